This design comes from an exercise in tuning for small area, a short achievable clock period and few clock cycles on the open sky130 flow, not from production work. At most, simulation tests tie the RTL to the original design; equivalence was not proved. Order is by start time. A run may have started before the one above it ended, and the first run may already hold edits. Not every run is shown, and edits may drop behaviour that the tests do not exercise. Only the layout flow was run in runs 2 to 10, 20, 21, 26, 27, 31 to 34, 38, 41, 42, 47, 49, 50, 53 to 57, 60, 61 and 66 to 69; the RTL was not checked for function there. The clock cells of runs 25 to 50 and 52 to 73 come from the design's own scripts or RTL, not from TritonCTS. The flow treats the clock pin as an ideal source. Dropping or thinning the clock tree relies on that and would not hold on a real chip.

<file path="constraint.sdc">
create_clock -name core_clock -period 14.0 [get_ports {clk}]
set_input_delay 2.8000 -clock core_clock [delete_from_list [all_inputs] [get_ports {clk}]]
set_output_delay 2.8000 -clock core_clock [all_outputs]
set_load 0.01 [all_outputs]
</file>
<file path="design.v">
module AEC(clk, rst, ascii_in, ready, valid, result);
input clk;
input rst;
input ready;
input [7:0] ascii_in;
output valid;
output [6:0] result;
reg active;             
reg valid_r;            
reg c_dig;              
reg c_op;               
reg [3:0] c_val;        
wire inexpr = ready | active;
wire [7:0] a = ascii_in;
wire is_eq  = a[4] & a[3] & a[2];             
wire is_dig = a[6] | (a[4] & ~(a[3] & a[2]));  
wire is_op  = ~a[6] & ~a[4];                   
wire [2:0] a_inc = a[2:0] + 3'd1;
wire [3:0] dval = a[6] ? {1'b1, a_inc} : a[3:0];
always @(posedge clk) begin
	if (rst) begin
		active  <= 1'b0;
		valid_r <= 1'b0;
		c_dig   <= 1'b0;
		c_op    <= 1'b0;
	end else begin
		active  <= inexpr & ~is_eq;
		valid_r <= inexpr & is_eq;
		c_dig   <= inexpr & is_dig;
		c_op    <= inexpr & is_op;
	end
	c_val <= c_op_next_val;
end
wire [3:0] c_op_next_val = is_dig ? dval : {1'b0, a[2:0]};
reg [6:0] A, B;
reg [13:0] E0, E1, E2;    
reg [5:0] F;              
reg po;                   
wire k_lp  = c_op & (c_val[2:0] == 3'd0);    
wire k_rp  = c_op & (c_val[2:0] == 3'd1);    
wire k_mul = c_op & (c_val[2:0] == 3'd2);    
wire k_add = c_op & (c_val[2:0] == 3'd3);    
wire k_sub = c_op & (c_val[2:0] == 3'd5);    
wire [6:0] Asel = k_rp ? (F[0] ? E0[13:7] : 7'd0) : A;
wire [6:0] Bsel = k_rp ? (F[0] ? E0[6:0]  : 7'd1) : B;
wire [6:0] X    = k_rp ? A : (k_mul ? 7'h7f : {3'd0, c_val});
wire [6:0] P    = Bsel * X;
wire [6:0] Q    = Asel + P;
always @(posedge clk) begin
	if (rst) begin
		A  <= 7'd0;
		B  <= 7'd1;
		F  <= 6'd0;
		po <= 1'b0;
	end else begin
		po <= k_mul | k_add | k_sub;
		if (valid_r | k_lp) begin
			A <= 7'd0;
			B <= 7'd1;
		end else if (c_dig | k_rp) begin
			A <= Q;
			B <= P;
		end else if (k_mul) begin
			A <= Q;
		end else if (k_add) begin
			B <= 7'd1;
		end else if (k_sub) begin
			B <= 7'h7f;
		end
		if (k_lp)
			F <= {F[4:0], po};
		else if (k_rp)
			F <= {1'b0, F[5:1]};
	end
	if (k_lp & po) begin
		E0 <= {A, B};
		E1 <= E0;
		E2 <= E1;
	end else if (k_rp & F[0]) begin
		E0 <= E1;
		E1 <= E2;
	end
end
assign valid  = valid_r;
assign result = A;
endmodule
</file>
<file path="config.mk">
export PLATFORM = sky130hd
export DESIGN_NAME = AEC
export DESIGN_NICKNAME = AEC
export VERILOG_FILES = /design/flow/design.v
export SDC_FILE = /design/flow/constraint.sdc
export NUM_CORES = 4
export LEC_CHECK = 0
export CAP_MARGIN = 20
export CORE_MARGIN = 2
export CORE_UTILIZATION = 30
export SLEW_MARGIN = 20
</file>
<file path="run.sh">
#!/bin/bash
# synth_recipe.tcl (not shown) runs the flow's synth.tcl, then flattens the netlist and writes it again
# the make line also repeats each setting of config.mk as NAME=value (left out here)
make -C /OpenROAD-flow-scripts/flow DESIGN_CONFIG=/design/flow/config.mk WORK_HOME=/design/flow/orfs CLKGATE_MAP_FILE= SYNTH_SCRIPT=/design/flow/synth_recipe.tcl finish
</file>
==> results.toml, run 1 <==
[status]
status = "finished clean"

[route]
highest_layer = "met4"
drt_pre_antenna_iters = 5
wl_met1_mm = 4.03
drtAntennaViolNets = 0
drtIter0Drc = 113
viasPerCell = 4.75
vias = 2852
met3_length_um = 379
route.detailed.drc = 0
wl_met2_mm = 4.00
routedWlPerCell_um = 14.2
wl_mm = 8.52

[synthesis]
synth_seq_cells = 71
ys_seq_area_frac = 0.469
yosys_warnings = 1
synth_cell_types = 48
synthesis.area_um2 = 3930
synth_nets = 450
synth_edf_count = 42
async_flop_share = 0
ys.flop_type = "edfxtp_1"
synth_area_per_cell_um2 = 9.56
synth_cells = 411

[final_layout]
layout_common_cells = "nand2_1, nor2_1, edfxtp_1"
diodes = 0
syn_to_final_growth_pct = 16.2
final_cell_area_um2 = 4570
layout_commonest_cell = "nand2_1"
finalNonFillerCells = 601
nets = 463
drive_gt1_frac = 0.0769

[setup_path]
path_cells = "and4bb_4, mux2i_1, or2_2, fa_1, inv_1, ha_1, inv_1, fa_1, fa_1, inv_1, ha_1, xnor2_1, ha_1, a21o_1, a31oi_1, xnor2_1, xnor3_1, mux2i_1, nor2_1"
required_ps = 14190
path_delay_family = "adder cells"
cp_max_fo = 20
worstPathBufferInverterCount = 3
startpoint = "c_val[0]$_DFF_P_"
cp-end-kind = "register"
cp_num_cells = 19
critPathKind = "reg -> reg"
critPathCapture = "A[6]$_SDFFE_PP0P_"
r2r_end = "A[6]$_SDFFE_PP0P_"
slowest_stage = "dfxtp_1"
max_stage_delay_ps = 790
crit_arrival_ps = 6280
r2r_slack_ps = 7910
startpoint_type = "register"
reg2regPathDepth = 19
reg2reg_from = "c_val[0]$_DFF_P_"

[placement]
dpl_cell_area_um2 = 4250
dp_cells = 585
numPortBuffers = 16
hpwl_mm = 5.66
routabilityCongestion = 0.886

[sta]
worst_pin_slew_ps = 799
setup_viol = 0
fmax_mhz = 164
setup-tns-final_ps = 0
post-route-min-period_ps = 6090
finalHoldViolations = 0
min_period_over_period = 0.435
clock-skew-final_ps = 7.31
rsz0062_at_grt = "no"
maxSlewHeadroom = 0.465
slew_viol_final = 0

[global_routing]
grt_remaining_overflow = 0
grt_pass1_vias = 2961
antenna_found_initial = 0
grt_max_degree = 42
grt_pass1_wl_mm = 14.4
grt.total_usage = 0.128

[clock_tree]
cts_max_level = 3
root_buffer = "clkbuf_16"
cts_resized = 0
cts_tree = "yes"
clockBufferDepth = 2
insertion_delay_ps = 330
cts_setup_buffers = 0
path_clk_slew_ps = 60
cts_buffers = 9
cts.sinks = 71
cts-hold-fix-buffers = 0

[floorplan]
num_rows = 41
initial_core_util = 0.309
coreArea_um2 = 12700
die_h_um = 118
die_w_um = 118
io_pins = 19
dieArea_um2 = 14000

[hold_path]
hp-class = "reg -> reg"
worstHoldPathCells = 0

[run]
cap_violations = 0
## how the worst min path moves through the flow
stage          slack, ps                to             start
2_1_floorplan        430   E2[0]$_DFFE_PP_   E1[0]$_DFFE_PP_
3_3_place_gp         430  E2[13]$_DFFE_PP_  E1[13]$_DFFE_PP_
3_5_place_dp         440  E2[11]$_DFFE_PP_  E1[11]$_DFFE_PP_
4_1_cts              460  E2[12]$_DFFE_PP_  E1[12]$_DFFE_PP_
5_1_grt              460   E2[7]$_DFFE_PP_   E1[7]$_DFFE_PP_
6_report             460  E2[12]$_DFFE_PP_  E1[12]$_DFFE_PP_
## routing by layer
| layer | vias to the layer above | track usage |
|---|---|---|
| li1 | 1418 | - |
| met1 | 1379 | 0.161 |
| met2 | 44 | 0.215 |
| met3 | 11 | 0.0338 |
| met4 | 0 | 0.0394 |
| met5 | - | 0 |
## sequential cells by signal, indices dropped and copies added, names as in the netlist
| signal | flops |
|---|---|
| c_val | 4 |
| E1 | 14 |
| active | 1 |
| A | 7 |
| valid_r | 1 |
| E2 | 14 |
| c_dig | 1 |
| c_op | 1 |
| E0 | 14 |
| po | 1 |
| F | 6 |
| B | 7 |
## cells by family (layout without fill, tap and decap cells)
| kind of cell | count (synthesis) | count (layout) | synth area share |
|---|---|---|---|
| simple gates | 198 | 198 | 0.222 |
| flops | 71 | 71 | 0.469 |
| compound gates | 54 | 54 | 0.0882 |
| fa+ha+maj | 28 | 28 | 0.104 |
| buf+inv | 28 | 46 | 0.0309 |
| xor+xnor | 20 | 20 | 0.0538 |
| mux | 12 | 12 | 0.0318 |
## metrics by stage
stage	setup slack, ps	utilization	hold WS (ps)
after floorplan	8790	-	426
after global placement	7940	0.334	432
after detailed placement	7860	0.334	439
after CTS	7850	0.359	456
after global routing	7680	0.359	463
final	7910	0.359	455
## cell type report
cell class,instances,area (um^2)
Sequential cell,71,1840
Fill cell,1350,8160
Multi-Input combinational cell,312,1970
Timing Repair Buffer,19,183
Tap cell,172,215
Clock inverter,6,85.1
Inverter,11,41.3
Clock buffer,10,229
## synthesized netlist by cell type, types with 2 or more instances
cell type  number  area, um^2
nand2_1       102         383
nor2_1         49         184
edfxtp_1       42        1260
dfxtp_1        29         581
ha_1           20         250
a21oi_1        19        95.1
xnor2_1        11        96.3
clkbuf_1       10        37.5
inv_1          10        37.5
mux2i_1        10         100
nor3_1         10        50.1
fa_1            8         160
nor2b_1         8        50.1
a21o_1          7        52.6
nand3_1         7        35.0
nand2b_1        6        37.5
o21ai_0         6        30.0
xor2_1          6        52.6
a211oi_1        5        37.5
and3b_1         4        35.0
buf_1           4        15.0
a21oi_2         3        26.3
o21ai_1         3        15.0
o21bai_1        3        22.5
or2_2           3        18.8
and2_1          2        12.5
buf_6           2        22.5
o21a_1          2        15.0
Testbench counts, summed over its fixed seeds: cycles 27,544.
Power of run 1 is not shown: the default activity estimate is doubtful for this run.
==> run 2, diff against run 1 <==
==> design.v (replaced) <==
module AEC(clk, rst, ascii_in, ready, valid, result);
input clk;
input rst;
input ready;
input [7:0] ascii_in;
output valid;
output [6:0] result;
reg active;             
reg valid_r;            
reg k_dig, k_pm, k_mul, k_lp, k_rp;    
reg [3:0] xv;           
wire inexpr = ready | active;
wire [7:0] a = ascii_in;
wire is_eq  = a[4] & a[3] & a[2];              
wire is_dig = a[6] | (a[4] & ~(a[3] & a[2]));  
wire is_op  = ~a[6] & ~a[4];                   
wire [2:0] a_inc = a[2:0] + 3'd1;
wire [3:0] dval = a[6] ? {1'b1, a_inc} : a[3:0];
always @(posedge clk) begin
	if (rst) begin
		active  <= 1'b0;
		valid_r <= 1'b0;
		k_dig   <= 1'b0;
		k_pm    <= 1'b0;
		k_mul   <= 1'b0;
		k_lp    <= 1'b0;
		k_rp    <= 1'b0;
	end else begin
		active  <= inexpr & ~is_eq;
		valid_r <= inexpr & is_eq;
		k_dig   <= inexpr & is_dig;
		k_pm    <= inexpr & is_op & a[0] & (a[1] | a[2]);  
		k_mul   <= inexpr & is_op & ~a[0] & a[1];    
		k_lp    <= inexpr & is_op & ~a[0] & ~a[1];   
		k_rp    <= inexpr & is_op & a[0] & ~a[2] & ~a[1];  
	end
	xv <= a[6] ? {1'b1, a_inc} : (is_op & a[1] & ~a[0]) ? 4'hf : a[3:0];
end
reg [6:0] A, B;
reg [13:0] E0, E1, E2;    
reg [5:0] F;              
reg po;                   
wire [6:0] Asel = k_rp ? (F[0] ? E0[13:7] : 7'd0) : A;
wire [6:0] Bsel = k_rp ? (F[0] ? E0[6:0]  : 7'd1) : B;
wire [6:0] X    = k_rp ? A : {{3{k_mul}}, xv};
wire [6:0] P    = Bsel * X;
wire [6:0] Q    = Asel + P;
always @(posedge clk) begin
	if (rst) begin
		A  <= 7'd0;
		B  <= 7'd1;
		F  <= 6'd0;
		po <= 1'b0;
	end else begin
		po <= k_mul | k_pm;
		if (valid_r | k_lp) begin
			A <= 7'd0;
			B <= 7'd1;
		end else if (k_dig | k_rp) begin
			A <= Q;
			B <= P;
		end else if (k_mul) begin
			A <= Q;
		end else if (k_pm) begin
			B <= xv[2] ? 7'h7f : 7'd1;
		end
		if (k_lp)
			F <= {F[4:0], po};
		else if (k_rp)
			F <= {1'b0, F[5:1]};
	end
	if (k_lp & po) begin
		E0 <= {A, B};
		E1 <= E0;
		E2 <= E1;
	end else if (k_rp & F[0]) begin
		E0 <= E1;
		E1 <= E2;
	end
end
assign valid  = valid_r;
assign result = A;
endmodule
==> run 2 against run 1 <==
  * Design area grew 1.5%
  * Sequential share of layout area grew 0.72 points
  * Core utilization shrank 0.63 points
  * Non-clock buffer count unchanged
  * Worst hold slack got worse by 12 ps
  * Global-route usage fell by 1.0 points
==> results.toml, run 2 <==
[status]
status = "finished clean"

[setup_path]
cp-end-kind = "register"
slowest_stage = "fa_1"
reg2reg_from = "k_rp$_SDFF_PP0_"
startpoint = "k_rp$_SDFF_PP0_"
max_stage_delay_ps = 560
critPathKind = "reg -> reg"
r2r_slack_ps = 8740
cp_max_fo = 47
required_ps = 14190
critPathCapture = "B[6]$_SDFFE_PP0P_"

[route]
route.detailed.drc = 0
wl_mm = 8.10
vias = 2716
viasPerCell = 4.74
drtAntennaViolNets = 0
drtIter0Drc = 186

[synthesis]
synthAdderAreaFrac = 0.102
synth_top_family_by_area = "simple AND/OR/NAND/NOR gates"
synth_edf_count = 42
ys_seq_area_frac = 0.475
synthesis.area_um2 = 4010
netlist_top_cells_count = "edfxtp_1, nor2_1, a21oi_1, dfxtp_1, nand2_1"
synthTopCellsByArea = "edfxtp_1, dfxtp_1, mux2_2"
ys.flop_type = "edfxtp_1"
synth_area_per_cell_um2 = 10.6
synth_seq_cells = 74
synthMuxAreaShare = 0.0872
yosys.area.top_type = "edfxtp_1"
synth_cell_types = 46
yosysTopAreaCellShare = 0.315
synthXorXnorAreaFrac = 0.0465
synth_compound_area_frac = 0.120

[hold_path]
hold-path-endpoint = "E2[4]$_DFFE_PP_"
hold_start = "E1[4]$_DFFE_PP_"
worstHoldPathCells = 0

[clock_tree]
clockBufferDepth = 2
root_buffer = "clkbuf_16"
cts_max_level = 3
insertion_delay_ps = 340
cts_setup_buffers = 0
cts_tree = "yes"
cts-hold-fix-buffers = 0
cts_buffers = 9
cts.sinks = 74

[global_routing]
grt_max_degree = 48
grt_pass1_vias = 2664
grt_pass1_wl_mm = 13.3

[sta]
maxSlewHeadroom = 0.509
clock-skew-final_ps = 11.0
finalHoldViolations = 0
setup_viol = 0
setup-tns-final_ps = 0
slew_viol_final = 0
fmax_mhz = 190
min_period_over_period = 0.376
timing.hold.ws_ps = 444

[floorplan]
die_w_um = 120
dieArea_um2 = 14300
num_rows = 42
coreArea_um2 = 13100
initial_core_util = 0.305
die_h_um = 120

[placement]
hpwl_mm = 5.76
numPortBuffers = 16
dpl_cell_area_um2 = 4330

[final_layout]
multi_input_area_um2 = 1950
nets = 431
syn_to_final_growth_pct = 15.7
diodes = 0

[run]
cap_violations = 0
run 2: cell types whose count changed in the layout (fill, tap and decap cells not counted), moves of 4 or more:
cell,change
a21o_1,-4
a21oi_1,+13
and3b_1,-4
inv_1,+10
mux2_2,+22
nand2_1,-71
nand3_1,-4
nor2_1,-7
o21ai_0,+10
or3_1,+4
xor2_1,-4
run 2: layer usage:
layer	part of all wire	up-vias	track usage
met2	0.45	44	0.179
met5	0	-	0
met1	0.50	1288	0.164
li1	-	1375	-
met4	0.0094	0	0.0301
met3	0.042	9	0.0352
run 2: area by class of cell:
type | instances | share of cell area
tap | 176 | 0.0475
multi-input combinational | 268 | 0.422
sequential | 74 | 0.411
timing repair buffer | 19 | 0.0394
clock buffer | 13 | 0.0562
clock inverter | 3 | 0.00837
inverter | 20 | 0.0162
run 2: stage by stage:
stage | setup WS, ps | cells | utilization
final | 8740 | 573 | 0.353
after CTS | 8730 | 573 | 0.353
after floorplan | 9190 | 379 | -
after global routing | 8400 | 573 | 0.353
after detailed placement | 8770 | 557 | 0.330
after global placement | 8820 | 557 | 0.330
run 2: worst max-delay path: cells and delay by family, from the launching register on:
| kind | cells | cell delay (ps) |
|---|---|---|
| adders and majority gates | 5 | 1950 |
| and+or+nand+nor | 3 | 890 |
| xor gates and xnor gates | 3 | 770 |
| AOI/OAI and AO/OA | 3 | 620 |
| buffers and inverters | 3 | 560 |
| DFF | 1 | 300 |
Power of run 2 is not shown: the default activity estimate is doubtful for this run.
==> run 3, diff against run 2 <==
==> flow/run.sh (new file) <==
#!/bin/bash
# Standard ORFS layout (standard.sh) with a few extra make settings:
# a tighter setup repair target, plain buf_1 port buffers instead of the
# delay buffers buffer_ports picks by default, and no CTS dummy loads.
set -euo pipefail
MARGIN=$(cat flow/margin 2>/dev/null || echo 10)
bash standard.sh \
  "SETUP_SLACK_MARGIN=${MARGIN}" \
  "BUFFER_PORTS_ARGS=-buffer_cell sky130_fd_sc_hd__buf_1" \
  "CTS_ARGS=-sink_clustering_enable -repair_clock_nets -dont_use_dummy_load" \
  finish > standard_flow.log 2>&1
==> flow/margin (new file) <==
10
==> standard.sh (new file) <==
#!/bin/bash
# synth_recipe.tcl (not shown) runs the flow's synth.tcl, then flattens the netlist and writes it again
# the make line also repeats each setting of config.mk as NAME=value (left out here)
make -C /OpenROAD-flow-scripts/flow DESIGN_CONFIG=/design/flow/config.mk WORK_HOME=/design/flow/orfs CLKGATE_MAP_FILE= SYNTH_SCRIPT=/design/flow/synth_recipe.tcl "${@:-finish}"
removed: run.sh
==> run 3 against run 2 <==
  * Sequential share of layout area shrank 1.7 points
  * Critical path depth shrank 1
  * Worst setup slack gained 1000 ps
  * Die area is the same
  * Final cell count grew 1.0%
  * Clock skew grew 5.3 ps
  * Global-route usage grew 1.1 points
  * Design area grew 4.9%
==> results.toml, run 3 <==
[clock_tree]
root_buffer = "clkbuf_16"
cts.sinks = 74
insertion_delay_ps = 340
cts_max_level = 3
path_clk_slew_ps = 50
clockBufferDepth = 2
cts_tree = "yes"
cts_buffers = 9

[synthesis]
ys.flop_type = "edfxtp_1"
synth_edf_count = 42
netlist_top_cells_count = "edfxtp_1, nor2_1, a21oi_1, dfxtp_1, nand2_1"
synth_seq_cells = 74
synth_nets = 418
synthTopCellsByArea = "edfxtp_1, dfxtp_1, mux2_2"
synth_cells = 379
yosys.area.top_type = "edfxtp_1"
synthesis.area_um2 = 4010
ys_seq_area_frac = 0.475
yosysTopAreaCellShare = 0.315
synth_area_per_cell_um2 = 10.6
async_flop_share = 0
synth_cell_types = 46
yosys_warnings = 1

[route]
drtIter0Drc = 215
drtAntennaViolNets = 0
vias = 2821
route.detailed.drc = 0
viasPerCell = 4.87
met3_length_um = 332
highest_layer = "met4"
routedWlPerCell_um = 15.1
wl_met2_mm = 4.04
wl_met1_mm = 4.29
drt_pre_antenna_iters = 5
wl_mm = 8.75

[sta]
slew_viol_final = 0
post-route-min-period_ps = 4260
rsz0062_at_grt = "yes"
clock-skew-final_ps = 16.3
fmax_mhz = 235
worst_pin_slew_ps = 727
timing.hold.ws_ps = 448
setup-tns-final_ps = 0
maxSlewHeadroom = 0.515
min_period_over_period = 0.304
finalWorstSetupSlack_ps = 9740
finalHoldViolations = 0
setup_viol = 0

[final_layout]
post-route-util = 0.370
nets = 444
layout_common_cells = "edfxtp_1, nor2_1, nand2_1"
final_cell_area_um2 = 4860
fillCellCount = 1314
finalNonFillerCells = 579
syn_to_final_growth_pct = 21.3
layout_commonest_cell = "edfxtp_1"
reg_top3 = "E0 (14), E1 (14), E2 (14)"
diodes = 0
drive_gt1_frac = 0.213

[setup_path]
cp_max_fo = 5
path_cells = "buf_12, and2b_2, a32o_2, fa_1, ha_4, ha_4, fa_1, ha_4, xor2_2, ha_4, o21ai_1, o21bai_1, a21oi_2, xnor2_1, xnor2_1, a211oi_2"
cp_common_cell = "ha_4"
worstPathBufferInverterCount = 1
crit_arrival_ps = 4450
max_stage_delay_ps = 570
path_delay_family = "adder cells"
required_ps = 14190
critPathKind = "reg -> reg"
cp-end-kind = "register"
slowest_stage = "fa_1"
startpoint_type = "register"

[global_routing]
grt_remaining_overflow = 0
grt_pass1_vias = 2766
antenna_found_initial = 0
use_met2 = 0.199
use_met1 = 0.178
grt_most_used_layer = "met2"
grt.total_usage = 0.129
grt_pass1_wl_mm = 14.3
grt_max_degree = 37
grtUsageMet3 = 0.0356

[placement]
numPortBuffers = 16
routabilityCongestion = 0.823
place_ws_ps = 9070
dpl_cell_area_um2 = 4290
hpwl_mm = 5.77
dp_cells = 557

[run]
cap_violations = 0

[hold_path]
hp-class = "reg -> reg"

[floorplan]
die_h_um = 120
coreArea_um2 = 13100
initial_core_util = 0.305
num_rows = 42
io_pins = 19
die_w_um = 120
dieArea_um2 = 14300

[status]
status = "finished clean"
run 3: path summary, 6_finish.rpt:
kind | from | end | slack, ps | depth (start not counted)
setup / recovery | k_rp$_SDFF_PP0_ | A[6]$_SDFFE_PP0P_ | 9740 | 16
hold / removal | E1[6]$_DFFE_PP_ | E2[6]$_DFFE_PP_ | 450 | 0
setup reg to reg | k_rp$_SDFF_PP0_ | A[6]$_SDFFE_PP0P_ | 9740 | 16
hold reg to reg | E1[6]$_DFFE_PP_ | E2[6]$_DFFE_PP_ | 450 | 0
run 3: layout make-up:
class | instances | area (um^2) | area share
Tap cell | 176 | 220 | 0.0453
Multi-Input combinational cell | 268 | 2150 | 0.443
Inverter | 20 | 75.1 | 0.0155
Clock buffer | 9 | 225 | 0.0464
Sequential cell | 74 | 1910 | 0.393
Timing Repair Buffer | 32 | 277 | 0.0569
run 3: what timing repair did:
| action | in CTS | in global routing |
|---|---|---|
| pin swaps | 7 | 6 |
| gates resized for setup | 15 | 17 |
| cloned | 2 | 1 |
| buffers inserted | 6 | 4 |
| hold buffers | 0 | 0 |
| setup endpoints to repair | 7 | 4 |
run 3: kinds of logic (layout without fill, tap and decap cells):
logic type | Yosys count | in the layout | share of synthesized area
compound gates | 76 | 76 | 0.120
xor+xnor | 18 | 18 | 0.0465
fa+ha+maj | 28 | 28 | 0.102
buf+inv | 37 | 61 | 0.0375
flops | 74 | 74 | 0.475
mux | 32 | 32 | 0.0872
simple gates | 114 | 114 | 0.132
Power of run 3 is not shown: the default activity estimate is doubtful for this run.
==> run 4, diff against run 3 <==
==> flow/run.sh (replaced) <==
#!/bin/bash
# Runs the standard ORFS layout (standard.sh) with the extra make
# settings listed one per line in flow/make_args.
set -euo pipefail
mapfile -t extra < flow/make_args
bash standard.sh "${extra[@]}" finish > standard_flow.log 2>&1
==> flow/make_args (new file) <==
SETUP_SLACK_MARGIN=10
BUFFER_PORTS_ARGS=-buffer_cell sky130_fd_sc_hd__buf_1
CTS_ARGS=-sink_clustering_enable -repair_clock_nets -dont_use_dummy_load -sink_clustering_size 40 -sink_clustering_max_diameter 150
removed: flow/margin
==> run 4 against run 3 <==
  * Critical path depth stayed put
  * Design area unchanged
  * Worst hold slack unchanged
  * Synthesized area is the same
  * Die area stayed put
  * Critical path type unchanged
  * Synthesized cell count stayed put
==> results.toml, run 4 <==
[setup_path]
reg2reg_from = "k_rp$_SDFF_PP0_"
slowest_stage = "fa_1"
critPathKind = "reg -> reg"
path_cells = "buf_12, and2b_2, a32o_2, fa_1, ha_4, ha_4, fa_1, ha_4, xor2_2, ha_4, o21ai_1, o21bai_1, a21oi_2, xnor2_1, xnor2_1, a211oi_2"
worstPathBufferInverterCount = 1
r2r_end = "A[6]$_SDFFE_PP0P_"
required_ps = 14190
reg2regPathDepth = 16
startpoint = "k_rp$_SDFF_PP0_"
startpoint_type = "register"

[placement]
hpwl_mm = 5.77
numPortBuffers = 16
dp_cells = 557
place_ws_ps = 9070

[hold_path]
worstHoldPathCells = 0
hold-path-endpoint = "E2[6]$_DFFE_PP_"
hp-class = "reg -> reg"
hold_start = "E1[6]$_DFFE_PP_"

[route]
wl_mm = 8.75
drtIter0Drc = 215
met3_length_um = 332
viasPerCell = 4.87
drtAntennaViolNets = 0
drt_pre_antenna_iters = 5
wl_met1_mm = 4.29
highest_layer = "met4"
vias = 2821

[sta]
timing.hold.ws_ps = 448
maxSlewHeadroom = 0.515
slew_viol_final = 0
fmax_mhz = 235
setup-tns-final_ps = 0
min_period_over_period = 0.304
rsz0062_at_grt = "yes"
post-route-min-period_ps = 4260
worst_pin_slew_ps = 727

[floorplan]
dieArea_um2 = 14300
io_pins = 19
coreArea_um2 = 13100
die_w_um = 120
die_h_um = 120
num_rows = 42

[synthesis]
synthXorXnorAreaFrac = 0.0465
synth_seq_cells = 74
synthesis.area_um2 = 4010
synthAdderAreaFrac = 0.102
yosysTopAreaCellShare = 0.315
async_flop_share = 0
synth_compound_area_frac = 0.120
netlist_top_cells_count = "edfxtp_1, nor2_1, a21oi_1, dfxtp_1, nand2_1"
synthSimpleGateAreaFrac = 0.132
synth_nets = 418

[clock_tree]
clockBufferDepth = 2
cts-hold-fix-buffers = 0
path_clk_slew_ps = 50
insertion_delay_ps = 340
cts.sinks = 74

[global_routing]
grt_pass1_wl_mm = 14.3
grt_pass1_vias = 2766
antenna_found_initial = 0
grt_most_used_layer = "met2"
use_met1 = 0.178
grtUsageMet3 = 0.0356
grt_max_degree = 37

[final_layout]
finalNonFillerCells = 579
layout_commonest_cell = "edfxtp_1"
nets = 444
diodes = 0
syn_to_final_growth_pct = 21.3
reg_top3 = "E0 (14), E1 (14), E2 (14)"

[status]
status = "finished clean"
-- run 4: cell counts in the layout (fill, tap and decap cells not counted) --
Identical to the previous run, type by type.
-- run 4: worst max path at each step --
stage | endpoint | cells after the start
finish | A[6]$_SDFFE_PP0P_ | 16
global route | A[6]$_SDFFE_PP0P_ | 15
CTS | A[6]$_SDFFE_PP0P_ | 16
detailed placement | A[6]$_SDFFE_PP0P_ | 17
global placement | A[6]$_SDFFE_PP0P_ | 17
floorplan | A[6]$_SDFFE_PP0P_ | 19
-- run 4: what timing repair did --
| item | 4_1_cts | 5_1_grt |
|---|---|---|
| resized for setup | 15 | 17 |
| cloned | 2 | 1 |
| pin swaps | 7 | 6 |
| endpoints found under the setup margin | 7 | 4 |
| buffers inserted | 6 | 4 |
-- run 4: stage by stage --
step	instance area [um^2]	util
2_1_floorplan	4100	-
3_3_place_gp	4290	0.327
3_5_place_dp	4290	0.327
4_1_cts	4700	0.358
5_1_grt	4860	0.370
6_report	4860	0.370
-- run 4: area by class of cell --
class,count,area [um^2],share of cell area
flip-flops and latches,74,1910,0.393
inverters,20,75.1,0.0155
repair buffers,32,277,0.0569
well taps,176,220,0.0453
multi-input cells,268,2150,0.443
clock buffers,9,225,0.0464
-- run 4: cell families after synthesis --
group	after synthesis
fa+ha+maj	28
mux	32
simple gates	114
flops	74
buf+inv	37
compound gates	76
xor+xnor	18
Power of run 4 is not shown: the default activity estimate is doubtful for this run.
==> run 5, diff against run 4 <==
==> flow/make_args (replaced) <==
SETUP_SLACK_MARGIN=10
BUFFER_PORTS_ARGS=-buffer_cell sky130_fd_sc_hd__buf_1
CTS_ARGS=-sink_clustering_enable -repair_clock_nets -dont_use_dummy_load
--- a/config.mk
+++ b/config.mk
@@ -5,7 +5,8 @@
 export SDC_FILE = /design/flow/constraint.sdc
 export NUM_CORES = 4
 export LEC_CHECK = 0
+export ABC_AREA = 1
 export CAP_MARGIN = 20
 export CORE_MARGIN = 2
-export CORE_UTILIZATION = 30
+export CORE_UTILIZATION = 50
 export SLEW_MARGIN = 20
==> run 5 against run 4 <==
  * Count of clock-buffer cells in the layout did not move
  * Sequential share of layout area grew 0.41 points
  * Clock skew rose by 5.8 ps
  * Global-route usage grew 8.9 points
  * Synthesized cell count up 29%
  * Die area down 37%
  * Worst hold slack better by 14 ps
  * First-iteration DRC count fell by 14%
  * Highest routed layer unchanged
  * Routed wire length rose by 1.1%
  * Still clean
  * Register-to-register slack improved by 120 ps
==> results.toml, run 5 <==
[synthesis]
ys.flop_type = "edfxtp_1"
yosys_warnings = 1
ys_seq_area_frac = 0.462
synth_edf_count = 42
synth_nets = 527
async_flop_share = 0
yosysTopAreaCellShare = 0.307
synthesis.area_um2 = 4110
synth_cells = 488
yosys.area.top_type = "edfxtp_1"
yosysMostFrequentCell = "nand2_1"
synth_area_per_cell_um2 = 8.43

[sta]
fmax_mhz = 242
finalHoldViolations = 0
min_period_over_period = 0.296
worst_pin_slew_ps = 744
rsz0062_at_grt = "yes"
setup-tns-final_ps = 0

[route]
routedWlPerCell_um = 14.2
wl_mm = 8.84
route.detailed.drc = 0
viasPerCell = 5.08
drt_pre_antenna_iters = 5

[global_routing]
grt_pass1_wl_mm = 14.7
grt_remaining_overflow = 0
antenna_found_initial = 0
grt.total_usage = 0.218
grt_pass1_vias = 3022

[clock_tree]
path_clk_slew_ps = 70
cts_tree = "yes"
cts.sinks = 74
root_buffer = "clkbuf_8"
clockBufferDepth = 2
cts_max_level = 3

[final_layout]
fillCellCount = 752
layout_commonest_cell = "nand2_1"
multi_input_area_um2 = 2020
layout_common_cells = "nand2_1, inv_1, edfxtp_1"
final_cell_area_um2 = 4800
syn_to_final_growth_pct = 16.6
regArea_um2 = 1910
nets = 560
reg_top3 = "E0 (14), E1 (14), E2 (14)"
drive_gt1_frac = 0.154

[placement]
numPortBuffers = 16
hpwl_mm = 6.28
routabilityCongestion = 0.853
dpl_cell_area_um2 = 4270

[hold_path]
worstHoldPathCells = 2
hp-class = "reg -> reg"
hold-path-endpoint = "F[5]$_SDFFE_PP0P_"

[status]
status = "finished clean"

[setup_path]
cp_num_cells = 19
critPathCapture = "A[6]$_SDFFE_PP0P_"
r2r_slack_ps = 9860
reg2reg_from = "k_rp$_SDFF_PP0_"
cp_common_cell = "fa_1"
crit_arrival_ps = 4350
cp-end-kind = "register"
slowest_stage = "fa_1"
startpoint_type = "register"
critPathKind = "reg -> reg"
cp_max_fo = 5
path_cells = "buf_12, buf_16, o21ai_4, nand2_2, fa_1, inv_1, ha_1, inv_2, fa_1, fa_1, inv_2, ha_4, xor2_4, ha_4, a21oi_4, xnor2_2, nand3_1, nand2_1, a21oi_2"
reg2regPathDepth = 19

[floorplan]
coreArea_um2 = 8090
dieArea_um2 = 8970
die_h_um = 94.7
io_pins = 19
die_w_um = 94.7

[run]
cap_violations = 0
==> run 5: layer usage <==
layer	part of all wire	track usage	wire [um]
met1	0.48	0.303	4250
met2	0.47	0.341	4180
met3	0.035	0.0431	312
met4	0.012	0.0749	104
met5	0	0	0
==> run 5: per-stage QoR <==
| step | utilization | worst slack (ps) | cells | hold slack [ps] |
|---|---|---|---|---|
| 5_1_grt | 0.593 | 9630 | 624 | 476 |
| 6_report | 0.593 | 9860 | 624 | 463 |
| 4_1_cts | 0.580 | 9830 | 623 | 465 |
| 3_3_place_gp | 0.527 | 9370 | 600 | 451 |
| 2_1_floorplan | - | 10010 | 488 | 427 |
| 3_5_place_dp | 0.527 | 9320 | 600 | 439 |
==> run 5: worst min-delay path: stages, from the launching register on <==
cell and delay [ps]:
dfxtp_1 310, nand2_1 60, a21oi_1 50
==> run 5: cell type report <==
class | instances | area share
inverters | 87 | 0.0707
flip-flops and latches | 74 | 0.397
clock buffers | 9 | 0.0258
multi-input cells | 314 | 0.421
repair buffers | 35 | 0.0576
well taps | 105 | 0.0274
==> run 5: cells by family after synthesis <==
logic type,Yosys count,share of synthesized area
adders and majority gates,28,0.0998
AOI/OAI and AO/OA,82,0.119
xor gates and xnor gates,8,0.0170
and+or+nand+nor,196,0.202
buffers and inverters,100,0.100
DFF,74,0.462
==> run 5: timing repair <==
action,4_1_cts,5_1_grt
setup endpoints to repair,6,4
buffers inserted,12,1
endpoints found under the hold margin,0,0
pin swaps,9,10
gates resized for setup,32,18
gates cloned,2,0
hold buffers,0,0
Power of run 5 is not shown: the default activity estimate is doubtful for this run.
==> run 6, diff against run 5 <==
==> flow/make_args (replaced) <==
SETUP_SLACK_MARGIN=10
BUFFER_PORTS_ARGS=-buffer_cell sky130_fd_sc_hd__buf_1
CTS_ARGS=-sink_clustering_enable -repair_clock_nets -dont_use_dummy_load -buf_list sky130_fd_sc_hd__clkbuf_4
==> run 6 against run 5 <==
  * Fmax fell by 0.32%
  * Via count fell by 0.44%
  * Still clean
  * Critical path type unchanged
  * Synthesized cell count did not move
  * Critical endpoint is now A[5]$_SDFFE_PP0P_
==> results.toml, run 6 <==
[status]
status = "finished clean"

[placement]
place_ws_ps = 9320
dpl_cell_area_um2 = 4270
hpwl_mm = 6.28
numPortBuffers = 16
routabilityCongestion = 0.853
dp_cells = 600

[route]
drt_pre_antenna_iters = 4
wl_mm = 8.84
routedWlPerCell_um = 14.2
drtIter0Drc = 180
vias = 3153
drtAntennaViolNets = 0
route.detailed.drc = 0
viasPerCell = 5.05

[global_routing]
grt.total_usage = 0.218
grt_pass1_wl_mm = 14.6
grt_remaining_overflow = 0
antenna_found_initial = 0
grt_max_degree = 54
grt_pass1_vias = 3013

[synthesis]
synth_cell_types = 41
yosysMostFrequentCell = "nand2_1"
ys.flop_type = "edfxtp_1"
synth_nets = 527
synth_area_per_cell_um2 = 8.43
synth_cells = 488
yosys.area.top_type = "edfxtp_1"
synth_edf_count = 42
yosysTopAreaCellShare = 0.307
yosys_warnings = 1
synthTopCellsByArea = "edfxtp_1, dfxtp_1, nand2_1"
netlist_top_cells_count = "nand2_1, inv_1, edfxtp_1, o21ai_0, dfxtp_1"
synth_seq_cells = 74
synthesis.area_um2 = 4110
async_flop_share = 0
ys_seq_area_frac = 0.462

[setup_path]
r2r_slack_ps = 9850
cp_common_cell = "fa_1"
critPathKind = "reg -> reg"
slowest_stage = "fa_1"
worstPathBufferInverterCount = 7
path_cells = "buf_12, buf_16, o21ai_4, nand2_2, fa_1, inv_1, ha_1, inv_2, fa_1, fa_1, inv_2, ha_4, xor2_4, ha_4, buf_4, xor2_1, o211ai_1, inv_1"
required_ps = 14300
max_stage_delay_ps = 560
cp_max_fo = 6
cp-end-kind = "register"
path_delay_family = "adder cells"
startpoint_type = "register"
crit_arrival_ps = 4450

[final_layout]
diodes = 0
post-route-util = 0.581
nets = 560
drive_gt1_frac = 0.146
layout_common_cells = "nand2_1, inv_1, edfxtp_1"
final_cell_area_um2 = 4700
syn_to_final_growth_pct = 14.3
reg_top3 = "E0 (14), E1 (14), E2 (14)"
finalNonFillerCells = 624
layout_commonest_cell = "nand2_1"

[sta]
finalWorstSetupSlack_ps = 9850
worst_pin_slew_ps = 749
rsz0062_at_grt = "yes"
post-route-min-period_ps = 4150
clock-skew-final_ps = 35.3
finalHoldViolations = 0
maxSlewHeadroom = 0.500
min_period_over_period = 0.297
setup-tns-final_ps = 0
timing.hold.ws_ps = 461
fmax_mhz = 241
slew_viol_final = 0
setup_viol = 0

[floorplan]
num_rows = 33
io_pins = 19
initial_core_util = 0.508
die_h_um = 94.7
die_w_um = 94.7
dieArea_um2 = 8970
coreArea_um2 = 8090

[clock_tree]
clockBufferDepth = 2
insertion_delay_ps = 430
cts_buffers = 9
cts.sinks = 74
root_buffer = "clkbuf_4"
path_clk_slew_ps = 110
cts_tree = "yes"
cts_max_level = 3

[run]
cap_violations = 0

[hold_path]
hp-class = "reg -> reg"
-- run 6: worst paths after layout --
path | from | cells past startpoint | end
min reg2reg | k_pm$_SDFF_PP0_ | 2 | po$_SDFF_PP0_
max reg2reg | k_rp$_SDFF_PP0_ | 18 | A[5]$_SDFFE_PP0P_
max | k_rp$_SDFF_PP0_ | 18 | A[5]$_SDFFE_PP0P_
min | k_pm$_SDFF_PP0_ | 2 | po$_SDFF_PP0_
-- run 6: area by class of cell --
| class | instances | area (um^2) |
|---|---|---|
| fillers | 766 | 3390 |
| clock buffers | 9 | 67.6 |
| repair buffers | 35 | 273 |
| inverters | 87 | 334 |
| multi-input cells | 314 | 1990 |
| flip-flops and latches | 74 | 1910 |
| well taps | 105 | 131 |
-- run 6: metal layers --
metal  track usage  up-vias  share of wire
met2         0.341       38           0.47
met4        0.0737        0          0.016
li1              -     1648              -
met1         0.303     1454           0.48
met5             0        -              0
met3        0.0431       13          0.028
-- run 6: cell families (layout without fill, tap and decap cells) --
group | count (synthesis) | after routing | share of synthesized area
AO/OA/AOI/OAI | 82 | 82 | 0.119
flip-flops | 74 | 74 | 0.462
XOR/XNOR | 8 | 8 | 0.0170
AND/OR/NAND/NOR | 196 | 196 | 0.202
adder cells (fa/ha/maj) | 28 | 28 | 0.0998
buffers and inverters | 100 | 131 | 0.100
-- run 6: timing repair --
action / in CTS / in global routing
buffers inserted: 11 / 2
gates resized for setup: 30 / 11
endpoints found under the hold margin: 0 / 0
cloned: 2 / 0
hold buffers: 0 / 0
pin swaps: 9 / 6
setup endpoints to repair: 6 / 5
Power of run 6 is not shown: the default activity estimate is doubtful for this run.
==> run 7, diff against run 6 <==
==> flow/make_args (replaced) <==
SETUP_SLACK_MARGIN=11
BUFFER_PORTS_ARGS=-buffer_cell sky130_fd_sc_hd__buf_1
CTS_ARGS=-sink_clustering_enable -repair_clock_nets -dont_use_dummy_load -buf_list sky130_fd_sc_hd__clkbuf_8
==> run 7 against run 6 <==
  * Still clean
  * Global-route usage is 1.5 points higher
  * Non-clock buffer count is 35 higher
  * Fmax fell by 0.47%
  * First-iteration DRC count increased by 30%
  * Core utilization rose by 10 points
  * Highest routed layer unchanged
==> results.toml, run 7 <==
[global_routing]
grt_remaining_overflow = 0
antenna_found_initial = 0
grt_pass1_wl_mm = 15.8
grt_max_degree = 54
grt_pass1_vias = 3203
grt.total_usage = 0.233

[route]
drtAntennaViolNets = 0
route.detailed.drc = 0
routedWlPerCell_um = 15.4
vias = 3464
drt_pre_antenna_iters = 5
drtIter0Drc = 234
viasPerCell = 5.26
wl_mm = 10.2

[synthesis]
synth_compound_area_frac = 0.119
synth_nets = 527
yosys_warnings = 1
yosys.area.top_type = "edfxtp_1"
synth_cells = 488
ys_seq_area_frac = 0.462
synth_top_family_by_area = "simple AND/OR/NAND/NOR gates"
synth_seq_cells = 74
yosysTopAreaCellShare = 0.307
synth_edf_count = 42
async_flop_share = 0
synthSimpleGateAreaFrac = 0.202
synthesis.area_um2 = 4110
yosysMostFrequentCell = "nand2_1"
synthXorXnorAreaFrac = 0.0170
synthMuxAreaShare = 0
synthAdderAreaFrac = 0.0998
synthTopCellsByArea = "edfxtp_1, dfxtp_1, nand2_1"
synth_cell_types = 41
ys.flop_type = "edfxtp_1"
netlist_top_cells_count = "nand2_1, inv_1, edfxtp_1, o21ai_0, dfxtp_1"
synth_area_per_cell_um2 = 8.43

[sta]
timing.hold.ws_ps = 444
clock-skew-final_ps = 22.6
setup-tns-final_ps = 0
min_period_over_period = 0.298
maxSlewHeadroom = 0.493
setup_viol = 0
rsz0062_at_grt = "yes"
post-route-min-period_ps = 4170
slew_viol_final = 0
finalWorstSetupSlack_ps = 9830
worst_pin_slew_ps = 760
fmax_mhz = 240
finalHoldViolations = 0

[placement]
place_ws_ps = 9220
hpwl_mm = 6.48
routabilityCongestion = 0.873
dp_cells = 598
numPortBuffers = 16
dpl_cell_area_um2 = 4400

[hold_path]
hp-class = "reg -> reg"

[setup_path]
cp-end-kind = "register"
crit_arrival_ps = 4430
required_ps = 14260
cp_max_fo = 7
startpoint_type = "register"
critPathKind = "reg -> reg"

[final_layout]
syn_to_final_growth_pct = 34.1
nets = 595
final_cell_area_um2 = 5520
finalNonFillerCells = 659
layout_common_cells = "nand2_1, inv_1, edfxtp_1"
fillCellCount = 660
reg_top3 = "E0 (14), E1 (14), E2 (14)"
drive_gt1_frac = 0.329
post-route-util = 0.682
diodes = 0
layout_commonest_cell = "nand2_1"

[floorplan]
die_w_um = 94.7
io_pins = 19
die_h_um = 94.7
initial_core_util = 0.508
coreArea_um2 = 8090
num_rows = 33
dieArea_um2 = 8970

[clock_tree]
clockBufferDepth = 2
path_clk_slew_ps = 80
root_buffer = "clkbuf_8"
cts.sinks = 74
cts_max_level = 3
cts_buffers = 9
cts_tree = "yes"
cts-hold-fix-buffers = 0
insertion_delay_ps = 350

[status]
status = "finished clean"

[run]
cap_violations = 0
## run 7: cell counts after synthesis
No cell type changed its count.
## run 7: path summary, 6_finish.rpt
kind              startpoint           endpoint  slack [ps]  cells after the start
max          k_rp$_SDFF_PP0_  A[6]$_SDFFE_PP0P_        9830                     20
max reg2reg  k_rp$_SDFF_PP0_  A[6]$_SDFFE_PP0P_        9830                     20
min          E1[9]$_DFFE_PP_    E2[9]$_DFFE_PP_         440                      0
min reg2reg  E1[9]$_DFFE_PP_    E2[9]$_DFFE_PP_         440                      0
## run 7: what timing repair did
action / CTS / global route
pin swaps: 19 / 45
gates cloned: 0 / 1
buffers inserted: 23 / 28
gates resized for setup: 70 / 67
endpoints found under the setup margin: 37 / 39
## run 7: critical path: stages (launching register included)
cell and delay [ps]:
dfxtp_4 460, buf_8 160, nand3_4 80, nand2_4 100
nand2_2 60, fa_1 560, inv_2 50, ha_4 250
inv_2 30, fa_1 470, fa_1 530, inv_2 50
ha_4 260, xor2_4 190, ha_4 280, a21oi_4 50
xnor2_2 220, inv_1 60, nand2_1 50, nand2_1 50
a21oi_2 110
## run 7: final cells by class
type,instances,area [um^2],area share
Multi-Input combinational cell,314,2240,0.406
Sequential cell,74,1930,0.350
Timing Repair Buffer,70,729,0.132
Inverter,87,365,0.0662
Tap cell,105,131,0.0238
Clock buffer,9,124,0.0225
## run 7: routing by layer
layer | part of all wire | global-route usage
met3 | 0.048 | 0.0367
met5 | 0 | 0
met1 | 0.44 | 0.334
met4 | 0.036 | 0.0978
met2 | 0.47 | 0.352
Power of run 7 is not shown: the default activity estimate is doubtful for this run.
==> run 8, diff against run 7 <==
--- a/design.v
+++ b/design.v
@@ -40,10 +40,13 @@
 reg [13:0] E0, E1, E2;    
 reg [5:0] F;              
 reg po;                   
+wire nx_rp = ~a[6] & ~a[4] & a[0] & ~a[1] & ~a[2];
+wire pop_now = k_rp & F[0];
+wire nx_f = k_rp ? F[1] : F[0];
+wire [6:0] nx_c = nx_f ? (pop_now ? E1[6:0] : E0[6:0]) : 7'd1;
 wire [6:0] Asel = k_rp ? (F[0] ? E0[13:7] : 7'd0) : A;
-wire [6:0] Bsel = k_rp ? (F[0] ? E0[6:0]  : 7'd1) : B;
 wire [6:0] X    = k_rp ? A : {{3{k_mul}}, xv};
-wire [6:0] P    = Bsel * X;
+wire [6:0] P    = B * X;
 wire [6:0] Q    = Asel + P;
 always @(posedge clk) begin
 	if (rst) begin
@@ -58,7 +61,7 @@
 			B <= 7'd1;
 		end else if (k_dig | k_rp) begin
 			A <= Q;
-			B <= P;
+			B <= nx_rp ? nx_c : P;
 		end else if (k_mul) begin
 			A <= Q;
 		end else if (k_pm) begin
==> flow/make_args (replaced) <==
SETUP_SLACK_MARGIN=10
BUFFER_PORTS_ARGS=-buffer_cell sky130_fd_sc_hd__buf_1
CTS_ARGS=-sink_clustering_enable -repair_clock_nets -dont_use_dummy_load -buf_list sky130_fd_sc_hd__clkbuf_8
==> run 8 against run 7 <==
  * Sequential share of layout area is 5.2 points higher
  * Via count is 5.7% lower
  * Global-route usage is 0.67 points lower
  * Non-clock buffer count is 43 lower
  * Clock skew hardly changed
  * Worst setup slack better by 99 ps
  * Core utilization is 9.5 points lower
  * First-iteration DRC count is 32% lower
  * Critical path type unchanged
  * Largest cell class unchanged
==> results.toml, run 8 <==
[synthesis]
synth_nets = 538
yosys_warnings = 1
synthesis.area_um2 = 4120
synth_cell_types = 39
async_flop_share = 0
ys_seq_area_frac = 0.462
synth_top_family_by_area = "simple AND/OR/NAND/NOR gates"
synthSimpleGateAreaFrac = 0.218
netlist_top_cells_count = "nand2_1, inv_1, edfxtp_1, nor2_1, o21ai_0"
synth_cells = 499
synthTopCellsByArea = "edfxtp_1, dfxtp_1, nand2_1"
synth_compound_area_frac = 0.122
synthXorXnorAreaFrac = 0.0128
yosysMostFrequentCell = "nand2_1"
yosysTopAreaCellShare = 0.306
synthMuxAreaShare = 0
synth_edf_count = 42
synth_seq_cells = 74
synthAdderAreaFrac = 0.0997

[sta]
fmax_mhz = 245
setup_viol = 0
min_period_over_period = 0.291
rsz0062_at_grt = "yes"
finalHoldViolations = 0
post-route-min-period_ps = 4070

[route]
viasPerCell = 5.19
drtIter0Drc = 159
route.detailed.drc = 0
drtAntennaViolNets = 0
wl_mm = 9.18
vias = 3267

[clock_tree]
cts-hold-fix-buffers = 0
cts_tree = "yes"
path_clk_slew_ps = 90
insertion_delay_ps = 360
cts.sinks = 74
cts_max_level = 3
root_buffer = "clkbuf_8"

[final_layout]
nets = 566
layout_commonest_cell = "nand2_1"
diodes = 0
layout_common_cells = "nand2_1, inv_1, edfxtp_1"
finalNonFillerCells = 630
fillCellCount = 755
final_cell_area_um2 = 4750
regArea_um2 = 1910

[setup_path]
startpoint_type = "register"
cp-end-kind = "register"
critPathCapture = "A[6]$_SDFFE_PP0P_"
startpoint = "k_rp$_SDFF_PP0_"
required_ps = 14230
critPathKind = "reg -> reg"
reg2reg_from = "k_rp$_SDFF_PP0_"
reg2regPathDepth = 22
r2r_slack_ps = 9930

[hold_path]
hp-class = "reg -> reg"
hold_start = "E1[10]$_DFFE_PP_"
worstHoldPathCells = 0
hold-path-endpoint = "E2[10]$_DFFE_PP_"

[placement]
routabilityCongestion = 0.812
dp_cells = 612
numPortBuffers = 16
dpl_cell_area_um2 = 4300

[floorplan]
coreArea_um2 = 8090
die_w_um = 94.7
io_pins = 19
num_rows = 33
initial_core_util = 0.509

[status]
status = "finished clean"

[global_routing]
grt.total_usage = 0.226
grt_remaining_overflow = 0
-- run 8: changes by cell type after synthesis, moves of 4 or more --
cell / change
nor2_1: +15
inv_1: -9
nand2_1: +5
nand2_2: +5
a31oi_1: +4
inv_2: +4
-- run 8: through the flow --
step	util	worst slack, ps	hold WS, ps
after global placement	0.531	9400	437
after detailed placement	0.531	9380	436
after global routing	0.587	9720	479
after floorplan	-	10060	427
after CTS	0.572	9830	464
final	0.587	9930	463
-- run 8: metal layers --
layer	up-vias	track usage	routed length, um
li1	1677	-	-
met1	1528	0.324	4540
met2	52	0.348	4210
met3	10	0.0407	320
met4	0	0.0749	112
met5	-	0	0
-- run 8: critical path: stages (launching register included) --
cell	delay, ps
dfxtp_4	390
buf_6	130
nand2_2	70
nand2_4	70
inv_4	80
nor2_4	40
fa_1	590
ha_4	220
ha_4	220
fa_1	580
ha_4	240
a21oi_2	150
nand2_2	100
xor2_4	210
ha_4	270
inv_2	40
nor2_4	90
nor2_4	40
xnor2_2	130
nand3_1	90
nand2_1	50
nor2_1	90
nor2_1	40
-- run 8: layout make-up --
type / count / area share
Sequential cell: 74 / 0.402
Multi-Input combinational cell: 334 / 0.447
Inverter: 81 / 0.0661
Clock buffer: 9 / 0.0261
Timing Repair Buffer: 27 / 0.0316
Tap cell: 105 / 0.0277
-- run 8: repair_timing --
| item | in CTS | in global routing |
|---|---|---|
| buffers inserted | 9 | 0 |
| endpoints found under the setup margin | 9 | 8 |
| cloned | 0 | 0 |
| hold endpoints to repair | 0 | 0 |
| gates resized for setup | 27 | 32 |
| pin swaps | 16 | 25 |
Power of run 8 is not shown: the default activity estimate is doubtful for this run.
==> run 9, diff against run 8 <==
==> design.v (replaced) <==
module AEC(clk, rst, ascii_in, ready, valid, result);
input clk;
input rst;
input ready;
input [7:0] ascii_in;
output valid;
output [6:0] result;
reg active;             
reg valid_r;            
reg k_dig, k_pm, k_mul, k_lp, k_rp;    
reg [3:0] xv;           
wire inexpr = ready | active;
wire [7:0] a = ascii_in;
wire is_eq  = a[4] & a[3] & a[2];              
wire is_dig = a[6] | (a[4] & ~(a[3] & a[2]));  
wire is_op  = ~a[6] & ~a[4];                   
wire [2:0] a_inc = a[2:0] + 3'd1;
always @(posedge clk) begin
	if (rst) begin
		active  <= 1'b0;
		valid_r <= 1'b0;
		k_dig   <= 1'b0;
		k_pm    <= 1'b0;
		k_mul   <= 1'b0;
		k_lp    <= 1'b0;
		k_rp    <= 1'b0;
	end else begin
		active  <= inexpr & ~is_eq;
		valid_r <= inexpr & is_eq;
		k_dig   <= inexpr & is_dig;
		k_pm    <= inexpr & is_op & a[0] & (a[1] | a[2]);  
		k_mul   <= inexpr & is_op & ~a[0] & a[1];           
		k_lp    <= inexpr & is_op & ~a[0] & ~a[1];          
		k_rp    <= inexpr & is_op & a[0] & ~a[2] & ~a[1];   
	end
	xv <= a[6] ? {1'b1, a_inc} : (is_op & a[1] & ~a[0]) ? 4'hf : a[3:0];
end
reg [6:0] A, B, K;
reg [13:0] E0, E1, E2;    
reg [5:0] F;              
reg po;                   
wire [6:0] P = B * xv + (k_mul ? {~B[2:0], 4'd0} + 7'd16 : 7'd0);
wire [6:0] Q = A + P;
wire [6:0] S_o = F[0] ? E0[13:7] : 7'd0;
wire [6:0] R = S_o + A;
wire [6:0] K_o = F[0] ? E0[6:0] : K;
wire [6:0] negK = ~K + 7'd1;
always @(posedge clk) begin
	if (rst) begin
		A  <= 7'd0;
		B  <= 7'd1;
		K  <= 7'd1;
		F  <= 6'd0;
		po <= 1'b0;
	end else begin
		po <= k_mul | k_pm;
		if (valid_r) begin
			A <= 7'd0;
			B <= 7'd1;
			K <= 7'd1;
		end else if (k_dig) begin
			A <= Q;
			B <= P;
		end else if (k_mul) begin
			A <= Q;
		end else if (k_pm) begin
			B <= xv[2] ? negK : K;
		end else if (k_lp) begin
			A <= 7'd0;
			K <= B;
		end else if (k_rp) begin
			A <= R;
			B <= A;
			K <= K_o;
		end
		if (k_lp)
			F <= {F[4:0], po};
		else if (k_rp)
			F <= {1'b0, F[5:1]};
	end
	if (k_lp & po) begin
		E0 <= {A, K};
		E1 <= E0;
		E2 <= E1;
	end else if (k_rp & F[0]) begin
		E0 <= E1;
		E1 <= E2;
	end
end
assign valid  = valid_r;
assign result = A;
endmodule
==> run 9 against run 8 <==
  * Via count is 13% higher
  * Design area is 5.9% higher
  * Die area rose by 12%
  * Critical path depth is 21 lower
  * Worst hold slack lost 10 ps
  * Core utilization fell by 3.7 points
  * First-iteration DRC count rose by 21%
  * Register-to-register slack improved by 290 ps
  * Final cell count is 11% higher
==> results.toml, run 9 <==
[clock_tree]
cts.sinks = 81
cts_buffers = 9
path_clk_slew_ps = 80
cts_max_level = 3
clockBufferDepth = 2
insertion_delay_ps = 350
cts_tree = "yes"
root_buffer = "clkbuf_8"

[placement]
dpl_cell_area_um2 = 4790
dp_cells = 687
hpwl_mm = 7.24
numPortBuffers = 16
routabilityCongestion = 0.848
place_ws_ps = 9640

[final_layout]
post-route-util = 0.549
diodes = 0
finalNonFillerCells = 701
fillCellCount = 904
layout_commonest_cell = "nand2_1"
layout_common_cells = "nand2_1, inv_1, edfxtp_1"
nets = 637
reg_top3 = "E0 (14), E1 (14), E2 (14)"
final_cell_area_um2 = 5030
syn_to_final_growth_pct = 8.10
drive_gt1_frac = 0.0983

[synthesis]
yosysTopAreaCellShare = 0.271
netlist_top_cells_count = "nand2_1, inv_1, edfxtp_1, dfxtp_1, o21ai_0"
synthMuxAreaShare = 0
synth_top_family_by_area = "simple AND/OR/NAND/NOR gates"
ys.flop_type = "edfxtp_1"
synth_area_per_cell_um2 = 8.12
yosysMostFrequentCell = "nand2_1"
synthSimpleGateAreaFrac = 0.221
synthAdderAreaFrac = 0.109
yosys_warnings = 1
synth_seq_cells = 81
synth_cell_types = 40
synthesis.area_um2 = 4650
synth_edf_count = 42
synth_cells = 573
async_flop_share = 0
synth_compound_area_frac = 0.128
synth_nets = 618
yosys.area.top_type = "edfxtp_1"
synthXorXnorAreaFrac = 0.0151
synthTopCellsByArea = "edfxtp_1, dfxtp_1, nand2_1"
ys_seq_area_frac = 0.439

[setup_path]
cp-end-kind = "output pin"
max_stage_delay_ps = 540
critPathKind = "reg -> out"
path_cells = "buf_1"
slowest_stage = "dfxtp_1"
required_ps = 11200
cp_max_fo = 6
path_delay_family = "flip-flops"
crit_arrival_ps = 1080
worstPathBufferInverterCount = 1
startpoint_type = "register"

[floorplan]
io_pins = 19
coreArea_um2 = 9150
initial_core_util = 0.508
die_w_um = 100
dieArea_um2 = 10100
num_rows = 35
die_h_um = 100

[sta]
fmax_mhz = 258
maxSlewHeadroom = 0.341
clock-skew-final_ps = 28.7
setup_viol = 0
post-route-min-period_ps = 3880
setup-tns-final_ps = 0
finalHoldViolations = 0
worst_pin_slew_ps = 982
finalWorstSetupSlack_ps = 10120
slew_viol_final = 0
min_period_over_period = 0.277
rsz0062_at_grt = "no"
timing.hold.ws_ps = 453

[global_routing]
grt_pass1_wl_mm = 16.9
antenna_found_initial = 0
grt_remaining_overflow = 0
grt.total_usage = 0.214
grt_pass1_vias = 3552
grt_max_degree = 43

[route]
routedWlPerCell_um = 14.3
route.detailed.drc = 0
vias = 3681
drt_pre_antenna_iters = 6
drtAntennaViolNets = 0
viasPerCell = 5.25
wl_mm = 10.0
drtIter0Drc = 192

[status]
status = "finished clean"

[hold_path]
hp-class = "reg -> reg"

[run]
cap_violations = 0
## run 9: cell types whose count changed after synthesis, sizes merged, moves of 4 or more
cell / previous run / this run
nand2: 149 / 188
dfxtp: 32 / 39
nand4: 2 / 7
a22oi: 1 / 5
nand3: 16 / 24
xor2: 4 / 8
a21oi: 18 / 27
nor2: 41 / 21
inv: 80 / 85
a31oi: 8 / 13
buf: 3 / 8
o22ai: 7 / 3
## run 9: path summary, 6_finish.rpt
kind | slack, ps | end | depth (start not counted) | from
setup / recovery | 10120 | result[2] | 1 | A[2]$_SDFFE_PP0P_
hold / removal | 450 | E2[4]$_DFFE_PP_ | 0 | E1[4]$_DFFE_PP_
setup reg to reg | 10220 | A[6]$_SDFFE_PP0P_ | 19 | xv[3]$_SDFF_PP1_
hold reg to reg | 450 | E2[4]$_DFFE_PP_ | 0 | E1[4]$_DFFE_PP_
## run 9: layout make-up
class	instances	area [um^2]	share of cell area
Clock buffer	9	124	0.0246
Timing Repair Buffer	23	113	0.0224
Multi-Input combinational cell	390	2260	0.450
Sequential cell	81	2060	0.410
Inverter	87	327	0.0649
Tap cell	111	139	0.0276
## run 9: layer usage
layer  vias to the layer above  GRT usage  part of all wire
li1                       1909          -                 -
met3                         7     0.0388             0.045
met4                         0     0.0474            0.0078
met1                      1694      0.286              0.46
met5                         -          0                 0
met2                        71      0.364              0.49
## run 9: what timing repair did
| action | 4_1_cts | 5_1_grt |
|---|---|---|
| hold buffers | 0 | 0 |
| gates resized for setup | 4 | 17 |
| setup buffers | 1 | 4 |
| pin swaps | 0 | 6 |
| endpoints found under the setup margin | 4 | 2 |
Power of run 9 is not shown: the default activity estimate is doubtful for this run.
==> run 10, diff against run 9 <==
--- a/design.v
+++ b/design.v
@@ -33,14 +33,26 @@
 		k_lp    <= inexpr & is_op & ~a[0] & ~a[1];          
 		k_rp    <= inexpr & is_op & a[0] & ~a[2] & ~a[1];   
 	end
-	xv <= a[6] ? {1'b1, a_inc} : (is_op & a[1] & ~a[0]) ? 4'hf : a[3:0];
+	xv <= a[6] ? {1'b1, a_inc} : (is_op & a[1] & ~a[0]) ? 4'h1 : a[3:0];
 end
 reg [6:0] A, B, K;
 reg [13:0] E0, E1, E2;    
 reg [5:0] F;              
 reg po;                   
-wire [6:0] P = B * xv + (k_mul ? {~B[2:0], 4'd0} + 7'd16 : 7'd0);
-wire [6:0] Q = A + P;
+wire [6:0] r0 = ({7{xv[0]}} & B) ^ {7{k_mul}};
+wire [6:0] r1 = {7{xv[1]}} & {B[5:0], 1'b0};
+wire [6:0] r2 = {7{xv[2]}} & {B[4:0], 2'b0};
+wire [6:0] r3 = {7{xv[3]}} & {B[3:0], 3'b0};
+wire [6:0] s1 = r0 ^ r1 ^ r2;
+wire [6:0] c1 = (r0 & r1) | (r0 & r2) | (r1 & r2);
+wire [6:0] t1 = {c1[5:0], 1'b0};
+wire [6:0] s2 = s1 ^ t1 ^ r3;
+wire [6:0] c2 = (s1 & t1) | (s1 & r3) | (t1 & r3);
+wire [6:0] t2 = {c2[5:0], k_mul};
+wire [6:0] s3 = s2 ^ t2 ^ A;
+wire [6:0] c3 = (s2 & t2) | (s2 & A) | (t2 & A);
+wire [6:0] P = s2 + t2;
+wire [6:0] Q = s3 + {c3[5:0], 1'b0};
 wire [6:0] S_o = F[0] ? E0[13:7] : 7'd0;
 wire [6:0] R = S_o + A;
 wire [6:0] K_o = F[0] ? E0[6:0] : K;
==> run 10 against run 9 <==
  * Worst setup slack lost 47 ps
  * Register-to-register slack gained 160 ps
  * Clock skew shrank 4.9 ps
  * Via count shrank 1.6%
  * Flip-flop and latch count is the same
  * Global-route usage grew 0.72 points
  * Routed wire length grew 0.32%
  * Critical path depth is the same
  * Core utilization shrank 0.83 points
  * Fmax shrank 1.2%
  * First-iteration DRC count grew 6.3%
  * Sequential share of layout area grew 0.45 points
  * Critical endpoint is now result[4]
==> results.toml, run 10 <==
[setup_path]
startpoint = "A[4]$_SDFFE_PP0P_"
worstPathBufferInverterCount = 1
path_delay_family = "flip-flops"
r2r_slack_ps = 10380
startpoint_type = "register"
crit_arrival_ps = 1120
reg2reg_from = "xv[0]$_DFF_P_"
critPathCapture = "result[4]"
max_stage_delay_ps = 590
cp_max_fo = 6
slowest_stage = "dfxtp_1"
r2r_end = "A[6]$_SDFFE_PP0P_"
critPathKind = "reg -> out"
required_ps = 11200
cp-end-kind = "output pin"
cp_num_cells = 1
reg2regPathDepth = 16
path_cells = "buf_1"

[floorplan]
num_rows = 35
die_h_um = 100
dieArea_um2 = 10100
coreArea_um2 = 9110
io_pins = 19
initial_core_util = 0.509
die_w_um = 100

[clock_tree]
clockBufferDepth = 2
cts-hold-fix-buffers = 0
cts_buffers = 9
cts.sinks = 81
insertion_delay_ps = 350
cts_tree = "yes"
cts_max_level = 3
cts_setup_buffers = 0
root_buffer = "clkbuf_8"
path_clk_slew_ps = 70

[sta]
setup-tns-final_ps = 0
min_period_over_period = 0.280
maxSlewHeadroom = 0.318
finalHoldViolations = 0
fmax_mhz = 255
post-route-min-period_ps = 3920
clock-skew-final_ps = 23.8
setup_viol = 0
rsz0062_at_grt = "no"
slew_viol_final = 0
worst_pin_slew_ps = 1020

[synthesis]
synth_nets = 608
yosysTopAreaCellShare = 0.272
synth_seq_cells = 81
yosys.area.top_type = "edfxtp_1"
ys_seq_area_frac = 0.440
synthAdderAreaFrac = 0.111
synthTopCellsByArea = "edfxtp_1, dfxtp_1, nand2_1"
synth_edf_count = 42
synth_top_family_by_area = "simple AND/OR/NAND/NOR gates"
synthMuxAreaShare = 0
async_flop_share = 0
ys.flop_type = "edfxtp_1"
synth_cell_types = 36
synthesis.area_um2 = 4640
synth_cells = 563
netlist_top_cells_count = "nand2_1, inv_1, edfxtp_1, o21ai_0, dfxtp_1"
synthXorXnorAreaFrac = 0.0264
yosysMostFrequentCell = "nand2_1"
synth_compound_area_frac = 0.134
yosys_warnings = 1
synthSimpleGateAreaFrac = 0.205
synth_area_per_cell_um2 = 8.24

[route]
route.detailed.drc = 0
viasPerCell = 5.26
wl_mm = 10.0
drtIter0Drc = 204
routedWlPerCell_um = 14.6
drtAntennaViolNets = 0
drt_pre_antenna_iters = 4
vias = 3622

[hold_path]
hp-class = "reg -> reg"
hold-path-endpoint = "E2[4]$_DFFE_PP_"
worstHoldPathCells = 0
hold_start = "E1[4]$_DFFE_PP_"

[placement]
routabilityCongestion = 0.807
hpwl_mm = 7.41
numPortBuffers = 16
dp_cells = 680

[final_layout]
multi_input_area_um2 = 2210
finalNonFillerCells = 689
nets = 625
syn_to_final_growth_pct = 6.26
diodes = 0
reg_top3 = "E0 (14), E1 (14), E2 (14)"
layout_commonest_cell = "nand2_1"
layout_common_cells = "nand2_1, inv_1, edfxtp_1"
drive_gt1_frac = 0.0467
regArea_um2 = 2040
fillCellCount = 878

[status]
status = "finished clean"

[global_routing]
grt_max_degree = 46
grt_remaining_overflow = 0
antenna_found_initial = 0
grt_pass1_vias = 3606
grt.total_usage = 0.221
grt_pass1_wl_mm = 17.2

[run]
cap_violations = 0
[run 10: timing repair]
action | in CTS | in global routing
endpoints found under the hold margin | 0 | 0
endpoints found under the setup margin | 0 | 1
resized for setup | 0 | 1
[run 10: logic make-up after synthesis]
| family | after synthesis |
|---|---|
| adder cells (fa/ha/maj) | 34 |
| XOR/XNOR | 14 |
| buffers and inverters | 100 |
| AND/OR/NAND/NOR | 231 |
| AO/OA/AOI/OAI | 103 |
| flip-flops | 81 |
[run 10: cell type report]
class,count,share of cell area
inverter,87,0.0663
timing repair buffer,19,0.0168
multi-input combinational,382,0.449
tap,111,0.0282
sequential,81,0.415
clock buffer,9,0.0251
[run 10: through the flow]
step | hold slack [ps] | worst slack, ps | area [um^2] | utilization
finish | 451 | 10080 | 4930 | 0.541
global route | 469 | 10020 | 4930 | 0.541
CTS | 451 | 10030 | 4930 | 0.541
detailed placement | 437 | 10230 | 4800 | 0.527
global placement | 430 | 10250 | 4800 | 0.527
floorplan | 427 | 10390 | 4640 | -
[run 10: routing by layer]
metal	track usage	routed length, um	share of wire
met5	0	0	0
met2	0.373	4920	0.49
met4	0.0738	128	0.013
met3	0.0432	427	0.042
met1	0.286	4570	0.45
Power of run 10 is not shown: the default activity estimate is doubtful for this run.
==> run 11, diff against run 10 <==
--- a/design.v
+++ b/design.v
@@ -36,7 +36,8 @@
 	xv <= a[6] ? {1'b1, a_inc} : (is_op & a[1] & ~a[0]) ? 4'h1 : a[3:0];
 end
 reg [6:0] A, B, K;
-reg [13:0] E0, E1, E2;    
+reg [13:0] E0, E1;        
+reg [6:0] E2;             
 reg [5:0] F;              
 reg po;                   
 wire [6:0] r0 = ({7{xv[0]}} & B) ^ {7{k_mul}};
@@ -93,10 +94,10 @@
 	if (k_lp & po) begin
 		E0 <= {A, K};
 		E1 <= E0;
-		E2 <= E1;
+		E2 <= E1[13:7];
 	end else if (k_rp & F[0]) begin
 		E0 <= E1;
-		E1 <= E2;
+		E1 <= {E2, 7'd1};
 	end
 end
 assign valid  = valid_r;
==> run 11 against run 10 <==
  * Still clean
  * Design area fell by 4.1%
  * Count of clock-buffer cells in the layout unchanged
  * Flip-flop and latch count is 7 lower
  * Global-route usage decreased by 1.6 points
  * Sequential share of layout area is 2.7 points lower
  * Core utilization rose by 0.35 points
  * Largest cell class unchanged
==> results.toml, run 11 <==
[status]
status = "finished clean"

[placement]
dp_cells = 661
routabilityCongestion = 0.830
dpl_cell_area_um2 = 4600
place_ws_ps = 10230
hpwl_mm = 6.91
numPortBuffers = 16

[clock_tree]
cts_tree = "yes"
cts_max_level = 3
cts.sinks = 74
insertion_delay_ps = 350
cts_setup_buffers = 0
clockBufferDepth = 2
cts-hold-fix-buffers = 0
cts_buffers = 9
path_clk_slew_ps = 70

[floorplan]
dieArea_um2 = 9700
die_h_um = 98.5
num_rows = 34
coreArea_um2 = 8680
initial_core_util = 0.515
io_pins = 19
die_w_um = 98.5

[sta]
slew_viol_final = 0
post-route-min-period_ps = 3950
setup-tns-final_ps = 0
maxSlewHeadroom = 0.587
worst_pin_slew_ps = 619
finalWorstSetupSlack_ps = 10050
finalHoldViolations = 0
fmax_mhz = 253
timing.hold.ws_ps = 456
clock-skew-final_ps = 30.3
setup_viol = 0
min_period_over_period = 0.282

[setup_path]
r2r_end = "A[6]$_SDFFE_PP0P_"
startpoint_type = "register"
cp-end-kind = "output pin"
worstPathBufferInverterCount = 1
required_ps = 11200
path_delay_family = "flip-flops"
critPathKind = "reg -> out"
max_stage_delay_ps = 620
cp_max_fo = 6
path_cells = "buf_1"
crit_arrival_ps = 1150
reg2regPathDepth = 16
reg2reg_from = "xv[0]$_DFF_P_"
slowest_stage = "dfxtp_1"
r2r_slack_ps = 10450

[route]
wl_met2_mm = 4.45
routedWlPerCell_um = 13.9
drtIter0Drc = 185
wl_met1_mm = 4.39
viasPerCell = 5.22
drtAntennaViolNets = 0
highest_layer = "met4"
wl_mm = 9.31
met3_length_um = 340
vias = 3500
drt_pre_antenna_iters = 4

[synthesis]
ys.flop_type = "dfxtp_1"
synth_edf_count = 35
synth_cell_types = 45
synthTopCellsByArea = "edfxtp_1, dfxtp_1, nand2_1"
yosys_warnings = 1
netlist_top_cells_count = "nand2_1, inv_1, dfxtp_1, o21ai_0, edfxtp_1"
synthesis.area_um2 = 4470
ys_seq_area_frac = 0.410
async_flop_share = 0
yosysMostFrequentCell = "nand2_1"
synth_seq_cells = 74
synth_cells = 549
synth_nets = 594
yosys.area.top_type = "edfxtp_1"
synth_area_per_cell_um2 = 8.13

[final_layout]
nets = 609
drive_gt1_frac = 0.0730
finalNonFillerCells = 670
layout_common_cells = "nand2_1, inv_1, dfxtp_1"
fillCellCount = 865
layout_commonest_cell = "nand2_1"
final_cell_area_um2 = 4730
post-route-util = 0.545
reg_top3 = "E0 (14), E1 (14)"
syn_to_final_growth_pct = 5.83
diodes = 0

[global_routing]
grt_remaining_overflow = 0
use_met2 = 0.350
grtUsageMet3 = 0.0362
grt_pass1_wl_mm = 15.9
use_met1 = 0.266
grt_most_used_layer = "met2"
antenna_found_initial = 0
grt.total_usage = 0.205
grt_pass1_vias = 3389
grt_max_degree = 41

[run]
cap_violations = 0

[hold_path]
hold-path-endpoint = "E2[3]$_DFFE_PP_"
hp-class = "reg -> reg"
worstHoldPathCells = 0
hold_start = "E1[10]$_DFFE_PP_"
-- run 11: logic make-up (layout without fill, tap and decap cells) --
family | count (synthesis) | after routing | share of synthesized area
simple gates | 223 | 223 | 0.214
buf+inv | 104 | 117 | 0.0941
compound gates | 101 | 101 | 0.139
flops | 74 | 74 | 0.410
fa+ha+maj | 34 | 34 | 0.115
xor+xnor | 13 | 13 | 0.0272
-- run 11: worst max-delay path by stage --
stage,start,endpoint,slack [ps],depth (start not counted)
detailed placement,k_mul$_SDFF_PP0_,A[6]$_SDFFE_PP0P_,10230,13
global placement,k_mul$_SDFF_PP0_,A[6]$_SDFFE_PP0P_,10250,13
finish,A[5]$_SDFFE_PP0P_,result[5],10050,1
floorplan,rst,B[2]$_SDFFE_PP0P_,10450,4
CTS,A[5]$_SDFFE_PP0P_,result[5],10030,1
global route,A[5]$_SDFFE_PP0P_,result[5],10020,1
-- run 11: worst reg2reg max path: cells and delay by family, from the launching register on --
family / cells / cell delay (ps)
AO/OA/AOI/OAI: 2 / 250
adder cells (fa/ha/maj): 4 / 1900
buffers and inverters: 2 / 120
AND/OR/NAND/NOR: 7 / 600
flip-flops: 1 / 480
XOR/XNOR: 1 / 160
-- run 11: cell type report --
cell class | count | area [um^2] | area share
repair buffers | 19 | 82.6 | 0.0175
well taps | 108 | 135 | 0.0286
flip-flops and latches | 74 | 1830 | 0.388
inverters | 89 | 334 | 0.0707
multi-input cells | 371 | 2220 | 0.469
clock buffers | 9 | 124 | 0.0262
Testbench counts for the RTL of run 11, summed over its fixed seeds: cycles 27,544.
Power of run 11 is not shown: the default activity estimate is doubtful for this run.
==> run 12, diff against run 11 <==
==> flow/make_args (replaced) <==
SETUP_SLACK_MARGIN=10.6
BUFFER_PORTS_ARGS=-buffer_cell sky130_fd_sc_hd__buf_1
CTS_ARGS=-sink_clustering_enable -repair_clock_nets -dont_use_dummy_load -buf_list sky130_fd_sc_hd__clkbuf_8
==> run 12 against run 11 <==
  * Fmax increased by 9.5%
  * Flip-flop and latch count unchanged
  * Final cell count increased by 2.4%
  * Core utilization increased by 3.1 points
  * Routed wire length increased by 5.5%
  * Die area unchanged
  * Highest routed layer unchanged
  * Worst hold slack got worse by 5.1 ps
  * Register-to-register slack improved by 190 ps
  * Largest cell class unchanged
  * Design area increased by 5.6%
==> results.toml, run 12 <==
[route]
vias = 3584
viasPerCell = 5.22
drt_pre_antenna_iters = 4
route.detailed.drc = 0
drtAntennaViolNets = 0
wl_mm = 9.83
routedWlPerCell_um = 14.3
drtIter0Drc = 133

[sta]
maxSlewHeadroom = 0.596
setup_viol = 0
min_period_over_period = 0.258
post-route-min-period_ps = 3610
worst_pin_slew_ps = 605
slew_viol_final = 0
clock-skew-final_ps = 23.0
timing.hold.ws_ps = 451
finalHoldViolations = 0
setup-tns-final_ps = 0
rsz0062_at_grt = "yes"
fmax_mhz = 277
finalWorstSetupSlack_ps = 10390

[placement]
routabilityCongestion = 0.849
dpl_cell_area_um2 = 4600
numPortBuffers = 16
place_ws_ps = 10090
dp_cells = 660
hpwl_mm = 7.02

[final_layout]
layout_common_cells = "nand2_1, inv_1, edfxtp_1"
drive_gt1_frac = 0.149
post-route-util = 0.575
nets = 625
final_cell_area_um2 = 4990
finalNonFillerCells = 686
layout_commonest_cell = "nand2_1"
syn_to_final_growth_pct = 11.8
diodes = 0
reg_top3 = "E0 (14), E1 (14)"

[floorplan]
initial_core_util = 0.515
die_w_um = 98.5
dieArea_um2 = 9700
io_pins = 19
num_rows = 34
coreArea_um2 = 8680
die_h_um = 98.5

[clock_tree]
cts.sinks = 74
root_buffer = "clkbuf_8"
cts-hold-fix-buffers = 0
cts_max_level = 3
cts_resized = 36
clockBufferDepth = 2
insertion_delay_ps = 350
path_clk_slew_ps = 70
cts_setup_buffers = 14
cts_buffers = 9
cts_tree = "yes"

[synthesis]
yosysTopAreaCellShare = 0.235
yosys.area.top_type = "edfxtp_1"
synth_edf_count = 35
synth_area_per_cell_um2 = 8.13
synthTopCellsByArea = "edfxtp_1, dfxtp_1, nand2_1"
synthesis.area_um2 = 4470
ys.flop_type = "dfxtp_1"
netlist_top_cells_count = "nand2_1, inv_1, dfxtp_1, o21ai_0, edfxtp_1"
ys_seq_area_frac = 0.410
synth_nets = 594
yosysMostFrequentCell = "nand2_1"
synth_seq_cells = 74
synth_cells = 549
synth_cell_types = 45
yosys_warnings = 1
async_flop_share = 0

[setup_path]
r2r_slack_ps = 10640
r2r_end = "A[6]$_SDFFE_PP0P_"
cp-end-kind = "output pin"
reg2reg_from = "xv[0]$_DFF_P_"
cp_max_fo = 2
required_ps = 11200
slowest_stage = "dfxtp_4"
path_cells = "buf_6"
critPathKind = "reg -> out"
path_delay_family = "flip-flops"
max_stage_delay_ps = 360
crit_arrival_ps = 810
startpoint_type = "register"
worstPathBufferInverterCount = 1
reg2regPathDepth = 16

[hold_path]
hp-class = "reg -> reg"
hold_start = "E1[10]$_DFFE_PP_"
worstHoldPathCells = 0
hold-path-endpoint = "E2[3]$_DFFE_PP_"

[global_routing]
grt_remaining_overflow = 0
grt.total_usage = 0.217
grt_pass1_wl_mm = 16.6
grt_max_degree = 41
grt_pass1_vias = 3524
antenna_found_initial = 0

[run]
cap_violations = 0

[status]
status = "finished clean"
run 12: cell counts after synthesis:
No cell type changed its count.
run 12: how the worst max path moves through the flow:
stage | from | slack [ps] | cells after the start | to
4_1_cts | A[5]$_SDFFE_PP0P_ | 10370 | 1 | result[5]
3_5_place_dp | rst | 10090 | 4 | A[1]$_SDFFE_PP0P_
6_report | A[5]$_SDFFE_PP0P_ | 10390 | 1 | result[5]
2_1_floorplan | ascii_in[6] | 10610 | 6 | xv[2]$_DFF_P_
5_1_grt | A[5]$_SDFFE_PP0P_ | 10370 | 1 | result[5]
3_3_place_gp | rst | 10130 | 4 | A[0]$_SDFFE_PP0P_
run 12: final cells by class:
cell class	count	area (um^2)
inverters	89	338
well taps	108	135
multi-input cells	371	2260
fillers	822	3690
flip-flops and latches	74	1870
clock buffers	9	124
repair buffers	35	263
run 12: cells by family after synthesis:
| kind of cell | count (synthesis) | synth area share |
|---|---|---|
| buffers and inverters | 104 | 0.0941 |
| AOI/OAI and AO/OA | 101 | 0.139 |
| adders and majority gates | 34 | 0.115 |
| and+or+nand+nor | 223 | 0.214 |
| DFF | 74 | 0.410 |
| xor gates and xnor gates | 13 | 0.0272 |
run 12: layer usage:
metal | track usage | wire length (um) | vias to the layer above
met5 | 0 | 0 | -
met4 | 0.0622 | 109 | 0
met3 | 0.0376 | 287 | 10
met2 | 0.379 | 4910 | 61
met1 | 0.277 | 4520 | 1665
li1 | - | - | 1848
Power of run 12 is not shown: the default activity estimate is doubtful for this run.
==> run 13, diff against run 12 <==
==> flow/make_args (replaced) <==
SETUP_SLACK_MARGIN=10.3
BUFFER_PORTS_ARGS=-buffer_cell sky130_fd_sc_hd__buf_1
CTS_ARGS=-sink_clustering_enable -repair_clock_nets -dont_use_dummy_load -buf_list sky130_fd_sc_hd__clkbuf_8
==> run 13 against run 12 <==
  * Count of clock-buffer cells in the layout did not move
  * Register-to-register slack got worse by 120 ps
  * Global-route usage decreased by 0.98 points
  * Synthesized cell count unchanged
  * Critical endpoint is now result[1]
  * Largest cell class unchanged
==> results.toml, run 13 <==
[sta]
maxSlewHeadroom = 0.587
fmax_mhz = 273
clock-skew-final_ps = 30.5
finalHoldViolations = 0
slew_viol_final = 0
finalWorstSetupSlack_ps = 10330
setup-tns-final_ps = 0
timing.hold.ws_ps = 456
setup_viol = 0
worst_pin_slew_ps = 618
rsz0062_at_grt = "yes"
min_period_over_period = 0.262
post-route-min-period_ps = 3670

[route]
drtIter0Drc = 175
vias = 3528
viasPerCell = 5.23
drtAntennaViolNets = 0
routedWlPerCell_um = 14.0
wl_mm = 9.46
route.detailed.drc = 0
drt_pre_antenna_iters = 4

[final_layout]
layout_commonest_cell = "nand2_1"
nets = 614
reg_top3 = "E0 (14), E1 (14)"
syn_to_final_growth_pct = 7.31
layout_common_cells = "nand2_1, inv_1, edfxtp_1, o21ai_0, dfxtp_1"
final_cell_area_um2 = 4790
diodes = 0
drive_gt1_frac = 0.104

[floorplan]
initial_core_util = 0.515
io_pins = 19
coreArea_um2 = 8680
die_h_um = 98.5
num_rows = 34
dieArea_um2 = 9700
die_w_um = 98.5

[synthesis]
yosysMostFrequentCell = "nand2_1"
yosys_warnings = 1
synthTopCellsByArea = "edfxtp_1, dfxtp_1, nand2_1"
async_flop_share = 0
synth_cells = 549
synth_seq_cells = 74
ys_seq_area_frac = 0.410
synth_nets = 594
yosys.area.top_type = "edfxtp_1"
synth_cell_types = 45
synth_edf_count = 35
ys.flop_type = "dfxtp_1"
synthesis.area_um2 = 4470
netlist_top_cells_count = "nand2_1, inv_1, dfxtp_1, o21ai_0, edfxtp_1"
yosysTopAreaCellShare = 0.235
synth_area_per_cell_um2 = 8.13

[setup_path]
cp_max_fo = 5
slowest_stage = "dfxtp_2"
crit_arrival_ps = 870
startpoint_type = "register"
worstPathBufferInverterCount = 1
path_cells = "clkbuf_2"
reg2reg_from = "B[3]$_SDFFE_PP0P_"
critPathKind = "reg -> out"
path_delay_family = "flip-flops"
cp-end-kind = "output pin"
max_stage_delay_ps = 390
required_ps = 11200
startpoint = "A[1]$_SDFFE_PP0P_"

[clock_tree]
cts.sinks = 74
path_clk_slew_ps = 70
cts_max_level = 3
root_buffer = "clkbuf_8"
cts_tree = "yes"
cts-hold-fix-buffers = 0
clockBufferDepth = 2
insertion_delay_ps = 350
cts_buffers = 9

[placement]
numPortBuffers = 16
routabilityCongestion = 0.830
hpwl_mm = 6.91
place_ws_ps = 10230
dpl_cell_area_um2 = 4600

[global_routing]
grt_remaining_overflow = 0
grt_pass1_vias = 3407
grt.total_usage = 0.207
grt_pass1_wl_mm = 16.0
antenna_found_initial = 0
grt_max_degree = 41

[status]
status = "finished clean"

[run]
cap_violations = 0

[hold_path]
hold_start = "E1[10]$_DFFE_PP_"
hp-class = "reg -> reg"
[run 13: kinds of logic (layout without fill, tap and decap cells)]
family                     count (synthesis)  in the layout  share of synthesized area
DFF                                       74             74                      0.410
AOI/OAI and AO/OA                        101            101                      0.139
buffers and inverters                    104            122                     0.0941
xor gates and xnor gates                  13             13                     0.0272
adders and majority gates                 34             34                      0.115
and+or+nand+nor                          223            223                      0.214
[run 13: stage by stage]
step	cells	util
2_1_floorplan	549	-
3_3_place_gp	661	0.530
6_report	675	0.552
3_5_place_dp	661	0.530
5_1_grt	675	0.552
4_1_cts	672	0.549
[run 13: area by class of cell]
cell class / count / area [um^2]
Clock buffer: 9 / 124
Fill cell: 856 / 3890
Inverter: 89 / 334
Multi-Input combinational cell: 371 / 2220
Sequential cell: 74 / 1850
Tap cell: 108 / 135
Timing Repair Buffer: 24 / 128
[run 13: per-layer routing]
| metal | track usage | part of all wire | vias up |
|---|---|---|---|
| met5 | 0 | 0 | - |
| met4 | 0.0643 | 0.014 | 0 |
| met3 | 0.0362 | 0.036 | 9 |
| met2 | 0.357 | 0.49 | 55 |
| met1 | 0.266 | 0.46 | 1626 |
| li1 | - | - | 1838 |
[run 13: final timing paths]
check	depth (start not counted)	endpoint	slack (ps)
worst max-delay path	1	result[1]	10330
worst min-delay path	0	E2[3]$_DFFE_PP_	460
worst max register to register	16	A[6]$_SDFFE_PP0P_	10520
worst min register to register	0	E2[3]$_DFFE_PP_	460
[run 13: what timing repair did]
action | CTS | global route
buffers inserted | 2 | 3
pin swaps | 0 | 0
endpoints found under the setup margin | 8 | 6
gates resized for setup | 13 | 6
Power of run 13 is not shown: the default activity estimate is doubtful for this run.
==> run 14, diff against run 13 <==
--- a/config.mk
+++ b/config.mk
@@ -5,7 +5,6 @@
 export SDC_FILE = /design/flow/constraint.sdc
 export NUM_CORES = 4
 export LEC_CHECK = 0
-export ABC_AREA = 1
 export CAP_MARGIN = 20
 export CORE_MARGIN = 2
 export CORE_UTILIZATION = 50
==> run 14 against run 13 <==
  * Via count fell by 14%
  * Flip-flop and latch count did not move
  * Critical endpoint is now result[2]
  * Critical path depth did not move
  * Clock skew fell by 12 ps
  * Synthesized cell count fell by 25%
  * Core utilization rose by 1.3 points
  * Worst hold slack got worse by 13 ps
  * Design area fell by 2.6%
  * Final cell count fell by 21%
  * Count of clock-buffer cells in the layout did not move
==> results.toml, run 14 <==
[route]
met3_length_um = 425
routedWlPerCell_um = 17.0
wl_met1_mm = 4.30
wl_mm = 9.07
vias = 3036
drt_pre_antenna_iters = 4
viasPerCell = 5.69
wl_met2_mm = 4.25
route.detailed.drc = 0
drtAntennaViolNets = 0

[synthesis]
synth_cells = 413
synthTopCellsByArea = "edfxtp_1, dfxtp_1, ha_1"
synth_nets = 458
ys.flop_type = "dfxtp_1"
synth_seq_cells = 74
synth_area_per_cell_um2 = 10.4
ys_seq_area_frac = 0.428
synth_edf_count = 35
yosysTopAreaCellShare = 0.246
yosysMostFrequentCell = "dfxtp_1"
synth_cell_types = 49
async_flop_share = 0

[floorplan]
io_pins = 19
taps = 105
die_h_um = 96.5
dieArea_um2 = 9310
initial_core_util = 0.518
num_rows = 33

[placement]
place_ws_ps = 9750
numPortBuffers = 16

[setup_path]
max_stage_delay_ps = 390
path_cells = "clkbuf_2"
slowest_stage = "dfxtp_4"
cp-end-kind = "output pin"
startpoint_type = "register"
critPathKind = "reg -> out"

[status]
status = "finished clean"

[clock_tree]
cts_buffers = 9
insertion_delay_ps = 350
path_clk_slew_ps = 80
cts-hold-fix-buffers = 0
clockBufferDepth = 2
cts_resized = 26
cts.sinks = 74
root_buffer = "clkbuf_8"
cts_setup_buffers = 4

[sta]
maxSlewHeadroom = 0.309
setup-tns-final_ps = 0
slew_viol_final = 0
post-route-min-period_ps = 3670
min_period_over_period = 0.262
fmax_mhz = 273
finalWorstSetupSlack_ps = 10330

[final_layout]
sh_seq_area = 0.401
nFlopsAndLatches = 74
multi_input_area_um2 = 2340
nNonClkBuffers = 27
syn_to_final_growth_pct = 9.03
regArea_um2 = 1870
drive_gt1_frac = 0.175
layout_common_cells = "nand2_1, nor2_1, edfxtp_1"
diodes = 0
final-clk-cell-share = 0.0265
multi_input_area_share = 0.501
bufAreaShareNonClock = 0.0330

[global_routing]
grt_pass1_vias = 2928
grt_pass1_wl_mm = 14.8
grt.total_usage = 0.212
antenna_found_initial = 0

[run]
cap_violations = 0

[hold_path]
hp-class = "reg -> reg"
[run 14: cell types whose count changed in the layout (fill, tap and decap cells not counted), sizes merged, moves of 13 or more]
| cell | previous run | this run |
|---|---|---|
| nand3 | 24 | 4 |
| o21ai | 41 | 12 |
| mux2 | 0 | 21 |
| and2 | 0 | 13 |
| nand2 | 159 | 38 |
| inv | 88 | 12 |
[run 14: kinds of logic (layout without fill, tap and decap cells)]
family	Yosys count	in the layout	synth area share
mux	33	33	0.0833
xor+xnor	30	30	0.0667
buf+inv	33	48	0.0313
simple gates	126	127	0.143
flops	74	74	0.428
fa+ha+maj	34	34	0.120
compound gates	83	83	0.127
[run 14: final timing paths]
check | from | cells after the start | endpoint | slack [ps]
setup / recovery | A[2]$_SDFFE_PP0P_ | 1 | result[2] | 10330
setup reg to reg | B[2]$_SDFFE_PP0P_ | 10 | A[6]$_SDFFE_PP0P_ | 10440
hold reg to reg | E1[7]$_DFFE_PP_ | 0 | E2[0]$_DFFE_PP_ | 440
hold / removal | E1[7]$_DFFE_PP_ | 0 | E2[0]$_DFFE_PP_ | 440
[run 14: metrics by stage]
step / hold slack, ps / util / area [um^2] / instances
after global placement: 421 / 0.533 / 4400 / 514
final: 443 / 0.565 / 4670 / 534
after floorplan: 420 / - / 4320 / 413
after global routing: 466 / 0.565 / 4670 / 534
after detailed placement: 427 / 0.534 / 4410 / 514
after CTS: 445 / 0.558 / 4610 / 528
[run 14: per-layer routing]
metal	global-route usage	vias to the layer above
met5	0	-
met4	0.0528	0
met3	0.0473	13
met2	0.339	57
met1	0.295	1457
li1	-	1509
Power of run 14 is not shown: the default activity estimate is doubtful for this run.
==> run 15, diff against run 14 <==
--- a/config.mk
+++ b/config.mk
@@ -5,7 +5,8 @@
 export SDC_FILE = /design/flow/constraint.sdc
 export NUM_CORES = 4
 export LEC_CHECK = 0
+export ABC_AREA = 1
 export CAP_MARGIN = 20
 export CORE_MARGIN = 2
-export CORE_UTILIZATION = 50
+export CORE_UTILIZATION = 65
 export SLEW_MARGIN = 20
==> run 15 against run 14 <==
  * Still clean
  * Non-clock buffer count fell by 3
  * Worst hold slack gained 12 ps
  * Global-route usage up 6.1 points
  * Clock skew rose by 1.6 ps
  * Count of clock-buffer cells in the layout stayed put
  * Die area shrank 19%
  * Routed wire length increased by 3.6%
  * Worst setup slack gained 8.3 ps
  * Core utilization rose by 14 points
  * Final cell count rose by 21%
  * Critical path type unchanged
==> results.toml, run 15 <==
[final_layout]
diodes = 0
nets = 614
layout_commonest_cell = "nand2_1"
layout_common_cells = "nand2_1, inv_1, edfxtp_1, o21ai_0"
final_cell_area_um2 = 4770
drive_gt1_frac = 0.111
reg_top3 = "E0 (14), E1 (14)"
syn_to_final_growth_pct = 6.72

[sta]
maxSlewHeadroom = 0.583
slew_viol_final = 0
setup-tns-final_ps = 0
min_period_over_period = 0.261
worst_pin_slew_ps = 625
post-route-min-period_ps = 3660
rsz0062_at_grt = "no"
setup_viol = 0
fmax_mhz = 273
finalHoldViolations = 0
clock-skew-final_ps = 20.4

[route]
drtAntennaViolNets = 0
wl_mm = 9.39
viasPerCell = 5.53
drt_pre_antenna_iters = 4
drtIter0Drc = 208
routedWlPerCell_um = 14.5
vias = 3578
route.detailed.drc = 0

[clock_tree]
cts_buffers = 9
cts.sinks = 74
cts-hold-fix-buffers = 0
insertion_delay_ps = 340
cts_tree = "yes"
clockBufferDepth = 2
cts_max_level = 3
root_buffer = "clkbuf_8"
path_clk_slew_ps = 80

[synthesis]
synthTopCellsByArea = "edfxtp_1, dfxtp_1, nand2_1"
synth_seq_cells = 74
async_flop_share = 0
ys.flop_type = "dfxtp_1"
yosys_warnings = 1
synth_edf_count = 35
yosysMostFrequentCell = "nand2_1"
synth_nets = 594
synth_cells = 549
yosysTopAreaCellShare = 0.235
netlist_top_cells_count = "nand2_1, inv_1, dfxtp_1, o21ai_0, edfxtp_1"
synth_area_per_cell_um2 = 8.13
synth_cell_types = 45
yosys.area.top_type = "edfxtp_1"
synthesis.area_um2 = 4470
ys_seq_area_frac = 0.410

[setup_path]
required_ps = 11200
max_stage_delay_ps = 390
cp-end-kind = "output pin"
crit_arrival_ps = 860
r2r_end = "A[6]$_SDFFE_PP0P_"
worstPathBufferInverterCount = 1
critPathKind = "reg -> out"
startpoint = "A[3]$_SDFFE_PP0P_"
cp_max_fo = 5
path_delay_family = "flip-flops"
cp_num_cells = 1
startpoint_type = "register"
critPathCapture = "result[3]"
slowest_stage = "dfxtp_4"
reg2reg_from = "k_mul$_SDFF_PP0_"
reg2regPathDepth = 13
path_cells = "clkbuf_2"
r2r_slack_ps = 10460

[floorplan]
die_h_um = 86.9
die_w_um = 86.9
initial_core_util = 0.665
num_rows = 30
io_pins = 19
coreArea_um2 = 6720
dieArea_um2 = 7550

[run]
cap_violations = 0

[global_routing]
antenna_found_initial = 0
grt.total_usage = 0.273
grt_remaining_overflow = 0
grt_pass1_wl_mm = 15.8
grt_pass1_vias = 3416
grt_max_degree = 41

[placement]
dpl_cell_area_um2 = 4560
numPortBuffers = 16
routabilityCongestion = 0.811
hpwl_mm = 7.02

[hold_path]
hold-path-endpoint = "E2[4]$_DFFE_PP_"
hold_start = "E1[11]$_DFFE_PP_"
hp-class = "reg -> reg"
worstHoldPathCells = 0

[status]
status = "finished clean"
-- run 15: cell types whose count changed after synthesis, moves of 17 or more --
cell / previous run / this run
mux2_2: 21 / 0
inv_1: 12 / 80
nand2_1: 38 / 151
o21ai_0: 12 / 36
nand3_1: 4 / 21
-- run 15: what timing repair did --
item	CTS	global route
setup endpoints to repair	12	9
resized for setup	13	9
buffers inserted	0	6
cloned	0	0
-- run 15: area by class of cell --
type | count | area (um^2)
clock buffer | 9 | 124
fill | 569 | 1950
inverter | 89 | 334
multi-input combinational | 371 | 2220
sequential | 74 | 1850
tap | 80 | 100
timing repair buffer | 24 | 129
-- run 15: per-layer routing --
layer  vias up  routed length, um  GRT usage
met4         0                146     0.0938
met1      1664               4300      0.348
li1       1834                  -          -
met2        65               4630      0.470
met5         -                  0          0
met3        15                308     0.0483
-- run 15: cells by family (layout without fill, tap and decap cells) --
logic type | count (synthesis) | in the layout | synth area share
compound gates | 101 | 101 | 0.139
xor+xnor | 13 | 13 | 0.0272
fa+ha+maj | 34 | 34 | 0.115
buf+inv | 104 | 122 | 0.0941
flops | 74 | 74 | 0.410
simple gates | 223 | 223 | 0.214
-- run 15: metrics by stage --
step	util	hold slack, ps	worst slack (ps)	cells
after floorplan	-	427	10450	549
after global placement	0.678	433	9500	632
after detailed placement	0.679	435	9870	632
after CTS	0.701	453	10200	641
after global routing	0.709	473	10300	647
final	0.709	455	10340	647
Power of run 15 is not shown: the default activity estimate is doubtful for this run.
==> run 16, diff against run 15 <==
==> flow/make_args (replaced) <==
SETUP_SLACK_MARGIN=10.3
BUFFER_PORTS_ARGS=-buffer_cell sky130_fd_sc_hd__buf_1
CTS_ARGS=-sink_clustering_enable -repair_clock_nets -dont_use_dummy_load -buf_list sky130_fd_sc_hd__clkbuf_8
ADDER_MAP_FILE=
--- a/config.mk
+++ b/config.mk
@@ -5,8 +5,7 @@
 export SDC_FILE = /design/flow/constraint.sdc
 export NUM_CORES = 4
 export LEC_CHECK = 0
-export ABC_AREA = 1
 export CAP_MARGIN = 20
 export CORE_MARGIN = 2
-export CORE_UTILIZATION = 65
+export CORE_UTILIZATION = 50
 export SLEW_MARGIN = 20
==> run 16 against run 15 <==
  * Worst hold slack worse by 2.7 ps
  * Design area grew 7.2%
  * Critical path depth unchanged
  * Final cell count increased by 0.77%
  * Synthesized cell count is 4.2% lower
  * Sequential share of layout area fell by 2.5 points
  * Core utilization fell by 16 points
  * Die area up 38%
  * Synthesized area is 7.7% higher
  * First-iteration DRC count grew 24%
  * Via count grew 7.9%
  * Critical path type unchanged
==> results.toml, run 16 <==
[status]
status = "finished clean"

[clock_tree]
clockBufferDepth = 2
cts-hold-fix-buffers = 0
root_buffer = "clkbuf_8"
insertion_delay_ps = 350
cts_tree = "yes"

[final_layout]
final-clk-cell-share = 0.0242
nets = 536
sh_seq_area = 0.365
largestClassByArea = "multi-input gates"
drive_gt1_frac = 0.163
fillCellCount = 896
post-route-util = 0.551
multi_input_gates = 401
layout_common_cells = "nand2_1, nor2_1, edfxtp_1"
syn_to_final_growth_pct = 6.27
diodes = 0
multi_input_area_share = 0.541
final_cell_area_um2 = 5110
bufAreaShareNonClock = 0.0282

[setup_path]
required_ps = 11200
cp_max_fo = 7
reg2regPathDepth = 10
worstPathBufferInverterCount = 1
crit_arrival_ps = 860
path_delay_family = "flip-flops"
reg2reg_from = "B[0]$_SDFFE_PP1P_"
slowest_stage = "dfxtp_4"
critPathKind = "reg -> out"
max_stage_delay_ps = 390
cp-end-kind = "output pin"

[synthesis]
synth_area_per_cell_um2 = 9.14
yosysTopAreaCellShare = 0.219
synthesis.area_um2 = 4810
synth_seq_cells = 74
async_flop_share = 0
netlist_top_cells_count = "nand2_1, nor2_1, dfxtp_1, edfxtp_1, o21ai_0"
synthTopCellsByArea = "edfxtp_1, dfxtp_1, xnor2_1"
synth_compound_area_frac = 0.221
ys_seq_area_frac = 0.381
synth_cells = 526

[hold_path]
hold-path-endpoint = "E2[1]$_DFFE_PP_"
worstHoldPathCells = 0
hold_start = "E1[8]$_DFFE_PP_"
hp-class = "reg -> reg"

[sta]
rsz0062_at_grt = "no"
setup-tns-final_ps = 0
finalHoldViolations = 0
finalWorstSetupSlack_ps = 10340
setup_viol = 0
worst_pin_slew_ps = 734
slew_viol_final = 0
clock-skew-final_ps = 25.2
min_period_over_period = 0.261

[route]
drtAntennaViolNets = 0
vias = 3860
wl_met2_mm = 5.03
drtIter0Drc = 258
route.detailed.drc = 0
wl_met1_mm = 5.00
met3_length_um = 567
viasPerCell = 5.92

[floorplan]
die_h_um = 102
taps = 129

[global_routing]
grt_most_used_layer = "met2"
use_met1 = 0.309

[placement]
hpwl_mm = 7.77
dp_cells = 638
place_ws_ps = 9900
numPortBuffers = 16
routabilityCongestion = 0.809
## run 16: changes by cell type in the layout (fill, tap and decap cells not counted), sizes merged, moves of 8 or more
cell and change:
a211oi +12, fa -12, ha -22, inv -74, maj3 +8, mux2 +20, mux2i +13, nand2 -103
nand3 -16, nor2 +17, nor3 +9, xnor2 +30
## run 16: cells by family (layout without fill, tap and decap cells)
| kind of cell | after synthesis | count (layout) |
|---|---|---|
| AO/OA/AOI/OAI | 147 | 147 |
| adder cells (fa/ha/maj) | 8 | 8 |
| flip-flops | 74 | 74 |
| XOR/XNOR | 47 | 47 |
| buffers and inverters | 51 | 48 |
| multiplexers | 33 | 33 |
| AND/OR/NAND/NOR | 166 | 166 |
## run 16: worst reg2reg max path: stages (launching register included)
cell      delay (ps)
dfxtp_1          660
nand2_2          200
xor2_2           360
mux2_2           400
a221oi_4         320
maj3_4           300
nor2_1            60
nor3_1           400
a21boi_0         270
or3_1            150
o211ai_1          80
## run 16: what timing repair did
item,4_1_cts,5_1_grt
setup endpoints to repair,9,8
resized for setup,17,8
setup buffers,4,1
## run 16: worst max path at each step
| stage | startpoint | to | slack, ps | cells past startpoint |
|---|---|---|---|---|
| finish | A[2]$_SDFFE_PP0P_ | result[2] | 10340 | 1 |
| floorplan | rst | A[6]$_SDFFE_PP0P_ | 10160 | 7 |
| global placement | rst | A[5]$_SDFFE_PP0P_ | 9920 | 6 |
| global route | A[2]$_SDFFE_PP0P_ | result[2] | 10300 | 1 |
| CTS | A[0]$_SDFFE_PP0P_ | result[0] | 10260 | 1 |
| detailed placement | rst | A[5]$_SDFFE_PP0P_ | 9900 | 6 |
Power of run 16 is not shown: the default activity estimate is doubtful for this run.
==> run 17, diff against run 16 <==
--- a/design.v
+++ b/design.v
@@ -5,10 +5,10 @@
 input [7:0] ascii_in;
 output valid;
 output [6:0] result;
-reg active;             
 reg valid_r;            
 reg k_dig, k_pm, k_mul, k_lp, k_rp;    
 reg [3:0] xv;           
+wire active = k_dig | k_pm | k_mul | k_lp | k_rp;
 wire inexpr = ready | active;
 wire [7:0] a = ascii_in;
 wire is_eq  = a[4] & a[3] & a[2];              
@@ -17,7 +17,6 @@
 wire [2:0] a_inc = a[2:0] + 3'd1;
 always @(posedge clk) begin
 	if (rst) begin
-		active  <= 1'b0;
 		valid_r <= 1'b0;
 		k_dig   <= 1'b0;
 		k_pm    <= 1'b0;
@@ -25,7 +24,6 @@
 		k_lp    <= 1'b0;
 		k_rp    <= 1'b0;
 	end else begin
-		active  <= inexpr & ~is_eq;
 		valid_r <= inexpr & is_eq;
 		k_dig   <= inexpr & is_dig;
 		k_pm    <= inexpr & is_op & a[0] & (a[1] | a[2]);  
@@ -33,17 +31,20 @@
 		k_lp    <= inexpr & is_op & ~a[0] & ~a[1];          
 		k_rp    <= inexpr & is_op & a[0] & ~a[2] & ~a[1];   
 	end
-	xv <= a[6] ? {1'b1, a_inc} : (is_op & a[1] & ~a[0]) ? 4'h1 : a[3:0];
+	xv <= a[6] ? {1'b1, a_inc} :
+	      is_op ? {2'b00, a[1] & ~a[0]} | {1'b0, a[2], 2'b00} :
+	      a[3:0];
 end
 reg [6:0] A, B, K;
 reg [13:0] E0, E1;        
 reg [6:0] E2;             
 reg [5:0] F;              
 reg po;                   
+wire [6:0] S_o = {7{k_rp & F[0]}} & E0[13:7];
 wire [6:0] r0 = ({7{xv[0]}} & B) ^ {7{k_mul}};
 wire [6:0] r1 = {7{xv[1]}} & {B[5:0], 1'b0};
 wire [6:0] r2 = {7{xv[2]}} & {B[4:0], 2'b0};
-wire [6:0] r3 = {7{xv[3]}} & {B[3:0], 3'b0};
+wire [6:0] r3 = ({7{xv[3]}} & {B[3:0], 3'b0}) | S_o;
 wire [6:0] s1 = r0 ^ r1 ^ r2;
 wire [6:0] c1 = (r0 & r1) | (r0 & r2) | (r1 & r2);
 wire [6:0] t1 = {c1[5:0], 1'b0};
@@ -54,8 +55,6 @@
 wire [6:0] c3 = (s2 & t2) | (s2 & A) | (t2 & A);
 wire [6:0] P = s2 + t2;
 wire [6:0] Q = s3 + {c3[5:0], 1'b0};
-wire [6:0] S_o = F[0] ? E0[13:7] : 7'd0;
-wire [6:0] R = S_o + A;
 wire [6:0] K_o = F[0] ? E0[6:0] : K;
 wire [6:0] negK = ~K + 7'd1;
 always @(posedge clk) begin
@@ -64,9 +63,7 @@
 		B  <= 7'd1;
 		K  <= 7'd1;
 		F  <= 6'd0;
-		po <= 1'b0;
 	end else begin
-		po <= k_mul | k_pm;
 		if (valid_r) begin
 			A <= 7'd0;
 			B <= 7'd1;
@@ -82,7 +79,7 @@
 			A <= 7'd0;
 			K <= B;
 		end else if (k_rp) begin
-			A <= R;
+			A <= Q;
 			B <= A;
 			K <= K_o;
 		end
@@ -91,6 +88,7 @@
 		else if (k_rp)
 			F <= {1'b0, F[5:1]};
 	end
+	po <= k_mul | k_pm;
 	if (k_lp & po) begin
 		E0 <= {A, K};
 		E1 <= E0;
==> flow/make_args (replaced) <==
SETUP_SLACK_MARGIN=10.3
BUFFER_PORTS_ARGS=-buffer_cell sky130_fd_sc_hd__buf_1
CTS_ARGS=-sink_clustering_enable -repair_clock_nets -dont_use_dummy_load -buf_list sky130_fd_sc_hd__clkbuf_8
==> run 17 against run 16 <==
  * Final cell count shrank 21%
  * Fmax is essentially flat
  * Synthesized cell count shrank 25%
  * Worst hold slack gained 8.4 ps
  * Synthesized area shrank 15%
  * Design area shrank 11%
  * Still clean on timing, DRC and antenna
  * Critical path depth is the same
==> results.toml, run 17 <==
[route]
wl_met2_mm = 4.12
met3_length_um = 293
wl_mm = 8.90
drt_pre_antenna_iters = 4
drtIter0Drc = 115
routedWlPerCell_um = 17.2
highest_layer = "met4"

[setup_path]
worstPathBufferInverterCount = 1
startpoint_type = "register"
max_stage_delay_ps = 380
cp_num_cells = 1
crit_arrival_ps = 860
reg2reg_from = "k_mul$_SDFF_PP0_"
r2r_end = "A[6]$_SDFFE_PP0P_"
cp-end-kind = "output pin"
slowest_stage = "dfxtp_4"
reg2regPathDepth = 14
path_delay_family = "flip-flops"
startpoint = "A[6]$_SDFFE_PP0P_"
cp_max_fo = 5

[sta]
setup_viol = 0
min_period_over_period = 0.261
maxSlewHeadroom = 0.535
clock-skew-final_ps = 19.4
setup-tns-final_ps = 0
finalHoldViolations = 0
rsz0062_at_grt = "yes"
fmax_mhz = 273

[final_layout]
reg_top3 = "E0 (14), E1 (14)"
bufAreaShareNonClock = 0.0353
largestClassByArea = "multi-input gates"
final-clk-cell-share = 0.0273
multi_input_area_um2 = 2150
fillCellCount = 754
final.clkbuf_count = 9
nNonClkBuffers = 28
drive_gt1_frac = 0.180
syn_to_final_growth_pct = 10.9
regArea_um2 = 1850

[synthesis]
netlist_top_cells_count = "nor2_1, dfxtp_1, edfxtp_1, inv_1, nand2_1"
synthesis.area_um2 = 4100
yosys_warnings = 1
ys.flop_type = "dfxtp_1"
synth_nets = 437
async_flop_share = 0
ys_seq_area_frac = 0.442
synth_edf_count = 35
synth_seq_cells = 73
synth_cell_types = 43
yosys.area.top_type = "edfxtp_1"

[floorplan]
dieArea_um2 = 8930
io_pins = 19
num_rows = 33
taps = 105
die_w_um = 94.5

[global_routing]
grt_pass1_vias = 2775
grt_most_used_layer = "met2"
grt_pass1_wl_mm = 14.4
grt_max_degree = 31
use_met2 = 0.350
grt_remaining_overflow = 0
use_met1 = 0.297

[clock_tree]
cts_buffers = 9
cts_tree = "yes"
cts_max_level = 3
insertion_delay_ps = 350

[placement]
routabilityCongestion = 0.822
hpwl_mm = 6.21
place_ws_ps = 9810

[hold_path]
hp-class = "reg -> reg"

[status]
status = "finished clean"
==> run 17: changes by cell type after synthesis, sizes merged, moves of 16 or more <==
cell / previous run / this run
ha: 0 / 17
o21ai: 36 / 10
fa: 0 / 16
inv: 14 / 31
nand2: 56 / 30
==> run 17: cell families after synthesis <==
kind of cell             Yosys count  synth area share
buffers and inverters             49            0.0476
adder cells (fa/ha/maj)           33             0.130
flip-flops                        73             0.442
multiplexers                      29            0.0757
XOR/XNOR                          29            0.0620
AND/OR/NAND/NOR                  107             0.122
AO/OA/AOI/OAI                     73             0.120
==> run 17: worst min-delay path by stage <==
stage,slack [ps],depth (start not counted),to,start
2_1_floorplan,420,0,E2[1]$_DFFE_PP_,E1[8]$_DFFE_PP_
3_3_place_gp,430,0,E2[0]$_DFFE_PP_,E1[7]$_DFFE_PP_
3_5_place_dp,430,0,E2[6]$_DFFE_PP_,E1[13]$_DFFE_PP_
4_1_cts,460,0,E2[3]$_DFFE_PP_,E1[10]$_DFFE_PP_
5_1_grt,480,0,E2[0]$_DFFE_PP_,E1[7]$_DFFE_PP_
6_report,460,0,E2[0]$_DFFE_PP_,E1[7]$_DFFE_PP_
==> run 17: timing repair <==
item | 4_1_cts | 5_1_grt
gates resized for setup | 21 | 19
buffers inserted | 4 | 4
setup endpoints to repair | 13 | 8
pin swaps | 0 | 3
==> run 17: metrics by stage <==
step	hold WS, ps	area, um^2	utilization	std cells
2_1_floorplan	420	4140	-	393
3_3_place_gp	431	4260	0.526	500
3_5_place_dp	435	4260	0.526	500
4_1_cts	463	4450	0.549	513
5_1_grt	475	4540	0.561	517
6_report	461	4540	0.561	517
Testbench counts for the RTL of run 17, summed over its fixed seeds: cycles 27,544.
Power of run 17 is not shown: the default activity estimate is doubtful for this run.
==> run 18, diff against run 17 <==
==> flow/make_args (replaced) <==
SETUP_SLACK_MARGIN=10.4
BUFFER_PORTS_ARGS=-buffer_cell sky130_fd_sc_hd__buf_1
CTS_ARGS=-sink_clustering_enable -repair_clock_nets -dont_use_dummy_load -buf_list sky130_fd_sc_hd__clkbuf_8
==> run 18 against run 17 <==
  * Sequential share of layout area down 1.6 points
  * Via count up 2.5%
  * Core utilization up 2.5 points
  * Die area unchanged
  * Non-clock buffer count up 13
  * Synthesized area unchanged
  * Design area up 4.4%
  * Final cell count up 2.5%
  * Clock skew down 5.6 ps
  * Count of clock-buffer cells in the layout unchanged
==> results.toml, run 18 <==
[status]
status = "finished clean"

[floorplan]
dieArea_um2 = 8930
io_pins = 19
die_h_um = 94.5
initial_core_util = 0.506
num_rows = 33
coreArea_um2 = 8090

[setup_path]
path_delay_family = "flip-flops"
reg2regPathDepth = 14
r2r_end = "A[6]$_SDFFE_PP0P_"
cp_max_fo = 2
r2r_slack_ps = 10520
max_stage_delay_ps = 350
crit_arrival_ps = 800
cp-end-kind = "output pin"
slowest_stage = "dfxtp_4"
startpoint_type = "register"
reg2reg_from = "B[2]$_SDFFE_PP0P_"
worstPathBufferInverterCount = 1

[sta]
setup-tns-final_ps = 0
slew_viol_final = 0
setup_viol = 0
fmax_mhz = 277
min_period_over_period = 0.257
finalHoldViolations = 0
timing.hold.ws_ps = 446
rsz0062_at_grt = "yes"
post-route-min-period_ps = 3600
clock-skew-final_ps = 13.9

[synthesis]
synth_edf_count = 35
synthMuxAreaShare = 0.0757
async_flop_share = 0
synthSimpleGateAreaFrac = 0.122
ys_seq_area_frac = 0.442
yosysMostFrequentCell = "nor2_1"
yosys_warnings = 1
synth_compound_area_frac = 0.120
synth_top_family_by_area = "adder cells"
ys.flop_type = "dfxtp_1"
synthesis.area_um2 = 4100
synth_seq_cells = 73
synthAdderAreaFrac = 0.130
synth_nets = 437
synthTopCellsByArea = "edfxtp_1, dfxtp_1, fa_1"
yosysTopAreaCellShare = 0.257

[final_layout]
reg_top3 = "E0 (14), E1 (14)"
final_cell_area_um2 = 4740
syn_to_final_growth_pct = 15.7
layout_commonest_cell = "nor2_1"
layout_common_cells = "nor2_1, edfxtp_1, nand2_1"
fillCellCount = 731

[route]
drt_pre_antenna_iters = 4
wl_mm = 9.10
vias = 2896
route.detailed.drc = 0
drtIter0Drc = 129

[global_routing]
grt_pass1_wl_mm = 14.5
grt.total_usage = 0.218
grt_remaining_overflow = 0
grt_pass1_vias = 2842
grt_max_degree = 31
antenna_found_initial = 0

[clock_tree]
cts_max_level = 3
insertion_delay_ps = 340
cts.sinks = 73
cts-hold-fix-buffers = 0

[hold_path]
worstHoldPathCells = 0
hold-path-endpoint = "E2[3]$_DFFE_PP_"

[run]
cap_violations = 0

[placement]
routabilityCongestion = 0.820
dpl_cell_area_um2 = 4270
## run 18: cell counts after synthesis
No cell type changed its count.
## run 18: routing by layer
metal  part of all wire  vias up  global-route usage
met2               0.49       42               0.364
li1                   -     1427                   -
met4              0.011        0              0.0543
met5                  0        -                   0
met3              0.038       10              0.0495
met1               0.46     1417               0.288
## run 18: worst max path at each step
stage	start	end	slack [ps]	cells after the start
after floorplan	rst	B[6]$_SDFFE_PP0P_	10350	5
after global placement	k_mul$_SDFF_PP0_	A[6]$_SDFFE_PP0P_	9840	13
after detailed placement	k_mul$_SDFF_PP0_	A[6]$_SDFFE_PP0P_	9790	13
after CTS	B[2]$_SDFFE_PP0P_	A[6]$_SDFFE_PP0P_	10350	14
after global routing	B[2]$_SDFFE_PP0P_	A[6]$_SDFFE_PP0P_	10340	14
final	A[6]$_SDFFE_PP0P_	result[6]	10400	1
## run 18: cell type report
cell class                      count  area, um^2  share of cell area
Multi-Input combinational cell    271        2200               0.464
Sequential cell                    73        1860               0.392
Timing Repair Buffer               41         308              0.0649
Tap cell                          105         131              0.0277
Clock buffer                        9         124              0.0261
Inverter                           31         120              0.0253
## run 18: per-stage QoR
| stage | utilization | worst slack [ps] | std cells |
|---|---|---|---|
| floorplan | - | 10350 | 393 |
| global placement | 0.528 | 9840 | 501 |
| detailed placement | 0.528 | 9790 | 501 |
| CTS | 0.567 | 10350 | 523 |
| global route | 0.586 | 10340 | 530 |
| finish | 0.586 | 10400 | 530 |
## run 18: timing repair
action | in CTS | in global routing
setup endpoints to repair | 13 | 10
buffers inserted | 13 | 7
resized for setup | 39 | 19
pin swaps | 1 | 19
Power of run 18 is not shown: the default activity estimate is doubtful for this run.
==> run 19, diff against run 18 <==
==> flow/make_args (replaced) <==
SETUP_SLACK_MARGIN=10.2
BUFFER_PORTS_ARGS=-buffer_cell sky130_fd_sc_hd__buf_1
CTS_ARGS=-sink_clustering_enable -repair_clock_nets -dont_use_dummy_load -buf_list sky130_fd_sc_hd__clkbuf_8
==> run 19 against run 18 <==
  * Worst hold slack lost 12 ps
  * Synthesized cell count is the same
  * Count of clock-buffer cells in the layout is the same
  * Clock skew grew 6.2 ps
  * Flip-flop and latch count is the same
  * Routed wire length shrank 7.1%
  * Final cell count shrank 2.1%
  * Register-to-register slack lost 190 ps
  * Design area shrank 5.0%
==> results.toml, run 19 <==
[status]
status = "finished clean"

[setup_path]
startpoint_type = "register"
required_ps = 11200
crit_arrival_ps = 970
cp-end-kind = "output pin"
path_delay_family = "flip-flops"
slowest_stage = "dfxtp_1"
path_cells = "buf_1"
max_stage_delay_ps = 450
critPathKind = "reg -> out"
worstPathBufferInverterCount = 1
cp_max_fo = 5

[synthesis]
synth_nets = 437
synth_area_per_cell_um2 = 10.4
yosys_warnings = 1
synth_seq_cells = 73
yosysMostFrequentCell = "nor2_1"
yosysTopAreaCellShare = 0.257
yosys.area.top_type = "edfxtp_1"
ys_seq_area_frac = 0.442
synthesis.area_um2 = 4100
synth_cell_types = 43
synthTopCellsByArea = "edfxtp_1, dfxtp_1, fa_1"
synth_edf_count = 35
ys.flop_type = "dfxtp_1"
netlist_top_cells_count = "nor2_1, dfxtp_1, edfxtp_1, inv_1, nand2_1"
async_flop_share = 0
synth_cells = 393

[global_routing]
grt_pass1_wl_mm = 14.0
grt_pass1_vias = 2691
grt.total_usage = 0.209
antenna_found_initial = 0
grt_remaining_overflow = 0
grt_max_degree = 31

[sta]
slew_viol_final = 0
worst_pin_slew_ps = 685
clock-skew-final_ps = 20.1
rsz0062_at_grt = "yes"
finalHoldViolations = 0
timing.hold.ws_ps = 434
fmax_mhz = 265
setup-tns-final_ps = 0
setup_viol = 0
post-route-min-period_ps = 3770
finalWorstSetupSlack_ps = 10230
min_period_over_period = 0.270
maxSlewHeadroom = 0.540

[clock_tree]
cts_max_level = 3
clockBufferDepth = 2
path_clk_slew_ps = 70
cts.sinks = 73
cts_buffers = 9
insertion_delay_ps = 350
cts_tree = "yes"
root_buffer = "clkbuf_8"

[final_layout]
nets = 460
layout_common_cells = "nor2_1, edfxtp_1, nand2_1, inv_1, dfxtp_1"
post-route-util = 0.557
diodes = 0
fillCellCount = 772
layout_commonest_cell = "nor2_1"
finalNonFillerCells = 519
syn_to_final_growth_pct = 9.96
regArea_um2 = 1830
multi_input_area_um2 = 2140
final_cell_area_um2 = 4500
reg_top3 = "E0 (14), E1 (14)"
drive_gt1_frac = 0.140

[floorplan]
num_rows = 33
initial_core_util = 0.506
coreArea_um2 = 8090
die_h_um = 94.5
die_w_um = 94.5
io_pins = 19
dieArea_um2 = 8930

[placement]
dp_cells = 500
hpwl_mm = 6.18
dpl_cell_area_um2 = 4260
routabilityCongestion = 0.822
numPortBuffers = 16
place_ws_ps = 9820

[hold_path]
hp-class = "reg -> reg"

[route]
wl_mm = 8.45
vias = 2889
route.detailed.drc = 0
drt_pre_antenna_iters = 5
drtAntennaViolNets = 0
drtIter0Drc = 184
viasPerCell = 5.57
routedWlPerCell_um = 16.3

[run]
cap_violations = 0
## run 19: path summary, 6_finish.rpt
kind,start,endpoint,slack [ps],depth (start not counted)
worst max-delay path,A[6]$_SDFFE_PP0P_,result[6],10230,1
worst min-delay path,E1[11]$_DFFE_PP_,E2[4]$_DFFE_PP_,430,0
worst max register to register,k_mul$_SDFF_PP0_,A[6]$_SDFFE_PP0P_,10330,14
worst min register to register,E1[11]$_DFFE_PP_,E2[4]$_DFFE_PP_,430,0
## run 19: logic make-up (layout without fill, tap and decap cells)
kind of cell,count (synthesis),after routing,share of synthesized area
buffers and inverters,49,70,0.0476
AND/OR/NAND/NOR,107,107,0.122
XOR/XNOR,29,29,0.0620
flip-flops,73,73,0.442
adder cells (fa/ha/maj),33,33,0.130
multiplexers,29,29,0.0757
AO/OA/AOI/OAI,73,73,0.120
## run 19: area by class of cell
class                      instances  area share
timing repair buffer              30      0.0367
inverter                          31      0.0267
sequential                        73       0.405
tap                              105      0.0292
multi-input combinational        271       0.475
clock buffer                       9      0.0275
## run 19: what timing repair did
item	4_1_cts	5_1_grt
resized for setup	2	12
hold buffers	0	0
endpoints found under the setup margin	3	7
pin swaps	0	1
setup buffers	0	10
## run 19: layer usage
metal | GRT usage | share of wire | vias up
li1 | - | - | 1406
met2 | 0.337 | 0.46 | 64
met4 | 0.0580 | 0.013 | 0
met1 | 0.287 | 0.49 | 1401
met3 | 0.0455 | 0.032 | 18
met5 | 0 | 0 | -
Power of run 19 is not shown: the default activity estimate is doubtful for this run.
==> run 20, diff against run 19 <==
--- a/design.v
+++ b/design.v
@@ -58,17 +58,13 @@
 wire [6:0] K_o = F[0] ? E0[6:0] : K;
 wire [6:0] negK = ~K + 7'd1;
 always @(posedge clk) begin
-	if (rst) begin
-		A  <= 7'd0;
-		B  <= 7'd1;
-		K  <= 7'd1;
-		F  <= 6'd0;
+	if (~active) begin
+		A <= 7'd0;
+		B <= 7'd1;
+		K <= 7'd1;
+		F <= 6'd0;
 	end else begin
-		if (valid_r) begin
-			A <= 7'd0;
-			B <= 7'd1;
-			K <= 7'd1;
-		end else if (k_dig) begin
+		if (k_dig) begin
 			A <= Q;
 			B <= P;
 		end else if (k_mul) begin
==> flow/make_args (replaced) <==
SETUP_SLACK_MARGIN=10.3
BUFFER_PORTS_ARGS=-buffer_cell sky130_fd_sc_hd__buf_1
CTS_ARGS=-sink_clustering_enable -repair_clock_nets -dont_use_dummy_load -buf_list sky130_fd_sc_hd__clkbuf_8
==> run 20 against run 19 <==
  * Final cell count decreased by 0.96%
  * Global-route usage rose by 0.79 points
  * Worst setup slack improved by 90 ps
  * Design area up 2.5%
  * First-iteration DRC count increased by 13%
  * Die area is 0.35% higher
  * Fmax increased by 2.4%
  * Still clean on timing, DRC and antenna
  * Critical path depth is 13 higher
  * Sequential share of layout area decreased by 0.26 points
  * Synthesized area is 0.37% higher
  * Count of clock-buffer cells in the layout unchanged
  * Clock skew grew 2.8 ps
==> results.toml, run 20 <==
[final_layout]
layout_common_cells = "edfxtp_1, nor2_1, nand2_1"
post-route-util = 0.571
drive_gt1_frac = 0.215
diodes = 0
layout_commonest_cell = "edfxtp_1"
nets = 455
fillCellCount = 745
reg_top3 = "E0 (14), E1 (14)"
final_cell_area_um2 = 4620

[floorplan]
dieArea_um2 = 8960
die_h_um = 94.7

[hold_path]
hold_start = "E1[11]$_DFFE_PP_"
worstHoldPathCells = 0
hold-path-endpoint = "E2[4]$_DFFE_PP_"

[clock_tree]
clockBufferDepth = 2
root_buffer = "clkbuf_8"
cts-hold-fix-buffers = 0
cts.sinks = 73
path_clk_slew_ps = 80
insertion_delay_ps = 350
cts_tree = "yes"

[placement]
routabilityCongestion = 0.825
dp_cells = 491
place_ws_ps = 9770
hpwl_mm = 6.36

[sta]
min_period_over_period = 0.263
setup_viol = 0
finalHoldViolations = 0
finalWorstSetupSlack_ps = 10320
fmax_mhz = 271
setup-tns-final_ps = 0
maxSlewHeadroom = 0.514
rsz0062_at_grt = "yes"
worst_pin_slew_ps = 724

[setup_path]
reg2regPathDepth = 14
path_delay_family = "adder cells"
reg2reg_from = "xv[0]$_DFF_P_"
critPathKind = "reg -> reg"
worstPathBufferInverterCount = 2
r2r_slack_ps = 10320
cp-end-kind = "register"
max_stage_delay_ps = 580
slowest_stage = "fa_1"
required_ps = 14230
crit_arrival_ps = 3910

[route]
vias = 2849
drtIter0Drc = 208
routedWlPerCell_um = 17.5
viasPerCell = 5.54
drtAntennaViolNets = 0

[synthesis]
synth_cells = 386
async_flop_share = 0
yosysMostFrequentCell = "dfxtp_1"
synth_edf_count = 35
synthTopCellsByArea = "edfxtp_1, dfxtp_1, fa_1"
synth_seq_cells = 73
synthesis.area_um2 = 4110
synth_top_family_by_area = "adder cells"
yosys_warnings = 1
synthSimpleGateAreaFrac = 0.117
netlist_top_cells_count = "dfxtp_1, edfxtp_1, nor2_1, nand2_1, inv_1"
ys_seq_area_frac = 0.441
synth_area_per_cell_um2 = 10.7
ys.flop_type = "dfxtp_1"
yosysTopAreaCellShare = 0.256

[global_routing]
grt_remaining_overflow = 0
grt_pass1_wl_mm = 14.2
grt_max_degree = 29
grt_pass1_vias = 2726

[status]
status = "finished clean"

[run]
cap_violations = 0
[run 20: final cells by class]
| class | instances | area, um^2 | area share |
|---|---|---|---|
| Timing Repair Buffer | 33 | 200 | 0.0434 |
| Tap cell | 105 | 131 | 0.0285 |
| Inverter | 31 | 124 | 0.0268 |
| Clock buffer | 9 | 124 | 0.0268 |
| Multi-Input combinational cell | 263 | 2180 | 0.472 |
| Sequential cell | 73 | 1860 | 0.403 |
[run 20: timing repair]
action | 4_1_cts | 5_1_grt
resized for setup | 24 | 20
setup buffers | 11 | 3
pin swaps | 4 | 9
gates cloned | 0 | 0
setup endpoints to repair | 9 | 6
[run 20: how the worst max path moves through the flow]
| stage | cells past startpoint | slack [ps] | start | to |
|---|---|---|---|---|
| global route | 14 | 10160 | xv[0]$_DFF_P_ | A[6]$_SDFFE_PN0P_ |
| finish | 14 | 10320 | xv[0]$_DFF_P_ | A[6]$_SDFFE_PN0P_ |
| floorplan | 3 | 10310 | ascii_in[6] | k_rp$_SDFF_PP0_ |
| CTS | 14 | 10270 | xv[0]$_DFF_P_ | A[6]$_SDFFE_PN0P_ |
| global placement | 13 | 9850 | k_mul$_SDFF_PP0_ | A[6]$_SDFFE_PN0P_ |
| detailed placement | 13 | 9770 | k_mul$_SDFF_PP0_ | A[6]$_SDFFE_PN0P_ |
[run 20: metal layers]
metal | routed length, um | up-vias | GRT usage
met5 | 0 | - | 0
met3 | 321 | 10 | 0.0567
met1 | 4000 | 1387 | 0.283
met4 | 97 | 0 | 0.0592
li1 | - | 1395 | -
met2 | 4550 | 57 | 0.360
Power of run 20 is not shown: the default activity estimate is doubtful for this run.
==> run 21, diff against run 20 <==
--- a/design.v
+++ b/design.v
@@ -32,7 +32,7 @@
 		k_rp    <= inexpr & is_op & a[0] & ~a[2] & ~a[1];   
 	end
 	xv <= a[6] ? {1'b1, a_inc} :
-	      is_op ? {2'b00, a[1] & ~a[0]} | {1'b0, a[2], 2'b00} :
+	      is_op ? {1'b0, a[2], 2'b00} :
 	      a[3:0];
 end
 reg [6:0] A, B, K;
@@ -41,7 +41,7 @@
 reg [5:0] F;              
 reg po;                   
 wire [6:0] S_o = {7{k_rp & F[0]}} & E0[13:7];
-wire [6:0] r0 = ({7{xv[0]}} & B) ^ {7{k_mul}};
+wire [6:0] r0 = {7{xv[0]}} & B;
 wire [6:0] r1 = {7{xv[1]}} & {B[5:0], 1'b0};
 wire [6:0] r2 = {7{xv[2]}} & {B[4:0], 2'b0};
 wire [6:0] r3 = ({7{xv[3]}} & {B[3:0], 3'b0}) | S_o;
@@ -50,13 +50,14 @@
 wire [6:0] t1 = {c1[5:0], 1'b0};
 wire [6:0] s2 = s1 ^ t1 ^ r3;
 wire [6:0] c2 = (s1 & t1) | (s1 & r3) | (t1 & r3);
-wire [6:0] t2 = {c2[5:0], k_mul};
+wire [6:0] t2 = {c2[5:0], 1'b0};
 wire [6:0] s3 = s2 ^ t2 ^ A;
 wire [6:0] c3 = (s2 & t2) | (s2 & A) | (t2 & A);
 wire [6:0] P = s2 + t2;
 wire [6:0] Q = s3 + {c3[5:0], 1'b0};
 wire [6:0] K_o = F[0] ? E0[6:0] : K;
 wire [6:0] negK = ~K + 7'd1;
+wire nx_mul = ~a[6] & ~a[4] & a[1] & ~a[0];
 always @(posedge clk) begin
 	if (~active) begin
 		A <= 7'd0;
@@ -65,17 +66,16 @@
 		F <= 6'd0;
 	end else begin
 		if (k_dig) begin
-			A <= Q;
+			if (~nx_mul)
+				A <= Q;
 			B <= P;
-		end else if (k_mul) begin
-			A <= Q;
 		end else if (k_pm) begin
 			B <= xv[2] ? negK : K;
 		end else if (k_lp) begin
 			A <= 7'd0;
 			K <= B;
 		end else if (k_rp) begin
-			A <= Q;
+			A <= nx_mul ? S_o : Q;
 			B <= A;
 			K <= K_o;
 		end
==> run 21 against run 20 <==
  * Critical path depth down 7
  * Fmax down 7.9%
  * Still clean
  * Highest routed layer unchanged
  * Routed wire length up 2.3%
  * Register-to-register slack worse by 60 ps
  * Synthesized area down 0.64%
  * Die area down 0.61%
  * Flip-flop and latch count unchanged
  * Clock skew down 0.72 ps
  * First-iteration DRC count down 15%
  * Sequential share of layout area about the same
==> results.toml, run 21 <==
[placement]
dp_cells = 501
numPortBuffers = 16
routabilityCongestion = 0.846
place_ws_ps = 9480

[synthesis]
ys_seq_area_frac = 0.443
async_flop_share = 0
synth_seq_cells = 73
synthesis.area_um2 = 4090
synth_edf_count = 35
yosysTopAreaCellShare = 0.257
synth_nets = 439
ys.flop_type = "dfxtp_1"
yosys_warnings = 1
netlist_top_cells_count = "nor2_1, dfxtp_1, nand2_1, edfxtp_1, a21oi_1"

[route]
highest_layer = "met4"
drt_pre_antenna_iters = 4
vias = 2962
wl_met2_mm = 4.51
route.detailed.drc = 0
viasPerCell = 5.69
routedWlPerCell_um = 17.6
drtIter0Drc = 177
wl_mm = 9.18

[final_layout]
final-clk-cell-share = 0.0271
nFlopsAndLatches = 73
syn_to_final_growth_pct = 11.7
multi_input_gates = 284
finalNonFillerCells = 521
drive_gt1_frac = 0.165
layout_commonest_cell = "nor2_1"
layout_common_cells = "nor2_1, nand2_1, edfxtp_1"
nets = 463
reg_top3 = "E0 (14), E1 (14)"
regArea_um2 = 1840
diodes = 0

[hold_path]
hold-path-endpoint = "E2[1]$_DFFE_PP_"
worstHoldPathCells = 0
hold_start = "E1[8]$_DFFE_PP_"
hp-class = "reg -> reg"

[setup_path]
reg2regPathDepth = 14
r2r_end = "A[5]$_SDFFE_PN0P_"
startpoint_type = "primary input"
required_ps = 14270
r2r_slack_ps = 10260
cp-end-kind = "register"

[sta]
rsz0062_at_grt = "yes"
finalHoldViolations = 0
maxSlewHeadroom = 0.363
timing.hold.ws_ps = 460
slew_viol_final = 0
setup-tns-final_ps = 0
min_period_over_period = 0.286
post-route-min-period_ps = 4000

[floorplan]
dieArea_um2 = 8910
num_rows = 32
die_w_um = 94.4
initial_core_util = 0.523
taps = 102
die_h_um = 94.4

[clock_tree]
root_buffer = "clkbuf_8"
path_clk_slew_ps = 80
cts_buffers = 9
cts-hold-fix-buffers = 0
cts_tree = "yes"
cts.sinks = 73

[global_routing]
grt_remaining_overflow = 0
grt_most_used_layer = "met2"
antenna_found_initial = 0
use_met1 = 0.282
grt_max_degree = 35

[status]
status = "finished clean"
## run 21: cell count changes in the layout (fill, tap and decap cells not counted), moves of 4 or more
cell | previous run | this run
dfxtp_1 | 22 | 26
inv_1 | 26 | 21
mux2_1 | 0 | 16
dfxtp_4 | 11 | 4
o22ai_1 | 4 | 0
a21oi_2 | 0 | 7
o21ai_0 | 14 | 4
mux2_2 | 16 | 0
nand2_1 | 29 | 36
nor2_1 | 33 | 44
o21ai_1 | 0 | 11
## run 21: timing repair
item / in CTS / in global routing
gates resized for setup: 28 / 19
pin swaps: 15 / 11
setup buffers: 4 / 7
setup endpoints to repair: 14 / 13
## run 21: metrics by stage
step	instance area, um^2	util
6_report	4560	0.584
5_1_grt	4560	0.584
4_1_cts	4460	0.572
3_5_place_dp	4250	0.545
3_3_place_gp	4250	0.545
2_1_floorplan	4120	-
## run 21: kinds of logic (layout without fill, tap and decap cells)
| kind of cell | count (synthesis) | count (layout) | synth area share |
|---|---|---|---|
| flops | 73 | 73 | 0.443 |
| buf+inv | 40 | 62 | 0.0380 |
| xor+xnor | 20 | 20 | 0.0518 |
| simple gates | 122 | 122 | 0.139 |
| compound gates | 80 | 80 | 0.124 |
| mux | 31 | 31 | 0.0809 |
| fa+ha+maj | 31 | 31 | 0.123 |
## run 21: worst max-delay path: stages
cell     delay [ps]
buf_8           100
or4b_4          630
nor2_4          260
nand2_1         120
a21oi_2         160
a21oi_1          70
nor2_1          130
Power of run 21 is not shown: the default activity estimate is doubtful for this run.
==> run 22, diff against run 21 <==
--- a/design.v
+++ b/design.v
@@ -32,7 +32,7 @@
 		k_rp    <= inexpr & is_op & a[0] & ~a[2] & ~a[1];   
 	end
 	xv <= a[6] ? {1'b1, a_inc} :
-	      is_op ? {1'b0, a[2], 2'b00} :
+	      is_op ? {2'b00, a[1] & ~a[0]} | {1'b0, a[2], 2'b00} :
 	      a[3:0];
 end
 reg [6:0] A, B, K;
@@ -41,7 +41,7 @@
 reg [5:0] F;              
 reg po;                   
 wire [6:0] S_o = {7{k_rp & F[0]}} & E0[13:7];
-wire [6:0] r0 = {7{xv[0]}} & B;
+wire [6:0] r0 = ({7{xv[0]}} & B) ^ {7{k_mul}};
 wire [6:0] r1 = {7{xv[1]}} & {B[5:0], 1'b0};
 wire [6:0] r2 = {7{xv[2]}} & {B[4:0], 2'b0};
 wire [6:0] r3 = ({7{xv[3]}} & {B[3:0], 3'b0}) | S_o;
@@ -50,32 +50,36 @@
 wire [6:0] t1 = {c1[5:0], 1'b0};
 wire [6:0] s2 = s1 ^ t1 ^ r3;
 wire [6:0] c2 = (s1 & t1) | (s1 & r3) | (t1 & r3);
-wire [6:0] t2 = {c2[5:0], 1'b0};
+wire [6:0] t2 = {c2[5:0], k_mul};
 wire [6:0] s3 = s2 ^ t2 ^ A;
 wire [6:0] c3 = (s2 & t2) | (s2 & A) | (t2 & A);
 wire [6:0] P = s2 + t2;
 wire [6:0] Q = s3 + {c3[5:0], 1'b0};
 wire [6:0] K_o = F[0] ? E0[6:0] : K;
 wire [6:0] negK = ~K + 7'd1;
-wire nx_mul = ~a[6] & ~a[4] & a[1] & ~a[0];
 always @(posedge clk) begin
-	if (~active) begin
-		A <= 7'd0;
-		B <= 7'd1;
-		K <= 7'd1;
-		F <= 6'd0;
+	if (rst) begin
+		A  <= 7'd0;
+		B  <= 7'd1;
+		K  <= 7'd1;
+		F  <= 6'd0;
 	end else begin
-		if (k_dig) begin
-			if (~nx_mul)
-				A <= Q;
+		if (valid_r) begin
+			A <= 7'd0;
+			B <= 7'd1;
+			K <= 7'd1;
+		end else if (k_dig) begin
+			A <= Q;
 			B <= P;
+		end else if (k_mul) begin
+			A <= Q;
 		end else if (k_pm) begin
 			B <= xv[2] ? negK : K;
 		end else if (k_lp) begin
 			A <= 7'd0;
 			K <= B;
 		end else if (k_rp) begin
-			A <= nx_mul ? S_o : Q;
+			A <= Q;
 			B <= A;
 			K <= K_o;
 		end
--- a/config.mk
+++ b/config.mk
@@ -7,5 +7,5 @@
 export LEC_CHECK = 0
 export CAP_MARGIN = 20
 export CORE_MARGIN = 2
-export CORE_UTILIZATION = 50
+export CORE_UTILIZATION = 40
 export SLEW_MARGIN = 20
==> run 22 against run 21 <==
  * Routed wire length is 1.5% lower
  * Critical path type is now reg -> out
  * Final cell count up 5.2%
  * First-iteration DRC count is 27% lower
  * Count of clock-buffer cells in the layout unchanged
  * Flip-flop and latch count unchanged
  * Worst hold slack worse by 15 ps
  * Fmax up 9.1%
  * Critical path depth decreased by 6
  * Still clean on timing, DRC and antenna
  * Clock skew is 7.0 ps lower
==> results.toml, run 22 <==
[final_layout]
diodes = 0
syn_to_final_growth_pct = 12.7
layout_common_cells = "nor2_1, edfxtp_1, nand2_1, inv_1, dfxtp_1"
multi_input_area_um2 = 2170
nFlopsAndLatches = 73
layout_commonest_cell = "nor2_1"
nNonClkBuffers = 31
drive_gt1_frac = 0.188
multi_input_area_share = 0.470
bufAreaShareNonClock = 0.0406
multi_input_gates = 271
final.clkbuf_count = 9
largestClassByArea = "multi-input gates"
fillCellCount = 918
sh_seq_area = 0.400

[setup_path]
startpoint_type = "register"
critPathKind = "reg -> out"
cp-end-kind = "output pin"
max_stage_delay_ps = 380
cp_max_fo = 5
slowest_stage = "dfxtp_4"
worstPathBufferInverterCount = 1
path_cells = "buf_2"

[synthesis]
ys.flop_type = "dfxtp_1"
synth_edf_count = 35
netlist_top_cells_count = "nor2_1, dfxtp_1, edfxtp_1, inv_1, nand2_1"
yosysTopAreaCellShare = 0.257
yosys_warnings = 1
synth_cells = 393
synthesis.area_um2 = 4100
synth_nets = 437
synth_seq_cells = 73
synth_area_per_cell_um2 = 10.4
yosys.area.top_type = "edfxtp_1"

[floorplan]
taps = 133
initial_core_util = 0.415
die_w_um = 105
num_rows = 36
dieArea_um2 = 11100
coreArea_um2 = 9860
io_pins = 19

[sta]
rsz0062_at_grt = "yes"
maxSlewHeadroom = 0.486
setup-tns-final_ps = 0
worst_pin_slew_ps = 766
setup_viol = 0
clock-skew-final_ps = 15.1
timing.hold.ws_ps = 446
finalHoldViolations = 0
slew_viol_final = 0
finalWorstSetupSlack_ps = 10330

[hold_path]
hp-class = "reg -> reg"

[clock_tree]
path_clk_slew_ps = 70
cts.sinks = 73
insertion_delay_ps = 350
cts_tree = "yes"
root_buffer = "clkbuf_8"
cts_max_level = 3
clockBufferDepth = 2

[route]
drt_pre_antenna_iters = 5
route.detailed.drc = 0
vias = 2903
drtIter0Drc = 129
viasPerCell = 5.30

[global_routing]
grt.total_usage = 0.171
grt_remaining_overflow = 0
grt_pass1_wl_mm = 14.8

[placement]
place_ws_ps = 9860
routabilityCongestion = 0.809
numPortBuffers = 16

[status]
status = "finished clean"
-- run 22: cell count changes in the layout (fill, tap and decap cells not counted), moves of 7 or more --
cell,change
mux2_1,-16
mux2_2,+16
o21ai_1,-11
inv_1,+9
xnor2_1,+9
a21oi_1,-7
a22oi_1,+7
-- run 22: cell families (layout without fill, tap and decap cells) --
| logic type | count (synthesis) | after routing | synth area share |
|---|---|---|---|
| and+or+nand+nor | 107 | 107 | 0.122 |
| AOI/OAI and AO/OA | 73 | 73 | 0.120 |
| DFF | 73 | 73 | 0.442 |
| buffers and inverters | 49 | 71 | 0.0476 |
| adders and majority gates | 33 | 33 | 0.130 |
| xor gates and xnor gates | 29 | 29 | 0.0620 |
| muxes | 29 | 29 | 0.0757 |
-- run 22: final timing paths --
check	depth (start not counted)	start	end	slack, ps
hold / removal	0	E1[10]$_DFFE_PP_	E2[3]$_DFFE_PP_	450
setup reg to reg	14	k_mul$_SDFF_PP0_	A[6]$_SDFFE_PP0P_	10430
setup / recovery	1	A[6]$_SDFFE_PP0P_	result[6]	10330
hold reg to reg	0	E1[10]$_DFFE_PP_	E2[3]$_DFFE_PP_	450
-- run 22: repair_timing --
| item | in CTS | in global routing |
|---|---|---|
| setup endpoints to repair | 10 | 7 |
| gates resized for setup | 25 | 16 |
| pin swaps | 0 | 6 |
| setup buffers | 1 | 10 |
| hold buffers | 0 | 0 |
-- run 22: metal layers --
layer  GRT usage  up-vias  part of all wire
met4      0.0514        0             0.018
met3      0.0418       15             0.047
li1            -     1414                 -
met1       0.228     1413              0.46
met2       0.275       61              0.47
met5           0        -                 0
Testbench counts for the RTL of run 22, summed over its fixed seeds: cycles 27,544.
Power of run 22 is not shown: the default activity estimate is doubtful for this run.
==> run 23, diff against run 22 <==
--- a/config.mk
+++ b/config.mk
@@ -7,5 +7,5 @@
 export LEC_CHECK = 0
 export CAP_MARGIN = 20
 export CORE_MARGIN = 2
-export CORE_UTILIZATION = 40
+export CORE_UTILIZATION = 70
 export SLEW_MARGIN = 20
==> run 23 against run 22 <==
  * Final cell count shrank 12%
  * Sequential share of layout area grew 0.96 points
  * Synthesized area is the same
  * Still clean
  * Non-clock buffer count decreased by 7
  * Clock skew up 13 ps
  * First-iteration DRC count grew 86%
  * Via count rose by 2.0%
  * Core utilization increased by 34 points
  * Flip-flop and latch count stayed put
  * Routed wire length is 0.15% higher
  * Design area shrank 2.4%
  * Critical path depth unchanged
==> results.toml, run 23 <==
[sta]
clock-skew-final_ps = 28.2
post-route-min-period_ps = 3680
slew_viol_final = 0
rsz0062_at_grt = "yes"
finalHoldViolations = 0
worst_pin_slew_ps = 996
fmax_mhz = 272
min_period_over_period = 0.263
setup_viol = 0
maxSlewHeadroom = 0.334
setup-tns-final_ps = 0

[global_routing]
grt_remaining_overflow = 0
grt.total_usage = 0.301
grt_max_degree = 31
antenna_found_initial = 0
grt_pass1_vias = 2900
grt_pass1_wl_mm = 14.2

[route]
route.detailed.drc = 0
vias = 2961
wl_met2_mm = 4.47
drtAntennaViolNets = 0
wl_mm = 9.05
wl_met1_mm = 3.77
drt_pre_antenna_iters = 4
met3_length_um = 419
routedWlPerCell_um = 18.9
viasPerCell = 6.17
highest_layer = "met4"
drtIter0Drc = 240

[final_layout]
nets = 454
diodes = 0
layout_common_cells = "nor2_1, edfxtp_1, nand2_1, inv_1, dfxtp_1"
post-route-util = 0.809
reg_top3 = "E0 (14), E1 (14)"
drive_gt1_frac = 0.172
syn_to_final_growth_pct = 10.0
layout_commonest_cell = "nor2_1"
finalNonFillerCells = 480

[hold_path]
hold_start = "E1[10]$_DFFE_PP_"
hp-class = "reg -> reg"

[setup_path]
cp_max_fo = 5
cp-end-kind = "output pin"
path_delay_family = "flip-flops"
required_ps = 11200
startpoint = "A[6]$_SDFFE_PP0P_"
critPathKind = "reg -> out"
reg2reg_from = "k_mul$_SDFF_PP0_"
crit_arrival_ps = 880
path_cells = "buf_1"
worstPathBufferInverterCount = 1
startpoint_type = "register"
slowest_stage = "dfxtp_2"
max_stage_delay_ps = 390

[floorplan]
io_pins = 19
die_h_um = 80.5
initial_core_util = 0.735
coreArea_um2 = 5570
dieArea_um2 = 6480
num_rows = 27
die_w_um = 80.5

[synthesis]
synth_cell_types = 43
synthTopCellsByArea = "edfxtp_1, dfxtp_1, fa_1"
synth_cells = 393
synth_nets = 437
yosysTopAreaCellShare = 0.257
synth_edf_count = 35
synthesis.area_um2 = 4100
async_flop_share = 0
ys_seq_area_frac = 0.442
ys.flop_type = "dfxtp_1"
synth_seq_cells = 73
netlist_top_cells_count = "nor2_1, dfxtp_1, edfxtp_1, inv_1, nand2_1"
synth_area_per_cell_um2 = 10.4
yosys_warnings = 1
yosys.area.top_type = "edfxtp_1"
yosysMostFrequentCell = "nor2_1"

[clock_tree]
cts_tree = "yes"
cts.sinks = 73
root_buffer = "clkbuf_8"
insertion_delay_ps = 360
path_clk_slew_ps = 80
cts_max_level = 3
cts_buffers = 9
clockBufferDepth = 2

[placement]
dp_cells = 466
hpwl_mm = 6.31
routabilityCongestion = 0.861
numPortBuffers = 16

[run]
cap_violations = 0

[status]
status = "finished clean"
-- run 23: cell counts after synthesis --
No cell type changed its count.
-- run 23: worst paths after layout --
kind                        to  slack [ps]  cells past startpoint
max                  result[6]       10320                      1
min            E2[3]$_DFFE_PP_         460                      0
max reg2reg  A[6]$_SDFFE_PP0P_       10420                     14
min reg2reg    E2[3]$_DFFE_PP_         460                      0
-- run 23: repair_timing --
item / 4_1_cts / 5_1_grt
setup endpoints to repair: 9 / 5
hold buffers: 0 / 0
pin swaps: 0 / 12
gates resized for setup: 18 / 22
setup buffers: 0 / 5
-- run 23: logic make-up after synthesis --
group                      after synthesis  synth area share
buffers and inverters                   49            0.0476
muxes                                   29            0.0757
AOI/OAI and AO/OA                       73             0.120
and+or+nand+nor                        107             0.122
DFF                                     73             0.442
adders and majority gates               33             0.130
xor gates and xnor gates                29            0.0620
-- run 23: cell type report --
cell class | instances | area (um^2)
clock buffer | 9 | 124
timing repair buffer | 24 | 128
inverter | 31 | 120
sequential | 73 | 1850
multi-input combinational | 271 | 2200
tap | 72 | 90.1
fill | 353 | 1070
-- run 23: routing by layer --
| metal | up-vias | global-route usage |
|---|---|---|
| met5 | - | 0 |
| met3 | 27 | 0.0416 |
| met1 | 1438 | 0.362 |
| met2 | 100 | 0.516 |
| met4 | 0 | 0.171 |
| li1 | 1396 | - |
-- run 23: metrics by stage --
stage	cell area [um^2]	hold WS (ps)	setup slack, ps
after CTS	4360	463	10250
after global routing	4510	461	10300
after floorplan	4140	420	10330
after global placement	4210	444	9980
after detailed placement	4210	440	9970
final	4510	458	10320
Power of run 23 is not shown: the default activity estimate is doubtful for this run.
==> run 24, diff against run 23 <==
--- a/config.mk
+++ b/config.mk
@@ -7,5 +7,5 @@
 export LEC_CHECK = 0
 export CAP_MARGIN = 20
 export CORE_MARGIN = 2
-export CORE_UTILIZATION = 70
+export CORE_UTILIZATION = 60
 export SLEW_MARGIN = 20
==> run 24 against run 23 <==
  * Critical endpoint unchanged
  * Critical path type unchanged
  * Core utilization decreased by 13 points
  * Register-to-register slack about the same
  * Routed wire length decreased by 5.4%
  * Fmax increased by 0.28%
  * Synthesized area unchanged
  * Still clean
==> results.toml, run 24 <==
[status]
status = "finished clean"

[synthesis]
async_flop_share = 0
synth_top_family_by_area = "adder cells"
synth_edf_count = 35
yosysMostFrequentCell = "nor2_1"
synth_area_per_cell_um2 = 10.4
synthAdderAreaFrac = 0.130
synth_cells = 393
synthXorXnorAreaFrac = 0.0620
yosys.area.top_type = "edfxtp_1"
yosys_warnings = 1
synthSimpleGateAreaFrac = 0.122
synth_compound_area_frac = 0.120
netlist_top_cells_count = "nor2_1, dfxtp_1, edfxtp_1, inv_1, nand2_1"
synth_nets = 437
ys.flop_type = "dfxtp_1"
synthTopCellsByArea = "edfxtp_1, dfxtp_1, fa_1"
synth_seq_cells = 73
synth_cell_types = 43
synthMuxAreaShare = 0.0757
synthesis.area_um2 = 4100
ys_seq_area_frac = 0.442
yosysTopAreaCellShare = 0.257

[floorplan]
coreArea_um2 = 6680
initial_core_util = 0.613
die_w_um = 86.6
io_pins = 19
die_h_um = 86.6
num_rows = 30
dieArea_um2 = 7500

[final_layout]
layout_commonest_cell = "nor2_1"
layout_common_cells = "nor2_1, edfxtp_1, nand2_1, inv_1, dfxtp_1"
fillCellCount = 553
syn_to_final_growth_pct = 10.8
reg_top3 = "E0 (14), E1 (14)"
nets = 458
drive_gt1_frac = 0.170
diodes = 0

[setup_path]
slowest_stage = "dfxtp_4"
r2r_end = "A[6]$_SDFFE_PP0P_"
critPathKind = "reg -> out"
max_stage_delay_ps = 390
startpoint = "A[6]$_SDFFE_PP0P_"
critPathCapture = "result[6]"
path_delay_family = "flip-flops"
required_ps = 11200
cp_num_cells = 1
cp-end-kind = "output pin"
r2r_slack_ps = 10410
startpoint_type = "register"
path_cells = "buf_2"
reg2regPathDepth = 14
cp_max_fo = 5
worstPathBufferInverterCount = 1
reg2reg_from = "k_mul$_SDFF_PP0_"
crit_arrival_ps = 870

[sta]
slew_viol_final = 0
rsz0062_at_grt = "yes"
min_period_over_period = 0.262
clock-skew-final_ps = 28.7
fmax_mhz = 273
worst_pin_slew_ps = 696
setup_viol = 0
post-route-min-period_ps = 3670
finalHoldViolations = 0
setup-tns-final_ps = 0
maxSlewHeadroom = 0.532

[route]
wl_mm = 8.57
viasPerCell = 5.71
route.detailed.drc = 0
drtIter0Drc = 131
drtAntennaViolNets = 0
routedWlPerCell_um = 17.4
drt_pre_antenna_iters = 5
vias = 2807

[clock_tree]
clockBufferDepth = 2
cts_buffers = 9
cts-hold-fix-buffers = 0
path_clk_slew_ps = 80
root_buffer = "clkbuf_8"
cts_max_level = 3
cts_tree = "yes"
insertion_delay_ps = 360
cts.sinks = 73

[hold_path]
hold_start = "E1[8]$_DFFE_PP_"
hp-class = "reg -> reg"
worstHoldPathCells = 0
hold-path-endpoint = "E2[1]$_DFFE_PP_"

[global_routing]
grt.total_usage = 0.250
grt_pass1_wl_mm = 14.0
grt_pass1_vias = 2779
grt_max_degree = 31
antenna_found_initial = 0
grt_remaining_overflow = 0

[run]
cap_violations = 0

[placement]
routabilityCongestion = 0.814
hpwl_mm = 6.12
numPortBuffers = 16
run 24: cell count changes in the layout (fill, tap and decap cells not counted), sizes merged:
cell and delta:
clkbuf +4
run 24: logic make-up after synthesis:
group           count (synthesis)
simple gates                  107
flops                          73
fa+ha+maj                      33
compound gates                 73
buf+inv                        49
xor+xnor                       29
mux                            29
run 24: per-layer routing:
metal	vias up	part of all wire	routed length, um	GRT usage
li1	1405	-	-	-
met1	1330	0.46	3980	0.323
met2	49	0.47	4040	0.410
met3	23	0.031	264	0.0429
met4	0	0.033	281	0.118
met5	-	0	0	0
run 24: metrics by stage:
| step | setup slack, ps | hold WS (ps) | cell area [um^2] | util | cells |
|---|---|---|---|---|---|
| after floorplan | 10330 | 420 | 4140 | - | 393 |
| after global placement | 9910 | 426 | 4220 | 0.632 | 474 |
| after detailed placement | 9870 | 435 | 4220 | 0.632 | 474 |
| after CTS | 10300 | 463 | 4430 | 0.663 | 488 |
| after global routing | 10290 | 479 | 4540 | 0.679 | 492 |
| final | 10330 | 458 | 4540 | 0.679 | 492 |
run 24: timing repair:
action,in CTS,in global routing
resized for setup,21,15
pin swaps,1,7
setup buffers,5,3
endpoints found under the hold margin,0,0
setup endpoints to repair,10,8
run 24: cell type report:
cell class,instances,area (um^2),area share
well taps,80,100,0.0221
multi-input cells,271,2170,0.478
clock buffers,9,124,0.0273
inverters,31,120,0.0265
flip-flops and latches,73,1850,0.407
repair buffers,28,179,0.0394
Power of run 24 is not shown: the default activity estimate is doubtful for this run.
==> run 25, diff against run 24 <==
==> flow/run.sh (replaced) <==
#!/bin/bash
# Runs the standard ORFS layout (standard.sh) with the extra make
# settings listed one per line in flow/make_args, and flow/pre_cts.tcl as
# the CTS step's PRE_CTS_TCL hook (it builds the clock tree itself).
# make's output goes to standard_flow.log; each ORFS step also writes its
# own log under orfs/logs/.
set -euo pipefail
mapfile -t extra < flow/make_args
bash standard.sh "${extra[@]}" "PRE_CTS_TCL=$PWD/flow/pre_cts.tcl" finish > standard_flow.log 2>&1
==> flow/make_args (replaced) <==
SETUP_SLACK_MARGIN=10.4
BUFFER_PORTS_ARGS=-buffer_cell sky130_fd_sc_hd__buf_1
==> flow/pre_cts.tcl (new file) <==
# Clock distribution for this small design: the clock port drives four
# clkbuf_16, one per quadrant of the clock sinks, each placed at the centre
# of its sinks and driving them directly.  TritonCTS builds a deeper tree
# (nine buffers in two levels) for the same sinks; here the CTS step's own
# clock_tree_synthesis call is turned into a no-op that only propagates the
# clock, and the rest of the step (legalisation, timing repair) runs as usual.
proc my_split_clock { } {
  set block [ord::get_db_block]
  set clknet [[$block findBTerm clk] getNet]
  set master [[ord::get_db] findMaster sky130_fd_sc_hd__clkbuf_16]
  set sinks {}
  foreach it [$clknet getITerms] {
    set loc [[$it getInst] getLocation]
    lappend sinks [list [lindex $loc 0] [lindex $loc 1] $it]
  }
  set sinks [lsort -integer -index 0 $sinks]
  set half [expr {([llength $sinks] + 1) / 2}]
  set groups {}
  foreach part [list [lrange $sinks 0 [expr {$half - 1}]] [lrange $sinks $half end]] {
    set part [lsort -integer -index 1 $part]
    set h [expr {([llength $part] + 1) / 2}]
    lappend groups [lrange $part 0 [expr {$h - 1}]] [lrange $part $h end]
  }
  set g 0
  foreach grp $groups {
    if { [llength $grp] == 0 } { continue }
    set buf [odb::dbInst_create $block $master clkbuf_q$g]
    set net [odb::dbNet_create $block clknet_q$g]
    $net setSigType CLOCK
    set sx 0
    set sy 0
    foreach s $grp {
      set it [lindex $s 2]
      incr sx [lindex $s 0]
      incr sy [lindex $s 1]
      $it disconnect
      $it connect $net
    }
    [$buf findITerm A] connect $clknet
    [$buf findITerm X] connect $net
    $buf setLocation [expr {$sx / [llength $grp]}] [expr {$sy / [llength $grp]}]
    $buf setPlacementStatus PLACED
    puts "clock buffer clkbuf_q$g drives [llength $grp] sinks"
    incr g
  }
}

my_split_clock
rename clock_tree_synthesis my_unused_clock_tree_synthesis
proc clock_tree_synthesis { args } {
  set_propagated_clock [all_clocks]
  puts "clock_tree_synthesis skipped: the clock tree was built in PRE_CTS_TCL"
}
--- a/config.mk
+++ b/config.mk
@@ -7,5 +7,5 @@
 export LEC_CHECK = 0
 export CAP_MARGIN = 20
 export CORE_MARGIN = 2
-export CORE_UTILIZATION = 60
+export CORE_UTILIZATION = 50
 export SLEW_MARGIN = 20
==> run 25 against run 24 <==
  * Still clean on timing, DRC and antenna
  * Worst setup slack better by 89 ps
  * First-iteration DRC count up 23%
  * Synthesized area unchanged
  * Register-to-register slack better by 90 ps
  * Largest cell class unchanged
==> results.toml, run 25 <==
[placement]
dpl_cell_area_um2 = 4270
hpwl_mm = 6.24
dp_cells = 501
numPortBuffers = 16
routabilityCongestion = 0.820

[route]
vias = 2826
drtAntennaViolNets = 0
highest_layer = "met4"
routedWlPerCell_um = 17.1
drtIter0Drc = 161
viasPerCell = 5.50
met3_length_um = 274
wl_met1_mm = 4.13
wl_met2_mm = 4.30
drt_pre_antenna_iters = 4
route.detailed.drc = 0
wl_mm = 8.77

[setup_path]
max_stage_delay_ps = 450
required_ps = 11200
slowest_stage = "dfxtp_1"
cp_max_fo = 4
worstPathBufferInverterCount = 1
path_cells = "buf_1"
cp-end-kind = "output pin"
crit_arrival_ps = 780
path_delay_family = "flip-flops"
critPathKind = "reg -> out"
startpoint_type = "register"

[global_routing]
use_met1 = 0.289
grt_most_used_layer = "met2"
grt_remaining_overflow = 0
grt_max_degree = 31
antenna_found_initial = 0
grtUsageMet3 = 0.0136
grt_pass1_vias = 2771
grt_pass1_wl_mm = 14.1
use_met2 = 0.346
grt.total_usage = 0.201

[final_layout]
final_cell_area_um2 = 4590
diodes = 0
layout_commonest_cell = "nor2_1"
drive_gt1_frac = 0.169
nets = 455
syn_to_final_growth_pct = 12.2
finalNonFillerCells = 514
fillCellCount = 746
layout_common_cells = "nor2_1, edfxtp_1, nand2_1"
reg_top3 = "E0 (14), E1 (14)"

[sta]
clock-skew-final_ps = 15.6
worst_pin_slew_ps = 766
slew_viol_final = 0
rsz0062_at_grt = "yes"
setup-tns-final_ps = 0
finalHoldViolations = 0
post-route-min-period_ps = 3580
setup_viol = 0
fmax_mhz = 279
maxSlewHeadroom = 0.489
min_period_over_period = 0.256

[floorplan]
num_rows = 33
dieArea_um2 = 8930
io_pins = 19
initial_core_util = 0.506
coreArea_um2 = 8090
die_h_um = 94.5
die_w_um = 94.5

[synthesis]
synthMuxAreaShare = 0.0757
synthesis.area_um2 = 4100
synthTopCellsByArea = "edfxtp_1, dfxtp_1, fa_1"
synthXorXnorAreaFrac = 0.0620
synth_seq_cells = 73
yosysMostFrequentCell = "nor2_1"
netlist_top_cells_count = "nor2_1, dfxtp_1, edfxtp_1, inv_1, nand2_1"
synth_nets = 437
synth_top_family_by_area = "adder cells"
yosys.area.top_type = "edfxtp_1"
synth_compound_area_frac = 0.120
synth_cells = 393
synth_edf_count = 35
yosys_warnings = 1
ys_seq_area_frac = 0.442
synth_area_per_cell_um2 = 10.4
yosysTopAreaCellShare = 0.257
async_flop_share = 0
synth_cell_types = 43
ys.flop_type = "dfxtp_1"
synthSimpleGateAreaFrac = 0.122
synthAdderAreaFrac = 0.130

[clock_tree]
cts-hold-fix-buffers = 0
insertion_delay_ps = 150
path_clk_slew_ps = 90

[hold_path]
hp-class = "reg -> reg"

[run]
cap_violations = 0

[status]
status = "finished clean"
run 25: cell counts after synthesis:
No cell type changed its count.
run 25: worst paths after layout:
| kind | endpoint | slack [ps] | cells past startpoint | start |
|---|---|---|---|---|
| worst max-delay path | result[5] | 10420 | 1 | A[5]$_SDFFE_PP0P_ |
| worst min-delay path | E2[3]$_DFFE_PP_ | 450 | 0 | E1[10]$_DFFE_PP_ |
| worst max register to register | A[6]$_SDFFE_PP0P_ | 10500 | 14 | B[2]$_SDFFE_PP0P_ |
| worst min register to register | E2[3]$_DFFE_PP_ | 450 | 0 | E1[10]$_DFFE_PP_ |
run 25: stage by stage:
stage	util	hold WS (ps)	worst slack (ps)
after global routing	0.568	455	10330
final	0.568	450	10420
after detailed placement	0.528	431	9790
after CTS	0.552	451	10330
after floorplan	-	420	10350
after global placement	0.528	426	9840
run 25: repair_timing:
action	in CTS	in global routing
buffers inserted	6	3
setup endpoints to repair	9	7
gates resized for setup	14	22
pin swaps	2	18
run 25: cells by family after synthesis:
| family | Yosys count |
|---|---|
| AND/OR/NAND/NOR | 107 |
| AO/OA/AOI/OAI | 73 |
| flip-flops | 73 |
| buffers and inverters | 49 |
| adder cells (fa/ha/maj) | 33 |
| XOR/XNOR | 29 |
| multiplexers | 29 |
run 25: cell type report:
cell class / instances / area (um^2) / share of cell area
multi-input combinational: 271 / 2210 / 0.481
tap: 105 / 131 / 0.0286
inverter: 31 / 120 / 0.0261
sequential: 73 / 1840 / 0.400
timing repair buffer: 30 / 193 / 0.0419
buffer: 4 / 100 / 0.0218
Power of run 25 is not shown: the default activity estimate is doubtful for this run.
==> run 26, diff against run 25 <==
--- a/design.v
+++ b/design.v
@@ -58,17 +58,13 @@
 wire [6:0] K_o = F[0] ? E0[6:0] : K;
 wire [6:0] negK = ~K + 7'd1;
 always @(posedge clk) begin
-	if (rst) begin
-		A  <= 7'd0;
-		B  <= 7'd1;
-		K  <= 7'd1;
-		F  <= 6'd0;
+	if (~active) begin
+		A <= 7'd0;
+		B <= 7'd1;
+		K <= 7'd1;
+		F <= 6'd0;
 	end else begin
-		if (valid_r) begin
-			A <= 7'd0;
-			B <= 7'd1;
-			K <= 7'd1;
-		end else if (k_dig) begin
+		if (k_dig) begin
 			A <= Q;
 			B <= P;
 		end else if (k_mul) begin
==> flow/make_args (replaced) <==
SETUP_SLACK_MARGIN=10.3
BUFFER_PORTS_ARGS=-buffer_cell sky130_fd_sc_hd__buf_1
==> run 26 against run 25 <==
  * Design area down 1.5%
  * Flip-flop and latch count unchanged
  * Routed wire length down 0.81%
  * Still clean
  * Fmax down 1.8%
  * Sequential share of layout area up 0.60 points
  * First-iteration DRC count down 6.2%
  * Worst setup slack worse by 67 ps
  * Clock skew down 5.6 ps
  * Via count down 2.1%
  * Highest routed layer unchanged
  * Synthesized area up 0.37%
  * Synthesized cell count down 1.8%
  * Register-to-register slack worse by 150 ps
==> results.toml, run 26 <==
[status]
status = "finished clean"

[floorplan]
die_w_um = 94.7
taps = 105
num_rows = 33
coreArea_um2 = 8090
initial_core_util = 0.508
dieArea_um2 = 8960
die_h_um = 94.7

[synthesis]
synth_cells = 386
yosysMostFrequentCell = "dfxtp_1"
ys.flop_type = "dfxtp_1"
synth_seq_cells = 73
yosys.area.top_type = "edfxtp_1"
yosysTopAreaCellShare = 0.256
yosys_warnings = 1
synth_area_per_cell_um2 = 10.7
synthesis.area_um2 = 4110
ys_seq_area_frac = 0.441

[final_layout]
nets = 446
syn_to_final_growth_pct = 10.1
final_cell_area_um2 = 4530
reg_top3 = "E0 (14), E1 (14)"
finalNonFillerCells = 505
multi_input_area_share = 0.481
fillCellCount = 740
post-route-util = 0.559
sh_seq_area = 0.406
nFlopsAndLatches = 73
drive_gt1_frac = 0.163
largestClassByArea = "multi-input gates"
multi_input_gates = 263
multi_input_area_um2 = 2180

[setup_path]
worstPathBufferInverterCount = 2
cp_max_fo = 6
cp-end-kind = "register"
crit_arrival_ps = 3690
max_stage_delay_ps = 580
cp_common_cell = "fa_1"
slowest_stage = "fa_1"
startpoint_type = "register"
required_ps = 14050
path_cells = "and2_1, fa_1, fa_1, inv_1, fa_1, inv_2, ha_4, a211oi_4, o21bai_1, a21oi_1, xnor3_1, a21o_1, a21o_1"

[clock_tree]
cts-hold-fix-buffers = 0
path_clk_slew_ps = 80
insertion_delay_ps = 150

[placement]
numPortBuffers = 16
hpwl_mm = 6.36
dpl_cell_area_um2 = 4270
routabilityCongestion = 0.825

[sta]
finalWorstSetupSlack_ps = 10350
slew_viol_final = 0
setup-tns-final_ps = 0
maxSlewHeadroom = 0.525
post-route-min-period_ps = 3650
rsz0062_at_grt = "yes"
min_period_over_period = 0.261
setup_viol = 0
timing.hold.ws_ps = 451

[route]
drt_pre_antenna_iters = 4
wl_mm = 8.70
drtAntennaViolNets = 0
drtIter0Drc = 151
vias = 2767
viasPerCell = 5.48
routedWlPerCell_um = 17.2

[global_routing]
antenna_found_initial = 0
grt_remaining_overflow = 0
grt_max_degree = 29
grt_pass1_vias = 2653

[hold_path]
hp-class = "reg -> reg"

[run]
cap_violations = 0
## run 26: changes by cell type in the layout (fill, tap and decap cells not counted), moves of 3 or more
cell,delta
a21o_1,+3
nor2_1,-7
a22oi_1,-9
xnor2_1,-8
o22ai_1,+4
a32oi_1,+3
a211oi_2,-3
nand3_1,-3
o21ai_0,+6
a21oi_1,+4
## run 26: logic make-up (layout without fill, tap and decap cells)
kind of cell    after synthesis  in the layout  synth area share
buf+inv                      50             64            0.0530
xor+xnor                     22             22            0.0590
mux                          30             30            0.0779
simple gates                101            101             0.117
compound gates               77             77             0.123
flops                        73             73             0.441
fa+ha+maj                    33             33             0.130
## run 26: path summary, 6_finish.rpt
check,slack [ps],startpoint,depth (start not counted),to
min,450,E1[9]$_DFFE_PP_,0,E2[2]$_DFFE_PP_
min reg2reg,450,E1[9]$_DFFE_PP_,0,E2[2]$_DFFE_PP_
max reg2reg,10350,B[0]$_SDFFE_PN1P_,13,A[6]$_SDFFE_PN0P_
max,10350,B[0]$_SDFFE_PN1P_,13,A[6]$_SDFFE_PN0P_
## run 26: worst reg2reg max path: stages, from the launching register on
cell	delay [ps]
dfxtp_1	370
and2_1	190
fa_1	510
fa_1	580
inv_1	60
fa_1	490
inv_2	60
ha_4	220
a211oi_4	220
o21bai_1	90
a21oi_1	150
xnor3_1	270
a21o_1	170
a21o_1	160
## run 26: routing by layer
metal,GRT usage,part of all wire
met5,0,0
met4,0.0266,0.016
met3,0.00798,0.030
met2,0.345,0.50
met1,0.281,0.45
## run 26: timing repair
action,in CTS,in global routing
buffers inserted,9,1
endpoints found under the setup margin,3,3
resized for setup,12,11
pin swaps,4,7
Power of run 26 is not shown: the default activity estimate is doubtful for this run.
==> run 27, diff against run 26 <==
==> flow/make_args (replaced) <==
SETUP_SLACK_MARGIN=10.5
BUFFER_PORTS_ARGS=-buffer_cell sky130_fd_sc_hd__buf_1
==> run 27 against run 26 <==
  * Still clean on timing, DRC and antenna
  * Synthesized area unchanged
  * Die area unchanged
  * Worst setup slack improved by 73 ps
  * Sequential share of layout area decreased by 0.97 points
  * Register-to-register slack improved by 70 ps
  * Clock skew decreased by 1.0 ps
  * Routed wire length decreased by 1.4%
  * Worst hold slack improved by 1.9 ps
  * Critical path depth increased by 1
==> results.toml, run 27 <==
[status]
status = "finished clean"

[synthesis]
synth_cells = 386
synth_area_per_cell_um2 = 10.7
async_flop_share = 0
synth_compound_area_frac = 0.123
yosys.area.top_type = "edfxtp_1"
synth_seq_cells = 73
synthMuxAreaShare = 0.0779
ys.flop_type = "dfxtp_1"
synth_cell_types = 50
yosys_warnings = 1
netlist_top_cells_count = "dfxtp_1, edfxtp_1, nor2_1, nand2_1, inv_1"
synthesis.area_um2 = 4110
synthTopCellsByArea = "edfxtp_1, dfxtp_1, fa_1"
synthSimpleGateAreaFrac = 0.117
synth_nets = 430
synthAdderAreaFrac = 0.130
synth_top_family_by_area = "adder cells"
synth_edf_count = 35
ys_seq_area_frac = 0.441
yosysMostFrequentCell = "dfxtp_1"
yosysTopAreaCellShare = 0.256
synthXorXnorAreaFrac = 0.0590

[placement]
dpl_cell_area_um2 = 4300
routabilityCongestion = 0.817
place_ws_ps = 9810
hpwl_mm = 6.20
dp_cells = 492
numPortBuffers = 16

[global_routing]
grt.total_usage = 0.201
grt_pass1_vias = 2718
grt_max_degree = 29
antenna_found_initial = 0
grt_remaining_overflow = 0
grt_pass1_wl_mm = 14.2

[clock_tree]
path_clk_slew_ps = 80
cts-hold-fix-buffers = 0
insertion_delay_ps = 140

[sta]
setup_viol = 0
min_period_over_period = 0.255
setup-tns-final_ps = 0
finalHoldViolations = 0
worst_pin_slew_ps = 708
slew_viol_final = 0
finalWorstSetupSlack_ps = 10430
post-route-min-period_ps = 3570
clock-skew-final_ps = 8.92
maxSlewHeadroom = 0.524
fmax_mhz = 280
rsz0062_at_grt = "yes"
timing.hold.ws_ps = 453

[route]
drtAntennaViolNets = 0
wl_mm = 8.57
route.detailed.drc = 0
viasPerCell = 5.45
routedWlPerCell_um = 16.8
drtIter0Drc = 182
drt_pre_antenna_iters = 4
vias = 2778

[run]
cap_violations = 0

[hold_path]
hp-class = "reg -> reg"

[floorplan]
io_pins = 19
die_h_um = 94.7
num_rows = 33
initial_core_util = 0.508
dieArea_um2 = 8960
coreArea_um2 = 8090
die_w_um = 94.7

[setup_path]
required_ps = 14040
cp_common_cell = "fa_1"
crit_arrival_ps = 3620
path_cells = "buf_4, and2_1, fa_1, inv_1, fa_1, inv_1, fa_1, ha_4, o21ai_4, o21bai_1, a21oi_2, xnor3_1, a21o_1, a21o_1"
cp_max_fo = 5
worstPathBufferInverterCount = 3
critPathKind = "reg -> reg"
slowest_stage = "fa_1"
startpoint_type = "register"
max_stage_delay_ps = 530
r2r_slack_ps = 10430
path_delay_family = "adder cells"
cp-end-kind = "register"

[final_layout]
post-route-util = 0.578
nets = 451
layout_commonest_cell = "edfxtp_1"
diodes = 0
layout_common_cells = "edfxtp_1, nor2_1, nand2_1"
final_cell_area_um2 = 4680
finalNonFillerCells = 510
syn_to_final_growth_pct = 13.7
reg_top3 = "E0 (14), E1 (14)"
drive_gt1_frac = 0.227
[run 27: final cells by class]
type                    count  area [um^2]
fillers                   697         3420
multi-input cells         263         2230
flip-flops and latches     73         1850
repair buffers             34          230
well taps                 105          131
inverters                  31          129
plain buffers               4          100
[run 27: routing by layer]
metal / routed length [um] / part of all wire / GRT usage / up-vias
met1: 4010 / 0.47 / 0.284 / 1346
met5: 0 / 0 / 0 / -
met3: 174 / 0.020 / 0.00718 / 9
li1: - / - / - / 1387
met4: 133 / 0.016 / 0.0242 / 0
met2: 4250 / 0.50 / 0.356 / 36
[run 27: what timing repair did]
item,4_1_cts,5_1_grt
pin swaps,9,7
buffers inserted,13,1
setup endpoints to repair,14,13
resized for setup,37,14
[run 27: worst register-to-register path: stages (launching register included)]
cell      delay (ps)
dfxtp_4          350
buf_4            160
and2_1           140
fa_1             480
inv_1             50
fa_1             530
inv_1             70
fa_1             510
ha_4             320
o21ai_4           60
o21bai_1         180
a21oi_2           80
xnor3_1          220
a21o_1           170
a21o_1           160
[run 27: path summary, 6_finish.rpt]
kind         cells after the start               from                 to
max                             14  B[2]$_SDFFE_PN0P_  A[6]$_SDFFE_PN0P_
min                              0    E1[7]$_DFFE_PP_    E2[0]$_DFFE_PP_
max reg2reg                     14  B[2]$_SDFFE_PN0P_  A[6]$_SDFFE_PN0P_
min reg2reg                      0    E1[7]$_DFFE_PP_    E2[0]$_DFFE_PP_
Power of run 27 is not shown: the default activity estimate is doubtful for this run.
==> run 28, diff against run 27 <==
--- a/design.v
+++ b/design.v
@@ -58,13 +58,17 @@
 wire [6:0] K_o = F[0] ? E0[6:0] : K;
 wire [6:0] negK = ~K + 7'd1;
 always @(posedge clk) begin
-	if (~active) begin
-		A <= 7'd0;
-		B <= 7'd1;
-		K <= 7'd1;
-		F <= 6'd0;
+	if (rst) begin
+		A  <= 7'd0;
+		B  <= 7'd1;
+		K  <= 7'd1;
+		F  <= 6'd0;
 	end else begin
-		if (k_dig) begin
+		if (valid_r) begin
+			A <= 7'd0;
+			B <= 7'd1;
+			K <= 7'd1;
+		end else if (k_dig) begin
 			A <= Q;
 			B <= P;
 		end else if (k_mul) begin
==> flow/make_args (replaced) <==
SETUP_SLACK_MARGIN=10.3
BUFFER_PORTS_ARGS=-buffer_cell sky130_fd_sc_hd__buf_1
==> run 28 against run 27 <==
  * Synthesized area decreased by 0.37%
  * Final cell count rose by 0.78%
  * Critical path depth decreased by 10
  * Via count increased by 0.50%
  * Global-route usage decreased by 0.48 points
  * Synthesized cell count grew 1.8%
  * Fmax down 1.2%
  * Clock skew is 4.2 ps lower
  * First-iteration DRC count fell by 53%
  * Design area fell by 3.3%
==> results.toml, run 28 <==
[route]
routedWlPerCell_um = 16.7
met3_length_um = 272
wl_met1_mm = 4.05
drtAntennaViolNets = 0
drt_pre_antenna_iters = 5
wl_met2_mm = 4.16
viasPerCell = 5.43

[setup_path]
required_ps = 14080
worstPathBufferInverterCount = 1
slowest_stage = "or2_4"
cp_max_fo = 18
startpoint_type = "primary input"
cp-end-kind = "register"
path_delay_family = "compound AO/OA/AOI/OAI gates"
crit_arrival_ps = 3700

[synthesis]
synth_seq_cells = 73
yosys.area.top_type = "edfxtp_1"
yosysMostFrequentCell = "nor2_1"
yosys_warnings = 1
synth_nets = 437
synth_edf_count = 35
synth_cells = 393
synth_area_per_cell_um2 = 10.4
synthTopCellsByArea = "edfxtp_1, dfxtp_1, fa_1"
synthAdderAreaFrac = 0.130
yosysTopAreaCellShare = 0.257
synthMuxAreaShare = 0.0757
ys.flop_type = "dfxtp_1"
synth_top_family_by_area = "adder cells"
synthXorXnorAreaFrac = 0.0620
synthesis.area_um2 = 4100
netlist_top_cells_count = "nor2_1, dfxtp_1, edfxtp_1, inv_1, nand2_1"
synthSimpleGateAreaFrac = 0.122

[final_layout]
multi_input_area_share = 0.481
syn_to_final_growth_pct = 10.4
layout_commonest_cell = "nor2_1"
inverters = 31
multi_input_gates = 271
layout_common_cells = "nor2_1, edfxtp_1, dfxtp_1, nand2_1, inv_1"
nFlopsAndLatches = 73
multi_input_area_um2 = 2180
sh_seq_area = 0.405
diodes = 0
regArea_um2 = 1830

[clock_tree]
cts_resized = 3
cts_setup_buffers = 0
insertion_delay_ps = 140
cts-hold-fix-buffers = 0

[global_routing]
grt_pass1_vias = 2689
use_met1 = 0.286
grt_max_degree = 31
grt_remaining_overflow = 0
grt_pass1_wl_mm = 13.9
grt.total_usage = 0.196
grt_most_used_layer = "met2"
antenna_found_initial = 0
use_met2 = 0.336

[sta]
clock-skew-final_ps = 4.77
rsz0062_at_grt = "no"
post-route-min-period_ps = 3620
slew_viol_final = 0
setup_viol = 0
fmax_mhz = 276

[floorplan]
io_pins = 19
die_w_um = 94.5
die_h_um = 94.5
coreArea_um2 = 8090

[status]
status = "finished clean"

[placement]
hpwl_mm = 6.21

[hold_path]
hp-class = "reg -> reg"

[run]
cap_violations = 0
## run 28: cell types whose count changed after synthesis, moves of 3 or more
| cell | before | now |
|---|---|---|
| a22oi_1 | 0 | 9 |
| xnor2_1 | 12 | 21 |
| nor2_1 | 33 | 40 |
| o21ai_0 | 15 | 10 |
| a211oi_1 | 15 | 19 |
| o22ai_1 | 4 | 0 |
| a21o_1 | 7 | 4 |
| a21oi_1 | 18 | 15 |
| a32oi_1 | 3 | 0 |
| nand3_1 | 1 | 4 |
## run 28: path summary, 6_finish.rpt
path	cells after the start	slack, ps	to	startpoint
min reg2reg	0	460	E2[0]$_DFFE_PP_	E1[7]$_DFFE_PP_
max reg2reg	13	10480	A[6]$_SDFFE_PP0P_	k_mul$_SDFF_PP0_
min	0	460	E2[0]$_DFFE_PP_	E1[7]$_DFFE_PP_
max	4	10380	B[6]$_SDFFE_PP0P_	rst
## run 28: cell families (layout without fill, tap and decap cells)
group	count (synthesis)	after routing
AO/OA/AOI/OAI	73	73
XOR/XNOR	29	29
adder cells (fa/ha/maj)	33	33
buffers and inverters	49	65
flip-flops	73	73
multiplexers	29	29
AND/OR/NAND/NOR	107	107
## run 28: per-stage QoR
stage / hold WS [ps] / area [um^2] / setup WS (ps) / instances / util
finish: 464 / 4520 / 10380 / 514 / 0.559
global route: 476 / 4520 / 10320 / 514 / 0.559
CTS: 466 / 4370 / 10200 / 504 / 0.539
detailed placement: 435 / 4260 / 9810 / 500 / 0.526
global placement: 431 / 4260 / 9860 / 500 / 0.526
floorplan: 420 / 4140 / 10330 / 393 / -
Testbench counts for the RTL of run 28, summed over its fixed seeds: cycles 27,544.
Power of run 28 is not shown: the default activity estimate is doubtful for this run.
==> run 29, diff against run 28 <==
==> flow/make_args (replaced) <==
SETUP_SLACK_MARGIN=10.35
BUFFER_PORTS_ARGS=-buffer_cell sky130_fd_sc_hd__buf_1
==> run 29 against run 28 <==
  * Critical endpoint is now result[5]
  * Routed wire length up 1.3%
  * Flip-flop and latch count unchanged
  * Largest cell class unchanged
  * Still clean on timing, DRC and antenna
  * Critical path type is now reg -> out
  * Fmax rose by 1.1%
==> results.toml, run 29 <==
[status]
status = "finished clean"

[setup_path]
path_delay_family = "flip-flops"
required_ps = 11200
worstPathBufferInverterCount = 1
cp_max_fo = 4
cp-end-kind = "output pin"
startpoint_type = "register"
critPathKind = "reg -> out"
max_stage_delay_ps = 450
slowest_stage = "dfxtp_1"
path_cells = "buf_1"
crit_arrival_ps = 780

[synthesis]
async_flop_share = 0
synth_top_family_by_area = "adder cells"
synth_compound_area_frac = 0.120
synthTopCellsByArea = "edfxtp_1, dfxtp_1, fa_1"
synth_seq_cells = 73
synthSimpleGateAreaFrac = 0.122
yosys_warnings = 1
yosys.area.top_type = "edfxtp_1"
netlist_top_cells_count = "nor2_1, dfxtp_1, edfxtp_1, inv_1, nand2_1"
synth_nets = 437
synthAdderAreaFrac = 0.130
ys.flop_type = "dfxtp_1"
yosysMostFrequentCell = "nor2_1"
synth_cell_types = 43
synthMuxAreaShare = 0.0757
yosysTopAreaCellShare = 0.257
ys_seq_area_frac = 0.442
synth_edf_count = 35
synthesis.area_um2 = 4100
synth_area_per_cell_um2 = 10.4
synthXorXnorAreaFrac = 0.0620
synth_cells = 393

[route]
drtIter0Drc = 117
wl_mm = 8.69
routedWlPerCell_um = 16.8
route.detailed.drc = 0
drt_pre_antenna_iters = 4
drtAntennaViolNets = 0
vias = 2820
viasPerCell = 5.45

[final_layout]
layout_common_cells = "nor2_1, edfxtp_1, nand2_1, inv_1, dfxtp_1"
layout_commonest_cell = "nor2_1"
reg_top3 = "E0 (14), E1 (14)"
diodes = 0
drive_gt1_frac = 0.167
nets = 458
syn_to_final_growth_pct = 12.4

[run]
cap_violations = 0

[sta]
finalHoldViolations = 0
clock-skew-final_ps = 12.7
fmax_mhz = 279
maxSlewHeadroom = 0.532
worst_pin_slew_ps = 701
setup_viol = 0
post-route-min-period_ps = 3580
setup-tns-final_ps = 0
min_period_over_period = 0.256
slew_viol_final = 0
rsz0062_at_grt = "yes"

[global_routing]
grt.total_usage = 0.196
grt_remaining_overflow = 0
grt_pass1_wl_mm = 13.9
grt_pass1_vias = 2748
antenna_found_initial = 0
grt_max_degree = 31

[clock_tree]
cts-hold-fix-buffers = 0
insertion_delay_ps = 150
path_clk_slew_ps = 90

[floorplan]
num_rows = 33
initial_core_util = 0.506
die_w_um = 94.5
io_pins = 19
die_h_um = 94.5
coreArea_um2 = 8090
dieArea_um2 = 8930

[placement]
hpwl_mm = 6.15
routabilityCongestion = 0.820
numPortBuffers = 16

[hold_path]
hp-class = "reg -> reg"
## run 29: cell counts after synthesis
Identical to the previous run, type by type.
## run 29: routing by layer
metal  track usage  share of wire  up-vias
met2         0.337           0.48       36
met4        0.0169         0.0084        0
li1              -              -     1403
met3        0.0128          0.024        4
met1         0.285           0.49     1377
met5             0              0        -
## run 29: worst paths after layout
kind | depth (start not counted) | endpoint | slack, ps | startpoint
hold / removal | 0 | E2[0]$_DFFE_PP_ | 450 | E1[7]$_DFFE_PP_
setup reg to reg | 13 | A[6]$_SDFFE_PP0P_ | 10470 | k_mul$_SDFF_PP0_
hold reg to reg | 0 | E2[0]$_DFFE_PP_ | 450 | E1[7]$_DFFE_PP_
setup / recovery | 1 | result[5] | 10420 | A[5]$_SDFFE_PP0P_
## run 29: area by class of cell
| type | count | area (um^2) |
|---|---|---|
| multi-input cells | 271 | 2220 |
| plain buffers | 4 | 100 |
| inverters | 31 | 120 |
| well taps | 105 | 131 |
| flip-flops and latches | 73 | 1840 |
| repair buffers | 33 | 201 |
| fillers | 720 | 3490 |
## run 29: repair_timing
action,4_1_cts,5_1_grt
setup endpoints to repair,7,10
setup buffers,6,6
gates resized for setup,8,23
pin swaps,1,7
## run 29: through the flow
stage               std cells  hold WS (ps)  utilization  setup slack [ps]  cell area, um^2
CTS                       511           452        0.549             10270             4440
detailed placement        501           434        0.528              9790             4270
global route              517           470        0.569             10290             4610
global placement          501           426        0.528              9840             4270
floorplan                 393           420            -             10350             4160
finish                    517           450        0.569             10420             4610
Power of run 29 is not shown: the default activity estimate is doubtful for this run.
==> run 30, diff against run 29 <==
==> flow/make_args (replaced) <==
SETUP_SLACK_MARGIN=10.3
BUFFER_PORTS_ARGS=-buffer_cell sky130_fd_sc_hd__buf_1
--- a/flow/pre_cts.tcl
+++ b/flow/pre_cts.tcl
@@ -1,5 +1,5 @@
 # Clock distribution for this small design: the clock port drives four
-# clkbuf_16, one per quadrant of the clock sinks, each placed at the centre
+# clkbuf_8, one per quadrant of the clock sinks, each placed at the centre
 # of its sinks and driving them directly.  TritonCTS builds a deeper tree
 # (nine buffers in two levels) for the same sinks; here the CTS step's own
 # clock_tree_synthesis call is turned into a no-op that only propagates the
@@ -7,7 +7,7 @@
 proc my_split_clock { } {
   set block [ord::get_db_block]
   set clknet [[$block findBTerm clk] getNet]
-  set master [[ord::get_db] findMaster sky130_fd_sc_hd__clkbuf_16]
+  set master [[ord::get_db] findMaster sky130_fd_sc_hd__clkbuf_8]
   set sinks {}
   foreach it [$clknet getITerms] {
     set loc [[$it getInst] getLocation]
==> run 30 against run 29 <==
  * Critical path depth is the same
  * Global-route usage about the same
  * Core utilization is 1.5 points lower
  * Flip-flop and latch count unchanged
  * Routed wire length decreased by 1.2%
  * Register-to-register slack hardly changed
  * Clock skew decreased by 4.3 ps
  * Synthesized area is the same
  * Synthesized cell count unchanged
  * First-iteration DRC count decreased by 12%
  * Critical endpoint is now result[3]
  * Largest cell class unchanged
==> results.toml, run 30 <==
[status]
status = "finished clean"

[sta]
fmax_mhz = 275
setup_viol = 0
clock-skew-final_ps = 8.39
rsz0062_at_grt = "no"
post-route-min-period_ps = 3630
slew_viol_final = 0
finalHoldViolations = 0
maxSlewHeadroom = 0.539
worst_pin_slew_ps = 686
setup-tns-final_ps = 0
min_period_over_period = 0.260

[placement]
routabilityCongestion = 0.822
dpl_cell_area_um2 = 4260
dp_cells = 500
hpwl_mm = 6.21
numPortBuffers = 16

[setup_path]
required_ps = 11200
path_delay_family = "flip-flops"
cp_max_fo = 5
max_stage_delay_ps = 480
critPathKind = "reg -> out"
slowest_stage = "dfxtp_1"
crit_arrival_ps = 830
startpoint_type = "register"
cp-end-kind = "output pin"
worstPathBufferInverterCount = 1
path_cells = "buf_1"

[floorplan]
io_pins = 19
initial_core_util = 0.506
die_h_um = 94.5
dieArea_um2 = 8930
coreArea_um2 = 8090
die_w_um = 94.5
num_rows = 33

[global_routing]
grt_max_degree = 31
grt.total_usage = 0.196
grt_remaining_overflow = 0
grt_pass1_vias = 2698
antenna_found_initial = 0
grt_pass1_wl_mm = 13.8

[synthesis]
synth_cells = 393
synthSimpleGateAreaFrac = 0.122
synth_cell_types = 43
ys.flop_type = "dfxtp_1"
synth_compound_area_frac = 0.120
yosysMostFrequentCell = "nor2_1"
netlist_top_cells_count = "nor2_1, dfxtp_1, edfxtp_1, inv_1, nand2_1"
synthXorXnorAreaFrac = 0.0620
synthTopCellsByArea = "edfxtp_1, dfxtp_1, fa_1"
ys_seq_area_frac = 0.442
synth_area_per_cell_um2 = 10.4
synthMuxAreaShare = 0.0757
yosysTopAreaCellShare = 0.257
synth_top_family_by_area = "adder cells"
yosys_warnings = 1
synth_edf_count = 35
yosys.area.top_type = "edfxtp_1"
synthesis.area_um2 = 4100
async_flop_share = 0
synth_seq_cells = 73
synth_nets = 437
synthAdderAreaFrac = 0.130

[final_layout]
syn_to_final_growth_pct = 9.44
diodes = 0
layout_common_cells = "nor2_1, edfxtp_1, dfxtp_1, nand2_1, inv_1"
finalNonFillerCells = 515
layout_commonest_cell = "nor2_1"
nets = 456
drive_gt1_frac = 0.141
reg_top3 = "E0 (14), E1 (14)"
final_cell_area_um2 = 4480

[route]
vias = 2790
drt_pre_antenna_iters = 4
wl_mm = 8.59
route.detailed.drc = 0
routedWlPerCell_um = 16.7
drtAntennaViolNets = 0
drtIter0Drc = 103
viasPerCell = 5.42

[hold_path]
hp-class = "reg -> reg"

[clock_tree]
path_clk_slew_ps = 120
insertion_delay_ps = 170
cts_resized = 3
cts-hold-fix-buffers = 0
cts_setup_buffers = 0

[run]
cap_violations = 0
==> run 30: cell counts after synthesis <==
Identical to the previous run, type by type.
==> run 30: worst paths after layout <==
path                             to  slack [ps]  cells past startpoint         startpoint
hold / removal      E2[0]$_DFFE_PP_         470                      0    E1[7]$_DFFE_PP_
hold reg to reg     E2[0]$_DFFE_PP_         470                      0    E1[7]$_DFFE_PP_
setup reg to reg  A[6]$_SDFFE_PP0P_       10480                     13   k_mul$_SDFF_PP0_
setup / recovery          result[3]       10370                      1  A[3]$_SDFFE_PP0P_
==> run 30: stage by stage <==
stage                     hold WS, ps   util  worst slack [ps]
after floorplan                   420      -             10330
after global placement            431  0.526              9860
after detailed placement          435  0.526              9810
after CTS                         474  0.534             10200
after global routing              485  0.554             10300
final                             472  0.554             10370
==> run 30: layout make-up <==
cell class	count	area [um^2]
flip-flops and latches	73	1830
multi-input cells	271	2180
well taps	105	131
inverters	31	120
repair buffers	31	171
fillers	748	3610
plain buffers	4	55.1
==> run 30: cells by family (layout without fill, tap and decap cells) <==
family                   after synthesis  count (layout)
AND/OR/NAND/NOR                      107             107
AO/OA/AOI/OAI                         73              73
flip-flops                            73              73
buffers and inverters                 49              66
adder cells (fa/ha/maj)               33              33
XOR/XNOR                              29              29
multiplexers                          29              29
==> run 30: metal layers <==
metal | vias to the layer above | part of all wire | GRT usage
met4 | 0 | 0.012 | 0.0193
met3 | 5 | 0.032 | 0.00718
met1 | 1340 | 0.48 | 0.285
li1 | 1403 | - | -
met2 | 42 | 0.47 | 0.339
met5 | - | 0 | 0
Power of run 30 is not shown: the default activity estimate is doubtful for this run.
==> run 31, diff against run 30 <==
--- a/design.v
+++ b/design.v
@@ -32,7 +32,7 @@
 		k_rp    <= inexpr & is_op & a[0] & ~a[2] & ~a[1];   
 	end
 	xv <= a[6] ? {1'b1, a_inc} :
-	      is_op ? {2'b00, a[1] & ~a[0]} | {1'b0, a[2], 2'b00} :
+	      is_op ? {1'b0, a[2], 2'b00} :
 	      a[3:0];
 end
 reg [6:0] A, B, K;
@@ -41,10 +41,10 @@
 reg [5:0] F;              
 reg po;                   
 wire [6:0] S_o = {7{k_rp & F[0]}} & E0[13:7];
-wire [6:0] r0 = ({7{xv[0]}} & B) ^ {7{k_mul}};
+wire [6:0] r0 = {7{xv[0]}} & B;
 wire [6:0] r1 = {7{xv[1]}} & {B[5:0], 1'b0};
 wire [6:0] r2 = {7{xv[2]}} & {B[4:0], 2'b0};
-wire [6:0] r3 = ({7{xv[3]}} & {B[3:0], 3'b0}) | S_o;
+wire [6:0] r3 = ({7{xv[3]}} & {B[3:0], 3'b0}) | S_o | ({7{k_mul}} & ~B);
 wire [6:0] s1 = r0 ^ r1 ^ r2;
 wire [6:0] c1 = (r0 & r1) | (r0 & r2) | (r1 & r2);
 wire [6:0] t1 = {c1[5:0], 1'b0};
--- a/flow/pre_cts.tcl
+++ b/flow/pre_cts.tcl
@@ -1,5 +1,5 @@
 # Clock distribution for this small design: the clock port drives four
-# clkbuf_8, one per quadrant of the clock sinks, each placed at the centre
+# clkbuf_16, one per quadrant of the clock sinks, each placed at the centre
 # of its sinks and driving them directly.  TritonCTS builds a deeper tree
 # (nine buffers in two levels) for the same sinks; here the CTS step's own
 # clock_tree_synthesis call is turned into a no-op that only propagates the
@@ -7,7 +7,7 @@
 proc my_split_clock { } {
   set block [ord::get_db_block]
   set clknet [[$block findBTerm clk] getNet]
-  set master [[ord::get_db] findMaster sky130_fd_sc_hd__clkbuf_8]
+  set master [[ord::get_db] findMaster sky130_fd_sc_hd__clkbuf_16]
   set sinks {}
   foreach it [$clknet getITerms] {
     set loc [[$it getInst] getLocation]
==> run 31 against run 30 <==
  * First-iteration DRC count rose by 20%
  * Final cell count shrank 0.97%
  * Via count shrank 0.75%
  * Synthesized area is 0.76% lower
  * Sequential share of layout area rose by 0.99 points
  * Global-route usage is 0.67 points higher
  * Routed wire length down 0.58%
  * Clock skew grew 3.9 ps
  * Core utilization is 0.33 points higher
  * Critical path depth unchanged
  * Critical path type unchanged
==> results.toml, run 31 <==
[route]
wl_met2_mm = 4.13
drt_pre_antenna_iters = 4
highest_layer = "met4"
wl_met1_mm = 3.99
vias = 2769
met3_length_um = 359
wl_mm = 8.54
viasPerCell = 5.43
route.detailed.drc = 0
drtIter0Drc = 124
routedWlPerCell_um = 16.7
drtAntennaViolNets = 0

[sta]
rsz0062_at_grt = "yes"
worst_pin_slew_ps = 761
min_period_over_period = 0.262
slew_viol_final = 0
setup_viol = 0
timing.hold.ws_ps = 454
finalHoldViolations = 0
post-route-min-period_ps = 3670
maxSlewHeadroom = 0.490
fmax_mhz = 273
clock-skew-final_ps = 12.2
finalWorstSetupSlack_ps = 10330
setup-tns-final_ps = 0

[final_layout]
regArea_um2 = 1820
diodes = 0
fillCellCount = 721
multi_input_area_um2 = 2070
finalNonFillerCells = 510
syn_to_final_growth_pct = 7.02
reg_top3 = "E0 (14), E1 (14)"
drive_gt1_frac = 0.0931
layout_common_cells = "nand2_1, nor2_1, edfxtp_1"
final_cell_area_um2 = 4350
nets = 453
layout_commonest_cell = "nand2_1"
post-route-util = 0.557

[synthesis]
async_flop_share = 0
synth_area_per_cell_um2 = 10.2
yosys_warnings = 1
yosysMostFrequentCell = "nand2_1"
synthesis.area_um2 = 4070
netlist_top_cells_count = "nand2_1, dfxtp_1, nor2_1, edfxtp_1, inv_1"
synthTopCellsByArea = "edfxtp_1, dfxtp_1, fa_1"
synth_cells = 400
yosys.area.top_type = "edfxtp_1"
synth_edf_count = 35
ys.flop_type = "dfxtp_1"
synth_nets = 443
yosysTopAreaCellShare = 0.259
synth_seq_cells = 73
ys_seq_area_frac = 0.446
synth_cell_types = 41

[global_routing]
grt_pass1_vias = 2760
grt_max_degree = 32
antenna_found_initial = 0
grt_pass1_wl_mm = 14.2
grt_remaining_overflow = 0
grt.total_usage = 0.203

[floorplan]
die_w_um = 94.2
die_h_um = 94.2
coreArea_um2 = 7810
num_rows = 32
io_pins = 19
initial_core_util = 0.521
dieArea_um2 = 8870

[setup_path]
reg2regPathDepth = 13
startpoint_type = "register"
critPathKind = "reg -> out"
max_stage_delay_ps = 530
slowest_stage = "dfxtp_1"
cp_max_fo = 5
crit_arrival_ps = 870
cp-end-kind = "output pin"
required_ps = 11200
path_delay_family = "flip-flops"
path_cells = "buf_1"
cp_num_cells = 1
worstPathBufferInverterCount = 1

[placement]
dp_cells = 504
routabilityCongestion = 0.841
place_ws_ps = 10160
numPortBuffers = 16
hpwl_mm = 6.26
dpl_cell_area_um2 = 4210

[hold_path]
hp-class = "reg -> reg"
worstHoldPathCells = 0

[run]
cap_violations = 0

[clock_tree]
insertion_delay_ps = 150
path_clk_slew_ps = 70
cts-hold-fix-buffers = 0

[status]
status = "finished clean"
## run 31: timing repair
action	4_1_cts	5_1_grt
resized for setup	0	6
endpoints found under the setup margin	0	6
buffers inserted	0	2
## run 31: worst paths after layout
kind	start	to	slack (ps)
max	A[6]$_SDFFE_PP0P_	result[6]	10330
min	E1[7]$_DFFE_PP_	E2[0]$_DFFE_PP_	450
max reg2reg	B[2]$_SDFFE_PP0P_	A[6]$_SDFFE_PP0P_	10440
min reg2reg	E1[7]$_DFFE_PP_	E2[0]$_DFFE_PP_	450
## run 31: worst register-to-register path, stage by stage (launching register included)
cell	delay (ps)
dfxtp_2	430
nand2_1	100
fa_1	530
inv_1	50
fa_1	560
inv_1	60
fa_1	520
inv_1	60
ha_1	260
a21o_1	170
a21oi_1	250
o21ai_0	200
xnor2_1	180
o21ai_1	70
## run 31: logic make-up (layout without fill, tap and decap cells)
kind of cell	after synthesis	count (layout)	synth area share
AND/OR/NAND/NOR	116	116	0.130
AO/OA/AOI/OAI	80	80	0.122
flip-flops	73	73	0.446
buffers and inverters	49	57	0.0474
adder cells (fa/ha/maj)	32	32	0.128
multiplexers	29	29	0.0760
XOR/XNOR	21	21	0.0505
## run 31: metal layers
| layer | vias up | GRT usage |
|---|---|---|
| met5 | - | 0 |
| met2 | 46 | 0.357 |
| li1 | 1393 | - |
| met1 | 1326 | 0.290 |
| met3 | 4 | 0.0120 |
| met4 | 0 | 0.0121 |
## run 31: layout make-up
type                    count  share of cell area
repair buffers             22              0.0270
plain buffers               4              0.0230
multi-input cells         278               0.476
inverters                  31              0.0267
flip-flops and latches     73               0.418
well taps                 102              0.0293
Power of run 31 is not shown: the default activity estimate is doubtful for this run.
==> run 32, diff against run 31 <==
==> flow/make_args (replaced) <==
SETUP_SLACK_MARGIN=10.4
BUFFER_PORTS_ARGS=-buffer_cell sky130_fd_sc_hd__buf_1
==> run 32 against run 31 <==
  * Core utilization grew 0.64 points
  * Sequential share of layout area shrank 0.28 points
  * Critical path depth increased by 3
  * Register-to-register slack better by 70 ps
  * Worst hold slack got worse by 9.9 ps
  * Routed wire length fell by 1.2%
  * Worst setup slack improved by 110 ps
  * Synthesized cell count unchanged
==> results.toml, run 32 <==
[final_layout]
layout_common_cells = "nand2_1, nor2_1, edfxtp_1"
reg_top3 = "E0 (14), E1 (14)"
layout_commonest_cell = "nand2_1"
fillCellCount = 718
syn_to_final_growth_pct = 8.25
nets = 453
diodes = 0
drive_gt1_frac = 0.123

[setup_path]
crit_arrival_ps = 3610
r2r_slack_ps = 10510
path_cells = "clkbuf_2, or2_4, buf_12, a211oi_1"
reg2regPathDepth = 13
cp_max_fo = 10
cp_num_cells = 4
required_ps = 14050
reg2reg_from = "B[2]$_SDFFE_PP0P_"
critPathCapture = "B[5]$_SDFFE_PP0P_"
worstPathBufferInverterCount = 2
startpoint_type = "primary input"
path_delay_family = "buffers and inverters"
slowest_stage = "or2_4"
cp-end-kind = "register"
startpoint = "rst"
max_stage_delay_ps = 300
r2r_end = "A[6]$_SDFFE_PP0P_"
critPathKind = "in -> reg"

[global_routing]
grtUsageMet3 = 0.0193
use_met1 = 0.282
use_met2 = 0.329
grt_pass1_vias = 2922
grt_pass1_wl_mm = 14.1
grt_remaining_overflow = 0
grt_max_degree = 32
grt_most_used_layer = "met2"
antenna_found_initial = 0
grt.total_usage = 0.199

[hold_path]
hold_start = "E1[13]$_DFFE_PP_"
worstHoldPathCells = 0
hp-class = "reg -> reg"
hold-path-endpoint = "E2[6]$_DFFE_PP_"

[run]
cap_violations = 0

[synthesis]
synth_nets = 443
ys_seq_area_frac = 0.446
synthesis.area_um2 = 4070
synthTopCellsByArea = "edfxtp_1, dfxtp_1, fa_1"
yosysMostFrequentCell = "nand2_1"
synth_cell_types = 41
synth_area_per_cell_um2 = 10.2
synth_seq_cells = 73
yosysTopAreaCellShare = 0.259
ys.flop_type = "dfxtp_1"
synth_edf_count = 35
netlist_top_cells_count = "nand2_1, dfxtp_1, nor2_1, edfxtp_1, inv_1"
yosys_warnings = 1
synth_cells = 400
yosys.area.top_type = "edfxtp_1"
async_flop_share = 0

[sta]
maxSlewHeadroom = 0.497
setup_viol = 0
min_period_over_period = 0.254
post-route-min-period_ps = 3550
rsz0062_at_grt = "yes"
finalHoldViolations = 0
slew_viol_final = 0
clock-skew-final_ps = 11.3
fmax_mhz = 281
worst_pin_slew_ps = 750
setup-tns-final_ps = 0

[route]
highest_layer = "met4"
drt_pre_antenna_iters = 4
routedWlPerCell_um = 16.6
drtAntennaViolNets = 0
viasPerCell = 5.51
wl_mm = 8.44
drtIter0Drc = 98
wl_met1_mm = 4.02
route.detailed.drc = 0
wl_met2_mm = 3.87
met3_length_um = 338
vias = 2812

[floorplan]
initial_core_util = 0.521
num_rows = 32
die_h_um = 94.2
io_pins = 19
coreArea_um2 = 7810
die_w_um = 94.2
dieArea_um2 = 8870

[clock_tree]
cts-hold-fix-buffers = 0
path_clk_slew_ps = 70
insertion_delay_ps = 150

[placement]
routabilityCongestion = 0.788
hpwl_mm = 6.17
numPortBuffers = 16

[status]
status = "finished clean"
-- run 32: cell counts after synthesis --
No cell type changed its count.
-- run 32: metrics by stage --
step	util	area (um^2)	cells	hold WS (ps)	worst slack (ps)
final	0.564	4400	510	444	10450
after global routing	0.564	4400	510	461	10360
after CTS	0.561	4380	510	448	10390
after detailed placement	0.542	4230	504	435	10170
after global placement	0.542	4230	504	423	10200
after floorplan	-	4130	400	420	10360
-- run 32: worst reg2reg max path, delay by kind of cell (launching register included) --
| family | cells | cell delay (ps) |
|---|---|---|
| simple gates | 1 | 100 |
| flops | 1 | 420 |
| compound gates | 4 | 600 |
| fa+ha+maj | 4 | 1910 |
| xor+xnor | 1 | 170 |
| buf+inv | 3 | 180 |
-- run 32: logic make-up (layout without fill, tap and decap cells) --
logic type | after synthesis | in the layout | share of synthesized area
xor+xnor | 21 | 21 | 0.0505
compound gates | 80 | 80 | 0.122
mux | 29 | 29 | 0.0760
fa+ha+maj | 32 | 32 | 0.128
flops | 73 | 73 | 0.446
buf+inv | 49 | 57 | 0.0474
simple gates | 116 | 116 | 0.130
-- run 32: cell type report --
class | count | area (um^2) | share of cell area
repair buffers | 22 | 131 | 0.0299
inverters | 31 | 116 | 0.0264
plain buffers | 4 | 100 | 0.0227
well taps | 102 | 128 | 0.0290
multi-input cells | 278 | 2100 | 0.477
flip-flops and latches | 73 | 1830 | 0.415
-- run 32: timing repair --
action / CTS / global route
setup buffers: 2 / 0
resized for setup: 6 / 10
cloned: 0 / 0
pin swaps: 1 / 1
setup endpoints to repair: 6 / 16
hold endpoints to repair: 0 / 0
Power of run 32 is not shown: the default activity estimate is doubtful for this run.
==> run 33, diff against run 32 <==
==> flow/make_args (replaced) <==
SETUP_SLACK_MARGIN=10.6
BUFFER_PORTS_ARGS=-buffer_cell sky130_fd_sc_hd__buf_1
==> run 33 against run 32 <==
  * First-iteration DRC count rose by 18%
  * Final cell count rose by 3.3%
  * Critical path type is now reg -> out
  * Worst hold slack improved by 21 ps
==> results.toml, run 33 <==
[setup_path]
startpoint_type = "register"
crit_arrival_ps = 630
cp_max_fo = 2
cp-end-kind = "output pin"
required_ps = 11200
slowest_stage = "dfxtp_4"
critPathKind = "reg -> out"
path_delay_family = "flip-flops"
max_stage_delay_ps = 370
worstPathBufferInverterCount = 1
path_cells = "buf_6"

[synthesis]
ys.flop_type = "dfxtp_1"
synth_nets = 443
synthesis.area_um2 = 4070
synthTopCellsByArea = "edfxtp_1, dfxtp_1, fa_1"
synth_cells = 400
synth_seq_cells = 73
synth_edf_count = 35
async_flop_share = 0
synth_cell_types = 41
yosys.area.top_type = "edfxtp_1"
synth_area_per_cell_um2 = 10.2
yosysTopAreaCellShare = 0.259
ys_seq_area_frac = 0.446
yosys_warnings = 1
netlist_top_cells_count = "nand2_1, dfxtp_1, nor2_1, edfxtp_1, inv_1"
yosysMostFrequentCell = "nand2_1"

[floorplan]
io_pins = 19
dieArea_um2 = 8870
coreArea_um2 = 7810
num_rows = 32
initial_core_util = 0.521
taps = 102
die_h_um = 94.2
die_w_um = 94.2

[hold_path]
hp-class = "reg -> reg"

[sta]
finalHoldViolations = 0
setup_viol = 0
slew_viol_final = 0
maxSlewHeadroom = 0.482
fmax_mhz = 292
worst_pin_slew_ps = 772
clock-skew-final_ps = 7.78
post-route-min-period_ps = 3430
setup-tns-final_ps = 0
rsz0062_at_grt = "yes"
min_period_over_period = 0.245

[final_layout]
multi_input_gates = 278
multi_input_area_share = 0.459
fillCellCount = 701
nets = 470
regArea_um2 = 1860
inverters = 31
final_cell_area_um2 = 4680
layout_commonest_cell = "nand2_1"
syn_to_final_growth_pct = 15.2
reg_top3 = "E0 (14), E1 (14)"
nFlopsAndLatches = 73
diodes = 0
largestClassByArea = "multi-input gates"
layout_common_cells = "nand2_1, edfxtp_1, nor2_1"
drive_gt1_frac = 0.228
multi_input_area_um2 = 2150
sh_seq_area = 0.398

[placement]
numPortBuffers = 16
dpl_cell_area_um2 = 4230
hpwl_mm = 6.37
routabilityCongestion = 0.820

[global_routing]
use_met2 = 0.362
grt_max_degree = 32
use_met1 = 0.290
antenna_found_initial = 0
grtUsageMet3 = 0.0144
grt_remaining_overflow = 0
grt_most_used_layer = "met2"
grt.total_usage = 0.210
grt_pass1_wl_mm = 14.5
grt_pass1_vias = 2873

[route]
routedWlPerCell_um = 17.1
drtAntennaViolNets = 0
route.detailed.drc = 0
drt_pre_antenna_iters = 4
drtIter0Drc = 116
viasPerCell = 5.43
vias = 2864
wl_mm = 9.00

[clock_tree]
path_clk_slew_ps = 80
insertion_delay_ps = 140

[run]
cap_violations = 0

[status]
status = "finished clean"
run 33: changes by cell type in the layout (fill, tap and decap cells not counted), moves of 8 or more:
cell,change
buf_4,+17
buf_1,-10
dfxtp_4,+10
buf_6,+9
dfxtp_1,-8
run 33: path summary, 6_finish.rpt:
kind                                         from           endpoint  slack [ps]  cells past startpoint
worst max-delay path            A[6]$_SDFFE_PP0P_          result[6]       10570                      1
worst min-delay path             E1[12]$_DFFE_PP_    E2[5]$_DFFE_PP_         470                      0
worst min register to register   E1[12]$_DFFE_PP_    E2[5]$_DFFE_PP_         470                      0
worst max register to register      xv[2]$_DFF_P_  A[6]$_SDFFE_PP0P_       10650                     13
run 33: cell families after synthesis:
logic type / Yosys count / share of synthesized area
xor gates and xnor gates: 21 / 0.0505
buffers and inverters: 49 / 0.0474
muxes: 29 / 0.0760
adders and majority gates: 32 / 0.128
and+or+nand+nor: 116 / 0.130
DFF: 73 / 0.446
AOI/OAI and AO/OA: 80 / 0.122
run 33: through the flow:
stage	hold slack, ps	cells	util	setup slack (ps)
2_1_floorplan	420	400	-	10360
3_3_place_gp	437	504	0.542	10190
3_5_place_dp	436	504	0.542	10190
4_1_cts	471	520	0.583	10560
5_1_grt	481	527	0.600	10520
6_report	466	527	0.600	10570
run 33: what timing repair did:
action	4_1_cts	5_1_grt
pin swaps	1	12
setup endpoints to repair	35	24
gates resized for setup	49	23
hold buffers	0	0
buffers inserted	12	7
run 33: layer usage:
metal	vias up	wire [um]
met5	-	0
met4	0	252
met3	14	312
met2	46	4320
met1	1375	4120
li1	1429	-
Power of run 33 is not shown: the default activity estimate is doubtful for this run.
==> run 34, diff against run 33 <==
==> flow/make_args (replaced) <==
SETUP_SLACK_MARGIN=10.5
BUFFER_PORTS_ARGS=-buffer_cell sky130_fd_sc_hd__buf_1
==> run 34 against run 33 <==
  * Design area is 4.1% lower
  * First-iteration DRC count is 6.0% higher
  * Fmax is 1.6% lower
  * Clock skew is 1.4 ps higher
  * Flip-flop and latch count stayed put
  * Critical path type unchanged
  * Largest cell class unchanged
==> results.toml, run 34 <==
[global_routing]
grtUsageMet3 = 0.0209
grt_max_degree = 32
grt_pass1_vias = 2817
grt_remaining_overflow = 0
use_met2 = 0.360
grt_most_used_layer = "met2"
antenna_found_initial = 0

[sta]
clock-skew-final_ps = 9.19
worst_pin_slew_ps = 878
rsz0062_at_grt = "yes"
min_period_over_period = 0.249
setup_viol = 0
post-route-min-period_ps = 3480
setup-tns-final_ps = 0
maxSlewHeadroom = 0.411
finalWorstSetupSlack_ps = 10520

[setup_path]
r2r_end = "A[6]$_SDFFE_PP0P_"
critPathKind = "reg -> out"
worstPathBufferInverterCount = 1
r2r_slack_ps = 10590
path_delay_family = "flip-flops"
slowest_stage = "dfxtp_2"
reg2reg_from = "B[2]$_SDFFE_PP0P_"
cp-end-kind = "output pin"
cp_max_fo = 4
reg2regPathDepth = 13
max_stage_delay_ps = 390
startpoint_type = "register"

[route]
routedWlPerCell_um = 17.2
wl_met1_mm = 4.15
wl_mm = 8.89
met3_length_um = 298
route.detailed.drc = 0
drtIter0Drc = 123
drt_pre_antenna_iters = 4
wl_met2_mm = 4.25
vias = 2813

[final_layout]
post-route-util = 0.575
inverters = 31
nFlopsAndLatches = 73
sh_seq_area = 0.410
diodes = 0
multi_input_area_um2 = 2110
layout_commonest_cell = "nand2_1"
largestClassByArea = "multi-input gates"
regArea_um2 = 1840
multi_input_area_share = 0.469
finalNonFillerCells = 517
multi_input_gates = 278
syn_to_final_growth_pct = 10.5

[synthesis]
yosys_warnings = 1
netlist_top_cells_count = "nand2_1, dfxtp_1, nor2_1, edfxtp_1, inv_1"
ys_seq_area_frac = 0.446
synth_seq_cells = 73
yosys.area.top_type = "edfxtp_1"
yosysMostFrequentCell = "nand2_1"
synthTopCellsByArea = "edfxtp_1, dfxtp_1, fa_1"
synth_cells = 400
yosysTopAreaCellShare = 0.259

[hold_path]
hp-class = "reg -> reg"
worstHoldPathCells = 0
hold-path-endpoint = "E2[2]$_DFFE_PP_"

[placement]
dp_cells = 504
place_ws_ps = 10170
numPortBuffers = 16

[status]
status = "finished clean"

[floorplan]
die_h_um = 94.2
initial_core_util = 0.521
dieArea_um2 = 8870
io_pins = 19

[clock_tree]
insertion_delay_ps = 150
## run 34: changes by cell type in the layout (fill, tap and decap cells not counted), sizes merged
| cell | change |
|---|---|
| buf | -14 |
| clkbuf | +4 |
## run 34: worst max-delay path by stage
| stage | endpoint | slack [ps] | startpoint | cells past startpoint |
|---|---|---|---|---|
| 2_1_floorplan | K[2]$_SDFFE_PP0P_ | 10360 | rst | 5 |
| 3_3_place_gp | B[6]$_SDFFE_PP0P_ | 10200 | rst | 5 |
| 3_5_place_dp | B[6]$_SDFFE_PP0P_ | 10170 | rst | 5 |
| 4_1_cts | result[6] | 10470 | A[6]$_SDFFE_PP0P_ | 1 |
| 5_1_grt | A[6]$_SDFFE_PP0P_ | 10410 | B[2]$_SDFFE_PP0P_ | 13 |
| 6_report | result[1] | 10520 | A[1]$_SDFFE_PP0P_ | 1 |
## run 34: through the flow
step	hold slack, ps	instance area (um^2)
5_1_grt	485	4490
4_1_cts	470	4420
2_1_floorplan	420	4130
3_3_place_gp	437	4230
6_report	473	4490
3_5_place_dp	442	4230
## run 34: logic make-up (layout without fill, tap and decap cells)
group	after synthesis	count (layout)	synth area share
AO/OA/AOI/OAI	80	80	0.122
XOR/XNOR	21	21	0.0505
adder cells (fa/ha/maj)	32	32	0.128
buffers and inverters	49	64	0.0474
flip-flops	73	73	0.446
multiplexers	29	29	0.0760
AND/OR/NAND/NOR	116	116	0.130
## run 34: repair_timing
action,in CTS,in global routing
pin swaps,1,1
resized for setup,22,13
endpoints found under the setup margin,29,18
hold buffers,0,0
setup buffers,3,6
Power of run 34 is not shown: the default activity estimate is doubtful for this run.
==> run 35, diff against run 34 <==
--- a/design.v
+++ b/design.v
@@ -58,17 +58,13 @@
 wire [6:0] K_o = F[0] ? E0[6:0] : K;
 wire [6:0] negK = ~K + 7'd1;
 always @(posedge clk) begin
-	if (rst) begin
-		A  <= 7'd0;
-		B  <= 7'd1;
-		K  <= 7'd1;
-		F  <= 6'd0;
+	if (~active) begin
+		A <= 7'd0;
+		B <= 7'd1;
+		K <= 7'd1;
+		F <= 6'd0;
 	end else begin
-		if (valid_r) begin
-			A <= 7'd0;
-			B <= 7'd1;
-			K <= 7'd1;
-		end else if (k_dig) begin
+		if (k_dig) begin
 			A <= Q;
 			B <= P;
 		end else if (k_mul) begin
==> flow/make_args (replaced) <==
SETUP_SLACK_MARGIN=10.4
BUFFER_PORTS_ARGS=-buffer_cell sky130_fd_sc_hd__buf_1
==> run 35 against run 34 <==
  * Still clean
  * Via count increased by 0.82%
  * Worst hold slack got worse by 14 ps
  * Clock skew increased by 1.8 ps
  * Routed wire length decreased by 2.7%
  * Critical endpoint is now result[5]
  * Highest routed layer unchanged
==> results.toml, run 35 <==
[synthesis]
async_flop_share = 0
synthesis.area_um2 = 4050
synth_seq_cells = 73
yosysTopAreaCellShare = 0.260
ys.flop_type = "dfxtp_1"
yosysMostFrequentCell = "nand2_1"
synthTopCellsByArea = "edfxtp_1, dfxtp_1, fa_1"
synth_nets = 442
synth_area_per_cell_um2 = 10.1
synth_edf_count = 35
ys_seq_area_frac = 0.448
yosys.area.top_type = "edfxtp_1"
netlist_top_cells_count = "nand2_1, dfxtp_1, edfxtp_1, nor2_1, inv_1"
yosys_warnings = 1
synth_cells = 399
synth_cell_types = 41

[sta]
setup-tns-final_ps = 0
maxSlewHeadroom = 0.520
finalHoldViolations = 0
clock-skew-final_ps = 11.0
slew_viol_final = 0
setup_viol = 0
rsz0062_at_grt = "no"
fmax_mhz = 281
worst_pin_slew_ps = 719
min_period_over_period = 0.254
post-route-min-period_ps = 3560

[global_routing]
grt.total_usage = 0.203
grt_pass1_wl_mm = 14.1
grt_max_degree = 32
antenna_found_initial = 0
grt_remaining_overflow = 0
grt_pass1_vias = 2763

[hold_path]
hp-class = "reg -> reg"
hold_start = "E1[13]$_DFFE_PP_"

[floorplan]
die_w_um = 94.0
io_pins = 19
initial_core_util = 0.521
die_h_um = 94.0
coreArea_um2 = 7770
dieArea_um2 = 8830
num_rows = 32

[final_layout]
multi_input_area_um2 = 2060
layout_common_cells = "nand2_1, edfxtp_1, nor2_1"
layout_commonest_cell = "nand2_1"
drive_gt1_frac = 0.123
reg_top3 = "E0 (14), E1 (14)"
nets = 459
regArea_um2 = 1840
fillCellCount = 702
diodes = 0
syn_to_final_growth_pct = 9.12

[route]
wl_mm = 8.65
drtIter0Drc = 136
vias = 2836
viasPerCell = 5.50
drtAntennaViolNets = 0
routedWlPerCell_um = 16.8
drt_pre_antenna_iters = 4
route.detailed.drc = 0

[setup_path]
startpoint = "A[5]$_SDFFE_PN0P_"
slowest_stage = "dfxtp_1"
cp-end-kind = "output pin"
reg2reg_from = "xv[0]$_DFF_P_"
path_cells = "buf_1"
max_stage_delay_ps = 430
critPathKind = "reg -> out"
startpoint_type = "register"
required_ps = 11200
crit_arrival_ps = 760
worstPathBufferInverterCount = 1
path_delay_family = "flip-flops"
cp_max_fo = 4

[placement]
numPortBuffers = 16
hpwl_mm = 6.34
routabilityCongestion = 0.788

[run]
cap_violations = 0

[clock_tree]
path_clk_slew_ps = 80
insertion_delay_ps = 150

[status]
status = "finished clean"
==> run 35: kinds of logic after synthesis <==
group / share of synthesized area
multiplexers: 0.0736
buffers and inverters: 0.0507
flip-flops: 0.448
AO/OA/AOI/OAI: 0.125
adder cells (fa/ha/maj): 0.129
XOR/XNOR: 0.0489
AND/OR/NAND/NOR: 0.125
==> run 35: what timing repair did <==
action,4_1_cts,5_1_grt
setup buffers,0,8
pin swaps,1,7
endpoints found under the setup margin,3,5
hold buffers,0,0
gates resized for setup,6,17
==> run 35: routing by layer <==
layer  wire, um  vias to the layer above  global-route usage
met3        272                        7              0.0193
met5          0                        -                   0
met4        109                        0              0.0254
met2       4230                       51               0.358
li1           -                     1402                   -
met1       4040                     1376               0.279
==> run 35: worst paths after layout <==
check / end / slack [ps] / cells after the start
setup reg to reg: A[6]$_SDFFE_PN0P_ / 10590 / 14
setup / recovery: result[5] / 10440 / 1
hold / removal: E2[6]$_DFFE_PP_ / 460 / 0
hold reg to reg: E2[6]$_DFFE_PP_ / 460 / 0
==> run 35: cell type report <==
| cell class | count | area share |
|---|---|---|
| plain buffers | 4 | 0.0227 |
| flip-flops and latches | 73 | 0.417 |
| multi-input cells | 274 | 0.467 |
| repair buffers | 29 | 0.0357 |
| inverters | 34 | 0.0289 |
| well taps | 102 | 0.0289 |
==> run 35: stage by stage <==
step	setup slack, ps	hold slack [ps]	instance area [um^2]	cells	utilization
floorplan	10480	420	4050	399	-
global placement	10200	428	4200	504	0.541
global route	10410	475	4420	516	0.568
detailed placement	10130	443	4200	504	0.541
CTS	10270	466	4310	508	0.555
finish	10440	459	4420	516	0.568
Testbench counts for the RTL of run 35, summed over its fixed seeds: cycles 27,544.
Power of run 35 is not shown: the default activity estimate is doubtful for this run.
==> run 36, diff against run 35 <==
==> flow/make_args (replaced) <==
SETUP_SLACK_MARGIN=10.5
BUFFER_PORTS_ARGS=-buffer_cell sky130_fd_sc_hd__buf_1
==> run 36 against run 35 <==
  * First-iteration DRC count is 21% lower
  * Global-route usage is 0.20 points lower
  * Fmax is 2.8% higher
  * Design area is 1.2% higher
  * Die area stayed put
  * Via count is 1.5% lower
  * Highest routed layer unchanged
  * Worst setup slack better by 98 ps
  * Register-to-register slack better by 50 ps
  * Largest cell class unchanged
  * Critical endpoint unchanged
==> results.toml, run 36 <==
[status]
status = "finished clean"

[sta]
clock-skew-final_ps = 9.73
slew_viol_final = 0
finalHoldViolations = 0
timing.hold.ws_ps = 458
maxSlewHeadroom = 0.517
min_period_over_period = 0.247
setup-tns-final_ps = 0
finalWorstSetupSlack_ps = 10540
fmax_mhz = 289
rsz0062_at_grt = "yes"
setup_viol = 0
worst_pin_slew_ps = 719
post-route-min-period_ps = 3460

[synthesis]
synth_edf_count = 35
synth_cells = 399
synth_nets = 442
async_flop_share = 0
yosys_warnings = 1
netlist_top_cells_count = "nand2_1, dfxtp_1, edfxtp_1, nor2_1, inv_1"
yosysTopAreaCellShare = 0.260
ys_seq_area_frac = 0.448
synth_area_per_cell_um2 = 10.1
ys.flop_type = "dfxtp_1"
synthTopCellsByArea = "edfxtp_1, dfxtp_1, fa_1"
synthesis.area_um2 = 4050
synth_seq_cells = 73
yosys.area.top_type = "edfxtp_1"
synth_cell_types = 41
yosysMostFrequentCell = "nand2_1"

[final_layout]
post-route-util = 0.575
multi_input_area_um2 = 2080
fillCellCount = 679
drive_gt1_frac = 0.166
diodes = 0
syn_to_final_growth_pct = 10.4
reg_top3 = "E0 (14), E1 (14)"
regArea_um2 = 1850
layout_commonest_cell = "nand2_1"
final_cell_area_um2 = 4470
nets = 461
layout_common_cells = "nand2_1, edfxtp_1, nor2_1"
finalNonFillerCells = 518

[clock_tree]
cts-hold-fix-buffers = 0
insertion_delay_ps = 150
path_clk_slew_ps = 80

[global_routing]
grt_pass1_vias = 2746
grt_max_degree = 32
grt_remaining_overflow = 0
grt_pass1_wl_mm = 14.1
antenna_found_initial = 0
grt.total_usage = 0.201

[placement]
place_ws_ps = 10160
routabilityCongestion = 0.793
hpwl_mm = 6.30
numPortBuffers = 16
dpl_cell_area_um2 = 4200
dp_cells = 504

[hold_path]
hp-class = "reg -> reg"
hold_start = "E1[13]$_DFFE_PP_"
hold-path-endpoint = "E2[6]$_DFFE_PP_"
worstHoldPathCells = 0

[floorplan]
die_h_um = 94.0
dieArea_um2 = 8830
die_w_um = 94.0
io_pins = 19
num_rows = 32
initial_core_util = 0.521
coreArea_um2 = 7770

[route]
route.detailed.drc = 0
drt_pre_antenna_iters = 4
routedWlPerCell_um = 16.2
vias = 2794
drtIter0Drc = 107
drtAntennaViolNets = 0
wl_mm = 8.41
viasPerCell = 5.39

[setup_path]
cp_max_fo = 4
path_cells = "clkbuf_2"
max_stage_delay_ps = 380
slowest_stage = "dfxtp_4"
worstPathBufferInverterCount = 1
crit_arrival_ps = 660
reg2reg_from = "B[0]$_SDFFE_PN1P_"
r2r_end = "A[6]$_SDFFE_PN0P_"
required_ps = 11200
critPathKind = "reg -> out"
reg2regPathDepth = 14
cp-end-kind = "output pin"
path_delay_family = "flip-flops"
startpoint_type = "register"
r2r_slack_ps = 10640

[run]
cap_violations = 0
run 36: cell families after synthesis:
| kind of cell | after synthesis | share of synthesized area |
|---|---|---|
| flip-flops | 73 | 0.448 |
| AO/OA/AOI/OAI | 82 | 0.125 |
| buffers and inverters | 52 | 0.0507 |
| AND/OR/NAND/NOR | 111 | 0.125 |
| XOR/XNOR | 21 | 0.0489 |
| adder cells (fa/ha/maj) | 32 | 0.129 |
| multiplexers | 28 | 0.0736 |
run 36: worst max-delay path by stage:
stage / depth (start not counted) / slack [ps] / to / from
after global placement: 14 / 10200 / A[6]$_SDFFE_PN0P_ / B[2]$_SDFFE_PN0P_
after global routing: 13 / 10470 / A[6]$_SDFFE_PN0P_ / B[3]$_SDFFE_PN0P_
after CTS: 14 / 10470 / A[6]$_SDFFE_PN0P_ / xv[0]$_DFF_P_
final: 1 / 10540 / result[5] / A[5]$_SDFFE_PN0P_
after floorplan: 3 / 10550 / k_lp$_SDFF_PP0_ / ascii_in[6]
after detailed placement: 14 / 10160 / A[6]$_SDFFE_PN0P_ / B[2]$_SDFFE_PN0P_
run 36: routing by layer:
metal  part of all wire  global-route usage  wire length [um]
met1               0.45               0.267              3760
met2               0.51               0.365              4310
met3              0.033              0.0177               274
met4             0.0076              0.0254                64
met5                  0                   0                 0
run 36: cell type report:
class,instances,share of cell area
multi-input combinational,274,0.465
sequential,73,0.415
timing repair buffer,31,0.0406
inverter,34,0.0286
tap,102,0.0286
buffer,4,0.0224
run 36: what timing repair did:
action                     CTS  global route
setup endpoints to repair    8            10
buffers inserted             3             7
resized for setup           23            18
pin swaps                    1             8
Power of run 36 is not shown: the default activity estimate is doubtful for this run.
==> run 37, diff against run 36 <==
==> flow/make_args (replaced) <==
SETUP_SLACK_MARGIN=10.6
BUFFER_PORTS_ARGS=-buffer_cell sky130_fd_sc_hd__buf_1
==> run 37 against run 36 <==
  * Routed wire length rose by 2.0%
  * Via count rose by 1.0%
  * Global-route usage rose by 0.20 points
  * Critical endpoint is now result[4]
  * Clock skew rose by 3.9 ps
  * Largest cell class unchanged
  * Flip-flop and latch count did not move
  * Still clean on timing, DRC and antenna
  * Design area rose by 2.5%
  * Final cell count rose by 1.2%
  * Synthesized cell count did not move
  * Register-to-register slack improved by 40 ps
  * Worst hold slack got worse by 3.6 ps
  * Core utilization rose by 1.4 points
  * Die area did not move
  * Critical path type unchanged
==> results.toml, run 37 <==
[final_layout]
diodes = 0
nets = 467
post-route-util = 0.589
reg_top3 = "E0 (14), E1 (14)"
syn_to_final_growth_pct = 13.1
layout_common_cells = "nand2_1, edfxtp_1, nor2_1"
drive_gt1_frac = 0.187
final_cell_area_um2 = 4580
fillCellCount = 686
layout_commonest_cell = "nand2_1"

[sta]
finalHoldViolations = 0
timing.hold.ws_ps = 454
worst_pin_slew_ps = 745
slew_viol_final = 0
rsz0062_at_grt = "yes"
setup_viol = 0
fmax_mhz = 292
maxSlewHeadroom = 0.499
min_period_over_period = 0.245
clock-skew-final_ps = 13.6
setup-tns-final_ps = 0
post-route-min-period_ps = 3430

[setup_path]
required_ps = 11200
reg2reg_from = "xv[0]$_DFF_P_"
reg2regPathDepth = 14
startpoint = "A[4]$_SDFFE_PN0P_"
critPathCapture = "result[4]"
startpoint_type = "register"
slowest_stage = "dfxtp_4"
worstPathBufferInverterCount = 1
path_delay_family = "flip-flops"
path_cells = "buf_6"
crit_arrival_ps = 630
critPathKind = "reg -> out"
cp_max_fo = 2
r2r_end = "A[6]$_SDFFE_PN0P_"
cp_num_cells = 1
max_stage_delay_ps = 360
cp-end-kind = "output pin"
r2r_slack_ps = 10680

[route]
drtIter0Drc = 178
viasPerCell = 5.39
routedWlPerCell_um = 16.4
drt_pre_antenna_iters = 4
drtAntennaViolNets = 0
wl_mm = 8.58
vias = 2822
route.detailed.drc = 0

[global_routing]
grt_pass1_vias = 2761
grt_max_degree = 32
antenna_found_initial = 0
grt_pass1_wl_mm = 14.2
grt_remaining_overflow = 0
grt.total_usage = 0.203

[floorplan]
num_rows = 32
coreArea_um2 = 7770
io_pins = 19
die_w_um = 94.0
dieArea_um2 = 8830
initial_core_util = 0.521
die_h_um = 94.0

[clock_tree]
insertion_delay_ps = 150
cts-hold-fix-buffers = 0
path_clk_slew_ps = 80

[hold_path]
hold-path-endpoint = "E2[6]$_DFFE_PP_"
hp-class = "reg -> reg"
worstHoldPathCells = 0
hold_start = "E1[13]$_DFFE_PP_"

[synthesis]
synth_cell_types = 41
synth_seq_cells = 73
synth_area_per_cell_um2 = 10.1
synthTopCellsByArea = "edfxtp_1, dfxtp_1, fa_1"
synthesis.area_um2 = 4050
yosys_warnings = 1
yosysMostFrequentCell = "nand2_1"
synth_cells = 399
yosysTopAreaCellShare = 0.260
synth_edf_count = 35
async_flop_share = 0
ys.flop_type = "dfxtp_1"
netlist_top_cells_count = "nand2_1, dfxtp_1, edfxtp_1, nor2_1, inv_1"
synth_nets = 442
yosys.area.top_type = "edfxtp_1"
ys_seq_area_frac = 0.448

[placement]
hpwl_mm = 6.22
routabilityCongestion = 0.789
dpl_cell_area_um2 = 4200
numPortBuffers = 16

[run]
cap_violations = 0

[status]
status = "finished clean"
## run 37: cell counts after synthesis
No cell type changed its count.
## run 37: area by class of cell
type,instances,area (um^2),share of cell area
multi-input cells,274,2090,0.457
inverters,34,128,0.0279
flip-flops and latches,73,1860,0.405
well taps,102,128,0.0279
repair buffers,37,274,0.0599
plain buffers,4,100,0.0219
## run 37: cell families (layout without fill, tap and decap cells)
family,after synthesis,after routing,share of synthesized area
multiplexers,28,28,0.0736
flip-flops,73,73,0.448
buffers and inverters,52,75,0.0507
AND/OR/NAND/NOR,111,111,0.125
XOR/XNOR,21,21,0.0489
adder cells (fa/ha/maj),32,32,0.129
AO/OA/AOI/OAI,82,82,0.125
## run 37: what timing repair did
action / 4_1_cts / 5_1_grt
gates resized for setup: 40 / 13
hold endpoints to repair: 0 / 0
setup buffers: 10 / 6
setup endpoints to repair: 15 / 12
pin swaps: 3 / 6
## run 37: through the flow
stage                     std cells  setup slack [ps]
final                           524             10570
after global placement          504             10210
after detailed placement        504             10210
after floorplan                 399             10600
after global routing            524             10560
after CTS                       518             10560
## run 37: routing by layer
| metal | part of all wire | routed length [um] | GRT usage |
|---|---|---|---|
| met2 | 0.50 | 4300 | 0.369 |
| met3 | 0.029 | 253 | 0.0144 |
| met1 | 0.46 | 3940 | 0.275 |
| met5 | 0 | 0 | 0 |
| met4 | 0.011 | 91 | 0.0193 |
Power of run 37 is not shown: the default activity estimate is doubtful for this run.
==> run 38, diff against run 37 <==
--- a/design.v
+++ b/design.v
@@ -32,7 +32,7 @@
 		k_rp    <= inexpr & is_op & a[0] & ~a[2] & ~a[1];   
 	end
 	xv <= a[6] ? {1'b1, a_inc} :
-	      is_op ? {1'b0, a[2], 2'b00} :
+	      is_op ? ((a[1] & ~a[0]) ? 4'hf : {1'b0, a[2], 2'b00}) :
 	      a[3:0];
 end
 reg [6:0] A, B, K;
@@ -41,20 +41,23 @@
 reg [5:0] F;              
 reg po;                   
 wire [6:0] S_o = {7{k_rp & F[0]}} & E0[13:7];
-wire [6:0] r0 = {7{xv[0]}} & B;
-wire [6:0] r1 = {7{xv[1]}} & {B[5:0], 1'b0};
-wire [6:0] r2 = {7{xv[2]}} & {B[4:0], 2'b0};
-wire [6:0] r3 = ({7{xv[3]}} & {B[3:0], 3'b0}) | S_o | ({7{k_mul}} & ~B);
+wire one0 = xv[0];
+wire two0 = xv[1] & ~xv[0];
+wire neg0 = xv[1];
+wire one1 = xv[1] ^ xv[2];
+wire two1 = (xv[3] & ~xv[2] & ~xv[1]) | (~xv[3] & xv[2] & xv[1]);
+wire neg1 = xv[3];
+wire d2   = xv[3] & ~k_mul;
+wire [6:0] r0 = (({7{one0}} & B) | ({7{two0}} & {B[5:0], 1'b0})) ^ {7{neg0}};
+wire [6:0] r1 = {((({5{one1}} & B[4:0]) | ({5{two1}} & {B[3:0], 1'b0})) ^ {5{neg1}}), 2'b00} | S_o;
+wire [6:0] r2 = {{3{d2}} & B[2:0], 1'b0, neg1, 1'b0, neg0};
 wire [6:0] s1 = r0 ^ r1 ^ r2;
 wire [6:0] c1 = (r0 & r1) | (r0 & r2) | (r1 & r2);
 wire [6:0] t1 = {c1[5:0], 1'b0};
-wire [6:0] s2 = s1 ^ t1 ^ r3;
-wire [6:0] c2 = (s1 & t1) | (s1 & r3) | (t1 & r3);
-wire [6:0] t2 = {c2[5:0], k_mul};
-wire [6:0] s3 = s2 ^ t2 ^ A;
-wire [6:0] c3 = (s2 & t2) | (s2 & A) | (t2 & A);
-wire [6:0] P = s2 + t2;
-wire [6:0] Q = s3 + {c3[5:0], 1'b0};
+wire [6:0] s2 = s1 ^ t1 ^ A;
+wire [6:0] c2 = (s1 & t1) | (s1 & A) | (t1 & A);
+wire [6:0] P = s1 + t1;
+wire [6:0] Q = s2 + {c2[5:0], 1'b0};
 wire [6:0] K_o = F[0] ? E0[6:0] : K;
 wire [6:0] negK = ~K + 7'd1;
 always @(posedge clk) begin
==> flow/make_args (replaced) <==
SETUP_SLACK_MARGIN=10.5
BUFFER_PORTS_ARGS=-buffer_cell sky130_fd_sc_hd__buf_1
==> run 38 against run 37 <==
  * Flip-flop and latch count unchanged
  * Synthesized area up 2.4%
  * Global-route usage up 0.097 points
  * Critical path type unchanged
  * Core utilization down 3.3 points
  * Worst setup slack worse by 95 ps
  * Critical endpoint is now result[0]
  * Synthesized cell count up 2.5%
  * Via count up 2.6%
  * Fmax down 2.7%
  * Sequential share of layout area up 0.083 points
  * Register-to-register slack worse by 50 ps
  * Still clean
==> results.toml, run 38 <==
[synthesis]
ys_seq_area_frac = 0.437
synth_seq_cells = 73
async_flop_share = 0
yosys_warnings = 1
yosysMostFrequentCell = "nor2_1"
synth_edf_count = 35
synth_cells = 409
synth_cell_types = 54
synthesis.area_um2 = 4140
synth_nets = 446
ys.flop_type = "dfxtp_1"
yosysTopAreaCellShare = 0.254
netlist_top_cells_count = "nor2_1, dfxtp_1, edfxtp_1, nand2_1"
synth_area_per_cell_um2 = 10.1
yosys.area.top_type = "edfxtp_1"
synthTopCellsByArea = "edfxtp_1, dfxtp_1, fa_1"

[route]
drtIter0Drc = 214
drt_pre_antenna_iters = 4
vias = 2896
viasPerCell = 5.54
drtAntennaViolNets = 0
route.detailed.drc = 0
routedWlPerCell_um = 17.0
wl_mm = 8.87

[setup_path]
critPathKind = "reg -> out"
r2r_slack_ps = 10630
reg2reg_from = "xv[2]$_DFF_P_"
cp_max_fo = 5
worstPathBufferInverterCount = 1
startpoint_type = "register"
r2r_end = "A[6]$_SDFFE_PN0P_"
crit_arrival_ps = 720
cp-end-kind = "output pin"
max_stage_delay_ps = 400
required_ps = 11200
startpoint = "A[0]$_SDFFE_PN0P_"
cp_num_cells = 1
slowest_stage = "dfxtp_2"
critPathCapture = "result[0]"
path_cells = "buf_1"
path_delay_family = "flip-flops"
reg2regPathDepth = 13

[sta]
setup_viol = 0
post-route-min-period_ps = 3520
rsz0062_at_grt = "yes"
min_period_over_period = 0.252
timing.hold.ws_ps = 451
fmax_mhz = 284
clock-skew-final_ps = 10.8
slew_viol_final = 0
worst_pin_slew_ps = 736
maxSlewHeadroom = 0.505
finalWorstSetupSlack_ps = 10480
setup-tns-final_ps = 0
finalHoldViolations = 0

[placement]
dp_cells = 512
hpwl_mm = 6.47
numPortBuffers = 16
dpl_cell_area_um2 = 4270
routabilityCongestion = 0.828
place_ws_ps = 10110

[hold_path]
worstHoldPathCells = 0
hold-path-endpoint = "E2[0]$_DFFE_PP_"
hp-class = "reg -> reg"
hold_start = "E1[7]$_DFFE_PP_"

[global_routing]
grt_max_degree = 32
grt_pass1_vias = 2825
grt.total_usage = 0.204
antenna_found_initial = 0
grt_remaining_overflow = 0
grt_pass1_wl_mm = 14.4

[final_layout]
final_cell_area_um2 = 4530
diodes = 0
syn_to_final_growth_pct = 9.24
layout_commonest_cell = "nor2_1"
finalNonFillerCells = 523
drive_gt1_frac = 0.189
reg_top3 = "E0 (14), E1 (14)"
nets = 457
post-route-util = 0.556
layout_common_cells = "nor2_1, edfxtp_1, dfxtp_1"

[floorplan]
num_rows = 33
io_pins = 19
die_w_um = 95.0
die_h_um = 95.0
dieArea_um2 = 9030
initial_core_util = 0.509
coreArea_um2 = 8130

[clock_tree]
insertion_delay_ps = 150
cts-hold-fix-buffers = 0
path_clk_slew_ps = 80

[status]
status = "finished clean"

[run]
cap_violations = 0
run 38: changes by cell type in the layout (fill, tap and decap cells not counted), sizes merged, moves of 7 or more:
cell,previous run,this run
buf,36,23
nor2,35,49
inv,34,26
nand2,42,26
a22oi,0,7
run 38: worst register-to-register path, cell delays in order (launching register included):
cell,delay [ps]
dfxtp_2,470
xor2_2,140
and2_2,230
a222oi_1,290
nand2_1,150
fa_1,560
inv_1,60
fa_1,480
inv_1,50
ha_1,320
nand2_1,60
o21ai_0,210
xor2_1,170
o22ai_1,80
run 38: final cells by class:
cell class              count  area, um^2
fillers                   715        3610
inverters                  26        97.6
well taps                 105         131
flip-flops and latches     73        1840
multi-input cells         287        2180
repair buffers             28         181
plain buffers               4         100
run 38: timing repair:
| item | CTS | global route |
|---|---|---|
| endpoints found under the setup margin | 18 | 17 |
| buffers inserted | 1 | 6 |
| pin swaps | 3 | 1 |
| resized for setup | 24 | 19 |
run 38: cells by family after synthesis:
kind of cell    synth area share
flops                      0.437
simple gates               0.126
fa+ha+maj                 0.0966
compound gates             0.146
xor+xnor                  0.0661
buf+inv                   0.0513
mux                       0.0773
run 38: layer usage:
metal	wire [um]	part of all wire	track usage
met1	4230	0.48	0.291
met2	4270	0.48	0.359
met3	292	0.033	0.0119
met4	74	0.0083	0.0133
met5	0	0	0
Power of run 38 is not shown: the default activity estimate is doubtful for this run.
==> run 39, diff against run 38 <==
--- a/design.v
+++ b/design.v
@@ -32,7 +32,7 @@
 		k_rp    <= inexpr & is_op & a[0] & ~a[2] & ~a[1];   
 	end
 	xv <= a[6] ? {1'b1, a_inc} :
-	      is_op ? ((a[1] & ~a[0]) ? 4'hf : {1'b0, a[2], 2'b00}) :
+	      is_op ? {1'b0, a[2], 2'b00} :
 	      a[3:0];
 end
 reg [6:0] A, B, K;
@@ -41,23 +41,20 @@
 reg [5:0] F;              
 reg po;                   
 wire [6:0] S_o = {7{k_rp & F[0]}} & E0[13:7];
-wire one0 = xv[0];
-wire two0 = xv[1] & ~xv[0];
-wire neg0 = xv[1];
-wire one1 = xv[1] ^ xv[2];
-wire two1 = (xv[3] & ~xv[2] & ~xv[1]) | (~xv[3] & xv[2] & xv[1]);
-wire neg1 = xv[3];
-wire d2   = xv[3] & ~k_mul;
-wire [6:0] r0 = (({7{one0}} & B) | ({7{two0}} & {B[5:0], 1'b0})) ^ {7{neg0}};
-wire [6:0] r1 = {((({5{one1}} & B[4:0]) | ({5{two1}} & {B[3:0], 1'b0})) ^ {5{neg1}}), 2'b00} | S_o;
-wire [6:0] r2 = {{3{d2}} & B[2:0], 1'b0, neg1, 1'b0, neg0};
+wire [6:0] r0 = {7{xv[0]}} & B;
+wire [6:0] r1 = {7{xv[1]}} & {B[5:0], 1'b0};
+wire [6:0] r2 = {7{xv[2]}} & {B[4:0], 2'b0};
+wire [6:0] r3 = ({7{xv[3]}} & {B[3:0], 3'b0}) | S_o | ({7{k_mul}} & ~B);
 wire [6:0] s1 = r0 ^ r1 ^ r2;
 wire [6:0] c1 = (r0 & r1) | (r0 & r2) | (r1 & r2);
 wire [6:0] t1 = {c1[5:0], 1'b0};
-wire [6:0] s2 = s1 ^ t1 ^ A;
-wire [6:0] c2 = (s1 & t1) | (s1 & A) | (t1 & A);
-wire [6:0] P = s1 + t1;
-wire [6:0] Q = s2 + {c2[5:0], 1'b0};
+wire [6:0] s2 = s1 ^ t1 ^ r3;
+wire [6:0] c2 = (s1 & t1) | (s1 & r3) | (t1 & r3);
+wire [6:0] t2 = {c2[5:0], k_mul};
+wire [6:0] s3 = s2 ^ t2 ^ A;
+wire [6:0] c3 = (s2 & t2) | (s2 & A) | (t2 & A);
+wire [6:0] P = s2 + t2;
+wire [6:0] Q = s3 + {c3[5:0], 1'b0};
 wire [6:0] K_o = F[0] ? E0[6:0] : K;
 wire [6:0] negK = ~K + 7'd1;
 always @(posedge clk) begin
--- a/config.mk
+++ b/config.mk
@@ -7,5 +7,5 @@
 export LEC_CHECK = 0
 export CAP_MARGIN = 20
 export CORE_MARGIN = 2
-export CORE_UTILIZATION = 50
+export CORE_UTILIZATION = 60
 export SLEW_MARGIN = 20
==> run 39 against run 38 <==
  * First-iteration DRC count grew 9.3%
  * Register-to-register slack about the same
  * Worst setup slack improved by 41 ps
  * Flip-flop and latch count stayed put
  * Via count shrank 1.6%
  * Synthesized area down 2.3%
  * Clock skew down 3.0 ps
  * Global-route usage rose by 2.5 points
  * Largest cell class unchanged
  * Highest routed layer unchanged
==> results.toml, run 39 <==
[synthesis]
yosys_warnings = 1
synth_cell_types = 41
yosys.area.top_type = "edfxtp_1"
synth_cells = 399
netlist_top_cells_count = "nand2_1, dfxtp_1, edfxtp_1, nor2_1, inv_1"
synth_top_family_by_area = "adder cells"
synthSimpleGateAreaFrac = 0.125
synthAdderAreaFrac = 0.129
synth_edf_count = 35
yosysTopAreaCellShare = 0.260
synth_seq_cells = 73
synthMuxAreaShare = 0.0736
synth_compound_area_frac = 0.125
synthTopCellsByArea = "edfxtp_1, dfxtp_1, fa_1"
ys.flop_type = "dfxtp_1"
async_flop_share = 0
synth_nets = 442
synthesis.area_um2 = 4050
yosysMostFrequentCell = "nand2_1"
synthXorXnorAreaFrac = 0.0489
synth_area_per_cell_um2 = 10.1
ys_seq_area_frac = 0.448

[setup_path]
worstPathBufferInverterCount = 1
slowest_stage = "dfxtp_1"
required_ps = 11200
path_delay_family = "flip-flops"
cp_max_fo = 4
max_stage_delay_ps = 390
cp-end-kind = "output pin"
cp_num_cells = 1
reg2regPathDepth = 14
startpoint_type = "register"
path_cells = "clkbuf_2"
crit_arrival_ps = 680
critPathKind = "reg -> out"

[status]
status = "finished clean"

[sta]
min_period_over_period = 0.249
maxSlewHeadroom = 0.501
timing.hold.ws_ps = 470
post-route-min-period_ps = 3480
setup-tns-final_ps = 0
rsz0062_at_grt = "yes"
setup_viol = 0
slew_viol_final = 0
worst_pin_slew_ps = 742
clock-skew-final_ps = 7.79
fmax_mhz = 287
finalHoldViolations = 0

[global_routing]
grt_pass1_vias = 2757
grtUsageMet3 = 0.00962
use_met2 = 0.416
grt_remaining_overflow = 0
grt_most_used_layer = "met2"
use_met1 = 0.312
grt_pass1_wl_mm = 13.5
antenna_found_initial = 0
grt.total_usage = 0.229
grt_max_degree = 32

[route]
met3_length_um = 246
wl_met2_mm = 4.14
wl_mm = 8.16
drt_pre_antenna_iters = 5
vias = 2849
highest_layer = "met4"
viasPerCell = 5.78
drtAntennaViolNets = 0
drtIter0Drc = 234
route.detailed.drc = 0
wl_met1_mm = 3.67
routedWlPerCell_um = 16.5

[final_layout]
nets = 461
reg_top3 = "E0 (14), E1 (14)"
fillCellCount = 512
syn_to_final_growth_pct = 9.37
layout_common_cells = "nand2_1, edfxtp_1, nor2_1"
layout_commonest_cell = "nand2_1"
drive_gt1_frac = 0.154
multi_input_area_um2 = 2070
diodes = 0
regArea_um2 = 1850

[placement]
hpwl_mm = 6.08
numPortBuffers = 16
routabilityCongestion = 0.847

[floorplan]
num_rows = 29
io_pins = 19
coreArea_um2 = 6420
die_w_um = 86.1
dieArea_um2 = 7420
die_h_um = 86.1
initial_core_util = 0.630

[hold_path]
worstHoldPathCells = 0
hp-class = "reg -> reg"

[clock_tree]
path_clk_slew_ps = 80
insertion_delay_ps = 140

[run]
cap_violations = 0
==> run 39: cell count changes in the layout (fill, tap and decap cells not counted), sizes merged, moves of 5 or more <==
cell,previous run,this run
a22oi,7,0
and2,4,9
buf,23,28
fa,10,16
inv,26,34
nand2,26,42
nor2,49,35
xor2,13,7
==> run 39: metrics by stage <==
step | setup WS, ps | utilization | instance area [um^2] | cells
after detailed placement | 10180 | 0.649 | 4170 | 479
after CTS | 10460 | 0.671 | 4310 | 484
final | 10520 | 0.689 | 4430 | 493
after global routing | 10480 | 0.689 | 4430 | 493
after floorplan | 10550 | - | 4050 | 399
after global placement | 10220 | 0.649 | 4170 | 479
==> run 39: repair_timing <==
action / 4_1_cts / 5_1_grt
setup endpoints to repair: 6 / 8
setup buffers: 1 / 9
gates resized for setup: 19 / 16
hold buffers: 0 / 0
pin swaps: 1 / 6
==> run 39: worst paths after layout <==
kind	from	end	slack, ps
worst max register to register	xv[0]$_DFF_P_	A[6]$_SDFFE_PN0P_	10640
worst max-delay path	A[2]$_SDFFE_PN0P_	result[2]	10520
worst min-delay path	E1[7]$_DFFE_PP_	E2[0]$_DFFE_PP_	470
worst min register to register	E1[7]$_DFFE_PP_	E2[0]$_DFFE_PP_	470
==> run 39: cell type report <==
class / count / area share
Multi-Input combinational cell: 274 / 0.469
Inverter: 34 / 0.0288
Buffer: 4 / 0.0226
Tap cell: 77 / 0.0218
Sequential cell: 73 / 0.418
Timing Repair Buffer: 31 / 0.0404
Testbench counts for the RTL of run 39, summed over its fixed seeds: cycles 27,544.
Power of run 39 is not shown: the default activity estimate is doubtful for this run.
==> run 40, diff against run 39 <==
--- a/config.mk
+++ b/config.mk
@@ -7,5 +7,5 @@
 export LEC_CHECK = 0
 export CAP_MARGIN = 20
 export CORE_MARGIN = 2
-export CORE_UTILIZATION = 60
+export CORE_UTILIZATION = 40
 export SLEW_MARGIN = 20
==> run 40 against run 39 <==
  * Largest cell class unchanged
  * Still clean
  * Routed wire length grew 1.0%
  * Synthesized area unchanged
  * Core utilization decreased by 23 points
  * First-iteration DRC count is 47% lower
  * Critical path type unchanged
  * Worst hold slack worse by 16 ps
  * Critical path depth unchanged
==> results.toml, run 40 <==
[route]
wl_mm = 8.24
drtIter0Drc = 125
highest_layer = "met4"
route.detailed.drc = 0
met3_length_um = 212
routedWlPerCell_um = 15.0
wl_met2_mm = 3.67
drt_pre_antenna_iters = 4

[synthesis]
yosys.area.top_type = "edfxtp_1"
synth_nets = 442
synth_seq_cells = 73
yosys_warnings = 1
netlist_top_cells_count = "nand2_1, dfxtp_1, edfxtp_1, nor2_1, inv_1"
synth_top_family_by_area = "adder cells"
synthesis.area_um2 = 4050
yosysMostFrequentCell = "nand2_1"
ys_seq_area_frac = 0.448
synth_edf_count = 35
synth_cell_types = 41
synth_cells = 399
synthSimpleGateAreaFrac = 0.125
synth_area_per_cell_um2 = 10.1
synthXorXnorAreaFrac = 0.0489
synth_compound_area_frac = 0.125
ys.flop_type = "dfxtp_1"

[global_routing]
grt_pass1_wl_mm = 13.8
grt_pass1_vias = 2661
grt.total_usage = 0.152
antenna_found_initial = 0
grt_most_used_layer = "met2"
grt_remaining_overflow = 0

[placement]
routabilityCongestion = 0.833
hpwl_mm = 6.13

[setup_path]
worstPathBufferInverterCount = 1
max_stage_delay_ps = 390
startpoint_type = "register"
required_ps = 11200
slowest_stage = "dfxtp_1"
cp-end-kind = "output pin"
reg2reg_from = "xv[0]$_DFF_P_"
path_cells = "clkbuf_2"
cp_num_cells = 1
crit_arrival_ps = 680

[sta]
setup-tns-final_ps = 0
post-route-min-period_ps = 3480
rsz0062_at_grt = "yes"
finalWorstSetupSlack_ps = 10520
worst_pin_slew_ps = 743
maxSlewHeadroom = 0.501
finalHoldViolations = 0
slew_viol_final = 0
clock-skew-final_ps = 6.96
min_period_over_period = 0.249

[floorplan]
die_h_um = 105
dieArea_um2 = 10900
coreArea_um2 = 9820
io_pins = 19

[clock_tree]
cts-hold-fix-buffers = 0
insertion_delay_ps = 140
cts_resized = 22

[status]
status = "finished clean"

[final_layout]
drive_gt1_frac = 0.163
fillCellCount = 987
post-route-util = 0.459
layout_commonest_cell = "nand2_1"
nets = 461

[hold_path]
hold-path-endpoint = "E2[4]$_DFFE_PP_"
worstHoldPathCells = 0
hold_start = "E1[11]$_DFFE_PP_"
hp-class = "reg -> reg"

[run]
cap_violations = 0
==> run 40: cell counts after synthesis <==
No cell type changed its count.
==> run 40: per-stage QoR <==
| step | instance area, um^2 | std cells |
|---|---|---|
| 2_1_floorplan | 4050 | 399 |
| 3_3_place_gp | 4240 | 535 |
| 3_5_place_dp | 4250 | 535 |
| 4_1_cts | 4410 | 543 |
| 5_1_grt | 4510 | 549 |
| 6_report | 4510 | 549 |
==> run 40: how the worst max path moves through the flow <==
stage | startpoint | end | slack [ps]
after global placement | B[2]$_SDFFE_PN0P_ | A[6]$_SDFFE_PN0P_ | 10170
after floorplan | ascii_in[6] | k_lp$_SDFF_PP0_ | 10550
after detailed placement | B[2]$_SDFFE_PN0P_ | A[6]$_SDFFE_PN0P_ | 10150
final | A[6]$_SDFFE_PN0P_ | result[6] | 10520
after global routing | xv[1]$_DFF_P_ | A[6]$_SDFFE_PN0P_ | 10460
after CTS | B[1]$_SDFFE_PN0P_ | A[6]$_SDFFE_PN0P_ | 10470
==> run 40: cells by family (layout without fill, tap and decap cells) <==
group / Yosys count / count (layout)
AND/OR/NAND/NOR: 111 / 111
flip-flops: 73 / 73
buffers and inverters: 52 / 69
multiplexers: 28 / 28
adder cells (fa/ha/maj): 32 / 32
XOR/XNOR: 21 / 21
AO/OA/AOI/OAI: 82 / 82
==> run 40: area by class of cell <==
type	instances	area (um^2)	share of cell area
flip-flops and latches	73	1850	0.410
well taps	133	166	0.0369
repair buffers	31	181	0.0402
multi-input cells	274	2090	0.463
inverters	34	128	0.0283
plain buffers	4	100	0.0222
Power of run 40 is not shown: the default activity estimate is doubtful for this run.
==> run 41, diff against run 40 <==
--- a/design.v
+++ b/design.v
@@ -32,7 +32,7 @@
 		k_rp    <= inexpr & is_op & a[0] & ~a[2] & ~a[1];   
 	end
 	xv <= a[6] ? {1'b1, a_inc} :
-	      is_op ? {1'b0, a[2], 2'b00} :
+	      is_op ? {a[2], 3'b000} :
 	      a[3:0];
 end
 reg [6:0] A, B, K;
@@ -44,19 +44,21 @@
 wire [6:0] r0 = {7{xv[0]}} & B;
 wire [6:0] r1 = {7{xv[1]}} & {B[5:0], 1'b0};
 wire [6:0] r2 = {7{xv[2]}} & {B[4:0], 2'b0};
-wire [6:0] r3 = ({7{xv[3]}} & {B[3:0], 3'b0}) | S_o | ({7{k_mul}} & ~B);
+wire sub = k_pm & xv[3];
+wire cin = k_mul | sub;
+wire [6:0] r3 = ({7{xv[3] & ~k_pm}} & {B[3:0], 3'b0}) | S_o | ({7{k_mul}} & ~B) |
+                ({7{k_pm}} & (K ^ {7{sub}}));
 wire [6:0] s1 = r0 ^ r1 ^ r2;
 wire [6:0] c1 = (r0 & r1) | (r0 & r2) | (r1 & r2);
 wire [6:0] t1 = {c1[5:0], 1'b0};
 wire [6:0] s2 = s1 ^ t1 ^ r3;
 wire [6:0] c2 = (s1 & t1) | (s1 & r3) | (t1 & r3);
-wire [6:0] t2 = {c2[5:0], k_mul};
+wire [6:0] t2 = {c2[5:0], cin};
 wire [6:0] s3 = s2 ^ t2 ^ A;
 wire [6:0] c3 = (s2 & t2) | (s2 & A) | (t2 & A);
 wire [6:0] P = s2 + t2;
 wire [6:0] Q = s3 + {c3[5:0], 1'b0};
 wire [6:0] K_o = F[0] ? E0[6:0] : K;
-wire [6:0] negK = ~K + 7'd1;
 always @(posedge clk) begin
 	if (~active) begin
 		A <= 7'd0;
@@ -70,7 +72,7 @@
 		end else if (k_mul) begin
 			A <= Q;
 		end else if (k_pm) begin
-			B <= xv[2] ? negK : K;
+			B <= P;
 		end else if (k_lp) begin
 			A <= 7'd0;
 			K <= B;
--- a/config.mk
+++ b/config.mk
@@ -7,5 +7,5 @@
 export LEC_CHECK = 0
 export CAP_MARGIN = 20
 export CORE_MARGIN = 2
-export CORE_UTILIZATION = 40
+export CORE_UTILIZATION = 50
 export SLEW_MARGIN = 20
==> run 41 against run 40 <==
  * Still clean on timing, DRC and antenna
  * Worst setup slack better by 5.2 ps
  * Clock skew increased by 2.6 ps
  * Highest routed layer unchanged
  * Critical path type unchanged
  * Global-route usage rose by 4.6 points
  * Synthesized cell count is 3.3% lower
  * Register-to-register slack worse by 90 ps
  * Sequential share of layout area up 0.69 points
  * Final cell count down 8.2%
  * Worst hold slack is essentially flat
==> results.toml, run 41 <==
[global_routing]
antenna_found_initial = 0
grt_most_used_layer = "met2"
grt_pass1_wl_mm = 13.9
grt_pass1_vias = 2660
grt_max_degree = 29
grt_remaining_overflow = 0
grt.total_usage = 0.199
grtUsageMet3 = 0.0136
use_met1 = 0.292

[setup_path]
max_stage_delay_ps = 400
startpoint = "A[6]$_SDFFE_PN0P_"
reg2regPathDepth = 13
critPathCapture = "result[6]"
r2r_end = "A[6]$_SDFFE_PN0P_"
critPathKind = "reg -> out"
startpoint_type = "register"
slowest_stage = "dfxtp_4"
cp_max_fo = 5
required_ps = 11200
crit_arrival_ps = 680

[synthesis]
synth_cell_types = 39
yosysMostFrequentCell = "nand2_1"
synth_seq_cells = 73
yosys_warnings = 1
synthSimpleGateAreaFrac = 0.126
synth_edf_count = 35
ys_seq_area_frac = 0.450
synth_cells = 386
ys.flop_type = "dfxtp_1"
synthTopCellsByArea = "edfxtp_1, dfxtp_1, fa_1"
synthMuxAreaShare = 0.0781
synthesis.area_um2 = 4020
async_flop_share = 0

[sta]
slew_viol_final = 0
fmax_mhz = 288
timing.hold.ws_ps = 454
rsz0062_at_grt = "yes"
setup_viol = 0

[route]
highest_layer = "met4"
wl_met2_mm = 4.08
viasPerCell = 5.51
vias = 2777
wl_met1_mm = 3.91
routedWlPerCell_um = 16.9
met3_length_um = 303
drtIter0Drc = 172
wl_mm = 8.52
drtAntennaViolNets = 0

[final_layout]
layout_common_cells = "nand2_1, edfxtp_1, nor2_1"
multi_input_gates = 268
post-route-util = 0.576
sh_seq_area = 0.417
nFlopsAndLatches = 73
largestClassByArea = "multi-input gates"
multi_input_area_share = 0.470
drive_gt1_frac = 0.201
diodes = 0
multi_input_area_um2 = 2100
regArea_um2 = 1860
inverters = 26

[placement]
routabilityCongestion = 0.790
numPortBuffers = 16
hpwl_mm = 6.03

[run]
cap_violations = 0

[floorplan]
dieArea_um2 = 8780
die_h_um = 93.7
num_rows = 32
initial_core_util = 0.518
taps = 102

[clock_tree]
insertion_delay_ps = 150

[status]
status = "finished clean"
[run 41: stage by stage]
| step | area [um^2] | setup slack [ps] | std cells |
|---|---|---|---|
| final | 4470 | 10520 | 504 |
| after global routing | 4470 | 10360 | 504 |
| after CTS | 4350 | 10480 | 498 |
| after detailed placement | 4150 | 10250 | 488 |
| after global placement | 4150 | 10290 | 488 |
| after floorplan | 4020 | 10530 | 386 |
[run 41: worst min-delay path by stage]
stage / from / endpoint / slack, ps / depth (start not counted)
2_1_floorplan: E1[7]$_DFFE_PP_ / E2[0]$_DFFE_PP_ / 420 / 0
3_3_place_gp: E1[13]$_DFFE_PP_ / E2[6]$_DFFE_PP_ / 420 / 0
3_5_place_dp: E1[7]$_DFFE_PP_ / E2[0]$_DFFE_PP_ / 440 / 0
4_1_cts: E1[7]$_DFFE_PP_ / E2[0]$_DFFE_PP_ / 450 / 0
5_1_grt: E1[13]$_DFFE_PP_ / E2[6]$_DFFE_PP_ / 480 / 0
6_report: E1[7]$_DFFE_PP_ / E2[0]$_DFFE_PP_ / 450 / 0
[run 41: timing repair]
item | CTS | global route
hold endpoints to repair | 0 | 0
pin swaps | 7 | 13
buffers inserted | 6 | 6
resized for setup | 33 | 18
endpoints found under the setup margin | 7 | 13
[run 41: worst reg2reg max path, cell delays in order, from the launching register on]
cell	delay (ps)
dfxtp_4	370
and2_4	160
fa_1	490
fa_1	570
inv_1	50
fa_1	510
inv_2	50
ha_4	260
a21oi_2	60
o211ai_1	250
a21oi_2	100
xnor2_1	210
xnor2_1	100
a32o_1	200
Power of run 41 is not shown: the default activity estimate is doubtful for this run.
==> run 42, diff against run 41 <==
==> flow/make_args (replaced) <==
SETUP_SLACK_MARGIN=10.4
BUFFER_PORTS_ARGS=-buffer_cell sky130_fd_sc_hd__buf_1
==> run 42 against run 41 <==
  * Fmax down 2.0%
  * Global-route usage shrank 0.11 points
  * Clock skew about the same
  * Synthesized cell count stayed put
  * Final cell count is 1.6% lower
  * Worst setup slack worse by 69 ps
  * Via count rose by 0.29%
  * Critical path type unchanged
==> results.toml, run 42 <==
[floorplan]
die_w_um = 93.7
coreArea_um2 = 7770
num_rows = 32
io_pins = 19
die_h_um = 93.7
initial_core_util = 0.518
dieArea_um2 = 8780

[route]
vias = 2785
wl_mm = 8.47
route.detailed.drc = 0
viasPerCell = 5.61
routedWlPerCell_um = 17.1
drtIter0Drc = 172
drtAntennaViolNets = 0
drt_pre_antenna_iters = 7

[synthesis]
synth_edf_count = 35
yosys.area.top_type = "edfxtp_1"
yosysMostFrequentCell = "nand2_1"
yosys_warnings = 1
netlist_top_cells_count = "nand2_1, dfxtp_1, edfxtp_1, nor2_1, inv_1"
synthTopCellsByArea = "edfxtp_1, dfxtp_1, fa_1"
synth_nets = 428
synth_cell_types = 39
ys.flop_type = "dfxtp_1"
synth_cells = 386
async_flop_share = 0
synth_seq_cells = 73
synthesis.area_um2 = 4020
ys_seq_area_frac = 0.450
yosysTopAreaCellShare = 0.261
synth_area_per_cell_um2 = 10.4

[sta]
fmax_mhz = 282
min_period_over_period = 0.253
finalWorstSetupSlack_ps = 10450
timing.hold.ws_ps = 453
rsz0062_at_grt = "yes"
setup-tns-final_ps = 0
maxSlewHeadroom = 0.426
post-route-min-period_ps = 3550
finalHoldViolations = 0
worst_pin_slew_ps = 862
clock-skew-final_ps = 9.85
setup_viol = 0
slew_viol_final = 0

[final_layout]
layout_commonest_cell = "nand2_1"
nets = 438
reg_top3 = "E0 (14), E1 (14)"
finalNonFillerCells = 496
post-route-util = 0.563
diodes = 0
drive_gt1_frac = 0.157
layout_common_cells = "nand2_1, edfxtp_1, nor2_1"
syn_to_final_growth_pct = 8.65
final_cell_area_um2 = 4370

[placement]
dp_cells = 488
routabilityCongestion = 0.790
dpl_cell_area_um2 = 4150
numPortBuffers = 16
hpwl_mm = 6.03
place_ws_ps = 10250

[status]
status = "finished clean"

[setup_path]
cp_num_cells = 1
path_delay_family = "flip-flops"
r2r_end = "A[6]$_SDFFE_PN0P_"
worstPathBufferInverterCount = 1
crit_arrival_ps = 750
path_cells = "buf_1"
max_stage_delay_ps = 430
r2r_slack_ps = 10530
startpoint_type = "register"
startpoint = "A[4]$_SDFFE_PN0P_"
slowest_stage = "dfxtp_2"
cp-end-kind = "output pin"
reg2regPathDepth = 13
reg2reg_from = "xv[1]$_DFF_P_"
cp_max_fo = 5
critPathKind = "reg -> out"
required_ps = 11200

[global_routing]
grt_remaining_overflow = 0
grt_pass1_vias = 2623
grt_pass1_wl_mm = 13.8
antenna_found_initial = 0
grt_max_degree = 29
grt.total_usage = 0.198

[hold_path]
worstHoldPathCells = 0
hp-class = "reg -> reg"
hold_start = "E1[7]$_DFFE_PP_"
hold-path-endpoint = "E2[0]$_DFFE_PP_"

[clock_tree]
cts-hold-fix-buffers = 0
insertion_delay_ps = 150
path_clk_slew_ps = 80

[run]
cap_violations = 0
[run 42: what timing repair did]
action | CTS | global route
resized for setup | 8 | 27
endpoints found under the setup margin | 6 | 4
buffers inserted | 0 | 4
pin swaps | 0 | 7
[run 42: metal layers]
metal | global-route usage | part of all wire | vias up | routed length, um
met3 | 0.0136 | 0.032 | 13 | 275
met2 | 0.318 | 0.47 | 55 | 3990
met5 | 0 | 0 | - | 0
met1 | 0.296 | 0.47 | 1355 | 3980
li1 | - | - | 1362 | -
met4 | 0.0399 | 0.026 | 0 | 219
[run 42: worst max path at each step]
stage | endpoint | slack (ps)
floorplan | xv[3]$_SDFF_PP1_ | 10530
CTS | A[6]$_SDFFE_PN0P_ | 10350
finish | result[4] | 10450
global placement | A[6]$_SDFFE_PN0P_ | 10290
global route | A[6]$_SDFFE_PN0P_ | 10390
detailed placement | A[6]$_SDFFE_PN0P_ | 10250
[run 42: cell families after synthesis]
kind of cell / share of synthesized area
flip-flops: 0.450
buffers and inverters: 0.0457
AO/OA/AOI/OAI: 0.122
XOR/XNOR: 0.0519
adder cells (fa/ha/maj): 0.126
AND/OR/NAND/NOR: 0.126
multiplexers: 0.0781
[run 42: cell type report]
cell class                 instances  area (um^2)
sequential                        73         1850
tap                              102          128
fill                             696         3400
timing repair buffer              23          113
inverter                          26         97.6
buffer                             4          100
multi-input combinational        268         2080
Power of run 42 is not shown: the default activity estimate is doubtful for this run.
==> run 43, diff against run 42 <==
--- a/design.v
+++ b/design.v
@@ -32,7 +32,7 @@
 		k_rp    <= inexpr & is_op & a[0] & ~a[2] & ~a[1];   
 	end
 	xv <= a[6] ? {1'b1, a_inc} :
-	      is_op ? {a[2], 3'b000} :
+	      is_op ? {1'b0, a[2], 2'b00} :
 	      a[3:0];
 end
 reg [6:0] A, B, K;
@@ -44,21 +44,19 @@
 wire [6:0] r0 = {7{xv[0]}} & B;
 wire [6:0] r1 = {7{xv[1]}} & {B[5:0], 1'b0};
 wire [6:0] r2 = {7{xv[2]}} & {B[4:0], 2'b0};
-wire sub = k_pm & xv[3];
-wire cin = k_mul | sub;
-wire [6:0] r3 = ({7{xv[3] & ~k_pm}} & {B[3:0], 3'b0}) | S_o | ({7{k_mul}} & ~B) |
-                ({7{k_pm}} & (K ^ {7{sub}}));
+wire [6:0] r3 = ({7{xv[3]}} & {B[3:0], 3'b0}) | S_o | ({7{k_mul}} & ~B);
 wire [6:0] s1 = r0 ^ r1 ^ r2;
 wire [6:0] c1 = (r0 & r1) | (r0 & r2) | (r1 & r2);
 wire [6:0] t1 = {c1[5:0], 1'b0};
 wire [6:0] s2 = s1 ^ t1 ^ r3;
 wire [6:0] c2 = (s1 & t1) | (s1 & r3) | (t1 & r3);
-wire [6:0] t2 = {c2[5:0], cin};
+wire [6:0] t2 = {c2[5:0], k_mul};
 wire [6:0] s3 = s2 ^ t2 ^ A;
 wire [6:0] c3 = (s2 & t2) | (s2 & A) | (t2 & A);
 wire [6:0] P = s2 + t2;
 wire [6:0] Q = s3 + {c3[5:0], 1'b0};
 wire [6:0] K_o = F[0] ? E0[6:0] : K;
+wire [6:0] negK = ~K + 7'd1;
 always @(posedge clk) begin
 	if (~active) begin
 		A <= 7'd0;
@@ -72,7 +70,7 @@
 		end else if (k_mul) begin
 			A <= Q;
 		end else if (k_pm) begin
-			B <= P;
+			B <= xv[2] ? negK : K;
 		end else if (k_lp) begin
 			A <= 7'd0;
 			K <= B;
==> flow/make_args (replaced) <==
SETUP_SLACK_MARGIN=10.5
BUFFER_PORTS_ARGS=-buffer_cell sky130_fd_sc_hd__buf_1
--- a/config.mk
+++ b/config.mk
@@ -9,3 +9,4 @@
 export CORE_MARGIN = 2
 export CORE_UTILIZATION = 50
 export SLEW_MARGIN = 20
+export TNS_END_PERCENT = 0
==> run 43 against run 42 <==
  * Still clean on timing, DRC and antenna
  * Die area increased by 0.57%
  * Clock skew decreased by 0.59 ps
  * Flip-flop and latch count unchanged
  * Design area increased by 1.7%
  * Largest cell class unchanged
==> results.toml, run 43 <==
[status]
status = "finished clean"

[final_layout]
regArea_um2 = 1850
layout_commonest_cell = "nand2_1"
reg_top3 = "E0 (14), E1 (14)"
diodes = 0
fillCellCount = 686
drive_gt1_frac = 0.144
layout_common_cells = "nand2_1, edfxtp_1, nor2_1"
syn_to_final_growth_pct = 9.86
multi_input_area_um2 = 2060
nets = 461

[clock_tree]
cts-hold-fix-buffers = 0
insertion_delay_ps = 150
path_clk_slew_ps = 80

[setup_path]
max_stage_delay_ps = 410
cp_num_cells = 1
cp_max_fo = 5
cp-end-kind = "output pin"
path_cells = "clkbuf_2"
required_ps = 11200
crit_arrival_ps = 700
reg2reg_from = "B[4]$_SDFFE_PN0P_"
worstPathBufferInverterCount = 1
critPathKind = "reg -> out"
path_delay_family = "flip-flops"
r2r_slack_ps = 10630
r2r_end = "A[6]$_SDFFE_PN0P_"
reg2regPathDepth = 13
startpoint = "A[3]$_SDFFE_PN0P_"
slowest_stage = "dfxtp_4"
critPathCapture = "result[3]"
startpoint_type = "register"

[synthesis]
yosysMostFrequentCell = "nand2_1"
synth_compound_area_frac = 0.125
synthSimpleGateAreaFrac = 0.125
ys_seq_area_frac = 0.448
synthMuxAreaShare = 0.0736
yosys_warnings = 1
synthXorXnorAreaFrac = 0.0489
yosysTopAreaCellShare = 0.260
synth_nets = 442
yosys.area.top_type = "edfxtp_1"
ys.flop_type = "dfxtp_1"
synth_edf_count = 35
netlist_top_cells_count = "nand2_1, dfxtp_1, edfxtp_1, nor2_1, inv_1"
synth_seq_cells = 73
synthAdderAreaFrac = 0.129
synthesis.area_um2 = 4050
synth_top_family_by_area = "adder cells"
synth_area_per_cell_um2 = 10.1
synth_cell_types = 41
async_flop_share = 0
synthTopCellsByArea = "edfxtp_1, dfxtp_1, fa_1"
synth_cells = 399

[global_routing]
grt.total_usage = 0.199
grt_pass1_wl_mm = 14.0
grt_remaining_overflow = 0
grt_max_degree = 32
antenna_found_initial = 0
grt_pass1_vias = 2735

[sta]
finalHoldViolations = 0
rsz0062_at_grt = "yes"
post-route-min-period_ps = 3500
fmax_mhz = 286
setup_viol = 0
timing.hold.ws_ps = 458
slew_viol_final = 0
min_period_over_period = 0.250
worst_pin_slew_ps = 706
maxSlewHeadroom = 0.526
setup-tns-final_ps = 0
clock-skew-final_ps = 9.26

[placement]
numPortBuffers = 16
routabilityCongestion = 0.793
hpwl_mm = 6.30

[floorplan]
io_pins = 19
initial_core_util = 0.521
dieArea_um2 = 8830
die_w_um = 94.0
die_h_um = 94.0
coreArea_um2 = 7770
num_rows = 32

[route]
vias = 2806
route.detailed.drc = 0
drtIter0Drc = 89
routedWlPerCell_um = 16.2
wl_mm = 8.40
viasPerCell = 5.42
drtAntennaViolNets = 0
drt_pre_antenna_iters = 5

[hold_path]
hp-class = "reg -> reg"

[run]
cap_violations = 0
[run 43: how the worst min path moves through the flow]
stage	slack, ps	start	endpoint	cells past startpoint
6_report	460	E1[13]$_DFFE_PP_	E2[6]$_DFFE_PP_	0
2_1_floorplan	420	E1[10]$_DFFE_PP_	E2[3]$_DFFE_PP_	0
4_1_cts	460	E1[13]$_DFFE_PP_	E2[6]$_DFFE_PP_	0
5_1_grt	480	E1[8]$_DFFE_PP_	E2[1]$_DFFE_PP_	0
3_5_place_dp	440	E1[10]$_DFFE_PP_	E2[3]$_DFFE_PP_	0
3_3_place_gp	430	E1[13]$_DFFE_PP_	E2[6]$_DFFE_PP_	0
[run 43: what timing repair did]
item,4_1_cts,5_1_grt
setup endpoints to repair,8,12
pin swaps,1,7
hold endpoints to repair,0,0
cloned,0,0
resized for setup,18,14
buffers inserted,1,9
[run 43: final cells by class]
class,instances,area share
Multi-Input combinational cell,274,0.464
Sequential cell,73,0.416
Timing Repair Buffer,31,0.0397
Inverter,34,0.0287
Tap cell,102,0.0287
Buffer,4,0.0225
[run 43: metrics by stage]
stage | utilization | std cells | setup WS (ps) | area [um^2]
after CTS | 0.559 | 509 | 10460 | 4340
after global placement | 0.541 | 504 | 10200 | 4200
final | 0.572 | 518 | 10500 | 4450
after global routing | 0.572 | 518 | 10460 | 4450
after floorplan | - | 399 | 10550 | 4050
after detailed placement | 0.541 | 504 | 10160 | 4200
[run 43: layer usage]
metal	track usage	share of wire	vias up
li1	-	-	1407
met1	0.270	0.46	1364
met2	0.357	0.50	29
met3	0.0177	0.030	6
met4	0.0254	0.012	0
met5	0	0	-
Testbench counts for the RTL of run 43, summed over its fixed seeds: cycles 27,544.
Power of run 43 is not shown: the default activity estimate is doubtful for this run.
==> run 44, diff against run 43 <==
--- a/config.mk
+++ b/config.mk
@@ -9,4 +9,4 @@
 export CORE_MARGIN = 2
 export CORE_UTILIZATION = 50
 export SLEW_MARGIN = 20
-export TNS_END_PERCENT = 0
+export TNS_END_PERCENT = 10
==> run 44 against run 43 <==
  * Via count unchanged
  * Final cell count unchanged
  * Clock skew unchanged
  * Highest routed layer unchanged
  * Routed wire length is the same
  * Synthesized cell count unchanged
  * Die area unchanged
  * Global-route usage unchanged
  * Sequential share of layout area did not move
  * Design area unchanged
  * Worst setup slack unchanged
  * Still clean on timing, DRC and antenna
  * First-iteration DRC count unchanged
  * Core utilization unchanged
==> results.toml, run 44 <==
[final_layout]
fillCellCount = 686
drive_gt1_frac = 0.144
post-route-util = 0.572
regArea_um2 = 1850
reg_top3 = "E0 (14), E1 (14)"
nets = 461
syn_to_final_growth_pct = 9.86
layout_common_cells = "nand2_1, edfxtp_1, nor2_1"
multi_input_area_um2 = 2060
layout_commonest_cell = "nand2_1"
finalNonFillerCells = 518
diodes = 0

[setup_path]
max_stage_delay_ps = 410
critPathKind = "reg -> out"
path_delay_family = "flip-flops"
cp_max_fo = 5
startpoint_type = "register"
slowest_stage = "dfxtp_4"
crit_arrival_ps = 700
cp_num_cells = 1
cp-end-kind = "output pin"
required_ps = 11200
worstPathBufferInverterCount = 1
reg2regPathDepth = 13
path_cells = "clkbuf_2"

[global_routing]
use_met1 = 0.270
antenna_found_initial = 0
grt_most_used_layer = "met2"
grt_pass1_wl_mm = 14.0
grt_max_degree = 32
grtUsageMet3 = 0.0177
grt_remaining_overflow = 0
grt.total_usage = 0.199
grt_pass1_vias = 2735
use_met2 = 0.357

[placement]
dp_cells = 504
routabilityCongestion = 0.793
hpwl_mm = 6.30
numPortBuffers = 16

[route]
route.detailed.drc = 0
drtAntennaViolNets = 0
routedWlPerCell_um = 16.2
vias = 2806
drt_pre_antenna_iters = 5
wl_mm = 8.40
drtIter0Drc = 89
viasPerCell = 5.42

[sta]
setup_viol = 0
setup-tns-final_ps = 0
finalHoldViolations = 0
slew_viol_final = 0
maxSlewHeadroom = 0.526
worst_pin_slew_ps = 706
clock-skew-final_ps = 9.26
min_period_over_period = 0.250
fmax_mhz = 286
timing.hold.ws_ps = 458
rsz0062_at_grt = "yes"
post-route-min-period_ps = 3500

[clock_tree]
cts_resized = 18
cts_setup_buffers = 1
path_clk_slew_ps = 80
insertion_delay_ps = 150
cts-hold-fix-buffers = 0

[floorplan]
num_rows = 32
io_pins = 19
initial_core_util = 0.521
die_w_um = 94.0
dieArea_um2 = 8830
die_h_um = 94.0
coreArea_um2 = 7770

[synthesis]
yosys.area.top_type = "edfxtp_1"
synth_edf_count = 35
async_flop_share = 0
synth_nets = 442
synthTopCellsByArea = "edfxtp_1, dfxtp_1, fa_1"
synth_area_per_cell_um2 = 10.1
yosysMostFrequentCell = "nand2_1"
ys.flop_type = "dfxtp_1"
yosys_warnings = 1
ys_seq_area_frac = 0.448
netlist_top_cells_count = "nand2_1, dfxtp_1, edfxtp_1, nor2_1, inv_1"
synthesis.area_um2 = 4050
synth_cell_types = 41
synth_seq_cells = 73
yosysTopAreaCellShare = 0.260
synth_cells = 399

[run]
cap_violations = 0

[hold_path]
worstHoldPathCells = 0
hp-class = "reg -> reg"

[status]
status = "finished clean"
run 44: cell type report:
type,instances,area share
inverter,34,0.0287
tap,102,0.0287
timing repair buffer,31,0.0397
buffer,4,0.0225
sequential,73,0.416
multi-input combinational,274,0.464
run 44: metal layers:
metal / up-vias / routed length (um)
li1: 1407 / -
met1: 1364 / 3830
met3: 6 / 252
met2: 29 / 4210
met5: - / 0
met4: 0 / 101
run 44: cell families (layout without fill, tap and decap cells):
group | after synthesis | count (layout) | share of synthesized area
and+or+nand+nor | 111 | 111 | 0.125
AOI/OAI and AO/OA | 82 | 82 | 0.125
DFF | 73 | 73 | 0.448
buffers and inverters | 52 | 69 | 0.0507
adders and majority gates | 32 | 32 | 0.129
muxes | 28 | 28 | 0.0736
xor gates and xnor gates | 21 | 21 | 0.0489
run 44: per-stage QoR:
step | instance area [um^2] | setup WS [ps]
final | 4450 | 10500
after global routing | 4450 | 10460
after CTS | 4340 | 10460
after detailed placement | 4200 | 10160
after global placement | 4200 | 10200
after floorplan | 4050 | 10550
run 44: path summary, 6_finish.rpt:
path | startpoint | end | slack (ps)
worst max-delay path | A[3]$_SDFFE_PN0P_ | result[3] | 10500
worst min-delay path | E1[13]$_DFFE_PP_ | E2[6]$_DFFE_PP_ | 460
worst max register to register | B[4]$_SDFFE_PN0P_ | A[6]$_SDFFE_PN0P_ | 10630
worst min register to register | E1[13]$_DFFE_PP_ | E2[6]$_DFFE_PP_ | 460
Power of run 44 is not shown: the default activity estimate is doubtful for this run.
==> run 45, diff against run 44 <==
--- a/flow/pre_cts.tcl
+++ b/flow/pre_cts.tcl
@@ -1,5 +1,5 @@
-# Clock distribution for this small design: the clock port drives four
-# clkbuf_16, one per quadrant of the clock sinks, each placed at the centre
+# Clock distribution for this small design: the clock port drives three
+# clkbuf_16, one per third of the clock sinks, each placed at the centre
 # of its sinks and driving them directly.  TritonCTS builds a deeper tree
 # (nine buffers in two levels) for the same sinks; here the CTS step's own
 # clock_tree_synthesis call is turned into a no-op that only propagates the
@@ -13,13 +13,12 @@
     set loc [[$it getInst] getLocation]
     lappend sinks [list [lindex $loc 0] [lindex $loc 1] $it]
   }
+  # three groups: sinks sorted by x, split in equal thirds
   set sinks [lsort -integer -index 0 $sinks]
-  set half [expr {([llength $sinks] + 1) / 2}]
+  set n [llength $sinks]
   set groups {}
-  foreach part [list [lrange $sinks 0 [expr {$half - 1}]] [lrange $sinks $half end]] {
-    set part [lsort -integer -index 1 $part]
-    set h [expr {([llength $part] + 1) / 2}]
-    lappend groups [lrange $part 0 [expr {$h - 1}]] [lrange $part $h end]
+  for {set k 0} {$k < 3} {incr k} {
+    lappend groups [lrange $sinks [expr {$k * $n / 3}] [expr {($k + 1) * $n / 3 - 1}]]
   }
   set g 0
   foreach grp $groups {
--- a/config.mk
+++ b/config.mk
@@ -9,4 +9,3 @@
 export CORE_MARGIN = 2
 export CORE_UTILIZATION = 50
 export SLEW_MARGIN = 20
-export TNS_END_PERCENT = 10
==> run 45 against run 44 <==
  * Sequential share of layout area is 0.21 points higher
  * First-iteration DRC count is 49% higher
  * Flip-flop and latch count stayed put
  * Worst hold slack better by 4.0 ps
  * Worst setup slack better by 5.2 ps
  * Synthesized cell count stayed put
  * Die area stayed put
  * Register-to-register slack worse by 20 ps
  * Critical path depth stayed put
  * Critical endpoint is now result[5]
  * Largest cell class unchanged
==> results.toml, run 45 <==
[floorplan]
die_h_um = 94.0
coreArea_um2 = 7770
io_pins = 19
die_w_um = 94.0
dieArea_um2 = 8830
num_rows = 32
initial_core_util = 0.521

[setup_path]
worstPathBufferInverterCount = 1
max_stage_delay_ps = 390
critPathCapture = "result[5]"
required_ps = 11200
path_delay_family = "flip-flops"
r2r_slack_ps = 10610
cp_num_cells = 1
crit_arrival_ps = 690
reg2regPathDepth = 13
critPathKind = "reg -> out"
cp-end-kind = "output pin"
reg2reg_from = "B[5]$_SDFFE_PN0P_"
r2r_end = "A[6]$_SDFFE_PN0P_"
startpoint = "A[5]$_SDFFE_PN0P_"
startpoint_type = "register"
path_cells = "buf_2"
cp_max_fo = 4
slowest_stage = "dfxtp_2"

[synthesis]
synth_cells = 399
yosys_warnings = 1
synthTopCellsByArea = "edfxtp_1, dfxtp_1, fa_1"
netlist_top_cells_count = "nand2_1, dfxtp_1, edfxtp_1, nor2_1, inv_1"
synth_seq_cells = 73
yosysTopAreaCellShare = 0.260
async_flop_share = 0
yosys.area.top_type = "edfxtp_1"
synth_nets = 442
ys.flop_type = "dfxtp_1"
synthesis.area_um2 = 4050
ys_seq_area_frac = 0.448
synth_area_per_cell_um2 = 10.1
synth_edf_count = 35
synth_cell_types = 41
yosysMostFrequentCell = "nand2_1"

[hold_path]
hold-path-endpoint = "E2[6]$_DFFE_PP_"
hold_start = "E1[13]$_DFFE_PP_"
worstHoldPathCells = 0
hp-class = "reg -> reg"

[placement]
numPortBuffers = 16
routabilityCongestion = 0.793
hpwl_mm = 6.30

[final_layout]
multi_input_area_um2 = 2070
diodes = 0
drive_gt1_frac = 0.159
reg_top3 = "E0 (14), E1 (14)"
syn_to_final_growth_pct = 9.62
layout_commonest_cell = "nand2_1"
layout_common_cells = "nand2_1, edfxtp_1, nor2_1"
fillCellCount = 689
regArea_um2 = 1860
nets = 460

[route]
drt_pre_antenna_iters = 4
drtIter0Drc = 133
viasPerCell = 5.47
routedWlPerCell_um = 16.3
drtAntennaViolNets = 0
vias = 2826
wl_mm = 8.40
route.detailed.drc = 0

[global_routing]
grt_pass1_wl_mm = 14.0
grt.total_usage = 0.200
grt_max_degree = 32
antenna_found_initial = 0
grt_remaining_overflow = 0
grt_pass1_vias = 2733

[sta]
post-route-min-period_ps = 3490
setup_viol = 0
slew_viol_final = 0
min_period_over_period = 0.250
clock-skew-final_ps = 19.6
maxSlewHeadroom = 0.516
worst_pin_slew_ps = 721
setup-tns-final_ps = 0
finalHoldViolations = 0
fmax_mhz = 286
rsz0062_at_grt = "yes"

[run]
cap_violations = 0

[clock_tree]
path_clk_slew_ps = 100
cts-hold-fix-buffers = 0
insertion_delay_ps = 170

[status]
status = "finished clean"
[run 45: changes by cell type in the layout (fill, tap and decap cells not counted), sizes merged]
| cell | previous run | this run |
|---|---|---|
| buf | 28 | 26 |
| clkbuf | 7 | 8 |
[run 45: what timing repair did]
action,CTS,global route
endpoints found under the setup margin,8,10
pin swaps,1,8
buffers inserted,3,7
gates resized for setup,23,17
[run 45: through the flow]
stage / util / std cells / hold WS [ps] / instance area (um^2) / setup WS, ps
3_5_place_dp: 0.541 / 504 / 436 / 4200 / 10160
5_1_grt: 0.571 / 517 / 492 / 4440 / 10470
6_report: 0.571 / 517 / 462 / 4440 / 10510
3_3_place_gp: 0.541 / 504 / 429 / 4200 / 10200
2_1_floorplan: - / 399 / 420 / 4050 / 10550
4_1_cts: 0.558 / 510 / 465 / 4340 / 10470
[run 45: cells by family after synthesis]
logic type / Yosys count / share of synthesized area
and+or+nand+nor: 111 / 0.125
xor gates and xnor gates: 21 / 0.0489
adders and majority gates: 32 / 0.129
AOI/OAI and AO/OA: 82 / 0.125
DFF: 73 / 0.448
buffers and inverters: 52 / 0.0507
muxes: 28 / 0.0736
[run 45: metal layers]
| metal | track usage | up-vias | wire length (um) |
|---|---|---|---|
| li1 | - | 1403 | - |
| met1 | 0.266 | 1366 | 3750 |
| met2 | 0.368 | 50 | 4290 |
| met3 | 0.0136 | 7 | 285 |
| met4 | 0.0217 | 0 | 78 |
| met5 | 0 | - | 0 |
[run 45: area by class of cell]
class	instances	area share
multi-input combinational	274	0.466
sequential	73	0.418
timing repair buffer	31	0.0409
inverter	34	0.0288
tap	102	0.0288
buffer	3	0.0169
Power of run 45 is not shown: the default activity estimate is doubtful for this run.
==> run 46, diff against run 45 <==
--- a/flow/pre_cts.tcl
+++ b/flow/pre_cts.tcl
@@ -1,5 +1,5 @@
-# Clock distribution for this small design: the clock port drives three
-# clkbuf_16, one per third of the clock sinks, each placed at the centre
+# Clock distribution for this small design: the clock port drives four
+# clkbuf_16, one per quadrant of the clock sinks, each placed at the centre
 # of its sinks and driving them directly.  TritonCTS builds a deeper tree
 # (nine buffers in two levels) for the same sinks; here the CTS step's own
 # clock_tree_synthesis call is turned into a no-op that only propagates the
@@ -13,12 +13,13 @@
     set loc [[$it getInst] getLocation]
     lappend sinks [list [lindex $loc 0] [lindex $loc 1] $it]
   }
-  # three groups: sinks sorted by x, split in equal thirds
   set sinks [lsort -integer -index 0 $sinks]
-  set n [llength $sinks]
+  set half [expr {([llength $sinks] + 1) / 2}]
   set groups {}
-  for {set k 0} {$k < 3} {incr k} {
-    lappend groups [lrange $sinks [expr {$k * $n / 3}] [expr {($k + 1) * $n / 3 - 1}]]
+  foreach part [list [lrange $sinks 0 [expr {$half - 1}]] [lrange $sinks $half end]] {
+    set part [lsort -integer -index 1 $part]
+    set h [expr {([llength $part] + 1) / 2}]
+    lappend groups [lrange $part 0 [expr {$h - 1}]] [lrange $part $h end]
   }
   set g 0
   foreach grp $groups {
--- a/config.mk
+++ b/config.mk
@@ -5,6 +5,7 @@
 export SDC_FILE = /design/flow/constraint.sdc
 export NUM_CORES = 4
 export LEC_CHECK = 0
+export ABC_AREA = 1
 export CAP_MARGIN = 20
 export CORE_MARGIN = 2
 export CORE_UTILIZATION = 50
==> run 46 against run 45 <==
  * Still clean on timing, DRC and antenna
  * Worst hold slack better by 6.5 ps
  * Sequential share of layout area is 2.2 points lower
  * Flip-flop and latch count stayed put
  * First-iteration DRC count is 67% higher
  * Global-route usage is 0.19 points higher
  * Design area is 5.3% higher
  * Via count is 22% higher
  * Synthesized cell count is 32% higher
  * Critical endpoint is now result[6]
  * Largest cell class unchanged
==> results.toml, run 46 <==
[synthesis]
synth_cells = 528
yosys_warnings = 1
synthTopCellsByArea = "edfxtp_1, dfxtp_1, nand2_1"
yosysTopAreaCellShare = 0.242
synthMuxAreaShare = 0
ys_seq_area_frac = 0.417
async_flop_share = 0
synth_compound_area_frac = 0.153
synth_nets = 571
ys.flop_type = "dfxtp_1"
synthSimpleGateAreaFrac = 0.198
netlist_top_cells_count = "nand2_1, inv_1, o21ai_0, dfxtp_1, edfxtp_1"
synthXorXnorAreaFrac = 0.00605
synthAdderAreaFrac = 0.120
synth_edf_count = 35
synthesis.area_um2 = 4340
yosysMostFrequentCell = "nand2_1"
yosys.area.top_type = "edfxtp_1"

[setup_path]
cp-end-kind = "output pin"
worstPathBufferInverterCount = 1
critPathKind = "reg -> out"
cp_max_fo = 4
path_delay_family = "flip-flops"
required_ps = 11200
reg2reg_from = "B[2]$_SDFFE_PN0P_"
path_cells = "buf_2"
startpoint = "A[6]$_SDFFE_PN0P_"
max_stage_delay_ps = 380

[floorplan]
num_rows = 33
die_w_um = 97.2
die_h_um = 97.2
initial_core_util = 0.523
io_pins = 19
coreArea_um2 = 8300

[run]
cap_violations = 0

[final_layout]
nets = 586
syn_to_final_growth_pct = 7.55
sh_seq_area = 0.396
reg_top3 = "E0 (14), E1 (14)"
inverters = 99
regArea_um2 = 1850
drive_gt1_frac = 0.120
nFlopsAndLatches = 73
layout_common_cells = "nand2_1, inv_1, o21ai_0"
multi_input_area_um2 = 2090
diodes = 0

[clock_tree]
path_clk_slew_ps = 80
insertion_delay_ps = 150

[route]
viasPerCell = 5.33
drtAntennaViolNets = 0
drtIter0Drc = 222
routedWlPerCell_um = 14.9
route.detailed.drc = 0
vias = 3442
wl_mm = 9.65

[sta]
post-route-min-period_ps = 3470
clock-skew-final_ps = 8.89
finalHoldViolations = 0
setup_viol = 0
fmax_mhz = 288
worst_pin_slew_ps = 530
maxSlewHeadroom = 0.647
setup-tns-final_ps = 0

[placement]
routabilityCongestion = 0.905
numPortBuffers = 16
hpwl_mm = 7.22

[hold_path]
hold_start = "E1[11]$_DFFE_PP_"
hp-class = "reg -> reg"

[global_routing]
grt_pass1_wl_mm = 15.9
grt_max_degree = 48

[status]
status = "finished clean"
## run 46: cell types whose count changed in the layout (fill, tap and decap cells not counted), moves of 12 or more
cell,delta
nand2_1,+96
a211oi_1,-17
inv_1,+56
xnor2_1,-12
nand3_1,+22
mux2i_1,-14
mux2_2,-14
nor2_1,-13
o21ai_0,+22
## run 46: kinds of logic (layout without fill, tap and decap cells)
family,count (synthesis),after routing
buffers and inverters,113,126
AND/OR/NAND/NOR,200,200
AO/OA/AOI/OAI,107,107
adder cells (fa/ha/maj),32,32
XOR/XNOR,3,3
flip-flops,73,73
## run 46: path summary, 6_finish.rpt
kind | to | slack [ps] | cells after the start
worst max register to register | A[6]$_SDFFE_PN0P_ | 10630 | 18
worst min register to register | E2[4]$_DFFE_PP_ | 470 | 0
worst min-delay path | E2[4]$_DFFE_PP_ | 470 | 0
worst max-delay path | result[6] | 10530 | 1
## run 46: per-stage QoR
stage / instance area, um^2 / instances / worst slack [ps] / hold WS, ps / util
global route: 4670 / 646 / 10420 / 478 / 0.563
CTS: 4590 / 641 / 10500 / 465 / 0.553
floorplan: 4340 / 528 / 10640 / 427 / -
detailed placement: 4470 / 637 / 10290 / 439 / 0.538
global placement: 4470 / 637 / 10310 / 454 / 0.538
finish: 4670 / 646 / 10530 / 468 / 0.563
## run 46: repair_timing
action | CTS | global route
buffers inserted | 0 | 5
endpoints found under the setup margin | 5 | 11
pin swaps | 0 | 4
hold buffers | 0 | 0
resized for setup | 17 | 15
## run 46: layer usage
metal	global-route usage	share of wire
met1	0.308	0.49
met2	0.331	0.47
met4	0.0141	0.0075
met3	0.0122	0.035
met5	0	0
Power of run 46 is not shown: the default activity estimate is doubtful for this run.
==> run 47, diff against run 46 <==
--- a/design.v
+++ b/design.v
@@ -32,7 +32,7 @@
 		k_rp    <= inexpr & is_op & a[0] & ~a[2] & ~a[1];   
 	end
 	xv <= a[6] ? {1'b1, a_inc} :
-	      is_op ? {1'b0, a[2], 2'b00} :
+	      is_op ? {a[2], 3'b000} :
 	      a[3:0];
 end
 reg [6:0] A, B, K;
@@ -44,19 +44,21 @@
 wire [6:0] r0 = {7{xv[0]}} & B;
 wire [6:0] r1 = {7{xv[1]}} & {B[5:0], 1'b0};
 wire [6:0] r2 = {7{xv[2]}} & {B[4:0], 2'b0};
-wire [6:0] r3 = ({7{xv[3]}} & {B[3:0], 3'b0}) | S_o | ({7{k_mul}} & ~B);
+wire sub = k_pm & xv[3];
+wire cin = k_mul | sub;
+wire [6:0] r3 = ({7{xv[3] & ~k_pm}} & {B[3:0], 3'b0}) | S_o | ({7{k_mul}} & ~B) |
+                ({7{k_pm}} & (K ^ {7{sub}}));
 wire [6:0] s1 = r0 ^ r1 ^ r2;
 wire [6:0] c1 = (r0 & r1) | (r0 & r2) | (r1 & r2);
 wire [6:0] t1 = {c1[5:0], 1'b0};
 wire [6:0] s2 = s1 ^ t1 ^ r3;
 wire [6:0] c2 = (s1 & t1) | (s1 & r3) | (t1 & r3);
-wire [6:0] t2 = {c2[5:0], k_mul};
+wire [6:0] t2 = {c2[5:0], cin};
 wire [6:0] s3 = s2 ^ t2 ^ A;
 wire [6:0] c3 = (s2 & t2) | (s2 & A) | (t2 & A);
 wire [6:0] P = s2 + t2;
 wire [6:0] Q = s3 + {c3[5:0], 1'b0};
 wire [6:0] K_o = F[0] ? E0[6:0] : K;
-wire [6:0] negK = ~K + 7'd1;
 always @(posedge clk) begin
 	if (~active) begin
 		A <= 7'd0;
@@ -70,7 +72,7 @@
 		end else if (k_mul) begin
 			A <= Q;
 		end else if (k_pm) begin
-			B <= xv[2] ? negK : K;
+			B <= P;
 		end else if (k_lp) begin
 			A <= 7'd0;
 			K <= B;
==> flow/make_args (replaced) <==
SETUP_SLACK_MARGIN=10.45
BUFFER_PORTS_ARGS=-buffer_cell sky130_fd_sc_hd__buf_1
--- a/config.mk
+++ b/config.mk
@@ -5,7 +5,6 @@
 export SDC_FILE = /design/flow/constraint.sdc
 export NUM_CORES = 4
 export LEC_CHECK = 0
-export ABC_AREA = 1
 export CAP_MARGIN = 20
 export CORE_MARGIN = 2
 export CORE_UTILIZATION = 50
==> run 47 against run 46 <==
  * Still clean
  * Register-to-register slack worse by 100 ps
  * Fmax is 1.5% lower
  * Critical path depth stayed put
  * Final cell count is 23% lower
  * Worst setup slack worse by 53 ps
  * Synthesized area is 7.4% lower
  * Critical path type unchanged
  * Critical endpoint unchanged
  * Largest cell class unchanged
==> results.toml, run 47 <==
[sta]
setup-tns-final_ps = 0
fmax_mhz = 284
finalHoldViolations = 0
worst_pin_slew_ps = 821
post-route-min-period_ps = 3530
rsz0062_at_grt = "yes"
setup_viol = 0
clock-skew-final_ps = 9.37
slew_viol_final = 0
min_period_over_period = 0.252
timing.hold.ws_ps = 454
maxSlewHeadroom = 0.453
finalWorstSetupSlack_ps = 10470

[synthesis]
synth_edf_count = 35
ys_seq_area_frac = 0.450
synthTopCellsByArea = "edfxtp_1, dfxtp_1, fa_1"
yosys_warnings = 1
yosys.area.top_type = "edfxtp_1"
yosysTopAreaCellShare = 0.261
synth_seq_cells = 73
synthesis.area_um2 = 4020
yosysMostFrequentCell = "nand2_1"
synth_cell_types = 39
netlist_top_cells_count = "nand2_1, dfxtp_1, edfxtp_1, nor2_1, inv_1"
async_flop_share = 0
ys.flop_type = "dfxtp_1"
synth_cells = 386
synth_area_per_cell_um2 = 10.4
synth_nets = 428

[setup_path]
path_cells = "buf_1"
critPathKind = "reg -> out"
required_ps = 11200
r2r_slack_ps = 10530
cp_max_fo = 5
crit_arrival_ps = 730
startpoint_type = "register"
slowest_stage = "dfxtp_2"
max_stage_delay_ps = 410
worstPathBufferInverterCount = 1
cp-end-kind = "output pin"
path_delay_family = "flip-flops"

[floorplan]
initial_core_util = 0.518
num_rows = 32
die_w_um = 93.7
coreArea_um2 = 7770
io_pins = 19
dieArea_um2 = 8780
die_h_um = 93.7

[route]
drtAntennaViolNets = 0
drt_pre_antenna_iters = 4
wl_mm = 8.46
route.detailed.drc = 0
wl_met2_mm = 3.94
viasPerCell = 5.55
wl_met1_mm = 4.04
highest_layer = "met4"
vias = 2755
met3_length_um = 267
drtIter0Drc = 170
routedWlPerCell_um = 17.1

[global_routing]
grt_most_used_layer = "met2"
grt.total_usage = 0.198
grt_max_degree = 29
use_met2 = 0.320
grt_remaining_overflow = 0
antenna_found_initial = 0
grtUsageMet3 = 0.0136
grt_pass1_vias = 2631
grt_pass1_wl_mm = 13.8
use_met1 = 0.295

[final_layout]
drive_gt1_frac = 0.165
finalNonFillerCells = 496
fillCellCount = 697
syn_to_final_growth_pct = 9.14
layout_commonest_cell = "nand2_1"
reg_top3 = "E0 (14), E1 (14)"
diodes = 0
post-route-util = 0.565
nets = 438
final_cell_area_um2 = 4390
layout_common_cells = "nand2_1, edfxtp_1, nor2_1"

[placement]
numPortBuffers = 16
dp_cells = 488
routabilityCongestion = 0.790
place_ws_ps = 10250
dpl_cell_area_um2 = 4150
hpwl_mm = 6.03

[hold_path]
hp-class = "reg -> reg"

[run]
cap_violations = 0

[clock_tree]
insertion_delay_ps = 150
path_clk_slew_ps = 70

[status]
status = "finished clean"
## run 47: changes by cell type after synthesis, moves of 11 or more
cell      before  now
nand2_1      138   39
a211oi_1       0   11
xnor2_1        0   16
clkbuf_1       3   17
nand3_1       23    1
mux2_2         0   19
inv_1         90   26
o21ai_0       44   21
## run 47: layout make-up
class                      count  area, um^2  share of cell area
multi-input combinational    268        2090               0.476
sequential                    73        1860               0.423
tap                          102         128              0.0291
timing repair buffer          23         114              0.0259
buffer                         4         100              0.0228
inverter                      26        97.6              0.0222
## run 47: what timing repair did
action / in CTS / in global routing
buffers inserted: 0 / 4
pin swaps: 0 / 7
hold buffers: 0 / 0
setup endpoints to repair: 6 / 10
resized for setup: 9 / 32
## run 47: cells by family (layout without fill, tap and decap cells)
family / after synthesis / count (layout) / synth area share
buffers and inverters: 45 / 53 / 0.0457
AND/OR/NAND/NOR: 109 / 109 / 0.126
flip-flops: 73 / 73 / 0.450
multiplexers: 29 / 29 / 0.0781
AO/OA/AOI/OAI: 76 / 76 / 0.122
XOR/XNOR: 23 / 23 / 0.0519
adder cells (fa/ha/maj): 31 / 31 / 0.126
## run 47: path summary, 6_finish.rpt
kind / startpoint / endpoint / depth (start not counted)
max: A[6]$_SDFFE_PN0P_ / result[6] / 1
min: E1[7]$_DFFE_PP_ / E2[0]$_DFFE_PP_ / 0
max reg2reg: xv[1]$_DFF_P_ / A[6]$_SDFFE_PN0P_ / 13
min reg2reg: E1[7]$_DFFE_PP_ / E2[0]$_DFFE_PP_ / 0
Power of run 47 is not shown: the default activity estimate is doubtful for this run.
==> run 48, diff against run 47 <==
--- a/design.v
+++ b/design.v
@@ -32,7 +32,7 @@
 		k_rp    <= inexpr & is_op & a[0] & ~a[2] & ~a[1];   
 	end
 	xv <= a[6] ? {1'b1, a_inc} :
-	      is_op ? {a[2], 3'b000} :
+	      is_op ? {1'b0, a[2], 2'b00} :
 	      a[3:0];
 end
 reg [6:0] A, B, K;
@@ -44,21 +44,19 @@
 wire [6:0] r0 = {7{xv[0]}} & B;
 wire [6:0] r1 = {7{xv[1]}} & {B[5:0], 1'b0};
 wire [6:0] r2 = {7{xv[2]}} & {B[4:0], 2'b0};
-wire sub = k_pm & xv[3];
-wire cin = k_mul | sub;
-wire [6:0] r3 = ({7{xv[3] & ~k_pm}} & {B[3:0], 3'b0}) | S_o | ({7{k_mul}} & ~B) |
-                ({7{k_pm}} & (K ^ {7{sub}}));
+wire [6:0] r3 = ({7{xv[3]}} & {B[3:0], 3'b0}) | S_o | ({7{k_mul}} & ~B);
 wire [6:0] s1 = r0 ^ r1 ^ r2;
 wire [6:0] c1 = (r0 & r1) | (r0 & r2) | (r1 & r2);
 wire [6:0] t1 = {c1[5:0], 1'b0};
 wire [6:0] s2 = s1 ^ t1 ^ r3;
 wire [6:0] c2 = (s1 & t1) | (s1 & r3) | (t1 & r3);
-wire [6:0] t2 = {c2[5:0], cin};
+wire [6:0] t2 = {c2[5:0], k_mul};
 wire [6:0] s3 = s2 ^ t2 ^ A;
 wire [6:0] c3 = (s2 & t2) | (s2 & A) | (t2 & A);
 wire [6:0] P = s2 + t2;
 wire [6:0] Q = s3 + {c3[5:0], 1'b0};
 wire [6:0] K_o = F[0] ? E0[6:0] : K;
+wire [6:0] negK = ~K + 7'd1;
 always @(posedge clk) begin
 	if (~active) begin
 		A <= 7'd0;
@@ -72,7 +70,7 @@
 		end else if (k_mul) begin
 			A <= Q;
 		end else if (k_pm) begin
-			B <= P;
+			B <= xv[2] ? negK : K;
 		end else if (k_lp) begin
 			A <= 7'd0;
 			K <= B;
==> run 48 against run 47 <==
  * Synthesized area is 0.59% higher
  * Critical endpoint unchanged
  * Sequential share of layout area is 0.50 points lower
  * Critical path depth stayed put
  * Die area is 0.57% higher
  * Critical path type unchanged
  * Worst hold slack better by 5.8 ps
==> results.toml, run 48 <==
[placement]
numPortBuffers = 16
dpl_cell_area_um2 = 4200
dp_cells = 504
hpwl_mm = 6.34
routabilityCongestion = 0.788
place_ws_ps = 10130

[sta]
rsz0062_at_grt = "yes"
fmax_mhz = 284
post-route-min-period_ps = 3520
setup-tns-final_ps = 0
min_period_over_period = 0.252
worst_pin_slew_ps = 702
clock-skew-final_ps = 11.2
timing.hold.ws_ps = 459
slew_viol_final = 0
finalWorstSetupSlack_ps = 10480
finalHoldViolations = 0
setup_viol = 0
maxSlewHeadroom = 0.528

[synthesis]
async_flop_share = 0
yosys_warnings = 1
synth_cell_types = 41
synthSimpleGateAreaFrac = 0.125
synth_nets = 442
yosys.area.top_type = "edfxtp_1"
netlist_top_cells_count = "nand2_1, dfxtp_1, edfxtp_1, nor2_1, inv_1"
synth_seq_cells = 73
synth_edf_count = 35
synthMuxAreaShare = 0.0736
ys_seq_area_frac = 0.448
synth_compound_area_frac = 0.125
yosysMostFrequentCell = "nand2_1"
synth_cells = 399
synthesis.area_um2 = 4050
ys.flop_type = "dfxtp_1"
yosysTopAreaCellShare = 0.260
synthTopCellsByArea = "edfxtp_1, dfxtp_1, fa_1"
synthAdderAreaFrac = 0.129
synth_top_family_by_area = "adder cells"
synth_area_per_cell_um2 = 10.1
synthXorXnorAreaFrac = 0.0489

[setup_path]
crit_arrival_ps = 720
required_ps = 11200
path_delay_family = "flip-flops"
max_stage_delay_ps = 400
path_cells = "buf_1"
critPathKind = "reg -> out"
cp_max_fo = 3
worstPathBufferInverterCount = 1
r2r_end = "A[6]$_SDFFE_PN0P_"
startpoint_type = "register"
r2r_slack_ps = 10590
reg2regPathDepth = 13
slowest_stage = "dfxtp_1"
cp-end-kind = "output pin"
reg2reg_from = "B[4]$_SDFFE_PN0P_"

[route]
viasPerCell = 5.47
drtIter0Drc = 140
vias = 2817
wl_mm = 8.61
drt_pre_antenna_iters = 4
route.detailed.drc = 0
drtAntennaViolNets = 0
routedWlPerCell_um = 16.7

[floorplan]
dieArea_um2 = 8830
coreArea_um2 = 7770
num_rows = 32
initial_core_util = 0.521
die_w_um = 94.0
io_pins = 19
die_h_um = 94.0

[global_routing]
grt_pass1_wl_mm = 14.2
antenna_found_initial = 0
grt_remaining_overflow = 0
grt.total_usage = 0.204
grt_pass1_vias = 2777
grt_max_degree = 32

[run]
cap_violations = 0

[final_layout]
syn_to_final_growth_pct = 9.28
drive_gt1_frac = 0.136
diodes = 0
finalNonFillerCells = 515
post-route-util = 0.569
layout_commonest_cell = "nand2_1"
nets = 458
reg_top3 = "E0 (14), E1 (14)"
final_cell_area_um2 = 4420
layout_common_cells = "nand2_1, edfxtp_1, nor2_1"

[clock_tree]
insertion_delay_ps = 150
path_clk_slew_ps = 80

[hold_path]
hold-path-endpoint = "E2[6]$_DFFE_PP_"
hold_start = "E1[13]$_DFFE_PP_"
hp-class = "reg -> reg"
worstHoldPathCells = 0

[status]
status = "finished clean"
## run 48: cell types whose count changed after synthesis, sizes merged, moves of 5 or more
cell,delta
a21oi,+5
nor2b,-6
inv,+8
mux2,-5
a22oi,-9
a211oi,+6
nor3,-5
nor2,+6
## run 48: area by class of cell
cell class	count	area, um^2
fillers	698	3350
multi-input cells	274	2060
flip-flops and latches	73	1850
repair buffers	28	153
inverters	34	128
well taps	102	128
plain buffers	4	100
## run 48: how the worst max path moves through the flow
stage / start / endpoint / cells past startpoint
finish: A[6]$_SDFFE_PN0P_ / result[6] / 1
global route: xv[0]$_DFF_P_ / A[6]$_SDFFE_PN0P_ / 14
CTS: B[1]$_SDFFE_PN0P_ / A[6]$_SDFFE_PN0P_ / 14
detailed placement: B[2]$_SDFFE_PN0P_ / A[6]$_SDFFE_PN0P_ / 14
global placement: B[2]$_SDFFE_PN0P_ / A[6]$_SDFFE_PN0P_ / 14
floorplan: xv[2]$_DFF_P_ / A[6]$_SDFFE_PN0P_ / 15
## run 48: what timing repair did
action	4_1_cts	5_1_grt
hold buffers	0	0
endpoints found under the setup margin	4	6
pin swaps	1	7
setup buffers	1	6
resized for setup	15	16
endpoints found under the hold margin	0	0
## run 48: per-layer routing
metal	vias to the layer above	track usage	part of all wire
li1	1400	-	-
met1	1377	0.279	0.47
met2	33	0.361	0.50
met3	7	0.0193	0.027
met4	0	0.0254	0.0093
met5	-	0	0
Testbench counts for the RTL of run 48, summed over its fixed seeds: cycles 27,544.
Power of run 48 is not shown: the default activity estimate is doubtful for this run.
==> run 49, diff against run 48 <==
--- a/design.v
+++ b/design.v
@@ -32,7 +32,7 @@
 		k_rp    <= inexpr & is_op & a[0] & ~a[2] & ~a[1];   
 	end
 	xv <= a[6] ? {1'b1, a_inc} :
-	      is_op ? {1'b0, a[2], 2'b00} :
+	      is_op ? {a[2], 3'b000} :
 	      a[3:0];
 end
 reg [6:0] A, B, K;
@@ -44,19 +44,21 @@
 wire [6:0] r0 = {7{xv[0]}} & B;
 wire [6:0] r1 = {7{xv[1]}} & {B[5:0], 1'b0};
 wire [6:0] r2 = {7{xv[2]}} & {B[4:0], 2'b0};
-wire [6:0] r3 = ({7{xv[3]}} & {B[3:0], 3'b0}) | S_o | ({7{k_mul}} & ~B);
+wire sub = k_pm & xv[3];
+wire cin = k_mul | sub;
+wire [6:0] r3 = ({7{xv[3] & ~k_pm}} & {B[3:0], 3'b0}) | S_o | ({7{k_mul}} & ~B) |
+                ({7{k_pm}} & (K ^ {7{sub}}));
 wire [6:0] s1 = r0 ^ r1 ^ r2;
 wire [6:0] c1 = (r0 & r1) | (r0 & r2) | (r1 & r2);
 wire [6:0] t1 = {c1[5:0], 1'b0};
 wire [6:0] s2 = s1 ^ t1 ^ r3;
 wire [6:0] c2 = (s1 & t1) | (s1 & r3) | (t1 & r3);
-wire [6:0] t2 = {c2[5:0], k_mul};
+wire [6:0] t2 = {c2[5:0], cin};
 wire [6:0] s3 = s2 ^ t2 ^ A;
 wire [6:0] c3 = (s2 & t2) | (s2 & A) | (t2 & A);
 wire [6:0] P = s2 + t2;
 wire [6:0] Q = s3 + {c3[5:0], 1'b0};
 wire [6:0] K_o = F[0] ? E0[6:0] : K;
-wire [6:0] negK = ~K + 7'd1;
 always @(posedge clk) begin
 	if (~active) begin
 		A <= 7'd0;
@@ -70,7 +72,7 @@
 		end else if (k_mul) begin
 			A <= Q;
 		end else if (k_pm) begin
-			B <= xv[2] ? negK : K;
+			B <= P;
 		end else if (k_lp) begin
 			A <= 7'd0;
 			K <= B;
--- a/config.mk
+++ b/config.mk
@@ -8,4 +8,5 @@
 export CAP_MARGIN = 20
 export CORE_MARGIN = 2
 export CORE_UTILIZATION = 50
+export GPL_TIMING_DRIVEN = 0
 export SLEW_MARGIN = 20
==> run 49 against run 48 <==
  * Still clean
  * Design area decreased by 0.68%
  * Critical path depth did not move
  * Fmax fell by 2.6%
  * Flip-flop and latch count unchanged
  * Critical path type unchanged
  * Critical endpoint unchanged
==> results.toml, run 49 <==
[status]
status = "finished clean"

[route]
viasPerCell = 5.56
vias = 2824
drt_pre_antenna_iters = 6
wl_mm = 8.50
drtIter0Drc = 202
highest_layer = "met4"
wl_met1_mm = 3.86

[setup_path]
critPathKind = "reg -> out"
r2r_slack_ps = 10480
reg2regPathDepth = 13
path_delay_family = "flip-flops"
cp-end-kind = "output pin"
startpoint_type = "register"
path_cells = "buf_1"
worstPathBufferInverterCount = 1
crit_arrival_ps = 820
cp_num_cells = 1
required_ps = 11200
cp_max_fo = 5
startpoint = "A[6]$_SDFFE_PN0P_"
max_stage_delay_ps = 490
critPathCapture = "result[6]"

[sta]
maxSlewHeadroom = 0.511
worst_pin_slew_ps = 728
finalHoldViolations = 0
clock-skew-final_ps = 5.89
setup-tns-final_ps = 0
post-route-min-period_ps = 3620
setup_viol = 0
timing.hold.ws_ps = 446
slew_viol_final = 0

[floorplan]
io_pins = 19
die_h_um = 93.7
num_rows = 32
coreArea_um2 = 7770
initial_core_util = 0.518

[global_routing]
grt_pass1_vias = 2667
grt.total_usage = 0.199
antenna_found_initial = 0
use_met2 = 0.338
grt_most_used_layer = "met2"
use_met1 = 0.286
grtUsageMet3 = 0.00722

[synthesis]
yosys.area.top_type = "edfxtp_1"
synthMuxAreaShare = 0.0781
synthXorXnorAreaFrac = 0.0519
netlist_top_cells_count = "nand2_1, dfxtp_1, edfxtp_1, nor2_1, inv_1"
synthTopCellsByArea = "edfxtp_1, dfxtp_1, fa_1"
synth_top_family_by_area = "adder cells"
ys_seq_area_frac = 0.450
synth_seq_cells = 73
ys.flop_type = "dfxtp_1"
synth_cell_types = 39
synthAdderAreaFrac = 0.126
synthSimpleGateAreaFrac = 0.126
yosys_warnings = 1
synthesis.area_um2 = 4020
synth_area_per_cell_um2 = 10.4
synth_edf_count = 35

[hold_path]
hold-path-endpoint = "E2[4]$_DFFE_PP_"
worstHoldPathCells = 0
hp-class = "reg -> reg"

[clock_tree]
path_clk_slew_ps = 80
cts-hold-fix-buffers = 0

[final_layout]
syn_to_final_growth_pct = 9.18
drive_gt1_frac = 0.140
layout_common_cells = "nand2_1, edfxtp_1, nor2_1"
reg_top3 = "E0 (14), E1 (14)"

[placement]
routabilityCongestion = 0.791

[run]
cap_violations = 0
-- run 49: changes by cell type in the layout (fill, tap and decap cells not counted), moves of 5 or more --
cell / previous run / this run
a211oi_1: 17 / 11
nor2b_1: 3 / 8
buf_4: 12 / 3
o21ai_1: 0 / 5
a21oi_1: 21 / 15
mux2_2: 14 / 19
a22oi_1: 0 / 9
inv_1: 34 / 26
clkbuf_1: 0 / 14
nor3_1: 2 / 7
nor2_1: 35 / 29
-- run 49: metrics by stage --
step	area (um^2)	instances	worst slack [ps]	utilization
final	4390	508	10380	0.565
after global routing	4390	508	10360	0.565
after CTS	4320	505	10360	0.557
after detailed placement	4200	501	10230	0.541
after global placement	4200	501	10250	0.541
after floorplan	4020	386	10530	-
-- run 49: kinds of logic (layout without fill, tap and decap cells) --
logic type / count (synthesis) / in the layout
xor gates and xnor gates: 23 / 23
buffers and inverters: 45 / 65
muxes: 29 / 29
and+or+nand+nor: 109 / 109
adders and majority gates: 31 / 31
DFF: 73 / 73
AOI/OAI and AO/OA: 76 / 76
-- run 49: final cells by class --
cell class,instances,area (um^2)
Tap cell,102,128
Inverter,26,97.6
Fill cell,705,3380
Sequential cell,73,1840
Timing Repair Buffer,16,73.8
Buffer,23,190
Multi-Input combinational cell,268,2060
-- run 49: what timing repair did --
| action | 4_1_cts | 5_1_grt |
|---|---|---|
| pin swaps | 1 | 9 |
| gates resized for setup | 12 | 22 |
| setup endpoints to repair | 7 | 7 |
| hold endpoints to repair | 0 | 0 |
| setup buffers | 0 | 3 |
Power of run 49 is not shown: the default activity estimate is doubtful for this run.
==> run 50, diff against run 49 <==
--- a/config.mk
+++ b/config.mk
@@ -8,5 +8,5 @@
 export CAP_MARGIN = 20
 export CORE_MARGIN = 2
 export CORE_UTILIZATION = 50
-export GPL_TIMING_DRIVEN = 0
+export PLACE_DENSITY = 0.8
 export SLEW_MARGIN = 20
==> run 50 against run 49 <==
  * Clock skew rose by 1.3 ps
  * Design area rose by 0.14%
  * Synthesized cell count did not move
  * Die area did not move
  * Sequential share of layout area rose by 0.14 points
  * Register-to-register slack barely moved
  * Core utilization rose by 0.081 points
  * First-iteration DRC count rose by 20%
  * Synthesized area did not move
  * Flip-flop and latch count did not move
  * Largest cell class unchanged
==> results.toml, run 50 <==
[status]
status = "finished clean"

[synthesis]
synth_edf_count = 35
yosysMostFrequentCell = "nand2_1"
synthTopCellsByArea = "edfxtp_1, dfxtp_1, fa_1"
ys_seq_area_frac = 0.450
synth_nets = 428
synth_seq_cells = 73
synth_cells = 386
netlist_top_cells_count = "nand2_1, dfxtp_1, edfxtp_1, nor2_1, inv_1"
synth_cell_types = 39
yosys.area.top_type = "edfxtp_1"
synthesis.area_um2 = 4020
synth_area_per_cell_um2 = 10.4
ys.flop_type = "dfxtp_1"
yosys_warnings = 1
yosysTopAreaCellShare = 0.261
async_flop_share = 0

[route]
drt_pre_antenna_iters = 5
drtAntennaViolNets = 0
routedWlPerCell_um = 16.9
met3_length_um = 407
highest_layer = "met4"
wl_met1_mm = 3.71
wl_met2_mm = 4.18
viasPerCell = 5.76
vias = 2882
wl_mm = 8.44
route.detailed.drc = 0
drtIter0Drc = 242

[setup_path]
reg2regPathDepth = 12
path_delay_family = "flip-flops"
path_cells = "buf_1"
slowest_stage = "dfxtp_1"
startpoint_type = "register"
worstPathBufferInverterCount = 1
cp-end-kind = "output pin"
crit_arrival_ps = 790
max_stage_delay_ps = 460
cp_max_fo = 5
cp_num_cells = 1
required_ps = 11200
critPathKind = "reg -> out"

[global_routing]
grt_pass1_wl_mm = 13.5
grt_most_used_layer = "met2"
use_met1 = 0.267
grt_pass1_vias = 2717
grtUsageMet3 = 0.0112
grt.total_usage = 0.192
grt_max_degree = 29
grt_remaining_overflow = 0
use_met2 = 0.336
antenna_found_initial = 0

[placement]
routabilityCongestion = 0.829
hpwl_mm = 6.03
dp_cells = 488
dpl_cell_area_um2 = 4150
numPortBuffers = 16

[sta]
maxSlewHeadroom = 0.424
slew_viol_final = 0
setup-tns-final_ps = 0
rsz0062_at_grt = "yes"
finalHoldViolations = 0
post-route-min-period_ps = 3590
worst_pin_slew_ps = 858
fmax_mhz = 279
clock-skew-final_ps = 7.16
setup_viol = 0
min_period_over_period = 0.256

[clock_tree]
path_clk_slew_ps = 70
cts-hold-fix-buffers = 0
cts_setup_buffers = 0
insertion_delay_ps = 140
cts_resized = 11

[final_layout]
reg_top3 = "E0 (14), E1 (14)"
final_cell_area_um2 = 4400
finalNonFillerCells = 500
layout_common_cells = "nand2_1, edfxtp_1, nor2_1"
syn_to_final_growth_pct = 9.33
fillCellCount = 672
layout_commonest_cell = "nand2_1"
nets = 442
drive_gt1_frac = 0.163
diodes = 0

[floorplan]
coreArea_um2 = 7770
io_pins = 19
initial_core_util = 0.518
num_rows = 32
die_h_um = 93.7
die_w_um = 93.7
dieArea_um2 = 8780

[hold_path]
worstHoldPathCells = 0
hp-class = "reg -> reg"

[run]
cap_violations = 0
-- run 50: logic make-up (layout without fill, tap and decap cells) --
| logic type | count (synthesis) | after routing | synth area share |
|---|---|---|---|
| and+or+nand+nor | 109 | 109 | 0.126 |
| AOI/OAI and AO/OA | 76 | 76 | 0.122 |
| DFF | 73 | 73 | 0.450 |
| buffers and inverters | 45 | 57 | 0.0457 |
| adders and majority gates | 31 | 31 | 0.126 |
| muxes | 29 | 29 | 0.0781 |
| xor gates and xnor gates | 23 | 23 | 0.0519 |
-- run 50: per-stage QoR --
stage / util / worst slack [ps] / hold WS (ps)
finish: 0.566 / 10410 / 453
global route: 0.566 / 10380 / 478
CTS: 0.549 / 10390 / 457
detailed placement: 0.534 / 10270 / 443
global placement: 0.534 / 10300 / 426
floorplan: - / 10530 / 420
-- run 50: area by class of cell --
cell class / instances / area [um^2] / area share
well taps: 102 / 128 / 0.0290
flip-flops and latches: 73 / 1850 / 0.421
multi-input cells: 268 / 2080 / 0.472
repair buffers: 27 / 144 / 0.0327
inverters: 26 / 97.6 / 0.0222
plain buffers: 4 / 100 / 0.0228
-- run 50: worst paths after layout --
check,start,to,slack (ps)
worst max-delay path,A[6]$_SDFFE_PN0P_,result[6],10410
worst min-delay path,E1[13]$_DFFE_PP_,E2[6]$_DFFE_PP_,450
worst max register to register,k_rp$_SDFF_PP0_,A[6]$_SDFFE_PN0P_,10490
worst min register to register,E1[13]$_DFFE_PP_,E2[6]$_DFFE_PP_,450
Power of run 50 is not shown: the default activity estimate is doubtful for this run.
==> run 51, diff against run 50 <==
--- a/design.v
+++ b/design.v
@@ -32,7 +32,7 @@
 		k_rp    <= inexpr & is_op & a[0] & ~a[2] & ~a[1];   
 	end
 	xv <= a[6] ? {1'b1, a_inc} :
-	      is_op ? {a[2], 3'b000} :
+	      is_op ? {1'b0, a[2], 2'b00} :
 	      a[3:0];
 end
 reg [6:0] A, B, K;
@@ -44,21 +44,19 @@
 wire [6:0] r0 = {7{xv[0]}} & B;
 wire [6:0] r1 = {7{xv[1]}} & {B[5:0], 1'b0};
 wire [6:0] r2 = {7{xv[2]}} & {B[4:0], 2'b0};
-wire sub = k_pm & xv[3];
-wire cin = k_mul | sub;
-wire [6:0] r3 = ({7{xv[3] & ~k_pm}} & {B[3:0], 3'b0}) | S_o | ({7{k_mul}} & ~B) |
-                ({7{k_pm}} & (K ^ {7{sub}}));
+wire [6:0] r3 = ({7{xv[3]}} & {B[3:0], 3'b0}) | S_o | ({7{k_mul}} & ~B);
 wire [6:0] s1 = r0 ^ r1 ^ r2;
 wire [6:0] c1 = (r0 & r1) | (r0 & r2) | (r1 & r2);
 wire [6:0] t1 = {c1[5:0], 1'b0};
 wire [6:0] s2 = s1 ^ t1 ^ r3;
 wire [6:0] c2 = (s1 & t1) | (s1 & r3) | (t1 & r3);
-wire [6:0] t2 = {c2[5:0], cin};
+wire [6:0] t2 = {c2[5:0], k_mul};
 wire [6:0] s3 = s2 ^ t2 ^ A;
 wire [6:0] c3 = (s2 & t2) | (s2 & A) | (t2 & A);
 wire [6:0] P = s2 + t2;
 wire [6:0] Q = s3 + {c3[5:0], 1'b0};
 wire [6:0] K_o = F[0] ? E0[6:0] : K;
+wire [6:0] negK = ~K + 7'd1;
 always @(posedge clk) begin
 	if (~active) begin
 		A <= 7'd0;
@@ -72,7 +70,7 @@
 		end else if (k_mul) begin
 			A <= Q;
 		end else if (k_pm) begin
-			B <= P;
+			B <= xv[2] ? negK : K;
 		end else if (k_lp) begin
 			A <= 7'd0;
 			K <= B;
==> run.sh (new file) <==
#!/bin/bash
# synth_recipe.tcl (not shown) runs the flow's synth.tcl, then flattens the netlist and writes it again
# the make line also repeats each setting of config.mk as NAME=value (left out here)
make -C /OpenROAD-flow-scripts/flow DESIGN_CONFIG=/design/flow/config.mk WORK_HOME=/design/flow/orfs CLKGATE_MAP_FILE= SYNTH_SCRIPT=/design/flow/synth_recipe.tcl finish
--- a/config.mk
+++ b/config.mk
@@ -8,5 +8,6 @@
 export CAP_MARGIN = 20
 export CORE_MARGIN = 2
 export CORE_UTILIZATION = 50
-export PLACE_DENSITY = 0.8
+export CTS_BUF_LIST = sky130_fd_sc_hd__clkbuf_8
+export SETUP_SLACK_MARGIN = 5
 export SLEW_MARGIN = 20
removed: flow/run.sh
removed: flow/make_args
removed: flow/pre_cts.tcl
removed: standard.sh
==> run 51 against run 50 <==
  * Critical endpoint is now result[4]
  * Register-to-register slack lost 390 ps
  * Synthesized area grew 0.59%
  * Die area grew 0.57%
  * Still clean on timing, DRC and antenna
  * Flip-flop and latch count unchanged
  * Global-route usage grew 2.1 points
  * First-iteration DRC count down 22%
  * Worst hold slack better by 8.2 ps
  * Critical path depth did not move
  * Fmax down 16%
==> results.toml, run 51 <==
[status]
status = "finished clean"

[setup_path]
r2r_end = "A[6]$_SDFFE_PN0P_"
worstPathBufferInverterCount = 1
reg2reg_from = "xv[2]$_DFF_P_"
path_cells = "clkdlybuf4s50_1"
crit_arrival_ps = 1490
critPathKind = "reg -> out"
max_stage_delay_ps = 600
cp-end-kind = "output pin"
path_delay_family = "buffers and inverters"
required_ps = 11200
slowest_stage = "clkdlybuf4s50_1"
reg2regPathDepth = 14
cp_max_fo = 5

[sta]
min_period_over_period = 0.306
finalHoldViolations = 0
setup_viol = 0
post-route-min-period_ps = 4290
fmax_mhz = 233
worst_pin_slew_ps = 682
maxSlewHeadroom = 0.542
clock-skew-final_ps = 12.8
slew_viol_final = 0
timing.hold.ws_ps = 462
setup-tns-final_ps = 0

[final_layout]
nets = 456
final-clk-cell-share = 0.0383
multi_input_area_share = 0.456
drive_gt1_frac = 0.0909
inverters = 34
regArea_um2 = 1810
layout_commonest_cell = "nand2_1"
reg_top3 = "E0 (14), E1 (14)"
syn_to_final_growth_pct = 10.7
nNonClkBuffers = 21
multi_input_gates = 274
fillCellCount = 727
diodes = 0
largestClassByArea = "multi-input gates"
bufAreaShareNonClock = 0.0441
finalNonFillerCells = 520
sh_seq_area = 0.404
final.clkbuf_count = 9
nFlopsAndLatches = 73

[floorplan]
io_pins = 19
initial_core_util = 0.521
coreArea_um2 = 7770
num_rows = 32
dieArea_um2 = 8830
die_h_um = 94.0
die_w_um = 94.0
taps = 102

[route]
viasPerCell = 5.34
route.detailed.drc = 0
drt_pre_antenna_iters = 4
drtAntennaViolNets = 0
drtIter0Drc = 188
vias = 2776
routedWlPerCell_um = 16.4

[synthesis]
yosys.area.top_type = "edfxtp_1"
synth_area_per_cell_um2 = 10.1
synthMuxAreaShare = 0.0736
yosysTopAreaCellShare = 0.260
synth_edf_count = 35
synth_compound_area_frac = 0.125
synth_seq_cells = 73
synthXorXnorAreaFrac = 0.0489
async_flop_share = 0
synth_cells = 399
synth_cell_types = 41
synth_nets = 442
synthAdderAreaFrac = 0.129
yosys_warnings = 1
ys.flop_type = "dfxtp_1"
synthesis.area_um2 = 4050
ys_seq_area_frac = 0.448
synthSimpleGateAreaFrac = 0.125
yosysMostFrequentCell = "nand2_1"
synth_top_family_by_area = "adder cells"

[global_routing]
grt_pass1_vias = 2794
antenna_found_initial = 0
grt_remaining_overflow = 0
grt_max_degree = 32
grt.total_usage = 0.213

[hold_path]
hold-path-endpoint = "E2[1]$_DFFE_PP_"
hold_start = "E1[8]$_DFFE_PP_"
hp-class = "reg -> reg"
worstHoldPathCells = 0

[placement]
routabilityCongestion = 0.823
dp_cells = 504
numPortBuffers = 16
hpwl_mm = 6.31

[clock_tree]
cts_setup_buffers = 0
cts-hold-fix-buffers = 0
clockBufferDepth = 2
path_clk_slew_ps = 80
cts_max_level = 3
cts_buffers = 9
cts_tree = "yes"
cts.sinks = 73
insertion_delay_ps = 350

[run]
cap_violations = 0
[run 51: metal layers]
| layer | vias to the layer above | share of wire | GRT usage |
|---|---|---|---|
| met3 | 8 | 0.033 | 0.0417 |
| met1 | 1319 | 0.46 | 0.266 |
| li1 | 1403 | - | - |
| met4 | 0 | 0.011 | 0.0688 |
| met5 | - | 0 | 0 |
| met2 | 46 | 0.50 | 0.371 |
[run 51: worst max path at each step]
| stage | startpoint | end | cells past startpoint |
|---|---|---|---|
| after global routing | A[4]$_SDFFE_PN0P_ | result[4] | 1 |
| after global placement | A[4]$_SDFFE_PN0P_ | result[4] | 1 |
| final | A[4]$_SDFFE_PN0P_ | result[4] | 1 |
| after detailed placement | ascii_in[6] | k_lp$_SDFF_PP0_ | 3 |
| after CTS | A[4]$_SDFFE_PN0P_ | result[4] | 1 |
| after floorplan | xv[2]$_DFF_P_ | A[6]$_SDFFE_PN0P_ | 15 |
[run 51: per-stage QoR]
step | worst slack, ps | instance area [um^2] | util
detailed placement | 10040 | 4300 | 0.554
CTS | 9650 | 4470 | 0.576
global route | 9660 | 4480 | 0.577
finish | 9710 | 4480 | 0.577
global placement | 10030 | 4300 | 0.554
floorplan | 10480 | 4050 | -
[run 51: cells by family (layout without fill, tap and decap cells)]
logic type                 Yosys count  in the layout
AOI/OAI and AO/OA                   82             82
xor gates and xnor gates            21             21
adders and majority gates           32             32
buffers and inverters               52             71
DFF                                 73             73
muxes                               28             28
and+or+nand+nor                    111            111
Testbench counts for the RTL of run 51, summed over its fixed seeds: cycles 27,544.
Power of run 51 is not shown: the default activity estimate is doubtful for this run.
==> run 52, diff against run 51 <==
==> flow/run.sh (new file) <==
#!/bin/bash
# Runs the standard ORFS layout (standard.sh) with the extra make
# settings listed one per line in flow/make_args, and flow/pre_cts.tcl as
# the CTS step's PRE_CTS_TCL hook (it builds the clock tree itself).
# make's output goes to standard_flow.log; each ORFS step also writes its
# own log under orfs/logs/.
set -euo pipefail
mapfile -t extra < flow/make_args
bash standard.sh "${extra[@]}" "PRE_CTS_TCL=$PWD/flow/pre_cts.tcl" finish > standard_flow.log 2>&1
==> flow/make_args (new file) <==
SETUP_SLACK_MARGIN=10.5
BUFFER_PORTS_ARGS=-buffer_cell sky130_fd_sc_hd__buf_1
==> flow/pre_cts.tcl (new file) <==
# Clock distribution for this small design: the clock port drives four
# clkbuf_16, one per quadrant of the clock sinks, each placed at the centre
# of its sinks and driving them directly.  TritonCTS builds a deeper tree
# (nine buffers in two levels) for the same sinks; here the CTS step's own
# clock_tree_synthesis call is turned into a no-op that only propagates the
# clock, and the rest of the step (legalisation, timing repair) runs as usual.
proc my_split_clock { } {
  set block [ord::get_db_block]
  set clknet [[$block findBTerm clk] getNet]
  set master [[ord::get_db] findMaster sky130_fd_sc_hd__clkbuf_16]
  set sinks {}
  foreach it [$clknet getITerms] {
    set loc [[$it getInst] getLocation]
    lappend sinks [list [lindex $loc 0] [lindex $loc 1] $it]
  }
  set sinks [lsort -integer -index 0 $sinks]
  set half [expr {([llength $sinks] + 1) / 2}]
  set groups {}
  foreach part [list [lrange $sinks 0 [expr {$half - 1}]] [lrange $sinks $half end]] {
    set part [lsort -integer -index 1 $part]
    set h [expr {([llength $part] + 1) / 2}]
    lappend groups [lrange $part 0 [expr {$h - 1}]] [lrange $part $h end]
  }
  set g 0
  foreach grp $groups {
    if { [llength $grp] == 0 } { continue }
    set buf [odb::dbInst_create $block $master clkbuf_q$g]
    set net [odb::dbNet_create $block clknet_q$g]
    $net setSigType CLOCK
    set sx 0
    set sy 0
    foreach s $grp {
      set it [lindex $s 2]
      incr sx [lindex $s 0]
      incr sy [lindex $s 1]
      $it disconnect
      $it connect $net
    }
    [$buf findITerm A] connect $clknet
    [$buf findITerm X] connect $net
    $buf setLocation [expr {$sx / [llength $grp]}] [expr {$sy / [llength $grp]}]
    $buf setPlacementStatus PLACED
    puts "clock buffer clkbuf_q$g drives [llength $grp] sinks"
    incr g
  }
}

my_split_clock
rename clock_tree_synthesis my_unused_clock_tree_synthesis
proc clock_tree_synthesis { args } {
  set_propagated_clock [all_clocks]
  puts "clock_tree_synthesis skipped: the clock tree was built in PRE_CTS_TCL"
}
==> standard.sh (new file) <==
#!/bin/bash
# synth_recipe.tcl (not shown) runs the flow's synth.tcl, then flattens the netlist and writes it again
# the make line also repeats each setting of config.mk as NAME=value (left out here)
make -C /OpenROAD-flow-scripts/flow DESIGN_CONFIG=/design/flow/config.mk WORK_HOME=/design/flow/orfs CLKGATE_MAP_FILE= SYNTH_SCRIPT=/design/flow/synth_recipe.tcl "${@:-finish}"
==> config.mk (replaced) <==
export PLATFORM = sky130hd
export DESIGN_NAME = AEC
export DESIGN_NICKNAME = AEC
export VERILOG_FILES = /design/flow/design.v
export SDC_FILE = /design/flow/constraint.sdc
export NUM_CORES = 4
export LEC_CHECK = 0
export CAP_MARGIN = 0
export CORE_MARGIN = 2
export CORE_UTILIZATION = 50
export SLEW_MARGIN = 0
removed: run.sh
==> run 52 against run 51 <==
  * Still clean on timing, DRC and antenna
  * Design area down 0.47%
  * Fmax up 24%
  * Worst hold slack got worse by 4.1 ps
  * Sequential share of layout area rose by 1.1 points
  * Critical path depth is the same
  * Final cell count is 0.38% lower
  * Flip-flop and latch count is the same
  * Via count up 1.5%
  * Clock skew fell by 3.0 ps
  * Register-to-register slack better by 540 ps
  * Core utilization shrank 0.27 points
  * Global-route usage decreased by 1.3 points
==> results.toml, run 52 <==
[status]
status = "finished clean"

[route]
vias = 2817
drtAntennaViolNets = 0
viasPerCell = 5.44
wl_mm = 8.41
drtIter0Drc = 98

[synthesis]
netlist_top_cells_count = "nand2_1, dfxtp_1, edfxtp_1, nor2_1, inv_1"
synth_edf_count = 35
synth_seq_cells = 73
synthesis.area_um2 = 4050
async_flop_share = 0
ys_seq_area_frac = 0.448
yosysTopAreaCellShare = 0.260
ys.flop_type = "dfxtp_1"
synth_area_per_cell_um2 = 10.1
synth_nets = 442
yosysMostFrequentCell = "nand2_1"
yosys.area.top_type = "edfxtp_1"

[placement]
dp_cells = 504
place_ws_ps = 10160
numPortBuffers = 16
hpwl_mm = 6.30
routabilityCongestion = 0.793

[run]
cap_violations = 0

[global_routing]
grt_remaining_overflow = 0
antenna_found_initial = 0
grt_pass1_wl_mm = 14.1
grt_pass1_vias = 2746
grt.total_usage = 0.201

[final_layout]
post-route-util = 0.574
reg_top3 = "E0 (14), E1 (14)"
multi_input_area_um2 = 2070
drive_gt1_frac = 0.166
layout_common_cells = "nand2_1, edfxtp_1, nor2_1"
diodes = 0
nets = 461
finalNonFillerCells = 518
layout_commonest_cell = "nand2_1"
syn_to_final_growth_pct = 10.2

[hold_path]
hp-class = "reg -> reg"
worstHoldPathCells = 0
hold_start = "E1[13]$_DFFE_PP_"
hold-path-endpoint = "E2[6]$_DFFE_PP_"

[sta]
finalHoldViolations = 0
maxSlewHeadroom = 0.241
setup_viol = 0
fmax_mhz = 289
min_period_over_period = 0.247
post-route-min-period_ps = 3460
rsz0062_at_grt = "yes"

[floorplan]
die_h_um = 94.0
dieArea_um2 = 8830
initial_core_util = 0.521
num_rows = 32
io_pins = 19
die_w_um = 94.0

[setup_path]
cp_max_fo = 4
reg2regPathDepth = 13
critPathKind = "reg -> out"
max_stage_delay_ps = 380
cp-end-kind = "output pin"
startpoint = "A[5]$_SDFFE_PN0P_"
r2r_end = "A[6]$_SDFFE_PN0P_"
r2r_slack_ps = 10640
path_delay_family = "flip-flops"
cp_num_cells = 1
required_ps = 11200
startpoint_type = "register"

[clock_tree]
cts-hold-fix-buffers = 0
insertion_delay_ps = 150
path_clk_slew_ps = 80
-- run 52: cell count changes in the layout (fill, tap and decap cells not counted), sizes merged --
cell / previous run / this run
clkinv: 4 / 0
clkinvlp: 1 / 0
clkbuf: 9 / 7
inv: 36 / 34
clkdlybuf4s50: 16 / 0
buf: 5 / 28
-- run 52: layout make-up --
class,count,area share
timing repair buffer,31,0.0407
multi-input combinational,274,0.464
inverter,34,0.0286
tap,102,0.0286
buffer,4,0.0224
sequential,73,0.416
-- run 52: cells by family (layout without fill, tap and decap cells) --
group / count (synthesis) / after routing / synth area share
XOR/XNOR: 21 / 21 / 0.0489
buffers and inverters: 52 / 69 / 0.0507
adder cells (fa/ha/maj): 32 / 32 / 0.129
AND/OR/NAND/NOR: 111 / 111 / 0.125
AO/OA/AOI/OAI: 82 / 82 / 0.125
multiplexers: 28 / 28 / 0.0736
flip-flops: 73 / 73 / 0.448
-- run 52: stage by stage --
| step | hold slack (ps) | area [um^2] |
|---|---|---|
| floorplan | 420 | 4050 |
| global placement | 429 | 4200 |
| detailed placement | 436 | 4200 |
| CTS | 458 | 4360 |
| global route | 479 | 4460 |
| finish | 458 | 4460 |
-- run 52: per-layer routing --
metal	vias up	GRT usage	part of all wire
met5	-	0	0
met4	0	0.0254	0.015
met3	8	0.0177	0.031
met2	33	0.365	0.51
met1	1368	0.267	0.45
li1	1408	-	-
-- run 52: timing repair --
item	in CTS	in global routing
hold endpoints to repair	0	0
setup buffers	3	7
gates resized for setup	23	18
endpoints found under the setup margin	8	10
cloned	0	0
pin swaps	1	8
Power of run 52 is not shown: the default activity estimate is doubtful for this run.
==> run 53, diff against run 52 <==
--- a/design.v
+++ b/design.v
@@ -32,7 +32,7 @@
 		k_rp    <= inexpr & is_op & a[0] & ~a[2] & ~a[1];   
 	end
 	xv <= a[6] ? {1'b1, a_inc} :
-	      is_op ? {1'b0, a[2], 2'b00} :
+	      is_op ? {a[2], 3'b000} :
 	      a[3:0];
 end
 reg [6:0] A, B, K;
@@ -44,19 +44,21 @@
 wire [6:0] r0 = {7{xv[0]}} & B;
 wire [6:0] r1 = {7{xv[1]}} & {B[5:0], 1'b0};
 wire [6:0] r2 = {7{xv[2]}} & {B[4:0], 2'b0};
-wire [6:0] r3 = ({7{xv[3]}} & {B[3:0], 3'b0}) | S_o | ({7{k_mul}} & ~B);
+wire sub = k_pm & xv[3];
+wire cin = k_mul | sub;
+wire [6:0] r3 = ({7{xv[3] & ~k_pm}} & {B[3:0], 3'b0}) | S_o | ({7{k_mul}} & ~B) |
+                ({7{k_pm}} & (K ^ {7{sub}}));
 wire [6:0] s1 = r0 ^ r1 ^ r2;
 wire [6:0] c1 = (r0 & r1) | (r0 & r2) | (r1 & r2);
 wire [6:0] t1 = {c1[5:0], 1'b0};
 wire [6:0] s2 = s1 ^ t1 ^ r3;
 wire [6:0] c2 = (s1 & t1) | (s1 & r3) | (t1 & r3);
-wire [6:0] t2 = {c2[5:0], k_mul};
+wire [6:0] t2 = {c2[5:0], cin};
 wire [6:0] s3 = s2 ^ t2 ^ A;
 wire [6:0] c3 = (s2 & t2) | (s2 & A) | (t2 & A);
 wire [6:0] P = s2 + t2;
 wire [6:0] Q = s3 + {c3[5:0], 1'b0};
 wire [6:0] K_o = F[0] ? E0[6:0] : K;
-wire [6:0] negK = ~K + 7'd1;
 always @(posedge clk) begin
 	if (~active) begin
 		A <= 7'd0;
@@ -70,7 +72,7 @@
 		end else if (k_mul) begin
 			A <= Q;
 		end else if (k_pm) begin
-			B <= xv[2] ? negK : K;
+			B <= P;
 		end else if (k_lp) begin
 			A <= 7'd0;
 			K <= B;
==> flow/make_args (replaced) <==
SETUP_SLACK_MARGIN=10.45
BUFFER_PORTS_ARGS=-buffer_cell sky130_fd_sc_hd__buf_1
==> run 53 against run 52 <==
  * Synthesized cell count is 3.3% lower
  * Critical endpoint is now result[6]
  * Via count is 2.2% lower
  * Still clean
  * Final cell count is 4.2% lower
  * Die area is 0.56% lower
  * Register-to-register slack worse by 110 ps
  * Global-route usage is 0.28 points lower
  * Critical path depth stayed put
==> results.toml, run 53 <==
[status]
status = "finished clean"

[setup_path]
required_ps = 11200
startpoint_type = "register"
critPathKind = "reg -> out"
path_cells = "buf_1"
path_delay_family = "flip-flops"
worstPathBufferInverterCount = 1
cp_max_fo = 5
crit_arrival_ps = 730
slowest_stage = "dfxtp_2"
cp-end-kind = "output pin"
max_stage_delay_ps = 410

[final_layout]
finalNonFillerCells = 496
syn_to_final_growth_pct = 9.14
nets = 438
final_cell_area_um2 = 4390
diodes = 0
drive_gt1_frac = 0.165
layout_commonest_cell = "nand2_1"
post-route-util = 0.565
reg_top3 = "E0 (14), E1 (14)"
layout_common_cells = "nand2_1, edfxtp_1, nor2_1"
fillCellCount = 697

[synthesis]
synth_cell_types = 39
synth_cells = 386
yosys_warnings = 1
yosys.area.top_type = "edfxtp_1"
synthMuxAreaShare = 0.0781
synth_seq_cells = 73
synth_compound_area_frac = 0.122
async_flop_share = 0
yosysMostFrequentCell = "nand2_1"
synth_edf_count = 35
synthAdderAreaFrac = 0.126
synthTopCellsByArea = "edfxtp_1, dfxtp_1, fa_1"
synth_top_family_by_area = "adder cells"
ys.flop_type = "dfxtp_1"
synth_area_per_cell_um2 = 10.4
synthesis.area_um2 = 4020
synthXorXnorAreaFrac = 0.0519
yosysTopAreaCellShare = 0.261
synthSimpleGateAreaFrac = 0.126
ys_seq_area_frac = 0.450
synth_nets = 428
netlist_top_cells_count = "nand2_1, dfxtp_1, edfxtp_1, nor2_1, inv_1"

[global_routing]
grt_remaining_overflow = 0
grt.total_usage = 0.198
grt_max_degree = 29
grt_pass1_vias = 2631
grt_pass1_wl_mm = 13.8
antenna_found_initial = 0

[sta]
fmax_mhz = 284
clock-skew-final_ps = 9.37
worst_pin_slew_ps = 821
finalWorstSetupSlack_ps = 10470
post-route-min-period_ps = 3530
setup_viol = 0
slew_viol_final = 0
timing.hold.ws_ps = 454
maxSlewHeadroom = 0.453
finalHoldViolations = 0
min_period_over_period = 0.252
setup-tns-final_ps = 0
rsz0062_at_grt = "yes"

[floorplan]
initial_core_util = 0.518
dieArea_um2 = 8780
die_w_um = 93.7
coreArea_um2 = 7770
num_rows = 32
die_h_um = 93.7
io_pins = 19

[route]
viasPerCell = 5.55
drtIter0Drc = 170
routedWlPerCell_um = 17.1
drtAntennaViolNets = 0
wl_mm = 8.46
route.detailed.drc = 0
vias = 2755
drt_pre_antenna_iters = 4

[placement]
dpl_cell_area_um2 = 4150
hpwl_mm = 6.03
numPortBuffers = 16
place_ws_ps = 10250
routabilityCongestion = 0.790
dp_cells = 488

[clock_tree]
cts-hold-fix-buffers = 0
path_clk_slew_ps = 70
insertion_delay_ps = 150

[run]
cap_violations = 0

[hold_path]
hp-class = "reg -> reg"
-- run 53: changes by cell type in the layout (fill, tap and decap cells not counted), sizes merged, moves of 5 or more --
cell | previous run | this run
nor2b | 3 | 9
inv | 34 | 26
mux2 | 14 | 19
nor2 | 35 | 29
a22oi | 0 | 9
nor3 | 2 | 7
a21oi | 22 | 17
buf | 28 | 22
a211oi | 17 | 11
-- run 53: worst paths after layout --
path	start	to	slack, ps	cells after the start
worst min-delay path	E1[7]$_DFFE_PP_	E2[0]$_DFFE_PP_	450	0
worst max-delay path	A[6]$_SDFFE_PN0P_	result[6]	10470	1
worst min register to register	E1[7]$_DFFE_PP_	E2[0]$_DFFE_PP_	450	0
worst max register to register	xv[1]$_DFF_P_	A[6]$_SDFFE_PN0P_	10530	13
-- run 53: final cells by class --
class                      count  area, um^2  area share
tap                          102         128      0.0291
inverter                      26        97.6      0.0222
sequential                    73        1860       0.423
multi-input combinational    268        2090       0.476
timing repair buffer          23         114      0.0259
buffer                         4         100      0.0228
-- run 53: routing by layer --
| metal | part of all wire | track usage | vias up | routed length (um) |
|---|---|---|---|---|
| li1 | - | - | 1362 | - |
| met1 | 0.48 | 0.295 | 1330 | 4040 |
| met2 | 0.47 | 0.320 | 50 | 3940 |
| met3 | 0.032 | 0.0136 | 13 | 267 |
| met4 | 0.026 | 0.0399 | 0 | 219 |
| met5 | 0 | 0 | - | 0 |
-- run 53: what timing repair did --
item | 4_1_cts | 5_1_grt
setup endpoints to repair | 6 | 10
pin swaps | 0 | 7
resized for setup | 9 | 32
cloned | 0 | 0
setup buffers | 0 | 4
Power of run 53 is not shown: the default activity estimate is doubtful for this run.
==> run 54, diff against run 53 <==
--- a/design.v
+++ b/design.v
@@ -32,39 +32,46 @@
 		k_rp    <= inexpr & is_op & a[0] & ~a[2] & ~a[1];   
 	end
 	xv <= a[6] ? {1'b1, a_inc} :
-	      is_op ? {a[2], 3'b000} :
+	      is_op ? {1'b0, a[2], 2'b00} :
 	      a[3:0];
 end
 reg [6:0] A, B, K;
-reg [13:0] E0, E1;        
-reg [6:0] E2;             
+reg [13:0] E0;            
+reg [6:0] E1;             
+reg v0, v1;               
+reg [6:0] T;              
+reg tm;                   
 reg [5:0] F;              
 reg po;                   
-wire [6:0] S_o = {7{k_rp & F[0]}} & E0[13:7];
+wire pop = k_rp & F[0] & ~tm;      
+wire tclose = k_rp & F[0] & tm;    
+wire push = k_lp & po & ~v1;       
+wire topen = k_lp & po & v1;       
+wire [6:0] S_o = {7{pop}} & E0[13:7];
 wire [6:0] r0 = {7{xv[0]}} & B;
 wire [6:0] r1 = {7{xv[1]}} & {B[5:0], 1'b0};
 wire [6:0] r2 = {7{xv[2]}} & {B[4:0], 2'b0};
-wire sub = k_pm & xv[3];
-wire cin = k_mul | sub;
-wire [6:0] r3 = ({7{xv[3] & ~k_pm}} & {B[3:0], 3'b0}) | S_o | ({7{k_mul}} & ~B) |
-                ({7{k_pm}} & (K ^ {7{sub}}));
+wire [6:0] r3 = ({7{xv[3]}} & {B[3:0], 3'b0}) | S_o | ({7{k_mul}} & ~B);
 wire [6:0] s1 = r0 ^ r1 ^ r2;
 wire [6:0] c1 = (r0 & r1) | (r0 & r2) | (r1 & r2);
 wire [6:0] t1 = {c1[5:0], 1'b0};
 wire [6:0] s2 = s1 ^ t1 ^ r3;
 wire [6:0] c2 = (s1 & t1) | (s1 & r3) | (t1 & r3);
-wire [6:0] t2 = {c2[5:0], cin};
+wire [6:0] t2 = {c2[5:0], k_mul};
 wire [6:0] s3 = s2 ^ t2 ^ A;
 wire [6:0] c3 = (s2 & t2) | (s2 & A) | (t2 & A);
 wire [6:0] P = s2 + t2;
 wire [6:0] Q = s3 + {c3[5:0], 1'b0};
-wire [6:0] K_o = F[0] ? E0[6:0] : K;
+wire [6:0] negK = ~K + 7'd1;
 always @(posedge clk) begin
 	if (~active) begin
-		A <= 7'd0;
-		B <= 7'd1;
-		K <= 7'd1;
-		F <= 6'd0;
+		A  <= 7'd0;
+		B  <= 7'd1;
+		K  <= 7'd1;
+		F  <= 6'd0;
+		v0 <= 1'b0;
+		v1 <= 1'b0;
+		tm <= 1'b0;
 	end else begin
 		if (k_dig) begin
 			A <= Q;
@@ -72,29 +79,44 @@
 		end else if (k_mul) begin
 			A <= Q;
 		end else if (k_pm) begin
-			B <= P;
+			B <= xv[2] ? negK : K;
 		end else if (k_lp) begin
-			A <= 7'd0;
+			if (push)
+				A <= 7'd0;
 			K <= B;
+		end else if (tclose) begin
+			K <= T;
 		end else if (k_rp) begin
 			A <= Q;
 			B <= A;
-			K <= K_o;
+			if (pop)
+				K <= E0[6:0];
 		end
 		if (k_lp)
 			F <= {F[4:0], po};
 		else if (k_rp)
 			F <= {1'b0, F[5:1]};
+		if (push) begin
+			v0 <= 1'b1;
+			v1 <= v0;
+		end else if (pop) begin
+			v0 <= v1;
+			v1 <= 1'b0;
+		end
+		if (topen)
+			tm <= 1'b1;
+		else if (tclose)
+			tm <= 1'b0;
 	end
 	po <= k_mul | k_pm;
-	if (k_lp & po) begin
+	if (push) begin
 		E0 <= {A, K};
-		E1 <= E0;
-		E2 <= E1[13:7];
-	end else if (k_rp & F[0]) begin
-		E0 <= E1;
-		E1 <= {E2, 7'd1};
+		E1 <= E0[13:7];
+	end else if (pop) begin
+		E0 <= {E1, 7'd1};
 	end
+	if (topen)
+		T <= K;
 end
 assign valid  = valid_r;
 assign result = A;
==> flow/make_args (replaced) <==
SETUP_SLACK_MARGIN=10.5
BUFFER_PORTS_ARGS=-buffer_cell sky130_fd_sc_hd__buf_1
--- a/config.mk
+++ b/config.mk
@@ -5,7 +5,7 @@
 export SDC_FILE = /design/flow/constraint.sdc
 export NUM_CORES = 4
 export LEC_CHECK = 0
-export CAP_MARGIN = 0
+export CAP_MARGIN = 20
 export CORE_MARGIN = 2
 export CORE_UTILIZATION = 50
-export SLEW_MARGIN = 0
+export SLEW_MARGIN = 20
==> run 54 against run 53 <==
  * Critical path depth stayed put
  * Via count rose by 4.3%
  * Die area down 2.0%
  * Largest cell class unchanged
  * Global-route usage increased by 0.91 points
  * Worst setup slack worse by 110 ps
  * Highest routed layer unchanged
  * Critical path type unchanged
  * Clock skew is 5.8 ps higher
  * Register-to-register slack worse by 160 ps
  * Sequential share of layout area down 3.4 points
  * Worst hold slack improved by 5.2 ps
  * Fmax decreased by 3.1%
  * Core utilization grew 0.21 points
==> results.toml, run 54 <==
[setup_path]
cp-end-kind = "output pin"
cp_max_fo = 6
crit_arrival_ps = 840
worstPathBufferInverterCount = 1
path_cells = "buf_1"
critPathKind = "reg -> out"
r2r_slack_ps = 10370
slowest_stage = "dfxtp_1"
path_delay_family = "flip-flops"
startpoint_type = "register"
max_stage_delay_ps = 500
required_ps = 11200

[synthesis]
synthesis.area_um2 = 3940
yosysMostFrequentCell = "nand2_1"
synth_area_per_cell_um2 = 9.56
async_flop_share = 0
synthSimpleGateAreaFrac = 0.148
ys_seq_area_frac = 0.422
synth_cells = 412
synth_compound_area_frac = 0.129
synthAdderAreaFrac = 0.132
netlist_top_cells_count = "nand2_1, nor2_1, dfxtp_1, inv_1, a21oi_1"
synth_nets = 455
yosys.area.top_type = "edfxtp_1"
yosysTopAreaCellShare = 0.213
ys.flop_type = "dfxtp_1"
synth_top_family_by_area = "simple AND/OR/NAND/NOR gates"
synthMuxAreaShare = 0.0667
synthXorXnorAreaFrac = 0.0492
synthTopCellsByArea = "edfxtp_1, dfxtp_1, fa_1"
synth_cell_types = 42
synth_edf_count = 28
yosys_warnings = 1
synth_seq_cells = 69

[final_layout]
post-route-util = 0.567
nets = 475
diodes = 0
syn_to_final_growth_pct = 10.7
max_flop_register = "E0"
finalNonFillerCells = 532
layout_common_cells = "nand2_1, nor2_1, inv_1"
layout_commonest_cell = "nand2_1"
largest_reg_flops = 14
fillCellCount = 729
drive_gt1_frac = 0.121
final_cell_area_um2 = 4360

[clock_tree]
path_clk_slew_ps = 80
insertion_delay_ps = 150
cts-hold-fix-buffers = 0

[sta]
worst_pin_slew_ps = 850
maxSlewHeadroom = 0.429
rsz0062_at_grt = "yes"
min_period_over_period = 0.260
fmax_mhz = 275
slew_viol_final = 0
setup_viol = 0
timing.hold.ws_ps = 459
finalHoldViolations = 0
finalWorstSetupSlack_ps = 10360
clock-skew-final_ps = 15.1
post-route-min-period_ps = 3640
setup-tns-final_ps = 0

[floorplan]
initial_core_util = 0.513
die_h_um = 92.8
coreArea_um2 = 7690
io_pins = 19
die_w_um = 92.8
num_rows = 32
dieArea_um2 = 8610

[placement]
dpl_cell_area_um2 = 4110
place_ws_ps = 9960
dp_cells = 517
routabilityCongestion = 0.843
numPortBuffers = 16
hpwl_mm = 6.48

[status]
status = "finished clean"

[global_routing]
grt_max_degree = 22
antenna_found_initial = 0
grt.total_usage = 0.207
grt_pass1_vias = 2782
grt_remaining_overflow = 0
grt_pass1_wl_mm = 14.3

[route]
routedWlPerCell_um = 16.2
drtIter0Drc = 186
route.detailed.drc = 0
viasPerCell = 5.40
vias = 2873
drtAntennaViolNets = 0
wl_mm = 8.64
drt_pre_antenna_iters = 4

[run]
cap_violations = 0

[hold_path]
hp-class = "reg -> reg"
==> run 54: metal layers <==
metal  GRT usage  vias up  wire length (um)
met5           0        -                 0
met4      0.0306        0               123
met3      0.0244       12               414
met2       0.319       54              3780
met1       0.320     1371              4310
li1            -     1436                 -
==> run 54: worst paths after layout <==
| path | from | end | cells past startpoint |
|---|---|---|---|
| max | A[6]$_SDFFE_PN0P_ | result[6] | 1 |
| min | E0[7]$_DFFE_PP_ | E1[0]$_DFFE_PP_ | 0 |
| min reg2reg | E0[7]$_DFFE_PP_ | E1[0]$_DFFE_PP_ | 0 |
| max reg2reg | xv[2]$_DFF_P_ | A[6]$_SDFFE_PN0P_ | 13 |
==> run 54: layout make-up <==
| class | instances | area [um^2] | share of cell area |
|---|---|---|---|
| inverters | 37 | 139 | 0.0318 |
| flip-flops and latches | 69 | 1700 | 0.390 |
| multi-input cells | 290 | 2120 | 0.487 |
| repair buffers | 30 | 171 | 0.0393 |
| plain buffers | 4 | 100 | 0.0229 |
| well taps | 102 | 128 | 0.0293 |
==> run 54: what timing repair did <==
action                                  in CTS  in global routing
endpoints found under the setup margin      11                  7
gates cloned                                 0                  0
setup buffers                                7                  4
gates resized for setup                     26                  6
pin swaps                                    7                  5
endpoints found under the hold margin        0                  0
==> run 54: logic make-up (layout without fill, tap and decap cells) <==
group	after synthesis	after routing
and+or+nand+nor	131	131
muxes	26	26
adders and majority gates	32	32
xor gates and xnor gates	19	19
DFF	69	69
AOI/OAI and AO/OA	82	82
buffers and inverters	53	71
Power of run 54 is not shown: the default activity estimate is doubtful for this run.
==> run 55, diff against run 54 <==
==> flow/make_args (replaced) <==
SETUP_SLACK_MARGIN=10.4
BUFFER_PORTS_ARGS=-buffer_cell sky130_fd_sc_hd__buf_1
==> run 55 against run 54 <==
  * Design area shrank 0.75%
  * Via count shrank 0.84%
  * Final cell count shrank 0.38%
  * Synthesized cell count is the same
  * Clock skew is essentially flat
  * Still clean
  * Die area is the same
  * Synthesized area is the same
  * Fmax shrank 0.39%
  * Worst setup slack lost 14 ps
  * Core utilization shrank 0.42 points
  * Largest cell class unchanged
  * Sequential share of layout area is essentially flat
==> results.toml, run 55 <==
[synthesis]
ys_seq_area_frac = 0.422
synth_area_per_cell_um2 = 9.56
yosysTopAreaCellShare = 0.213
synth_cell_types = 42
synthesis.area_um2 = 3940
yosys.area.top_type = "edfxtp_1"
synth_nets = 455
netlist_top_cells_count = "nand2_1, nor2_1, dfxtp_1, inv_1, a21oi_1"
yosys_warnings = 1
synth_seq_cells = 69
synthTopCellsByArea = "edfxtp_1, dfxtp_1, fa_1"

[setup_path]
slowest_stage = "fa_1"
r2r_end = "A[6]$_SDFFE_PN0P_"
path_cells = "and2_4, fa_1, fa_1, inv_1, fa_1, inv_2, ha_4, a211oi_2, o21bai_1, a21oi_1, xnor3_1, and3b_1, a2111oi_2"
reg2reg_from = "xv[2]$_DFF_P_"
cp-end-kind = "register"
cp_max_fo = 4
required_ps = 14050
path_delay_family = "adder cells"
max_stage_delay_ps = 560
reg2regPathDepth = 13
worstPathBufferInverterCount = 2
critPathKind = "reg -> reg"
crit_arrival_ps = 3710

[sta]
maxSlewHeadroom = 0.423
timing.hold.ws_ps = 456
min_period_over_period = 0.261
post-route-min-period_ps = 3650
rsz0062_at_grt = "yes"
fmax_mhz = 274
setup-tns-final_ps = 0
slew_viol_final = 0
setup_viol = 0

[final_layout]
finalNonFillerCells = 530
final_cell_area_um2 = 4330
layout_common_cells = "nand2_1, nor2_1, inv_1"
max_flop_register = "E0"
post-route-util = 0.563
syn_to_final_growth_pct = 9.88
drive_gt1_frac = 0.0981
largest_reg_flops = 14

[clock_tree]
cts-hold-fix-buffers = 0
insertion_delay_ps = 150
cts_resized = 17
cts_setup_buffers = 7

[placement]
dpl_cell_area_um2 = 4110
place_ws_ps = 9960
dp_cells = 517
numPortBuffers = 16

[route]
vias = 2849
routedWlPerCell_um = 16.2
viasPerCell = 5.38
drtIter0Drc = 216
route.detailed.drc = 0
drtAntennaViolNets = 0

[run]
cap_violations = 0

[floorplan]
coreArea_um2 = 7690
die_w_um = 92.8
io_pins = 19
dieArea_um2 = 8610
initial_core_util = 0.513
die_h_um = 92.8

[hold_path]
worstHoldPathCells = 0
hp-class = "reg -> reg"

[global_routing]
grt_max_degree = 22
grt_remaining_overflow = 0
antenna_found_initial = 0
grt_pass1_vias = 2806
grt_pass1_wl_mm = 14.4
grt.total_usage = 0.208

[status]
status = "finished clean"
-- run 55: per-layer routing --
metal	wire length (um)	vias up	share of wire	global-route usage
li1	-	1427	-	-
met1	4210	1357	0.49	0.320
met2	3810	53	0.44	0.324
met3	427	12	0.050	0.0244
met4	123	0	0.014	0.0306
met5	0	-	0	0
-- run 55: cell families (layout without fill, tap and decap cells) --
kind of cell               after synthesis  in the layout  synth area share
adders and majority gates               32             32             0.132
muxes                                   26             26            0.0667
AOI/OAI and AO/OA                       82             82             0.129
xor gates and xnor gates                19             19            0.0492
buffers and inverters                   53             69            0.0533
DFF                                     69             69             0.422
and+or+nand+nor                        131            131             0.148
-- run 55: layout make-up --
cell class / count / area [um^2]
multi-input cells: 290 / 2120
inverters: 37 / 139
repair buffers: 28 / 150
well taps: 102 / 128
fillers: 725 / 3360
plain buffers: 4 / 100
flip-flops and latches: 69 / 1690
-- run 55: worst max-delay path by stage --
stage / from / to / slack [ps] / cells past startpoint
floorplan: xv[2]$_DFF_P_ / A[6]$_SDFFE_PN0P_ / 10460 / 14
global placement: k_rp$_SDFF_PP0_ / A[6]$_SDFFE_PN0P_ / 10030 / 14
detailed placement: k_rp$_SDFF_PP0_ / A[6]$_SDFFE_PN0P_ / 9960 / 14
CTS: xv[2]$_DFF_P_ / A[6]$_SDFFE_PN0P_ / 10320 / 13
global route: xv[2]$_DFF_P_ / A[6]$_SDFFE_PN0P_ / 10220 / 13
finish: xv[2]$_DFF_P_ / A[6]$_SDFFE_PN0P_ / 10350 / 13
Power of run 55 is not shown: the default activity estimate is doubtful for this run.
==> run 56, diff against run 55 <==
--- a/design.v
+++ b/design.v
@@ -73,25 +73,22 @@
 		v1 <= 1'b0;
 		tm <= 1'b0;
 	end else begin
-		if (k_dig) begin
+		if (push)
+			A <= 7'd0;
+		else if (~k_pm)
 			A <= Q;
+		if (k_dig)
 			B <= P;
-		end else if (k_mul) begin
-			A <= Q;
-		end else if (k_pm) begin
+		else if (k_pm)
 			B <= xv[2] ? negK : K;
-		end else if (k_lp) begin
-			if (push)
-				A <= 7'd0;
+		else if (k_rp & ~tclose)
+			B <= A;
+		if (k_lp)
 			K <= B;
-		end else if (tclose) begin
+		else if (tclose)
 			K <= T;
-		end else if (k_rp) begin
-			A <= Q;
-			B <= A;
-			if (pop)
-				K <= E0[6:0];
-		end
+		else if (pop)
+			K <= E0[6:0];
 		if (k_lp)
 			F <= {F[4:0], po};
 		else if (k_rp)
==> flow/make_args (replaced) <==
SETUP_SLACK_MARGIN=10.5
BUFFER_PORTS_ARGS=-buffer_cell sky130_fd_sc_hd__buf_1
==> run 56 against run 55 <==
  * Via count shrank 1.8%
  * Core utilization up 0.050 points
  * Register-to-register slack better by 20 ps
  * First-iteration DRC count is 44% lower
  * Fmax is 0.65% higher
  * Die area is 2.1% lower
  * Critical path depth did not move
  * Still clean on timing, DRC and antenna
  * Clock skew down 2.4 ps
==> results.toml, run 56 <==
[status]
status = "finished clean"

[synthesis]
synth_cell_types = 42
ys.flop_type = "dfxtp_1"
synthesis.area_um2 = 3850
yosysMostFrequentCell = "nor2_1"
ys_seq_area_frac = 0.431
synthAdderAreaFrac = 0.135
synth_cells = 405
synth_compound_area_frac = 0.132
synth_nets = 448
synth_edf_count = 28
netlist_top_cells_count = "nor2_1, nand2_1, dfxtp_1, a21oi_1"
synth_top_family_by_area = "simple AND/OR/NAND/NOR gates"
synthXorXnorAreaFrac = 0.0484
async_flop_share = 0
synth_seq_cells = 69
synthMuxAreaShare = 0.0494
synthTopCellsByArea = "edfxtp_1, dfxtp_1, fa_1"
yosys.area.top_type = "edfxtp_1"
synth_area_per_cell_um2 = 9.52
yosysTopAreaCellShare = 0.218
synthSimpleGateAreaFrac = 0.156
yosys_warnings = 1

[global_routing]
use_met1 = 0.296
grt_most_used_layer = "met2"
grt_remaining_overflow = 0
grtUsageMet3 = 0.0107
grt_pass1_wl_mm = 14.0
antenna_found_initial = 0
grt_pass1_vias = 2752
grt.total_usage = 0.203
grt_max_degree = 30
use_met2 = 0.348

[sta]
setup_viol = 0
clock-skew-final_ps = 12.3
min_period_over_period = 0.259
maxSlewHeadroom = 0.343
setup-tns-final_ps = 0
rsz0062_at_grt = "yes"
slew_viol_final = 0
post-route-min-period_ps = 3630
finalHoldViolations = 0
fmax_mhz = 275
worst_pin_slew_ps = 984

[hold_path]
hp-class = "reg -> reg"

[route]
wl_met2_mm = 3.96
drtAntennaViolNets = 0
met3_length_um = 265
highest_layer = "met4"
vias = 2797
wl_mm = 8.24
drt_pre_antenna_iters = 4
route.detailed.drc = 0
routedWlPerCell_um = 15.9
drtIter0Drc = 122
viasPerCell = 5.40
wl_met1_mm = 3.89

[clock_tree]
path_clk_slew_ps = 70
insertion_delay_ps = 150
cts_resized = 29
cts_setup_buffers = 5
cts-hold-fix-buffers = 0

[final_layout]
max_flop_register = "E0"
drive_gt1_frac = 0.147
nets = 461
largest_reg_flops = 14
syn_to_final_growth_pct = 11.3
fillCellCount = 708
layout_commonest_cell = "nor2_1"
layout_common_cells = "nor2_1, nand2_1, a21oi_1"
diodes = 0

[placement]
routabilityCongestion = 0.822
hpwl_mm = 5.73
numPortBuffers = 16

[setup_path]
critPathKind = "reg -> reg"
worstPathBufferInverterCount = 2
cp-end-kind = "register"
crit_arrival_ps = 3700
startpoint_type = "register"
path_cells = "and2_4, fa_1, fa_1, inv_1, fa_1, inv_2, ha_4, a211oi_4, o21bai_1, a21oi_2, xnor3_1, or3_4, a21oi_2"
path_delay_family = "adder cells"
cp_common_cell = "fa_1"
slowest_stage = "fa_1"
cp_max_fo = 4
max_stage_delay_ps = 550
required_ps = 14070

[floorplan]
coreArea_um2 = 7610
io_pins = 19
die_h_um = 91.8
num_rows = 32
dieArea_um2 = 8430
die_w_um = 91.8
initial_core_util = 0.507

[run]
cap_violations = 0
run 56: cell count changes after synthesis, sizes merged, moves of 4 or more:
cell    previous run  this run
a211oi             4        16
a21oi             29        34
a22oi              5         0
clkbuf            13        17
inv               37        28
mux2i             24        19
nand2             54        49
nor2              43        54
o21ai             21        15
run 56: final cells by class:
| class | instances | area [um^2] | area share |
|---|---|---|---|
| multi-input cells | 289 | 2110 | 0.492 |
| plain buffers | 4 | 100 | 0.0233 |
| inverters | 28 | 105 | 0.0245 |
| well taps | 102 | 128 | 0.0298 |
| flip-flops and latches | 69 | 1710 | 0.398 |
| repair buffers | 26 | 140 | 0.0327 |
run 56: metrics by stage:
stage / utilization / instance area [um^2] / cells / hold slack [ps] / setup slack, ps
3_3_place_gp: 0.527 / 4010 / 506 / 441 / 10060
2_1_floorplan: - / 3880 / 405 / 426 / 10460
4_1_cts: 0.551 / 4190 / 515 / 467 / 10300
3_5_place_dp: 0.527 / 4010 / 506 / 459 / 10030
5_1_grt: 0.564 / 4290 / 518 / 476 / 10220
6_report: 0.564 / 4290 / 518 / 462 / 10370
run 56: final timing paths:
check | startpoint | slack, ps | cells after the start | end
worst min-delay path | E0[13]$_DFFE_PP_ | 460 | 0 | E1[6]$_DFFE_PP_
worst max-delay path | xv[2]$_DFF_P_ | 10370 | 13 | A[6]$_SDFFE_PP0N_
worst min register to register | E0[13]$_DFFE_PP_ | 460 | 0 | E1[6]$_DFFE_PP_
worst max register to register | xv[2]$_DFF_P_ | 10370 | 13 | A[6]$_SDFFE_PP0N_
Power of run 56 is not shown: the default activity estimate is doubtful for this run.
==> run 57, diff against run 56 <==
==> flow/make_args (replaced) <==
SETUP_SLACK_MARGIN=10.4
BUFFER_PORTS_ARGS=-buffer_cell sky130_fd_sc_hd__buf_1
==> run 57 against run 56 <==
  * Design area decreased by 2.2%
  * Worst setup slack got worse by 27 ps
  * Routed wire length grew 0.52%
  * Critical path depth unchanged
  * Register-to-register slack got worse by 30 ps
  * Synthesized cell count unchanged
  * Global-route usage grew 0.20 points
  * Core utilization decreased by 1.3 points
  * Critical endpoint unchanged
==> results.toml, run 57 <==
[clock_tree]
cts_setup_buffers = 4
path_clk_slew_ps = 70
insertion_delay_ps = 150
cts-hold-fix-buffers = 0

[global_routing]
grt_remaining_overflow = 0
antenna_found_initial = 0
grt.total_usage = 0.205
grt_pass1_vias = 2783
grt_max_degree = 30

[route]
viasPerCell = 5.39
vias = 2777
wl_mm = 8.28
route.detailed.drc = 0
drtIter0Drc = 134
drtAntennaViolNets = 0

[sta]
rsz0062_at_grt = "yes"
clock-skew-final_ps = 9.57
post-route-min-period_ps = 3660
finalHoldViolations = 0
min_period_over_period = 0.261
worst_pin_slew_ps = 958

[final_layout]
final_cell_area_um2 = 4190
multi_input_area_um2 = 2060
fillCellCount = 715
layout_common_cells = "nor2_1, nand2_1, a21oi_1"
diodes = 0
layout_commonest_cell = "nor2_1"
post-route-util = 0.551
drive_gt1_frac = 0.0969
largest_reg_flops = 14
syn_to_final_growth_pct = 8.77
regArea_um2 = 1690

[setup_path]
slowest_stage = "fa_1"
cp_common_cell = "fa_1"
critPathKind = "reg -> reg"
r2r_slack_ps = 10340
cp_max_fo = 5
reg2reg_from = "xv[0]$_DFF_P_"
reg2regPathDepth = 13
required_ps = 14070
max_stage_delay_ps = 580
r2r_end = "A[6]$_SDFFE_PP0N_"
path_cells = "and2_1, fa_1, fa_1, inv_1, fa_1, inv_2, ha_4, a211oi_2, o21bai_1, a21oi_1, xnor3_1, or3_1, a21oi_1"
crit_arrival_ps = 3730

[synthesis]
yosys.area.top_type = "edfxtp_1"
synth_seq_cells = 69
yosysMostFrequentCell = "nor2_1"
ys_seq_area_frac = 0.431
synthTopCellsByArea = "edfxtp_1, dfxtp_1, fa_1"
yosys_warnings = 1
yosysTopAreaCellShare = 0.218
synthXorXnorAreaFrac = 0.0484
synth_compound_area_frac = 0.132
synth_top_family_by_area = "simple AND/OR/NAND/NOR gates"
synth_edf_count = 28
synth_area_per_cell_um2 = 9.52
synth_nets = 448

[floorplan]
dieArea_um2 = 8430
initial_core_util = 0.507
die_h_um = 91.8
coreArea_um2 = 7610
die_w_um = 91.8
io_pins = 19

[run]
cap_violations = 0

[status]
status = "finished clean"

[placement]
numPortBuffers = 16
place_ws_ps = 10040
hpwl_mm = 5.85

[hold_path]
hp-class = "reg -> reg"
hold-path-endpoint = "E1[6]$_DFFE_PP_"
hold_start = "E0[13]$_DFFE_PP_"
run 57: cell counts after synthesis:
No cell type changed its count.
run 57: cell type report:
| cell class | count | share of cell area |
|---|---|---|
| plain buffers | 4 | 0.0239 |
| inverters | 28 | 0.0251 |
| multi-input cells | 289 | 0.491 |
| flip-flops and latches | 69 | 0.403 |
| well taps | 102 | 0.0304 |
| repair buffers | 23 | 0.0269 |
run 57: worst max path at each step:
stage	start	end	slack, ps	cells after the start
after floorplan	xv[2]$_DFF_P_	A[6]$_SDFFE_PP0N_	10410	14
after global placement	tm$_SDFFE_PN0P_	A[6]$_SDFFE_PP0N_	10070	14
after detailed placement	k_rp$_SDFF_PP0_	A[6]$_SDFFE_PP0N_	10040	14
after CTS	xv[0]$_DFF_P_	A[6]$_SDFFE_PP0N_	10310	13
after global routing	B[2]$_SDFFE_PN0P_	A[6]$_SDFFE_PP0N_	10130	13
final	xv[0]$_DFF_P_	A[6]$_SDFFE_PP0N_	10340	13
run 57: per-layer routing:
layer,up-vias,wire length (um),GRT usage
met3,10,334,0.00822
met1,1311,3900,0.299
met4,0,130,0.0274
met5,-,0,0
li1,1398,-,-
met2,58,3920,0.352
run 57: critical path, delay by kind of cell, from the launching register on:
family / cells / cell delay [ps]
fa+ha+maj: 4 / 1800
xor+xnor: 1 / 230
flops: 1 / 370
buf+inv: 2 / 120
simple gates: 2 / 490
compound gates: 4 / 590
run 57: metrics by stage:
step / std cells / hold slack (ps)
global route: 515 / 470
finish: 515 / 461
floorplan: 405 / 426
CTS: 515 / 462
global placement: 507 / 451
detailed placement: 507 / 454
Power of run 57 is not shown: the default activity estimate is doubtful for this run.
==> run 58, diff against run 57 <==
--- a/design.v
+++ b/design.v
@@ -63,9 +63,9 @@
 wire [6:0] P = s2 + t2;
 wire [6:0] Q = s3 + {c3[5:0], 1'b0};
 wire [6:0] negK = ~K + 7'd1;
+wire a_q = active & ~push & ~k_pm;
 always @(posedge clk) begin
 	if (~active) begin
-		A  <= 7'd0;
 		B  <= 7'd1;
 		K  <= 7'd1;
 		F  <= 6'd0;
@@ -73,10 +73,6 @@
 		v1 <= 1'b0;
 		tm <= 1'b0;
 	end else begin
-		if (push)
-			A <= 7'd0;
-		else if (~k_pm)
-			A <= Q;
 		if (k_dig)
 			B <= P;
 		else if (k_pm)
@@ -105,6 +101,7 @@
 		else if (tclose)
 			tm <= 1'b0;
 	end
+	A <= ({7{a_q}} & Q) | ({7{k_pm}} & A);
 	po <= k_mul | k_pm;
 	if (push) begin
 		E0 <= {A, K};
==> flow/make_args (replaced) <==
SETUP_SLACK_MARGIN=10.5
BUFFER_PORTS_ARGS=-buffer_cell sky130_fd_sc_hd__buf_1
==> run 58 against run 57 <==
  * First-iteration DRC count is 28% higher
  * Fmax grew 0.32%
  * Routed wire length grew 0.53%
  * Worst setup slack better by 12 ps
  * Sequential share of layout area increased by 0.21 points
  * Flip-flop and latch count is the same
  * Highest routed layer unchanged
  * Final cell count down 1.2%
  * Critical path depth down 2
  * Clock skew shrank 1.2 ps
  * Worst hold slack improved by 11 ps
  * Die area fell by 0.84%
  * Design area shrank 0.15%
==> results.toml, run 58 <==
[status]
status = "finished clean"

[sta]
slew_viol_final = 0
post-route-min-period_ps = 3650
timing.hold.ws_ps = 472
setup-tns-final_ps = 0
rsz0062_at_grt = "yes"
setup_viol = 0
maxSlewHeadroom = 0.361
worst_pin_slew_ps = 958
min_period_over_period = 0.260
fmax_mhz = 274
finalHoldViolations = 0
clock-skew-final_ps = 8.36

[setup_path]
critPathKind = "reg -> reg"
cp_max_fo = 7
slowest_stage = "fa_1"
max_stage_delay_ps = 610
cp_common_cell = "fa_1"
startpoint_type = "register"
cp-end-kind = "register"
worstPathBufferInverterCount = 0
path_cells = "and2_1, fa_1, fa_1, fa_1, ha_1, a211oi_2, o21bai_1, a21oi_1, xor3_2, a21oi_1, o22ai_1"
path_delay_family = "adder cells"
required_ps = 14030
crit_arrival_ps = 3680

[placement]
numPortBuffers = 16
hpwl_mm = 5.93
routabilityCongestion = 0.801

[global_routing]
grt_pass1_wl_mm = 14.1
antenna_found_initial = 0
grt_max_degree = 30
grtUsageMet3 = 0.0249
use_met1 = 0.312
grt.total_usage = 0.208
use_met2 = 0.335
grt_remaining_overflow = 0
grt_pass1_vias = 2706
grt_most_used_layer = "met2"

[route]
route.detailed.drc = 0
wl_met2_mm = 3.78
drt_pre_antenna_iters = 4
met3_length_um = 379
wl_mm = 8.33
drtIter0Drc = 171
routedWlPerCell_um = 16.4
drtAntennaViolNets = 0
highest_layer = "met4"
wl_met1_mm = 4.09
vias = 2785
viasPerCell = 5.47

[final_layout]
layout_commonest_cell = "nand2_1"
diodes = 0
drive_gt1_frac = 0.117
post-route-util = 0.571
max_flop_register = "E0"
largest_reg_flops = 14
syn_to_final_growth_pct = 9.56
fillCellCount = 655
nets = 455
layout_common_cells = "nand2_1, nor2_1, edfxtp_1, a21oi_1, dfxtp_1"

[synthesis]
yosys.area.top_type = "edfxtp_1"
synth_edf_count = 28
ys_seq_area_frac = 0.435
netlist_top_cells_count = "nand2_1, nor2_1, dfxtp_1, a21oi_1, edfxtp_1"
yosysMostFrequentCell = "nand2_1"
synth_cell_types = 41
synthesis.area_um2 = 3820
async_flop_share = 0
yosysTopAreaCellShare = 0.220
synthTopCellsByArea = "edfxtp_1, dfxtp_1, fa_1"
synth_seq_cells = 69
synth_area_per_cell_um2 = 9.67
synth_nets = 438
yosys_warnings = 1
synth_cells = 395
ys.flop_type = "dfxtp_1"

[floorplan]
die_w_um = 91.4
dieArea_um2 = 8350
num_rows = 31
initial_core_util = 0.521
die_h_um = 91.4
coreArea_um2 = 7330
io_pins = 19

[clock_tree]
path_clk_slew_ps = 80
cts-hold-fix-buffers = 0
insertion_delay_ps = 140

[run]
cap_violations = 0

[hold_path]
hp-class = "reg -> reg"
run 58: worst paths after layout:
kind	from	endpoint	slack, ps	cells past startpoint
max	xv[0]$_DFF_P_	A[6]$_DFF_P_	10350	11
min	E0[12]$_DFFE_PP_	E1[5]$_DFFE_PP_	470	0
max reg2reg	xv[0]$_DFF_P_	A[6]$_DFF_P_	10350	11
min reg2reg	E0[12]$_DFFE_PP_	E1[5]$_DFFE_PP_	470	0
run 58: kinds of logic (layout without fill, tap and decap cells):
group	count (synthesis)	count (layout)	share of synthesized area
AO/OA/AOI/OAI	84	84	0.142
AND/OR/NAND/NOR	135	135	0.154
XOR/XNOR	18	18	0.0488
multiplexers	16	16	0.0419
adder cells (fa/ha/maj)	32	32	0.136
buffers and inverters	41	56	0.0423
flip-flops	69	69	0.435
run 58: through the flow:
stage / cells / area [um^2] / setup slack (ps)
after floorplan: 395 / 3830 / 10550
after global placement: 495 / 3960 / 9950
after detailed placement: 495 / 3960 / 9950
after CTS: 502 / 4120 / 10310
after global routing: 509 / 4190 / 10220
final: 509 / 4190 / 10350
run 58: layout make-up:
cell class | count | area, um^2 | share of cell area
buffer | 4 | 100 | 0.0239
sequential | 69 | 1700 | 0.405
timing repair buffer | 28 | 159 | 0.0380
multi-input combinational | 285 | 2020 | 0.482
inverter | 24 | 90.1 | 0.0215
tap | 99 | 124 | 0.0296
run 58: timing repair:
item,CTS,global route
hold endpoints to repair,0,0
setup endpoints to repair,9,9
setup buffers,3,7
pin swaps,1,3
gates resized for setup,20,12
gates cloned,0,0
Testbench counts for the RTL of run 58, summed over its fixed seeds: cycles 27,544.
Power of run 58 is not shown: the default activity estimate is doubtful for this run.
==> run 59, diff against run 58 <==
==> flow/make_args (replaced) <==
SETUP_SLACK_MARGIN=10.4
BUFFER_PORTS_ARGS=-buffer_cell sky130_fd_sc_hd__buf_1
==> run 59 against run 58 <==
  * Routed wire length down 0.59%
  * Sequential share of layout area grew 0.47 points
  * Worst hold slack got worse by 1.2 ps
  * Highest routed layer unchanged
  * Still clean on timing, DRC and antenna
  * Synthesized area did not move
==> results.toml, run 59 <==
[status]
status = "finished clean"

[sta]
finalWorstSetupSlack_ps = 10380
finalHoldViolations = 0
rsz0062_at_grt = "yes"
clock-skew-final_ps = 10.6
slew_viol_final = 0
fmax_mhz = 276
post-route-min-period_ps = 3620
min_period_over_period = 0.259
setup_viol = 0
maxSlewHeadroom = 0.353
setup-tns-final_ps = 0
worst_pin_slew_ps = 971

[route]
wl_mm = 8.28
wl_met2_mm = 3.63
routedWlPerCell_um = 16.5
drtIter0Drc = 192
highest_layer = "met4"
drt_pre_antenna_iters = 4
vias = 2741
met3_length_um = 557
viasPerCell = 5.46
drtAntennaViolNets = 0
wl_met1_mm = 3.89
route.detailed.drc = 0

[clock_tree]
cts_resized = 17
cts-hold-fix-buffers = 0
path_clk_slew_ps = 80
insertion_delay_ps = 140
cts_setup_buffers = 3

[synthesis]
yosys.area.top_type = "edfxtp_1"
yosysMostFrequentCell = "nand2_1"
ys_seq_area_frac = 0.435
synthTopCellsByArea = "edfxtp_1, dfxtp_1, fa_1"
synthesis.area_um2 = 3820
yosys_warnings = 1
synth_nets = 438
synth_cell_types = 41
ys.flop_type = "dfxtp_1"
yosysTopAreaCellShare = 0.220
synth_seq_cells = 69
synth_edf_count = 28
async_flop_share = 0
synth_area_per_cell_um2 = 9.67
netlist_top_cells_count = "nand2_1, nor2_1, dfxtp_1, a21oi_1, edfxtp_1"
synth_cells = 395

[setup_path]
crit_arrival_ps = 3650
cp_common_cell = "fa_1"
cp_max_fo = 7
critPathKind = "reg -> reg"
slowest_stage = "fa_1"
reg2regPathDepth = 11
required_ps = 14030
path_cells = "and2_1, fa_1, fa_1, fa_1, ha_1, a211oi_2, o21bai_1, a21oi_1, xor3_2, a21oi_1, o22ai_1"
cp-end-kind = "register"
max_stage_delay_ps = 560
startpoint_type = "register"

[global_routing]
grt.total_usage = 0.208
use_met1 = 0.320
grt_most_used_layer = "met1"
grt_remaining_overflow = 0
antenna_found_initial = 0
grt_max_degree = 30
use_met2 = 0.319
grt_pass1_wl_mm = 14.1
grtUsageMet3 = 0.0199
grt_pass1_vias = 2746

[hold_path]
worstHoldPathCells = 0
hp-class = "reg -> reg"

[final_layout]
diodes = 0
largest_reg_flops = 14
finalNonFillerCells = 502
nets = 448
fillCellCount = 645
drive_gt1_frac = 0.0794
syn_to_final_growth_pct = 7.60
layout_common_cells = "nand2_1, nor2_1, edfxtp_1, a21oi_1, dfxtp_1"
max_flop_register = "E0"
layout_commonest_cell = "nand2_1"

[placement]
place_ws_ps = 9820
routabilityCongestion = 0.838
hpwl_mm = 5.91
numPortBuffers = 16
dp_cells = 495

[floorplan]
num_rows = 31
die_w_um = 91.4
coreArea_um2 = 7330
io_pins = 19
dieArea_um2 = 8350
die_h_um = 91.4
initial_core_util = 0.521

[run]
cap_violations = 0
## run 59: metrics by stage
| step | utilization | hold WS, ps | cell area, um^2 |
|---|---|---|---|
| 2_1_floorplan | - | 426 | 3830 |
| 3_3_place_gp | 0.541 | 454 | 3960 |
| 3_5_place_dp | 0.541 | 452 | 3960 |
| 4_1_cts | 0.561 | 480 | 4110 |
| 5_1_grt | 0.561 | 493 | 4110 |
| 6_report | 0.561 | 471 | 4110 |
## run 59: critical path, delay by kind of cell, from the launching register on
kind	cells	cell delay, ps
adders and majority gates	4	1880
DFF	1	370
xor gates and xnor gates	1	320
and+or+nand+nor	1	180
AOI/OAI and AO/OA	5	760
## run 59: area by class of cell
class,count,area (um^2),area share
multi-input combinational,285,2010,0.490
sequential,69,1680,0.410
tap,99,124,0.0301
buffer,4,100,0.0244
timing repair buffer,21,97.6,0.0237
inverter,24,90.1,0.0219
## run 59: cell families after synthesis
kind of cell / synth area share
XOR/XNOR: 0.0488
flip-flops: 0.435
AND/OR/NAND/NOR: 0.154
buffers and inverters: 0.0423
adder cells (fa/ha/maj): 0.136
AO/OA/AOI/OAI: 0.142
multiplexers: 0.0419
## run 59: worst paths after layout
kind                                 startpoint               to  slack [ps]
worst min register to register  E0[7]$_DFFE_PP_  E1[0]$_DFFE_PP_         470
worst max-delay path              xv[0]$_DFF_P_     A[6]$_DFF_P_       10380
worst max register to register    xv[0]$_DFF_P_     A[6]$_DFF_P_       10380
worst min-delay path            E0[7]$_DFFE_PP_  E1[0]$_DFFE_PP_         470
Power of run 59 is not shown: the default activity estimate is doubtful for this run.
==> run 60, diff against run 59 <==
--- a/design.v
+++ b/design.v
@@ -32,7 +32,7 @@
 		k_rp    <= inexpr & is_op & a[0] & ~a[2] & ~a[1];   
 	end
 	xv <= a[6] ? {1'b1, a_inc} :
-	      is_op ? {1'b0, a[2], 2'b00} :
+	      is_op ? ((a[1] & ~a[0]) ? 4'hf : {1'b0, a[2], 2'b00}) :
 	      a[3:0];
 end
 reg [6:0] A, B, K;
@@ -48,20 +48,23 @@
 wire push = k_lp & po & ~v1;       
 wire topen = k_lp & po & v1;       
 wire [6:0] S_o = {7{pop}} & E0[13:7];
-wire [6:0] r0 = {7{xv[0]}} & B;
-wire [6:0] r1 = {7{xv[1]}} & {B[5:0], 1'b0};
-wire [6:0] r2 = {7{xv[2]}} & {B[4:0], 2'b0};
-wire [6:0] r3 = ({7{xv[3]}} & {B[3:0], 3'b0}) | S_o | ({7{k_mul}} & ~B);
+wire one0 = xv[0];
+wire two0 = xv[1] & ~xv[0];
+wire neg0 = xv[1];
+wire one1 = xv[1] ^ xv[2];
+wire two1 = (xv[3] & ~xv[2] & ~xv[1]) | (~xv[3] & xv[2] & xv[1]);
+wire neg1 = xv[3];
+wire d2   = xv[3] & ~k_mul;
+wire [6:0] r0 = (({7{one0}} & B) | ({7{two0}} & {B[5:0], 1'b0})) ^ {7{neg0}};
+wire [6:0] r1 = {((({5{one1}} & B[4:0]) | ({5{two1}} & {B[3:0], 1'b0})) ^ {5{neg1}}), 2'b00} | S_o;
+wire [6:0] r2 = {{3{d2}} & B[2:0], 1'b0, neg1, 1'b0, neg0};
 wire [6:0] s1 = r0 ^ r1 ^ r2;
 wire [6:0] c1 = (r0 & r1) | (r0 & r2) | (r1 & r2);
 wire [6:0] t1 = {c1[5:0], 1'b0};
-wire [6:0] s2 = s1 ^ t1 ^ r3;
-wire [6:0] c2 = (s1 & t1) | (s1 & r3) | (t1 & r3);
-wire [6:0] t2 = {c2[5:0], k_mul};
-wire [6:0] s3 = s2 ^ t2 ^ A;
-wire [6:0] c3 = (s2 & t2) | (s2 & A) | (t2 & A);
-wire [6:0] P = s2 + t2;
-wire [6:0] Q = s3 + {c3[5:0], 1'b0};
+wire [6:0] s2 = s1 ^ t1 ^ A;
+wire [6:0] c2 = (s1 & t1) | (s1 & A) | (t1 & A);
+wire [6:0] P = s1 + t1;
+wire [6:0] Q = s2 + {c2[5:0], 1'b0};
 wire [6:0] negK = ~K + 7'd1;
 wire a_q = active & ~push & ~k_pm;
 always @(posedge clk) begin
==> flow/make_args (replaced) <==
SETUP_SLACK_MARGIN=10.5
BUFFER_PORTS_ARGS=-buffer_cell sky130_fd_sc_hd__buf_1
==> run 60 against run 59 <==
  * Register-to-register slack better by 250 ps
  * Fmax up 3.5%
  * Routed wire length down 0.35%
  * Flip-flop and latch count unchanged
  * Global-route usage down 1.1 points
  * Sequential share of layout area down 1.3 points
  * Worst hold slack worse by 5.9 ps
  * Synthesized area up 1.4%
  * Synthesized cell count down 0.76%
  * Design area up 4.2%
  * Final cell count up 0.20%
  * Highest routed layer unchanged
==> results.toml, run 60 <==
[synthesis]
yosys_warnings = 1
synthTopCellsByArea = "edfxtp_1, dfxtp_1, fa_1"
ys.flop_type = "dfxtp_1"
yosysMostFrequentCell = "nor2_1"
synth_edf_count = 28
synth_seq_cells = 69
synth_area_per_cell_um2 = 9.88
netlist_top_cells_count = "nor2_1, dfxtp_1, a21oi_1, edfxtp_1, nand2_1"
yosys.area.top_type = "edfxtp_1"

[global_routing]
grt_pass1_wl_mm = 13.5
grt_max_degree = 30
use_met2 = 0.330
use_met1 = 0.291
grt_pass1_vias = 2674
grtUsageMet3 = 0.00822
grt_remaining_overflow = 0

[route]
wl_met1_mm = 4.03
met3_length_um = 321
routedWlPerCell_um = 16.4
viasPerCell = 5.66
drt_pre_antenna_iters = 4
highest_layer = "met4"
wl_mm = 8.25
wl_met2_mm = 3.76
drtIter0Drc = 163
route.detailed.drc = 0
vias = 2847
drtAntennaViolNets = 0

[sta]
clock-skew-final_ps = 5.61
maxSlewHeadroom = 0.350
setup_viol = 0
post-route-min-period_ps = 3500
finalHoldViolations = 0
fmax_mhz = 286
finalWorstSetupSlack_ps = 10500
min_period_over_period = 0.250
timing.hold.ws_ps = 465

[final_layout]
nets = 440
layout_common_cells = "nor2_1, a21oi_1, dfxtp_1, edfxtp_1, nand2_1"
layout_commonest_cell = "nor2_1"
largest_reg_flops = 14
fillCellCount = 713
multi_input_area_um2 = 2110
post-route-util = 0.563
regArea_um2 = 1700
max_flop_register = "E0"
drive_gt1_frac = 0.162
final_cell_area_um2 = 4280

[status]
status = "finished clean"

[clock_tree]
insertion_delay_ps = 140
cts_setup_buffers = 6
cts-hold-fix-buffers = 0
path_clk_slew_ps = 70

[floorplan]
initial_core_util = 0.509
io_pins = 19
die_h_um = 92.0
coreArea_um2 = 7610
die_w_um = 92.0
dieArea_um2 = 8460

[setup_path]
slowest_stage = "or4_4"
cp-end-kind = "register"
critPathKind = "in -> reg"
path_cells = "buf_2, or4_4, nor3_2"
required_ps = 14070
reg2regPathDepth = 11

[placement]
dpl_cell_area_um2 = 3990
place_ws_ps = 9900
routabilityCongestion = 0.820
hpwl_mm = 5.94

[run]
cap_violations = 0

[hold_path]
hp-class = "reg -> reg"
==> run 60: cell types whose count changed after synthesis, sizes merged, moves of 4 or more <==
cell   delta
a21oi     +5
a22o      +5
buf       +8
fa        -6
inv       -4
mux2      +7
nand2    -35
nor2      +4
nor3      +6
o21ai     +6
xor2      +7
==> run 60: final timing paths <==
kind	from	to	slack [ps]
max	ascii_in[6]	k_rp$_SDFF_PP0_	10500
min	E0[8]$_DFFE_PP_	E1[1]$_DFFE_PP_	470
max reg2reg	tm$_SDFFE_PN0P_	A[6]$_DFF_P_	10630
min reg2reg	E0[8]$_DFFE_PP_	E1[1]$_DFFE_PP_	470
==> run 60: cells by family (layout without fill, tap and decap cells) <==
family | after synthesis | after routing | share of synthesized area
and+or+nand+nor | 111 | 111 | 0.133
AOI/OAI and AO/OA | 97 | 97 | 0.162
adders and majority gates | 26 | 26 | 0.103
xor gates and xnor gates | 26 | 26 | 0.0662
buffers and inverters | 42 | 51 | 0.0494
muxes | 21 | 21 | 0.0565
DFF | 69 | 69 | 0.429
==> run 60: final cells by class <==
cell class,instances,area share
Timing Repair Buffer,27,0.0397
Tap cell,102,0.0298
Buffer,4,0.0234
Sequential cell,69,0.396
Multi-Input combinational cell,281,0.493
Inverter,20,0.0175
==> run 60: worst reg2reg max path, cell delays in order (launching register included) <==
cell and delay [ps]:
dfxtp_4 450, and3b_2 310, a222oi_1 280, nand2_1 130, fa_1 590, fa_1 440, ha_1 340, nand2_1 60
o21ai_1 140, xnor3_1 270, a21oi_1 160, o22ai_1 100
Power of run 60 is not shown: the default activity estimate is doubtful for this run.
==> run 61, diff against run 60 <==
==> flow/make_args (replaced) <==
SETUP_SLACK_MARGIN=10.4
BUFFER_PORTS_ARGS=-buffer_cell sky130_fd_sc_hd__buf_1
==> run 61 against run 60 <==
  * First-iteration DRC count up 38%
  * Synthesized cell count is the same
  * Synthesized area did not move
  * Flip-flop and latch count unchanged
  * Highest routed layer unchanged
  * Register-to-register slack worse by 90 ps
  * Still clean
  * Global-route usage is 0.57 points higher
  * Worst setup slack lost 77 ps
  * Largest cell class unchanged
==> results.toml, run 61 <==
[setup_path]
slowest_stage = "or4_4"
required_ps = 14070
max_stage_delay_ps = 530
cp_max_fo = 8
reg2reg_from = "xv[1]$_DFF_P_"
critPathKind = "in -> reg"
r2r_slack_ps = 10540
path_cells = "clkbuf_4, or4_4, nor3_2"
startpoint_type = "primary input"
cp-end-kind = "register"
startpoint = "ascii_in[4]"
reg2regPathDepth = 12

[final_layout]
largest_reg_flops = 14
drive_gt1_frac = 0.125
max_flop_register = "E0"
syn_to_final_growth_pct = 9.08
diodes = 0
finalNonFillerCells = 501
fillCellCount = 700

[sta]
clock-skew-final_ps = 7.80
maxSlewHeadroom = 0.354
setup-tns-final_ps = 0
min_period_over_period = 0.255
slew_viol_final = 0
setup_viol = 0
finalHoldViolations = 0
fmax_mhz = 280
timing.hold.ws_ps = 460
rsz0062_at_grt = "no"
finalWorstSetupSlack_ps = 10430
post-route-min-period_ps = 3570
worst_pin_slew_ps = 968

[synthesis]
yosys.area.top_type = "edfxtp_1"
synth_nets = 429
netlist_top_cells_count = "nor2_1, dfxtp_1, a21oi_1, edfxtp_1, nand2_1"
ys.flop_type = "dfxtp_1"
synth_area_per_cell_um2 = 9.88
synth_cell_types = 51
synth_edf_count = 28
async_flop_share = 0
synth_seq_cells = 69
synth_cells = 392

[global_routing]
grt.total_usage = 0.203
grtUsageMet3 = 0.00904
grt_remaining_overflow = 0
use_met1 = 0.294
grt_pass1_wl_mm = 13.8
grt_max_degree = 30
antenna_found_initial = 0
grt_most_used_layer = "met2"

[floorplan]
num_rows = 32
io_pins = 19
die_h_um = 92.0
die_w_um = 92.0
initial_core_util = 0.509

[route]
wl_met1_mm = 4.03
wl_mm = 8.41
drtIter0Drc = 225
met3_length_um = 230
drt_pre_antenna_iters = 5
viasPerCell = 5.64

[placement]
dp_cells = 491
routabilityCongestion = 0.809
dpl_cell_area_um2 = 3980
hpwl_mm = 6.01

[hold_path]
hp-class = "reg -> reg"
hold-path-endpoint = "E1[5]$_DFFE_PP_"

[clock_tree]
path_clk_slew_ps = 70
insertion_delay_ps = 140

[run]
cap_violations = 0

[status]
status = "finished clean"
run 61: cell counts after synthesis:
Identical to the previous run, type by type.
run 61: kinds of logic (layout without fill, tap and decap cells):
kind of cell | after synthesis | count (layout) | synth area share
multiplexers | 21 | 21 | 0.0565
flip-flops | 69 | 69 | 0.429
XOR/XNOR | 26 | 26 | 0.0662
adder cells (fa/ha/maj) | 26 | 26 | 0.103
buffers and inverters | 42 | 49 | 0.0494
AO/OA/AOI/OAI | 97 | 97 | 0.162
AND/OR/NAND/NOR | 111 | 111 | 0.133
run 61: timing repair:
action / CTS / global route
resized for setup: 24 / 6
buffers inserted: 6 / 0
pin swaps: 3 / 3
setup endpoints to repair: 10 / 4
run 61: cell type report:
class                           count  share of cell area
Timing Repair Buffer               25              0.0332
Sequential cell                    69               0.398
Inverter                           20              0.0178
Multi-Input combinational cell    281               0.498
Buffer                              4              0.0237
Tap cell                          102              0.0302
run 61: worst max path at each step:
| stage | end | slack [ps] | depth (start not counted) |
|---|---|---|---|
| final | k_rp$_SDFF_PP0_ | 10430 | 3 |
| after global routing | A[6]$_DFF_P_ | 10390 | 14 |
| after CTS | A[6]$_DFF_P_ | 10380 | 12 |
| after detailed placement | A[6]$_DFF_P_ | 9860 | 14 |
| after global placement | A[6]$_DFF_P_ | 9930 | 14 |
| after floorplan | k_rp$_SDFF_PP0_ | 10370 | 3 |
run 61: critical path: cells and delay by family:
| family | cells | cell delay, ps |
|---|---|---|
| buf+inv | 1 | 160 |
| simple gates | 2 | 680 |
Power of run 61 is not shown: the default activity estimate is doubtful for this run.
==> run 62, diff against run 61 <==
==> design.v (replaced) <==
module AEC(clk, rst, ascii_in, ready, valid, result);
input clk;
input rst;
input ready;
input [7:0] ascii_in;
output valid;
output [6:0] result;
reg valid_r;            
reg k_dig, k_pm, k_mul, k_lp, k_rp;    
reg [3:0] xv;           
wire active = k_dig | k_pm | k_mul | k_lp | k_rp;
wire inexpr = ready | active;
wire [7:0] a = ascii_in;
wire is_eq  = a[4] & a[3] & a[2];              
wire is_dig = a[6] | (a[4] & ~(a[3] & a[2]));  
wire is_op  = ~a[6] & ~a[4];                   
wire [2:0] a_inc = a[2:0] + 3'd1;
always @(posedge clk) begin
	if (rst) begin
		valid_r <= 1'b0;
		k_dig   <= 1'b0;
		k_pm    <= 1'b0;
		k_mul   <= 1'b0;
		k_lp    <= 1'b0;
		k_rp    <= 1'b0;
	end else begin
		valid_r <= inexpr & is_eq;
		k_dig   <= inexpr & is_dig;
		k_pm    <= inexpr & is_op & a[0] & (a[1] | a[2]);  
		k_mul   <= inexpr & is_op & ~a[0] & a[1];           
		k_lp    <= inexpr & is_op & ~a[0] & ~a[1];          
		k_rp    <= inexpr & is_op & a[0] & ~a[2] & ~a[1];   
	end
	xv <= a[6] ? {1'b1, a_inc} :
	      is_op ? {1'b0, a[2], 2'b00} :
	      a[3:0];
end
reg [6:0] A, B, K;
reg [13:0] E0;            
reg [6:0] E1;             
reg v0, v1;               
reg [6:0] T;              
reg tm;                   
reg [5:0] F;              
reg po;                   
wire pop = k_rp & F[0] & ~tm;      
wire tclose = k_rp & F[0] & tm;    
wire push = k_lp & po & ~v1;       
wire topen = k_lp & po & v1;       
wire [6:0] S_o = {7{pop}} & E0[13:7];
wire [6:0] r0 = {7{xv[0]}} & B;
wire [6:0] r1 = {7{xv[1]}} & {B[5:0], 1'b0};
wire [6:0] r2 = {7{xv[2]}} & {B[4:0], 2'b0};
wire [6:0] r3 = ({7{xv[3]}} & {B[3:0], 3'b0}) | S_o | ({7{k_mul}} & ~B);
wire [6:0] s1 = r0 ^ r1 ^ r2;
wire [6:0] c1 = (r0 & r1) | (r0 & r2) | (r1 & r2);
wire [6:0] t1 = {c1[5:0], 1'b0};
wire [6:0] s2 = s1 ^ t1 ^ r3;
wire [6:0] c2 = (s1 & t1) | (s1 & r3) | (t1 & r3);
wire [6:0] t2 = {c2[5:0], k_mul};
wire [6:0] s3 = s2 ^ t2 ^ A;
wire [6:0] c3 = (s2 & t2) | (s2 & A) | (t2 & A);
wire [6:0] P = s2 + t2;
wire [6:0] Q = s3 + {c3[5:0], 1'b0};
wire [6:0] negK = ~K + 7'd1;
wire a_q = active & ~push & ~k_pm;
wire b_a = k_rp & ~tclose;
wire b_h = k_mul | k_lp | tclose;
wire k_h = k_dig | k_pm | k_mul | (k_rp & ~F[0]);
always @(posedge clk) begin
	A <= ({7{a_q}} & Q) | ({7{k_pm}} & A);
	B <= ({7{k_dig}} & P) | ({7{k_pm & ~xv[2]}} & K) | ({7{k_pm & xv[2]}} & negK) |
	     ({7{b_a}} & A) | ({7{b_h}} & B) | {6'd0, ~active};
	K <= ({7{k_lp}} & B) | ({7{tclose}} & T) | ({7{pop}} & E0[6:0]) |
	     ({7{k_h}} & K) | {6'd0, ~active};
	po <= k_mul | k_pm;
	F <= ({6{active & ~k_lp & ~k_rp}} & F) | ({6{k_lp}} & {F[4:0], po}) |
	     ({6{k_rp}} & {1'b0, F[5:1]});
	v0 <= (active & ~push & ~pop & v0) | push | (pop & v1);
	v1 <= (active & ~push & ~pop & v1) | (push & v0);
	tm <= (active & ~tclose & tm) | topen;
	E0 <= ({14{push}} & {A, K}) | ({14{pop}} & {E1, 7'd1}) | ({14{~push & ~pop}} & E0);
	E1 <= ({7{push}} & E0[13:7]) | ({7{~push}} & E1);
	T  <= ({7{topen}} & K) | ({7{~topen}} & T);
end
assign valid  = valid_r;
assign result = A;
endmodule
==> flow/make_args (replaced) <==
SETUP_SLACK_MARGIN=10.5
BUFFER_PORTS_ARGS=-buffer_cell sky130_fd_sc_hd__buf_1
==> run 62 against run 61 <==
  * Final cell count shrank 5.6%
  * Global-route usage grew 1.2 points
  * Fmax grew 0.66%
  * Design area shrank 5.7%
  * Critical path type is now reg -> reg
==> results.toml, run 62 <==
[status]
status = "finished clean"

[final_layout]
layout_common_cells = "nand2_1, dfxtp_1, inv_1"
multi_input_area_um2 = 1900
syn_to_final_growth_pct = 12.4
fillCellCount = 629
drive_gt1_frac = 0.146
regArea_um2 = 1570
nets = 422
nFlopsAndLatches = 69
sh_seq_area = 0.394
inverters = 29
layout_commonest_cell = "nand2_1"
largestClassByArea = "multi-input gates"

[setup_path]
max_stage_delay_ps = 550
critPathKind = "reg -> reg"
slowest_stage = "fa_1"
worstPathBufferInverterCount = 1
crit_arrival_ps = 3600
path_delay_family = "adder cells"
r2r_end = "A[6]$_DFF_P_"
cp-end-kind = "register"
path_cells = "nand2_2, fa_1, inv_1, fa_1, fa_1, ha_1, a21o_1, a21oi_2, o21bai_1, a21oi_2, xnor2_2, o21bai_1, a22o_1"
reg2regPathDepth = 13
required_ps = 14040
reg2reg_from = "xv[0]$_DFF_P_"
r2r_slack_ps = 10450
startpoint_type = "register"
cp_max_fo = 5

[sta]
post-route-min-period_ps = 3550
setup_viol = 0
setup-tns-final_ps = 0
min_period_over_period = 0.254
worst_pin_slew_ps = 715
rsz0062_at_grt = "yes"

[floorplan]
die_h_um = 88.2
die_w_um = 88.2
num_rows = 30
initial_core_util = 0.519
dieArea_um2 = 7780
coreArea_um2 = 6830

[route]
drtAntennaViolNets = 0
viasPerCell = 5.70
wl_mm = 8.13
drtIter0Drc = 222
route.detailed.drc = 0

[synthesis]
synthTopCellsByArea = "dfxtp_1, edfxtp_1, fa_1"
async_flop_share = 0
synthesis.area_um2 = 3540
synth_compound_area_frac = 0.178
synth_cell_types = 40
synth_edf_count = 14
synthSimpleGateAreaFrac = 0.123
synthMuxAreaShare = 0.0258
synth_cells = 353
ys_seq_area_frac = 0.429
synthAdderAreaFrac = 0.147
yosys.area.top_type = "dfxtp_1"
synth_seq_cells = 69
synth_top_family_by_area = "compound AO/OA/AOI/OAI gates"
yosys_warnings = 1

[clock_tree]
cts_setup_buffers = 5
cts-hold-fix-buffers = 0
cts_resized = 32

[global_routing]
grt_pass1_wl_mm = 13.2
grt_pass1_vias = 2626
grt_max_degree = 26

[hold_path]
hold-path-endpoint = "v1$_DFF_P_"
worstHoldPathCells = 2

[run]
cap_violations = 0

[placement]
routabilityCongestion = 0.837
hpwl_mm = 5.78
==> run 62: changes by cell type after synthesis, moves of 7 or more <==
cell      before  now
a222oi_1       2   12
nand2_1       22   55
xor2_1        13    5
nor2_1        50   18
a211oi_1      18    1
dfxtp_1       41   55
a21oi_1       33   11
and2_1        11    4
a221o_1        0    9
edfxtp_1      28   14
inv_1         20   29
==> run 62: per-layer routing <==
| layer | vias to the layer above | global-route usage | wire, um |
|---|---|---|---|
| met4 | 0 | 0.0386 | 195 |
| met1 | 1306 | 0.305 | 3780 |
| met5 | - | 0 | 0 |
| met2 | 71 | 0.364 | 3780 |
| met3 | 16 | 0.0170 | 363 |
| li1 | 1304 | - | - |
==> run 62: per-stage QoR <==
stage / hold WS [ps] / instance area [um^2] / cells / worst slack, ps
4_1_cts: 458 / 3880 / 464 / 10500
3_3_place_gp: 426 / 3680 / 455 / 10000
6_report: 456 / 3980 / 473 / 10450
5_1_grt: 480 / 3980 / 473 / 10300
2_1_floorplan: 415 / 3540 / 353 / 10540
3_5_place_dp: 440 / 3690 / 455 / 9890
==> run 62: worst max-delay path by stage <==
stage / from / cells past startpoint / slack [ps] / to
final: xv[0]$_DFF_P_ / 13 / 10450 / A[6]$_DFF_P_
after global routing: xv[0]$_DFF_P_ / 13 / 10300 / A[6]$_DFF_P_
after CTS: B[2]$_DFF_P_ / 13 / 10500 / A[6]$_DFF_P_
after detailed placement: tm$_DFF_P_ / 13 / 9890 / A[6]$_DFF_P_
after global placement: tm$_DFF_P_ / 13 / 10000 / A[6]$_DFF_P_
after floorplan: ascii_in[6] / 3 / 10540 / xv[0]$_DFF_P_
Testbench counts for the RTL of run 62, summed over its fixed seeds: cycles 27,544.
Power of run 62 is not shown: the default activity estimate is doubtful for this run.
==> run 63, diff against run 62 <==
==> flow/make_args (replaced) <==
SETUP_SLACK_MARGIN=10.4
BUFFER_PORTS_ARGS=-buffer_cell sky130_fd_sc_hd__buf_1
==> run 63 against run 62 <==
  * First-iteration DRC count shrank 19%
  * Flip-flop and latch count is the same
  * Sequential share of layout area grew 0.85 points
  * Worst hold slack lost 5.1 ps
  * Via count shrank 4.8%
  * Register-to-register slack gained 100 ps
  * Final cell count shrank 2.3%
  * Worst setup slack lost 29 ps
  * Fmax shrank 0.81%
  * Largest cell class unchanged
  * Clock skew grew 0.54 ps
  * Die area is the same
  * Core utilization shrank 2.0 points
==> results.toml, run 63 <==
[status]
status = "finished clean"

[setup_path]
max_stage_delay_ps = 450
crit_arrival_ps = 780
path_delay_family = "flip-flops"
slowest_stage = "dfxtp_1"
cp_max_fo = 5
cp-end-kind = "output pin"
critPathKind = "reg -> out"
path_cells = "buf_1"
startpoint_type = "register"
required_ps = 11200
worstPathBufferInverterCount = 1

[placement]
numPortBuffers = 16
hpwl_mm = 5.69
dp_cells = 455
routabilityCongestion = 0.850

[synthesis]
yosys.area.top_type = "dfxtp_1"
synth_cells = 353
synth_seq_cells = 69
synth_edf_count = 14
async_flop_share = 0
ys.flop_type = "dfxtp_1"
yosysTopAreaCellShare = 0.311
synth_area_per_cell_um2 = 10.0
yosys_warnings = 1
synth_cell_types = 40
synth_nets = 396
ys_seq_area_frac = 0.429
synthTopCellsByArea = "dfxtp_1, edfxtp_1, fa_1"
netlist_top_cells_count = "dfxtp_1, nand2_1, inv_1, nor2_1, o21ai_0"
synthesis.area_um2 = 3540

[floorplan]
io_pins = 19
die_w_um = 88.2
dieArea_um2 = 7780
coreArea_um2 = 6830
num_rows = 30
die_h_um = 88.2
initial_core_util = 0.519

[global_routing]
grt_pass1_wl_mm = 12.6
grt_most_used_layer = "met2"
grtUsageMet3 = 0.0179
use_met2 = 0.328
antenna_found_initial = 0
use_met1 = 0.303
grt_max_degree = 26
grt_pass1_vias = 2494
grt.total_usage = 0.202
grt_remaining_overflow = 0

[clock_tree]
insertion_delay_ps = 150
cts-hold-fix-buffers = 0
path_clk_slew_ps = 80

[route]
drtAntennaViolNets = 0
drt_pre_antenna_iters = 6
viasPerCell = 5.56
routedWlPerCell_um = 16.8
route.detailed.drc = 0
wl_mm = 7.78
wl_met2_mm = 3.61
vias = 2567
met3_length_um = 329
wl_met1_mm = 3.76
drtIter0Drc = 179
highest_layer = "met4"

[sta]
fmax_mhz = 279
min_period_over_period = 0.256
maxSlewHeadroom = 0.541
rsz0062_at_grt = "yes"
setup_viol = 0
slew_viol_final = 0
finalHoldViolations = 0
clock-skew-final_ps = 11.8
setup-tns-final_ps = 0
timing.hold.ws_ps = 451
worst_pin_slew_ps = 688
post-route-min-period_ps = 3580

[final_layout]
layout_common_cells = "nand2_1, dfxtp_1, inv_1"
drive_gt1_frac = 0.0874
layout_commonest_cell = "nand2_1"
nets = 411
syn_to_final_growth_pct = 8.65
diodes = 0
finalNonFillerCells = 462
fillCellCount = 634

[run]
cap_violations = 0

[hold_path]
hp-class = "reg -> reg"
## run 63: cell families (layout without fill, tap and decap cells)
| kind of cell | after synthesis | count (layout) | synth area share |
|---|---|---|---|
| compound gates | 84 | 84 | 0.178 |
| xor+xnor | 19 | 19 | 0.0530 |
| fa+ha+maj | 32 | 32 | 0.147 |
| buf+inv | 40 | 53 | 0.0445 |
| flops | 69 | 69 | 0.429 |
| mux | 9 | 9 | 0.0258 |
| simple gates | 100 | 100 | 0.123 |
## run 63: cell type report
cell class                 count  area, um^2  area share
buffer                         4         100      0.0260
inverter                      29         109      0.0283
sequential                    69        1550       0.403
tap                           96         120      0.0312
timing repair buffer          20        90.1      0.0234
multi-input combinational    244        1880       0.488
## run 63: metrics by stage
stage	area [um^2]	util	setup slack, ps
3_5_place_dp	3690	0.540	10010
2_1_floorplan	3540	-	10450
3_3_place_gp	3680	0.539	10000
6_report	3850	0.564	10420
5_1_grt	3850	0.564	10360
4_1_cts	3800	0.557	10380
## run 63: worst paths after layout
check                startpoint  cells past startpoint        endpoint  slack [ps]
setup / recovery   A[6]$_DFF_P_                      1       result[6]       10420
setup reg to reg  xv[0]$_DFF_P_                     13    A[6]$_DFF_P_       10550
hold / removal         register                      2  E0[12]$_DFF_P_         450
hold reg to reg        register                      2  E0[12]$_DFF_P_         450
## run 63: repair_timing
| item | CTS | global route |
|---|---|---|
| pin swaps | 1 | 4 |
| gates resized for setup | 12 | 11 |
| setup buffers | 0 | 3 |
| endpoints found under the setup margin | 5 | 5 |
| hold endpoints to repair | 0 | 0 |
Power of run 63 is not shown: the default activity estimate is doubtful for this run.
==> run 64, diff against run 63 <==
==> flow/make_args (replaced) <==
SETUP_SLACK_MARGIN=10.3
BUFFER_PORTS_ARGS=-buffer_cell sky130_fd_sc_hd__buf_1
==> run 64 against run 63 <==
  * Routed wire length up 0.10%
  * Design area down 0.78%
  * Flip-flop and latch count unchanged
  * Critical endpoint is now result[4]
  * Core utilization down 0.44 points
  * Sequential share of layout area up 0.12 points
  * Largest cell class unchanged
  * Fmax down 0.97%
  * Die area unchanged
  * Worst hold slack better by 0.69 ps
  * Critical path depth unchanged
  * Via count up 1.5%
  * Critical path type unchanged
==> results.toml, run 64 <==
[status]
status = "finished clean"

[clock_tree]
cts_setup_buffers = 0
path_clk_slew_ps = 80
insertion_delay_ps = 150

[placement]
place_ws_ps = 10010
routabilityCongestion = 0.850
dpl_cell_area_um2 = 3690
hpwl_mm = 5.69
numPortBuffers = 16
dp_cells = 455

[final_layout]
final_cell_area_um2 = 3820
drive_gt1_frac = 0.0634
post-route-util = 0.559
finalNonFillerCells = 459
nets = 408
layout_common_cells = "nand2_1, dfxtp_1, inv_1"
layout_commonest_cell = "nand2_1"
diodes = 0
syn_to_final_growth_pct = 7.80

[sta]
fmax_mhz = 277
setup-tns-final_ps = 0
rsz0062_at_grt = "no"
slew_viol_final = 0
finalHoldViolations = 0
finalWorstSetupSlack_ps = 10390
setup_viol = 0
maxSlewHeadroom = 0.545
post-route-min-period_ps = 3610
worst_pin_slew_ps = 682
timing.hold.ws_ps = 452
min_period_over_period = 0.258
clock-skew-final_ps = 10.6

[setup_path]
worstPathBufferInverterCount = 1
r2r_slack_ps = 10510
max_stage_delay_ps = 480
slowest_stage = "dfxtp_1"
startpoint_type = "register"
required_ps = 11200
critPathKind = "reg -> out"
path_delay_family = "flip-flops"
crit_arrival_ps = 810
r2r_end = "A[6]$_DFF_P_"
cp-end-kind = "output pin"
cp_num_cells = 1
reg2regPathDepth = 13
reg2reg_from = "xv[0]$_DFF_P_"
path_cells = "buf_1"
cp_max_fo = 5

[route]
drt_pre_antenna_iters = 6
wl_mm = 7.79
routedWlPerCell_um = 17.0
vias = 2605
drtAntennaViolNets = 0
route.detailed.drc = 0
drtIter0Drc = 170
viasPerCell = 5.68

[global_routing]
grt_pass1_wl_mm = 12.6
antenna_found_initial = 0
grt_max_degree = 26
grt.total_usage = 0.202
grt_pass1_vias = 2493
grt_remaining_overflow = 0

[floorplan]
dieArea_um2 = 7780
die_h_um = 88.2
die_w_um = 88.2
num_rows = 30
initial_core_util = 0.519
coreArea_um2 = 6830
io_pins = 19

[synthesis]
yosys_warnings = 1
synth_seq_cells = 69
yosysTopAreaCellShare = 0.311
ys_seq_area_frac = 0.429
synthTopCellsByArea = "dfxtp_1, edfxtp_1, fa_1"
netlist_top_cells_count = "dfxtp_1, nand2_1, inv_1, nor2_1, o21ai_0"
synthesis.area_um2 = 3540
synth_area_per_cell_um2 = 10.0
synth_edf_count = 14
synth_cell_types = 40
yosys.area.top_type = "dfxtp_1"
async_flop_share = 0
synth_nets = 396
ys.flop_type = "dfxtp_1"
synth_cells = 353

[hold_path]
worstHoldPathCells = 2
hold-path-endpoint = "E0[12]$_DFF_P_"
hp-class = "reg -> reg"

[run]
cap_violations = 0
-- run 64: cell counts after synthesis --
Identical to the previous run, type by type.
-- run 64: worst max path at each step --
stage	startpoint	end	slack, ps
after floorplan	xv[2]$_DFF_P_	A[6]$_DFF_P_	10450
after global placement	tm$_DFF_P_	A[6]$_DFF_P_	10000
after detailed placement	tm$_DFF_P_	A[6]$_DFF_P_	10010
after CTS	B[1]$_DFF_P_	A[6]$_DFF_P_	10330
after global routing	B[2]$_DFF_P_	A[6]$_DFF_P_	10320
final	A[4]$_DFF_P_	result[4]	10390
-- run 64: cell type report --
class | instances | area (um^2)
Fill cell | 640 | 3010
Multi-Input combinational cell | 244 | 1880
Sequential cell | 69 | 1540
Tap cell | 96 | 120
Inverter | 29 | 109
Buffer | 4 | 100
Timing Repair Buffer | 17 | 67.6
-- run 64: repair_timing --
action                     CTS  global route
hold buffers                 0             0
setup endpoints to repair    1             1
gates resized for setup      6            11
pin swaps                    0             1
-- run 64: layer usage --
layer | GRT usage | wire length (um) | vias to the layer above | share of wire
li1 | - | - | 1274 | -
met1 | 0.303 | 3740 | 1259 | 0.48
met2 | 0.328 | 3540 | 63 | 0.45
met3 | 0.0179 | 389 | 9 | 0.050
met4 | 0.0289 | 111 | 0 | 0.014
met5 | 0 | 0 | - | 0
-- run 64: kinds of logic after synthesis --
logic type / count (synthesis) / synth area share
flip-flops: 69 / 0.429
XOR/XNOR: 19 / 0.0530
AO/OA/AOI/OAI: 84 / 0.178
buffers and inverters: 40 / 0.0445
AND/OR/NAND/NOR: 100 / 0.123
adder cells (fa/ha/maj): 32 / 0.147
multiplexers: 9 / 0.0258
Power of run 64 is not shown: the default activity estimate is doubtful for this run.
==> run 65, diff against run 64 <==
==> flow/make_args (replaced) <==
SETUP_SLACK_MARGIN=10.4
BUFFER_PORTS_ARGS=-buffer_cell sky130_fd_sc_hd__buf_1
--- a/config.mk
+++ b/config.mk
@@ -7,5 +7,5 @@
 export LEC_CHECK = 0
 export CAP_MARGIN = 20
 export CORE_MARGIN = 2
-export CORE_UTILIZATION = 50
+export CORE_UTILIZATION = 60
 export SLEW_MARGIN = 20
==> run 65 against run 64 <==
  * Flip-flop and latch count is the same
  * Design area grew 0.85%
  * Synthesized area is the same
  * Die area shrank 16%
  * First-iteration DRC count grew 36%
  * Routed wire length shrank 4.5%
  * Via count grew 0.65%
  * Largest cell class unchanged
  * Final cell count shrank 3.9%
  * Sequential share of layout area shrank 0.081 points
  * Clock skew shrank 3.9 ps
  * Fmax grew 1.8%
  * Register-to-register slack gained 50 ps
==> results.toml, run 65 <==
[status]
status = "finished clean"

[global_routing]
use_met2 = 0.369
grt.total_usage = 0.236
grtUsageMet3 = 0.0244
grt_remaining_overflow = 0
grt_pass1_wl_mm = 12.1
antenna_found_initial = 0
grt_most_used_layer = "met2"
grt_pass1_vias = 2395
grt_max_degree = 19
use_met1 = 0.353

[route]
drtIter0Drc = 231
drt_pre_antenna_iters = 6
wl_mm = 7.44
viasPerCell = 5.95
routedWlPerCell_um = 16.9
drtAntennaViolNets = 0
vias = 2622
route.detailed.drc = 0

[sta]
fmax_mhz = 282
setup_viol = 0
finalHoldViolations = 0
maxSlewHeadroom = 0.274
timing.hold.ws_ps = 443
worst_pin_slew_ps = 1090
clock-skew-final_ps = 6.80

[final_layout]
finalNonFillerCells = 441
layout_common_cells = "nand2_1, dfxtp_1, inv_1"
multi_input_area_um2 = 1890
drive_gt1_frac = 0.0976
syn_to_final_growth_pct = 8.72
final_cell_area_um2 = 3850
regArea_um2 = 1550
fillCellCount = 460
diodes = 0

[floorplan]
dieArea_um2 = 6540
coreArea_um2 = 5610
die_h_um = 80.9
die_w_um = 80.9
io_pins = 19
initial_core_util = 0.632

[synthesis]
ys_seq_area_frac = 0.429
synth_cells = 353
synth_edf_count = 14
synth_nets = 396
yosys.area.top_type = "dfxtp_1"
async_flop_share = 0
ys.flop_type = "dfxtp_1"
synth_seq_cells = 69
synthTopCellsByArea = "dfxtp_1, edfxtp_1, fa_1"
yosysTopAreaCellShare = 0.311
synth_area_per_cell_um2 = 10.0
synth_cell_types = 40
synthesis.area_um2 = 3540

[setup_path]
worstPathBufferInverterCount = 1
reg2reg_from = "B[2]$_DFF_P_"
cp_num_cells = 1
cp-end-kind = "output pin"
cp_max_fo = 5
max_stage_delay_ps = 440
slowest_stage = "dfxtp_1"
r2r_slack_ps = 10560
required_ps = 11200
critPathKind = "reg -> out"

[placement]
dpl_cell_area_um2 = 3650
place_ws_ps = 10040

[hold_path]
worstHoldPathCells = 2
hold-path-endpoint = "v1$_DFF_P_"
hp-class = "reg -> reg"

[clock_tree]
cts-hold-fix-buffers = 0
insertion_delay_ps = 140
[run 65: per-layer routing]
metal	share of wire	routed length, um
met2	0.45	3340
met1	0.47	3510
met5	0	0
met3	0.058	428
met4	0.021	154
[run 65: layout make-up]
cell class / instances / area share
repair buffers: 23 / 0.0292
flip-flops and latches: 69 / 0.403
well taps: 72 / 0.0234
plain buffers: 4 / 0.0260
multi-input cells: 244 / 0.490
inverters: 29 / 0.0283
[run 65: how the worst max path moves through the flow]
stage,start,end,slack (ps)
2_1_floorplan,xv[2]$_DFF_P_,A[6]$_DFF_P_,10450
5_1_grt,B[2]$_DFF_P_,A[6]$_DFF_P_,10350
3_3_place_gp,tm$_DFF_P_,A[6]$_DFF_P_,10010
4_1_cts,B[2]$_DFF_P_,A[6]$_DFF_P_,10370
6_report,A[6]$_DFF_P_,result[6],10450
3_5_place_dp,tm$_DFF_P_,A[6]$_DFF_P_,10040
[run 65: cell families (layout without fill, tap and decap cells)]
group | Yosys count | in the layout | share of synthesized area
simple gates | 100 | 100 | 0.123
compound gates | 84 | 84 | 0.178
flops | 69 | 69 | 0.429
buf+inv | 40 | 56 | 0.0445
fa+ha+maj | 32 | 32 | 0.147
xor+xnor | 19 | 19 | 0.0530
mux | 9 | 9 | 0.0258
[run 65: worst min-delay path: cells and delay by family, from the launching register on]
| family | cells | cell delay [ps] |
|---|---|---|
| flip-flops | 1 | 310 |
| AND/OR/NAND/NOR | 2 | 90 |
[run 65: timing repair]
action / 4_1_cts / 5_1_grt
pin swaps: 1 / 5
resized for setup: 14 / 12
setup buffers: 0 / 6
endpoints found under the setup margin: 7 / 3
Power of run 65 is not shown: the default activity estimate is doubtful for this run.
==> run 66, diff against run 65 <==
--- a/design.v
+++ b/design.v
@@ -32,7 +32,7 @@
 		k_rp    <= inexpr & is_op & a[0] & ~a[2] & ~a[1];   
 	end
 	xv <= a[6] ? {1'b1, a_inc} :
-	      is_op ? {1'b0, a[2], 2'b00} :
+	      is_op ? {a[2], 3'b000} :
 	      a[3:0];
 end
 reg [6:0] A, B, K;
@@ -51,26 +51,27 @@
 wire [6:0] r0 = {7{xv[0]}} & B;
 wire [6:0] r1 = {7{xv[1]}} & {B[5:0], 1'b0};
 wire [6:0] r2 = {7{xv[2]}} & {B[4:0], 2'b0};
-wire [6:0] r3 = ({7{xv[3]}} & {B[3:0], 3'b0}) | S_o | ({7{k_mul}} & ~B);
+wire sub = k_pm & xv[3];
+wire cin = k_mul | sub;
+wire [6:0] r3 = ({7{xv[3] & ~k_pm}} & {B[3:0], 3'b0}) | S_o | ({7{k_mul}} & ~B) |
+                ({7{k_pm}} & (K ^ {7{sub}}));
 wire [6:0] s1 = r0 ^ r1 ^ r2;
 wire [6:0] c1 = (r0 & r1) | (r0 & r2) | (r1 & r2);
 wire [6:0] t1 = {c1[5:0], 1'b0};
 wire [6:0] s2 = s1 ^ t1 ^ r3;
 wire [6:0] c2 = (s1 & t1) | (s1 & r3) | (t1 & r3);
-wire [6:0] t2 = {c2[5:0], k_mul};
+wire [6:0] t2 = {c2[5:0], cin};
 wire [6:0] s3 = s2 ^ t2 ^ A;
 wire [6:0] c3 = (s2 & t2) | (s2 & A) | (t2 & A);
 wire [6:0] P = s2 + t2;
 wire [6:0] Q = s3 + {c3[5:0], 1'b0};
-wire [6:0] negK = ~K + 7'd1;
 wire a_q = active & ~push & ~k_pm;
 wire b_a = k_rp & ~tclose;
 wire b_h = k_mul | k_lp | tclose;
 wire k_h = k_dig | k_pm | k_mul | (k_rp & ~F[0]);
 always @(posedge clk) begin
 	A <= ({7{a_q}} & Q) | ({7{k_pm}} & A);
-	B <= ({7{k_dig}} & P) | ({7{k_pm & ~xv[2]}} & K) | ({7{k_pm & xv[2]}} & negK) |
-	     ({7{b_a}} & A) | ({7{b_h}} & B) | {6'd0, ~active};
+	B <= ({7{k_dig | k_pm}} & P) | ({7{b_a}} & A) | ({7{b_h}} & B) | {6'd0, ~active};
 	K <= ({7{k_lp}} & B) | ({7{tclose}} & T) | ({7{pop}} & E0[6:0]) |
 	     ({7{k_h}} & K) | {6'd0, ~active};
 	po <= k_mul | k_pm;
==> flow/make_args (replaced) <==
SETUP_SLACK_MARGIN=10.5
BUFFER_PORTS_ARGS=-buffer_cell sky130_fd_sc_hd__buf_1
--- a/config.mk
+++ b/config.mk
@@ -7,5 +7,5 @@
 export LEC_CHECK = 0
 export CAP_MARGIN = 20
 export CORE_MARGIN = 2
-export CORE_UTILIZATION = 60
+export CORE_UTILIZATION = 50
 export SLEW_MARGIN = 20
==> run 66 against run 65 <==
  * Worst setup slack improved by 82 ps
  * Synthesized area barely moved
  * Critical path depth did not move
  * First-iteration DRC count fell by 45%
  * Critical path type unchanged
  * Routed wire length rose by 1.4%
  * Design area rose by 2.6%
  * Fmax rose by 2.4%
  * Synthesized cell count fell by 0.57%
  * Sequential share of layout area fell by 0.77 points
  * Clock skew rose by 2.3 ps
  * Worst hold slack improved by 2.8 ps
  * Still clean
  * Via count fell by 1.8%
==> results.toml, run 66 <==
[final_layout]
post-route-util = 0.579
diodes = 0
layout_commonest_cell = "nand2_1"
layout_common_cells = "nand2_1, dfxtp_1, inv_1"
final_cell_area_um2 = 3950
drive_gt1_frac = 0.153
finalNonFillerCells = 468
syn_to_final_growth_pct = 11.5
nets = 416
fillCellCount = 642

[synthesis]
synth_compound_area_frac = 0.175
async_flop_share = 0
ys.flop_type = "dfxtp_1"
synth_cells = 351
synth_edf_count = 14
synthMuxAreaShare = 0.0258
synth_seq_cells = 69
yosys.area.top_type = "dfxtp_1"
yosys_warnings = 1
yosysMostFrequentCell = "dfxtp_1"
synthSimpleGateAreaFrac = 0.123
synthesis.area_um2 = 3550
yosysTopAreaCellShare = 0.311
synthAdderAreaFrac = 0.143
ys_seq_area_frac = 0.429
netlist_top_cells_count = "dfxtp_1, nand2_1, inv_1, nor2_1, o21ai_1"
synthXorXnorAreaFrac = 0.0603
synth_nets = 393
synthTopCellsByArea = "dfxtp_1, edfxtp_1, fa_1"
synth_area_per_cell_um2 = 10.1
synth_cell_types = 45
synth_top_family_by_area = "compound AO/OA/AOI/OAI gates"

[setup_path]
slowest_stage = "dfxtp_2"
cp_max_fo = 5
path_cells = "buf_2"
critPathKind = "reg -> out"
cp-end-kind = "output pin"
r2r_slack_ps = 10570
crit_arrival_ps = 670
cp_num_cells = 1
max_stage_delay_ps = 380
reg2regPathDepth = 12
required_ps = 11200
worstPathBufferInverterCount = 1
path_delay_family = "flip-flops"
startpoint_type = "register"

[sta]
post-route-min-period_ps = 3470
slew_viol_final = 0
timing.hold.ws_ps = 446
fmax_mhz = 288
rsz0062_at_grt = "yes"
worst_pin_slew_ps = 1040
finalWorstSetupSlack_ps = 10530
setup_viol = 0
clock-skew-final_ps = 9.11
setup-tns-final_ps = 0
maxSlewHeadroom = 0.303
min_period_over_period = 0.248
finalHoldViolations = 0

[placement]
numPortBuffers = 16
routabilityCongestion = 0.805
dp_cells = 451
place_ws_ps = 9810
dpl_cell_area_um2 = 3680
hpwl_mm = 5.33

[clock_tree]
cts_resized = 30
cts-hold-fix-buffers = 0
insertion_delay_ps = 140
path_clk_slew_ps = 80
cts_setup_buffers = 4

[status]
status = "finished clean"

[global_routing]
grt_max_degree = 23
grt_pass1_wl_mm = 12.4
antenna_found_initial = 0
grt.total_usage = 0.201
grt_pass1_vias = 2500
grt_remaining_overflow = 0

[hold_path]
hp-class = "reg -> reg"
worstHoldPathCells = 2

[floorplan]
num_rows = 30
dieArea_um2 = 7780
initial_core_util = 0.519
die_w_um = 88.2
die_h_um = 88.2
io_pins = 19
coreArea_um2 = 6830

[route]
wl_mm = 7.54
drtAntennaViolNets = 0
route.detailed.drc = 0
vias = 2576
drtIter0Drc = 128
viasPerCell = 5.50
drt_pre_antenna_iters = 4
routedWlPerCell_um = 16.1

[run]
cap_violations = 0
run 66: changes by cell type in the layout (fill, tap and decap cells not counted), sizes merged, moves of 3 or more:
cell    change
xor2        +8
a222oi      -7
a22oi       +7
and2        +7
nand2       -7
xnor2       -5
clkbuf      +4
buf         +3
nand2b      -3
o21ai       +3
run 66: worst paths after layout:
kind,from,end
setup / recovery,A[0]$_DFF_P_,result[0]
hold / removal,v0$_DFF_P_,v1$_DFF_P_
setup reg to reg,B[2]$_DFF_P_,A[6]$_DFF_P_
hold reg to reg,v0$_DFF_P_,v1$_DFF_P_
run 66: layer usage:
metal / vias up / track usage / share of wire
met3: 12 / 0.0168 / 0.038
met4: 0 / 0.0317 / 0.018
met5: - / 0 / 0
li1: 1270 / - / -
met2: 40 / 0.354 / 0.47
met1: 1254 / 0.278 / 0.47
run 66: cell type report:
| cell class | instances | area (um^2) | area share |
|---|---|---|---|
| inverter | 27 | 101 | 0.0256 |
| sequential | 69 | 1560 | 0.395 |
| multi-input combinational | 242 | 1890 | 0.479 |
| buffer | 4 | 100 | 0.0253 |
| timing repair buffer | 30 | 176 | 0.0446 |
| tap | 96 | 120 | 0.0304 |
run 66: logic make-up (layout without fill, tap and decap cells):
logic type      count (synthesis)  after routing
simple gates                   95             95
compound gates                 85             85
flops                          69             69
buf+inv                        40             61
fa+ha+maj                      31             31
xor+xnor                       22             22
mux                             9              9
run 66: tightest hold or removal path: cells and delay by family (launching register included):
family        cells  cell delay [ps]
simple gates      2               90
flops             1              310
Power of run 66 is not shown: the default activity estimate is doubtful for this run.
==> run 67, diff against run 66 <==
==> flow/make_args (replaced) <==
SETUP_SLACK_MARGIN=10.4
BUFFER_PORTS_ARGS=-buffer_cell sky130_fd_sc_hd__buf_1
==> run 67 against run 66 <==
  * Core utilization decreased by 1.1 points
  * Routed wire length shrank 2.5%
  * Final cell count decreased by 1.3%
  * Via count fell by 2.1%
  * Critical endpoint is now result[4]
==> results.toml, run 67 <==
[status]
status = "finished clean"

[sta]
min_period_over_period = 0.253
rsz0062_at_grt = "yes"
worst_pin_slew_ps = 1040
maxSlewHeadroom = 0.304
post-route-min-period_ps = 3540
fmax_mhz = 283
setup_viol = 0
finalHoldViolations = 0
slew_viol_final = 0
clock-skew-final_ps = 7.96
finalWorstSetupSlack_ps = 10460
setup-tns-final_ps = 0
timing.hold.ws_ps = 449

[final_layout]
drive_gt1_frac = 0.107
syn_to_final_growth_pct = 9.28
nets = 410
final_cell_area_um2 = 3870
layout_commonest_cell = "nand2_1"
finalNonFillerCells = 462
post-route-util = 0.567
layout_common_cells = "nand2_1, dfxtp_1, inv_1"
diodes = 0

[placement]
dpl_cell_area_um2 = 3680
hpwl_mm = 5.33
routabilityCongestion = 0.805
place_ws_ps = 9810
dp_cells = 451
numPortBuffers = 16

[synthesis]
synth_cells = 351
ys_seq_area_frac = 0.429
synth_area_per_cell_um2 = 10.1
ys.flop_type = "dfxtp_1"
yosys_warnings = 1
synth_seq_cells = 69
synth_edf_count = 14
synthesis.area_um2 = 3550
yosysMostFrequentCell = "dfxtp_1"
synth_cell_types = 45
yosysTopAreaCellShare = 0.311
async_flop_share = 0
synthTopCellsByArea = "dfxtp_1, edfxtp_1, fa_1"
netlist_top_cells_count = "dfxtp_1, nand2_1, inv_1, nor2_1, o21ai_1"
synth_nets = 393
yosys.area.top_type = "dfxtp_1"

[setup_path]
reg2regPathDepth = 12
required_ps = 11200
reg2reg_from = "xv[1]$_DFF_P_"
critPathCapture = "result[4]"
cp_num_cells = 1
startpoint_type = "register"
cp_max_fo = 5
startpoint = "A[4]$_DFF_P_"
r2r_slack_ps = 10510
path_cells = "buf_1"
critPathKind = "reg -> out"
cp-end-kind = "output pin"
worstPathBufferInverterCount = 1
path_delay_family = "flip-flops"
r2r_end = "A[6]$_DFF_P_"
slowest_stage = "dfxtp_2"
crit_arrival_ps = 740
max_stage_delay_ps = 420

[floorplan]
die_w_um = 88.2
io_pins = 19
dieArea_um2 = 7780
num_rows = 30
initial_core_util = 0.519
coreArea_um2 = 6830
die_h_um = 88.2

[route]
route.detailed.drc = 0
drtAntennaViolNets = 0
vias = 2522
viasPerCell = 5.46
wl_mm = 7.36
routedWlPerCell_um = 15.9
drt_pre_antenna_iters = 4
drtIter0Drc = 126

[global_routing]
grt_pass1_wl_mm = 12.3
antenna_found_initial = 0
grt_pass1_vias = 2459
grt_remaining_overflow = 0
grt_max_degree = 23
grt.total_usage = 0.199

[run]
cap_violations = 0

[clock_tree]
path_clk_slew_ps = 80
cts-hold-fix-buffers = 0
insertion_delay_ps = 140

[hold_path]
hp-class = "reg -> reg"
## run 67: final cells by class
cell class                 instances  area (um^2)
fill                             647         2960
inverter                          27          101
buffer                             4          100
sequential                        69         1540
tap                               96          120
multi-input combinational        242         1890
timing repair buffer              24          120
## run 67: cell families after synthesis
group	count (synthesis)	share of synthesized area
compound gates	85	0.175
simple gates	95	0.123
fa+ha+maj	31	0.143
flops	69	0.429
buf+inv	40	0.0438
mux	9	0.0258
xor+xnor	22	0.0603
## run 67: worst min path at each step
stage	startpoint	to	cells after the start
final	v0$_DFF_P_	v1$_DFF_P_	2
after global placement	v0$_DFF_P_	v1$_DFF_P_	2
after floorplan	v0$_DFF_P_	v1$_DFF_P_	2
after detailed placement	v0$_DFF_P_	v1$_DFF_P_	2
after CTS	E0[11]$_DFF_P_	register	0
after global routing	v0$_DFF_P_	v1$_DFF_P_	2
## run 67: metal layers
| layer | part of all wire | track usage | wire length [um] | up-vias |
|---|---|---|---|---|
| met1 | 0.48 | 0.276 | 3540 | 1220 |
| li1 | - | - | - | 1257 |
| met5 | 0 | 0 | 0 | - |
| met3 | 0.024 | 0.0140 | 177 | 10 |
| met4 | 0.018 | 0.0303 | 131 | 0 |
| met2 | 0.48 | 0.350 | 3510 | 35 |
## run 67: what timing repair did
action | 4_1_cts | 5_1_grt
buffers inserted | 1 | 6
setup endpoints to repair | 10 | 3
gates resized for setup | 12 | 9
pin swaps | 1 | 1
Power of run 67 is not shown: the default activity estimate is doubtful for this run.
==> run 68, diff against run 67 <==
--- a/design.v
+++ b/design.v
@@ -6,9 +6,10 @@
 output valid;
 output [6:0] result;
 reg valid_r;            
-reg k_dig, k_pm, k_mul, k_lp, k_rp;    
+reg k_dig, k_add, k_sub, k_mul, k_lp, k_rp;    
 reg [3:0] xv;           
-wire active = k_dig | k_pm | k_mul | k_lp | k_rp;
+wire active = k_dig | k_add | k_sub | k_mul | k_lp | k_rp;
+wire k_pm = k_add | k_sub;
 wire inexpr = ready | active;
 wire [7:0] a = ascii_in;
 wire is_eq  = a[4] & a[3] & a[2];              
@@ -19,20 +20,22 @@
 	if (rst) begin
 		valid_r <= 1'b0;
 		k_dig   <= 1'b0;
-		k_pm    <= 1'b0;
+		k_add   <= 1'b0;
+		k_sub   <= 1'b0;
 		k_mul   <= 1'b0;
 		k_lp    <= 1'b0;
 		k_rp    <= 1'b0;
 	end else begin
 		valid_r <= inexpr & is_eq;
 		k_dig   <= inexpr & is_dig;
-		k_pm    <= inexpr & is_op & a[0] & (a[1] | a[2]);  
+		k_add   <= inexpr & is_op & a[0] & a[1];            
+		k_sub   <= inexpr & is_op & a[0] & a[2];            
 		k_mul   <= inexpr & is_op & ~a[0] & a[1];           
 		k_lp    <= inexpr & is_op & ~a[0] & ~a[1];          
 		k_rp    <= inexpr & is_op & a[0] & ~a[2] & ~a[1];   
 	end
 	xv <= a[6] ? {1'b1, a_inc} :
-	      is_op ? {a[2], 3'b000} :
+	      is_op ? {4{a[1] & ~a[0]}} :
 	      a[3:0];
 end
 reg [6:0] A, B, K;
@@ -48,23 +51,24 @@
 wire push = k_lp & po & ~v1;       
 wire topen = k_lp & po & v1;       
 wire [6:0] S_o = {7{pop}} & E0[13:7];
-wire [6:0] r0 = {7{xv[0]}} & B;
-wire [6:0] r1 = {7{xv[1]}} & {B[5:0], 1'b0};
-wire [6:0] r2 = {7{xv[2]}} & {B[4:0], 2'b0};
-wire sub = k_pm & xv[3];
-wire cin = k_mul | sub;
-wire [6:0] r3 = ({7{xv[3] & ~k_pm}} & {B[3:0], 3'b0}) | S_o | ({7{k_mul}} & ~B) |
-                ({7{k_pm}} & (K ^ {7{sub}}));
+wire one0 = xv[0];
+wire two0 = xv[1] & ~xv[0];
+wire neg0 = xv[1];
+wire one1 = xv[1] ^ xv[2];
+wire two1 = (xv[3] & ~xv[2] & ~xv[1]) | (~xv[3] & xv[2] & xv[1]);
+wire neg1 = xv[3];
+wire d2   = xv[3] & ~k_mul;
+wire [6:0] r0 = (({7{one0}} & B) | ({7{two0}} & {B[5:0], 1'b0})) ^ {7{neg0}};
+wire [6:0] r1 = {((({5{one1}} & B[4:0]) | ({5{two1}} & {B[3:0], 1'b0})) ^ {5{neg1}}), 2'b00} |
+                S_o | ({7{k_pm}} & (K ^ {7{k_sub}}));
+wire [6:0] r2 = {{3{d2}} & B[2:0], 1'b0, neg1, 1'b0, neg0 | k_sub};
 wire [6:0] s1 = r0 ^ r1 ^ r2;
 wire [6:0] c1 = (r0 & r1) | (r0 & r2) | (r1 & r2);
 wire [6:0] t1 = {c1[5:0], 1'b0};
-wire [6:0] s2 = s1 ^ t1 ^ r3;
-wire [6:0] c2 = (s1 & t1) | (s1 & r3) | (t1 & r3);
-wire [6:0] t2 = {c2[5:0], cin};
-wire [6:0] s3 = s2 ^ t2 ^ A;
-wire [6:0] c3 = (s2 & t2) | (s2 & A) | (t2 & A);
-wire [6:0] P = s2 + t2;
-wire [6:0] Q = s3 + {c3[5:0], 1'b0};
+wire [6:0] s2 = s1 ^ t1 ^ A;
+wire [6:0] c2 = (s1 & t1) | (s1 & A) | (t1 & A);
+wire [6:0] P = s1 + t1;
+wire [6:0] Q = s2 + {c2[5:0], 1'b0};
 wire a_q = active & ~push & ~k_pm;
 wire b_a = k_rp & ~tclose;
 wire b_h = k_mul | k_lp | tclose;
==> flow/make_args (replaced) <==
SETUP_SLACK_MARGIN=10.5
BUFFER_PORTS_ARGS=-buffer_cell sky130_fd_sc_hd__buf_1
==> run 68 against run 67 <==
  * Die area up 2.7%
  * First-iteration DRC count up 45%
  * Flip-flop and latch count up 1
  * Core utilization up 1.1 points
  * Global-route usage up 0.99 points
  * Fmax up 1.8%
  * Final cell count up 5.4%
  * Design area up 6.5%
  * Worst setup slack better by 62 ps
  * Routed wire length up 8.8%
  * Synthesized area up 2.8%
  * Critical path depth unchanged
==> results.toml, run 68 <==
[setup_path]
path_cells = "buf_2"
cp_max_fo = 4
r2r_end = "A[6]$_DFF_P_"
path_delay_family = "flip-flops"
r2r_slack_ps = 10600
critPathCapture = "result[6]"
reg2reg_from = "xv[1]$_DFF_P_"
worstPathBufferInverterCount = 1
crit_arrival_ps = 680
startpoint = "A[6]$_DFF_P_"
required_ps = 11200
max_stage_delay_ps = 390
slowest_stage = "dfxtp_4"
reg2regPathDepth = 12
cp_num_cells = 1
startpoint_type = "register"
critPathKind = "reg -> out"
cp-end-kind = "output pin"

[final_layout]
diodes = 0
drive_gt1_frac = 0.188
final_cell_area_um2 = 4130
layout_common_cells = "dfxtp_1, nand2_1, nor2_1, inv_1, a21oi_1"
fillCellCount = 661
syn_to_final_growth_pct = 13.3
finalNonFillerCells = 487
nets = 427
post-route-util = 0.578

[global_routing]
antenna_found_initial = 0
grt_pass1_wl_mm = 13.2
grt_max_degree = 24
grt.total_usage = 0.208
grt_pass1_vias = 2542
grt_remaining_overflow = 0

[route]
vias = 2730
viasPerCell = 5.61
drt_pre_antenna_iters = 4
route.detailed.drc = 0
drtAntennaViolNets = 0
routedWlPerCell_um = 16.4
wl_mm = 8.01
drtIter0Drc = 183

[status]
status = "finished clean"

[sta]
timing.hold.ws_ps = 443
maxSlewHeadroom = 0.344
rsz0062_at_grt = "yes"
setup_viol = 0
finalWorstSetupSlack_ps = 10520
min_period_over_period = 0.248
worst_pin_slew_ps = 980
fmax_mhz = 288
clock-skew-final_ps = 16.8
post-route-min-period_ps = 3480
slew_viol_final = 0
finalHoldViolations = 0
setup-tns-final_ps = 0

[floorplan]
num_rows = 31
coreArea_um2 = 7140
die_h_um = 89.4
die_w_um = 89.4
initial_core_util = 0.511
io_pins = 19
dieArea_um2 = 7990

[run]
cap_violations = 0

[synthesis]
yosys.area.top_type = "dfxtp_1"
yosys_warnings = 1
async_flop_share = 0
yosysMostFrequentCell = "dfxtp_1"
synth_cell_types = 46
synthesis.area_um2 = 3640
synth_edf_count = 14
synth_seq_cells = 70
synthTopCellsByArea = "dfxtp_1, edfxtp_1, fa_1"
synth_nets = 408
ys_seq_area_frac = 0.423
netlist_top_cells_count = "dfxtp_1, nand2_1, nor2_1, inv_1, a21oi_1"
synth_area_per_cell_um2 = 9.82
synth_cells = 371
ys.flop_type = "dfxtp_1"
yosysTopAreaCellShare = 0.308

[placement]
dpl_cell_area_um2 = 3750
place_ws_ps = 9580
hpwl_mm = 5.80
dp_cells = 468
routabilityCongestion = 0.869
numPortBuffers = 16

[hold_path]
worstHoldPathCells = 2
hp-class = "reg -> reg"
hold-path-endpoint = "v1$_DFF_P_"
hold_start = "v0$_DFF_P_"

[clock_tree]
insertion_delay_ps = 150
path_clk_slew_ps = 80
## run 68: changes by cell type after synthesis, moves of 4 or more
cell,before,now
and2_1,10,4
fa_1,16,11
clkbuf_1,7,11
o21ai_0,5,14
a21oi_1,9,25
xor2_1,13,8
nor2_1,17,28
mux2i_1,8,15
o21ai_1,17,1
## run 68: cells by family (layout without fill, tap and decap cells)
group	Yosys count	count (layout)	synth area share
muxes	15	15	0.0412
and+or+nand+nor	100	100	0.126
adders and majority gates	26	26	0.112
xor gates and xnor gates	15	15	0.0419
AOI/OAI and AO/OA	100	100	0.203
DFF	70	70	0.423
buffers and inverters	45	62	0.0532
## run 68: repair_timing
action                     in CTS  in global routing
pin swaps                       6                  8
gates resized for setup        51                 14
gates cloned                    0                  0
hold buffers                    0                  0
setup endpoints to repair      17                 14
buffers inserted               10                  5
## run 68: routing by layer
metal	GRT usage	routed length, um
met5	0	0
met4	0.0217	107
met3	0.0175	255
met2	0.337	3610
met1	0.316	4030
## run 68: area by class of cell
cell class / count / area (um^2) / share of cell area
inverters: 26 / 100 / 0.0242
flip-flops and latches: 70 / 1590 / 0.384
repair buffers: 32 / 199 / 0.0482
multi-input cells: 256 / 2020 / 0.489
plain buffers: 4 / 100 / 0.0242
well taps: 99 / 124 / 0.0300
Power of run 68 is not shown: the default activity estimate is doubtful for this run.
==> run 69, diff against run 68 <==
==> design.v: back to that of run 66 <==
==> flow/make_args (replaced) <==
SETUP_SLACK_MARGIN=10.6
BUFFER_PORTS_ARGS=-buffer_cell sky130_fd_sc_hd__buf_1
==> run 69 against run 68 <==
  * Still clean on timing, DRC and antenna
  * First-iteration DRC count down 37%
  * Flip-flop and latch count fell by 1
  * Global-route usage increased by 0.15 points
  * Critical endpoint is now A[6]$_DFF_P_
  * Highest routed layer unchanged
==> results.toml, run 69 <==
[status]
status = "finished clean"

[setup_path]
cp_max_fo = 7
crit_arrival_ps = 3490
cp-end-kind = "register"
reg2regPathDepth = 12
critPathKind = "reg -> reg"
required_ps = 14030
startpoint_type = "register"

[floorplan]
dieArea_um2 = 7780
initial_core_util = 0.519
num_rows = 30
io_pins = 19
die_h_um = 88.2
coreArea_um2 = 6830
die_w_um = 88.2

[clock_tree]
cts-hold-fix-buffers = 0
insertion_delay_ps = 140
path_clk_slew_ps = 80

[route]
route.detailed.drc = 0
drtAntennaViolNets = 0
wl_met2_mm = 3.74
drt_pre_antenna_iters = 4
routedWlPerCell_um = 16.3
met3_length_um = 285
wl_mm = 7.65
vias = 2585
wl_met1_mm = 3.51
highest_layer = "met4"
viasPerCell = 5.51
drtIter0Drc = 115

[final_layout]
fillCellCount = 626
diodes = 0
finalNonFillerCells = 469
post-route-util = 0.594
syn_to_final_growth_pct = 14.4
drive_gt1_frac = 0.174
layout_common_cells = "nand2_1, dfxtp_1, inv_1"
final_cell_area_um2 = 4060
nets = 417
layout_commonest_cell = "nand2_1"

[synthesis]
synth_nets = 393
yosys_warnings = 1
yosys.area.top_type = "dfxtp_1"
ys_seq_area_frac = 0.429
synthTopCellsByArea = "dfxtp_1, edfxtp_1, fa_1"
synth_seq_cells = 69
synth_compound_area_frac = 0.175
synth_area_per_cell_um2 = 10.1
synthesis.area_um2 = 3550
synth_cell_types = 45
yosysTopAreaCellShare = 0.311
synth_edf_count = 14
synth_top_family_by_area = "compound AO/OA/AOI/OAI gates"
synthAdderAreaFrac = 0.143
synthMuxAreaShare = 0.0258
yosysMostFrequentCell = "dfxtp_1"
synthXorXnorAreaFrac = 0.0603
async_flop_share = 0
netlist_top_cells_count = "dfxtp_1, nand2_1, inv_1, nor2_1, o21ai_1"
ys.flop_type = "dfxtp_1"
synthSimpleGateAreaFrac = 0.123
synth_cells = 351

[placement]
dp_cells = 452
dpl_cell_area_um2 = 3700
numPortBuffers = 16
hpwl_mm = 5.34
routabilityCongestion = 0.748

[global_routing]
use_met2 = 0.373
grt_most_used_layer = "met2"
grt_pass1_wl_mm = 12.9
grt_pass1_vias = 2568
use_met1 = 0.291
grt_max_degree = 23
grt.total_usage = 0.210
grtUsageMet3 = 0.0149
grt_remaining_overflow = 0
antenna_found_initial = 0

[sta]
slew_viol_final = 0
rsz0062_at_grt = "yes"
clock-skew-final_ps = 9.63
fmax_mhz = 290
worst_pin_slew_ps = 1010
setup-tns-final_ps = 0
setup_viol = 0
maxSlewHeadroom = 0.326
finalHoldViolations = 0
post-route-min-period_ps = 3450
min_period_over_period = 0.247

[hold_path]
worstHoldPathCells = 2
hp-class = "reg -> reg"

[run]
cap_violations = 0
## run 69: final timing paths
path | startpoint | endpoint | slack (ps)
max | B[0]$_DFF_P_ | A[6]$_DFF_P_ | 10550
min | v0$_DFF_P_ | v1$_DFF_P_ | 440
max reg2reg | B[0]$_DFF_P_ | A[6]$_DFF_P_ | 10550
min reg2reg | v0$_DFF_P_ | v1$_DFF_P_ | 440
## run 69: area by class of cell
type | count | area [um^2] | area share
Buffer | 4 | 100 | 0.0247
Multi-Input combinational cell | 242 | 1920 | 0.474
Sequential cell | 69 | 1570 | 0.386
Inverter | 27 | 101 | 0.0250
Timing Repair Buffer | 31 | 245 | 0.0605
Tap cell | 96 | 120 | 0.0296
## run 69: per-stage QoR
stage,hold WS [ps],setup slack [ps]
after floorplan,415,10590
after detailed placement,430,9830
final,438,10550
after CTS,443,10520
after global routing,469,10420
after global placement,421,9870
## run 69: critical path: stages, from the launching register on
cell and delay, ps:
dfxtp_2 360, and2_1 180, fa_1 550, fa_1 450
fa_1 480, ha_1 310, a21o_1 170, a21oi_2 170
o21bai_1 100, a21oi_2 150, xnor2_1 160, o21bai_1 90
a22o_1 170
## run 69: what timing repair did
action | 4_1_cts | 5_1_grt
resized for setup | 46 | 11
endpoints found under the setup margin | 17 | 16
cloned | 0 | 0
buffers inserted | 12 | 1
pin swaps | 2 | 2
hold endpoints to repair | 0 | 0
## run 69: kinds of logic after synthesis
group | count (synthesis)
AO/OA/AOI/OAI | 85
XOR/XNOR | 22
adder cells (fa/ha/maj) | 31
buffers and inverters | 40
flip-flops | 69
multiplexers | 9
AND/OR/NAND/NOR | 95
Power of run 69 is not shown: the default activity estimate is doubtful for this run.
==> run 70, diff against run 69 <==
--- a/design.v
+++ b/design.v
@@ -38,11 +38,12 @@
 reg [6:0] A, B, K;
 reg [13:0] E0;            
 reg [6:0] E1;             
-reg v0, v1;               
+reg v1;                   
 reg [6:0] T;              
 reg tm;                   
 reg [5:0] F;              
 reg po;                   
+wire v0 = |F;
 wire pop = k_rp & F[0] & ~tm;      
 wire tclose = k_rp & F[0] & tm;    
 wire push = k_lp & po & ~v1;       
@@ -77,7 +78,6 @@
 	po <= k_mul | k_pm;
 	F <= ({6{active & ~k_lp & ~k_rp}} & F) | ({6{k_lp}} & {F[4:0], po}) |
 	     ({6{k_rp}} & {1'b0, F[5:1]});
-	v0 <= (active & ~push & ~pop & v0) | push | (pop & v1);
 	v1 <= (active & ~push & ~pop & v1) | (push & v0);
 	tm <= (active & ~tclose & tm) | topen;
 	E0 <= ({14{push}} & {A, K}) | ({14{pop}} & {E1, 7'd1}) | ({14{~push & ~pop}} & E0);
==> flow/make_args (replaced) <==
SETUP_SLACK_MARGIN=10.4
BUFFER_PORTS_ARGS=-buffer_cell sky130_fd_sc_hd__buf_1
==> run 70 against run 69 <==
  * Register-to-register slack barely moved
  * Design area fell by 4.3%
  * Final cell count fell by 2.3%
  * Fmax fell by 2.3%
  * Flip-flop and latch count fell by 1
  * Synthesized cell count fell by 0.28%
  * Critical path depth fell by 11
  * Die area fell by 0.26%
  * Worst setup slack got worse by 81 ps
  * Critical endpoint is now result[4]
==> results.toml, run 70 <==
[sta]
clock-skew-final_ps = 9.27
maxSlewHeadroom = 0.316
setup_viol = 0
setup-tns-final_ps = 0
slew_viol_final = 0
min_period_over_period = 0.252
finalHoldViolations = 0
post-route-min-period_ps = 3530
fmax_mhz = 283
rsz0062_at_grt = "yes"
worst_pin_slew_ps = 1020
timing.hold.ws_ps = 465

[route]
drtIter0Drc = 117
drtAntennaViolNets = 0
viasPerCell = 5.55
routedWlPerCell_um = 16.3
drt_pre_antenna_iters = 5
route.detailed.drc = 0
vias = 2540
wl_mm = 7.45

[status]
status = "finished clean"

[synthesis]
synth_nets = 392
synth_seq_cells = 68
netlist_top_cells_count = "dfxtp_1, nand2_1, inv_1, fa_1, nor2_1"
yosys_warnings = 1
ys_seq_area_frac = 0.425
ys.flop_type = "dfxtp_1"
yosys.area.top_type = "dfxtp_1"
synth_edf_count = 14
synthesis.area_um2 = 3540
yosysMostFrequentCell = "dfxtp_1"
synth_cells = 350
synthTopCellsByArea = "dfxtp_1, edfxtp_1, fa_1"
synth_cell_types = 47
async_flop_share = 0
yosysTopAreaCellShare = 0.306
synth_area_per_cell_um2 = 10.1

[clock_tree]
cts-hold-fix-buffers = 0
insertion_delay_ps = 150
path_clk_slew_ps = 80

[setup_path]
path_delay_family = "flip-flops"
cp-end-kind = "output pin"
cp_num_cells = 1
crit_arrival_ps = 730
path_cells = "buf_1"
worstPathBufferInverterCount = 1
r2r_end = "A[6]$_DFF_P_"
startpoint = "A[4]$_DFF_P_"
reg2reg_from = "B[0]$_DFF_P_"
max_stage_delay_ps = 410
r2r_slack_ps = 10560
critPathCapture = "result[4]"
startpoint_type = "register"
cp_max_fo = 5
reg2regPathDepth = 12
slowest_stage = "dfxtp_2"
critPathKind = "reg -> out"
required_ps = 11200

[final_layout]
layout_commonest_cell = "nand2_1"
diodes = 0
nets = 406
layout_common_cells = "nand2_1, dfxtp_1, inv_1"
drive_gt1_frac = 0.122
post-route-util = 0.568
syn_to_final_growth_pct = 9.80
final_cell_area_um2 = 3880
fillCellCount = 633

[global_routing]
grt_pass1_wl_mm = 12.6
grt.total_usage = 0.201
grt_max_degree = 25
antenna_found_initial = 0
grt_pass1_vias = 2541
grt_remaining_overflow = 0

[placement]
routabilityCongestion = 0.766
dpl_cell_area_um2 = 3670
hpwl_mm = 5.34
numPortBuffers = 16

[run]
cap_violations = 0

[floorplan]
io_pins = 19
die_w_um = 88.1
dieArea_um2 = 7760
die_h_um = 88.1
num_rows = 30
initial_core_util = 0.518
coreArea_um2 = 6830

[hold_path]
hold-path-endpoint = "E0[10]$_DFF_P_"
hp-class = "reg -> reg"
worstHoldPathCells = 2
-- run 70: routing by layer --
metal	GRT usage	up-vias	wire, um
met4	0.0207	0	81
met3	0.0104	6	156
met5	0	-	0
met1	0.286	1248	3580
li1	-	1257	-
met2	0.355	29	3630
-- run 70: cell families (layout without fill, tap and decap cells) --
group,Yosys count,after routing,synth area share
buf+inv,42,54,0.0471
fa+ha+maj,31,31,0.144
flops,68,68,0.425
mux,9,9,0.0258
compound gates,87,87,0.179
xor+xnor,22,22,0.0605
simple gates,91,91,0.119
-- run 70: layout make-up --
cell class	count	area, um^2	area share
inverter	27	101	0.0261
buffer	4	100	0.0258
multi-input combinational	240	1910	0.491
timing repair buffer	23	125	0.0322
tap	96	120	0.0309
sequential	68	1530	0.393
-- run 70: worst register-to-register path: stages (launching register included) --
cell      delay, ps
dfxtp_2         370
and2_1          180
fa_1            550
fa_1            450
fa_1            470
ha_1            280
a21o_1          160
a21oi_2         160
o21bai_1        100
a21oi_2         180
xnor2_1         160
o21bai_1         80
a22o_1          180
-- run 70: through the flow --
step / cells / worst slack, ps
finish: 458 / 10470
global route: 458 / 10390
CTS: 454 / 10400
detailed placement: 449 / 9820
global placement: 449 / 9860
floorplan: 350 / 10510
-- run 70: timing repair --
item | CTS | global route
endpoints found under the hold margin | 0 | 0
gates cloned | 0 | 0
gates resized for setup | 11 | 20
setup buffers | 1 | 4
pin swaps | 0 | 2
setup endpoints to repair | 6 | 6
Testbench counts for the RTL of run 70, summed over its fixed seeds: cycles 27,544.
Power of run 70 is not shown: the default activity estimate is doubtful for this run.
==> run 71, diff against run 70 <==
==> flow/make_args (replaced) <==
SETUP_SLACK_MARGIN=10.5
BUFFER_PORTS_ARGS=-buffer_cell sky130_fd_sc_hd__buf_1
==> run 71 against run 70 <==
  * First-iteration DRC count rose by 6.0%
  * Global-route usage is essentially flat
  * Synthesized area unchanged
  * Worst hold slack got worse by 1.6 ps
  * Register-to-register slack better by 20 ps
  * Critical path depth stayed put
  * Worst setup slack gained 57 ps
  * Flip-flop and latch count stayed put
  * Critical endpoint unchanged
  * Largest cell class unchanged
==> results.toml, run 71 <==
[placement]
dpl_cell_area_um2 = 3670
numPortBuffers = 16
place_ws_ps = 9820
dp_cells = 449
routabilityCongestion = 0.766
hpwl_mm = 5.34

[floorplan]
num_rows = 30
io_pins = 19
dieArea_um2 = 7760
die_w_um = 88.1
die_h_um = 88.1
coreArea_um2 = 6830
initial_core_util = 0.518

[route]
drt_pre_antenna_iters = 4
viasPerCell = 5.61
drtAntennaViolNets = 0
drtIter0Drc = 124
route.detailed.drc = 0
vias = 2573
wl_mm = 7.47
routedWlPerCell_um = 16.3

[hold_path]
hp-class = "reg -> reg"

[setup_path]
worstPathBufferInverterCount = 1
max_stage_delay_ps = 390
cp_max_fo = 5
slowest_stage = "dfxtp_4"
required_ps = 11200
startpoint_type = "register"
crit_arrival_ps = 680
path_cells = "buf_2"
critPathKind = "reg -> out"
cp-end-kind = "output pin"
path_delay_family = "flip-flops"

[synthesis]
yosys.area.top_type = "dfxtp_1"
netlist_top_cells_count = "dfxtp_1, nand2_1, inv_1, fa_1, nor2_1"
synth_seq_cells = 68
yosysMostFrequentCell = "dfxtp_1"
synth_nets = 392
synth_cells = 350
synth_area_per_cell_um2 = 10.1
yosysTopAreaCellShare = 0.306
synth_edf_count = 14
synth_cell_types = 47
ys_seq_area_frac = 0.425
synthTopCellsByArea = "dfxtp_1, edfxtp_1, fa_1"
synthesis.area_um2 = 3540
ys.flop_type = "dfxtp_1"
async_flop_share = 0
yosys_warnings = 1

[global_routing]
grt_pass1_vias = 2540
grt_pass1_wl_mm = 12.6
grt.total_usage = 0.202
grt_max_degree = 25
antenna_found_initial = 0
grt_remaining_overflow = 0

[final_layout]
finalNonFillerCells = 459
final_cell_area_um2 = 3940
layout_common_cells = "nand2_1, dfxtp_1, inv_1"
drive_gt1_frac = 0.154
diodes = 0
syn_to_final_growth_pct = 11.4
post-route-util = 0.577
nets = 407
layout_commonest_cell = "nand2_1"

[status]
status = "finished clean"

[sta]
rsz0062_at_grt = "yes"
finalHoldViolations = 0
setup_viol = 0
slew_viol_final = 0
min_period_over_period = 0.248
maxSlewHeadroom = 0.314
setup-tns-final_ps = 0
timing.hold.ws_ps = 463
post-route-min-period_ps = 3480
worst_pin_slew_ps = 1020
finalWorstSetupSlack_ps = 10520
fmax_mhz = 288
clock-skew-final_ps = 8.12

[run]
cap_violations = 0

[clock_tree]
path_clk_slew_ps = 80
insertion_delay_ps = 140
cts-hold-fix-buffers = 0
## run 71: cell types whose count changed in the layout (fill, tap and decap cells not counted), sizes merged
cell | previous run | this run
clkbuf | 4 | 8
buf | 23 | 20
## run 71: layout make-up
class,instances,area (um^2)
Buffer,4,100
Fill cell,622,2890
Inverter,27,101
Multi-Input combinational cell,240,1930
Sequential cell,68,1540
Tap cell,96,120
Timing Repair Buffer,24,143
## run 71: cells by family after synthesis
family	after synthesis	synth area share
XOR/XNOR	22	0.0605
AO/OA/AOI/OAI	87	0.179
flip-flops	68	0.425
AND/OR/NAND/NOR	91	0.119
multiplexers	9	0.0258
buffers and inverters	42	0.0471
adder cells (fa/ha/maj)	31	0.144
## run 71: timing repair
action / in CTS / in global routing
pin swaps: 0 / 3
setup endpoints to repair: 11 / 11
resized for setup: 26 / 22
buffers inserted: 1 / 5
## run 71: final timing paths
| path | from | to | slack (ps) | cells past startpoint |
|---|---|---|---|---|
| min | register | E0[10]$_DFF_P_ | 460 | 2 |
| max reg2reg | B[0]$_DFF_P_ | A[6]$_DFF_P_ | 10580 | 12 |
| max | A[4]$_DFF_P_ | result[4] | 10520 | 1 |
| min reg2reg | register | E0[10]$_DFF_P_ | 460 | 2 |
## run 71: metal layers
| layer | vias up | track usage | share of wire |
|---|---|---|---|
| li1 | 1258 | - | - |
| met1 | 1268 | 0.287 | 0.47 |
| met2 | 41 | 0.355 | 0.49 |
| met3 | 6 | 0.0104 | 0.025 |
| met4 | 0 | 0.0207 | 0.011 |
| met5 | - | 0 | 0 |
Power of run 71 is not shown: the default activity estimate is doubtful for this run.
==> run 72, diff against run 71 <==
--- a/flow/pre_cts.tcl
+++ b/flow/pre_cts.tcl
@@ -1,5 +1,5 @@
-# Clock distribution for this small design: the clock port drives four
-# clkbuf_16, one per quadrant of the clock sinks, each placed at the centre
+# Clock distribution for this small design: the clock port drives three
+# clkbuf_16, one per third of the clock sinks, each placed at the centre
 # of its sinks and driving them directly.  TritonCTS builds a deeper tree
 # (nine buffers in two levels) for the same sinks; here the CTS step's own
 # clock_tree_synthesis call is turned into a no-op that only propagates the
@@ -13,13 +13,12 @@
     set loc [[$it getInst] getLocation]
     lappend sinks [list [lindex $loc 0] [lindex $loc 1] $it]
   }
+  # three groups: sinks sorted by x, split in equal thirds
   set sinks [lsort -integer -index 0 $sinks]
-  set half [expr {([llength $sinks] + 1) / 2}]
+  set n [llength $sinks]
   set groups {}
-  foreach part [list [lrange $sinks 0 [expr {$half - 1}]] [lrange $sinks $half end]] {
-    set part [lsort -integer -index 1 $part]
-    set h [expr {([llength $part] + 1) / 2}]
-    lappend groups [lrange $part 0 [expr {$h - 1}]] [lrange $part $h end]
+  for {set k 0} {$k < 3} {incr k} {
+    lappend groups [lrange $sinks [expr {$k * $n / 3}] [expr {($k + 1) * $n / 3 - 1}]]
   }
   set g 0
   foreach grp $groups {
==> run 72 against run 71 <==
  * Synthesized cell count unchanged
  * Fmax increased by 0.52%
  * Core utilization is 0.29 points higher
  * Global-route usage decreased by 0.079 points
  * Routed wire length fell by 0.23%
  * Die area stayed put
  * Design area grew 0.51%
  * Sequential share of layout area fell by 0.13 points
  * Synthesized area is the same
  * Critical path type unchanged
  * Critical endpoint is now result[5]
==> results.toml, run 72 <==
[setup_path]
startpoint_type = "register"
max_stage_delay_ps = 370
r2r_slack_ps = 10570
path_delay_family = "flip-flops"
required_ps = 11200
slowest_stage = "dfxtp_4"
reg2regPathDepth = 12
critPathKind = "reg -> out"
reg2reg_from = "B[0]$_DFF_P_"
crit_arrival_ps = 660
startpoint = "A[5]$_DFF_P_"
cp_max_fo = 4
cp_num_cells = 1
worstPathBufferInverterCount = 1
path_cells = "buf_2"
cp-end-kind = "output pin"

[global_routing]
grt.total_usage = 0.201
use_met2 = 0.355
grt_pass1_vias = 2532
use_met1 = 0.285
grt_max_degree = 25
grt_pass1_wl_mm = 12.6
grtUsageMet3 = 0.0123
grt_remaining_overflow = 0
antenna_found_initial = 0
grt_most_used_layer = "met2"

[clock_tree]
insertion_delay_ps = 160
path_clk_slew_ps = 90
cts-hold-fix-buffers = 0

[floorplan]
die_h_um = 88.1
dieArea_um2 = 7760
io_pins = 19
num_rows = 30
coreArea_um2 = 6830
die_w_um = 88.1
initial_core_util = 0.518

[sta]
clock-skew-final_ps = 9.96
finalHoldViolations = 0
worst_pin_slew_ps = 1050
post-route-min-period_ps = 3460
slew_viol_final = 0
maxSlewHeadroom = 0.299
rsz0062_at_grt = "yes"
fmax_mhz = 289
setup-tns-final_ps = 0
min_period_over_period = 0.247
setup_viol = 0

[hold_path]
hold_start = "E0[13]$_DFF_P_"
worstHoldPathCells = 2
hp-class = "reg -> reg"

[synthesis]
netlist_top_cells_count = "dfxtp_1, nand2_1, inv_1, fa_1, nor2_1"
synth_cell_types = 47
ys.flop_type = "dfxtp_1"
yosysTopAreaCellShare = 0.306
yosysMostFrequentCell = "dfxtp_1"
async_flop_share = 0
synth_seq_cells = 68
synth_cells = 350
yosys_warnings = 1
synth_edf_count = 14
synth_area_per_cell_um2 = 10.1
yosys.area.top_type = "dfxtp_1"
synthTopCellsByArea = "dfxtp_1, edfxtp_1, fa_1"
ys_seq_area_frac = 0.425
synth_nets = 392
synthesis.area_um2 = 3540

[route]
viasPerCell = 5.51
vias = 2564
drtIter0Drc = 160
routedWlPerCell_um = 16.0
drt_pre_antenna_iters = 7
wl_mm = 7.45
drtAntennaViolNets = 0
route.detailed.drc = 0

[final_layout]
nets = 413
syn_to_final_growth_pct = 12.0
layout_commonest_cell = "nand2_1"
drive_gt1_frac = 0.163
diodes = 0
layout_common_cells = "nand2_1, dfxtp_1, inv_1"

[placement]
routabilityCongestion = 0.766
numPortBuffers = 16
hpwl_mm = 5.34

[run]
cap_violations = 0

[status]
status = "finished clean"
==> run 72: final timing paths <==
check	end
setup / recovery	result[5]
hold / removal	E0[13]$_DFF_P_
setup reg to reg	A[6]$_DFF_P_
hold reg to reg	E0[13]$_DFF_P_
==> run 72: logic make-up after synthesis <==
logic type / count (synthesis) / synth area share
AOI/OAI and AO/OA: 87 / 0.179
adders and majority gates: 31 / 0.144
DFF: 68 / 0.425
buffers and inverters: 42 / 0.0471
muxes: 9 / 0.0258
xor gates and xnor gates: 22 / 0.0605
and+or+nand+nor: 91 / 0.119
==> run 72: area by class of cell <==
cell class | instances | area (um^2)
plain buffers | 3 | 75.1
well taps | 96 | 120
multi-input cells | 240 | 1920
fillers | 624 | 2870
repair buffers | 31 | 201
inverters | 27 | 101
flip-flops and latches | 68 | 1550
==> run 72: through the flow <==
stage | util | worst slack (ps) | cell area, um^2 | cells | hold WS [ps]
after detailed placement | 0.537 | 9820 | 3670 | 449 | 451
after floorplan | - | 10510 | 3540 | 350 | 430
after global routing | 0.579 | 10410 | 3960 | 465 | 490
after CTS | 0.559 | 10490 | 3820 | 454 | 471
final | 0.579 | 10540 | 3960 | 465 | 469
after global placement | 0.537 | 9860 | 3670 | 449 | 438
==> run 72: timing repair <==
item | CTS | global route
setup buffers | 2 | 11
resized for setup | 32 | 16
cloned | 0 | 0
pin swaps | 0 | 3
endpoints found under the setup margin | 11 | 12
==> run 72: per-layer routing <==
metal	vias up	share of wire
li1	1269	-
met2	61	0.49
met5	-	0
met1	1228	0.46
met4	0	0.0091
met3	6	0.040
Power of run 72 is not shown: the default activity estimate is doubtful for this run.
==> run 73, diff against run 72 <==
--- a/flow/pre_cts.tcl
+++ b/flow/pre_cts.tcl
@@ -1,5 +1,5 @@
-# Clock distribution for this small design: the clock port drives three
-# clkbuf_16, one per third of the clock sinks, each placed at the centre
+# Clock distribution for this small design: the clock port drives four
+# clkbuf_16, one per quadrant of the clock sinks, each placed at the centre
 # of its sinks and driving them directly.  TritonCTS builds a deeper tree
 # (nine buffers in two levels) for the same sinks; here the CTS step's own
 # clock_tree_synthesis call is turned into a no-op that only propagates the
@@ -13,12 +13,13 @@
     set loc [[$it getInst] getLocation]
     lappend sinks [list [lindex $loc 0] [lindex $loc 1] $it]
   }
-  # three groups: sinks sorted by x, split in equal thirds
   set sinks [lsort -integer -index 0 $sinks]
-  set n [llength $sinks]
+  set half [expr {([llength $sinks] + 1) / 2}]
   set groups {}
-  for {set k 0} {$k < 3} {incr k} {
-    lappend groups [lrange $sinks [expr {$k * $n / 3}] [expr {($k + 1) * $n / 3 - 1}]]
+  foreach part [list [lrange $sinks 0 [expr {$half - 1}]] [lrange $sinks $half end]] {
+    set part [lsort -integer -index 1 $part]
+    set h [expr {([llength $part] + 1) / 2}]
+    lappend groups [lrange $part 0 [expr {$h - 1}]] [lrange $part $h end]
   }
   set g 0
   foreach grp $groups {
--- a/config.mk
+++ b/config.mk
@@ -7,5 +7,5 @@
 export LEC_CHECK = 0
 export CAP_MARGIN = 20
 export CORE_MARGIN = 2
-export CORE_UTILIZATION = 50
+export CORE_UTILIZATION = 45
 export SLEW_MARGIN = 20
==> run 73 against run 72 <==
  * Sequential share of layout area up 0.34 points
  * Synthesized cell count unchanged
  * Die area up 11%
  * Global-route usage down 2.3 points
  * Clock skew down 2.9 ps
  * Worst hold slack worse by 14 ps
  * Routed wire length up 1.3%
  * Via count down 1.2%
==> results.toml, run 73 <==
[status]
status = "finished clean"

[sta]
min_period_over_period = 0.250
post-route-min-period_ps = 3510
slew_viol_final = 0
worst_pin_slew_ps = 977
clock-skew-final_ps = 7.04
setup_viol = 0
maxSlewHeadroom = 0.346
rsz0062_at_grt = "yes"
finalHoldViolations = 0
fmax_mhz = 285
setup-tns-final_ps = 0

[clock_tree]
cts_resized = 16
path_clk_slew_ps = 70
cts_setup_buffers = 1
insertion_delay_ps = 140
cts-hold-fix-buffers = 0

[setup_path]
max_stage_delay_ps = 400
required_ps = 11200
critPathKind = "reg -> out"
startpoint_type = "register"
path_delay_family = "flip-flops"
cp_max_fo = 5
path_cells = "buf_1"
reg2regPathDepth = 12
slowest_stage = "dfxtp_2"
crit_arrival_ps = 710
worstPathBufferInverterCount = 1
r2r_end = "A[6]$_DFF_P_"
cp-end-kind = "output pin"
reg2reg_from = "B[0]$_DFF_P_"
r2r_slack_ps = 10540
startpoint = "A[2]$_DFF_P_"

[synthesis]
synth_cell_types = 47
synth_area_per_cell_um2 = 10.1
synth_edf_count = 14
netlist_top_cells_count = "dfxtp_1, nand2_1, inv_1, fa_1, nor2_1"
synthesis.area_um2 = 3540
yosysMostFrequentCell = "dfxtp_1"
yosysTopAreaCellShare = 0.306
synthTopCellsByArea = "dfxtp_1, edfxtp_1, fa_1"
ys.flop_type = "dfxtp_1"
ys_seq_area_frac = 0.425
synth_cells = 350
synth_nets = 392
yosys_warnings = 1
async_flop_share = 0
synth_seq_cells = 68
yosys.area.top_type = "dfxtp_1"

[route]
route.detailed.drc = 0
vias = 2534
viasPerCell = 5.45
drtAntennaViolNets = 0
drt_pre_antenna_iters = 4
wl_mm = 7.55
routedWlPerCell_um = 16.2
drtIter0Drc = 167

[placement]
routabilityCongestion = 0.838
numPortBuffers = 16
hpwl_mm = 5.28

[final_layout]
drive_gt1_frac = 0.129
regArea_um2 = 1530
layout_common_cells = "nand2_1, dfxtp_1, inv_1"
multi_input_area_um2 = 1900
layout_commonest_cell = "nand2_1"
fillCellCount = 738
diodes = 0
nets = 407
syn_to_final_growth_pct = 9.73

[global_routing]
grt_pass1_wl_mm = 12.5
grt_pass1_vias = 2452
grt.total_usage = 0.178
grt_max_degree = 25
grt_remaining_overflow = 0
antenna_found_initial = 0

[floorplan]
coreArea_um2 = 7690
num_rows = 32
die_h_um = 92.6
dieArea_um2 = 8580
io_pins = 19
initial_core_util = 0.460
die_w_um = 92.6

[hold_path]
worstHoldPathCells = 2
hold-path-endpoint = "E0[8]$_DFF_P_"
hp-class = "reg -> reg"

[run]
cap_violations = 0
run 73: cell counts after synthesis:
Identical to the previous run, type by type.
run 73: cell families after synthesis:
family,after synthesis,synth area share
compound gates,87,0.179
fa+ha+maj,31,0.144
flops,68,0.425
xor+xnor,22,0.0605
simple gates,91,0.119
buf+inv,42,0.0471
mux,9,0.0258
run 73: area by class of cell:
type                       count  area share
multi-input combinational    240       0.489
inverter                      27      0.0261
sequential                    68       0.394
tap                          102      0.0329
timing repair buffer          24      0.0322
buffer                         4      0.0258
run 73: worst max-delay path by stage:
| stage | endpoint | slack [ps] | depth (start not counted) |
|---|---|---|---|
| 2_1_floorplan | A[6]$_DFF_P_ | 10510 | 15 |
| 3_3_place_gp | A[6]$_DFF_P_ | 9880 | 13 |
| 3_5_place_dp | A[6]$_DFF_P_ | 9860 | 13 |
| 4_1_cts | A[6]$_DFF_P_ | 10460 | 12 |
| 5_1_grt | A[6]$_DFF_P_ | 10370 | 15 |
| 6_report | result[2] | 10490 | 1 |
run 73: metal layers:
metal,share of wire,track usage,up-vias
li1,-,-,1257
met1,0.48,0.255,1224
met2,0.47,0.303,46
met3,0.032,0.0146,7
met4,0.015,0.0233,0
met5,0,0,-
run 73: per-stage QoR:
step,hold WS [ps],utilization,worst slack [ps],cells,area [um^2]
2_1_floorplan,430,-,10510,350,3540
3_3_place_gp,440,0.478,9880,455,3680
3_5_place_dp,443,0.478,9860,455,3680
4_1_cts,460,0.495,10460,460,3810
5_1_grt,482,0.505,10370,465,3880
6_report,455,0.505,10490,465,3880
Power of run 73 is not shown: the default activity estimate is doubtful for this run.

what the ideal ports hide:
In the flow no input, the clock included, has a driving cell. The finished layouts below were timed again as built, in two steps. Step 1 (the two cells are an assumption about what drives the block):
set clk [get_ports {clk}]
set_driving_cell -lib_cell sky130_fd_sc_hd__clkbuf_16 $clk
set_driving_cell -lib_cell sky130_fd_sc_hd__buf_2 [delete_from_list [all_inputs] $clk]
Step 2 adds t to the input delays and takes it off the output delays; t is the mean of the earliest and latest rising clock arrival at the registers after step 1. Input paths then give back, and output paths get back, about the clock's delay inside the block. Three values: ideal ports, drivers, drivers and shift; two values: the first two.
run | t, ns | setup slack, ns | worst setup path at the end | latest minus earliest clock arrival (ns) | worst slew at a driven data input, ns
run 1 | 0.367 | 7.911 / 7.911 / 7.911 | register to register | 0.008 / 0.009 | 0.03
run 2 | 0.363 | 8.742 / 8.742 / 8.742 | register to register | 0.011 / 0.011 | 0.03
run 3 | 0.362 | 9.744 / 9.744 / 9.744 | register to register | 0.017 / 0.017 | 0.03
run 4 | 0.362 | 9.744 / 9.744 / 9.744 | register to register | 0.017 / 0.017 | 0.03
run 5 | 0.365 | 9.860 / 9.860 / 9.860 | register to register | 0.022 / 0.023 | 0.03
run 6 | 0.439 | 9.847 / 9.847 / 9.847 | register to register | 0.036 / 0.035 | 0.03
run 7 | 0.366 | 9.827 / 9.827 / 9.827 | register to register | 0.023 / 0.022 | 0.06
run 8 | 0.381 | 9.926 / 9.926 / 9.825 | input to register | 0.024 / 0.023 | 0.03
run 9 | 0.371 | 10.125 / 10.092 / 9.940 | input to register | 0.030 / 0.029 | 0.03
run 10 | 0.371 | 10.078 / 10.043 / 10.218 | input to register | 0.025 / 0.025 | 0.03
run 11 | 0.367 | 10.046 / 10.013 / 10.249 | input to register | 0.030 / 0.031 | 0.03
run 12 | 0.371 | 10.388 / 10.352 / 10.323 | input to register | 0.023 / 0.024 | 0.03
run 13 | 0.366 | 10.331 / 10.298 / 10.250 | input to register | 0.030 / 0.030 | 0.03
run 14 | 0.368 | 10.334 / 10.302 / 10.014 | input to register | 0.020 / 0.019 | 0.03
run 15 | 0.365 | 10.343 / 10.311 / 10.098 | input to register | 0.021 / 0.020 | 0.03
run 16 | 0.369 | 10.341 / 10.309 / 10.009 | input to register | 0.026 / 0.025 | 0.03
run 17 | 0.369 | 10.342 / 10.310 / 10.034 | input to register | 0.019 / 0.020 | 0.03
run 18 | 0.373 | 10.396 / 10.360 / 10.087 | input to register | 0.014 / 0.014 | 0.03
run 19 | 0.369 | 10.226 / 10.194 / 10.023 | input to register | 0.020 / 0.021 | 0.03
run 20 | 0.373 | 10.316 / 10.316 / 10.177 | input to register | 0.023 / 0.023 | 0.03
run 21 | 0.370 | 10.001 / 9.996 / 9.626 | input to register | 0.024 / 0.023 | 0.06
run 22 | 0.371 | 10.334 / 10.301 / 10.047 | input to register | 0.016 / 0.015 | 0.03
run 23 | 0.375 | 10.320 / 10.289 / 10.038 | input to register | 0.028 / 0.028 | 0.03
run 24 | 0.372 | 10.331 / 10.302 / 10.061 | input to register | 0.028 / 0.029 | 0.03
run 25 | 0.227 | 10.420 / 10.339 / 10.291 | input to register | 0.015 / 0.015 | 0.03
run 26 | 0.215 | 10.353 / 10.314 / 10.206 | input to register | 0.012 / 0.011 | 0.03
run 27 | 0.218 | 10.425 / 10.386 / 10.286 | input to register | 0.008 / 0.009 | 0.04
run 28 | 0.220 | 10.380 / 10.322 / 10.222 | input to register | 0.005 / 0.005 | 0.03
run 29 | 0.225 | 10.421 / 10.342 / 10.256 | input to register | 0.012 / 0.013 | 0.03
run 30 | 0.232 | 10.367 / 10.299 / 10.234 | input to register | 0.008 / 0.009 | 0.03
run 31 | 0.223 | 10.333 / 10.253 / 10.181 | input to register | 0.013 / 0.012 | 0.03
run 32 | 0.221 | 10.446 / 10.367 / 10.284 | input to register | 0.011 / 0.012 | 0.03
run 33 | 0.224 | 10.573 / 10.489 / 10.397 | input to register | 0.008 / 0.008 | 0.06
run 34 | 0.222 | 10.517 / 10.439 / 10.381 | input to register | 0.009 / 0.009 | 0.04
run 35 | 0.222 | 10.443 / 10.364 / 10.424 | input to register | 0.011 / 0.011 | 0.03
run 36 | 0.225 | 10.541 / 10.459 / 10.416 | input to register | 0.010 / 0.009 | 0.03
run 37 | 0.223 | 10.574 / 10.493 / 10.484 | input to register | 0.013 / 0.013 | 0.03
run 38 | 0.222 | 10.479 / 10.400 / 10.328 | input to register | 0.010 / 0.011 | 0.05
run 39 | 0.215 | 10.520 / 10.443 / 10.416 | input to register | 0.008 / 0.007 | 0.03
run 40 | 0.218 | 10.518 / 10.440 / 10.437 | input to register | 0.007 / 0.007 | 0.03
run 41 | 0.222 | 10.523 / 10.443 / 10.405 | input to register | 0.009 / 0.009 | 0.03
run 42 | 0.222 | 10.454 / 10.374 / 10.386 | input to register | 0.010 / 0.010 | 0.03
run 43 | 0.224 | 10.501 / 10.419 / 10.399 | input to register | 0.009 / 0.010 | 0.03
run 44 | 0.224 | 10.501 / 10.419 / 10.399 | input to register | 0.009 / 0.010 | 0.03
run 45 | 0.217 | 10.506 / 10.445 / 10.410 | input to register | 0.020 / 0.020 | 0.03
run 46 | 0.222 | 10.528 / 10.448 / 10.392 | input to register | 0.009 / 0.009 | 0.04
run 47 | 0.221 | 10.474 / 10.395 / 10.390 | input to register | 0.009 / 0.009 | 0.03
run 48 | 0.221 | 10.476 / 10.397 / 10.424 | input to register | 0.011 / 0.012 | 0.03
run 49 | 0.220 | 10.382 / 10.302 / 10.421 | input to register | 0.007 / 0.008 | 0.03
run 50 | 0.218 | 10.411 / 10.332 / 10.393 | input to register | 0.007 / 0.008 | 0.03
run 51 | 0.378 | 9.712 / 9.678 / 9.996 | input to register | 0.013 / 0.013 | 0.03
run 52 | 0.225 | 10.541 / 10.459 / 10.415 | input to register | 0.010 / 0.010 | 0.03
run 53 | 0.221 | 10.474 / 10.395 / 10.390 | input to register | 0.009 / 0.009 | 0.03
run 54 | 0.223 | 10.360 / 10.279 / 10.373 | register to register | 0.015 / 0.015 | 0.03
run 55 | 0.222 | 10.346 / 10.285 / 10.346 | register to register | 0.015 / 0.015 | 0.03
run 56 | 0.221 | 10.370 / 10.367 / 10.370 | register to register | 0.013 / 0.012 | 0.03
run 57 | 0.220 | 10.342 / 10.342 / 10.342 | register to register | 0.010 / 0.010 | 0.03
run 58 | 0.214 | 10.354 / 10.354 / 10.354 | register to register | 0.010 / 0.009 | 0.03
run 59 | 0.215 | 10.380 / 10.374 / 10.380 | register to register | 0.011 / 0.010 | 0.03
run 60 | 0.208 | 10.503 / 10.462 / 10.328 | input to register | 0.007 / 0.007 | 0.04
run 61 | 0.213 | 10.426 / 10.355 / 10.269 | input to register | 0.008 / 0.008 | 0.03
run 62 | 0.217 | 10.450 / 10.441 / 10.407 | input to register | 0.012 / 0.012 | 0.03
run 63 | 0.217 | 10.421 / 10.344 / 10.380 | input to register | 0.013 / 0.013 | 0.03
run 64 | 0.218 | 10.385 / 10.308 / 10.372 | input to register | 0.012 / 0.011 | 0.03
run 65 | 0.210 | 10.448 / 10.373 / 10.383 | input to register | 0.007 / 0.007 | 0.03
run 66 | 0.217 | 10.530 / 10.452 / 10.395 | input to register | 0.009 / 0.009 | 0.03
run 67 | 0.217 | 10.461 / 10.384 / 10.372 | input to register | 0.008 / 0.008 | 0.03
run 68 | 0.222 | 10.523 / 10.443 / 10.388 | input to register | 0.016 / 0.017 | 0.03
run 69 | 0.217 | 10.548 / 10.507 / 10.440 | input to register | 0.010 / 0.010 | 0.03
run 70 | 0.218 | 10.466 / 10.389 / 10.352 | input to register | 0.010 / 0.010 | 0.03
run 71 | 0.217 | 10.523 / 10.445 / 10.392 | input to register | 0.009 / 0.009 | 0.03
run 72 | 0.210 | 10.541 / 10.482 / 10.395 | input to register | 0.011 / 0.010 | 0.03
run 73 | 0.214 | 10.493 / 10.418 / 10.403 | input to register | 0.007 / 0.007 | 0.03
After both steps every run listed still meets setup and hold. For run 21, which loses most, drivers alone change the setup slack by -0.005 ns; drivers and shift together by -0.375 ns.
